This design comes from an exercise in tuning for small area and a short achievable clock period on the open sky130 flow, not from production work.
RTL that was checked went through simulation tests only; none was proved equivalent to the original.
Order is by start time. A run may have started before the one above it ended, and the first run may already hold edits.
Some runs may be left out. An edit can pass the tests and still lose a function that they never use.
Only the layout flow was run in runs 5 to 10, 12, 13, 15, 24 to 26, 29, 30, 36, 37 and 40; the RTL was not checked for function there.
In runs 21 to 41 the design's own scripts or RTL, not TritonCTS, make the clock network.
The clock input has no modelled driver; a real chip could not lean on it and would need a root buffer or a full tree.
Power is estimated from default activity; no workload was simulated.

===== flow/constraint.sdc =====
create_clock -name core_clock -period 4.0 [get_ports {clk}]
set_input_delay 0.8000 -clock core_clock [delete_from_list [all_inputs] [get_ports {clk}]]
set_output_delay 0.8000 -clock core_clock [all_outputs]
set_load 0.01 [all_outputs]

===== flow/design.v =====
module async_ram_sp #(
	parameter MEM_DEPTH = 256, 
	parameter ADDR_SIZE = 8
	) (
	input [9:0] din,
	input clk, rst_n, rx_valid,
	output reg [7:0] dout,
	output reg tx_valid
	);
reg [7:0] mem [MEM_DEPTH-1:0];
reg [ADDR_SIZE-1:0] R_Addr, W_Addr;
always @(posedge clk) begin
	if (~rst_n) begin
		dout <= 8'd0;
		tx_valid <= 1'b0;
		R_Addr <= 8'b0;
		W_Addr <= 8'b0;
	end
	else if (rx_valid) begin
		case (din[9:8])
		2'b00: begin 				 
			W_Addr <= din[7:0];
			tx_valid <= 1'b0;
		end 
		2'b01: begin 				 
			mem[W_Addr] <= din[7:0];
			tx_valid <= 1'b0;
		end 
		2'b10: begin  				 
			R_Addr <= din[7:0];
			tx_valid <= 1'b0;
		end 
		default: begin  			 
			dout <= mem[R_Addr];
			tx_valid <= 1'b1;		 
		end
		endcase
	end
	else begin
		tx_valid <= 1'b0;			 
	end
end
endmodule
module slave (
	input MOSI, SS_n, clk, rst_n, tx_valid,
	input [7:0] tx_data,
	output reg MISO, rx_valid,
	output reg [9:0] rx_data
	);
parameter IDLE = 3'b000;
parameter CHK_CMD = 3'b001;
parameter READ_ADD = 3'b010;
parameter READ_DATA = 3'b011;
parameter WRITE = 3'b100;
reg [2:0] cs, ns;  						 
reg [4:0] counter; 						 
reg [10:0] shift_reg; 					 
reg [7:0] tx_shift_reg;					 
reg flag; 								 
always @(posedge clk) begin
	if (~rst_n) 
		counter <= 0; 					 
	else if (SS_n)
		counter <= 0;					 
	else if (cs != IDLE) 
		if (cs != READ_DATA && counter == 11)
			counter <= 0;
		else if (cs == READ_DATA && counter == 20)
			counter <= 0;
		else
			counter <= counter + 1;		 
	else 
		counter <= 0;
end
always @(posedge clk) begin
    if (~rst_n)
        shift_reg <= 11'd0;				 
    else if (~SS_n && cs != IDLE)  		 
        shift_reg <= {shift_reg[9:0], MOSI};  
    else
        shift_reg <= 11'd0;				 
end
always @(posedge clk) begin
	if (~rst_n) begin
		cs <= IDLE;						 
		flag <= 1'b0;					 
	end
	else begin
		cs <= ns;						 
		if (cs == READ_ADD) 
			flag <= 1'b1;
		else if (cs == READ_DATA) 
			flag <= 1'b0;
	end
end
always @(*) begin
	ns = cs;							 
	case (cs)
		IDLE: 
			if (SS_n) 
				ns = IDLE;				 
			else 
				ns = CHK_CMD;
		CHK_CMD: begin
            if (SS_n)
                ns = IDLE;
            else if (counter) begin
            	if (shift_reg[0]) begin  
                	ns = flag ? READ_DATA : READ_ADD;
            	end else begin
                	ns = WRITE; 		 
            	end
            end
        end
		READ_ADD: 
			if (SS_n) 
				ns = IDLE;
			else if (counter == 11)
				ns = READ_ADD;			 
		READ_DATA: 
			if (SS_n)
				ns = IDLE;
			else if (counter == 11)
				ns = READ_DATA;			 
		WRITE: 
			if (SS_n)
				ns = IDLE;
			else if (counter == 11)
				ns = WRITE;
		default: ns = IDLE;
	endcase
end
always @(posedge clk) begin
	if (~rst_n) begin
		MISO <= 1'd0;
		rx_valid <= 1'd0;
		rx_data <= 10'd0;
		tx_shift_reg <= 8'd0;
	end
	else begin
		case (cs)
		IDLE, CHK_CMD: begin
			MISO <= 1'd0;
			rx_valid <= 1'd0;
			rx_data <= 10'd0;
		end
		READ_ADD: begin
			MISO <= 1'b0;
			rx_valid <= 1'b0;
			if (counter == 11) begin 		 
				rx_data <= shift_reg[9:0];	 
				rx_valid <= 1'b1;			 
			end
			else 
				rx_valid <= 1'b0;
		end
		READ_DATA: begin
			rx_valid <= 1'b0;
            if (counter == 11) begin 		 
            	rx_data <= shift_reg[9:0];
				rx_valid <= 1'b1;
			end
			else if (counter == 13) begin 	 
    			tx_shift_reg <= tx_data;  	 
    			MISO <= tx_data[7];       	 
			end 
			else if (counter > 13) begin  	 
   				tx_shift_reg <= {tx_shift_reg[6:0], 1'b0};  
    			MISO <= tx_shift_reg[6];  	 
			end
			else begin
				MISO <= 1'b0;				 
			end
		end
		WRITE: begin
			rx_valid <= 1'b0;
            MISO <= 1'b0;
            if (counter == 11) begin
                rx_data <= shift_reg[9:0];	 
                rx_valid <= 1'b1;  			 
            end 
		end
		default: begin
			MISO <= 1'b0;
			rx_valid <= 1'b0;
			rx_data <= 10'd0;
		end
		endcase
	end
end
endmodule
module top (
    input clk, rst_n, MOSI, SS_n,
    output MISO
    );
wire [9:0] rx_data; 
wire rx_valid;
wire [7:0] tx_data; 
wire tx_valid;
slave dut (
    .MOSI(MOSI), 
    .SS_n(SS_n), 
    .clk(clk), 
    .rst_n(rst_n), 
    .tx_valid(tx_valid), 
    .tx_data(tx_data), 
    .MISO(MISO), 
    .rx_valid(rx_valid), 
    .rx_data(rx_data)
    );
async_ram_sp my_ram (
    .din(rx_data),
    .dout(tx_data),
    .rx_valid(rx_valid),
    .tx_valid(tx_valid),
    .clk(clk),
    .rst_n(rst_n)
    );
endmodule

===== flow/config.mk =====
export PLATFORM = sky130hd
export DESIGN_NAME = top
export DESIGN_NICKNAME = top
export VERILOG_FILES = /design/flow/design.v
export SDC_FILE = /design/flow/constraint.sdc
export NUM_CORES = 8
export LEC_CHECK = 0
export CAP_MARGIN = 20
export CORE_MARGIN = 2
export CORE_UTILIZATION = 40
export SLEW_MARGIN = 20

===== flow/run.sh =====
#!/bin/bash
# synth_recipe.tcl (not shown) runs the flow's synth.tcl, then flattens the netlist and writes it again
# the make line also repeats each setting of config.mk as NAME=value (left out here)
make -C /OpenROAD-flow-scripts/flow DESIGN_CONFIG=/design/flow/config.mk WORK_HOME=/design/flow/orfs CLKGATE_MAP_FILE= SYNTH_SCRIPT=/design/flow/synth_recipe.tcl finish

==> metrics.md, run 1 <==
| Metric | Value |
|---|---|
| Post-synth EDFFs | `approximately 2000` |
| 1st-iter DRT viols | `5246` |
| CTS buffer count | `207` |
| Slew @ Worst Pin | `roughly 1.2 ns` |
| Synth Warn # | `2` |
| Syn Area/Cell | `20.4 um2` |
| # resized after CTS | `0` |
| Final ANT Viol Nets | `0` |
| Nets | `approximately 4600` |
| Critical Path Max Stage Delay | `a little under 0.8 ns` |
| Maximum root-to-sink buffer count | `3` |
| Syn Nets | `around 4000` |
| IO Count | `5` |
| Worst Hold Class | `flip-flop to flip-flop` |
| Footprint of the multi-input gates | `0.0181 mm2` |
| Hpwl dp | `around 140 mm` |
| Most common flop cell mapped by yosys | `edfxtp_1` |
| Tot GR Track Use | `about a fifth` |
| Worst path most repeated cell | `buf_12` |
| CP max FO | `32` |
| Number of max-cap violations | `0` |
| Core ar. | `0.206 mm2` |
| Worst setup EP type | `flip-flop` |
| Simple-Gate Fraction of Synth Area | `approximately 3.2%` |
| Post-route setup slack | `approximately 0.39 ns` |
| I/O Buffers | `4` |
| WL per Instance | `29.7 um` |
| Fillers | `between 15000 and 20000` |
| Cell Count, Final, Fillers Out | `between 7000 and 8000` |
| Seq. cell area | `between 0.06 and 0.07 mm2` |
| Worst-skew pair later-pin latency | `around 0.86 ns` |
| Multiplexer share of the synthesized area | `between 10% and 20%` |
| Gr ovfl total | `0` |
| Critical path class | `flip-flop to flip-flop` |
| Clock slew at reported path FFs | `0.07 ns` |
| Fin. max-slew vios | `0` |
| CP max-delay cell | `o32ai_1` |
| Die Y | `approximately 460 um` |
| Final Skew | `between 0.05 and 0.06 ns` |
| Mapped Cells | `4065` |
| DRC Markers | `0` |
| Top post-synthesis cells by area | `edfxtp_1, mux4_2, mux2i_1, mux4_1, nor2_1` |
| Die Area | `approximately 0.21 mm2` |
| Count leader, synth | `edfxtp_1` |
| DP Worst Slack | `just under 0.4 ns` |
| CTS H-tree depth | `4` |
| Global-route wire length before repair | `around 320 mm` |
| Buffers & Inverters on Critical Path | `3` |
| Metal3 WL | `roughly 18 mm` |
| Synth-to-Final Area Change | `15.5%` |
| Largest register FFs | `slightly above 2000` |
| Largest net degree at the start of global routing | `around 130` |
| Via count | `roughly 43000` |
| Vias per cell | `approximately 5.8` |
| RD Place Congestion | `~0.9` |
| Synth Area in Adders | `less than 1%` |
| Antenna violations before repair | `3` |
| Metal-1 WL | `about 92 mm` |
| Share of the synthesized area in the top cell type | `about three quarters` |
| Drt total wl | `approximately 220 mm` |
| CTS tree | `done` |
| Final worst path period share | `roughly nine tenths` |
| Post CTS Setup Buffer Count | `0` |
| XOR/XNOR share of the synthesized area | `less than 1%` |
| Final core utilization | `around 46%` |
| Num Clock Sinks | `between 2000 and 2500` |
| Fmax | `between 200 and 300 MHz` |
| Final hold vios | `0` |
| Synth cell types | `74` |
| Cell family with most CP delay | `compound AO/OA/AOI/OAI gates` |
| Setup TNS | `0 ns` |
| CP Cell Sequence | `buf_12, buf_12, buf_4, mux4_2, o32ai_1, a2111oi_0, o2111ai_1, o311ai_1` |
| Row cnt | `167` |
| Final setup viols | `0` |
| Initial Util | `between 40% and 50%` |
| Unrepaired setup endpoints after global routing | `false` |
| Post-synthesis compound-gate area fraction | `3.31%` |
| Yosys reg bits | `between 2000 and 2500` |
| Metal2 WL | `about 100 mm` |
| Clock Tree Root | `clkbuf_16` |
| Worst rel slew slack | `approximately a fifth` |
| Status | `timing/DRC/antenna clean` |
| Share of layout cells above drive strength 1 | `approximately a quarter` |
| Min Tclk post-route | `~3.6 ns` |
| CP arrival | `~4.3 ns` |
| Synth Cell Area | `just over 0.08 mm2` |
| Post-synth ARST share | `0%` |
| Largest family of logic cells by synthesized area | `multiplexers` |
| CP startpoint kind | `flip-flop` |
| Required @ worst endpoint | `around 4.7 ns` |
| Synth top cells by count | `edfxtp_1, mux4_2, nor2_1` |
| Uppermost layer routed | `met4` |
| Iteration count of the initial detailed-routing pass | `5` |
| Die Wd | `around 460 um` |
| Cts hold-fix bufs | `0` |
| Sequential fraction of the synthesis area | `75.7%` |
| Number of global-route vias before repair | `42500` |
| Dpl cells | `7038` |
| Yosys top cell by area | `edfxtp_1` |
==> cells by family (layout without fill, tap and decap cells) <==
group / count (synthesis) / after routing
buffers and inverters: 263 / 910
xor gates and xnor gates: 3 / 3
muxes: 687 / 687
and+or+nand+nor: 608 / 608
DFF: 2110 / 2110
AOI/OAI and AO/OA: 391 / 391
adders and majority gates: 3 / 3
other: 0 / 1
==> final cells by class <==
| class | instances | area share (%) |
|---|---|---|
| Sequential cell | 2110 | 65.6 |
| Multi-Input combinational cell | 1692 | 18.9 |
| Clock buffer | 255 | 5.68 |
| Timing Repair Buffer | 522 | 4.64 |
| Tap cell | 2704 | 3.54 |
| Clock inverter | 123 | 1.60 |
| Inverter | 10 | 0.0418 |
| Antenna cell | 1 | 0.00261 |
==> layer usage <==
metal	track usage, %	vias up
met5	0	-
met4	6.71	0
met3	3.92	364
met2	32.5	1983
met1	29.6	22700
li1	-	17800
==> placed cells by master, fill, tap and decap left out, types with 35 or more instances in the layout <==
cell / count
buf_4: 477
o22ai_1: 82
mux2i_1: 252
nand3_1: 49
a21oi_1: 58
clkbuf_1: 40
nor2_1: 330
dfxtp_1: 50
o21ai_0: 42
a22oi_1: 41
o221ai_1: 44
buf_12: 41
nand2_1: 105
mux4_1: 79
mux4_2: 351
clkinv_1: 35
clkbuf_16: 207
edfxtp_1: 2048
==> worst paths after layout <==
check | depth (start not counted) | endpoint | start | slack [ns]
min reg2reg | 2 | dut.rx_data[2] | dut.shift_reg[2] | 0.44
min | 2 | dut.rx_data[2] | dut.shift_reg[2] | 0.44
max reg2reg | 8 | my_ram.dout[1] | my_ram.R_Addr[0] | 0.39
max | 8 | my_ram.dout[1] | my_ram.R_Addr[0] | 0.39
==> metrics by stage <==
| stage | instance area [um2] | hold slack [ns] |
|---|---|---|
| 2_1_floorplan | 82900 | 0.417 |
| 3_3_place_gp | 88700 | 0.427 |
| 3_5_place_dp | 88700 | 0.431 |
| 4_1_cts | 95700 | 0.443 |
| 5_1_grt | 95700 | 0.463 |
| 6_report | 95700 | 0.441 |
==> worst reg2reg max path, stage by stage, from the launching register on <==
cell and delay, ns:
dfxtp_4 0.62, buf_12 0.27, buf_12 0.28, buf_4 0.31
mux4_2 0.52, o32ai_1 0.79, a2111oi_0 0.33, o2111ai_1 0.21
o311ai_1 0.13
Power of run 1 is not shown: the default activity estimate is doubtful for this run.
==> inputs of run 2 (changes only) <==
==> flow/design.v (replaced) <==
module async_ram_sp (
	input clk, rst_n,
	input ho,               
	input [9:0] din,        
	output reg [7:0] dout   
	);
reg [4:0] d_ring;
reg [1:0] d_y;
always @(*) begin
	if (din[3:2] != 2'b11) begin
		d_ring = {1'b0, din[7:4]};
		d_y = din[3:2];
	end else begin
		case (din[7:4])
		4'd0:  begin d_ring = 5'd16; d_y = 2'd0; end
		4'd1:  begin d_ring = 5'd16; d_y = 2'd1; end
		4'd2:  begin d_ring = 5'd16; d_y = 2'd2; end
		4'd3:  begin d_ring = 5'd17; d_y = 2'd0; end
		4'd4:  begin d_ring = 5'd17; d_y = 2'd1; end
		4'd5:  begin d_ring = 5'd17; d_y = 2'd2; end
		4'd6:  begin d_ring = 5'd18; d_y = 2'd0; end
		4'd7:  begin d_ring = 5'd18; d_y = 2'd1; end
		4'd8:  begin d_ring = 5'd18; d_y = 2'd2; end
		4'd9:  begin d_ring = 5'd19; d_y = 2'd0; end
		4'd10: begin d_ring = 5'd19; d_y = 2'd1; end
		4'd11: begin d_ring = 5'd19; d_y = 2'd2; end
		4'd12: begin d_ring = 5'd20; d_y = 2'd0; end
		4'd13: begin d_ring = 5'd20; d_y = 2'd1; end
		4'd14: begin d_ring = 5'd20; d_y = 2'd2; end
		default: begin d_ring = 5'd21; d_y = 2'd0; end
		endcase
	end
end
wire [3:0] d_slot = {d_y, din[1:0]};
reg [1:0] phx, phy;
always @(posedge clk) begin
	phx <= phx + 2'd1;
	if (phx == 2'd3)
		phy <= (phy == 2'd2) ? 2'd0 : phy + 2'd1;
end
reg [4:0] r_ring, w_ring;    
reg [3:0] r_slot, w_slot;
reg [7:0] wdata;             
reg pw, pr;                  
reg wp;                      
reg wzd;                     
reg [7:0] pf;                
wire w_act = (pw & rst_n) | wp;
wire w_match = (phx == w_slot[1:0]) & ((phy == w_slot[3:2]) | (w_ring == 5'd21) | (w_slot[3:2] == 2'b11));
wire w_land = w_act & w_match;
wire w_keep = w_act & ~w_match;
wire r_match = (phx == r_slot[1:0]) & ((phy == r_slot[3:2]) | (r_ring == 5'd21));
wire [22*8-1:0] taps;
genvar g;
generate
	for (g = 0; g < 22; g = g + 1) begin : rg
		localparam N = (g == 21) ? 4 : 12;
		reg [8*N-1:0] s;
		wire [7:0] nxt = (w_land && w_ring == g) ? wdata : s[8*N-1 -: 8];
		always @(posedge clk)
			s <= {s[8*N-9:0], nxt};
		assign taps[8*g +: 8] = s[8*N-1 -: 8];
	end
endgenerate
wire hor = ho & rst_n;
wire zreq = ~rst_n | wzd;
always @(posedge clk) begin
	pw <= hor && din[9:8] == 2'b01;
	pr <= hor && din[9:8] == 2'b11;
	if (hor)
		wdata <= din[7:0];
	if (~rst_n) begin
		r_ring <= 5'd0;
		r_slot <= 4'd0;
	end else if (ho && din[9:8] == 2'b10) begin
		r_ring <= d_ring;
		r_slot <= d_slot;
	end
	wp <= w_keep;
	wzd <= zreq & w_keep;
	if (hor && din[9:8] == 2'b00) begin
		w_ring <= d_ring;
		w_slot <= d_slot;
	end else if (zreq && !w_keep) begin
		w_ring <= 5'd0;
		w_slot <= 4'd0;
	end
	if (r_match)
		pf <= (w_land && w_ring == r_ring) ? wdata : taps[8*r_ring +: 8];
	if (~rst_n)
		dout <= 8'd0;
	else if (pr)
		dout <= pf;
end
endmodule
module slave (
	input MOSI, SS_n, clk, rst_n,
	input [7:0] tx_data,
	output reg MISO,
	output ho,                   
	output reg [9:0] shift_reg   
	);
localparam IDLE = 3'b000;
localparam CHK_CMD = 3'b001;
localparam READ_ADD = 3'b010;
localparam READ_DATA = 3'b011;
localparam WRITE = 3'b100;
reg [2:0] cs, ns;
reg [4:0] counter;
reg flag;
always @(posedge clk) begin
	if (~rst_n)
		counter <= 0;
	else if (SS_n)
		counter <= 0;
	else if (cs != IDLE)
		if (cs != READ_DATA && counter == 11)
			counter <= 0;
		else if (cs == READ_DATA && counter == 20)
			counter <= 0;
		else
			counter <= counter + 1;
	else
		counter <= 0;
end
always @(posedge clk)
	shift_reg <= {shift_reg[8:0], MOSI};
always @(posedge clk) begin
	if (~rst_n) begin
		cs <= IDLE;
		flag <= 1'b0;
	end
	else begin
		cs <= ns;
		if (cs == READ_ADD)
			flag <= 1'b1;
		else if (cs == READ_DATA)
			flag <= 1'b0;
	end
end
always @(*) begin
	ns = cs;
	case (cs)
		IDLE:      ns = SS_n ? IDLE : CHK_CMD;
		CHK_CMD:   if (SS_n) ns = IDLE;
		           else if (counter != 0) ns = shift_reg[0] ? (flag ? READ_DATA : READ_ADD) : WRITE;
		READ_ADD,
		READ_DATA,
		WRITE:     if (SS_n) ns = IDLE;
		default:   ns = IDLE;
	endcase
end
assign ho = (cs == READ_ADD || cs == READ_DATA || cs == WRITE) && counter == 11;
wire [2:0] bit_idx = 3'd4 - counter[2:0];    
always @(posedge clk) begin
	if (~rst_n)
		MISO <= 1'b0;
	else
		MISO <= (cs == READ_DATA) && (counter >= 13) && tx_data[bit_idx];
end
endmodule
module top (
    input clk, rst_n, MOSI, SS_n,
    output MISO
    );
wire [9:0] sr;
wire ho;
wire [7:0] tx_data;
slave dut (
    .MOSI(MOSI),
    .SS_n(SS_n),
    .clk(clk),
    .rst_n(rst_n),
    .tx_data(tx_data),
    .MISO(MISO),
    .ho(ho),
    .shift_reg(sr)
    );
async_ram_sp my_ram (
    .clk(clk),
    .rst_n(rst_n),
    .ho(ho),
    .din(sr),
    .dout(tx_data)
    );
endmodule
==> metrics.md, run 2 <==
| Metric | Value |
|---|---|
| Status | `timing/DRC/antenna clean` |
| IO Count | `5` |
| Synth top cells by count | `dfxtp_1, mux2_2, mux2i_1` |
| Clock slew at reported path FFs | `about 0.070 ns` |
| Most common flop cell mapped by yosys | `dfxtp_1` |
| Post-synthesis compound-gate area fraction | `roughly 1.2%` |
| Num Clock Sinks | `2123` |
| Cell family with most CP delay | `simple AND/OR/NAND/NOR gates` |
| Final setup viols | `0` |
| Hpwl dp | `41.0 mm` |
| Worst setup EP type | `flip-flop` |
| CP arrival | `3.38 ns` |
| Die Area | `0.123 mm2` |
| Sequential fraction of the synthesis area | `88.9%` |
| Finished Cell Area | `0.0564 mm2` |
| Share of layout cells above drive strength 1 | `about 17%` |
| Via count | `about 19000` |
| Critical Path Max Stage Delay | `0.59 ns` |
| Number of max-cap violations | `0` |
| RD Place Congestion | `~0.78` |
| DP Worst Slack | `0.709 ns` |
| Global-route wire length before repair | `107 mm` |
| Final ANT Viol Nets | `0` |
| Final hold vios | `0` |
| CP startpoint kind | `flip-flop` |
| Count leader, synth | `dfxtp_1` |
| Buffers & Inverters on Critical Path | `0` |
| CTS tree | `done` |
| XOR/XNOR share of the synthesized area | `0.273%` |
| Largest family of logic cells by synthesized area | `multiplexers` |
| Worst rel slew slack | `34.6%` |
| Top post-synthesis cells by area | `dfxtp_1, mux2_2, mux2i_1, edfxtp_1, mux2_4` |
| Multiplexer share of the synthesized area | `a little under 7%` |
| WL per Instance | `approximately 15 um` |
| Hold WS | `between 0.2 and 0.3 ns` |
| Critical path class | `flip-flop to flip-flop` |
| I/O Buffers | `4` |
| Cts hold-fix bufs | `0` |
| Die Wd | `roughly 350 um` |
| Yosys top cell by area | `dfxtp_1` |
| Post-synth EDFFs | `27` |
| Antenna violations before repair | `1` |
| CP max-delay cell | `nor4bb_1` |
| Share of the synthesized area in the top cell type | `87.3%` |
| Row cnt | `approximately 130` |
| CP max FO | `10` |
| Worst Hold Class | `flip-flop to flip-flop` |
| Post-synth ARST share | `0%` |
| Syn Area/Cell | `17.5 um2` |
| DRC Markers | `0` |
| Tot GR Track Use | `roughly 12%` |
| Yosys reg bits | `between 2000 and 2500` |
| Syn Nets | `around 2800` |
| Synth Area in Adders | `0.234%` |
| Unrepaired setup endpoints after global routing | `false` |
| Vias per cell | `roughly 4` |
| Leading cell type in the layout, fill and taps excluded | `dfxtp_1` |
| Gr ovfl total | `0` |
| Largest net degree at the start of global routing | `between 40 and 50` |
| Core ar. | `roughly 0.12 mm2` |
| Nets | `slightly below 3000` |
| Largest register FFs | `2048` |
| Simple-Gate Fraction of Synth Area | `under 10%` |
| Initial Util | `about two fifths` |
| Drt total wl | `around 69 mm` |
| Fin. max-slew vios | `0` |
| Post CTS Setup Buffer Count | `0` |
| Slew @ Worst Pin | `around 1 ns` |
| Synth Warn # | `2` |
| Final Skew | `between 0.04 and 0.05 ns` |
| CP Cell Sequence | `ha_1, nor4bb_1, o21a_1, nand2_1, or3_1, o21ai_1` |
| Clock Tree Root | `clkbuf_16` |
| Required @ worst endpoint | `approximately 4.4 ns` |
| Most frequent cells in the layout | `dfxtp_1, clkbuf_16, mux2_2` |
| Min Tclk post-route | `2.99 ns` |
| Maximum root-to-sink buffer count | `3` |
| CTS buffer count | `~180` |
| Synth Cell Area | `a little under 0.05 mm2` |
| Final worst path period share | `roughly 75%` |
| CTS H-tree depth | `4` |
| Number of global-route vias before repair | `between 15000 and 20000` |
| Iteration count of the initial detailed-routing pass | `4` |
| Fmax | `~330 MHz` |
| Setup TNS | `0 ns` |
| Synth-to-Final Area Change | `17.2%` |
| Dpl cell area | `about 0.05 mm2` |
| Worst-skew pair later-pin latency | `about 0.77 ns` |
| Synth cell types | `55` |
| 1st-iter DRT viols | `around 1100` |
| Die Y | `351 um` |
| Mapped Cells | `approximately 2800` |
| # diodes | `0` |
| Post-route setup slack | `between 1 and 1.5 ns` |
| # resized after CTS | `0` |
==> run 2: cell count changes after synthesis, sizes merged, moves of 158 or more <==
cell and delta:
nor2 -292, edfxtp -2021, mux4 -425, mux2 +182
mux2i -158, dfxtp +2034
==> run 2: per-layer routing <==
metal / track usage [%] / vias to the layer above / routed length (um)
li1: - / 9242 / -
met1: 16.7 / 8874 / 36000
met2: 16.1 / 319 / 28000
met3: 2.82 / 166 / 2780
met4: 5.68 / 0 / 2560
met5: 0 / - / 0
==> run 2: per-stage QoR <==
stage / util [%] / std cells
floorplan: - / 2750
global placement: 41.8 / 4332
detailed placement: 41.8 / 4332
CTS: 47.1 / 4666
global route: 47.1 / 4666
finish: 47.1 / 4666
==> run 2: cell type report <==
cell class | count | area, um2
clock buffers | 265 | 5340
repair buffers | 25 | 210
multi-input cells | 557 | 5010
well taps | 1612 | 2020
fillers | 10100 | 63300
inverters | 15 | 56.3
clock inverters | 69 | 956
flip-flops and latches | 2123 | 42800
==> run 2: worst paths after layout <==
path                       start  slack (ns)  cells after the start                   to
max               dut.counter[0]        1.01                      6     my_ram.w_ring[4]
min          my_ram.rg[21].s[19]        0.29                      0  my_ram.rg[21].s[27]
max reg2reg       dut.counter[0]        1.01                      6     my_ram.w_ring[4]
min reg2reg  my_ram.rg[21].s[19]        0.29                      0  my_ram.rg[21].s[27]
==> run 2: kinds of logic (layout without fill, tap and decap cells) <==
| kind of cell | count (synthesis) | in the layout |
|---|---|---|
| flip-flops | 2123 | 2123 |
| adder cells (fa/ha/maj) | 9 | 9 |
| AND/OR/NAND/NOR | 162 | 162 |
| multiplexers | 286 | 286 |
| AO/OA/AOI/OAI | 85 | 85 |
| XOR/XNOR | 15 | 15 |
| buffers and inverters | 70 | 374 |
Power of run 2 is not shown: the default activity estimate is doubtful for this run.
==> inputs of run 3 (changes only) <==
--- a/flow/design.v
+++ b/flow/design.v
@@ -47,7 +47,15 @@
 reg [7:0] pf;                
+wire [1:0] nphx = phx + 2'd1;
+wire [1:0] nphy = (phx != 2'd3) ? phy : (phy == 2'd2) ? 2'd0 : phy + 2'd1;
+wire r_set = rst_n & ho & (din[9:8] == 2'b10);
+wire [4:0] nr_ring = ~rst_n ? 5'd0 : r_set ? d_ring : r_ring;
+wire [3:0] nr_slot = ~rst_n ? 4'd0 : r_set ? d_slot : r_slot;
+reg w_match, r_match;
+always @(posedge clk) begin
+	w_match <= (nphx == w_slot[1:0]) & ((nphy == w_slot[3:2]) | (w_ring == 5'd21) | (w_slot[3:2] == 2'b11));
+	r_match <= (nphx == nr_slot[1:0]) & ((nphy == nr_slot[3:2]) | (nr_ring == 5'd21));
+end
 wire w_act = (pw & rst_n) | wp;
-wire w_match = (phx == w_slot[1:0]) & ((phy == w_slot[3:2]) | (w_ring == 5'd21) | (w_slot[3:2] == 2'b11));
 wire w_land = w_act & w_match;
 wire w_keep = w_act & ~w_match;
-wire r_match = (phx == r_slot[1:0]) & ((phy == r_slot[3:2]) | (r_ring == 5'd21));
 wire [22*8-1:0] taps;
@@ -71,9 +79,4 @@
 		wdata <= din[7:0];
-	if (~rst_n) begin
-		r_ring <= 5'd0;
-		r_slot <= 4'd0;
-	end else if (ho && din[9:8] == 2'b10) begin
-		r_ring <= d_ring;
-		r_slot <= d_slot;
-	end
+	r_ring <= nr_ring;
+	r_slot <= nr_slot;
 	wp <= w_keep;
@@ -99,3 +102,3 @@
 	output reg MISO,
-	output ho,                   
+	output reg ho,               
 	output reg [9:0] shift_reg   
@@ -110,2 +113,4 @@
 reg flag;
+reg show;    
+wire in_frame = (cs == READ_ADD) || (cs == READ_DATA) || (cs == WRITE);
 always @(posedge clk) begin
@@ -152,3 +157,6 @@
 end
-assign ho = (cs == READ_ADD || cs == READ_DATA || cs == WRITE) && counter == 11;
+always @(posedge clk) begin
+	ho <= rst_n && !SS_n && in_frame && counter == 10;
+	show <= rst_n && !SS_n && cs == READ_DATA && counter >= 12 && counter <= 19;
+end
 wire [2:0] bit_idx = 3'd4 - counter[2:0];    
@@ -158,3 +166,3 @@
 	else
-		MISO <= (cs == READ_DATA) && (counter >= 13) && tx_data[bit_idx];
+		MISO <= show && tx_data[bit_idx];
 end
--- a/flow/config.mk
+++ b/flow/config.mk
@@ -10,2 +10,3 @@
 export CORE_UTILIZATION = 40
+export SETUP_SLACK_MARGIN = 2.0
 export SLEW_MARGIN = 20
==> metrics.md, run 3 <==
| Metric | Value |
|---|---|
| Status | `timing/DRC/antenna clean` |
| Leading cell type in the layout, fill and taps excluded | `dfxtp_1` |
| Core ar. | `0.120 mm2` |
| Share of the synthesized area in the top cell type | `slightly below 90%` |
| Row cnt | `roughly 130` |
| Synth top cells by count | `dfxtp_1, mux2_2, mux2i_1` |
| Clock Tree Root | `clkbuf_16` |
| Worst Hold Class | `flip-flop to flip-flop` |
| XOR/XNOR share of the synthesized area | `less than 1%` |
| Critical R2R Launch | `my_ram.r_ring[0]` |
| Clock slew at reported path FFs | `approximately 0.060 ns` |
| Syn Area/Cell | `17.4 um2` |
| CP max FO | `12` |
| Tot GR Track Use | `a little under an eighth` |
| Post-synth EDFFs | `27` |
| CP startpoint kind | `flip-flop` |
| Most common flop cell mapped by yosys | `dfxtp_1` |
| Largest net degree at the start of global routing | `27` |
| Synth Area in Adders | `less than 1%` |
| Cell family with most CP delay | `buffers and inverters` |
| Die Wd | `~350 um` |
| Critical path class | `flip-flop to flip-flop` |
| CP Cell Sequence | `buf_4, buf_12, buf_8, mux2i_1, a22oi_1, nand3_1, a31oi_1` |
| Synth Warn # | `2` |
| I/O Buffers | `4` |
| Post-synthesis compound-gate area fraction | `approximately 1.4%` |
| Die Area | `between 0.1 and 0.15 mm2` |
| Setup TNS | `0 ns` |
| Num Clock Sinks | `~2100` |
| Antenna violations before repair | `5` |
| Yosys reg bits | `roughly 2100` |
| Sequential fraction of the synthesis area | `a little under 90%` |
| Gr ovfl total | `0` |
| Fin. max-slew vios | `0` |
| Vias per cell | `~4.0` |
| Final setup viols | `0` |
| IO Count | `5` |
| Top post-synthesis cells by area | `dfxtp_1, mux2_2, mux2i_1, edfxtp_1, a22oi_1` |
| Final hold vios | `0` |
| Most frequent cells in the layout | `dfxtp_1, clkbuf_16, mux2_2` |
| Yosys top cell by area | `dfxtp_1` |
| Syn Nets | `roughly 2800` |
| Mapped Cells | `between 2000 and 3000` |
| Critical path origin | `my_ram.r_ring[0]` |
| Die Y | `around 350 um` |
| Synth Cell Area | `0.0481 mm2` |
| Drt total wl | `71.6 mm` |
| Synth-to-Final Area Change | `19.3%` |
| Final ANT Viol Nets | `0` |
| Fillers | `a little under 10000` |
| Hpwl dp | `between 40 and 50 mm` |
| Via count | `19000` |
| CTS tree | `done` |
| Iteration count of the initial detailed-routing pass | `5` |
| Nets | `about 3000` |
| Simple-Gate Fraction of Synth Area | `1.91%` |
| Number of global-route vias before repair | `18200` |
| Largest family of logic cells by synthesized area | `multiplexers` |
| RD Place Congestion | `0.815` |
| Final worst path period share | `about half` |
| Worst R2R End | `my_ram.pf[0]` |
| Worst path depth | `7` |
| Cell Count, Final, Fillers Out | `around 4700` |
| CTS buffer count | `~180` |
| Final core utilization | `a little under half` |
| Worst-skew pair later-pin latency | `around 0.76 ns` |
| Post-synth ARST share | `0%` |
| WL per Instance | `roughly 15 um` |
| Worst rel slew slack | `between 40 and 50%` |
| Crit path to | `my_ram.pf[0]` |
| Largest register FFs | `a little over 2000` |
| Share of layout cells above drive strength 1 | `between 10% and 20%` |
| Reg2Reg Depth | `7` |
| Initial Util | `between 40% and 50%` |
| CP arrival | `about 2.5 ns` |
| Global-route wire length before repair | `roughly 110 mm` |
| Cts hold-fix bufs | `0` |
| Unrepaired setup endpoints after global routing | `true` |
| Final Skew | `approximately 0.022 ns` |
| CP max-delay cell | `dfxtp_4` |
| 1st-iter DRT viols | `between 1000 and 1500` |
| Dpl cells | `4341` |
| Buffers & Inverters on Critical Path | `3` |
| Synth cell types | `56` |
| Count leader, synth | `dfxtp_1` |
| Worst setup EP type | `flip-flop` |
| Critical Path Max Stage Delay | `0.42 ns` |
| Multiplexer share of the synthesized area | `about 6.4%` |
| CTS H-tree depth | `4` |
| DRC Markers | `0` |
| Maximum root-to-sink buffer count | `3` |
| Flop2flop setup slack | `1.98 ns` |
| Slew @ Worst Pin | `between 0.7 and 0.8 ns` |
| Min Tclk post-route | `slightly above 2 ns` |
| # diodes | `0` |
| Required @ worst endpoint | `between 4 and 5 ns` |
| Fmax | `between 400 and 500 MHz` |
| Number of max-cap violations | `0` |
==> run 3: cell types whose count changed after synthesis, sizes merged, moves of 6 or more <==
cell / before / now
nand3: 29 / 19
mux2: 187 / 180
o21ai: 20 / 11
o221ai: 0 / 8
o22ai: 14 / 3
a22o: 0 / 6
nand2: 29 / 44
clkbuf: 35 / 21
buf: 20 / 32
a31oi: 0 / 7
nor4: 6 / 0
nor2: 40 / 46
a221oi: 0 / 6
==> run 3: how the worst min path moves through the flow <==
stage                                      to  slack (ns)                start  cells past startpoint
final                      my_ram.rg[4].s[54]        0.31   my_ram.rg[4].s[46]                      0
after global routing       my_ram.rg[4].s[70]        0.31   my_ram.rg[4].s[62]                      0
after CTS                  my_ram.rg[4].s[70]        0.31   my_ram.rg[4].s[62]                      0
after detailed placement  my_ram.rg[12].s[32]        0.31  my_ram.rg[12].s[24]                      0
after global placement     my_ram.rg[1].s[49]        0.31   my_ram.rg[1].s[41]                      0
after floorplan            my_ram.rg[0].s[10]        0.31    my_ram.rg[0].s[2]                      0
==> run 3: cells by family (layout without fill, tap and decap cells) <==
logic type      Yosys count  in the layout
simple gates            168            168
flops                  2127           2127
xor+xnor                 13             13
fa+ha+maj                 8              8
buf+inv                  68            418
compound gates           94             94
mux                     278            278
==> run 3: layout make-up <==
cell class,count,area [um2],area share [%]
Clock buffer,262,5320,9.28
Sequential cell,2127,42900,74.7
Multi-Input combinational cell,561,5340,9.30
Tap cell,1612,2020,3.51
Inverter,15,56.3,0.0981
Clock inverter,80,1080,1.88
Timing Repair Buffer,61,708,1.23
==> run 3: layer usage <==
layer / up-vias / share of wire (%) / track usage [%]
met1: 9110 / 51 / 16.9
li1: 9388 / - / -
met3: 135 / 4.1 / 2.85
met5: - / 0 / 0
met4: 0 / 2.8 / 4.82
met2: 324 / 42 / 16.9
==> run 3: timing repair <==
action,CTS,global route
cloned,2,0
endpoints found under the setup margin,195,50
resized for setup,61,31
pin swaps,12,11
setup buffers,26,7
hold endpoints to repair,0,0
==> run 3: per-stage QoR <==
step	area [um2]	setup slack, ns	hold slack [ns]
final	57400	1.98	0.308
after global routing	57400	1.91	0.313
after CTS	57200	1.94	0.306
after detailed placement	50100	0.782	0.312
after global placement	50100	0.833	0.310
after floorplan	48200	1.85	0.310
Power of run 3 is not shown: the default activity estimate is doubtful for this run.
==> inputs of run 4 (changes only) <==
--- a/flow/config.mk
+++ b/flow/config.mk
@@ -9,3 +9,6 @@
 export CORE_MARGIN = 2
-export CORE_UTILIZATION = 40
+export CORE_UTILIZATION = 60
+export CTS_CLUSTER_DIAMETER = 80
+export CTS_CLUSTER_SIZE = 26
+export PLACE_DENSITY = 0.7
 export SETUP_SLACK_MARGIN = 2.0
==> metrics.md, run 4 <==
| Metric | Value |
|---|---|
| Syn Area/Cell | `17.4 um2` |
| Syn Nets | `around 2800` |
| Post-synth EDFFs | `27` |
| Share of the synthesized area in the top cell type | `between 80% and 90%` |
| Met2 Resource Use GR | `between 20% and 30%` |
| CP max FO | `12` |
| Setup TNS | `0 ns` |
| Die Y | `around 290 um` |
| Worst Hold Class | `flip-flop to flip-flop` |
| Final setup viols | `0` |
| Drt total wl | `around 74 mm` |
| 1st-iter DRT viols | `approximately 1100` |
| Fmax | `roughly 500 MHz` |
| Hpwl dp | `roughly 44 mm` |
| Critical R2R Launch | `my_ram.r_ring[0]` |
| CP arrival | `~2.4 ns` |
| Vias per cell | `4.73` |
| Global-route wire length before repair | `between 100 and 150 mm` |
| Unrepaired setup endpoints after global routing | `true` |
| Mapped Cells | `around 2800` |
| Yosys reg bits | `2127` |
| Die Area | `around 0.08 mm2` |
| Synth-to-Final Area Change | `9.42%` |
| Post-synth ARST share | `0%` |
| Final worst path period share | `roughly half` |
| Clock slew at reported path FFs | `about 0.1 ns` |
| Leading cell type in the layout, fill and taps excluded | `dfxtp_1` |
| Row cnt | `between 100 and 150` |
| Most common flop cell mapped by yosys | `dfxtp_1` |
| Maximum root-to-sink buffer count | `3` |
| Most Crowded Layer GR | `met2` |
| Sequential fraction of the synthesis area | `89.1%` |
| Fin. max-slew vios | `0` |
| CTS H-tree depth | `3` |
| Yosys top cell by area | `dfxtp_1` |
| Met3 usage | `between 3 and 4%` |
| Worst rel slew slack | `between 40 and 50%` |
| Top post-synthesis cells by area | `dfxtp_1, mux2_2, mux2i_1, edfxtp_1, a22oi_1` |
| Number of global-route vias before repair | `18800` |
| Worst setup EP type | `flip-flop` |
| Core ar. | `just under 0.08 mm2` |
| Most frequent cells in the layout | `dfxtp_1, mux2_2, clkbuf_16` |
| I/O Buffers | `4` |
| DP Worst Slack | `around 0.55 ns` |
| Final hold vios | `0` |
| CTS buffer count | `between 90 and 100` |
| Tot GR Track Use | `between 15 and 20%` |
| Synth Warn # | `2` |
| Post-route setup slack | `2.00 ns` |
| Flop2flop setup slack | `2.00 ns` |
| Largest register FFs | `around 2000` |
| Hold path depth | `0` |
| Initial Util | `roughly 61%` |
| Final ANT Viol Nets | `0` |
| Critical path class | `flip-flop to flip-flop` |
| Final Skew | `around 0.025 ns` |
| CTS tree | `done` |
| IO Count | `5` |
| DRC Markers | `0` |
| Required @ worst endpoint | `~4.4 ns` |
| Worst-skew pair later-pin latency | `roughly 0.7 ns` |
| CP startpoint kind | `flip-flop` |
| Number of max-cap violations | `0` |
| Synth top cells by count | `dfxtp_1, mux2_2, mux2i_1` |
| Gr ovfl total | `0` |
| Reg2Reg Depth | `6` |
| Die Wd | `approximately 290 um` |
| Clock Tree Root | `clkbuf_16` |
| Num Clock Sinks | `roughly 2100` |
| Nets | `~2900` |
| GR Layer Usage met1 | `roughly a quarter` |
| Synth cell types | `56` |
| Via count | `18500` |
| Cts hold-fix bufs | `0` |
| Antenna violations before repair | `0` |
| Largest net degree at the start of global routing | `33` |
| RD Place Congestion | `between 0.8 and 0.9` |
| Min Tclk post-route | `2.00 ns` |
| Worst R2R End | `my_ram.pf[6]` |
| Iteration count of the initial detailed-routing pass | `8` |
| Synth Cell Area | `about 0.048 mm2` |
| WHS Endpoint | `my_ram.rg[13].s[73]` |
| Slew @ Worst Pin | `approximately 0.84 ns` |
| Count leader, synth | `dfxtp_1` |
| Worst hold path startpoint | `my_ram.rg[13].s[65]` |
| WL per Instance | `between 15 and 20 um` |
| Status | `timing/DRC/antenna clean` |
| Share of layout cells above drive strength 1 | `between 10 and 15%` |
-- run 4: cell counts after synthesis --
No cell type changed its count.
-- run 4: stage by stage --
stage	std cells	utilization [%]	cell area, um2	hold WS [ns]
floorplan	2756	-	48200	0.310
global placement	3775	62.4	49400	0.310
detailed placement	3775	62.4	49400	0.312
CTS	3905	66.2	52400	0.319
global route	3912	66.5	52600	0.325
finish	3914	66.5	52600	0.314
-- run 4: worst max-delay path by stage --
stage | from | end | slack, ns | cells after the start
after floorplan | rst_n | my_ram.rg[7].s[0] | 1.85 | 8
final | my_ram.r_ring[0] | my_ram.pf[6] | 2.00 | 6
after CTS | my_ram.r_ring[0] | my_ram.pf[1] | 2.00 | 7
after detailed placement | rst_n | my_ram.rg[15].s[3] | 0.55 | 6
after global placement | rst_n | my_ram.rg[15].s[5] | 0.56 | 6
after global routing | my_ram.r_ring[0] | my_ram.pf[5] | 1.94 | 7
-- run 4: logic make-up after synthesis --
logic type / share of synthesized area, %
AND/OR/NAND/NOR: 1.91
buffers and inverters: 0.700
XOR/XNOR: 0.237
flip-flops: 89.1
AO/OA/AOI/OAI: 1.42
multiplexers: 6.41
adder cells (fa/ha/maj): 0.208
-- run 4: layer usage --
metal,up-vias,routed length (um)
met5,-,0
met4,0,2640
met3,164,2900
met2,372,32700
met1,8935,35400
li1,9036,-
-- run 4: layout make-up --
type	count	area (um2)
fill	5285	26500
inverter	15	56.3
clock inverter	8	116
clock buffer	98	2370
tap	1050	1310
antenna	2	5.00
multi-input combinational	561	5270
timing repair buffer	53	633
sequential	2127	42900
-- run 4: worst max-delay path, cell delays in order (launching register included) --
cell,delay (ns)
dfxtp_4,0.39
buf_12,0.14
buf_16,0.19
mux2i_1,0.47
a221oi_2,0.21
a22oi_1,0.22
a31oi_1,0.10
-- run 4: repair_timing --
item | in CTS | in global routing
pin swaps | 6 | 9
cloned | 0 | 3
resized for setup | 54 | 27
buffers inserted | 24 | 4
setup endpoints to repair | 200 | 72
Power of run 4 is not shown: the default activity estimate is doubtful for this run.
==> inputs of run 5 (changes only) <==
--- a/flow/design.v
+++ b/flow/design.v
@@ -2,3 +2,3 @@
 	input clk, rst_n,
-	input ho,               
+	input rx_valid,         
 	input [9:0] din,        
@@ -40,2 +40,4 @@
 end
+wire [1:0] nphx = phx + 2'd1;
+wire [1:0] nphy = (phx != 2'd3) ? phy : (phy == 2'd2) ? 2'd0 : phy + 2'd1;
 reg [4:0] r_ring, w_ring;    
@@ -43,3 +45,2 @@
 reg [7:0] wdata;             
-reg pw, pr;                  
 reg wp;                      
@@ -47,8 +48,11 @@
 reg [7:0] pf;                
-wire [1:0] nphx = phx + 2'd1;
-wire [1:0] nphy = (phx != 2'd3) ? phy : (phy == 2'd2) ? 2'd0 : phy + 2'd1;
-wire r_set = rst_n & ho & (din[9:8] == 2'b10);
-wire [4:0] nr_ring = ~rst_n ? 5'd0 : r_set ? d_ring : r_ring;
-wire [3:0] nr_slot = ~rst_n ? 4'd0 : r_set ? d_slot : r_slot;
-reg w_match, r_match;
+reg w_match, r_match;        
+wire go = rx_valid & rst_n;    
+wire c00 = go & (din[9:8] == 2'b00);
+wire c01 = go & (din[9:8] == 2'b01);
+wire c10 = go & (din[9:8] == 2'b10);
+wire c11 = go & (din[9:8] == 2'b11);
+wire r_new = rx_valid & (din[9:8] == 2'b10);
+wire [4:0] nr_ring = r_new ? d_ring : r_ring;
+wire [3:0] nr_slot = r_new ? d_slot : r_slot;
 always @(posedge clk) begin
@@ -57,5 +61,4 @@
 end
-wire w_act = (pw & rst_n) | wp;
-wire w_land = w_act & w_match;
-wire w_keep = w_act & ~w_match;
+wire w_land = wp & w_match;
+wire w_keep = wp & ~w_match;
 wire [22*8-1:0] taps;
@@ -72,14 +75,10 @@
 endgenerate
-wire hor = ho & rst_n;
+wire [7:0] pf_d = !r_match ? pf : (w_land && w_ring == r_ring) ? wdata : taps[8*r_ring +: 8];
 wire zreq = ~rst_n | wzd;
 always @(posedge clk) begin
-	pw <= hor && din[9:8] == 2'b01;
-	pr <= hor && din[9:8] == 2'b11;
-	if (hor)
+	if (c01)
 		wdata <= din[7:0];
-	r_ring <= nr_ring;
-	r_slot <= nr_slot;
-	wp <= w_keep;
+	wp <= c01 | w_keep;
 	wzd <= zreq & w_keep;
-	if (hor && din[9:8] == 2'b00) begin
+	if (c00) begin
 		w_ring <= d_ring;
@@ -90,8 +89,14 @@
 	end
-	if (r_match)
-		pf <= (w_land && w_ring == r_ring) ? wdata : taps[8*r_ring +: 8];
+	if (~rst_n) begin
+		r_ring <= 5'd0;
+		r_slot <= 4'd0;
+	end else if (c10) begin
+		r_ring <= d_ring;
+		r_slot <= d_slot;
+	end
+	pf <= pf_d;
 	if (~rst_n)
 		dout <= 8'd0;
-	else if (pr)
-		dout <= pf;
+	else if (c11)
+		dout <= pf_d;
 end
@@ -102,4 +107,4 @@
 	output reg MISO,
-	output reg ho,               
-	output reg [9:0] shift_reg   
+	output reg hv,               
+	output reg [10:0] shift_reg  
 	);
@@ -113,2 +118,3 @@
 reg flag;
+reg ho;      
 reg show;    
@@ -131,3 +137,3 @@
 always @(posedge clk)
-	shift_reg <= {shift_reg[8:0], MOSI};
+	shift_reg <= {shift_reg[9:0], MOSI};
 always @(posedge clk) begin
@@ -159,2 +165,3 @@
 	ho <= rst_n && !SS_n && in_frame && counter == 10;
+	hv <= rst_n && ho;
 	show <= rst_n && !SS_n && cs == READ_DATA && counter >= 12 && counter <= 19;
@@ -173,5 +180,5 @@
     );
-wire [9:0] sr;
-wire ho;
-wire [7:0] tx_data;
+wire [10:0] sr;      
+wire hv;             
+wire [7:0] tx_data;  
 slave dut (
@@ -183,3 +190,3 @@
     .MISO(MISO),
-    .ho(ho),
+    .hv(hv),
     .shift_reg(sr)
@@ -189,4 +196,4 @@
     .rst_n(rst_n),
-    .ho(ho),
-    .din(sr),
+    .rx_valid(hv),
+    .din(sr[10:1]),
     .dout(tx_data)
--- a/flow/config.mk
+++ b/flow/config.mk
@@ -9,6 +9,6 @@
 export CORE_MARGIN = 2
-export CORE_UTILIZATION = 60
-export CTS_CLUSTER_DIAMETER = 80
-export CTS_CLUSTER_SIZE = 26
-export PLACE_DENSITY = 0.7
+export CORE_UTILIZATION = 70
+export CTS_CLUSTER_DIAMETER = 100
+export CTS_CLUSTER_SIZE = 30
+export PLACE_DENSITY = 0.8
 export SETUP_SLACK_MARGIN = 2.0
==> metrics.md, run 5 <==
| Metric | Value |
|---|---|
| Min Tclk post-route | `~2.1 ns` |
| Final ANT Viol Nets | `0` |
| Iteration count of the initial detailed-routing pass | `5` |
| Hpwl dp | `a little over 50 mm` |
| Finished Cell Area | `0.0525 mm2` |
| Fillers | `3501` |
| Reg2Reg Depth | `6` |
| Count leader, synth | `dfxtp_1` |
| Worst-skew pair later-pin latency | `~0.67 ns` |
| CP max FO | `7` |
| CTS H-tree depth | `3` |
| Initial Util | `between 70% and 80%` |
| Top post-synthesis cells by area | `dfxtp_1, mux2_2, mux4_2, edfxtp_1, mux2i_1` |
| Via count | `19100` |
| Largest net degree at the start of global routing | `32` |
| Number of global-route vias before repair | `a little under 20000` |
| Die Area | `between 0.07 and 0.08 mm2` |
| CTS tree | `done` |
| Num Clock Sinks | `approximately 2100` |
| Number of max-cap violations | `0` |
| Synth Warn # | `2` |
| DRC Markers | `0` |
| Hold WS | `between 0.3 and 0.4 ns` |
| RD Place Congestion | `0.839` |
| Yosys reg bits | `about 2100` |
| CTS buffer count | `80` |
| Core ar. | `0.0683 mm2` |
| Seq. cell area | `0.0428 mm2` |
| Uppermost layer routed | `met4` |
| Largest register FFs | `a little over 2000` |
| Clock slew at reported path FFs | `0.12 ns` |
| Critical path class | `flip-flop to flip-flop` |
| Row cnt | `between 90 and 100` |
| WL per Instance | `22.6 um` |
| Most frequent cells in the layout | `dfxtp_1, mux2_2, clkbuf_16` |
| Mapped Cells | `~2800` |
| Final worst path period share | `a little over half` |
| Hold path depth | `0` |
| Dpl cell area | `between 0.04 and 0.05 mm2` |
| Leading cell type in the layout, fill and taps excluded | `dfxtp_1` |
| Sequential fraction of the synthesis area | `between 80 and 90%` |
| Die Y | `approximately 270 um` |
| Synth top cells by count | `dfxtp_1, mux2_2, nor2_1` |
| Nets | `approximately 2900` |
| Maximum root-to-sink buffer count | `3` |
| Metal-1 WL | `about 40 mm` |
| Required @ worst endpoint | `~4.6 ns` |
| Antenna violations before repair | `2` |
| Slew @ Worst Pin | `1.06 ns` |
| Drt total wl | `85.1 mm` |
| Share of layout cells above drive strength 1 | `between 15 and 20%` |
| Synth-to-Final Area Change | `9.03%` |
| I/O Buffers | `4` |
| Setup TNS | `0 ns` |
| Synth Cell Area | `roughly 0.048 mm2` |
| Final setup viols | `0` |
| Syn Nets | `roughly 2800` |
| Final hold vios | `0` |
| Gr ovfl total | `0` |
| 1st-iter DRT viols | `around 1300` |
| Synth cell types | `70` |
| Post-synth ARST share | `0%` |
| Fin. max-slew vios | `0` |
| Tot GR Track Use | `24.1%` |
| IO Count | `5` |
| Global-route wire length before repair | `approximately 120 mm` |
| Share of the synthesized area in the top cell type | `approximately 90%` |
| Worst rel slew slack | `29.6%` |
| Yosys top cell by area | `dfxtp_1` |
| Most common flop cell mapped by yosys | `dfxtp_1` |
| Metal2 WL | `slightly above 40 mm` |
| Fmax | `about 470 MHz` |
| Vias per cell | `5.08` |
| CP startpoint kind | `flip-flop` |
| Footprint of the multi-input gates | `around 0.0056 mm2` |
| Status | `timing/DRC/antenna clean` |
| Syn Area/Cell | `17.4 um2` |
| Post-synth EDFFs | `19` |
| Final Skew | `about 0.031 ns` |
| Clock Tree Root | `clkbuf_16` |
| Metal3 WL | `around 2.4 mm` |
| Worst Hold Class | `flip-flop to flip-flop` |
| CP arrival | `approximately 2.7 ns` |
| Unrepaired setup endpoints after global routing | `true` |
| Worst setup EP type | `flip-flop` |
| Die Wd | `around 270 um` |
run 5: changes by cell type in the layout (fill, tap and decap cells not counted), sizes merged, moves of 8 or more:
cell	before	now
edfxtp	27	19
buf	47	69
clkbuf	101	88
mux4	6	26
dfxtp	2100	2108
a22oi	22	11
nor3b	2	11
mux2i	92	22
nor3	7	22
mux2	180	200
o21ai	11	22
run 5: final timing paths:
check	startpoint	end	slack [ns]
hold / removal	my_ram.rg[18].s[85]	my_ram.rg[18].s[93]	0.32
setup reg to reg	my_ram.r_ring[0]	my_ram.dout[3]	1.85
hold reg to reg	my_ram.rg[18].s[85]	my_ram.rg[18].s[93]	0.32
setup / recovery	my_ram.r_ring[0]	my_ram.dout[3]	1.85
run 5: layout make-up:
cell class                 count  share of cell area [%]
antenna                        2                 0.00952
clock buffer                  86                    3.97
clock inverter                 3                  0.0714
inverter                      15                   0.107
multi-input combinational    576                    10.7
sequential                  2127                    81.4
tap                          882                    2.10
timing repair buffer          73                    1.56
run 5: metrics by stage:
step	utilization [%]	setup slack, ns	cells
after floorplan	-	2.01	2775
after global routing	76.9	1.84	3762
final	76.9	1.85	3764
after CTS	76.5	1.86	3751
after detailed placement	72.0	0.987	3617
after global placement	72.0	1.01	3617
run 5: kinds of logic (layout without fill, tap and decap cells):
logic type,after synthesis,after routing,share of synthesized area [%]
AOI/OAI and AO/OA,106,106,1.57
xor gates and xnor gates,13,13,0.236
adders and majority gates,8,8,0.208
buffers and inverters,72,177,0.672
DFF,2127,2127,88.7
muxes,248,248,6.34
other,0,2,0
and+or+nand+nor,201,201,2.23
run 5: per-layer routing:
layer  vias to the layer above  global-route usage (%)
li1                       9157                       -
met1                      9527                    33.8
met2                       316                    39.6
met3                       128                    2.88
met4                         0                    7.49
met5                         -                       0
run 5: timing repair:
action                     CTS  global route
setup buffers               44            10
setup endpoints to repair  208           158
resized for setup          101            50
hold buffers                 0             0
cloned                       1             1
pin swaps                   25            26
run 5: worst max-delay path, stage by stage (launching register included):
cell	delay [ns]
dfxtp_4	0.42
buf_12	0.16
mux4_2	0.39
nor3_1	0.07
or4_4	0.54
o2111a_1	0.28
o41ai_2	0.18
Power of run 5 is not shown: the default activity estimate is doubtful for this run.
==> inputs of run 6 (changes only) <==
--- a/flow/design.v
+++ b/flow/design.v
@@ -57,2 +57,5 @@
 wire [3:0] nr_slot = r_new ? d_slot : r_slot;
+reg [21:0] rsel;
+always @(posedge clk)
+	rsel <= 22'd1 << nr_ring;
 always @(posedge clk) begin
@@ -75,3 +78,10 @@
 endgenerate
-wire [7:0] pf_d = !r_match ? pf : (w_land && w_ring == r_ring) ? wdata : taps[8*r_ring +: 8];
+reg [7:0] tap_r;
+integer i;
+always @(*) begin
+	tap_r = 8'd0;
+	for (i = 0; i < 22; i = i + 1)
+		tap_r = tap_r | (taps[8*i +: 8] & {8{rsel[i]}});
+end
+wire [7:0] pf_d = !r_match ? pf : (w_land && w_ring == r_ring) ? wdata : tap_r;
 wire zreq = ~rst_n | wzd;
==> metrics.md, run 6 <==
| Metric | Value |
|---|---|
| Final ANT Viol Nets | `0` |
| Synth Warn # | `2` |
| Clock slew at reported path FFs | `between 0.1 and 0.15 ns` |
| Clock Tree Root | `clkbuf_16` |
| Required @ worst endpoint | `about 4.6 ns` |
| Cell Count, Final, Fillers Out | `~3700` |
| Maximum root-to-sink buffer count | `3` |
| Synth Cell Area | `a little under 0.05 mm2` |
| Largest net degree at the start of global routing | `32` |
| Min Tclk post-route | `approximately 2.1 ns` |
| Final hold vios | `0` |
| WL per Instance | `about 22 um` |
| Syn Nets | `approximately 2800` |
| CP max-delay cell | `edfxtp_1` |
| Number of global-route vias before repair | `19900` |
| Yosys reg bits | `2149` |
| Dpl cells | `~3600` |
| Iteration count of the initial detailed-routing pass | `8` |
| Initial Util | `70.4%` |
| DRC Markers | `0` |
| I/O Buffers | `4` |
| Worst rel slew slack | `between 50% and 60%` |
| Post-synth EDFFs | `19` |
| Sequential fraction of the synthesis area | `between 80% and 90%` |
| Yosys top cell by area | `dfxtp_1` |
| Antenna violations before repair | `1` |
| Post-synth ARST share | `0%` |
| Critical path class | `flip-flop to flip-flop` |
| Synth top cells by count | `dfxtp_1, mux2_2, a22oi_1` |
| Largest register FFs | `about 2000` |
| Nets | `2867` |
| Num Clock Sinks | `roughly 2100` |
| CP Cell Sequence | `nor2_1, and3_1, nand2_1, mux2_2` |
| Status | `timing/DRC/antenna clean` |
| Global-route wire length before repair | `approximately 120 mm` |
| Setup TNS | `0 ns` |
| Critical Path Max Stage Delay | `around 0.52 ns` |
| Syn Area/Cell | `around 17 um2` |
| Worst-skew pair later-pin latency | `just under 0.7 ns` |
| Via count | `between 15000 and 20000` |
| Worst setup EP type | `flip-flop` |
| CP startpoint kind | `flip-flop` |
| RD Place Congestion | `between 0.8 and 0.9` |
| Final worst path period share | `a little over half` |
| Footprint of the multi-input gates | `0.00470 mm2` |
| Fmax | `between 400 and 500 MHz` |
| Die Wd | `266 um` |
| Share of the synthesized area in the top cell type | `88.8%` |
| Hpwl dp | `around 48 mm` |
| Unrepaired setup endpoints after global routing | `true` |
| Worst Hold Class | `flip-flop to flip-flop` |
| Vias per cell | `5.12` |
| Count leader, synth | `dfxtp_1` |
| Core ar. | `roughly 0.068 mm2` |
| Synth-to-Final Area Change | `7.49%` |
| Number of max-cap violations | `0` |
| Most common flop cell mapped by yosys | `dfxtp_1` |
| Most frequent cells in the layout | `dfxtp_1, mux2_2, clkbuf_16` |
| CTS tree | `done` |
| CTS buffer count | `approximately 80` |
| Leading cell type in the layout, fill and taps excluded | `dfxtp_1` |
| Row cnt | `between 90 and 100` |
| Final setup viols | `0` |
| Die Area | `about 0.071 mm2` |
| CP arrival | `about 2.7 ns` |
| Mapped Cells | `about 2800` |
| Final Skew | `around 0.025 ns` |
| 1st-iter DRT viols | `1600` |
| IO Count | `5` |
| Gr ovfl total | `0` |
| Die Y | `266 um` |
| Fin. max-slew vios | `0` |
| Slew @ Worst Pin | `approximately 0.75 ns` |
| Fillers | `3553` |
| Synth cell types | `50` |
| Drt total wl | `between 80 and 90 mm` |
| Cts hold-fix bufs | `0` |
| CP max FO | `8` |
| # diodes | `0` |
| Share of layout cells above drive strength 1 | `a little under an eighth` |
| CTS H-tree depth | `3` |
| Seq. cell area | `0.0432 mm2` |
| Top post-synthesis cells by area | `dfxtp_1, mux2_2, a22oi_1, edfxtp_1, nor2_1` |
| Tot GR Track Use | `between 20% and 30%` |
==> run 6: through the flow <==
| step | worst slack (ns) | hold slack (ns) | instance area (um2) | utilization [%] |
|---|---|---|---|---|
| after floorplan | 2.04 | 0.310 | 48000 | - |
| after global routing | 1.85 | 0.321 | 51600 | 75.7 |
| after detailed placement | 1.44 | 0.312 | 49000 | 71.9 |
| final | 1.90 | 0.323 | 51600 | 75.7 |
| after global placement | 1.51 | 0.310 | 49000 | 71.8 |
| after CTS | 1.88 | 0.314 | 51300 | 75.2 |
==> run 6: layout make-up <==
| type | instances | share of cell area, % |
|---|---|---|
| well taps | 882 | 2.14 |
| repair buffers | 38 | 0.722 |
| clock inverters | 5 | 0.162 |
| clock buffers | 89 | 4.11 |
| multi-input cells | 573 | 9.10 |
| flip-flops and latches | 2149 | 83.7 |
| inverters | 12 | 0.0945 |
==> run 6: worst max-delay path, delay by kind of cell (launching register included) <==
kind             cells  cell delay (ns)
and+or+nand+nor      3             1.00
DFF                  1             0.52
muxes                1             0.47
==> run 6: final timing paths <==
| check | from | endpoint | slack [ns] | depth (start not counted) |
|---|---|---|---|---|
| worst max-delay path | my_ram.w_ring[4] | my_ram.rg[12].s[7] | 1.90 | 4 |
| worst max register to register | my_ram.w_ring[4] | my_ram.rg[12].s[7] | 1.90 | 4 |
| worst min register to register | my_ram.rg[7].s[71] | my_ram.rg[7].s[79] | 0.32 | 0 |
| worst min-delay path | my_ram.rg[7].s[71] | my_ram.rg[7].s[79] | 0.32 | 0 |
==> run 6: per-layer routing <==
layer / wire length (um) / global-route usage, % / vias to the layer above
met2: 39500 / 38.9 / 474
met3: 3300 / 3.21 / 173
met4: 2770 / 8.32 / 0
met5: 0 / 0 / -
li1: - / - / 9123
met1: 35800 / 31.0 / 9423
==> run 6: what timing repair did <==
action | CTS | global route
buffers inserted | 3 | 21
cloned | 1 | 0
setup endpoints to repair | 161 | 168
pin swaps | 2 | 7
resized for setup | 26 | 20
==> run 6: cell families after synthesis <==
family / Yosys count / synth area share, %
adders and majority gates: 8 / 0.208
buffers and inverters: 73 / 0.612
AOI/OAI and AO/OA: 147 / 2.38
xor gates and xnor gates: 15 / 0.273
muxes: 188 / 4.43
DFF: 2149 / 89.9
and+or+nand+nor: 214 / 2.16
Power of run 6 is not shown: the default activity estimate is doubtful for this run.
==> inputs of run 7 (changes only) <==
--- a/flow/design.v
+++ b/flow/design.v
@@ -60,4 +60,5 @@
 	rsel <= 22'd1 << nr_ring;
-always @(posedge clk) begin
-	w_match <= (nphx == w_slot[1:0]) & ((nphy == w_slot[3:2]) | (w_ring == 5'd21) | (w_slot[3:2] == 2'b11));
+wire w_match_d = (nphx == w_slot[1:0]) & ((nphy == w_slot[3:2]) | (w_ring == 5'd21) | (w_slot[3:2] == 2'b11));
+always @(posedge clk) begin
+	w_match <= w_match_d;
 	r_match <= (nphx == nr_slot[1:0]) & ((nphy == nr_slot[3:2]) | (nr_ring == 5'd21));
@@ -66,2 +67,6 @@
 wire w_keep = wp & ~w_match;
+wire wp_d = c01 | w_keep;
+reg [21:0] land;
+always @(posedge clk)
+	land <= (wp_d & w_match_d) ? (22'd1 << w_ring) : 22'd0;
 wire [22*8-1:0] taps;
@@ -72,3 +77,3 @@
 		reg [8*N-1:0] s;
-		wire [7:0] nxt = (w_land && w_ring == g) ? wdata : s[8*N-1 -: 8];
+		wire [7:0] nxt = land[g] ? wdata : s[8*N-1 -: 8];
 		always @(posedge clk)
@@ -90,3 +95,3 @@
 		wdata <= din[7:0];
-	wp <= c01 | w_keep;
+	wp <= wp_d;
 	wzd <= zreq & w_keep;
--- a/flow/config.mk
+++ b/flow/config.mk
@@ -10,4 +10,4 @@
 export CORE_UTILIZATION = 70
-export CTS_CLUSTER_DIAMETER = 100
-export CTS_CLUSTER_SIZE = 30
+export CTS_CLUSTER_DIAMETER = 80
+export CTS_CLUSTER_SIZE = 26
 export PLACE_DENSITY = 0.8
==> metrics.md, run 7 <==
| Metric | Value |
|---|---|
| Status | `timing/DRC/antenna clean` |
| Unrepaired setup endpoints after global routing | `true` |
| Via count | `around 20000` |
| Most frequent cells in the layout | `dfxtp_1, mux2_2, clkbuf_16` |
| Largest register FFs | `2048` |
| Yosys top cell by area | `dfxtp_1` |
| Maximum root-to-sink buffer count | `3` |
| CTS buffer count | `94` |
| Cts hold-fix bufs | `0` |
| Synth cell types | `52` |
| Number of global-route vias before repair | `just over 20000` |
| CTS tree | `done` |
| Num Clock Sinks | `approximately 2200` |
| Critical path class | `flip-flop to flip-flop` |
| Final Skew | `between 0.02 and 0.03 ns` |
| IO Count | `5` |
| Synth Cell Area | `between 0.04 and 0.05 mm2` |
| Global-route wire length before repair | `about 130 mm` |
| Tot GR Track Use | `approximately a quarter` |
| 1st-iter DRT viols | `1674` |
| Syn Area/Cell | `approximately 17 um2` |
| Most common flop cell mapped by yosys | `dfxtp_1` |
| CP max FO | `8` |
| Hpwl dp | `approximately 54 mm` |
| Drt total wl | `approximately 89 mm` |
| Worst-skew pair later-pin latency | `approximately 0.67 ns` |
| Fmax | `between 400 and 500 MHz` |
| Slew @ Worst Pin | `1.12 ns` |
| Final hold vios | `0` |
| Fin. max-slew vios | `0` |
| Count leader, synth | `dfxtp_1` |
| Min Tclk post-route | `roughly 2.2 ns` |
| Leading cell type in the layout, fill and taps excluded | `dfxtp_1` |
| Synth Warn # | `2` |
| Most flop-heavy register | `my_ram.rg.s` |
| Worst rel slew slack | `25.1%` |
| Post-synth ARST share | `0%` |
| Vias per cell | `5.15` |
| RD Place Congestion | `about 1` |
| Synth-to-Final Area Change | `8.22%` |
| CP arrival | `between 2 and 3 ns` |
| Die Area | `around 0.072 mm2` |
| Row cnt | `96` |
| Antenna violations before repair | `1` |
| Nets | `between 2000 and 3000` |
| Post-synth EDFFs | `19` |
| Clock Tree Root | `clkbuf_16` |
| Number of max-cap violations | `0` |
| Gr ovfl total | `0` |
| Synth top cells by count | `dfxtp_1, mux2_2, a22oi_1` |
| Final worst path period share | `between 50% and 60%` |
| Final setup viols | `0` |
| Final ANT Viol Nets | `0` |
| Mapped Cells | `2872` |
| DRC Markers | `0` |
| WL per Instance | `around 23 um` |
| Worst Hold Class | `flip-flop to flip-flop` |
| Worst setup EP type | `flip-flop` |
| Largest net degree at the start of global routing | `28` |
| Iteration count of the initial detailed-routing pass | `5` |
| Share of layout cells above drive strength 1 | `roughly 13%` |
| Die Wd | `268 um` |
| Die Y | `approximately 270 um` |
| CP startpoint kind | `flip-flop` |
| Clock slew at reported path FFs | `approximately 0.1 ns` |
| Top post-synthesis cells by area | `dfxtp_1, mux2_2, a22oi_1, edfxtp_1, clkbuf_1` |
| Share of the synthesized area in the top cell type | `88.5%` |
| Core ar. | `0.0687 mm2` |
| Required @ worst endpoint | `between 4 and 5 ns` |
| Yosys reg bits | `roughly 2200` |
| Syn Nets | `just under 3000` |
| Sequential fraction of the synthesis area | `89.7%` |
| CTS H-tree depth | `3` |
| Setup TNS | `0 ns` |
| Initial Util | `between 70 and 80%` |
| I/O Buffers | `4` |
[run 7: cell types whose count changed in the layout (fill, tap and decap cells not counted), sizes merged, moves of 10 or more]
cell,before,now
nor2,71,56
a21oi,8,18
a22oi,79,89
nor4,3,30
clkbuf,89,102
dfxtp,2130,2152
inv,14,24
nand3,20,31
[run 7: path summary, 6_finish.rpt]
check | start | to | slack (ns) | cells past startpoint
max reg2reg | my_ram.rsel[9] | my_ram.dout[6] | 1.85 | 6
min | my_ram.rg[15].s[46] | my_ram.rg[15].s[54] | 0.31 | 0
max | my_ram.rsel[9] | my_ram.dout[6] | 1.85 | 6
min reg2reg | my_ram.rg[15].s[46] | my_ram.rg[15].s[54] | 0.31 | 0
[run 7: worst max-delay path, stage by stage (launching register included)]
cell     delay (ns)
dfxtp_1        0.52
a22oi_1        0.42
nand3_1        0.32
nor4_1         0.41
a21oi_2        0.12
nor2_2         0.15
o21ai_1        0.09
[run 7: per-stage QoR]
step	worst slack, ns	cells	util (%)	cell area (um2)	hold WS [ns]
final	1.85	3872	76.6	52700	0.310
after global routing	1.83	3871	76.6	52700	0.309
after CTS	1.98	3849	76.1	52300	0.310
after detailed placement	1.09	3733	72.2	49600	0.312
after global placement	1.26	3732	72.2	49600	0.310
after floorplan	2.00	2872	-	48700	0.310
[run 7: final cells by class]
cell class              instances  area (um2)
clock buffers                 102        2490
repair buffers                 42         350
fillers                      3611       16100
well taps                     931        1160
multi-input cells             599        4830
flip-flops and latches       2171       43700
clock inverters                 5        72.6
inverters                      21        78.8
diodes                          1        2.50
[run 7: what timing repair did]
action / CTS / global route
gates resized for setup: 20 / 46
setup endpoints to repair: 62 / 47
cloned: 2 / 1
pin swaps: 3 / 12
setup buffers: 7 / 21
[run 7: routing by layer]
metal	vias to the layer above	GRT usage, %	routed length, um
li1	9348	-	-
met1	9858	34.3	39800
met2	587	40.2	41800
met3	165	4.17	4520
met4	0	10.0	3120
met5	-	0	0
[run 7: logic make-up (layout without fill, tap and decap cells)]
group                    Yosys count  count (layout)  synth area share, %
XOR/XNOR                          14              14                0.252
AO/OA/AOI/OAI                    157             159                 2.23
AND/OR/NAND/NOR                  229             230                 2.36
adder cells (fa/ha/maj)            8               8                0.206
other                              0               1                    0
multiplexers                     188             188                 4.37
buffers and inverters            105             170                0.861
flip-flops                      2171            2171                 89.7
Power of run 7 is not shown: the default activity estimate is doubtful for this run.
==> inputs of run 8 (changes only) <==
--- a/flow/config.mk
+++ b/flow/config.mk
@@ -10,4 +10,4 @@
 export CORE_UTILIZATION = 70
-export CTS_CLUSTER_DIAMETER = 80
-export CTS_CLUSTER_SIZE = 26
+export CTS_CLUSTER_DIAMETER = 100
+export CTS_CLUSTER_SIZE = 30
 export PLACE_DENSITY = 0.8
==> metrics.md, run 8 <==
| Metric | Value |
|---|---|
| Final worst path period share | `a little over half` |
| Die Wd | `about 270 um` |
| Largest family of logic cells by synthesized area | `multiplexers` |
| Most frequent cells in the layout | `dfxtp_1, mux2_2, clkbuf_16` |
| Post-synth EDFFs | `19` |
| Required @ worst endpoint | `around 4.6 ns` |
| Most common flop cell mapped by yosys | `dfxtp_1` |
| Syn Nets | `between 2000 and 3000` |
| Vias per cell | `between 5 and 6` |
| Core ar. | `approximately 0.069 mm2` |
| Number of max-cap violations | `0` |
| Largest register FFs | `roughly 2000` |
| Antenna violations before repair | `0` |
| Syn Area/Cell | `around 17 um2` |
| Final ANT Viol Nets | `0` |
| Worst-skew pair later-pin latency | `0.69 ns` |
| Nets | `2928` |
| Yosys reg bits | `2171` |
| Unrepaired setup endpoints after global routing | `true` |
| Synth cell types | `52` |
| RD Place Congestion | `~1` |
| Gr ovfl total | `0` |
| Synth Area in Adders | `less than 1%` |
| Most flop-heavy register | `my_ram.rg.s` |
| Simple-Gate Fraction of Synth Area | `around 2.4%` |
| Slew @ Worst Pin | `around 1.1 ns` |
| Post-synthesis compound-gate area fraction | `2.23%` |
| Sequential fraction of the synthesis area | `between 80% and 90%` |
| I/O Buffers | `4` |
| Flop2flop setup slack | `1.87 ns` |
| Final Skew | `between 0.03 and 0.04 ns` |
| CTS buffer count | `between 80 and 90` |
| Worst rel slew slack | `26.0%` |
| CP max FO | `8` |
| CTS tree | `done` |
| Mapped Cells | `2872` |
| Via count | `a little under 20000` |
| Iteration count of the initial detailed-routing pass | `8` |
| Synth Warn # | `2` |
| Leading cell type in the layout, fill and taps excluded | `dfxtp_1` |
| Row cnt | `96` |
| Status | `timing/DRC/antenna clean` |
| 1st-iter DRT viols | `between 1500 and 2000` |
| Synth Cell Area | `just under 0.05 mm2` |
| CTS H-tree depth | `3` |
| Worst Hold Class | `flip-flop to flip-flop` |
| Share of layout cells above drive strength 1 | `12.6%` |
| Share of the synthesized area in the top cell type | `88.5%` |
| Multiplexer share of the synthesized area | `approximately 4.4%` |
| Top post-synthesis cells by area | `dfxtp_1, mux2_2, a22oi_1, edfxtp_1, clkbuf_1` |
| Largest net degree at the start of global routing | `32` |
| CP startpoint kind | `flip-flop` |
| Die Y | `approximately 270 um` |
| Critical path class | `flip-flop to flip-flop` |
| Clock Tree Root | `clkbuf_16` |
| Post-synth ARST share | `0%` |
| Number of global-route vias before repair | `between 15000 and 20000` |
| Count leader, synth | `dfxtp_1` |
| Worst setup EP type | `flip-flop` |
| Setup TNS | `0 ns` |
| Drt total wl | `~87 mm` |
| DRC Markers | `0` |
| CP arrival | `between 2 and 3 ns` |
| Fmax | `470 MHz` |
| Yosys top cell by area | `dfxtp_1` |
| WL per Instance | `roughly 23 um` |
| Num Clock Sinks | `around 2200` |
| Tot GR Track Use | `approximately 24%` |
| Maximum root-to-sink buffer count | `3` |
| Final hold vios | `0` |
| Fin. max-slew vios | `0` |
| Global-route wire length before repair | `roughly 130 mm` |
| Synth-to-Final Area Change | `7.55%` |
| Cts hold-fix bufs | `0` |
| Hpwl dp | `54.4 mm` |
| Initial Util | `a little over two thirds` |
| Min Tclk post-route | `around 2.1 ns` |
| Die Area | `between 0.07 and 0.08 mm2` |
| IO Count | `5` |
| Final setup viols | `0` |
| XOR/XNOR share of the synthesized area | `less than 1%` |
| Clock slew at reported path FFs | `between 0.1 and 0.15 ns` |
| Synth top cells by count | `dfxtp_1, mux2_2, a22oi_1` |
## run 8: cell counts after synthesis
Identical to the previous run, type by type.
## run 8: worst paths after layout
| path | endpoint | depth (start not counted) | start |
|---|---|---|---|
| worst max-delay path | my_ram.dout[2] | 6 | my_ram.rsel[9] |
| worst min register to register | my_ram.rg[14].s[29] | 0 | my_ram.rg[14].s[21] |
| worst min-delay path | my_ram.rg[14].s[29] | 0 | my_ram.rg[14].s[21] |
| worst max register to register | my_ram.dout[2] | 6 | my_ram.rsel[9] |
## run 8: worst max-delay path, stage by stage (launching register included)
cell	delay [ns]
dfxtp_1	0.49
a22oi_1	0.59
nand3_1	0.23
nor4_1	0.32
a21oi_1	0.13
nor2_1	0.16
o21ai_1	0.10
## run 8: through the flow
step                      worst slack (ns)  util (%)  cells  hold WS [ns]  instance area (um2)
after CTS                             1.97      75.6   3836         0.318                52000
after detailed placement              1.09      72.2   3733         0.312                49600
final                                 1.87      76.2   3858         0.313                52300
after global placement                1.26      72.2   3732         0.310                49600
after floorplan                       2.00         -   2872         0.310                48700
after global routing                  1.87      76.2   3857         0.323                52300
## run 8: per-layer routing
layer  global-route usage (%)  up-vias  part of all wire, %
li1                         -     9325                    -
met1                     34.0     9665                   45
met2                     39.1      550                   46
met3                     4.19      180                  5.1
met4                     8.94        0                  3.7
met5                        0        -                    0
## run 8: area by class of cell
class                           count  area [um2]
Timing Repair Buffer               41         343
Inverter                           21        78.8
Sequential cell                  2171       43700
Antenna cell                        1        2.50
Tap cell                          931        1160
Fill cell                        3678       16400
Clock inverter                      6        82.6
Multi-Input combinational cell    599        4860
Clock buffer                       88        2130
## run 8: kinds of logic after synthesis
kind of cell             after synthesis
multiplexers                         188
XOR/XNOR                              14
AND/OR/NAND/NOR                      229
buffers and inverters                105
AO/OA/AOI/OAI                        157
flip-flops                          2171
adder cells (fa/ha/maj)                8
## run 8: what timing repair did
| action | 4_1_cts | 5_1_grt |
|---|---|---|
| pin swaps | 3 | 14 |
| buffers inserted | 7 | 20 |
| endpoints found under the setup margin | 67 | 46 |
| gates cloned | 2 | 1 |
| resized for setup | 21 | 51 |
Power of run 8 is not shown: the default activity estimate is doubtful for this run.
==> inputs of run 9 (changes only) <==
--- a/flow/design.v
+++ b/flow/design.v
@@ -2,34 +2,40 @@
 	input clk, rst_n,
+	input ho,               
 	input rx_valid,         
-	input [9:0] din,        
+	input [10:0] sr,        
 	output reg [7:0] dout   
 	);
-reg [4:0] d_ring;
-reg [1:0] d_y;
-always @(*) begin
-	if (din[3:2] != 2'b11) begin
-		d_ring = {1'b0, din[7:4]};
-		d_y = din[3:2];
-	end else begin
-		case (din[7:4])
-		4'd0:  begin d_ring = 5'd16; d_y = 2'd0; end
-		4'd1:  begin d_ring = 5'd16; d_y = 2'd1; end
-		4'd2:  begin d_ring = 5'd16; d_y = 2'd2; end
-		4'd3:  begin d_ring = 5'd17; d_y = 2'd0; end
-		4'd4:  begin d_ring = 5'd17; d_y = 2'd1; end
-		4'd5:  begin d_ring = 5'd17; d_y = 2'd2; end
-		4'd6:  begin d_ring = 5'd18; d_y = 2'd0; end
-		4'd7:  begin d_ring = 5'd18; d_y = 2'd1; end
-		4'd8:  begin d_ring = 5'd18; d_y = 2'd2; end
-		4'd9:  begin d_ring = 5'd19; d_y = 2'd0; end
-		4'd10: begin d_ring = 5'd19; d_y = 2'd1; end
-		4'd11: begin d_ring = 5'd19; d_y = 2'd2; end
-		4'd12: begin d_ring = 5'd20; d_y = 2'd0; end
-		4'd13: begin d_ring = 5'd20; d_y = 2'd1; end
-		4'd14: begin d_ring = 5'd20; d_y = 2'd2; end
-		default: begin d_ring = 5'd21; d_y = 2'd0; end
-		endcase
-	end
-end
-wire [3:0] d_slot = {d_y, din[1:0]};
+function [8:0] ring_slot;    
+	input [7:0] a;
+	reg [4:0] r;
+	reg [1:0] y;
+	begin
+		if (a[3:2] != 2'b11) begin
+			r = {1'b0, a[7:4]};
+			y = a[3:2];
+		end else begin
+			case (a[7:4])
+			4'd0:  begin r = 5'd16; y = 2'd0; end
+			4'd1:  begin r = 5'd16; y = 2'd1; end
+			4'd2:  begin r = 5'd16; y = 2'd2; end
+			4'd3:  begin r = 5'd17; y = 2'd0; end
+			4'd4:  begin r = 5'd17; y = 2'd1; end
+			4'd5:  begin r = 5'd17; y = 2'd2; end
+			4'd6:  begin r = 5'd18; y = 2'd0; end
+			4'd7:  begin r = 5'd18; y = 2'd1; end
+			4'd8:  begin r = 5'd18; y = 2'd2; end
+			4'd9:  begin r = 5'd19; y = 2'd0; end
+			4'd10: begin r = 5'd19; y = 2'd1; end
+			4'd11: begin r = 5'd19; y = 2'd2; end
+			4'd12: begin r = 5'd20; y = 2'd0; end
+			4'd13: begin r = 5'd20; y = 2'd1; end
+			4'd14: begin r = 5'd20; y = 2'd2; end
+			default: begin r = 5'd21; y = 2'd0; end
+			endcase
+		end
+		ring_slot = {r, y, a[1:0]};
+	end
+endfunction
+wire [8:0] rd_addr = ring_slot(sr[7:0]);    
+wire [8:0] wr_addr = ring_slot(sr[8:1]);    
 reg [1:0] phx, phy;
@@ -49,18 +55,11 @@
 reg w_match, r_match;        
+reg [21:0] rsel;             
+reg [21:0] land;             
+reg [7:0] tq;                
+wire [4:0] nr_ring = (ho && sr[9:8] == 2'b10) ? rd_addr[8:4] : r_ring;
 wire go = rx_valid & rst_n;    
-wire c00 = go & (din[9:8] == 2'b00);
-wire c01 = go & (din[9:8] == 2'b01);
-wire c10 = go & (din[9:8] == 2'b10);
-wire c11 = go & (din[9:8] == 2'b11);
-wire r_new = rx_valid & (din[9:8] == 2'b10);
-wire [4:0] nr_ring = r_new ? d_ring : r_ring;
-wire [3:0] nr_slot = r_new ? d_slot : r_slot;
-reg [21:0] rsel;
-always @(posedge clk)
-	rsel <= 22'd1 << nr_ring;
+wire c00 = go & (sr[10:9] == 2'b00);
+wire c01 = go & (sr[10:9] == 2'b01);
+wire c11 = go & (sr[10:9] == 2'b11);
 wire w_match_d = (nphx == w_slot[1:0]) & ((nphy == w_slot[3:2]) | (w_ring == 5'd21) | (w_slot[3:2] == 2'b11));
-always @(posedge clk) begin
-	w_match <= w_match_d;
-	r_match <= (nphx == nr_slot[1:0]) & ((nphy == nr_slot[3:2]) | (nr_ring == 5'd21));
-end
 wire w_land = wp & w_match;
@@ -68,6 +67,9 @@
 wire wp_d = c01 | w_keep;
-reg [21:0] land;
-always @(posedge clk)
+always @(posedge clk) begin
+	w_match <= w_match_d;
+	r_match <= (nphx == r_slot[1:0]) & ((nphy == r_slot[3:2]) | (r_ring == 5'd21));
 	land <= (wp_d & w_match_d) ? (22'd1 << w_ring) : 22'd0;
-wire [22*8-1:0] taps;
+	rsel <= 22'd1 << nr_ring;
+end
+wire [22*8-1:0] pre;    
 genvar g;
@@ -80,17 +82,19 @@
 			s <= {s[8*N-9:0], nxt};
-		assign taps[8*g +: 8] = s[8*N-1 -: 8];
+		assign pre[8*g +: 8] = s[8*N-9 -: 8];
 	end
 endgenerate
-reg [7:0] tap_r;
+reg [7:0] tq_d;
 integer i;
 always @(*) begin
-	tap_r = 8'd0;
+	tq_d = 8'd0;
 	for (i = 0; i < 22; i = i + 1)
-		tap_r = tap_r | (taps[8*i +: 8] & {8{rsel[i]}});
-end
-wire [7:0] pf_d = !r_match ? pf : (w_land && w_ring == r_ring) ? wdata : tap_r;
+		tq_d = tq_d | (pre[8*i +: 8] & {8{rsel[i]}});
+end
+wire [7:0] pf_d = !r_match ? pf : (w_land && w_ring == r_ring) ? wdata : tq;
 wire zreq = ~rst_n | wzd;
 always @(posedge clk) begin
+	tq <= tq_d;
+	pf <= pf_d;
 	if (c01)
-		wdata <= din[7:0];
+		wdata <= sr[8:1];
 	wp <= wp_d;
@@ -98,4 +102,4 @@
 	if (c00) begin
-		w_ring <= d_ring;
-		w_slot <= d_slot;
+		w_ring <= wr_addr[8:4];
+		w_slot <= wr_addr[3:0];
 	end else if (zreq && !w_keep) begin
@@ -107,7 +111,6 @@
 		r_slot <= 4'd0;
-	end else if (c10) begin
-		r_ring <= d_ring;
-		r_slot <= d_slot;
-	end
-	pf <= pf_d;
+	end else if (ho && sr[9:8] == 2'b10) begin
+		r_ring <= rd_addr[8:4];
+		r_slot <= rd_addr[3:0];
+	end
 	if (~rst_n)
@@ -122,2 +125,3 @@
 	output reg MISO,
+	output reg ho,               
 	output reg hv,               
@@ -133,3 +137,2 @@
 reg flag;
-reg ho;      
 reg show;    
@@ -196,2 +199,3 @@
 wire [10:0] sr;      
+wire ho;             
 wire hv;             
@@ -205,2 +209,3 @@
     .MISO(MISO),
+    .ho(ho),
     .hv(hv),
@@ -211,4 +216,5 @@
     .rst_n(rst_n),
+    .ho(ho),
     .rx_valid(hv),
-    .din(sr[10:1]),
+    .sr(sr),
     .dout(tx_data)
--- a/flow/config.mk
+++ b/flow/config.mk
@@ -10,4 +10,4 @@
 export CORE_UTILIZATION = 70
-export CTS_CLUSTER_DIAMETER = 100
-export CTS_CLUSTER_SIZE = 30
+export CTS_CLUSTER_DIAMETER = 80
+export CTS_CLUSTER_SIZE = 26
 export PLACE_DENSITY = 0.8
==> metrics.md, run 9 <==
| Metric | Value |
|---|---|
| Nets | `2937` |
| 1st-iter DRT viols | `between 1000 and 1500` |
| Die Area | `0.0724 mm2` |
| CTS buffer count | `94` |
| Hpwl dp | `roughly 53 mm` |
| Yosys top cell by area | `dfxtp_1` |
| Reg2Reg Depth | `4` |
| CP arrival | `roughly 2.6 ns` |
| Footprint of the multi-input gates | `0.00502 mm2` |
| Fillers | `~3700` |
| Most frequent cells in the layout | `dfxtp_1, mux2_2, clkbuf_16` |
| Synth cell types | `57` |
| Status | `timing/DRC/antenna clean` |
| Share of the synthesized area in the top cell type | `88.1%` |
| Syn Area/Cell | `~17 um2` |
| Worst Hold Class | `flip-flop to flip-flop` |
| IO Count | `5` |
| Yosys reg bits | `2184` |
| Initial Util | `70.5%` |
| Num Clock Sinks | `around 2200` |
| Synth-to-Final Area Change | `7.52%` |
| Critical path class | `flip-flop to flip-flop` |
| Count leader, synth | `dfxtp_1` |
| Tot GR Track Use | `23.8%` |
| Die Y | `269 um` |
| Fin. max-slew vios | `0` |
| Worst rel slew slack | `between 30% and 40%` |
| Seq. cell area | `0.0439 mm2` |
| Largest net degree at the start of global routing | `28` |
| WL per Instance | `roughly 22 um` |
| Synth top cells by count | `dfxtp_1, mux2_2, clkbuf_1` |
| Setup TNS | `0 ns` |
| Drt total wl | `around 86 mm` |
| Min Tclk post-route | `approximately 2.0 ns` |
| Antenna violations before repair | `3` |
| I/O Buffers | `4` |
| Worst setup EP type | `flip-flop` |
| Final hold vios | `0` |
| Syn Nets | `2899` |
| Most common flop cell mapped by yosys | `dfxtp_1` |
| Maximum root-to-sink buffer count | `3` |
| Worst-skew pair later-pin latency | `0.69 ns` |
| Fmax | `~490 MHz` |
| Final worst path period share | `around half` |
| Global-route wire length before repair | `127 mm` |
| Unrepaired setup endpoints after global routing | `true` |
| Synth Warn # | `2` |
| Final setup viols | `0` |
| Final ANT Viol Nets | `0` |
| Iteration count of the initial detailed-routing pass | `5` |
| Core ar. | `around 0.07 mm2` |
| Number of max-cap violations | `0` |
| Synth Cell Area | `between 0.04 and 0.05 mm2` |
| Slew @ Worst Pin | `0.951 ns` |
| Post-synth ARST share | `0%` |
| Gr ovfl total | `0` |
| Clock Tree Root | `clkbuf_16` |
| Hold path depth | `0` |
| Die Wd | `about 270 um` |
| Number of global-route vias before repair | `between 20000 and 25000` |
| Required @ worst endpoint | `~4.6 ns` |
| Clock slew at reported path FFs | `0.10 ns` |
| Sequential fraction of the synthesis area | `between 80% and 90%` |
| Final Skew | `0.0263 ns` |
| CTS H-tree depth | `3` |
| Row cnt | `97` |
| Top post-synthesis cells by area | `dfxtp_1, mux2_2, edfxtp_1, clkbuf_1, nor2_1` |
| Most flop-heavy register | `my_ram.rg.s` |
| Mapped Cells | `2883` |
| CP max FO | `6` |
| RD Place Congestion | `around 0.83` |
| # diodes | `0` |
| Post-synth EDFFs | `19` |
| Leading cell type in the layout, fill and taps excluded | `dfxtp_1` |
| Vias per cell | `5.11` |
| CTS tree | `done` |
| Largest register FFs | `2048` |
| CP startpoint kind | `flip-flop` |
| Cts hold-fix bufs | `0` |
| Via count | `around 20000` |
| DRC Markers | `0` |
| Share of layout cells above drive strength 1 | `between 10% and 20%` |
## run 9: changes by cell type in the layout (fill, tap and decap cells not counted), moves of 8 or more
cell	change
a221oi_1	+32
nor4_2	-10
a22o_1	+30
o21ai_1	-9
buf_4	-12
clkbuf_16	+11
nand2_1	-22
a22oi_1	-57
nor3_1	+8
nor2_1	+22
nand3_1	-21
dfxtp_1	+14
a21oi_1	+10
nor2b_1	-11
## run 9: worst max-delay path, cell delays in order (launching register included)
cell and delay [ns]:
edfxtp_1 0.44, xor2_2 0.17, or4_4 0.57, or4_4 0.54, a32o_1 0.23
## run 9: worst paths after layout
kind                     startpoint                 to  slack, ns
setup / recovery   my_ram.w_ring[3]     my_ram.dout[3]       1.95
hold / removal    my_ram.rg[3].s[0]  my_ram.rg[3].s[8]       0.32
setup reg to reg   my_ram.w_ring[3]     my_ram.dout[3]       1.95
hold reg to reg   my_ram.rg[3].s[0]  my_ram.rg[3].s[8]       0.32
## run 9: area by class of cell
type | instances | share of cell area [%]
Clock buffer | 98 | 4.52
Clock inverter | 10 | 0.239
Inverter | 17 | 0.121
Multi-Input combinational cell | 598 | 9.50
Sequential cell | 2184 | 83.0
Tap cell | 940 | 2.22
Timing Repair Buffer | 26 | 0.376
## run 9: stage by stage
stage	setup slack [ns]	instances	util [%]	hold slack, ns	area [um2]
finish	1.95	3873	75.8	0.316	52900
global route	1.92	3873	75.8	0.325	52900
CTS	1.96	3867	75.6	0.315	52800
floorplan	2.00	2883	-	0.310	49200
global placement	1.06	3755	71.9	0.309	50200
detailed placement	0.919	3755	71.9	0.312	50200
## run 9: per-layer routing
metal | vias up | wire, um | track usage [%]
li1 | 9422 | - | -
met1 | 9763 | 38500 | 32.3
met2 | 433 | 41000 | 39.5
met3 | 156 | 3960 | 4.34
met4 | 2 | 2490 | 7.22
met5 | - | 16 | 0
## run 9: timing repair
| action | 4_1_cts | 5_1_grt |
|---|---|---|
| setup endpoints to repair | 55 | 39 |
| resized for setup | 20 | 13 |
| pin swaps | 8 | 5 |
| buffers inserted | 4 | 6 |
| cloned | 0 | 0 |
## run 9: cell families (layout without fill, tap and decap cells)
logic type               after synthesis  after routing  synth area share, %
XOR/XNOR                              14             14                0.249
adder cells (fa/ha/maj)               12             12                0.305
flip-flops                          2184           2184                 89.3
AND/OR/NAND/NOR                      210            210                 2.26
multiplexers                         197            197                 4.52
AO/OA/AOI/OAI                        165            165                 2.64
buffers and inverters                101            151                0.771
Power of run 9 is not shown: the default activity estimate is doubtful for this run.
==> inputs of run 10 (changes only) <==
--- a/flow/config.mk
+++ b/flow/config.mk
@@ -13,3 +13,3 @@
 export PLACE_DENSITY = 0.8
-export SETUP_SLACK_MARGIN = 2.0
+export SETUP_SLACK_MARGIN = 2.3
 export SLEW_MARGIN = 20
==> metrics.md, run 10 <==
| Metric | Value |
|---|---|
| Drt total wl | `90.8 mm` |
| Reg2Reg Depth | `4` |
| Final Skew | `0.0231 ns` |
| Post-synth EDFFs | `19` |
| Final setup viols | `0` |
| Yosys reg bits | `between 2000 and 2500` |
| Largest register FFs | `approximately 2000` |
| Most common flop cell mapped by yosys | `dfxtp_1` |
| Worst Hold Class | `flip-flop to flip-flop` |
| Share of the synthesized area in the top cell type | `about nine tenths` |
| Initial Util | `~70%` |
| Fin. max-slew vios | `0` |
| Row cnt | `97` |
| Critical R2R Launch | `my_ram.w_ring[3]` |
| Setup TNS | `0 ns` |
| Most frequent cells in the layout | `dfxtp_1, mux2_2, clkbuf_16` |
| Fmax | `481 MHz` |
| Most Crowded Layer GR | `met2` |
| Vias per cell | `roughly 5.2` |
| I/O Buffers | `4` |
| CTS H-tree depth | `3` |
| Hold path depth | `0` |
| Nets | `a little under 3000` |
| Number of max-cap violations | `0` |
| 1st-iter DRT viols | `1290` |
| Post-synth ARST share | `0%` |
| Most flop-heavy register | `my_ram.rg.s` |
| WL per Instance | `~23 um` |
| Die Wd | `roughly 270 um` |
| Cell Count, Final, Fillers Out | `3895` |
| CP max FO | `6` |
| Required @ worst endpoint | `between 4 and 5 ns` |
| CP arrival | `between 2 and 3 ns` |
| IO Count | `5` |
| WHS Endpoint | `my_ram.rg[4].s[21]` |
| Gr ovfl total | `0` |
| Worst rel slew slack | `between 30 and 40%` |
| Antenna violations before repair | `5` |
| Core ar. | `about 0.070 mm2` |
| Yosys top cell by area | `dfxtp_1` |
| Cts hold-fix bufs | `0` |
| Mapped Cells | `between 2000 and 3000` |
| Share of layout cells above drive strength 1 | `around 14%` |
| Global-route wire length before repair | `approximately 130 mm` |
| Worst hold path startpoint | `my_ram.rg[4].s[13]` |
| Slew @ Worst Pin | `roughly 1.0 ns` |
| Maximum root-to-sink buffer count | `3` |
| Sequential fraction of the synthesis area | `between 80 and 90%` |
| Top post-synthesis cells by area | `dfxtp_1, mux2_2, edfxtp_1, clkbuf_1, nor2_1` |
| Worst setup EP type | `flip-flop` |
| Count leader, synth | `dfxtp_1` |
| Met2 Resource Use GR | `approximately two fifths` |
| DP Worst Slack | `around 1.2 ns` |
| DRC Markers | `0` |
| Iteration count of the initial detailed-routing pass | `5` |
| Min Tclk post-route | `2.08 ns` |
| Met3 usage | `between 4 and 5%` |
| Dpl cells | `3759` |
| Hold WS | `0.317 ns` |
| Die Area | `0.0724 mm2` |
| Critical path class | `flip-flop to flip-flop` |
| RD Place Congestion | `about 0.84` |
| Die Y | `between 200 and 300 um` |
| Worst-skew pair later-pin latency | `0.69 ns` |
| Largest net degree at the start of global routing | `28` |
| Hpwl dp | `around 55 mm` |
| PwrDens | `between 600 and 700 mW/mm2` |
| Synth Cell Area | `~0.049 mm2` |
| Fillers | `~3600` |
| Synth cell types | `57` |
| Number of global-route vias before repair | `roughly 21000` |
| Worst R2R End | `my_ram.dout[3]` |
| Leading cell type in the layout, fill and taps excluded | `dfxtp_1` |
| CTS buffer count | `94` |
| Synth Warn # | `2` |
| Via count | `a little over 20000` |
| Clock Tree Root | `clkbuf_16` |
| Final ANT Viol Nets | `0` |
| Synth-to-Final Area Change | `8.92%` |
| Num Clock Sinks | `roughly 2200` |
| Syn Area/Cell | `between 15 and 20 um2` |
| Post-route setup slack | `1.92 ns` |
| Syn Nets | `approximately 2900` |
| Leakage | `roughly 21 nW` |
| Tot GR Track Use | `between 20% and 30%` |
| Flop2flop setup slack | `between 1.5 and 2 ns` |
| Clock slew at reported path FFs | `about 0.09 ns` |
| Max rail drop VDD | `roughly 0.45 mV` |
| Final worst path period share | `52.0%` |
| Unrepaired setup endpoints after global routing | `true` |
| GR Layer Usage met1 | `between 30 and 40%` |
| Status | `timing/DRC/antenna clean` |
| CP startpoint kind | `flip-flop` |
| Final hold vios | `0` |
| CTS tree | `done` |
| Synth top cells by count | `dfxtp_1, mux2_2, clkbuf_1` |
-- run 10: cell types whose count changed in the layout (fill, tap and decap cells not counted), moves of 9 or more --
| cell | change |
|---|---|
| a221oi_1 | -11 |
| a221oi_2 | +11 |
| buf_4 | +15 |
| dfxtp_1 | -11 |
| dfxtp_2 | +10 |
| nor4_1 | -9 |
-- run 10: power by group --
part / internal (mW) / total (mW) / switching [mW]
logic: 0.0510 / 0.121 / 0.0701
clock network: 4.39 / 10.6 / 6.17
registers: 21.8 / 21.8 / 0.0317
total: 26.2 / 32.5 / 6.27
-- run 10: worst max path at each step --
stage	slack, ns	cells after the start	from	endpoint
detailed placement	1.20	4	rst_n	my_ram.dout[2]
finish	1.92	4	my_ram.w_ring[3]	my_ram.dout[3]
global placement	1.16	4	rst_n	my_ram.dout[0]
global route	1.88	4	my_ram.w_ring[3]	my_ram.dout[5]
CTS	1.93	4	my_ram.w_ring[3]	my_ram.dout[3]
floorplan	2.00	4	my_ram.w_ring[0]	my_ram.dout[0]
-- run 10: critical path, stage by stage (launching register included) --
cell	delay, ns
edfxtp_1	0.44
xor2_2	0.18
or4_4	0.59
or4_4	0.52
a32o_1	0.26
-- run 10: metal layers --
layer	vias to the layer above	share of wire [%]
li1	9473	-
met1	9937	44
met2	561	47
met3	185	5.5
met4	0	3.8
met5	-	0
-- run 10: final cells by class --
type | count | area (um2) | area share (%)
flip-flops and latches | 2184 | 43900 | 82.0
well taps | 940 | 1180 | 2.19
inverters | 17 | 67.6 | 0.126
clock buffers | 101 | 2440 | 4.56
clock inverters | 7 | 71.3 | 0.133
repair buffers | 43 | 345 | 0.644
diodes | 1 | 2.50 | 0.00467
multi-input cells | 602 | 5550 | 10.4
-- run 10: logic make-up after synthesis --
| family | count (synthesis) | synth area share [%] |
|---|---|---|
| AOI/OAI and AO/OA | 165 | 2.64 |
| xor gates and xnor gates | 14 | 0.249 |
| adders and majority gates | 12 | 0.305 |
| buffers and inverters | 101 | 0.771 |
| DFF | 2184 | 89.3 |
| muxes | 197 | 4.52 |
| and+or+nand+nor | 210 | 2.26 |
-- run 10: timing repair --
action,CTS,global route
gates cloned,2,2
buffers inserted,9,14
gates resized for setup,59,52
setup endpoints to repair,80,72
pin swaps,11,24
-- run 10: per-stage QoR --
stage | cell area (um2) | total power [mW] | util [%]
after floorplan | 49300 | 22.4 | -
after global placement | 50300 | 22.4 | 72.1
after detailed placement | 50300 | 22.4 | 72.1
after CTS | 53200 | 32.6 | 76.2
after global routing | 53600 | 33.3 | 76.8
final | 53600 | 32.5 | 76.8
==> inputs of run 11 (changes only) <==
==> flow/design.v: back to that of run 3 <==
--- a/flow/config.mk
+++ b/flow/config.mk
@@ -10,6 +10,6 @@
 export CORE_UTILIZATION = 70
-export CTS_CLUSTER_DIAMETER = 80
-export CTS_CLUSTER_SIZE = 26
+export CTS_CLUSTER_DIAMETER = 100
+export CTS_CLUSTER_SIZE = 30
 export PLACE_DENSITY = 0.8
-export SETUP_SLACK_MARGIN = 2.3
+export SETUP_SLACK_MARGIN = 2.0
 export SLEW_MARGIN = 20
==> metrics.md, run 11 <==
| Metric | Value |
|---|---|
| Status | `timing/DRC/antenna clean` |
| Fillers | `3571` |
| Final ANT Viol Nets | `0` |
| Unrepaired setup endpoints after global routing | `true` |
| Share of layout cells above drive strength 1 | `14.3%` |
| Number of max-cap violations | `0` |
| CTS tree | `done` |
| Worst rel slew slack | `a little over two fifths` |
| IO Count | `5` |
| Row cnt | `96` |
| Vias per cell | `5.02` |
| Setup TNS | `0 ns` |
| Final Skew | `between 0.02 and 0.03 ns` |
| Post-synthesis compound-gate area fraction | `between 1 and 1.5%` |
| RD Place Congestion | `about 0.9` |
| 1st-iter DRT viols | `roughly 1200` |
| Post-synth ARST share | `0%` |
| Via count | `between 15000 and 20000` |
| Cell family with most CP delay | `multiplexers` |
| Post-route setup slack | `between 1.5 and 2 ns` |
| Die Area | `roughly 0.07 mm2` |
| Num Clock Sinks | `between 2000 and 2500` |
| Simple-Gate Fraction of Synth Area | `~1.9%` |
| Critical Path Max Stage Delay | `0.60 ns` |
| Most frequent cells in the layout | `dfxtp_1, mux2_2, mux2i_1, clkbuf_16, buf_4` |
| Synth-to-Final Area Change | `8.36%` |
| Synth Cell Area | `0.0481 mm2` |
| CP max FO | `8` |
| Synth Area in Adders | `less than 1%` |
| Final worst path period share | `approximately half` |
| Sequential fraction of the synthesis area | `between 80 and 90%` |
| Share of the synthesized area in the top cell type | `between 80% and 90%` |
| CTS buffer count | `80` |
| Syn Area/Cell | `around 17 um2` |
| Iteration count of the initial detailed-routing pass | `5` |
| Critical path class | `flip-flop to flip-flop` |
| Initial Util | `70.4%` |
| Most common flop cell mapped by yosys | `dfxtp_1` |
| WL per Instance | `21.3 um` |
| CP arrival | `~2.4 ns` |
| Largest family of logic cells by synthesized area | `multiplexers` |
| Required @ worst endpoint | `4.40 ns` |
| Largest register FFs | `between 2000 and 2500` |
| Clock slew at reported path FFs | `0.11 ns` |
| Largest net degree at the start of global routing | `34` |
| Number of global-route vias before repair | `~19000` |
| Gr ovfl total | `0` |
| Worst Hold Class | `flip-flop to flip-flop` |
| Die Wd | `266 um` |
| Multiplexer share of the synthesized area | `about 6.4%` |
| Core ar. | `0.0683 mm2` |
| Fmax | `492 MHz` |
| Synth Warn # | `2` |
| Synth cell types | `56` |
| CP Cell Sequence | `buf_12, mux4_2, mux2i_4, nand2_1, nand4_1, o221ai_2` |
| Nets | `roughly 2900` |
| Min Tclk post-route | `~2.0 ns` |
| CTS H-tree depth | `3` |
| DRC Markers | `0` |
| Drt total wl | `between 70 and 80 mm` |
| Fin. max-slew vios | `0` |
| Antenna violations before repair | `1` |
| Post-synth EDFFs | `27` |
| Final setup viols | `0` |
| Synth top cells by count | `dfxtp_1, mux2_2, mux2i_1` |
| Mapped Cells | `about 2800` |
| Worst-skew pair later-pin latency | `about 0.66 ns` |
| Count leader, synth | `dfxtp_1` |
| Buffers & Inverters on Critical Path | `1` |
| Hpwl dp | `45.1 mm` |
| CP max-delay cell | `mux4_2` |
| Final hold vios | `0` |
| Yosys top cell by area | `dfxtp_1` |
| Clock Tree Root | `clkbuf_16` |
| Global-route wire length before repair | `~120 mm` |
| DP Worst Slack | `about 0.76 ns` |
| CP startpoint kind | `flip-flop` |
| Syn Nets | `2768` |
| I/O Buffers | `4` |
| Yosys reg bits | `around 2100` |
| Tot GR Track Use | `around 22%` |
| Maximum root-to-sink buffer count | `3` |
| Die Y | `between 200 and 300 um` |
| Top post-synthesis cells by area | `dfxtp_1, mux2_2, mux2i_1, edfxtp_1, a22oi_1` |
| XOR/XNOR share of the synthesized area | `less than 1%` |
| Slew @ Worst Pin | `0.859 ns` |
| Leading cell type in the layout, fill and taps excluded | `dfxtp_1` |
| Worst setup EP type | `flip-flop` |
## run 11: cell count changes after synthesis, moves of 24 or more
cell and delta:
a22o_1 -24, nor2_1 -38, dfxtp_1 -65, a221oi_1 -26, mux2i_1 +77, clkbuf_1 -58
## run 11: cell type report
type	count	area, um2	area share (%)
diodes	1	2.50	0.00480
clock inverters	4	38.8	0.0744
multi-input cells	561	5310	10.2
well taps	882	1100	2.12
repair buffers	61	664	1.28
inverters	15	56.3	0.108
flip-flops and latches	2127	42900	82.3
clock buffers	87	2070	3.97
## run 11: cells by family after synthesis
| family | count (synthesis) |
|---|---|
| compound gates | 94 |
| flops | 2127 |
| mux | 278 |
| simple gates | 168 |
| buf+inv | 68 |
| xor+xnor | 13 |
| fa+ha+maj | 8 |
## run 11: metal layers
| layer | vias up | wire [um] | GRT usage [%] |
|---|---|---|---|
| met1 | 9220 | 36900 | 30.8 |
| met5 | - | 12 | 0 |
| met2 | 377 | 37700 | 36.0 |
| li1 | 9017 | - | - |
| met4 | 2 | 2200 | 7.70 |
| met3 | 139 | 2890 | 3.11 |
## run 11: worst paths after layout
check	to	start	slack, ns	cells past startpoint
max reg2reg	my_ram.pf[4]	my_ram.r_ring[0]	1.97	6
min reg2reg	my_ram.rg[20].s[56]	my_ram.rg[20].s[48]	0.32	0
max	my_ram.pf[4]	my_ram.r_ring[0]	1.97	6
min	my_ram.rg[20].s[56]	my_ram.rg[20].s[48]	0.32	0
## run 11: repair_timing
item	CTS	global route
endpoints found under the setup margin	203	122
buffers inserted	27	10
resized for setup	55	34
pin swaps	7	8
cloned	1	1
hold buffers	0	0
## run 11: stage by stage
stage / instance area, um2 / cells / hold slack, ns / util, %
CTS: 51800 / 3726 / 0.316 / 75.8
global route: 52100 / 3737 / 0.330 / 76.2
floorplan: 48200 / 2756 / 0.310 / -
detailed placement: 49200 / 3607 / 0.312 / 72.0
global placement: 49200 / 3607 / 0.310 / 72.0
finish: 52100 / 3738 / 0.320 / 76.2
Power of run 11 is not shown: the default activity estimate is doubtful for this run.
==> inputs of run 12 (changes only) <==
==> flow/design.v (replaced) <==
module async_ram_sp (
	input clk, rst_n,
	input ho,               
	input rx_valid,         
	input [10:0] sr,        
	output reg [7:0] dout   
	);
function [8:0] ring_slot;    
	input [7:0] a;
	reg [4:0] r;
	reg [1:0] y;
	begin
		if (a[3:2] != 2'b11) begin
			r = {1'b0, a[7:4]};
			y = a[3:2];
		end else begin
			case (a[7:4])
			4'd0:  begin r = 5'd16; y = 2'd0; end
			4'd1:  begin r = 5'd16; y = 2'd1; end
			4'd2:  begin r = 5'd16; y = 2'd2; end
			4'd3:  begin r = 5'd17; y = 2'd0; end
			4'd4:  begin r = 5'd17; y = 2'd1; end
			4'd5:  begin r = 5'd17; y = 2'd2; end
			4'd6:  begin r = 5'd18; y = 2'd0; end
			4'd7:  begin r = 5'd18; y = 2'd1; end
			4'd8:  begin r = 5'd18; y = 2'd2; end
			4'd9:  begin r = 5'd19; y = 2'd0; end
			4'd10: begin r = 5'd19; y = 2'd1; end
			4'd11: begin r = 5'd19; y = 2'd2; end
			4'd12: begin r = 5'd20; y = 2'd0; end
			4'd13: begin r = 5'd20; y = 2'd1; end
			4'd14: begin r = 5'd20; y = 2'd2; end
			default: begin r = 5'd21; y = 2'd0; end
			endcase
		end
		ring_slot = {r, y, a[1:0]};
	end
endfunction
function [21:0] ring_onehot;
	input [7:0] a;
	reg [15:0] hi;
	begin
		hi = 16'd1 << a[7:4];
		if (a[3:2] != 2'b11)
			ring_onehot = {6'd0, hi};
		else
			ring_onehot = {hi[15], |hi[14:12], |hi[11:9], |hi[8:6], |hi[5:3], |hi[2:0], 16'd0};
	end
endfunction
wire [8:0] rd_addr = ring_slot(sr[7:0]);    
wire [8:0] wr_addr = ring_slot(sr[8:1]);    
reg [1:0] phx, phy;
always @(posedge clk) begin
	phx <= phx + 2'd1;
	if (phx == 2'd3)
		phy <= (phy == 2'd2) ? 2'd0 : phy + 2'd1;
end
wire [1:0] nphx = phx + 2'd1;
wire [1:0] nphy = (phx != 2'd3) ? phy : (phy == 2'd2) ? 2'd0 : phy + 2'd1;
reg [4:0] r_ring, w_ring;    
reg [3:0] r_slot, w_slot;
reg [7:0] wdata;             
reg [7:0] wbus;              
reg wp;                      
reg wzd;                     
reg [7:0] pf;                
reg w_match, r_match;        
reg [21:0] rsel;             
reg [21:0] land;             
reg [7:0] tq;                
wire go = rx_valid & rst_n;    
wire c00 = go & (sr[10:9] == 2'b00);
wire c01 = go & (sr[10:9] == 2'b01);
wire c11 = go & (sr[10:9] == 2'b11);
wire w_match_d = (nphx == w_slot[1:0]) & ((nphy == w_slot[3:2]) | (w_ring == 5'd21) | (w_slot[3:2] == 2'b11));
wire w_land = wp & w_match;
wire w_keep = wp & ~w_match;
wire wp_d = c01 | w_keep;
always @(posedge clk) begin
	w_match <= w_match_d;
	r_match <= (nphx == r_slot[1:0]) & ((nphy == r_slot[3:2]) | (r_ring == 5'd21));
	land <= (wp_d & w_match_d) ? (22'd1 << w_ring) : 22'd0;
	rsel <= (ho && sr[9:8] == 2'b10) ? ring_onehot(sr[7:0]) : (22'd1 << r_ring);
end
wire [22*8-1:0] pre;    
genvar g;
generate
	for (g = 0; g < 22; g = g + 1) begin : rg
		localparam N = (g == 21) ? 4 : 12;
		reg [8*N-1:0] s;
		wire [7:0] nxt = land[g] ? wbus : s[8*N-1 -: 8];
		always @(posedge clk)
			s <= {s[8*N-9:0], nxt};
		assign pre[8*g +: 8] = s[8*N-9 -: 8];
	end
endgenerate
reg [7:0] tq_d;
integer i;
always @(*) begin
	tq_d = 8'd0;
	for (i = 0; i < 22; i = i + 1)
		tq_d = tq_d | (pre[8*i +: 8] & {8{rsel[i]}});
end
reg same_ring;
always @(posedge clk)
	same_ring <= (w_ring == r_ring);
wire [7:0] pf_d = !r_match ? pf : (w_land && same_ring) ? wdata : tq;
wire zreq = ~rst_n | wzd;
always @(posedge clk) begin
	tq <= tq_d;
	pf <= pf_d;
	if (c01)
		wdata <= sr[8:1];
	wbus <= c01 ? sr[8:1] : wdata;
	wp <= wp_d;
	wzd <= zreq & w_keep;
	if (c00) begin
		w_ring <= wr_addr[8:4];
		w_slot <= wr_addr[3:0];
	end else if (zreq && !w_keep) begin
		w_ring <= 5'd0;
		w_slot <= 4'd0;
	end
	if (~rst_n) begin
		r_ring <= 5'd0;
		r_slot <= 4'd0;
	end else if (ho && sr[9:8] == 2'b10) begin
		r_ring <= rd_addr[8:4];
		r_slot <= rd_addr[3:0];
	end
	if (~rst_n)
		dout <= 8'd0;
	else if (c11)
		dout <= pf_d;
end
endmodule
module slave (
	input MOSI, SS_n, clk, rst_n,
	input [7:0] tx_data,
	output reg MISO,
	output reg ho,               
	output reg hv,               
	output reg [10:0] shift_reg  
	);
localparam IDLE = 3'b000;
localparam CHK_CMD = 3'b001;
localparam READ_ADD = 3'b010;
localparam READ_DATA = 3'b011;
localparam WRITE = 3'b100;
reg [2:0] cs, ns;
reg [4:0] counter;
reg flag;
reg show;    
wire in_frame = (cs == READ_ADD) || (cs == READ_DATA) || (cs == WRITE);
always @(posedge clk) begin
	if (~rst_n)
		counter <= 0;
	else if (SS_n)
		counter <= 0;
	else if (cs != IDLE)
		if (cs != READ_DATA && counter == 11)
			counter <= 0;
		else if (cs == READ_DATA && counter == 20)
			counter <= 0;
		else
			counter <= counter + 1;
	else
		counter <= 0;
end
always @(posedge clk)
	shift_reg <= {shift_reg[9:0], MOSI};
always @(posedge clk) begin
	if (~rst_n) begin
		cs <= IDLE;
		flag <= 1'b0;
	end
	else begin
		cs <= ns;
		if (cs == READ_ADD)
			flag <= 1'b1;
		else if (cs == READ_DATA)
			flag <= 1'b0;
	end
end
always @(*) begin
	ns = cs;
	case (cs)
		IDLE:      ns = SS_n ? IDLE : CHK_CMD;
		CHK_CMD:   if (SS_n) ns = IDLE;
		           else if (counter != 0) ns = shift_reg[0] ? (flag ? READ_DATA : READ_ADD) : WRITE;
		READ_ADD,
		READ_DATA,
		WRITE:     if (SS_n) ns = IDLE;
		default:   ns = IDLE;
	endcase
end
always @(posedge clk) begin
	ho <= rst_n && !SS_n && in_frame && counter == 10;
	hv <= rst_n && ho;
	show <= rst_n && !SS_n && cs == READ_DATA && counter >= 12 && counter <= 19;
end
wire [2:0] bit_idx = 3'd4 - counter[2:0];    
always @(posedge clk) begin
	if (~rst_n)
		MISO <= 1'b0;
	else
		MISO <= show && tx_data[bit_idx];
end
endmodule
module top (
    input clk, rst_n, MOSI, SS_n,
    output MISO
    );
wire [10:0] sr;      
wire ho;             
wire hv;             
wire [7:0] tx_data;  
slave dut (
    .MOSI(MOSI),
    .SS_n(SS_n),
    .clk(clk),
    .rst_n(rst_n),
    .tx_data(tx_data),
    .MISO(MISO),
    .ho(ho),
    .hv(hv),
    .shift_reg(sr)
    );
async_ram_sp my_ram (
    .clk(clk),
    .rst_n(rst_n),
    .ho(ho),
    .rx_valid(hv),
    .sr(sr),
    .dout(tx_data)
    );
endmodule
--- a/flow/config.mk
+++ b/flow/config.mk
@@ -9,6 +9,6 @@
 export CORE_MARGIN = 2
-export CORE_UTILIZATION = 70
-export CTS_CLUSTER_DIAMETER = 100
-export CTS_CLUSTER_SIZE = 30
-export PLACE_DENSITY = 0.8
+export CORE_UTILIZATION = 78
+export CTS_CLUSTER_DIAMETER = 80
+export CTS_CLUSTER_SIZE = 26
+export PLACE_DENSITY = 0.86
 export SETUP_SLACK_MARGIN = 2.0
==> metrics.md, run 12 <==
| Metric | Value |
|---|---|
| CTS H-tree depth | `3` |
| Initial Util | `78.7%` |
| Clock Tree Root | `clkbuf_16` |
| Die Area | `about 0.066 mm2` |
| Min Tclk post-route | `between 2 and 2.5 ns` |
| Die Y | `roughly 260 um` |
| Final worst path period share | `between 50% and 60%` |
| Yosys reg bits | `approximately 2200` |
| Cts hold-fix bufs | `0` |
| Fin. max-slew vios | `0` |
| WL per Instance | `approximately 27 um` |
| Critical path class | `input port to flip-flop` |
| Most frequent cells in the layout | `dfxtp_1, mux2_2, clkbuf_16` |
| Gr ovfl total | `0` |
| Final ANT Viol Nets | `0` |
| Max rail drop VDD | `just under 0.8 mV` |
| Final Skew | `0.0226 ns` |
| Antenna violations before repair | `4` |
| Required @ worst endpoint | `roughly 4.6 ns` |
| Synth top cells by count | `dfxtp_1, mux2_2, clkbuf_1` |
| # diodes | `0` |
| Unrepaired setup endpoints after global routing | `false` |
| Row cnt | `92` |
| Number of max-cap violations | `0` |
| CP arrival | `roughly 2.6 ns` |
| Yosys top cell by area | `dfxtp_1` |
| Fmax | `between 400 and 500 MHz` |
| Vias per cell | `between 5 and 6` |
| Clock slew at reported path FFs | `roughly 0.11 ns` |
| Via count | `approximately 21000` |
| Final setup viols | `0` |
| Most common flop cell mapped by yosys | `dfxtp_1` |
| Slew @ Worst Pin | `0.990 ns` |
| 1st-iter DRT viols | `1947` |
| Synth-to-Final Area Change | `7.21%` |
| Final hold vios | `0` |
| Worst-skew pair later-pin latency | `0.69 ns` |
| Largest net degree at the start of global routing | `32` |
| Mapped Cells | `2932` |
| IO Count | `5` |
| Syn Nets | `between 2000 and 3000` |
| Leakage | `21.0 nW` |
| Die Wd | `approximately 260 um` |
| Share of the synthesized area in the top cell type | `87.5%` |
| Worst setup EP type | `flip-flop` |
| Worst rel slew slack | `between 30% and 40%` |
| Global-route wire length before repair | `around 150 mm` |
| CTS tree | `done` |
| Drt total wl | `104 mm` |
| Synth cell types | `62` |
| Synth Warn # | `2` |
| Fillers | `about 2500` |
| Sequential fraction of the synthesis area | `roughly nine tenths` |
| Maximum root-to-sink buffer count | `3` |
| CTS buffer count | `94` |
| DP Worst Slack | `around 1.1 ns` |
| CP max FO | `31` |
| Status | `timing/DRC/antenna clean` |
| Leading cell type in the layout, fill and taps excluded | `dfxtp_1` |
| Tot GR Track Use | `a little under a third` |
| Synth Cell Area | `0.0495 mm2` |
| Count leader, synth | `dfxtp_1` |
| Iteration count of the initial detailed-routing pass | `8` |
| Post-route setup slack | `1.97 ns` |
| Number of global-route vias before repair | `around 23000` |
| DRC Markers | `0` |
| Num Clock Sinks | `between 2000 and 2500` |
| Finished Cell Area | `~0.053 mm2` |
| Share of layout cells above drive strength 1 | `between 10% and 20%` |
| Syn Area/Cell | `approximately 17 um2` |
| I/O Buffers | `4` |
| Most flop-heavy register | `my_ram.rg.s` |
| Post-synth ARST share | `0%` |
| Worst Hold Class | `flip-flop to flip-flop` |
| RD Place Congestion | `around 0.94` |
| PwrDens | `roughly 620 mW/mm2` |
| Core ar. | `0.0630 mm2` |
| Setup TNS | `0 ns` |
| CP startpoint kind | `input port` |
| Hpwl dp | `60.7 mm` |
| Nets | `~3000` |
| Post-synth EDFFs | `19` |
| Top post-synthesis cells by area | `dfxtp_1, mux2_2, edfxtp_1, a22o_1, clkbuf_1` |
| Dpl cell area | `between 0.05 and 0.06 mm2` |
| Largest register FFs | `between 2000 and 2500` |
==> run 12: cell count changes in the layout (fill, tap and decap cells not counted), sizes merged, moves of 16 or more <==
cell / previous run / this run
mux2i: 92 / 7
dfxtp: 2100 / 2166
a22o: 6 / 39
buf: 56 / 27
a221oi: 6 / 34
o21ai: 11 / 28
nor3: 7 / 23
==> run 12: cells by family (layout without fill, tap and decap cells) <==
logic type	count (synthesis)	after routing	synth area share, %
buffers and inverters	118	158	0.970
xor gates and xnor gates	14	14	0.248
adders and majority gates	12	12	0.303
and+or+nand+nor	227	228	2.56
muxes	187	187	4.28
AOI/OAI and AO/OA	189	190	2.95
DFF	2185	2185	88.7
==> run 12: path summary, 6_finish.rpt <==
check / start / cells after the start / to / slack (ns)
min: my_ram.rg[21].s[9] / 0 / my_ram.rg[21].s[17] / 0.32
max reg2reg: my_ram.rsel[19] / 4 / my_ram.tq[2] / 2.04
max: rst_n / 6 / my_ram.land[5] / 1.97
min reg2reg: my_ram.rg[21].s[9] / 0 / my_ram.rg[21].s[17] / 0.32
==> run 12: layout make-up <==
| class | count | area, um2 | area share (%) |
|---|---|---|---|
| clock buffer | 100 | 2420 | 4.55 |
| timing repair buffer | 30 | 234 | 0.441 |
| clock inverter | 6 | 124 | 0.233 |
| inverter | 22 | 82.6 | 0.156 |
| tap | 846 | 1060 | 1.99 |
| sequential | 2185 | 43900 | 82.7 |
| multi-input combinational | 631 | 5250 | 9.89 |
==> run 12: timing repair <==
action	4_1_cts	5_1_grt
cloned	1	1
setup buffers	4	10
setup endpoints to repair	39	40
pin swaps	3	2
endpoints found under the hold margin	0	0
gates resized for setup	14	10
==> run 12: per-layer routing <==
metal | part of all wire (%) | track usage (%) | up-vias
li1 | - | - | 9547
met3 | 5.9 | 5.63 | 309
met1 | 39 | 39.6 | 10500
met4 | 5.4 | 14.7 | 2
met2 | 50 | 54.9 | 882
met5 | 0.011 | 0 | -
==> run 12: critical path, cell delays in order <==
cell	delay, ns
clkdlybuf4s50_1	0.47
buf_6	0.24
nand2_1	0.18
o21ai_4	0.32
nand3b_2	0.27
nor3_2	0.32
==> run 12: stage by stage <==
stage / hold slack (ns) / std cells / utilization [%] / total power [mW]
global route: 0.315 / 3820 / 84.3 / 33.6
finish: 0.315 / 3820 / 84.3 / 32.8
CTS: 0.311 / 3809 / 84.1 / 32.8
floorplan: 0.310 / 2932 / - / 22.5
global placement: 0.310 / 3698 / 79.9 / 22.5
detailed placement: 0.312 / 3698 / 79.9 / 22.5
==> run 12: where the power goes <==
part	internal, mW	switching [mW]
sequential	21.8	0.0546
clock	4.38	6.38
combinational	0.0517	0.0744
==> inputs of run 13 (changes only) <==
--- a/flow/config.mk
+++ b/flow/config.mk
@@ -9,6 +9,6 @@
 export CORE_MARGIN = 2
-export CORE_UTILIZATION = 78
+export CORE_UTILIZATION = 70
 export CTS_CLUSTER_DIAMETER = 80
 export CTS_CLUSTER_SIZE = 26
-export PLACE_DENSITY = 0.86
+export PLACE_DENSITY = 0.8
 export SETUP_SLACK_MARGIN = 2.0
==> metrics.md, run 13 <==
| Metric | Value |
|---|---|
| Unrepaired setup endpoints after global routing | `true` |
| Synth top cells by count | `dfxtp_1, mux2_2, clkbuf_1` |
| Die Y | `about 270 um` |
| Gr ovfl total | `0` |
| Cell Count, Final, Fillers Out | `a little under 4000` |
| Count leader, synth | `dfxtp_1` |
| Post-synth EDFFs | `19` |
| Synth cell types | `62` |
| Clock slew at reported path FFs | `0.10 ns` |
| Drt total wl | `around 92 mm` |
| Core ar. | `0.0700 mm2` |
| Synth Cell Area | `0.0495 mm2` |
| Via count | `about 20000` |
| Dpl cells | `roughly 3800` |
| CP Cell Sequence | `clkdlybuf4s50_1, buf_8, nand2_1, or3_4, o21ai_4` |
| Global-route wire length before repair | `approximately 140 mm` |
| Worst hold path startpoint | `my_ram.rg[13].s[60]` |
| Critical R2R Launch | `dut.shift_reg[5]` |
| Cell family with most CP delay | `buffers and inverters` |
| Min Tclk post-route | `between 1.5 and 2 ns` |
| Leakage | `21.0 nW` |
| Leading cell type in the layout, fill and taps excluded | `dfxtp_1` |
| Status | `timing/DRC/antenna clean` |
| CP max FO | `31` |
| Fin. max-slew vios | `0` |
| Sequential fraction of the synthesis area | `slightly below 90%` |
| Final ANT Viol Nets | `0` |
| Initial Util | `about 71%` |
| RD Place Congestion | `just under 1` |
| Required @ worst endpoint | `approximately 4.4 ns` |
| Hold WS | `between 0.3 and 0.4 ns` |
| PwrDens | `about 600 mW/mm2` |
| Iteration count of the initial detailed-routing pass | `5` |
| Max rail drop VDD | `roughly 0.5 mV` |
| Clock Tree Root | `clkbuf_16` |
| DRC Markers | `0` |
| 1st-iter DRT viols | `about 1400` |
| I/O Buffers | `4` |
| Worst setup EP type | `flip-flop` |
| CTS tree | `done` |
| Die Wd | `approximately 270 um` |
| Synth-to-Final Area Change | `7.40%` |
| Row cnt | `97` |
| Yosys reg bits | `roughly 2200` |
| Vias per cell | `roughly 5.2` |
| Top post-synthesis cells by area | `dfxtp_1, mux2_2, edfxtp_1, a22o_1, clkbuf_1` |
| Number of max-cap violations | `0` |
| Reg2Reg Depth | `5` |
| Tot GR Track Use | `~25%` |
| Nets | `approximately 3000` |
| Worst path depth | `5` |
| Most frequent cells in the layout | `dfxtp_1, mux2_2, clkbuf_16` |
| Final setup viols | `0` |
| CTS buffer count | `94` |
| CTS H-tree depth | `3` |
| Setup TNS | `0 ns` |
| Synth Warn # | `2` |
| Critical path class | `input port to flip-flop` |
| WL per Instance | `23.6 um` |
| Die Area | `about 0.073 mm2` |
| Worst-skew pair later-pin latency | `~0.70 ns` |
| Hold path depth | `0` |
| Worst Hold Class | `flip-flop to flip-flop` |
| Antenna violations before repair | `9` |
| Most common flop cell mapped by yosys | `dfxtp_1` |
| # diodes | `0` |
| Fmax | `a little over 500 MHz` |
| Mapped Cells | `2932` |
| Most flop-heavy register | `my_ram.rg.s` |
| Buffers & Inverters on Critical Path | `2` |
| Slew @ Worst Pin | `approximately 1 ns` |
| Hpwl dp | `56.6 mm` |
| Final hold vios | `0` |
| Final Skew | `between 0.02 and 0.03 ns` |
| Critical path origin | `rst_n` |
| Post-synth ARST share | `0%` |
| Largest register FFs | `between 2000 and 2500` |
| Syn Nets | `2948` |
| Num Clock Sinks | `2185` |
| Fillers | `between 3000 and 4000` |
| Final worst path period share | `49.0%` |
| CP max-delay cell | `clkdlybuf4s50_1` |
| CP startpoint kind | `input port` |
| Syn Area/Cell | `~17 um2` |
| Share of the synthesized area in the top cell type | `between 80% and 90%` |
| Worst rel slew slack | `between 30% and 40%` |
| Yosys top cell by area | `dfxtp_1` |
| Number of global-route vias before repair | `roughly 21000` |
| Critical Path Max Stage Delay | `~0.52 ns` |
| Share of layout cells above drive strength 1 | `a little under an eighth` |
| Maximum root-to-sink buffer count | `3` |
| CP arrival | `2.33 ns` |
| Largest net degree at the start of global routing | `32` |
| IO Count | `5` |
==> run 13: cell families (layout without fill, tap and decap cells) <==
| family | Yosys count | in the layout | share of synthesized area [%] |
|---|---|---|---|
| fa+ha+maj | 12 | 12 | 0.303 |
| compound gates | 189 | 190 | 2.95 |
| xor+xnor | 14 | 14 | 0.248 |
| buf+inv | 118 | 160 | 0.970 |
| simple gates | 227 | 227 | 2.56 |
| mux | 187 | 187 | 4.28 |
| flops | 2185 | 2185 | 88.7 |
==> run 13: metrics by stage <==
step           utilization, %  total power, mW  setup WS (ns)  area [um2]
2_1_floorplan               -             22.5           2.11       49500
3_3_place_gp             72.1             22.5           1.21       50500
3_5_place_dp             72.1             22.5           1.13       50500
4_1_cts                  75.9             32.8           2.01       53100
5_1_grt                  76.0             33.5           1.95       53200
6_report                 76.0             32.7           2.04       53200
==> run 13: cell type report <==
cell class / count / area [um2] / share of cell area (%)
Sequential cell: 2185 / 43900 / 82.6
Multi-Input combinational cell: 630 / 5230 / 9.84
Clock buffer: 101 / 2420 / 4.55
Tap cell: 940 / 1180 / 2.21
Timing Repair Buffer: 29 / 230 / 0.433
Clock inverter: 8 / 121 / 0.228
Inverter: 22 / 82.6 / 0.155
==> run 13: worst paths after layout <==
kind | endpoint | slack (ns)
max reg2reg | my_ram.rsel[20] | 2.04
min reg2reg | my_ram.rg[13].s[68] | 0.31
max | my_ram.w_slot[0] | 2.04
min | my_ram.rg[13].s[68] | 0.31
==> run 13: repair_timing <==
action	in CTS	in global routing
hold buffers	0	0
pin swaps	2	2
setup endpoints to repair	34	40
setup buffers	5	3
gates resized for setup	12	14
cloned	1	0
==> run 13: metal layers <==
metal  share of wire, %  vias up  routed length (um)  GRT usage (%)
li1                   -     9544                   -              -
met1                 43    10000               40100           34.1
met2                 48      631               44000           42.1
met3                4.9      184                4520           4.05
met4                3.8        2                3530           9.44
met5              0.014        -                  13              0
==> run 13: report_power, final <==
part	internal (mW)	switching (mW)	total, mW
Clock	4.39	6.26	10.6
Combinational	0.0530	0.0718	0.125
Sequential	21.8	0.0508	21.9
==> run 13: worst reg2reg max path, stage by stage (launching register included) <==
cell     delay [ns]
dfxtp_1        0.48
inv_1          0.23
ha_2           0.36
nor3_1         0.10
or3_1          0.35
o22ai_1        0.30
==> inputs of run 14 (changes only) <==
--- a/flow/design.v
+++ b/flow/design.v
@@ -38,13 +38,2 @@
 endfunction
-function [21:0] ring_onehot;
-	input [7:0] a;
-	reg [15:0] hi;
-	begin
-		hi = 16'd1 << a[7:4];
-		if (a[3:2] != 2'b11)
-			ring_onehot = {6'd0, hi};
-		else
-			ring_onehot = {hi[15], |hi[14:12], |hi[11:9], |hi[8:6], |hi[5:3], |hi[2:0], 16'd0};
-	end
-endfunction
 wire [8:0] rd_addr = ring_slot(sr[7:0]);    
@@ -62,3 +51,2 @@
 reg [7:0] wdata;             
-reg [7:0] wbus;              
 reg wp;                      
@@ -70,2 +58,3 @@
 reg [7:0] tq;                
+wire [4:0] nr_ring = (ho && sr[9:8] == 2'b10) ? rd_addr[8:4] : r_ring;
 wire go = rx_valid & rst_n;    
@@ -82,3 +71,3 @@
 	land <= (wp_d & w_match_d) ? (22'd1 << w_ring) : 22'd0;
-	rsel <= (ho && sr[9:8] == 2'b10) ? ring_onehot(sr[7:0]) : (22'd1 << r_ring);
+	rsel <= 22'd1 << nr_ring;
 end
@@ -90,3 +79,3 @@
 		reg [8*N-1:0] s;
-		wire [7:0] nxt = land[g] ? wbus : s[8*N-1 -: 8];
+		wire [7:0] nxt = land[g] ? wdata : s[8*N-1 -: 8];
 		always @(posedge clk)
@@ -113,3 +102,2 @@
 		wdata <= sr[8:1];
-	wbus <= c01 ? sr[8:1] : wdata;
 	wp <= wp_d;
==> metrics.md, run 14 <==
| Metric | Value |
|---|---|
| Maximum root-to-sink buffer count | `3` |
| Share of the synthesized area in the top cell type | `about nine tenths` |
| Slew @ Worst Pin | `~0.97 ns` |
| Nets | `approximately 3000` |
| Clock slew at reported path FFs | `~0.10 ns` |
| Row cnt | `97` |
| Clock Tree Root | `clkbuf_16` |
| Die Wd | `approximately 270 um` |
| Critical path class | `flip-flop to flip-flop` |
| Initial Util | `a little over two thirds` |
| Yosys top cell by area | `dfxtp_1` |
| Antenna violations before repair | `8` |
| Final ANT Viol Nets | `0` |
| Cts hold-fix bufs | `0` |
| Min Tclk post-route | `approximately 2.0 ns` |
| Yosys reg bits | `about 2200` |
| Dpl cell area | `between 0.05 and 0.06 mm2` |
| Final worst path period share | `slightly below 50%` |
| Status | `timing/DRC/antenna clean` |
| Synth Cell Area | `0.0492 mm2` |
| DRC Markers | `0` |
| Hold path depth | `0` |
| DP Worst Slack | `between 1 and 1.5 ns` |
| Reg2Reg Depth | `5` |
| Critical path origin | `my_ram.wdata[4]` |
| Num Clock Sinks | `roughly 2200` |
| Final setup viols | `0` |
| Global-route wire length before repair | `approximately 130 mm` |
| Sequential fraction of the synthesis area | `~89%` |
| Hold WS | `0.317 ns` |
| Via count | `about 20000` |
| Drt total wl | `between 90 and 100 mm` |
| Fmax | `roughly 510 MHz` |
| Worst rel slew slack | `around 36%` |
| Count leader, synth | `dfxtp_1` |
| Worst-skew pair later-pin latency | `0.69 ns` |
| CP startpoint kind | `flip-flop` |
| Setup TNS | `0 ns` |
| Post-synth EDFFs | `19` |
| Syn Nets | `2909` |
| Post-route setup slack | `about 2.0 ns` |
| Share of layout cells above drive strength 1 | `between 10 and 15%` |
| Hpwl dp | `55.8 mm` |
| CTS tree | `done` |
| CP arrival | `~2.6 ns` |
| Final Skew | `roughly 0.032 ns` |
| Largest net degree at the start of global routing | `31` |
| Most frequent cells in the layout | `dfxtp_1, mux2_2, clkbuf_16` |
| Worst Hold Class | `flip-flop to flip-flop` |
| Finished Cell Area | `0.0527 mm2` |
| Mapped Cells | `roughly 2900` |
| CTS H-tree depth | `3` |
| IO Count | `5` |
| Top post-synthesis cells by area | `dfxtp_1, mux2_2, edfxtp_1, clkbuf_1, a221oi_1` |
| Synth top cells by count | `dfxtp_1, mux2_2, clkbuf_1` |
| I/O Buffers | `4` |
| Iteration count of the initial detailed-routing pass | `8` |
| CP max FO | `15` |
| Die Y | `269 um` |
| Most flop-heavy register | `my_ram.rg.s` |
| Leading cell type in the layout, fill and taps excluded | `dfxtp_1` |
| Largest register FFs | `2048` |
| CTS buffer count | `94` |
| Synth cell types | `between 50 and 60` |
| Worst setup EP type | `flip-flop` |
| Core ar. | `0.0698 mm2` |
| Number of max-cap violations | `0` |
| Number of global-route vias before repair | `between 20000 and 25000` |
| RD Place Congestion | `between 0.9 and 1` |
| Post-synth ARST share | `0%` |
| Synth Warn # | `2` |
| Unrepaired setup endpoints after global routing | `false` |
| Fin. max-slew vios | `0` |
| Vias per cell | `about 5.2` |
| Final hold vios | `0` |
| Most common flop cell mapped by yosys | `dfxtp_1` |
| Synth-to-Final Area Change | `7.14%` |
| Die Area | `roughly 0.072 mm2` |
| Worst hold path startpoint | `my_ram.rg[2].s[33]` |
| Gr ovfl total | `0` |
| 1st-iter DRT viols | `~1700` |
| Tot GR Track Use | `roughly a quarter` |
| Fillers | `3696` |
| WL per Instance | `23.7 um` |
| Required @ worst endpoint | `between 4 and 5 ns` |
| Syn Area/Cell | `17.0 um2` |
| Critical R2R Launch | `my_ram.wdata[4]` |
[run 14: changes by cell type in the layout (fill, tap and decap cells not counted), moves of 5 or more]
cell / change
nand2_1: -20
nor2_1: +19
buf_4: -11
nand2b_1: -11
nand3_1: -10
a22o_1: -8
nor4_1: +8
mux2i_1: +7
nor2_2: -6
a32o_1: -5
o21ai_0: -5
[run 14: cells by family (layout without fill, tap and decap cells)]
logic type | after synthesis | count (layout) | synth area share, %
flip-flops | 2185 | 2185 | 89.2
AND/OR/NAND/NOR | 200 | 200 | 2.16
multiplexers | 197 | 197 | 4.51
AO/OA/AOI/OAI | 172 | 172 | 2.62
buffers and inverters | 113 | 148 | 0.905
XOR/XNOR | 14 | 14 | 0.249
adder cells (fa/ha/maj) | 12 | 12 | 0.305
other | 0 | 1 | 0
[run 14: repair_timing]
action                                  CTS  global route
pin swaps                                 0             0
gates resized for setup                   6            18
setup buffers                             0             2
gates cloned                              0             0
endpoints found under the setup margin   12            41
[run 14: area by class of cell]
type                       instances  area [um2]  area share (%)
tap                              940        1180            2.23
multi-input combinational        595        4920            9.33
clock inverter                     6        82.6           0.157
antenna                            1        2.50         0.00474
sequential                      2185       43900            83.3
timing repair buffer              17         133           0.251
inverter                          25        96.3           0.183
clock buffer                     100        2400            4.54
[run 14: critical path: stages, from the launching register on]
cell and delay [ns]:
edfxtp_1 0.85, buf_4 0.40, inv_1 0.07, o21ai_0 0.17, a21oi_1 0.11, o31ai_1 0.25
[run 14: routing by layer]
metal / vias to the layer above / track usage [%] / wire [um]
met3: 246 / 4.26 / 5190
met1: 9757 / 33.9 / 39000
met4: 0 / 12.0 / 4490
met5: - / 0 / 0
li1: 9394 / - / -
met2: 726 / 41.1 / 43100
[run 14: path summary, 6_finish.rpt]
kind                   endpoint  slack, ns
min reg2reg  my_ram.rg[2].s[41]       0.32
min          my_ram.rg[2].s[41]       0.32
max              my_ram.dout[4]       2.05
max reg2reg      my_ram.dout[4]       2.05
[run 14: metrics by stage]
stage               util (%)  std cells
floorplan                  -       2893
global placement        71.9       3760
detailed placement      71.9       3760
CTS                     75.5       3866
global route            75.6       3868
finish                  75.6       3869
Power of run 14 is not shown: the default activity estimate is doubtful for this run.
==> inputs of run 15 (changes only) <==
--- a/flow/design.v
+++ b/flow/design.v
@@ -2,5 +2,6 @@
 	input clk, rst_n,
+	input MOSI,             
+	input ho_d,             
 	input ho,               
-	input rx_valid,         
-	input [10:0] sr,        
+	input [9:0] sr,         
 	output reg [7:0] dout   
@@ -38,4 +39,4 @@
 endfunction
-wire [8:0] rd_addr = ring_slot(sr[7:0]);    
-wire [8:0] wr_addr = ring_slot(sr[8:1]);    
+wire [8:0] rd_addr = ring_slot({sr[6:0], MOSI});
+wire [8:0] wr_addr = ring_slot(sr[8:1]);
 reg [1:0] phx, phy;
@@ -50,3 +51,5 @@
 reg [3:0] r_slot, w_slot;
+reg pa, pw, pr;              
 reg [7:0] wdata;             
+reg [7:0] wbus;              
 reg wp;                      
@@ -58,7 +61,6 @@
 reg [7:0] tq;                
-wire [4:0] nr_ring = (ho && sr[9:8] == 2'b10) ? rd_addr[8:4] : r_ring;
-wire go = rx_valid & rst_n;    
-wire c00 = go & (sr[10:9] == 2'b00);
-wire c01 = go & (sr[10:9] == 2'b01);
-wire c11 = go & (sr[10:9] == 2'b11);
+reg same_ring;               
+wire c00 = pa & rst_n;
+wire c01 = pw & rst_n;
+wire c11 = pr & rst_n;
 wire w_match_d = (nphx == w_slot[1:0]) & ((nphy == w_slot[3:2]) | (w_ring == 5'd21) | (w_slot[3:2] == 2'b11));
@@ -68,6 +70,10 @@
 always @(posedge clk) begin
+	pa <= rst_n & ho & (sr[9:8] == 2'b00);
+	pw <= rst_n & ho & (sr[9:8] == 2'b01);
+	pr <= rst_n & ho & (sr[9:8] == 2'b11);
 	w_match <= w_match_d;
 	r_match <= (nphx == r_slot[1:0]) & ((nphy == r_slot[3:2]) | (r_ring == 5'd21));
-	land <= (wp_d & w_match_d) ? (22'd1 << w_ring) : 22'd0;
-	rsel <= 22'd1 << nr_ring;
+	land <= w_match_d ? ({22{wp_d}} & (22'd1 << w_ring)) : 22'd0;
+	rsel <= 22'd1 << r_ring;
+	same_ring <= (w_ring == r_ring);
 end
@@ -79,3 +85,3 @@
 		reg [8*N-1:0] s;
-		wire [7:0] nxt = land[g] ? wdata : s[8*N-1 -: 8];
+		wire [7:0] nxt = land[g] ? wbus : s[8*N-1 -: 8];
 		always @(posedge clk)
@@ -92,5 +98,2 @@
 end
-reg same_ring;
-always @(posedge clk)
-	same_ring <= (w_ring == r_ring);
 wire [7:0] pf_d = !r_match ? pf : (w_land && same_ring) ? wdata : tq;
@@ -102,2 +105,3 @@
 		wdata <= sr[8:1];
+	wbus <= c01 ? sr[8:1] : wdata;
 	wp <= wp_d;
@@ -114,3 +118,3 @@
 		r_slot <= 4'd0;
-	end else if (ho && sr[9:8] == 2'b10) begin
+	end else if (ho_d && sr[8:7] == 2'b10) begin
 		r_ring <= rd_addr[8:4];
@@ -128,5 +132,5 @@
 	output reg MISO,
+	output ho_d,                 
 	output reg ho,               
-	output reg hv,               
-	output reg [10:0] shift_reg  
+	output reg [9:0] shift_reg   
 	);
@@ -143,5 +147,3 @@
 always @(posedge clk) begin
-	if (~rst_n)
-		counter <= 0;
-	else if (SS_n)
+	if (SS_n)
 		counter <= 0;
@@ -158,3 +160,3 @@
 always @(posedge clk)
-	shift_reg <= {shift_reg[9:0], MOSI};
+	shift_reg <= {shift_reg[8:0], MOSI};
 always @(posedge clk) begin
@@ -184,5 +186,5 @@
 end
-always @(posedge clk) begin
-	ho <= rst_n && !SS_n && in_frame && counter == 10;
-	hv <= rst_n && ho;
+assign ho_d = rst_n && !SS_n && in_frame && counter == 10;
+always @(posedge clk) begin
+	ho <= ho_d;
 	show <= rst_n && !SS_n && cs == READ_DATA && counter >= 12 && counter <= 19;
@@ -201,5 +203,5 @@
     );
-wire [10:0] sr;      
+wire [9:0] sr;       
+wire ho_d;           
 wire ho;             
-wire hv;             
 wire [7:0] tx_data;  
@@ -212,4 +214,4 @@
     .MISO(MISO),
+    .ho_d(ho_d),
     .ho(ho),
-    .hv(hv),
     .shift_reg(sr)
@@ -219,4 +221,5 @@
     .rst_n(rst_n),
+    .MOSI(MOSI),
+    .ho_d(ho_d),
     .ho(ho),
-    .rx_valid(hv),
     .sr(sr),
==> metrics.md, run 15 <==
| Metric | Value |
|---|---|
| Status | `timing/DRC/antenna clean` |
| Leakage | `20.9 nW` |
| Core ar. | `0.0698 mm2` |
| Worst-skew pair later-pin latency | `around 0.7 ns` |
| Die Wd | `approximately 270 um` |
| Cts hold-fix bufs | `0` |
| CP max-delay cell | `or3_4` |
| Syn Nets | `between 2000 and 3000` |
| CP Cell Sequence | `ha_4, or3_4, a221oi_4, a2111oi_4, buf_6, nor4_4` |
| Die Y | `about 270 um` |
| CTS buffer count | `between 90 and 100` |
| Fin. max-slew vios | `0` |
| Final Skew | `~0.029 ns` |
| Footprint of the multi-input gates | `around 0.0049 mm2` |
| Antenna violations before repair | `3` |
| Drt total wl | `92.3 mm` |
| Number of global-route vias before repair | `20800` |
| PwrDens | `618 mW/mm2` |
| RD Place Congestion | `around 0.97` |
| Unrepaired setup endpoints after global routing | `false` |
| Post-synth EDFFs | `19` |
| CTS tree | `done` |
| I/O Buffers | `4` |
| Yosys reg bits | `around 2200` |
| Leading cell type in the layout, fill and taps excluded | `dfxtp_1` |
| Fmax | `approximately 500 MHz` |
| Maximum root-to-sink buffer count | `3` |
| Synth-to-Final Area Change | `7.68%` |
| CTS H-tree depth | `3` |
| Synth cell types | `52` |
| Seq. cell area | `between 0.04 and 0.05 mm2` |
| Clock slew at reported path FFs | `0.10 ns` |
| Share of the synthesized area in the top cell type | `between 80% and 90%` |
| Most flop-heavy register | `my_ram.rg.s` |
| Sequential fraction of the synthesis area | `approximately nine tenths` |
| Share of layout cells above drive strength 1 | `11.3%` |
| Initial Util | `around 70%` |
| Number of max-cap violations | `0` |
| Final hold vios | `0` |
| Slew @ Worst Pin | `between 1 and 1.5 ns` |
| Row cnt | `a little under 100` |
| Final core utilization | `between 70 and 80%` |
| Min Tclk post-route | `slightly below 2 ns` |
| Most frequent cells in the layout | `dfxtp_1, mux2_2, clkbuf_16` |
| CP arrival | `around 2.6 ns` |
| Final worst path period share | `49.4%` |
| IO Count | `5` |
| Count leader, synth | `dfxtp_1` |
| Critical path class | `flip-flop to flip-flop` |
| Fillers | `roughly 3700` |
| WL per Instance | `approximately 24 um` |
| Clock Tree Root | `clkbuf_16` |
| Nets | `2941` |
| Synth Cell Area | `slightly below 0.05 mm2` |
| CP max FO | `8` |
| Global-route wire length before repair | `134 mm` |
| Via count | `between 20000 and 25000` |
| Syn Area/Cell | `between 15 and 20 um2` |
| Final setup viols | `0` |
| Yosys top cell by area | `dfxtp_1` |
| Critical Path Max Stage Delay | `approximately 0.40 ns` |
| Num Clock Sinks | `~2200` |
| Tot GR Track Use | `25.9%` |
| Top post-synthesis cells by area | `dfxtp_1, mux2_2, edfxtp_1, a221oi_1, clkbuf_1` |
| Gr ovfl total | `0` |
| Hpwl dp | `roughly 56 mm` |
| Worst Hold Class | `flip-flop to flip-flop` |
| Required @ worst endpoint | `about 4.6 ns` |
| Vias per cell | `5.22` |
| Die Area | `around 0.072 mm2` |
| Most common flop cell mapped by yosys | `dfxtp_1` |
| Final ANT Viol Nets | `0` |
| Largest register FFs | `~2000` |
| Hold path depth | `0` |
| 1st-iter DRT viols | `between 1500 and 2000` |
| Post-synth ARST share | `0%` |
| Mapped Cells | `2887` |
| Reg2Reg Depth | `6` |
| Max rail drop VDD | `approximately 0.45 mV` |
| Worst setup EP type | `flip-flop` |
| Largest net degree at the start of global routing | `33` |
| Worst rel slew slack | `about 27%` |
| Iteration count of the initial detailed-routing pass | `6` |
| Synth Warn # | `2` |
| Setup TNS | `0 ns` |
| CP startpoint kind | `flip-flop` |
| DRC Markers | `0` |
| Synth top cells by count | `dfxtp_1, mux2_2, clkbuf_1` |
[run 15: area by class of cell]
class / count / area share [%]
inverters: 16 / 0.114
clock buffers: 101 / 4.60
diodes: 1 / 0.00473
clock inverters: 8 / 0.270
multi-input cells: 602 / 9.29
repair buffers: 25 / 0.419
well taps: 940 / 2.22
flip-flops and latches: 2186 / 83.1
[run 15: worst max-delay path: cells and delay by family, from the launching register on]
family                     cells  cell delay, ns
and+or+nand+nor                2            0.65
AOI/OAI and AO/OA              2            0.49
DFF                            1            0.38
adders and majority gates      1            0.19
buffers and inverters          1            0.16
[run 15: through the flow]
stage	instances	setup slack, ns	hold slack, ns	power, mW	area, um2
global placement	3758	1.27	0.310	22.5	50100
global route	3878	1.99	0.318	33.5	52900
finish	3879	2.02	0.307	32.7	52900
floorplan	2887	2.05	0.310	22.5	49100
detailed placement	3759	1.18	0.312	22.5	50100
CTS	3873	1.95	0.312	32.8	52800
[run 15: path summary, 6_finish.rpt]
kind	slack, ns	start	endpoint
hold / removal	0.31	my_ram.rg[14].s[75]	my_ram.rg[14].s[83]
setup / recovery	2.02	my_ram.phx[0]	my_ram.land[9]
setup reg to reg	2.02	my_ram.phx[0]	my_ram.land[9]
hold reg to reg	0.31	my_ram.rg[14].s[75]	my_ram.rg[14].s[83]
[run 15: timing repair]
action | CTS | global route
setup endpoints to repair | 32 | 30
setup buffers | 4 | 4
cloned | 1 | 1
pin swaps | 3 | 4
gates resized for setup | 13 | 12
[run 15: kinds of logic (layout without fill, tap and decap cells)]
group | Yosys count | count (layout) | share of synthesized area [%]
compound gates | 144 | 145 | 2.29
xor+xnor | 14 | 14 | 0.250
fa+ha+maj | 12 | 12 | 0.306
buf+inv | 100 | 150 | 0.802
flops | 2186 | 2186 | 89.5
mux | 189 | 189 | 4.39
other cells | 0 | 1 | 0
simple gates | 242 | 242 | 2.50
[run 15: layer usage]
layer / vias to the layer above / part of all wire (%) / track usage [%] / routed length [um]
li1: 9389 / - / - / -
met5: - / 0 / 0 / 0
met1: 9900 / 43 / 34.9 / 40100
met2: 703 / 46 / 41.7 / 42800
met3: 246 / 5.7 / 4.79 / 5250
met4: 0 / 4.4 / 10.6 / 4100
[run 15: where the power goes]
part           leakage [nW]  total, mW  switching, mW  internal (mW)
clock network          1.26       10.7           6.23           4.46
logic                  1.99      0.111         0.0646         0.0467
registers              17.6       21.9         0.0473           21.8
total                  20.9       32.7           6.34           26.4
==> inputs of run 16 (changes only) <==
--- a/flow/design.v
+++ b/flow/design.v
@@ -65,3 +65,7 @@
 wire c11 = pr & rst_n;
-wire w_match_d = (nphx == w_slot[1:0]) & ((nphy == w_slot[3:2]) | (w_ring == 5'd21) | (w_slot[3:2] == 2'b11));
+wire [1:0] nnphx = phx + 2'd2;
+wire [1:0] nnphy = (phx[1] == 1'b0) ? phy : (phy == 2'd2) ? 2'd0 : phy + 2'd1;
+reg w_match_d;
+always @(posedge clk)
+	w_match_d <= (nnphx == w_slot[1:0]) & ((nnphy == w_slot[3:2]) | (w_ring == 5'd21) | (w_slot[3:2] == 2'b11));
 wire w_land = wp & w_match;
==> metrics.md, run 16 <==
| Metric | Value |
|---|---|
| Synth Area in Adders | `less than 1%` |
| Yosys reg bits | `around 2200` |
| Critical path class | `input port to flip-flop` |
| CTS tree | `done` |
| Final worst path period share | `between 40 and 50%` |
| Hold path depth | `0` |
| Nets | `just under 3000` |
| Post-synth ARST share | `0%` |
| Clock Tree Root | `clkbuf_16` |
| Final Skew | `~0.021 ns` |
| Synth Warn # | `2` |
| Syn Nets | `2896` |
| DRC Markers | `0` |
| Buffers & Inverters on Critical Path | `1` |
| Share of the synthesized area in the top cell type | `between 80% and 90%` |
| Num Clock Sinks | `between 2000 and 2500` |
| Hpwl dp | `between 50 and 60 mm` |
| Setup TNS | `0 ns` |
| IO Count | `5` |
| Worst path depth | `5` |
| Synth-to-Final Area Change | `7.21%` |
| CP max-delay cell | `clkdlybuf4s50_1` |
| Drt total wl | `between 90 and 100 mm` |
| Global-route wire length before repair | `~130 mm` |
| Worst Hold Class | `flip-flop to flip-flop` |
| I/O Buffers | `4` |
| Worst rel slew slack | `35.4%` |
| CP Cell Sequence | `clkdlybuf4s50_1, and2_4, o21ai_2, or3b_1, nor3_2` |
| Final setup viols | `0` |
| Final ANT Viol Nets | `0` |
| Die Y | `~270 um` |
| Largest family of logic cells by synthesized area | `multiplexers` |
| Leading cell type in the layout, fill and taps excluded | `dfxtp_1` |
| Min Tclk post-route | `1.93 ns` |
| Post-synth EDFFs | `19` |
| CP max FO | `10` |
| Die Area | `0.0723 mm2` |
| Reg2Reg Depth | `4` |
| Die Wd | `about 270 um` |
| GR Layer Usage met1 | `approximately 34%` |
| Syn Area/Cell | `~17 um2` |
| Final hold vios | `0` |
| Antenna violations before repair | `8` |
| Slew @ Worst Pin | `a little under 1 ns` |
| Status | `timing/DRC/antenna clean` |
| Vias per cell | `about 5.2` |
| Critical Path Max Stage Delay | `0.61 ns` |
| Most frequent cells in the layout | `dfxtp_1, mux2_2, clkbuf_16` |
| Synth top cells by count | `dfxtp_1, mux2_2, nor2_1` |
| Multiplexer share of the synthesized area | `about 4.4%` |
| Clock slew at reported path FFs | `approximately 0.1 ns` |
| Cell family with most CP delay | `simple AND/OR/NAND/NOR gates` |
| Count leader, synth | `dfxtp_1` |
| Iteration count of the initial detailed-routing pass | `5` |
| Fillers | `~3700` |
| Core ar. | `~0.07 mm2` |
| Sequential fraction of the synthesis area | `around nine tenths` |
| XOR/XNOR share of the synthesized area | `0.250%` |
| Via count | `around 20000` |
| WL per Instance | `roughly 23 um` |
| Mapped Cells | `~2900` |
| Number of global-route vias before repair | `20400` |
| Top post-synthesis cells by area | `dfxtp_1, mux2_2, edfxtp_1, a221oi_1, a22o_1` |
| Most flop-heavy register | `my_ram.rg.s` |
| Required @ worst endpoint | `4.61 ns` |
| Largest net degree at the start of global routing | `32` |
| Maximum root-to-sink buffer count | `3` |
| Synth Cell Area | `between 0.04 and 0.05 mm2` |
| Worst setup EP type | `flip-flop` |
| Number of max-cap violations | `0` |
| RD Place Congestion | `0.968` |
| Worst-skew pair later-pin latency | `between 0.6 and 0.7 ns` |
| Tot GR Track Use | `25.2%` |
| Largest register FFs | `2048` |
| CP startpoint kind | `input port` |
| Met3 usage | `between 4 and 5%` |
| Unrepaired setup endpoints after global routing | `true` |
| Most common flop cell mapped by yosys | `dfxtp_1` |
| Fmax | `just over 500 MHz` |
| CTS buffer count | `94` |
| Row cnt | `97` |
| CP arrival | `roughly 2.6 ns` |
| Gr ovfl total | `0` |
| 1st-iter DRT viols | `approximately 1800` |
| CTS H-tree depth | `3` |
| Met2 Resource Use GR | `~40%` |
| Post-synthesis compound-gate area fraction | `around 2.3%` |
| Initial Util | `70.4%` |
| Synth cell types | `57` |
| Most Crowded Layer GR | `met2` |
| Yosys top cell by area | `dfxtp_1` |
| Simple-Gate Fraction of Synth Area | `around 2.4%` |
| Share of layout cells above drive strength 1 | `10.8%` |
| Fin. max-slew vios | `0` |
run 16: changes by cell type after synthesis, moves of 6 or more:
cell      delta
nand2_1     -13
nor2_1      +19
clkbuf_1     -6
nor4_2       -6
nor3_1      -10
run 16: worst register-to-register path: cells and delay by family (launching register included):
| family | cells | cell delay, ns |
|---|---|---|
| and+or+nand+nor | 2 | 0.32 |
| DFF | 1 | 0.72 |
| buffers and inverters | 1 | 0.37 |
| AOI/OAI and AO/OA | 1 | 0.35 |
run 16: cells by family (layout without fill, tap and decap cells):
group,count (synthesis),after routing
AND/OR/NAND/NOR,231,231
AO/OA/AOI/OAI,145,145
adder cells (fa/ha/maj),12,12
multiplexers,189,189
XOR/XNOR,14,14
buffers and inverters,102,142
flip-flops,2187,2187
other,0,1
run 16: layout make-up:
cell class              count  area (um2)  share of cell area, %
well taps                 940        1180                   2.23
inverters                  14        52.6                 0.0998
repair buffers             19         159                  0.302
clock buffers             102        2450                   4.65
clock inverters             7         119                  0.226
flip-flops and latches   2187       44000                   83.5
diodes                      1        2.50                0.00475
multi-input cells         591        4730                   8.98
run 16: path summary, 6_finish.rpt:
path | from | to | slack, ns
max | rst_n | my_ram.land[14] | 2.07
min | my_ram.rg[10].s[33] | my_ram.rg[10].s[41] | 0.32
max reg2reg | my_ram.wdata[0] | my_ram.dout[0] | 2.14
min reg2reg | my_ram.rg[10].s[33] | my_ram.rg[10].s[41] | 0.32
run 16: metrics by stage:
step	instances	setup slack (ns)	area (um2)	hold WS (ns)	util, %
5_1_grt	3860	2.00	52700	0.326	75.5
6_report	3861	2.07	52700	0.319	75.5
4_1_cts	3856	2.05	52600	0.323	75.4
3_3_place_gp	3747	1.48	50100	0.309	71.7
2_1_floorplan	2880	2.03	49100	0.310	-
3_5_place_dp	3747	1.37	50100	0.312	71.7
run 16: what timing repair did:
action	4_1_cts	5_1_grt
gates resized for setup	4	1
buffers inserted	0	3
gates cloned	0	0
endpoints found under the setup margin	1	10
hold buffers	0	0
run 16: layer usage:
layer  vias up  wire length [um]  part of all wire (%)
li1       9304                 -                     -
met1      9739             39400                    44
met2       654             41700                    46
met3       209              5190                   5.8
met4         0              3890                   4.3
met5         -                 0                     0
Power of run 16 is not shown: the default activity estimate is doubtful for this run.
==> inputs of run 17 (changes only) <==
--- a/flow/config.mk
+++ b/flow/config.mk
@@ -13,3 +13,3 @@
 export PLACE_DENSITY = 0.8
-export SETUP_SLACK_MARGIN = 2.0
+export SETUP_SLACK_MARGIN = 2.2
 export SLEW_MARGIN = 20
==> metrics.md, run 17 <==
| Metric | Value |
|---|---|
| Status | `timing/DRC/antenna clean` |
| Share of the synthesized area in the top cell type | `88.4%` |
| Final core utilization | `about three quarters` |
| Final hold vios | `0` |
| Largest register FFs | `slightly above 2000` |
| Synth cell types | `57` |
| CP arrival | `around 1.1 ns` |
| Gr ovfl total | `0` |
| Fin. max-slew vios | `0` |
| Die Area | `roughly 0.072 mm2` |
| Fmax | `between 500 and 600 MHz` |
| Power Total | `about 33 mW` |
| Synth Cell Area | `between 0.04 and 0.05 mm2` |
| Worst rel slew slack | `36.7%` |
| Drt total wl | `90.3 mm` |
| Number of max-cap violations | `0` |
| Antenna violations before repair | `8` |
| Worst-skew pair later-pin latency | `roughly 0.69 ns` |
| Cell Count, Final, Fillers Out | `3856` |
| CTS H-tree depth | `3` |
| Final setup viols | `0` |
| Vias per cell | `between 5 and 6` |
| Maximum root-to-sink buffer count | `3` |
| PwrDens | `618 mW/mm2` |
| Top post-synthesis cells by area | `dfxtp_1, mux2_2, edfxtp_1, a221oi_1, a22o_1` |
| Leakage | `between 20 and 25 nW` |
| Simple-Gate Fraction of Synth Area | `under 10%` |
| Yosys top cell by area | `dfxtp_1` |
| # diodes | `0` |
| CTS buffer count | `94` |
| Unrepaired setup endpoints after global routing | `true` |
| Synth Warn # | `2` |
| Most flop-heavy register | `my_ram.rg.s` |
| WL per Instance | `about 23 um` |
| Global-route wire length before repair | `between 100 and 150 mm` |
| DRC Markers | `0` |
| Post-synth ARST share | `0%` |
| Final Skew | `approximately 0.042 ns` |
| Most common flop cell mapped by yosys | `dfxtp_1` |
| I/O Buffers | `4` |
| Cell family with most CP delay | `flip-flops` |
| Final ANT Viol Nets | `0` |
| Setup TNS | `0 ns` |
| Hpwl dp | `55.5 mm` |
| Synth Area in Adders | `less than 1%` |
| Hold WS | `about 0.32 ns` |
| Clock Tree Root | `clkbuf_16` |
| RD Place Congestion | `roughly 1.0` |
| Buffers & Inverters on Critical Path | `1` |
| Synth-to-Final Area Change | `7.09%` |
| Slew @ Worst Pin | `between 0.9 and 1 ns` |
| Synth top cells by count | `dfxtp_1, mux2_2, nor2_1` |
| Share of layout cells above drive strength 1 | `10.8%` |
| Worst Hold Class | `flip-flop to flip-flop` |
| Num Clock Sinks | `roughly 2200` |
| Cts hold-fix bufs | `0` |
| Number of global-route vias before repair | `approximately 21000` |
| Worst setup EP type | `output pin` |
| Most frequent cells in the layout | `dfxtp_1, mux2_2, clkbuf_16` |
| Syn Area/Cell | `17.1 um2` |
| Yosys reg bits | `approximately 2200` |
| Min Tclk post-route | `1.92 ns` |
| 1st-iter DRT viols | `~1600` |
| CTS tree | `done` |
| Critical path class | `flip-flop to output pin` |
| Via count | `roughly 20000` |
| Largest family of logic cells by synthesized area | `multiplexers` |
| XOR/XNOR share of the synthesized area | `less than 1%` |
| Multiplexer share of the synthesized area | `approximately 4.4%` |
| Count leader, synth | `dfxtp_1` |
| Core ar. | `around 0.070 mm2` |
| Clock slew at reported path FFs | `0.10 ns` |
| CP startpoint kind | `flip-flop` |
| Tot GR Track Use | `about a quarter` |
| Die Y | `approximately 270 um` |
| Post-synth EDFFs | `19` |
| IO Count | `5` |
| Leading cell type in the layout, fill and taps excluded | `dfxtp_1` |
| Required @ worst endpoint | `about 3.2 ns` |
| CP Cell Sequence | `buf_2` |
| Syn Nets | `2896` |
| Dpl cells | `about 3700` |
| Final worst path period share | `between 40% and 50%` |
| Nets | `2922` |
| Max rail drop VDD | `approximately 0.63 mV` |
| Sequential fraction of the synthesis area | `a little under 90%` |
| CP max-delay cell | `dfxtp_1` |
| Iteration count of the initial detailed-routing pass | `6` |
| Mapped Cells | `2880` |
| Die Wd | `roughly 270 um` |
| Largest net degree at the start of global routing | `33` |
| Initial Util | `70.4%` |
| Fillers | `between 3000 and 4000` |
| CP max FO | `1` |
| Post-synthesis compound-gate area fraction | `approximately 2.3%` |
| Critical Path Max Stage Delay | `0.31 ns` |
| Row cnt | `97` |
==> run 17: where the power goes <==
| part | switching, mW | internal (mW) |
|---|---|---|
| sequential | 0.0462 | 21.8 |
| clock | 6.19 | 4.37 |
| combinational | 0.0450 | 0.0339 |
==> run 17: worst paths after layout <==
kind / start / end / slack, ns / cells past startpoint
worst max register to register: my_ram.wdata[0] / my_ram.dout[0] / 2.25 / 4
worst min register to register: my_ram.rg[18].s[40] / my_ram.rg[18].s[48] / 0.32 / 0
worst max-delay path: dut.MISO / MISO / 2.08 / 1
worst min-delay path: my_ram.rg[18].s[40] / my_ram.rg[18].s[48] / 0.32 / 0
==> run 17: cell families after synthesis <==
group                      after synthesis
AOI/OAI and AO/OA                      145
xor gates and xnor gates                14
adders and majority gates               12
buffers and inverters                  102
DFF                                   2187
muxes                                  189
and+or+nand+nor                        231
==> run 17: metal layers <==
metal / routed length, um / track usage [%] / up-vias
li1: - / - / 9304
met1: 39400 / 34.5 / 9812
met2: 42200 / 41.3 / 685
met3: 5280 / 4.55 / 204
met4: 3490 / 9.14 / 0
met5: 0 / 0 / -
==> run 17: layout make-up <==
cell class,instances,area [um2],share of cell area (%)
timing repair buffer,18,159,0.302
multi-input combinational,591,4740,9.01
tap,940,1180,2.24
clock inverter,4,75.1,0.143
sequential,2187,44000,83.6
clock buffer,102,2420,4.61
inverter,14,52.6,0.0999
==> run 17: repair_timing <==
action	CTS	global route
setup buffers	2	0
setup endpoints to repair	36	1
resized for setup	12	0
==> run 17: through the flow <==
step | instance area, um2 | setup WS, ns
final | 52600 | 2.08
after global placement | 50100 | 1.29
after detailed placement | 50100 | 1.19
after global routing | 52600 | 2.03
after CTS | 52600 | 2.05
after floorplan | 49100 | 2.21
==> inputs of run 18 (changes only) <==
--- a/flow/config.mk
+++ b/flow/config.mk
@@ -13,3 +13,3 @@
 export PLACE_DENSITY = 0.8
-export SETUP_SLACK_MARGIN = 2.2
+export SETUP_SLACK_MARGIN = 2.1
 export SLEW_MARGIN = 20
==> metrics.md, run 18 <==
| Metric | Value |
|---|---|
| Status | `timing/DRC/antenna clean` |
| Yosys top cell by area | `dfxtp_1` |
| Initial Util | `slightly above 70%` |
| Worst setup EP type | `output pin` |
| Setup TNS | `0 ns` |
| CTS buffer count | `94` |
| Top post-synthesis cells by area | `dfxtp_1, mux2_2, edfxtp_1, a221oi_1, a22o_1` |
| CP max-delay cell | `dfxtp_1` |
| Critical R2R Launch | `my_ram.wdata[0]` |
| Critical path class | `flip-flop to output pin` |
| Clock Tree Root | `clkbuf_16` |
| RD Place Congestion | `0.961` |
| Syn Nets | `between 2000 and 3000` |
| Footprint of the multi-input gates | `between 0.004 and 0.005 mm2` |
| Final ANT Viol Nets | `0` |
| Min Tclk post-route | `~1.9 ns` |
| Fillers | `roughly 3700` |
| Final setup viols | `0` |
| Reg2Reg Depth | `4` |
| IO Count | `5` |
| Synth cell types | `57` |
| CTS tree | `done` |
| Hold WS | `about 0.31 ns` |
| 1st-iter DRT viols | `about 1900` |
| Final Skew | `between 0.03 and 0.04 ns` |
| WHS Endpoint | `my_ram.rg[7].s[28]` |
| Maximum root-to-sink buffer count | `3` |
| Hpwl dp | `roughly 56 mm` |
| Worst hold path startpoint | `my_ram.rg[7].s[20]` |
| Number of global-route vias before repair | `roughly 21000` |
| Leading cell type in the layout, fill and taps excluded | `dfxtp_1` |
| Unrepaired setup endpoints after global routing | `true` |
| Antenna violations before repair | `8` |
| Yosys reg bits | `~2200` |
| Critical Path Max Stage Delay | `~0.30 ns` |
| Post-route setup slack | `about 2.1 ns` |
| I/O Buffers | `4` |
| Drt total wl | `90.5 mm` |
| Share of layout cells above drive strength 1 | `a little over a tenth` |
| Nets | `just under 3000` |
| Most frequent cells in the layout | `dfxtp_1, mux2_2, clkbuf_16` |
| Final hold vios | `0` |
| WL per Instance | `between 20 and 25 um` |
| Mapped Cells | `roughly 2900` |
| Die Y | `~270 um` |
| CP Cell Sequence | `buf_2` |
| CTS H-tree depth | `3` |
| Worst rel slew slack | `39.6%` |
| Synth top cells by count | `dfxtp_1, mux2_2, nor2_1` |
| Die Area | `between 0.07 and 0.08 mm2` |
| Number of max-cap violations | `0` |
| Largest register FFs | `approximately 2000` |
| Synth-to-Final Area Change | `7.09%` |
| CP max FO | `1` |
| Sequential fraction of the synthesis area | `approximately 90%` |
| CP arrival | `approximately 1.1 ns` |
| Core ar. | `approximately 0.07 mm2` |
| Seq. cell area | `0.0440 mm2` |
| Row cnt | `97` |
| Buffers & Inverters on Critical Path | `1` |
| Worst R2R End | `my_ram.dout[0]` |
| Syn Area/Cell | `roughly 17 um2` |
| Flop2flop setup slack | `~2.3 ns` |
| Synth Cell Area | `slightly below 0.05 mm2` |
| Count leader, synth | `dfxtp_1` |
| Worst-skew pair later-pin latency | `~0.7 ns` |
| Largest net degree at the start of global routing | `32` |
| Gr ovfl total | `0` |
| Hold path depth | `0` |
| Num Clock Sinks | `about 2200` |
| Worst Hold Class | `flip-flop to flip-flop` |
| Post-synth EDFFs | `19` |
| Clock slew at reported path FFs | `0.10 ns` |
| DP Worst Slack | `around 1.5 ns` |
| Synth Warn # | `2` |
| Die Wd | `roughly 270 um` |
| Required @ worst endpoint | `around 3.2 ns` |
| CP startpoint kind | `flip-flop` |
| DRC Markers | `0` |
| Most common flop cell mapped by yosys | `dfxtp_1` |
| Iteration count of the initial detailed-routing pass | `8` |
| Global-route wire length before repair | `132 mm` |
| Fmax | `524 MHz` |
| Tot GR Track Use | `25.6%` |
| Vias per cell | `between 5 and 6` |
| Share of the synthesized area in the top cell type | `slightly below 90%` |
| Most flop-heavy register | `my_ram.rg.s` |
| Final worst path period share | `47.7%` |
| Post-synth ARST share | `0%` |
| Via count | `about 20000` |
| Slew @ Worst Pin | `between 0.9 and 1 ns` |
| Fin. max-slew vios | `0` |
| Cell family with most CP delay | `flip-flops` |
[run 18: cell counts after synthesis]
Identical to the previous run, type by type.
[run 18: what timing repair did]
item	CTS	global route
hold buffers	0	0
pin swaps	0	0
setup endpoints to repair	1	8
endpoints found under the hold margin	0	0
setup buffers	0	3
resized for setup	4	2
[run 18: worst max path at each step]
stage / start / to / slack (ns) / cells past startpoint
floorplan: rst_n / my_ram.land[14] / 2.10 / 6
CTS: dut.MISO / MISO / 2.06 / 1
detailed placement: rst_n / my_ram.land[14] / 1.46 / 5
global placement: rst_n / my_ram.land[14] / 1.52 / 5
global route: dut.MISO / MISO / 2.05 / 1
finish: dut.MISO / MISO / 2.09 / 1
[run 18: cell type report]
type,instances,share of cell area [%]
Inverter,14,0.0999
Timing Repair Buffer,19,0.281
Tap cell,940,2.24
Multi-Input combinational cell,591,9.00
Sequential cell,2187,83.6
Clock inverter,8,0.224
Antenna cell,1,0.00476
Clock buffer,100,4.56
[run 18: kinds of logic (layout without fill, tap and decap cells)]
kind of cell | after synthesis | in the layout | synth area share (%)
DFF | 2187 | 2187 | 89.5
and+or+nand+nor | 231 | 231 | 2.37
muxes | 189 | 189 | 4.39
AOI/OAI and AO/OA | 145 | 145 | 2.31
buffers and inverters | 102 | 141 | 0.853
xor gates and xnor gates | 14 | 14 | 0.250
adders and majority gates | 12 | 12 | 0.306
other | 0 | 1 | 0
[run 18: metal layers]
| layer | wire [um] | GRT usage, % |
|---|---|---|
| met2 | 41600 | 41.1 |
| met5 | 12 | 0 |
| met1 | 39700 | 34.7 |
| met4 | 4030 | 10.4 |
| met3 | 5180 | 4.71 |
[run 18: through the flow]
stage / instances / instance area [um2] / util (%)
2_1_floorplan: 2880 / 49100 / -
3_3_place_gp: 3748 / 50100 / 71.7
3_5_place_dp: 3748 / 50100 / 71.7
4_1_cts: 3856 / 52600 / 75.3
5_1_grt: 3859 / 52600 / 75.4
6_report: 3860 / 52600 / 75.4
Power of run 18 is not shown: the default activity estimate is doubtful for this run.
==> inputs of run 19 (changes only) <==
==> flow/flow/run.sh (new file) <==
#!/bin/bash
# The standard flow's own layout (standard.sh), with one change in its clock tree synthesis step:
# flow/post_cts.tcl, sourced at the end of ORFS's cts.tcl, rebuilds the top of the
# clock tree so that the clock port drives four buffers that drive the leaf buffers.
set -euo pipefail
export CTS_ARGS="-sink_clustering_enable -repair_clock_nets -sink_clustering_size 26 -sink_clustering_max_diameter 80 -dont_use_dummy_load"
export POST_CTS_TCL="$PWD/flow/post_cts.tcl"
bash standard.sh finish > standard.log 2>&1
==> flow/flow/post_cts.tcl (new file) <==
# Sourced by ORFS's cts.tcl at its end (POST_CTS_TCL), after clock_tree_synthesis,
# repair_timing and detailed_placement.
#
# 1. The clock tree: TritonCTS builds a root buffer, a level of branch buffers and the
#    leaf buffers that drive the flip-flops. Here the root and branch buffers are replaced
#    by four buffers that the clock port drives directly, each driving a quarter of the
#    leaf buffers, which leaves two buffers between the port and every flip-flop.
#    The leaves are split so that the four buffers have balanced latencies.
# 2. The port buffers keep their place but get a plain buffer cell.
# 3. Then detailed placement, timing repair and detailed placement again, as cts.tcl does.

set ctree_block [ord::get_db_block]
set ctree_db [ord::get_db]
set ctree_clknet [[$ctree_block findBTerm clk] getNet]
set ctree_K 4

proc ctree_clock_loads {net} {
  set out {}
  foreach it [$net getITerms] {
    if {[$it isInputSignal]} {
      set inst [$it getInst]
      set m [[$inst getMaster] getName]
      if {[string match "*clkbuf*" $m] || [string match "*clkinv*" $m]} { lappend out $inst }
    }
  }
  return $out
}

# the leaf buffers and the buffers above them
set ctree_leaves {}
set ctree_upper {}
set frontier [ctree_clock_loads $ctree_clknet]
while {[llength $frontier]} {
  set next {}
  foreach inst $frontier {
    set below [ctree_clock_loads [[$inst findITerm X] getNet]]
    if {[llength $below] == 0} {
      lappend ctree_leaves $inst
    } else {
      lappend ctree_upper $inst
      set next [concat $next $below]
    }
  }
  set frontier $next
}
puts "ctree: [llength $ctree_leaves] leaf buffers, [llength $ctree_upper] buffers above them"

foreach inst $ctree_upper {
  set onet [[$inst findITerm X] getNet]
  odb::dbInst_destroy $inst
  if {$onet ne "NULL"} { odb::dbNet_destroy $onet }
}

# leaf positions
set ctree_pts {}
foreach l $ctree_leaves {
  set b [$l getBBox]
  lappend ctree_pts [list [expr {([$b xMin] + [$b xMax]) / 2}] [expr {([$b yMin] + [$b yMax]) / 2}]]
}
set ctree_n [llength $ctree_pts]

# balanced k-means: each group takes at most ceil(n/K) leaves
proc ctree_assign {pts cents K cap} {
  set pairs {}
  set i 0
  foreach p $pts {
    for {set k 0} {$k < $K} {incr k} {
      set c [lindex $cents $k]
      lappend pairs [list [expr {abs([lindex $p 0] - [lindex $c 0]) + abs([lindex $p 1] - [lindex $c 1])}] $i $k]
    }
    incr i
  }
  set pairs [lsort -real -index 0 $pairs]
  set asg [lrepeat [llength $pts] -1]
  set cnt [lrepeat $K 0]
  foreach pr $pairs {
    lassign $pr d i k
    if {[lindex $asg $i] >= 0 || [lindex $cnt $k] >= [lindex $cap $k]} { continue }
    lset asg $i $k
    lset cnt $k [expr {[lindex $cnt $k] + 1}]
  }
  return $asg
}
proc ctree_centroids {pts asg K} {
  set sx [lrepeat $K 0.0]; set sy [lrepeat $K 0.0]; set cn [lrepeat $K 0]
  foreach p $pts k $asg {
    lset sx $k [expr {[lindex $sx $k] + [lindex $p 0]}]
    lset sy $k [expr {[lindex $sy $k] + [lindex $p 1]}]
    lset cn $k [expr {[lindex $cn $k] + 1}]
  }
  set cents {}
  for {set k 0} {$k < $K} {incr k} {
    set c [expr {max(1, [lindex $cn $k])}]
    lappend cents [list [expr {[lindex $sx $k] / $c}] [expr {[lindex $sy $k] / $c}]]
  }
  return $cents
}

# start from the four quadrants around the leaves' centre
set mx 0.0; set my 0.0
foreach p $ctree_pts { set mx [expr {$mx + [lindex $p 0]}]; set my [expr {$my + [lindex $p 1]}] }
set mx [expr {$mx / $ctree_n}]; set my [expr {$my / $ctree_n}]
set ctree_asg {}
foreach p $ctree_pts {
  lappend ctree_asg [expr {([lindex $p 0] >= $mx) + 2 * ([lindex $p 1] >= $my)}]
}
set cap [lrepeat $ctree_K [expr {($ctree_n + $ctree_K - 1) / $ctree_K}]]
for {set it 0} {$it < 20} {incr it} {
  set cents [ctree_centroids $ctree_pts $ctree_asg $ctree_K]
  set ctree_asg [ctree_assign $ctree_pts $cents $ctree_K $cap]
}
set cents [ctree_centroids $ctree_pts $ctree_asg $ctree_K]

# the four buffers the clock port drives
set master [$ctree_db findMaster sky130_fd_sc_hd__clkbuf_16]
set ctree_tops {}
for {set k 0} {$k < $ctree_K} {incr k} {
  set inst [odb::dbInst_create $ctree_block $master "clkbuf_top_$k"]
  set c [lindex $cents $k]
  $inst setLocation [expr {int([lindex $c 0])}] [expr {int([lindex $c 1])}]
  $inst setPlacementStatus PLACED
  set net [odb::dbNet_create $ctree_block "clknet_top_$k"]
  $net setSigType CLOCK
  [$inst findITerm A] connect $ctree_clknet
  [$inst findITerm X] connect $net
  lappend ctree_tops $inst
}
proc ctree_connect {leaves asg tops} {
  foreach l $leaves k $asg {
    set it [$l findITerm A]
    $it disconnect
    $it connect [[[lindex $tops $k] findITerm X] getNet]
  }
}
ctree_connect $ctree_leaves $ctree_asg $ctree_tops

# 2. plain buffers at the ports
foreach inst [$ctree_block getInsts] {
  set nm [$inst getName]
  if {[regexp {^(input|output)\d+$} $nm] && [string match "*clkdlybuf*" [[$inst getMaster] getName]]} {
    set b [$ctree_db findMaster sky130_fd_sc_hd__buf_4]
    $inst swapMaster $b
  }
}

detailed_placement
estimate_parasitics -placement

# balance: move a leaf from the slowest group to the fastest, while that lowers the spread
proc ctree_group_latency {tops} {
  set out {}
  foreach t $tops {
    set net [[$t findITerm X] getNet]
    set worst 0.0
    foreach it [$net getITerms] {
      if {![$it isInputSignal]} { continue }
      set a [get_property [get_pins [[$it getInst] getName]/X] arrival_max_rise]
      if {$a > $worst} { set worst $a }
    }
    lappend out $worst
  }
  return $out
}
set_propagated_clock [all_clocks]
puts "ctree: group latencies [ctree_group_latency $ctree_tops]"

# 3. as cts.tcl does after clock_tree_synthesis
estimate_parasitics -placement
repair_timing_helper
detailed_placement
estimate_parasitics -placement
puts "ctree: group latencies after repair [ctree_group_latency $ctree_tops]"
check_placement -verbose
==> flow/standard.sh (new file) <==
#!/bin/bash
# synth_recipe.tcl (not shown) runs the flow's synth.tcl, then flattens the netlist and writes it again
# the make line also repeats each setting of config.mk as NAME=value (left out here)
make -C /OpenROAD-flow-scripts/flow DESIGN_CONFIG=/design/flow/config.mk WORK_HOME=/design/flow/orfs CLKGATE_MAP_FILE= SYNTH_SCRIPT=/design/flow/synth_recipe.tcl "${@:-finish}"
--- a/flow/config.mk
+++ b/flow/config.mk
@@ -10,6 +10,4 @@
 export CORE_UTILIZATION = 70
-export CTS_CLUSTER_DIAMETER = 80
-export CTS_CLUSTER_SIZE = 26
 export PLACE_DENSITY = 0.8
-export SETUP_SLACK_MARGIN = 2.1
+export SETUP_SLACK_MARGIN = 2.2
 export SLEW_MARGIN = 20
removed: flow/run.sh
==> metrics.md, run 19 <==
| Metric | Value |
|---|---|
| Setup TNS | `0 ns` |
| Status | `timing/DRC/antenna clean` |
| Initial Util | `70.4%` |
| Yosys top cell by area | `dfxtp_1` |
| RD Place Congestion | `0.996` |
| Nets | `2919` |
| Finished Cell Area | `0.0523 mm2` |
| Sequential fraction of the synthesis area | `between 80% and 90%` |
| Die Wd | `269 um` |
| 1st-iter DRT viols | `around 1600` |
| Dpl cell area | `0.0501 mm2` |
| Mapped Cells | `about 2900` |
| Reg2Reg Depth | `4` |
| Row cnt | `a little under 100` |
| Worst rel slew slack | `between 30% and 40%` |
| Clock slew at reported path FFs | `0.10 ns` |
| Top post-synthesis cells by area | `dfxtp_1, mux2_2, edfxtp_1, a221oi_1, a22o_1` |
| Dpl cells | `3748` |
| Min Tclk post-route | `approximately 1.8 ns` |
| Most frequent cells in the layout | `dfxtp_1, mux2_2, clkbuf_16` |
| Leading cell type in the layout, fill and taps excluded | `dfxtp_1` |
| Num Clock Sinks | `roughly 2200` |
| CP max FO | `1` |
| Worst-skew pair later-pin latency | `around 0.55 ns` |
| Die Y | `269 um` |
| Largest net degree at the start of global routing | `33` |
| Critical path class | `flip-flop to output pin` |
| I/O Buffers | `4` |
| Final setup viols | `0` |
| Count leader, synth | `dfxtp_1` |
| CP startpoint kind | `flip-flop` |
| Worst setup EP type | `output pin` |
| Global-route wire length before repair | `about 130 mm` |
| Synth Warn # | `2` |
| Die Area | `0.0723 mm2` |
| Drt total wl | `between 80 and 90 mm` |
| Final worst path period share | `roughly 45%` |
| Hpwl dp | `roughly 56 mm` |
| Fmax | `roughly 560 MHz` |
| CP Cell Sequence | `buf_2` |
| Number of global-route vias before repair | `20300` |
| CP arrival | `between 0.9 and 1 ns` |
| Buffers & Inverters on Critical Path | `1` |
| Post-synth EDFFs | `19` |
| Slew @ Worst Pin | `around 0.91 ns` |
| CP max-delay cell | `dfxtp_1` |
| Share of layout cells above drive strength 1 | `between 10% and 20%` |
| Gr ovfl total | `0` |
| Synth-to-Final Area Change | `6.56%` |
| Syn Area/Cell | `~17 um2` |
| Final Skew | `0.0674 ns` |
| Worst Hold Class | `flip-flop to flip-flop` |
| Critical R2R Launch | `my_ram.r_ring[2]` |
| IO Count | `5` |
| Final hold vios | `0` |
| Iteration count of the initial detailed-routing pass | `6` |
| WHS Endpoint | `my_ram.rg[13].s[42]` |
| Tot GR Track Use | `about 25%` |
| Post-synth ARST share | `0%` |
| Synth top cells by count | `dfxtp_1, mux2_2, nor2_1` |
| Most flop-heavy register | `my_ram.rg.s` |
| Flop2flop setup slack | `~2.3 ns` |
| DP Worst Slack | `between 1 and 1.5 ns` |
| Worst hold path startpoint | `my_ram.rg[13].s[34]` |
| Via count | `between 15000 and 20000` |
| Cell family with most CP delay | `flip-flops` |
| Worst R2R End | `my_ram.r_match` |
| Number of max-cap violations | `0` |
| Share of the synthesized area in the top cell type | `88.4%` |
| Hold path depth | `0` |
| Fillers | `3717` |
| Largest register FFs | `roughly 2000` |
| Unrepaired setup endpoints after global routing | `true` |
| Yosys reg bits | `2187` |
| Critical Path Max Stage Delay | `slightly above 0.3 ns` |
| Vias per cell | `5.17` |
| Syn Nets | `between 2000 and 3000` |
| Synth cell types | `between 50 and 60` |
| WL per Instance | `roughly 23 um` |
| Required @ worst endpoint | `between 3 and 4 ns` |
| Core ar. | `0.0698 mm2` |
| Post-route setup slack | `~2.2 ns` |
| Final ANT Viol Nets | `0` |
| Most common flop cell mapped by yosys | `dfxtp_1` |
| Fin. max-slew vios | `0` |
| Synth Cell Area | `between 0.04 and 0.05 mm2` |
| DRC Markers | `0` |
| Cell Count, Final, Fillers Out | `between 3000 and 4000` |
| Critical path origin | `dut.MISO` |
| Antenna violations before repair | `5` |
run 19: cell counts after synthesis:
No cell type changed its count.
run 19: cell type report, without the clock buffers:
cell class | count | area (um2) | share of cell area [%]
plain buffers | 4 | 100 | 0.191
flip-flops and latches | 2187 | 44000 | 84.0
diodes | 2 | 5.00 | 0.00956
inverters | 14 | 52.6 | 0.100
repair buffers | 20 | 165 | 0.316
multi-input cells | 591 | 4740 | 9.06
well taps | 940 | 1180 | 2.25
run 19: kinds of logic after synthesis:
| family | Yosys count | synth area share, % |
|---|---|---|
| AOI/OAI and AO/OA | 145 | 2.31 |
| muxes | 189 | 4.39 |
| adders and majority gates | 12 | 0.306 |
| buffers and inverters | 102 | 0.853 |
| DFF | 2187 | 89.5 |
| and+or+nand+nor | 231 | 2.37 |
| xor gates and xnor gates | 14 | 0.250 |
run 19: routing by layer:
layer	vias up	track usage (%)	routed length, um
li1	9296	-	-
met4	0	9.49	3550
met1	9750	33.7	38900
met2	630	40.9	41700
met5	-	0	0
met3	197	3.49	4560
run 19: how the worst max path moves through the flow:
stage,cells after the start,to
floorplan,6,my_ram.land[6]
global route,1,MISO
global placement,6,my_ram.land[15]
finish,1,MISO
detailed placement,6,my_ram.land[11]
run 19: metrics by stage:
step	utilization (%)	hold WS [ns]
2_1_floorplan	-	0.310
3_3_place_gp	71.7	0.310
3_5_place_dp	71.7	0.312
5_1_grt	75.0	0.283
6_report	75.0	0.283
Power of run 19 is not shown: the default activity estimate is doubtful for this run.
==> inputs of run 20 (changes only) <==
==> flow/flow/run.sh (replaced) <==
#!/bin/bash
# The standard flow's own layout (standard.sh), with one change in its clock tree synthesis step:
# flow/post_cts.tcl, sourced at the end of ORFS's cts.tcl (POST_CTS_TCL), replaces the
# clock tree with a two-level one (clock port -> 4 buffers -> 72 leaf buffers -> flip-flops).
# standard.sh's output goes to standard.log, each tool's to ORFS's own logs under orfs/logs.
set -euo pipefail
export CTS_ARGS="-sink_clustering_enable -repair_clock_nets -sink_clustering_size 26 -sink_clustering_max_diameter 80 -dont_use_dummy_load"
export POST_CTS_TCL="$PWD/flow/post_cts.tcl"
export CTREE_LEAVES=72
bash standard.sh finish > standard.log 2>&1
==> flow/flow/post_cts.tcl (replaced) <==
# Sourced by ORFS's cts.tcl at its end (POST_CTS_TCL), after clock_tree_synthesis,
# repair_timing and detailed_placement. It replaces the clock tree with a two-level one:
#   clock port -> 4 top buffers -> CTREE_LEAVES leaf buffers -> flip-flops
# The flip-flops are split into equal-sized compact groups by recursive bisection, one leaf
# buffer at the centre of each, and the leaf buffers likewise into four groups, one top
# buffer at the centre of each. Then the port buffers get a plain buffer cell, and detailed
# placement and timing repair run again, as cts.tcl does after clock_tree_synthesis.

set ct_block [ord::get_db_block]
set ct_db [ord::get_db]
set ct_clknet [[$ct_block findBTerm clk] getNet]
set ct_nleaf [expr {[info exists ::env(CTREE_LEAVES)] ? $::env(CTREE_LEAVES) : 84}]
set ct_ntop 4
set ct_buf [$ct_db findMaster sky130_fd_sc_hd__clkbuf_16]

# every clock buffer and inverter below the port, and every flip-flop clock pin
set ct_bufs {}
set ct_sinks {}
set frontier [list $ct_clknet]
while {[llength $frontier]} {
  set next {}
  foreach net $frontier {
    foreach it [$net getITerms] {
      if {![$it isInputSignal]} { continue }
      set inst [$it getInst]
      set m [[$inst getMaster] getName]
      if {[string match "*clkbuf*" $m] || [string match "*clkinv*" $m]} {
        lappend ct_bufs $inst
        lappend next [[$inst findITerm X] getNet]
      } else {
        lappend ct_sinks $it
      }
    }
  }
  set frontier $next
}
puts "ctree: [llength $ct_sinks] clock pins, [llength $ct_bufs] buffers removed"
foreach it $ct_sinks { $it disconnect }
foreach inst $ct_bufs {
  set onet [[$inst findITerm X] getNet]
  odb::dbInst_destroy $inst
  if {$onet ne "NULL"} { odb::dbNet_destroy $onet }
}

# items: {x y payload}; split into k groups of equal size by recursive bisection
proc ct_split {items k} {
  if {$k <= 1} { return [list $items] }
  set n [llength $items]
  set xs [lmap i $items {lindex $i 0}]
  set ys [lmap i $items {lindex $i 1}]
  set w [expr {[tcl::mathfunc::max {*}$xs] - [tcl::mathfunc::min {*}$xs]}]
  set h [expr {[tcl::mathfunc::max {*}$ys] - [tcl::mathfunc::min {*}$ys]}]
  set axis [expr {$w >= $h ? 0 : 1}]
  set sorted [lsort -real -index $axis $items]
  set k1 [expr {$k / 2}]
  set n1 [expr {int(round(double($n) * $k1 / $k))}]
  return [concat [ct_split [lrange $sorted 0 [expr {$n1 - 1}]] $k1] \
                 [ct_split [lrange $sorted $n1 end] [expr {$k - $k1}]]]
}
proc ct_centre {items} {
  set sx 0.0; set sy 0.0
  foreach i $items { set sx [expr {$sx + [lindex $i 0]}]; set sy [expr {$sy + [lindex $i 1]}] }
  set n [llength $items]
  return [list [expr {int($sx / $n)}] [expr {int($sy / $n)}]]
}
proc ct_buffer {name x y innet} {
  global ct_block ct_buf
  set inst [odb::dbInst_create $ct_block $ct_buf $name]
  $inst setLocation $x $y
  $inst setPlacementStatus PLACED
  set net [odb::dbNet_create $ct_block "clknet_$name"]
  $net setSigType CLOCK
  [$inst findITerm A] connect $innet
  [$inst findITerm X] connect $net
  return $inst
}

set items {}
foreach it $ct_sinks {
  set b [[$it getInst] getBBox]
  lappend items [list [expr {([$b xMin] + [$b xMax]) / 2}] [expr {([$b yMin] + [$b yMax]) / 2}] $it]
}
set leafgroups [ct_split $items $ct_nleaf]

# leaf buffers: first make them (their input nets come later), grouped for the top level
set litems {}
set li 0
foreach g $leafgroups {
  lassign [ct_centre $g] x y
  lappend litems [list $x $y $g $li]
  incr li
}
set topgroups [ct_split $litems $ct_ntop]
set ct_tops {}
set ti 0
foreach tg $topgroups {
  lassign [ct_centre $tg] x y
  set top [ct_buffer "clkbuf_top_$ti" $x $y $ct_clknet]
  lappend ct_tops $top
  set topnet [[$top findITerm X] getNet]
  foreach l $tg {
    lassign $l lx ly g idx
    set leaf [ct_buffer "clkbuf_leaf_$idx" $lx $ly $topnet]
    set lnet [[$leaf findITerm X] getNet]
    foreach s $g { [lindex $s 2] connect $lnet }
  }
  incr ti
}
puts "ctree: [llength $leafgroups] leaf buffers of [llength [lindex $leafgroups 0]] to [llength [lindex $leafgroups end]] clock pins, $ct_ntop top buffers"

# plain buffers at the ports
foreach inst [$ct_block getInsts] {
  if {[regexp {^(input|output)\d+$} [$inst getName]] && [string match "*clkdlybuf*" [[$inst getMaster] getName]]} {
    $inst swapMaster [$ct_db findMaster sky130_fd_sc_hd__buf_4]
  }
}

proc ct_report {} {
  global ct_tops
  set lat {}
  foreach t $ct_tops {
    set worst 0.0
    set best 1e9
    foreach it [[[$t findITerm X] getNet] getITerms] {
      if {![$it isInputSignal]} { continue }
      foreach it2 [[[[$it getInst] findITerm X] getNet] getITerms] {
        if {![$it2 isInputSignal]} { continue }
        set a [get_property [get_pins [[$it2 getInst] getName]/[[$it2 getMTerm] getName]] arrival_max_rise]
        if {$a > $worst} { set worst $a }
        if {$a < $best} { set best $a }
      }
    }
    lappend lat [format "%.3f-%.3f" $best $worst]
  }
  puts "ctree: clock pin arrival per top buffer: $lat"
}

detailed_placement
set_propagated_clock [all_clocks]
estimate_parasitics -placement
ct_report
repair_timing_helper
detailed_placement
estimate_parasitics -placement
ct_report
check_placement -verbose
==> metrics.md, run 20 <==
| Metric | Value |
|---|---|
| Status | `stopped before the end` |
| Failed at | `clock tree synthesis` |
| Halt Reason | `Error: cts.tcl, 90 can't read "ct_block": no such variable` |
| Count leader, synth | `dfxtp_1` |
| Syn Nets | `~2900` |
| Syn Area/Cell | `17.1 um2` |
| Dpl cell area | `approximately 0.05 mm2` |
| Initial Util | `70.4%` |
| Synth Warn # | `2` |
| Row cnt | `97` |
| Synth cell types | `57` |
| I/O Buffers | `4` |
| Yosys top cell by area | `dfxtp_1` |
| Sequential fraction of the synthesis area | `89.5%` |
| Post-synth ARST share | `0%` |
| Share of the synthesized area in the top cell type | `88.4%` |
| Hpwl dp | `around 56 mm` |
| DP Worst Slack | `approximately 1.2 ns` |
| IO Count | `5` |
| Num Clock Sinks | `approximately 2200` |
| Dpl cells | `roughly 3700` |
| Mapped Cells | `between 2000 and 3000` |
| Most common flop cell mapped by yosys | `dfxtp_1` |
| Synth Cell Area | `~0.049 mm2` |
| Die Wd | `~270 um` |
| RD Place Congestion | `0.996` |
| Synth top cells by count | `dfxtp_1, mux2_2, nor2_1` |
| Top post-synthesis cells by area | `dfxtp_1, mux2_2, edfxtp_1, a221oi_1, a22o_1` |
| Yosys reg bits | `between 2000 and 2500` |
| Post-synth EDFFs | `19` |
| Die Y | `269 um` |
## run 20: cell counts after synthesis
No cell type changed its count.
## run 20: cell families after synthesis
logic type      synth area share [%]
flops                           89.5
xor+xnor                       0.250
compound gates                  2.31
mux                             4.39
fa+ha+maj                      0.306
simple gates                    2.37
buf+inv                        0.853
## run 20: worst min-delay path by stage
stage / start / to / slack [ns] / depth (start not counted)
after floorplan: my_ram.rg[0].s[2] / my_ram.rg[0].s[10] / 0.31 / 0
after global placement: my_ram.rg[16].s[60] / my_ram.rg[16].s[68] / 0.31 / 0
after detailed placement: my_ram.rg[10].s[77] / my_ram.rg[10].s[85] / 0.31 / 0
## run 20: through the flow
| step | hold slack, ns | power [mW] |
|---|---|---|
| after detailed placement | 0.312 | 22.5 |
| after floorplan | 0.310 | 22.4 |
| after global placement | 0.310 | 22.5 |
## run 20: power groups by stage
stage	logic (mW)	clock network, mW	registers [mW]
after detailed placement	0.0728	0	22.4
after global placement	0.0672	0	22.4
after floorplan	0.0649	0	22.4
==> inputs of run 21 (changes only) <==
--- a/flow/flow/run.sh
+++ b/flow/flow/run.sh
@@ -2,3 +2,4 @@
 # The standard flow's own layout (standard.sh), with one change in its clock tree synthesis step:
-# flow/post_cts.tcl, sourced at the end of ORFS's cts.tcl (POST_CTS_TCL), replaces the
+# flow/post_cts.tcl (which runs flow/ctree.tcl), sourced at the end of ORFS's cts.tcl
+# (POST_CTS_TCL), replaces the
 # clock tree with a two-level one (clock port -> 4 buffers -> 72 leaf buffers -> flip-flops).
@@ -9,2 +10,4 @@
 export CTREE_LEAVES=72
+export CTREE_TOP=sky130_fd_sc_hd__clkbuf_16
+export CTREE_LEAF=sky130_fd_sc_hd__clkbuf_16
 bash standard.sh finish > standard.log 2>&1
==> flow/flow/ctree.tcl (new file) <==
# Sourced by ORFS's cts.tcl at its end (POST_CTS_TCL), after clock_tree_synthesis,
# repair_timing and detailed_placement. It replaces the clock tree with a two-level one:
#   clock port -> 4 top buffers -> CTREE_LEAVES leaf buffers -> flip-flops
# The flip-flops are split into equal-sized compact groups by recursive bisection, one leaf
# buffer at the centre of each, and the leaf buffers likewise into four groups, one top
# buffer at the centre of each. Then the port buffers get a plain buffer cell, and detailed
# placement and timing repair run again, as cts.tcl does after clock_tree_synthesis.

set ct_block [ord::get_db_block]
set ct_db [ord::get_db]
set ct_clknet [[$ct_block findBTerm clk] getNet]
set ct_nleaf [expr {[info exists ::env(CTREE_LEAVES)] ? $::env(CTREE_LEAVES) : 84}]
set ct_ntop 4
set ct_topcell [expr {[info exists ::env(CTREE_TOP)] ? $::env(CTREE_TOP) : "sky130_fd_sc_hd__clkbuf_16"}]
set ct_leafcell [expr {[info exists ::env(CTREE_LEAF)] ? $::env(CTREE_LEAF) : "sky130_fd_sc_hd__clkbuf_16"}]
# the output pin of a clock buffer (X) or inverter (Y)
proc ct_out {inst} {
  set it [$inst findITerm X]
  if {$it eq "NULL"} { set it [$inst findITerm Y] }
  return $it
}

# every clock buffer and inverter below the port, and every flip-flop clock pin
set ct_bufs {}
set ct_sinks {}
set frontier [list $ct_clknet]
while {[llength $frontier]} {
  set next {}
  foreach net $frontier {
    foreach it [$net getITerms] {
      if {![$it isInputSignal]} { continue }
      set inst [$it getInst]
      set m [[$inst getMaster] getName]
      if {[string match "*clkbuf*" $m] || [string match "*clkinv*" $m]} {
        lappend ct_bufs $inst
        lappend next [[ct_out $inst] getNet]
      } else {
        lappend ct_sinks $it
      }
    }
  }
  set frontier $next
}
puts "ctree: [llength $ct_sinks] clock pins, [llength $ct_bufs] buffers removed"
foreach it $ct_sinks { $it disconnect }
foreach inst $ct_bufs {
  set onet [[ct_out $inst] getNet]
  odb::dbInst_destroy $inst
  if {$onet ne "NULL"} { odb::dbNet_destroy $onet }
}

# items: {x y payload}; split into k groups of equal size by recursive bisection
proc ct_split {items k} {
  if {$k <= 1} { return [list $items] }
  set n [llength $items]
  set xs [lmap i $items {lindex $i 0}]
  set ys [lmap i $items {lindex $i 1}]
  set w [expr {[tcl::mathfunc::max {*}$xs] - [tcl::mathfunc::min {*}$xs]}]
  set h [expr {[tcl::mathfunc::max {*}$ys] - [tcl::mathfunc::min {*}$ys]}]
  set axis [expr {$w >= $h ? 0 : 1}]
  set sorted [lsort -real -index $axis $items]
  set k1 [expr {$k / 2}]
  set n1 [expr {int(round(double($n) * $k1 / $k))}]
  return [concat [ct_split [lrange $sorted 0 [expr {$n1 - 1}]] $k1] \
                 [ct_split [lrange $sorted $n1 end] [expr {$k - $k1}]]]
}
proc ct_centre {items} {
  set sx 0.0; set sy 0.0
  foreach i $items { set sx [expr {$sx + [lindex $i 0]}]; set sy [expr {$sy + [lindex $i 1]}] }
  set n [llength $items]
  return [list [expr {int($sx / $n)}] [expr {int($sy / $n)}]]
}
proc ct_buffer {name cell x y innet} {
  global ct_block ct_db
  set inst [odb::dbInst_create $ct_block [$ct_db findMaster $cell] $name]
  $inst setLocation $x $y
  $inst setPlacementStatus PLACED
  set net [odb::dbNet_create $ct_block "clknet_$name"]
  $net setSigType CLOCK
  [$inst findITerm A] connect $innet
  [ct_out $inst] connect $net
  return $inst
}

set items {}
foreach it $ct_sinks {
  set b [[$it getInst] getBBox]
  lappend items [list [expr {([$b xMin] + [$b xMax]) / 2}] [expr {([$b yMin] + [$b yMax]) / 2}] $it]
}
set leafgroups [ct_split $items $ct_nleaf]

# leaf buffers: first make them (their input nets come later), grouped for the top level
set litems {}
set li 0
foreach g $leafgroups {
  lassign [ct_centre $g] x y
  lappend litems [list $x $y $g $li]
  incr li
}
set topgroups [ct_split $litems $ct_ntop]
set ct_tops {}
set ti 0
foreach tg $topgroups {
  lassign [ct_centre $tg] x y
  set top [ct_buffer "clkbuf_top_$ti" $ct_topcell $x $y $ct_clknet]
  lappend ct_tops $top
  set topnet [[ct_out $top] getNet]
  foreach l $tg {
    lassign $l lx ly g idx
    set leaf [ct_buffer "clkbuf_leaf_$idx" $ct_leafcell $lx $ly $topnet]
    set lnet [[ct_out $leaf] getNet]
    foreach s $g { [lindex $s 2] connect $lnet }
  }
  incr ti
}
puts "ctree: [llength $leafgroups] leaf buffers of [llength [lindex $leafgroups 0]] to [llength [lindex $leafgroups end]] clock pins, $ct_ntop top buffers"

# plain buffers at the ports
foreach inst [$ct_block getInsts] {
  if {[regexp {^(input|output)\d+$} [$inst getName]] && [string match "*clkdlybuf*" [[$inst getMaster] getName]]} {
    $inst swapMaster [$ct_db findMaster sky130_fd_sc_hd__buf_4]
  }
}

proc ct_report {} {
  global ct_tops
  set lat {}
  foreach t $ct_tops {
    set worst 0.0
    set best 1e9
    foreach it [[[ct_out $t] getNet] getITerms] {
      if {![$it isInputSignal]} { continue }
      foreach it2 [[[ct_out [$it getInst]] getNet] getITerms] {
        if {![$it2 isInputSignal]} { continue }
        set a [get_property [get_pins [[$it2 getInst] getName]/[[$it2 getMTerm] getName]] arrival_max_rise]
        if {$a > $worst} { set worst $a }
        if {$a < $best} { set best $a }
      }
    }
    lappend lat [format "%.3f-%.3f" $best $worst]
  }
  puts "ctree: clock pin arrival per top buffer: $lat"
}

detailed_placement
set_propagated_clock [all_clocks]
estimate_parasitics -placement
ct_report
repair_timing_helper
detailed_placement
estimate_parasitics -placement
ct_report
check_placement -verbose
==> flow/flow/post_cts.tcl (replaced) <==
# Sourced by ORFS's cts.tcl at its end (POST_CTS_TCL), from inside a proc: run ctree.tcl,
# beside this file, at global level.
uplevel #0 [list source [file join [file dirname [file normalize [info script]]] ctree.tcl]]
==> metrics.md, run 21 <==
| Metric | Value |
|---|---|
| Worst rel slew slack | `roughly two fifths` |
| Hpwl dp | `55.5 mm` |
| Footprint of the multi-input gates | `approximately 0.0047 mm2` |
| Most frequent cells in the layout | `dfxtp_1, mux2_2, clkbuf_16` |
| Syn Area/Cell | `roughly 17 um2` |
| Seq. cell area | `around 0.044 mm2` |
| Global-route wire length before repair | `126 mm` |
| Status | `timing/DRC/antenna clean` |
| Setup TNS | `0 ns` |
| Nets | `slightly below 3000` |
| Row cnt | `between 90 and 100` |
| Most common flop cell mapped by yosys | `dfxtp_1` |
| Fillers | `~3700` |
| Flop2flop setup slack | `approximately 2.3 ns` |
| Worst setup EP type | `output pin` |
| Iteration count of the initial detailed-routing pass | `7` |
| Cell family with most CP delay | `flip-flops` |
| Final Skew | `between 0.02 and 0.03 ns` |
| Drt total wl | `87.8 mm` |
| Final setup viols | `0` |
| Synth Cell Area | `0.0491 mm2` |
| Yosys top cell by area | `dfxtp_1` |
| Uppermost layer routed | `met4` |
| Clock slew at reported path FFs | `0.11 ns` |
| Required @ worst endpoint | `3.20 ns` |
| Fmax | `between 500 and 600 MHz` |
| Buffers & Inverters on Critical Path | `1` |
| Metal3 WL | `around 4.3 mm` |
| Number of max-cap violations | `0` |
| Worst-skew pair later-pin latency | `about 0.52 ns` |
| Critical Path Max Stage Delay | `slightly above 0.3 ns` |
| CP max-delay cell | `dfxtp_1` |
| Core ar. | `about 0.07 mm2` |
| Gr ovfl total | `0` |
| CP max FO | `1` |
| Yosys reg bits | `roughly 2200` |
| Number of global-route vias before repair | `19700` |
| Reg2Reg Depth | `4` |
| Die Wd | `roughly 270 um` |
| CP Cell Sequence | `buf_2` |
| Worst R2R End | `my_ram.r_match` |
| Die Area | `between 0.07 and 0.08 mm2` |
| Sequential fraction of the synthesis area | `about nine tenths` |
| CP startpoint kind | `flip-flop` |
| Critical R2R Launch | `my_ram.r_ring[2]` |
| Final hold vios | `0` |
| Count leader, synth | `dfxtp_1` |
| Share of layout cells above drive strength 1 | `10.3%` |
| Min Tclk post-route | `1.75 ns` |
| IO Count | `5` |
| Unrepaired setup endpoints after global routing | `false` |
| Metal2 WL | `40.8 mm` |
| DRC Markers | `0` |
| Fin. max-slew vios | `0` |
| Most flop-heavy register | `my_ram.rg.s` |
| Antenna violations before repair | `8` |
| Mapped Cells | `approximately 2900` |
| Post-synth EDFFs | `19` |
| CP arrival | `between 0.9 and 1 ns` |
| Synth Warn # | `2` |
| Vias per cell | `between 5 and 6` |
| Worst path depth | `1` |
| Crit path to | `MISO` |
| Syn Nets | `just under 3000` |
| Synth-to-Final Area Change | `5.92%` |
| Worst Hold Class | `flip-flop to flip-flop` |
| Final ANT Viol Nets | `0` |
| Slew @ Worst Pin | `a little over 0.9 ns` |
| RD Place Congestion | `about 1` |
| Initial Util | `slightly above 70%` |
| Top post-synthesis cells by area | `dfxtp_1, mux2_2, edfxtp_1, a221oi_1, a22o_1` |
| Metal-1 WL | `roughly 39 mm` |
| Die Y | `between 200 and 300 um` |
| Share of the synthesized area in the top cell type | `approximately 90%` |
| Synth top cells by count | `dfxtp_1, mux2_2, nor2_1` |
| WL per Instance | `around 23 um` |
| Largest net degree at the start of global routing | `33` |
| Tot GR Track Use | `between 20% and 30%` |
| Largest register FFs | `2048` |
| Final worst path period share | `roughly 44%` |
| Leading cell type in the layout, fill and taps excluded | `dfxtp_1` |
| Post-synth ARST share | `0%` |
| Synth cell types | `57` |
| Critical path class | `flip-flop to output pin` |
| Num Clock Sinks | `about 2200` |
| Via count | `~20000` |
| 1st-iter DRT viols | `approximately 1500` |
| Critical path origin | `dut.MISO` |
| I/O Buffers | `4` |
run 21: worst min path at each step:
stage | from | endpoint | cells past startpoint
2_1_floorplan | my_ram.rg[0].s[2] | my_ram.rg[0].s[10] | 0
3_3_place_gp | my_ram.rg[16].s[60] | my_ram.rg[16].s[68] | 0
3_5_place_dp | my_ram.rg[10].s[77] | my_ram.rg[10].s[85] | 0
5_1_grt | my_ram.rg[1].s[75] | my_ram.rg[1].s[83] | 0
6_report | my_ram.rg[9].s[45] | my_ram.rg[9].s[53] | 0
run 21: area by class of cell:
class	instances	share of cell area, %
diodes	3	0.0144
inverters	14	0.101
flip-flops and latches	2187	84.5
well taps	940	2.26
repair buffers	20	0.329
multi-input cells	591	9.11
plain buffers	76	3.66
run 21: stage by stage:
stage / cells / area [um2] / hold WS [ns] / util, % / worst slack (ns)
after floorplan: 2880 / 49100 / 0.310 / - / 2.21
after global placement: 3747 / 50100 / 0.310 / 71.7 / 1.29
after detailed placement: 3748 / 50100 / 0.312 / 71.7 / 1.19
after global routing: 3828 / 52000 / 0.330 / 74.5 / 2.20
final: 3831 / 52000 / 0.323 / 74.6 / 2.25
run 21: logic make-up (layout without fill, tap and decap cells):
family                   count (synthesis)  count (layout)  share of synthesized area, %
AO/OA/AOI/OAI                          145             145                          2.31
XOR/XNOR                                14              14                         0.250
adder cells (fa/ha/maj)                 12              12                         0.306
buffers and inverters                  102             110                         0.853
flip-flops                            2187            2187                          89.5
multiplexers                           189             189                          4.39
other                                    0               3                             0
AND/OR/NAND/NOR                        231             231                          2.37
run 21: routing by layer:
metal | track usage [%] | vias to the layer above
li1 | - | 9245
met1 | 33.4 | 9691
met2 | 39.9 | 593
met3 | 3.35 | 183
met4 | 9.31 | 0
met5 | 0 | -
run 21: worst reg2reg max path, cell delays in order (launching register included):
cell and delay [ns]:
dfxtp_1 0.62, or3b_4 0.48, nor2_4 0.16, nor2_1 0.08, nor4_2 0.26
Power of run 21 is not shown: the default activity estimate is doubtful for this run.
==> inputs of run 22 (changes only) <==
--- a/flow/config.mk
+++ b/flow/config.mk
@@ -11,3 +11,3 @@
 export PLACE_DENSITY = 0.8
-export SETUP_SLACK_MARGIN = 2.2
+export SETUP_SLACK_MARGIN = 2.3
 export SLEW_MARGIN = 20
==> metrics.md, run 22 <==
| Metric | Value |
|---|---|
| Footprint of the multi-input gates | `0.00476 mm2` |
| Synth top cells by count | `dfxtp_1, mux2_2, nor2_1` |
| Clock slew at reported path FFs | `about 0.10 ns` |
| Status | `timing/DRC/antenna clean` |
| Final Skew | `about 0.031 ns` |
| Worst Hold Class | `flip-flop to flip-flop` |
| Post-synth EDFFs | `19` |
| XOR/XNOR share of the synthesized area | `0.250%` |
| Unrepaired setup endpoints after global routing | `true` |
| Worst-skew pair later-pin latency | `around 0.52 ns` |
| Final core utilization | `roughly 75%` |
| Number of global-route vias before repair | `20400` |
| Share of layout cells above drive strength 1 | `a little over a tenth` |
| Reg2Reg Depth | `5` |
| Most flop-heavy register | `my_ram.rg.s` |
| Post-synthesis compound-gate area fraction | `about 2.3%` |
| Die Y | `about 270 um` |
| Leading cell type in the layout, fill and taps excluded | `dfxtp_1` |
| Row cnt | `97` |
| Critical Path Max Stage Delay | `0.31 ns` |
| Count leader, synth | `dfxtp_1` |
| Synth cell types | `57` |
| CP Cell Sequence | `buf_2` |
| WHS Endpoint | `my_ram.rg[13].s[56]` |
| WL per Instance | `approximately 24 um` |
| Core ar. | `0.0698 mm2` |
| Initial Util | `70.4%` |
| Final ANT Viol Nets | `0` |
| IO Count | `5` |
| Flop2flop setup slack | `~2.4 ns` |
| Min Tclk post-route | `about 1.7 ns` |
| Final worst path period share | `between 40 and 50%` |
| Final hold vios | `0` |
| DP Worst Slack | `roughly 1.5 ns` |
| Sequential fraction of the synthesis area | `between 80% and 90%` |
| Top post-synthesis cells by area | `dfxtp_1, mux2_2, edfxtp_1, a221oi_1, a22o_1` |
| Via count | `19700` |
| CP startpoint kind | `flip-flop` |
| Fillers | `around 3700` |
| Hpwl dp | `56.9 mm` |
| Post-route setup slack | `2.25 ns` |
| CP max FO | `1` |
| Syn Area/Cell | `17.1 um2` |
| Drt total wl | `between 90 and 100 mm` |
| Cell family with most CP delay | `flip-flops` |
| Synth Area in Adders | `0.306%` |
| Slew @ Worst Pin | `about 1.0 ns` |
| Die Wd | `approximately 270 um` |
| Post-synth ARST share | `0%` |
| Num Clock Sinks | `2187` |
| RD Place Congestion | `~1` |
| Antenna violations before repair | `5` |
| Gr ovfl total | `0` |
| Vias per cell | `about 5.1` |
| Synth Cell Area | `between 0.04 and 0.05 mm2` |
| Nets | `2907` |
| Number of max-cap violations | `0` |
| CP max-delay cell | `dfxtp_1` |
| Fmax | `roughly 570 MHz` |
| Multiplexer share of the synthesized area | `around 4.4%` |
| Synth Warn # | `2` |
| Critical R2R Launch | `my_ram.phx[0]` |
| Fin. max-slew vios | `0` |
| Worst R2R End | `my_ram.r_match` |
| Global-route wire length before repair | `roughly 130 mm` |
| Mapped Cells | `2880` |
| Yosys top cell by area | `dfxtp_1` |
| Most frequent cells in the layout | `dfxtp_1, mux2_2, clkbuf_16` |
| # diodes | `0` |
| 1st-iter DRT viols | `between 1500 and 2000` |
| Yosys reg bits | `between 2000 and 2500` |
| Largest family of logic cells by synthesized area | `multiplexers` |
| Most common flop cell mapped by yosys | `dfxtp_1` |
| Seq. cell area | `about 0.044 mm2` |
| Final setup viols | `0` |
| Syn Nets | `roughly 2900` |
| Setup TNS | `0 ns` |
| Hold path depth | `0` |
| Die Area | `approximately 0.072 mm2` |
| Largest register FFs | `around 2000` |
| DRC Markers | `0` |
| Largest net degree at the start of global routing | `32` |
| Worst setup EP type | `output pin` |
| Tot GR Track Use | `between 20% and 30%` |
| Buffers & Inverters on Critical Path | `1` |
| Simple-Gate Fraction of Synth Area | `under 10%` |
| I/O Buffers | `4` |
| Synth-to-Final Area Change | `5.93%` |
| CP arrival | `roughly 0.95 ns` |
| Required @ worst endpoint | `around 3.2 ns` |
| Share of the synthesized area in the top cell type | `88.4%` |
| Iteration count of the initial detailed-routing pass | `5` |
| Worst rel slew slack | `31.7%` |
| Critical path class | `flip-flop to output pin` |
| Worst hold path startpoint | `my_ram.rg[13].s[48]` |
==> run 22: per-stage QoR <==
step,cells,area [um2],hold slack [ns]
floorplan,2880,49100,0.310
global placement,3749,50100,0.309
global route,3829,52000,0.332
finish,3829,52000,0.318
detailed placement,3749,50100,0.312
==> run 22: worst max path at each step <==
stage | startpoint | cells after the start | to | slack, ns
5_1_grt | dut.MISO | 1 | MISO | 2.21
3_5_place_dp | rst_n | 4 | my_ram.w_ring[1] | 1.47
3_3_place_gp | rst_n | 4 | my_ram.w_ring[1] | 1.55
6_report | dut.MISO | 1 | MISO | 2.25
2_1_floorplan | rst_n | 6 | my_ram.land[14] | 2.22
==> run 22: routing by layer <==
metal / routed length (um) / GRT usage [%] / up-vias
li1: - / - / 9246
met1: 39600 / 33.9 / 9603
met2: 41300 / 40.7 / 629
met3: 5130 / 4.37 / 232
met4: 4580 / 11.6 / 0
met5: 0 / 0 / -
==> run 22: final cells by class <==
cell class	count	share of cell area, %
inverter	14	0.101
buffer	76	3.66
timing repair buffer	21	0.305
multi-input combinational	591	9.15
tap	940	2.26
sequential	2187	84.5
==> run 22: cells by family after synthesis <==
family | Yosys count
compound gates | 145
xor+xnor | 14
fa+ha+maj | 12
buf+inv | 102
flops | 2187
mux | 189
simple gates | 231
Power of run 22 is not shown: the default activity estimate is doubtful for this run.
==> inputs of run 23 (changes only) <==
--- a/flow/design.v
+++ b/flow/design.v
@@ -58,4 +58,6 @@
 reg w_match, r_match;        
-reg [21:0] rsel;             
-reg [21:0] land;             
+reg [5:0] rsel_hi;           
+reg [3:0] rsel_lo;           
+reg [5:0] land_hi;           
+reg [3:0] land_lo;           
 reg [7:0] tq;                
@@ -79,4 +81,6 @@
 	r_match <= (nphx == r_slot[1:0]) & ((nphy == r_slot[3:2]) | (r_ring == 5'd21));
-	land <= w_match_d ? ({22{wp_d}} & (22'd1 << w_ring)) : 22'd0;
-	rsel <= 22'd1 << r_ring;
+	land_hi <= (w_match_d & wp_d) ? (6'd1 << w_ring[4:2]) : 6'd0;
+	land_lo <= 4'd1 << w_ring[1:0];
+	rsel_hi <= 6'd1 << r_ring[4:2];
+	rsel_lo <= 4'd1 << r_ring[1:0];
 	same_ring <= (w_ring == r_ring);
@@ -89,3 +93,3 @@
 		reg [8*N-1:0] s;
-		wire [7:0] nxt = land[g] ? wbus : s[8*N-1 -: 8];
+		wire [7:0] nxt = (land_hi[g / 4] & land_lo[g % 4]) ? wbus : s[8*N-1 -: 8];
 		always @(posedge clk)
@@ -100,3 +104,3 @@
 	for (i = 0; i < 22; i = i + 1)
-		tq_d = tq_d | (pre[8*i +: 8] & {8{rsel[i]}});
+		tq_d = tq_d | (pre[8*i +: 8] & {8{rsel_hi[i / 4] & rsel_lo[i % 4]}});
 end
==> metrics.md, run 23 <==
| Metric | Value |
|---|---|
| Vias per cell | `slightly above 5` |
| Syn Area/Cell | `approximately 17 um2` |
| Die Y | `around 270 um` |
| Worst rel slew slack | `45.5%` |
| Multiplexer share of the synthesized area | `under 10%` |
| XOR/XNOR share of the synthesized area | `0.234%` |
| Buffers & Inverters on Critical Path | `1` |
| Fmax | `about 580 MHz` |
| WL per Instance | `roughly 23 um` |
| Via count | `between 15000 and 20000` |
| Metal-1 WL | `between 30 and 40 mm` |
| Nets | `between 2000 and 3000` |
| Fin. max-slew vios | `0` |
| Largest family of logic cells by synthesized area | `multiplexers` |
| I/O Buffers | `4` |
| Top post-synthesis cells by area | `dfxtp_1, mux2_2, edfxtp_1, a22oi_1, nand2_1` |
| Share of the synthesized area in the top cell type | `about nine tenths` |
| Synth-to-Final Area Change | `6.58%` |
| Number of max-cap violations | `0` |
| Worst-skew pair later-pin latency | `around 0.50 ns` |
| CP max FO | `1` |
| DRC Markers | `0` |
| Critical Path Max Stage Delay | `about 0.33 ns` |
| Post-synth EDFFs | `19` |
| Critical path class | `flip-flop to output pin` |
| Synth Area in Adders | `0.308%` |
| IO Count | `5` |
| Gr ovfl total | `0` |
| Yosys reg bits | `approximately 2200` |
| Clock slew at reported path FFs | `roughly 0.11 ns` |
| Num Clock Sinks | `roughly 2200` |
| Number of global-route vias before repair | `between 20000 and 25000` |
| Required @ worst endpoint | `3.20 ns` |
| Initial Util | `between 70% and 80%` |
| Syn Nets | `approximately 2900` |
| Post-synthesis compound-gate area fraction | `2.72%` |
| Largest net degree at the start of global routing | `38` |
| Most frequent cells in the layout | `dfxtp_1, mux2_2, nand2_1` |
| Slew @ Worst Pin | `a little over 0.8 ns` |
| Final worst path period share | `43.5%` |
| Final hold vios | `0` |
| Hpwl dp | `about 54 mm` |
| CP max-delay cell | `dfxtp_2` |
| Uppermost layer routed | `met4` |
| Row cnt | `96` |
| Sequential fraction of the synthesis area | `between 80% and 90%` |
| Final ANT Viol Nets | `0` |
| Post-synth ARST share | `0%` |
| Final Skew | `roughly 0.017 ns` |
| Die Wd | `268 um` |
| CP Cell Sequence | `buf_6` |
| Count leader, synth | `dfxtp_1` |
| Antenna violations before repair | `3` |
| Synth Warn # | `2` |
| Min Tclk post-route | `~1.7 ns` |
| RD Place Congestion | `0.875` |
| Worst setup EP type | `output pin` |
| Global-route wire length before repair | `approximately 130 mm` |
| Tot GR Track Use | `roughly a quarter` |
| Yosys top cell by area | `dfxtp_1` |
| Unrepaired setup endpoints after global routing | `true` |
| CP startpoint kind | `flip-flop` |
| Largest register FFs | `between 2000 and 2500` |
| Leading cell type in the layout, fill and taps excluded | `dfxtp_1` |
| Synth top cells by count | `dfxtp_1, mux2_2, nand2_1` |
| Most common flop cell mapped by yosys | `dfxtp_1` |
| Metal2 WL | `roughly 42 mm` |
| Setup TNS | `0 ns` |
| Mapped Cells | `roughly 2900` |
| Status | `timing/DRC/antenna clean` |
| Simple-Gate Fraction of Synth Area | `under 10%` |
| Synth Cell Area | `just under 0.05 mm2` |
| Synth cell types | `between 50 and 60` |
| Share of layout cells above drive strength 1 | `between 10% and 20%` |
| Die Area | `~0.072 mm2` |
| 1st-iter DRT viols | `between 1500 and 2000` |
| Final setup viols | `0` |
| Metal3 WL | `roughly 3.9 mm` |
| Cell family with most CP delay | `flip-flops` |
| Iteration count of the initial detailed-routing pass | `8` |
| Drt total wl | `87.2 mm` |
| Worst Hold Class | `flip-flop to flip-flop` |
| CP arrival | `~0.94 ns` |
| Core ar. | `0.0687 mm2` |
-- run 23: cell types whose count changed after synthesis, sizes merged, moves of 14 or more --
cell    delta
clkbuf    -38
a221oi    -29
nand2     +28
nor2      -27
dfxtp     -24
a222oi    +20
a22oi     +16
a21oi     +14
buf       +14
-- run 23: final cells by class --
type | count | area (um2)
diodes | 1 | 2.50
plain buffers | 76 | 1900
fillers | 3656 | 16800
inverters | 24 | 93.8
multi-input cells | 606 | 4830
flip-flops and latches | 2163 | 43500
well taps | 931 | 1160
repair buffers | 33 | 365
-- run 23: metal layers --
layer / GRT usage [%] / vias up
li1: - / 9290
met1: 33.2 / 9740
met2: 41.0 / 570
met3: 2.75 / 172
met4: 8.80 / 0
met5: 0 / -
-- run 23: final timing paths --
path                                          from  slack [ns]  cells after the start            endpoint
worst max-delay path                      dut.MISO        2.26                      1                MISO
worst min-delay path            my_ram.rg[8].s[31]        0.32                      0  my_ram.rg[8].s[39]
worst max register to register   my_ram.rsel_hi[4]        2.29                      5        my_ram.tq[0]
worst min register to register  my_ram.rg[8].s[31]        0.32                      0  my_ram.rg[8].s[39]
-- run 23: through the flow --
step	setup WS [ns]	cells	hold WS (ns)	instance area [um2]	util, %
6_report	2.26	3834	0.324	51900	75.5
5_1_grt	2.22	3833	0.334	51900	75.5
3_5_place_dp	1.31	3746	0.312	49700	72.4
3_3_place_gp	1.38	3746	0.310	49700	72.4
2_1_floorplan	2.27	2857	0.310	48700	-
-- run 23: cells by family after synthesis --
group                      count (synthesis)
adders and majority gates                 12
and+or+nand+nor                          223
buffers and inverters                     88
xor gates and xnor gates                  13
DFF                                     2163
AOI/OAI and AO/OA                        170
muxes                                    188
Power of run 23 is not shown: the default activity estimate is doubtful for this run.
==> inputs of run 24 (changes only) <==
--- a/flow/design.v
+++ b/flow/design.v
@@ -10,29 +10,15 @@
 	input [7:0] a;
-	reg [4:0] r;
-	reg [1:0] y;
+	reg [3:0] q;
+	reg [2:0] d;     
+	reg [1:0] m;     
 	begin
-		if (a[3:2] != 2'b11) begin
-			r = {1'b0, a[7:4]};
-			y = a[3:2];
-		end else begin
-			case (a[7:4])
-			4'd0:  begin r = 5'd16; y = 2'd0; end
-			4'd1:  begin r = 5'd16; y = 2'd1; end
-			4'd2:  begin r = 5'd16; y = 2'd2; end
-			4'd3:  begin r = 5'd17; y = 2'd0; end
-			4'd4:  begin r = 5'd17; y = 2'd1; end
-			4'd5:  begin r = 5'd17; y = 2'd2; end
-			4'd6:  begin r = 5'd18; y = 2'd0; end
-			4'd7:  begin r = 5'd18; y = 2'd1; end
-			4'd8:  begin r = 5'd18; y = 2'd2; end
-			4'd9:  begin r = 5'd19; y = 2'd0; end
-			4'd10: begin r = 5'd19; y = 2'd1; end
-			4'd11: begin r = 5'd19; y = 2'd2; end
-			4'd12: begin r = 5'd20; y = 2'd0; end
-			4'd13: begin r = 5'd20; y = 2'd1; end
-			4'd14: begin r = 5'd20; y = 2'd2; end
-			default: begin r = 5'd21; y = 2'd0; end
-			endcase
-		end
-		ring_slot = {r, y, a[1:0]};
+		q = a[7:4];
+		d = (q >= 4'd15) ? 3'd5 : (q >= 4'd12) ? 3'd4 : (q >= 4'd9) ? 3'd3 :
+		    (q >= 4'd6) ? 3'd2 : (q >= 4'd3) ? 3'd1 : 3'd0;
+		m = (q == 4'd1 || q == 4'd4 || q == 4'd7 || q == 4'd10 || q == 4'd13) ? 2'd1 :
+		    (q == 4'd2 || q == 4'd5 || q == 4'd8 || q == 4'd11 || q == 4'd14) ? 2'd2 : 2'd0;
+		if (a[3:2] != 2'b11)
+			ring_slot = {1'b0, q, a[3:0]};
+		else
+			ring_slot = {2'b10, d, m, a[1:0]};
 	end
@@ -40,3 +26,3 @@
 wire [8:0] rd_addr = ring_slot({sr[6:0], MOSI});
-wire [8:0] wr_addr = ring_slot(sr[8:1]);
+wire [8:0] wr_addr = ring_slot(sr[7:0]);
 reg [1:0] phx, phy;
@@ -49,6 +35,7 @@
 wire [1:0] nphy = (phx != 2'd3) ? phy : (phy == 2'd2) ? 2'd0 : phy + 2'd1;
+wire [1:0] nnphx = phx + 2'd2;
+wire [1:0] nnphy = (phx[1] == 1'b0) ? phy : (phy == 2'd2) ? 2'd0 : phy + 2'd1;
 reg [4:0] r_ring, w_ring;    
 reg [3:0] r_slot, w_slot;
-reg pa, pw, pr;              
-reg [7:0] wdata;             
+reg pw, pr;                  
 reg [7:0] wbus;              
@@ -58,2 +45,3 @@
 reg w_match, r_match;        
+reg w_match_d;               
 reg [5:0] rsel_hi;           
@@ -64,23 +52,20 @@
 reg same_ring;               
-wire c00 = pa & rst_n;
-wire c01 = pw & rst_n;
-wire c11 = pr & rst_n;
-wire [1:0] nnphx = phx + 2'd2;
-wire [1:0] nnphy = (phx[1] == 1'b0) ? phy : (phy == 2'd2) ? 2'd0 : phy + 2'd1;
-reg w_match_d;
-always @(posedge clk)
+wire hv = ho & rst_n;                        
+wire w_act = (pw & rst_n) | wp;              
+wire w_land = w_act & w_match;               
+wire wp_d = w_act & ~w_match;                
+wire pw_d = hv & (sr[9:8] == 2'b01);
+wire lands = rst_n | wp;                     
+wire r_new = ho_d & (sr[8:7] == 2'b10);
+wire [4:0] nr_ring = ~rst_n ? 5'd0 : r_new ? rd_addr[8:4] : r_ring;
+always @(posedge clk) begin
+	pw <= pw_d;
+	pr <= hv & (sr[9:8] == 2'b11);
 	w_match_d <= (nnphx == w_slot[1:0]) & ((nnphy == w_slot[3:2]) | (w_ring == 5'd21) | (w_slot[3:2] == 2'b11));
-wire w_land = wp & w_match;
-wire w_keep = wp & ~w_match;
-wire wp_d = c01 | w_keep;
-always @(posedge clk) begin
-	pa <= rst_n & ho & (sr[9:8] == 2'b00);
-	pw <= rst_n & ho & (sr[9:8] == 2'b01);
-	pr <= rst_n & ho & (sr[9:8] == 2'b11);
 	w_match <= w_match_d;
 	r_match <= (nphx == r_slot[1:0]) & ((nphy == r_slot[3:2]) | (r_ring == 5'd21));
-	land_hi <= (w_match_d & wp_d) ? (6'd1 << w_ring[4:2]) : 6'd0;
+	land_hi <= (w_match_d & (pw_d | wp_d)) ? (6'd1 << w_ring[4:2]) : 6'd0;
 	land_lo <= 4'd1 << w_ring[1:0];
-	rsel_hi <= 6'd1 << r_ring[4:2];
-	rsel_lo <= 4'd1 << r_ring[1:0];
+	rsel_hi <= 6'd1 << nr_ring[4:2];
+	rsel_lo <= 4'd1 << nr_ring[1:0];
 	same_ring <= (w_ring == r_ring);
@@ -93,3 +78,3 @@
 		reg [8*N-1:0] s;
-		wire [7:0] nxt = (land_hi[g / 4] & land_lo[g % 4]) ? wbus : s[8*N-1 -: 8];
+		wire [7:0] nxt = (land_hi[g / 4] & land_lo[g % 4] & lands) ? wbus : s[8*N-1 -: 8];
 		always @(posedge clk)
@@ -106,3 +91,2 @@
 end
-wire [7:0] pf_d = !r_match ? pf : (w_land && same_ring) ? wdata : tq;
 wire zreq = ~rst_n | wzd;
@@ -110,12 +94,12 @@
 	tq <= tq_d;
-	pf <= pf_d;
-	if (c01)
-		wdata <= sr[8:1];
-	wbus <= c01 ? sr[8:1] : wdata;
+	if (r_match)
+		pf <= (w_land && same_ring) ? wbus : tq;
+	if (pw_d)
+		wbus <= sr[7:0];
 	wp <= wp_d;
-	wzd <= zreq & w_keep;
-	if (c00) begin
+	wzd <= zreq & wp_d;
+	if (hv && sr[9:8] == 2'b00) begin
 		w_ring <= wr_addr[8:4];
 		w_slot <= wr_addr[3:0];
-	end else if (zreq && !w_keep) begin
+	end else if (zreq && !wp_d) begin
 		w_ring <= 5'd0;
@@ -126,3 +110,3 @@
 		r_slot <= 4'd0;
-	end else if (ho_d && sr[8:7] == 2'b10) begin
+	end else if (r_new) begin
 		r_ring <= rd_addr[8:4];
@@ -132,4 +116,4 @@
 		dout <= 8'd0;
-	else if (c11)
-		dout <= pf_d;
+	else if (pr)
+		dout <= pf;
 end
==> metrics.md, run 24 <==
| Metric | Value |
|---|---|
| Post-synth ARST share | `0%` |
| Critical path origin | `my_ram.rsel_lo[0]` |
| Worst R2R End | `my_ram.tq[5]` |
| Hpwl dp | `about 48 mm` |
| Global-route wire length before repair | `around 120 mm` |
| Clock slew at reported path FFs | `~0.11 ns` |
| Required @ worst endpoint | `approximately 4.3 ns` |
| Vias per cell | `a little over 5` |
| Final setup viols | `0` |
| Die Wd | `about 270 um` |
| Setup TNS | `0 ns` |
| Fin. max-slew vios | `0` |
| Final worst path period share | `about 64%` |
| Worst-skew pair later-pin latency | `approximately 0.51 ns` |
| Hold path depth | `0` |
| Largest net degree at the start of global routing | `31` |
| Synth Cell Area | `just under 0.05 mm2` |
| Top post-synthesis cells by area | `dfxtp_1, mux2_2, edfxtp_1, a22oi_1, a222oi_1` |
| DRC Markers | `0` |
| Fillers | `approximately 3500` |
| Synth-to-Final Area Change | `7.99%` |
| Most common flop cell mapped by yosys | `dfxtp_1` |
| I/O Buffers | `4` |
| Critical Path Max Stage Delay | `0.78 ns` |
| Critical R2R Launch | `my_ram.rsel_lo[0]` |
| Final Skew | `0.0220 ns` |
| Leading cell type in the layout, fill and taps excluded | `dfxtp_1` |
| Worst setup EP type | `flip-flop` |
| Mapped Cells | `~2800` |
| Unrepaired setup endpoints after global routing | `true` |
| 1st-iter DRT viols | `1505` |
| Nets | `between 2000 and 3000` |
| CP arrival | `2.91 ns` |
| CP startpoint kind | `flip-flop` |
| Dpl cell area | `0.0496 mm2` |
| Synth top cells by count | `dfxtp_1, mux2_2, nand2_1` |
| Count leader, synth | `dfxtp_1` |
| Num Clock Sinks | `roughly 2200` |
| Flop2flop setup slack | `~1.4 ns` |
| Gr ovfl total | `0` |
| Worst path most repeated cell | `a222oi_1` |
| RD Place Congestion | `approximately 0.84` |
| Most frequent cells in the layout | `dfxtp_1, mux2_2, clkbuf_16` |
| Yosys top cell by area | `dfxtp_1` |
| Synth cell types | `55` |
| Status | `timing/DRC/antenna clean` |
| Slew @ Worst Pin | `approximately 0.90 ns` |
| Reg2Reg Depth | `4` |
| Share of the synthesized area in the top cell type | `between 80% and 90%` |
| Drt total wl | `approximately 85 mm` |
| Initial Util | `a little over two thirds` |
| Fmax | `~400 MHz` |
| Min Tclk post-route | `between 2 and 3 ns` |
| Share of layout cells above drive strength 1 | `~14%` |
| Via count | `around 19000` |
| Iteration count of the initial detailed-routing pass | `5` |
| Die Y | `about 270 um` |
| Crit path to | `my_ram.tq[5]` |
| Finished Cell Area | `~0.052 mm2` |
| Worst Hold Class | `flip-flop to flip-flop` |
| WL per Instance | `between 20 and 25 um` |
| Syn Area/Cell | `roughly 17 um2` |
| Critical path class | `flip-flop to flip-flop` |
| Worst rel slew slack | `between 30% and 40%` |
| Final hold vios | `0` |
| CP max FO | `2` |
| Post-synth EDFFs | `27` |
| CP Cell Sequence | `a222oi_1, inv_1, a222oi_1, nand4_1` |
| Final ANT Viol Nets | `0` |
| Syn Nets | `roughly 2800` |
| Sequential fraction of the synthesis area | `89.8%` |
| Antenna violations before repair | `4` |
| Number of max-cap violations | `0` |
| Yosys reg bits | `about 2200` |
| Die Area | `around 0.07 mm2` |
| Core ar. | `around 0.068 mm2` |
| Number of global-route vias before repair | `between 20000 and 25000` |
| IO Count | `5` |
| CP max-delay cell | `a222oi_1` |
| Row cnt | `96` |
| Synth Warn # | `2` |
| Tot GR Track Use | `~24%` |
| Largest register FFs | `2048` |
-- run 24: changes by cell type after synthesis, moves of 12 or more --
cell / change
a21oi_1: -12
nand2_1: -21
dfxtp_1: -19
buf_2: -13
clkbuf_1: +15
nand3_1: -13
-- run 24: worst min-delay path by stage --
stage	slack (ns)	start	to
global route	0.34	my_ram.rg[8].s[16]	my_ram.rg[8].s[24]
finish	0.32	my_ram.rg[1].s[71]	my_ram.rg[1].s[79]
floorplan	0.31	my_ram.rg[0].s[2]	my_ram.rg[0].s[10]
global placement	0.31	my_ram.rg[1].s[60]	my_ram.rg[1].s[68]
detailed placement	0.31	my_ram.rg[13].s[72]	my_ram.rg[13].s[80]
-- run 24: metal layers --
layer / part of all wire (%) / global-route usage [%] / up-vias
met5: 0.032 / 0 / -
li1: - / - / 9170
met3: 4.6 / 3.73 / 190
met1: 44 / 32.2 / 9473
met2: 47 / 39.4 / 494
met4: 4.8 / 10.6 / 4
-- run 24: critical path: cells and delay by family, from the launching register on --
family | cells | cell delay, ns
AOI/OAI and AO/OA | 2 | 1.55
DFF | 1 | 0.38
and+or+nand+nor | 1 | 0.27
buffers and inverters | 1 | 0.19
-- run 24: logic make-up (layout without fill, tap and decap cells) --
logic type | Yosys count | in the layout | synth area share (%)
and+or+nand+nor | 197 | 197 | 1.97
DFF | 2152 | 2152 | 89.8
muxes | 205 | 205 | 4.79
buffers and inverters | 86 | 160 | 0.697
AOI/OAI and AO/OA | 143 | 143 | 2.38
xor gates and xnor gates | 15 | 15 | 0.272
other | 0 | 1 | 0
adders and majority gates | 4 | 4 | 0.104
-- run 24: through the flow --
stage / util (%) / hold WS (ns) / setup WS, ns / instances
floorplan: - / 0.310 / 2.10 / 2802
global placement: 72.5 / 0.309 / 0.706 / 3656
detailed placement: 72.5 / 0.312 / 0.624 / 3656
global route: 76.2 / 0.336 / 1.55 / 3758
finish: 76.2 / 0.316 / 1.43 / 3759
-- run 24: final cells by class --
cell class | count | area, um2 | share of cell area [%]
sequential | 2152 | 43400 | 83.2
multi-input combinational | 564 | 5040 | 9.67
buffer | 76 | 1900 | 3.65
tap | 882 | 1100 | 2.12
timing repair buffer | 56 | 587 | 1.13
inverter | 28 | 111 | 0.214
antenna | 1 | 2.50 | 0.00480
Power of run 24 is not shown: the default activity estimate is doubtful for this run.
==> inputs of run 25 (changes only) <==
--- a/flow/design.v
+++ b/flow/design.v
@@ -84,8 +84,15 @@
 endgenerate
+reg [7:0] grp [0:5];
 reg [7:0] tq_d;
-integer i;
+integer i, j;
 always @(*) begin
+	for (j = 0; j < 6; j = j + 1) begin
+		grp[j] = 8'd0;
+		for (i = 0; i < 4; i = i + 1)
+			if (4 * j + i < 22)
+				grp[j] = grp[j] | (pre[8*(4*j+i) +: 8] & {8{rsel_lo[i]}});
+	end
 	tq_d = 8'd0;
-	for (i = 0; i < 22; i = i + 1)
-		tq_d = tq_d | (pre[8*i +: 8] & {8{rsel_hi[i / 4] & rsel_lo[i % 4]}});
+	for (j = 0; j < 6; j = j + 1)
+		tq_d = tq_d | (grp[j] & {8{rsel_hi[j]}});
 end
==> metrics.md, run 25 <==
| Metric | Value |
|---|---|
| Status | `timing/DRC/antenna clean` |
| Die Area | `0.0711 mm2` |
| Final Skew | `0.0271 ns` |
| Yosys reg bits | `about 2200` |
| Fmax | `553 MHz` |
| Post-synth EDFFs | `27` |
| CP startpoint kind | `input port` |
| Global-route wire length before repair | `about 120 mm` |
| Row cnt | `96` |
| Post-synth ARST share | `0%` |
| Fin. max-slew vios | `0` |
| Flop2flop setup slack | `roughly 2.2 ns` |
| Syn Area/Cell | `around 17 um2` |
| Worst rel slew slack | `roughly 53%` |
| Count leader, synth | `dfxtp_1` |
| Worst setup EP type | `flip-flop` |
| Clock slew at reported path FFs | `~0.12 ns` |
| Slew @ Worst Pin | `between 0.7 and 0.8 ns` |
| RD Place Congestion | `between 0.8 and 0.9` |
| Via count | `18900` |
| Critical path class | `input port to flip-flop` |
| 1st-iter DRT viols | `around 1300` |
| Gr ovfl total | `0` |
| Worst Hold Class | `flip-flop to flip-flop` |
| I/O Buffers | `4` |
| IO Count | `5` |
| Synth-to-Final Area Change | `7.80%` |
| Required @ worst endpoint | `4.42 ns` |
| Initial Util | `between 70 and 80%` |
| Largest net degree at the start of global routing | `41` |
| Final ANT Viol Nets | `0` |
| Largest register FFs | `roughly 2000` |
| Number of global-route vias before repair | `19800` |
| CP max FO | `5` |
| Most frequent cells in the layout | `dfxtp_1, mux2_2, a22oi_1` |
| WL per Instance | `between 20 and 25 um` |
| Share of layout cells above drive strength 1 | `14.5%` |
| # diodes | `0` |
| Synth cell types | `57` |
| Antenna violations before repair | `1` |
| Setup TNS | `0 ns` |
| Most common flop cell mapped by yosys | `dfxtp_1` |
| Syn Nets | `roughly 2800` |
| Vias per cell | `slightly above 5` |
| Unrepaired setup endpoints after global routing | `true` |
| Nets | `around 2900` |
| Mapped Cells | `around 2800` |
| Leading cell type in the layout, fill and taps excluded | `dfxtp_1` |
| Hpwl dp | `roughly 44 mm` |
| Synth top cells by count | `dfxtp_1, mux2_2, a22oi_1` |
| Core ar. | `between 0.06 and 0.07 mm2` |
| Die Wd | `about 270 um` |
| Share of the synthesized area in the top cell type | `about 90%` |
| Final setup viols | `0` |
| Yosys top cell by area | `dfxtp_1` |
| Synth Warn # | `3` |
| Iteration count of the initial detailed-routing pass | `5` |
| Die Y | `267 um` |
| Tot GR Track Use | `22.7%` |
| Top post-synthesis cells by area | `dfxtp_1, mux2_2, edfxtp_1, a22oi_1, nand2_1` |
| CP arrival | `2.22 ns` |
| Synth Cell Area | `approximately 0.048 mm2` |
| Drt total wl | `between 80 and 90 mm` |
| Final worst path period share | `45.2%` |
| Sequential fraction of the synthesis area | `~90%` |
| Final hold vios | `0` |
| Number of max-cap violations | `0` |
| Min Tclk post-route | `between 1.5 and 2 ns` |
| DRC Markers | `0` |
| Num Clock Sinks | `2152` |
| Worst-skew pair later-pin latency | `approximately 0.52 ns` |
## run 25: cell count changes after synthesis, moves of 6 or more
cell / change
a22oi_1: +58
nor2b_1: +13
nand2_1: +17
a222oi_1: -27
nor2_1: -10
inv_1: -16
a22o_1: -6
## run 25: cell families after synthesis
kind of cell	count (synthesis)	synth area share, %
fa+ha+maj	4	0.104
buf+inv	73	0.609
compound gates	162	2.51
mux	204	4.78
flops	2152	89.7
xor+xnor	14	0.254
simple gates	202	2.02
## run 25: routing by layer
metal | routed length (um) | up-vias | global-route usage (%) | part of all wire [%]
li1 | - | 9150 | - | -
met5 | 0 | - | 0 | 0
met1 | 38600 | 9345 | 32.6 | 48
met3 | 2580 | 140 | 2.86 | 3.2
met4 | 2450 | 0 | 6.70 | 3.0
met2 | 37000 | 312 | 36.7 | 46
## run 25: cell type report
cell class                 instances  area (um2)
buffer                            76        1900
fill                            3519       16400
inverter                          14        60.1
multi-input combinational        586        5230
sequential                      2152       43400
tap                              882        1100
timing repair buffer              42         412
## run 25: worst max-delay path, stage by stage
cell and delay (ns):
clkdlybuf4s15_2 0.21, and4b_1 0.31, o2111ai_4 0.21, buf_6 0.20, buf_6 0.12, o211a_4 0.24, and2_1 0.14
## run 25: final timing paths
| check | start | to | cells past startpoint |
|---|---|---|---|
| max | SS_n | my_ram.rsel_lo[3] | 7 |
| min | my_ram.rg[16].s[39] | my_ram.rg[16].s[47] | 0 |
| max reg2reg | dut.counter[0] | my_ram.rsel_lo[3] | 8 |
| min reg2reg | my_ram.rg[16].s[39] | my_ram.rg[16].s[47] | 0 |
## run 25: per-stage QoR
step	area [um2]	worst slack, ns	hold slack (ns)	utilization [%]	std cells
after global placement	49600	1.17	0.310	72.5	3658
after global routing	52100	2.15	0.334	76.1	3752
after floorplan	48600	2.09	0.310	-	2811
final	52100	2.19	0.321	76.1	3752
after detailed placement	49600	1.09	0.312	72.5	3658
Power of run 25 is not shown: the default activity estimate is doubtful for this run.
==> inputs of run 26 (changes only) <==
--- a/flow/design.v
+++ b/flow/design.v
@@ -59,3 +59,2 @@
 wire r_new = ho_d & (sr[8:7] == 2'b10);
-wire [4:0] nr_ring = ~rst_n ? 5'd0 : r_new ? rd_addr[8:4] : r_ring;
 always @(posedge clk) begin
@@ -68,4 +67,4 @@
 	land_lo <= 4'd1 << w_ring[1:0];
-	rsel_hi <= 6'd1 << nr_ring[4:2];
-	rsel_lo <= 4'd1 << nr_ring[1:0];
+	rsel_hi <= 6'd1 << r_ring[4:2];
+	rsel_lo <= 4'd1 << r_ring[1:0];
 	same_ring <= (w_ring == r_ring);
@@ -124,3 +123,3 @@
 	else if (pr)
-		dout <= pf;
+		dout <= r_match ? tq : pf;
 end
==> metrics.md, run 26 <==
| Metric | Value |
|---|---|
| Status | `timing/DRC/antenna clean` |
| Post-route setup slack | `2.21 ns` |
| Synth-to-Final Area Change | `7.05%` |
| Dpl cell area | `between 0.04 and 0.05 mm2` |
| Global-route wire length before repair | `121 mm` |
| Die Area | `~0.07 mm2` |
| Clock slew at reported path FFs | `0.12 ns` |
| Hold path depth | `0` |
| Largest register FFs | `2048` |
| IO Count | `5` |
| Tot GR Track Use | `between 20% and 30%` |
| Nets | `approximately 2900` |
| Share of layout cells above drive strength 1 | `between 10% and 20%` |
| Fin. max-slew vios | `0` |
| Syn Area/Cell | `around 17 um2` |
| Most common flop cell mapped by yosys | `dfxtp_1` |
| Reg2Reg Depth | `4` |
| Critical path class | `flip-flop to flip-flop` |
| Iteration count of the initial detailed-routing pass | `5` |
| Flop2flop setup slack | `around 2.2 ns` |
| Leading cell type in the layout, fill and taps excluded | `dfxtp_1` |
| Worst Hold Class | `flip-flop to flip-flop` |
| Top post-synthesis cells by area | `dfxtp_1, mux2_2, edfxtp_1, a22oi_1, nand2_1` |
| Vias per cell | `5.06` |
| Antenna violations before repair | `0` |
| Synth Cell Area | `~0.048 mm2` |
| Number of max-cap violations | `0` |
| Count leader, synth | `dfxtp_1` |
| Die Wd | `roughly 270 um` |
| Slew @ Worst Pin | `0.761 ns` |
| WHS Endpoint | `my_ram.rg[20].s[81]` |
| Number of global-route vias before repair | `slightly below 20000` |
| Drt total wl | `about 80 mm` |
| Yosys reg bits | `2152` |
| Worst hold path startpoint | `my_ram.rg[20].s[73]` |
| Unrepaired setup endpoints after global routing | `true` |
| Setup TNS | `0 ns` |
| Final setup viols | `0` |
| I/O Buffers | `4` |
| WL per Instance | `~22 um` |
| Share of the synthesized area in the top cell type | `roughly 88%` |
| Mapped Cells | `about 2800` |
| Yosys top cell by area | `dfxtp_1` |
| Post-synth ARST share | `0%` |
| Most frequent cells in the layout | `dfxtp_1, mux2_2, a22oi_1` |
| Min Tclk post-route | `between 1.5 and 2 ns` |
| # diodes | `0` |
| Sequential fraction of the synthesis area | `89.6%` |
| Final Skew | `about 0.032 ns` |
| 1st-iter DRT viols | `around 950` |
| Largest net degree at the start of global routing | `41` |
| Worst R2R End | `my_ram.r_slot[3]` |
| DRC Markers | `0` |
| Critical R2R Launch | `dut.shift_reg[7]` |
| Hpwl dp | `~47 mm` |
| CP startpoint kind | `flip-flop` |
| Required @ worst endpoint | `around 4.4 ns` |
| Worst rel slew slack | `between 40 and 50%` |
| Final hold vios | `0` |
| Fillers | `3645` |
| CP arrival | `roughly 2.2 ns` |
| Finished Cell Area | `approximately 0.052 mm2` |
| Buffers & Inverters on Critical Path | `0` |
| Final worst path period share | `44.8%` |
| Cell family with most CP delay | `simple AND/OR/NAND/NOR gates` |
| RD Place Congestion | `0.843` |
| Worst-skew pair later-pin latency | `0.52 ns` |
| Gr ovfl total | `0` |
| Synth cell types | `between 50 and 60` |
| CP max-delay cell | `or4b_4` |
| Num Clock Sinks | `between 2000 and 2500` |
| Die Y | `267 um` |
| Fmax | `about 560 MHz` |
| Initial Util | `a little over 70%` |
| Post-synth EDFFs | `27` |
| Core ar. | `between 0.06 and 0.07 mm2` |
| Final ANT Viol Nets | `0` |
| Synth top cells by count | `dfxtp_1, mux2_2, a22oi_1` |
| CP Cell Sequence | `or4b_4, a2111o_4, and3_4, a41o_1` |
| CP max FO | `4` |
| DP Worst Slack | `between 0.9 and 1 ns` |
| Synth Warn # | `3` |
| Row cnt | `96` |
| Worst setup EP type | `flip-flop` |
| Syn Nets | `2825` |
| Via count | `~19000` |
| Critical Path Max Stage Delay | `~0.57 ns` |
run 26: changes by cell type after synthesis, sizes merged, moves of 4 or more:
| cell | before | now |
|---|---|---|
| clkbuf | 50 | 57 |
| nor2 | 42 | 22 |
| o22ai | 0 | 4 |
| nand2 | 81 | 93 |
| o211a | 2 | 9 |
| a211oi | 8 | 3 |
| nand3b | 0 | 4 |
| inv | 13 | 8 |
| a21boi | 0 | 5 |
| nor2b | 27 | 13 |
| nor3b | 1 | 7 |
run 26: logic make-up (layout without fill, tap and decap cells):
group / after synthesis / count (layout) / synth area share [%]
DFF: 2152 / 2152 / 89.6
muxes: 199 / 199 / 4.64
AOI/OAI and AO/OA: 176 / 176 / 2.79
xor gates and xnor gates: 15 / 15 / 0.271
and+or+nand+nor: 198 / 198 / 1.99
adders and majority gates: 4 / 4 / 0.103
buffers and inverters: 73 / 120 / 0.610
run 26: final cells by class:
cell class	instances	area, um2	area share, %
buffer	76	1900	3.67
inverter	8	30.0	0.0580
multi-input combinational	592	5020	9.69
sequential	2152	43400	83.8
tap	882	1100	2.13
timing repair buffer	36	359	0.693
run 26: through the flow:
stage / utilization [%] / instances / hold WS, ns
floorplan: - / 2817 / 0.310
detailed placement: 72.4 / 3658 / 0.312
global route: 75.7 / 3746 / 0.333
finish: 75.7 / 3746 / 0.319
global placement: 72.4 / 3658 / 0.310
run 26: how the worst max path moves through the flow:
stage                startpoint                  to  slack [ns]  depth (start not counted)
2_1_floorplan             rst_n    my_ram.r_slot[2]        2.06                          6
3_3_place_gp              rst_n  my_ram.rg[18].s[7]        1.08                          7
3_5_place_dp              rst_n  my_ram.rg[18].s[4]        0.99                          7
5_1_grt        dut.shift_reg[7]    my_ram.r_slot[3]        2.18                          4
6_report       dut.shift_reg[7]    my_ram.r_slot[3]        2.21                          4
run 26: routing by layer:
layer  vias to the layer above  track usage [%]  wire length (um)
li1                       9185                -                 -
met5                         -                0                 0
met2                       297             38.4             38900
met4                         0             6.53              2200
met3                       123             2.34              2210
met1                      9344             32.1             37800
Power of run 26 is not shown: the default activity estimate is doubtful for this run.
==> inputs of run 27 (changes only) <==
==> flow/design.v: back to that of run 23 <==
--- a/flow/flow/run.sh
+++ b/flow/flow/run.sh
@@ -4,3 +4,3 @@
 # (POST_CTS_TCL), replaces the
-# clock tree with a two-level one (clock port -> 4 buffers -> 72 leaf buffers -> flip-flops).
+# clock tree with a two-level one (clock port -> 4 buffers -> 66 leaf buffers -> flip-flops).
 # standard.sh's output goes to standard.log, each tool's to ORFS's own logs under orfs/logs.
@@ -9,3 +9,3 @@
 export POST_CTS_TCL="$PWD/flow/post_cts.tcl"
-export CTREE_LEAVES=72
+export CTREE_LEAVES=66
 export CTREE_TOP=sky130_fd_sc_hd__clkbuf_16
==> metrics.md, run 27 <==
| Metric | Value |
|---|---|
| Share of the synthesized area in the top cell type | `roughly nine tenths` |
| Final setup viols | `0` |
| Core ar. | `between 0.06 and 0.07 mm2` |
| Die Y | `roughly 270 um` |
| Synth top cells by count | `dfxtp_1, mux2_2, nand2_1` |
| Yosys top cell by area | `dfxtp_1` |
| Final Skew | `around 0.038 ns` |
| Critical path class | `flip-flop to flip-flop` |
| Largest net degree at the start of global routing | `38` |
| Hpwl dp | `approximately 54 mm` |
| Row cnt | `96` |
| Seq. cell area | `0.0435 mm2` |
| Largest register FFs | `about 2000` |
| 1st-iter DRT viols | `1555` |
| Fmax | `between 500 and 600 MHz` |
| Die Wd | `268 um` |
| Top post-synthesis cells by area | `dfxtp_1, mux2_2, edfxtp_1, a22oi_1, nand2_1` |
| Worst Hold Class | `flip-flop to flip-flop` |
| Final worst path period share | `a little over two fifths` |
| DP Worst Slack | `~1.3 ns` |
| Clock slew at reported path FFs | `between 0.1 and 0.15 ns` |
| Iteration count of the initial detailed-routing pass | `7` |
| Status | `timing/DRC/antenna clean` |
| Via count | `~20000` |
| Post-route setup slack | `approximately 2.3 ns` |
| Synth Cell Area | `about 0.05 mm2` |
| Worst-skew pair later-pin latency | `between 0.5 and 0.6 ns` |
| Setup TNS | `0 ns` |
| Synth cell types | `between 50 and 60` |
| Synth-to-Final Area Change | `6.26%` |
| Fillers | `3698` |
| Num Clock Sinks | `2163` |
| Syn Nets | `2873` |
| Leading cell type in the layout, fill and taps excluded | `dfxtp_1` |
| Global-route wire length before repair | `between 100 and 150 mm` |
| CP Cell Sequence | `buf_12, a222oi_1, o22ai_2, a211oi_2, o2111ai_1` |
| Most frequent cells in the layout | `dfxtp_1, mux2_2, nand2_1` |
| Post-synth ARST share | `0%` |
| Min Tclk post-route | `roughly 1.7 ns` |
| Most common flop cell mapped by yosys | `dfxtp_1` |
| Fin. max-slew vios | `0` |
| Initial Util | `70.8%` |
| Number of global-route vias before repair | `between 20000 and 25000` |
| Gr ovfl total | `0` |
| CP max FO | `7` |
| Syn Area/Cell | `17.0 um2` |
| Unrepaired setup endpoints after global routing | `true` |
| Tot GR Track Use | `between 20% and 30%` |
| Count leader, synth | `dfxtp_1` |
| Drt total wl | `around 86 mm` |
| Sequential fraction of the synthesis area | `89.4%` |
| Yosys reg bits | `between 2000 and 2500` |
| Worst setup EP type | `flip-flop` |
| CP arrival | `2.13 ns` |
| Critical Path Max Stage Delay | `a little over 0.5 ns` |
| Post-synth EDFFs | `19` |
| Synth Warn # | `2` |
| Final ANT Viol Nets | `0` |
| CP max-delay cell | `a222oi_1` |
| Die Area | `approximately 0.072 mm2` |
| CP startpoint kind | `flip-flop` |
| Nets | `slightly below 3000` |
| WL per Instance | `approximately 23 um` |
| Share of layout cells above drive strength 1 | `approximately 11%` |
| Final hold vios | `0` |
| IO Count | `5` |
| Worst rel slew slack | `between 40% and 50%` |
| Vias per cell | `around 5` |
| Mapped Cells | `between 2000 and 3000` |
| I/O Buffers | `4` |
| Footprint of the multi-input gates | `about 0.0048 mm2` |
| Antenna violations before repair | `2` |
| DRC Markers | `0` |
| Number of max-cap violations | `0` |
| RD Place Congestion | `0.875` |
| Required @ worst endpoint | `~4.4 ns` |
| Slew @ Worst Pin | `between 0.8 and 0.9 ns` |
-- run 27: stage by stage --
step	util [%]	instance area (um2)	instances	hold slack (ns)
floorplan	-	48700	2857	0.310
global placement	72.4	49700	3746	0.310
detailed placement	72.4	49700	3746	0.312
global route	75.3	51700	3832	0.328
finish	75.3	51700	3833	0.305
-- run 27: final timing paths --
path | depth (start not counted) | startpoint | slack [ns] | endpoint
worst max-delay path | 5 | my_ram.rsel_hi[2] | 2.26 | my_ram.tq[0]
worst min-delay path | 0 | my_ram.rg[5].s[25] | 0.31 | my_ram.rg[5].s[33]
worst max register to register | 5 | my_ram.rsel_hi[2] | 2.26 | my_ram.tq[0]
worst min register to register | 0 | my_ram.rg[5].s[25] | 0.31 | my_ram.rg[5].s[33]
-- run 27: final cells by class --
| class | instances | area share [%] |
|---|---|---|
| antenna | 1 | 0.00484 |
| buffer | 70 | 3.39 |
| inverter | 24 | 0.181 |
| multi-input combinational | 606 | 9.32 |
| sequential | 2163 | 84.1 |
| tap | 931 | 2.25 |
| timing repair buffer | 38 | 0.719 |
-- run 27: kinds of logic (layout without fill, tap and decap cells) --
kind of cell	Yosys count	in the layout	share of synthesized area, %
adder cells (fa/ha/maj)	12	12	0.308
other	0	1	0
flip-flops	2163	2163	89.4
multiplexers	188	188	4.38
XOR/XNOR	13	13	0.234
AND/OR/NAND/NOR	223	223	2.17
AO/OA/AOI/OAI	170	170	2.72
buffers and inverters	88	132	0.825
-- run 27: per-layer routing --
layer  vias up  wire [um]  track usage [%]
li1       9293          -                -
met1      9563      38500             32.7
met2       518      41700             40.7
met3       134       3630             3.35
met4         0       2600             7.08
met5         -          0                0
-- run 27: worst max-delay path: cells and delay by family (launching register included) --
family | cells | cell delay (ns)
AOI/OAI and AO/OA | 4 | 1.11
DFF | 1 | 0.38
buffers and inverters | 1 | 0.14
Power of run 27 is not shown: the default activity estimate is doubtful for this run.
==> inputs of run 28 (changes only) <==
--- a/flow/flow/run.sh
+++ b/flow/flow/run.sh
@@ -4,3 +4,3 @@
 # (POST_CTS_TCL), replaces the
-# clock tree with a two-level one (clock port -> 4 buffers -> 66 leaf buffers -> flip-flops).
+# clock tree with a two-level one (clock port -> 4 buffers -> 72 leaf buffers -> flip-flops).
 # standard.sh's output goes to standard.log, each tool's to ORFS's own logs under orfs/logs.
@@ -9,3 +9,3 @@
 export POST_CTS_TCL="$PWD/flow/post_cts.tcl"
-export CTREE_LEAVES=66
+export CTREE_LEAVES=72
 export CTREE_TOP=sky130_fd_sc_hd__clkbuf_16
--- a/flow/config.mk
+++ b/flow/config.mk
@@ -11,3 +11,3 @@
 export PLACE_DENSITY = 0.8
-export SETUP_SLACK_MARGIN = 2.3
+export SETUP_SLACK_MARGIN = 2.26
 export SLEW_MARGIN = 20
==> metrics.md, run 28 <==
| Metric | Value |
|---|---|
| Largest net degree at the start of global routing | `37` |
| Most frequent cells in the layout | `dfxtp_1, mux2_2, nand2_1` |
| Nets | `2919` |
| Largest register FFs | `approximately 2000` |
| Final Skew | `between 0.015 and 0.02 ns` |
| Share of layout cells above drive strength 1 | `between 10% and 20%` |
| Synth-to-Final Area Change | `6.35%` |
| CP max-delay cell | `dfxtp_1` |
| Final setup viols | `0` |
| Critical path class | `flip-flop to output pin` |
| Via count | `around 20000` |
| Most common flop cell mapped by yosys | `dfxtp_1` |
| Setup TNS | `0 ns` |
| Final worst path period share | `a little over two fifths` |
| Gr ovfl total | `0` |
| Final ANT Viol Nets | `0` |
| Sequential fraction of the synthesis area | `89.4%` |
| Tot GR Track Use | `between 20% and 30%` |
| Post-synth EDFFs | `19` |
| Synth top cells by count | `dfxtp_1, mux2_2, nand2_1` |
| Critical Path Max Stage Delay | `about 0.32 ns` |
| Worst Hold Class | `flip-flop to flip-flop` |
| Top post-synthesis cells by area | `dfxtp_1, mux2_2, edfxtp_1, a22oi_1, nand2_1` |
| Final hold vios | `0` |
| Syn Nets | `around 2900` |
| Synth cell types | `57` |
| Required @ worst endpoint | `around 3.2 ns` |
| Yosys top cell by area | `dfxtp_1` |
| Clock slew at reported path FFs | `0.11 ns` |
| CP Cell Sequence | `buf_2` |
| Fin. max-slew vios | `0` |
| I/O Buffers | `4` |
| Number of max-cap violations | `0` |
| Antenna violations before repair | `3` |
| Finished Cell Area | `roughly 0.052 mm2` |
| Synth Cell Area | `0.0487 mm2` |
| DP Worst Slack | `approximately 1.5 ns` |
| Status | `timing/DRC/antenna clean` |
| Num Clock Sinks | `between 2000 and 2500` |
| Slew @ Worst Pin | `roughly 0.8 ns` |
| CP arrival | `roughly 0.94 ns` |
| Syn Area/Cell | `17.0 um2` |
| Cell family with most CP delay | `flip-flops` |
| 1st-iter DRT viols | `around 1500` |
| CP startpoint kind | `flip-flop` |
| IO Count | `5` |
| Worst rel slew slack | `46.7%` |
| Die Wd | `between 200 and 300 um` |
| Share of the synthesized area in the top cell type | `between 80% and 90%` |
| Unrepaired setup endpoints after global routing | `true` |
| Core ar. | `0.0687 mm2` |
| RD Place Congestion | `roughly 0.87` |
| DRC Markers | `0` |
| Number of global-route vias before repair | `20200` |
| Initial Util | `between 70% and 80%` |
| Dpl cell area | `roughly 0.05 mm2` |
| Count leader, synth | `dfxtp_1` |
| Fmax | `approximately 570 MHz` |
| Global-route wire length before repair | `around 130 mm` |
| Post-route setup slack | `approximately 2.3 ns` |
| Final core utilization | `roughly 75%` |
| Worst-skew pair later-pin latency | `0.51 ns` |
| Die Y | `between 200 and 300 um` |
| CP max FO | `1` |
| Vias per cell | `roughly 5.1` |
| Post-synth ARST share | `0%` |
| Die Area | `between 0.07 and 0.08 mm2` |
| Drt total wl | `around 87 mm` |
| Iteration count of the initial detailed-routing pass | `8` |
| Buffers & Inverters on Critical Path | `1` |
| Mapped Cells | `between 2000 and 3000` |
| Row cnt | `96` |
| WL per Instance | `around 23 um` |
| Min Tclk post-route | `roughly 1.7 ns` |
| Yosys reg bits | `between 2000 and 2500` |
| Worst setup EP type | `output pin` |
| Hpwl dp | `around 54 mm` |
| Synth Warn # | `2` |
| Fillers | `around 3800` |
| Leading cell type in the layout, fill and taps excluded | `dfxtp_1` |
[run 28: per-layer routing]
layer  track usage (%)  vias to the layer above  share of wire [%]
met2              40.9                      535                 48
met5                 0                        -              0.010
met1              32.8                     9523                 44
li1                  -                     9295                  -
met4              8.26                        2                3.5
met3              3.46                      184                4.9
[run 28: worst paths after layout]
check,slack [ns],depth (start not counted),endpoint,start
worst min-delay path,0.32,0,my_ram.rg[10].s[69],my_ram.rg[10].s[61]
worst max register to register,2.30,6,my_ram.tq[0],my_ram.rsel_hi[2]
worst max-delay path,2.26,1,MISO,dut.MISO
worst min register to register,0.32,0,my_ram.rg[10].s[69],my_ram.rg[10].s[61]
[run 28: layout make-up]
| cell class | count | area (um2) | area share, % |
|---|---|---|---|
| flip-flops and latches | 2163 | 43500 | 84.0 |
| well taps | 931 | 1160 | 2.25 |
| inverters | 24 | 93.8 | 0.181 |
| diodes | 1 | 2.50 | 0.00483 |
| multi-input cells | 606 | 4810 | 9.29 |
| repair buffers | 32 | 292 | 0.563 |
| plain buffers | 76 | 1900 | 3.67 |
[run 28: kinds of logic after synthesis]
group	share of synthesized area [%]
simple gates	2.17
buf+inv	0.825
mux	4.38
xor+xnor	0.234
compound gates	2.72
flops	89.4
fa+ha+maj	0.308
[run 28: per-stage QoR]
step,std cells,hold WS (ns)
floorplan,2857,0.310
global placement,3749,0.310
detailed placement,3749,0.312
global route,3832,0.331
finish,3833,0.322
Power of run 28 is not shown: the default activity estimate is doubtful for this run.
==> inputs of run 29 (changes only) <==
==> flow/design.v: back to that of run 26 <==
==> metrics.md, run 29 <==
| Metric | Value |
|---|---|
| Clock slew at reported path FFs | `around 0.11 ns` |
| Failing Checks | `antenna rules` |
| Min Tclk post-route | `1.82 ns` |
| Synth cell types | `56` |
| Initial Util | `a little over two thirds` |
| Flop2flop setup slack | `2.21 ns` |
| XOR/XNOR share of the synthesized area | `less than 1%` |
| Yosys reg bits | `2152` |
| Post-synthesis compound-gate area fraction | `about 2.8%` |
| Metal2 WL | `between 30 and 40 mm` |
| Reg2Reg Depth | `4` |
| Final worst path period share | `45.5%` |
| I/O Buffers | `4` |
| Nets | `approximately 2900` |
| Share of layout cells above drive strength 1 | `about an eighth` |
| Most common flop cell mapped by yosys | `dfxtp_1` |
| Top post-synthesis cells by area | `dfxtp_1, mux2_2, edfxtp_1, a22oi_1, nand2_1` |
| Worst R2R End | `my_ram.r_slot[3]` |
| CP startpoint kind | `input port` |
| Die Y | `267 um` |
| Crit path to | `my_ram.r_slot[3]` |
| Multiplexer share of the synthesized area | `4.64%` |
| Largest family of logic cells by synthesized area | `multiplexers` |
| CP max FO | `6` |
| Simple-Gate Fraction of Synth Area | `under 10%` |
| DRC Markers | `0` |
| Critical path origin | `SS_n` |
| Fillers | `between 3000 and 4000` |
| Critical R2R Launch | `dut.counter[2]` |
| Uppermost layer routed | `met4` |
| Synth Cell Area | `just under 0.05 mm2` |
| IO Count | `5` |
| Final Skew | `0.0207 ns` |
| Drt total wl | `approximately 80 mm` |
| Final core utilization | `75.7%` |
| Die Area | `approximately 0.071 mm2` |
| Worst Hold Class | `flip-flop to flip-flop` |
| RD Place Congestion | `between 0.8 and 0.9` |
| Die Wd | `around 270 um` |
| Global-route wire length before repair | `between 100 and 150 mm` |
| Status | `finished with violations` |
| Leading cell type in the layout, fill and taps excluded | `dfxtp_1` |
| Post-synth EDFFs | `27` |
| Vias per cell | `5.06` |
| Most frequent cells in the layout | `dfxtp_1, mux2_2, a22oi_1` |
| Required @ worst endpoint | `about 4.4 ns` |
| Mapped Cells | `2817` |
| Share of the synthesized area in the top cell type | `between 80% and 90%` |
| Worst rel slew slack | `47.1%` |
| Syn Area/Cell | `between 15 and 20 um2` |
| Synth-to-Final Area Change | `7.04%` |
| Iteration count of the initial detailed-routing pass | `5` |
| Largest net degree at the start of global routing | `between 40 and 50` |
| Synth Area in Adders | `less than 1%` |
| Final ANT Viol Nets | `1` |
| Gr ovfl total | `0` |
| Row cnt | `96` |
| Fin. max-slew vios | `0` |
| Critical path class | `input port to flip-flop` |
| Tot GR Track Use | `22.5%` |
| Sequential fraction of the synthesis area | `approximately 90%` |
| Final setup viols | `0` |
| Yosys top cell by area | `dfxtp_1` |
| Antenna violations before repair | `2` |
| Synth Warn # | `3` |
| Post-synth ARST share | `0%` |
| Count leader, synth | `dfxtp_1` |
| Number of global-route vias before repair | `19600` |
| Largest register FFs | `~2000` |
| Final hold vios | `0` |
| Core ar. | `between 0.06 and 0.07 mm2` |
| Via count | `between 15000 and 20000` |
| Syn Nets | `2825` |
| Unrepaired setup endpoints after global routing | `true` |
| Hpwl dp | `45.8 mm` |
| Metal-1 WL | `around 37 mm` |
| WL per Instance | `21.2 um` |
| Fmax | `550 MHz` |
| Number of max-cap violations | `0` |
| 1st-iter DRT viols | `around 1100` |
| Worst-skew pair later-pin latency | `0.51 ns` |
| Metal3 WL | `between 2 and 3 mm` |
| CP arrival | `2.22 ns` |
| Setup TNS | `0 ns` |
| Synth top cells by count | `dfxtp_1, mux2_2, a22oi_1` |
| Worst setup EP type | `flip-flop` |
| Num Clock Sinks | `~2200` |
| Slew @ Worst Pin | `a little under 0.8 ns` |
run 29: cell types whose count changed after synthesis, moves of 10 or more:
cell      before   now
a21oi_1       23     9
a222oi_1      20     0
a22o_1        19     9
a22oi_1       42   105
buf_2         18     2
clkbuf_1      33    56
dfxtp_1     2144  2125
inv_1         23     8
nand3_1       31    15
nor2_1        46    22
run 29: worst min path at each step:
stage / from / end / slack, ns / depth (start not counted)
6_report: my_ram.rg[15].s[72] / my_ram.rg[15].s[80] / 0.33 / 0
5_1_grt: my_ram.rg[10].s[62] / my_ram.rg[10].s[70] / 0.33 / 0
3_5_place_dp: my_ram.rg[13].s[7] / my_ram.rg[13].s[15] / 0.31 / 0
3_3_place_gp: my_ram.rg[5].s[13] / my_ram.rg[5].s[21] / 0.31 / 0
2_1_floorplan: my_ram.rg[0].s[2] / my_ram.rg[0].s[10] / 0.31 / 0
run 29: stage by stage:
stage | std cells | area [um2] | hold slack [ns] | worst slack, ns
2_1_floorplan | 2817 | 48600 | 0.310 | 2.06
3_3_place_gp | 3660 | 49600 | 0.309 | 1.07
3_5_place_dp | 3660 | 49600 | 0.312 | 1.09
5_1_grt | 3750 | 51800 | 0.335 | 2.15
6_report | 3755 | 51800 | 0.327 | 2.18
run 29: final cells by class:
| class | count | area, um2 | share of cell area [%] |
|---|---|---|---|
| inverter | 8 | 30.0 | 0.0580 |
| multi-input combinational | 592 | 4990 | 9.64 |
| sequential | 2152 | 43400 | 83.8 |
| timing repair buffer | 40 | 370 | 0.715 |
| antenna | 5 | 12.5 | 0.0242 |
| buffer | 76 | 1900 | 3.67 |
| tap | 882 | 1100 | 2.13 |
run 29: cells by family after synthesis:
group                      count (synthesis)
xor gates and xnor gates                  15
adders and majority gates                  4
AOI/OAI and AO/OA                        176
buffers and inverters                     73
DFF                                     2152
and+or+nand+nor                          198
muxes                                    199
run 29: critical path: stages:
cell and delay [ns]:
dlygate4sd2_1 0.32, nand2b_4 0.20, a2111o_4 0.50, and3_4 0.19, a41o_1 0.21
run 29: layer usage:
metal  up-vias  global-route usage, %
met2       338                   37.2
met3       131                   2.35
met1      9343                   31.7
met4         0                   6.82
met5         -                      0
li1       9183                      -
Power of run 29 is not shown: the default activity estimate is doubtful for this run.
==> inputs of run 30 (changes only) <==
--- a/flow/design.v
+++ b/flow/design.v
@@ -25,3 +25,6 @@
 endfunction
-wire [8:0] rd_addr = ring_slot({sr[6:0], MOSI});
+reg [8:0] dq;
+always @(posedge clk)
+	dq <= ring_slot({sr[5:0], 2'b00});
+wire [8:0] rd_addr = {dq[8:2], sr[0], MOSI};
 wire [8:0] wr_addr = ring_slot(sr[7:0]);
==> metrics.md, run 30 <==
| Metric | Value |
|---|---|
| Gr ovfl total | `0` |
| Clock slew at reported path FFs | `roughly 0.11 ns` |
| Die Y | `268 um` |
| Post-synth ARST share | `0%` |
| Post-synth EDFFs | `27` |
| Syn Nets | `between 2000 and 3000` |
| Required @ worst endpoint | `3.20 ns` |
| Worst-skew pair later-pin latency | `just over 0.5 ns` |
| Worst R2R End | `my_ram.tq[0]` |
| Die Wd | `approximately 270 um` |
| Drt total wl | `80.4 mm` |
| Synth top cells by count | `dfxtp_1, mux2_2, a22oi_1` |
| Initial Util | `70.8%` |
| Mapped Cells | `around 2800` |
| Iteration count of the initial detailed-routing pass | `5` |
| Sequential fraction of the synthesis area | `around nine tenths` |
| CP startpoint kind | `flip-flop` |
| Largest register FFs | `around 2000` |
| Vias per cell | `around 5` |
| Top post-synthesis cells by area | `dfxtp_1, mux2_2, edfxtp_1, a22oi_1, nand2_1` |
| Worst Hold Class | `flip-flop to flip-flop` |
| Largest net degree at the start of global routing | `31` |
| Final ANT Viol Nets | `0` |
| WHS Endpoint | `my_ram.rg[16].s[68]` |
| Final worst path period share | `around 44%` |
| Buffers & Inverters on Critical Path | `1` |
| 1st-iter DRT viols | `around 1300` |
| WL per Instance | `approximately 21 um` |
| Fin. max-slew vios | `0` |
| Num Clock Sinks | `2159` |
| Fmax | `roughly 570 MHz` |
| Antenna violations before repair | `3` |
| Synth cell types | `between 60 and 70` |
| Min Tclk post-route | `roughly 1.8 ns` |
| Worst hold path startpoint | `my_ram.rg[16].s[60]` |
| Tot GR Track Use | `22.4%` |
| Unrepaired setup endpoints after global routing | `true` |
| DP Worst Slack | `~1.0 ns` |
| Syn Area/Cell | `about 17 um2` |
| Critical path class | `flip-flop to output pin` |
| CP max FO | `1` |
| Worst rel slew slack | `48.4%` |
| Nets | `approximately 2900` |
| Synth Cell Area | `around 0.05 mm2` |
| Final Skew | `between 0.02 and 0.025 ns` |
| I/O Buffers | `4` |
| CP Cell Sequence | `buf_6` |
| Met3 usage | `under 10%` |
| Final hold vios | `0` |
| Share of the synthesized area in the top cell type | `between 80% and 90%` |
| Setup TNS | `0 ns` |
| Slew @ Worst Pin | `just under 0.8 ns` |
| IO Count | `5` |
| RD Place Congestion | `0.787` |
| Leading cell type in the layout, fill and taps excluded | `dfxtp_1` |
| Global-route wire length before repair | `around 120 mm` |
| Cell family with most CP delay | `flip-flops` |
| Yosys top cell by area | `dfxtp_1` |
| Share of layout cells above drive strength 1 | `approximately an eighth` |
| Synth Warn # | `3` |
| Number of global-route vias before repair | `a little under 20000` |
| Flop2flop setup slack | `~2.3 ns` |
| Final setup viols | `0` |
| Critical R2R Launch | `my_ram.rsel_lo[3]` |
| Critical Path Max Stage Delay | `~0.34 ns` |
| Status | `timing/DRC/antenna clean` |
| Count leader, synth | `dfxtp_1` |
| Most frequent cells in the layout | `dfxtp_1, mux2_2, a22oi_1` |
| DRC Markers | `0` |
| CP max-delay cell | `dfxtp_2` |
| Synth-to-Final Area Change | `6.59%` |
| GR Layer Usage met1 | `a little under a third` |
| Core ar. | `slightly below 0.07 mm2` |
| Hpwl dp | `~46 mm` |
| Row cnt | `96` |
| Reg2Reg Depth | `5` |
| Worst setup EP type | `output pin` |
| CP arrival | `between 0.9 and 1 ns` |
| Number of max-cap violations | `0` |
| Hold path depth | `0` |
| Via count | `19100` |
| Post-route setup slack | `between 2 and 2.5 ns` |
| Die Area | `0.0718 mm2` |
| Yosys reg bits | `~2200` |
| Met2 Resource Use GR | `36.5%` |
| Most Crowded Layer GR | `met2` |
| Most common flop cell mapped by yosys | `dfxtp_1` |
[run 30: metal layers]
layer  vias to the layer above  part of all wire (%)
met5                         -                     0
met4                         0                   3.3
met3                       155                   3.7
met2                       392                    46
met1                      9312                    47
li1                       9193                     -
[run 30: final cells by class]
| class | count | area (um2) |
|---|---|---|
| Antenna cell | 2 | 5.00 |
| Buffer | 76 | 1900 |
| Fill cell | 3561 | 16900 |
| Inverter | 11 | 41.3 |
| Multi-Input combinational cell | 593 | 5100 |
| Sequential cell | 2159 | 43500 |
| Tap cell | 931 | 1160 |
| Timing Repair Buffer | 25 | 234 |
[run 30: logic make-up (layout without fill, tap and decap cells)]
kind of cell | Yosys count | after routing | synth area share, %
DFF | 2159 | 2159 | 89.2
adders and majority gates | 4 | 4 | 0.103
xor gates and xnor gates | 15 | 15 | 0.270
and+or+nand+nor | 197 | 197 | 2.28
buffers and inverters | 78 | 112 | 0.698
muxes | 199 | 199 | 4.61
AOI/OAI and AO/OA | 178 | 178 | 2.82
other | 0 | 2 | 0
[run 30: stage by stage]
step	cells	instance area [um2]	hold slack, ns	utilization, %
after detailed placement	3715	49800	0.312	72.4
after global placement	3715	49800	0.309	72.4
after floorplan	2830	48800	0.310	-
after global routing	3795	52000	0.337	75.5
final	3797	52000	0.328	75.5
[run 30: worst max path at each step]
stage	slack [ns]	cells past startpoint	endpoint	startpoint
2_1_floorplan	2.23	4	my_ram.w_ring[0]	rst_n
5_1_grt	2.21	5	my_ram.r_match	my_ram.phx[1]
6_report	2.24	1	MISO	dut.MISO
3_5_place_dp	1.01	6	my_ram.rg[10].s[6]	rst_n
3_3_place_gp	1.14	6	my_ram.rg[19].s[0]	rst_n
Power of run 30 is not shown: the default activity estimate is doubtful for this run.
==> inputs of run 31 (changes only) <==
==> flow/design.v: back to that of run 23 <==
--- a/flow/flow/run.sh
+++ b/flow/flow/run.sh
@@ -4,3 +4,3 @@
 # (POST_CTS_TCL), replaces the
-# clock tree with a two-level one (clock port -> 4 buffers -> 72 leaf buffers -> flip-flops).
+# clock tree with a two-level one (clock port -> 4 buf_16 buffers -> 72 leaf buffers -> flip-flops).
 # standard.sh's output goes to standard.log, each tool's to ORFS's own logs under orfs/logs.
@@ -10,3 +10,3 @@
 export CTREE_LEAVES=72
-export CTREE_TOP=sky130_fd_sc_hd__clkbuf_16
+export CTREE_TOP=sky130_fd_sc_hd__buf_16
 export CTREE_LEAF=sky130_fd_sc_hd__clkbuf_16
==> metrics.md, run 31 <==
| Metric | Value |
|---|---|
| Status | `timing/DRC/antenna clean` |
| Top post-synthesis cells by area | `dfxtp_1, mux2_2, edfxtp_1, a22oi_1, nand2_1` |
| DRC Markers | `0` |
| Flop2flop setup slack | `between 2 and 2.5 ns` |
| Nets | `2919` |
| Share of the synthesized area in the top cell type | `between 80% and 90%` |
| Syn Nets | `between 2000 and 3000` |
| Gr ovfl total | `0` |
| Clock slew at reported path FFs | `0.11 ns` |
| Die Wd | `roughly 270 um` |
| CP arrival | `2.09 ns` |
| Global-route wire length before repair | `~130 mm` |
| Core ar. | `0.0687 mm2` |
| Syn Area/Cell | `17.0 um2` |
| Reg2Reg Depth | `5` |
| WL per Instance | `approximately 23 um` |
| Count leader, synth | `dfxtp_1` |
| Sequential fraction of the synthesis area | `about nine tenths` |
| Number of global-route vias before repair | `20200` |
| Hold path depth | `0` |
| Critical R2R Launch | `my_ram.rsel_lo[1]` |
| Synth-to-Final Area Change | `6.37%` |
| RD Place Congestion | `0.875` |
| Unrepaired setup endpoints after global routing | `true` |
| Antenna violations before repair | `6` |
| Most frequent cells in the layout | `dfxtp_1, mux2_2, nand2_1` |
| Yosys top cell by area | `dfxtp_1` |
| Worst hold path startpoint | `my_ram.rg[10].s[61]` |
| Drt total wl | `a little under 90 mm` |
| Critical path class | `flip-flop to flip-flop` |
| Largest net degree at the start of global routing | `37` |
| Die Y | `between 200 and 300 um` |
| Final setup viols | `0` |
| Via count | `between 15000 and 20000` |
| Post-synth EDFFs | `19` |
| CP max FO | `18` |
| Slew @ Worst Pin | `about 0.8 ns` |
| Die Area | `0.0717 mm2` |
| Mapped Cells | `2857` |
| Num Clock Sinks | `~2200` |
| Setup TNS | `0 ns` |
| Iteration count of the initial detailed-routing pass | `8` |
| Fillers | `~3800` |
| Synth top cells by count | `dfxtp_1, mux2_2, nand2_1` |
| Vias per cell | `5.12` |
| Synth cell types | `57` |
| Share of layout cells above drive strength 1 | `about 11%` |
| Min Tclk post-route | `~1.7 ns` |
| Final hold vios | `0` |
| Synth Warn # | `2` |
| Leading cell type in the layout, fill and taps excluded | `dfxtp_1` |
| Worst-skew pair later-pin latency | `0.48 ns` |
| Worst Hold Class | `flip-flop to flip-flop` |
| Fin. max-slew vios | `0` |
| WHS Endpoint | `my_ram.rg[10].s[69]` |
| CP startpoint kind | `flip-flop` |
| Post-synth ARST share | `0%` |
| Worst R2R End | `my_ram.tq[5]` |
| Row cnt | `96` |
| Fmax | `581 MHz` |
| Most common flop cell mapped by yosys | `dfxtp_1` |
| Required @ worst endpoint | `between 4 and 5 ns` |
| Hpwl dp | `between 50 and 60 mm` |
| Largest register FFs | `~2000` |
| Worst rel slew slack | `46.5%` |
| IO Count | `5` |
| Synth Cell Area | `slightly below 0.05 mm2` |
| Tot GR Track Use | `roughly a quarter` |
| Initial Util | `70.8%` |
| Yosys reg bits | `roughly 2200` |
| Final worst path period share | `a little over two fifths` |
| Final Skew | `0.0201 ns` |
| I/O Buffers | `4` |
| Number of max-cap violations | `0` |
| Worst setup EP type | `flip-flop` |
| 1st-iter DRT viols | `1634` |
| Final ANT Viol Nets | `0` |
## run 31: changes by cell type after synthesis, sizes merged, moves of 12 or more
| cell | previous run | this run |
|---|---|---|
| a21oi | 8 | 23 |
| dfxtp | 2132 | 2144 |
| nor2 | 22 | 46 |
| a22oi | 106 | 42 |
| inv | 11 | 23 |
| a222oi | 0 | 20 |
## run 31: worst max path at each step
stage / start / end / slack [ns] / depth (start not counted)
global placement: SS_n / my_ram.r_slot[1] / 1.57 / 5
floorplan: rst_n / my_ram.r_slot[2] / 2.26 / 6
detailed placement: SS_n / my_ram.r_ring[0] / 1.52 / 5
global route: my_ram.phx[1] / my_ram.r_match / 2.20 / 5
finish: my_ram.rsel_lo[1] / my_ram.tq[5] / 2.28 / 5
## run 31: final cells by class
cell class                 instances  area (um2)  share of cell area [%]
inverter                          24        93.8                   0.181
tap                              931        1160                    2.25
antenna                            1        2.50                 0.00483
sequential                      2163       43500                    84.0
buffer                            76        1910                    3.69
multi-input combinational        606        4810                    9.29
timing repair buffer              32         292                   0.563
## run 31: cell families after synthesis
group	count (synthesis)	synth area share (%)
compound gates	170	2.72
mux	188	4.38
flops	2163	89.4
fa+ha+maj	12	0.308
buf+inv	88	0.825
simple gates	223	2.17
xor+xnor	13	0.234
## run 31: critical path, stage by stage, from the launching register on
cell,delay [ns]
dfxtp_1,0.32
buf_4,0.22
a222oi_1,0.61
o22ai_1,0.17
nor3_1,0.15
o211ai_1,0.12
## run 31: per-layer routing
| layer | global-route usage, % | share of wire (%) |
|---|---|---|
| met2 | 41.1 | 48 |
| met4 | 8.15 | 3.5 |
| met1 | 32.9 | 44 |
| met5 | 0 | 0.030 |
| met3 | 3.62 | 4.9 |
## run 31: through the flow
stage / setup WS [ns] / hold WS, ns / std cells / area, um2 / util (%)
after floorplan: 2.26 / 0.310 / 2857 / 48700 / -
after global placement: 1.57 / 0.310 / 3749 / 49800 / 72.4
after detailed placement: 1.52 / 0.312 / 3749 / 49800 / 72.4
after global routing: 2.20 / 0.335 / 3832 / 51800 / 75.3
final: 2.28 / 0.321 / 3833 / 51800 / 75.4
Power of run 31 is not shown: the default activity estimate is doubtful for this run.
==> inputs of run 32 (changes only) <==
--- a/flow/design.v
+++ b/flow/design.v
@@ -99,8 +99,15 @@
 endgenerate
+reg [7:0] grp [0:5];
 reg [7:0] tq_d;
-integer i;
+integer i, j;
 always @(*) begin
+	for (j = 0; j < 6; j = j + 1) begin
+		grp[j] = 8'd0;
+		for (i = 0; i < 4; i = i + 1)
+			if (4 * j + i < 22)
+				grp[j] = grp[j] | (pre[8*(4*j+i) +: 8] & {8{rsel_lo[i]}});
+	end
 	tq_d = 8'd0;
-	for (i = 0; i < 22; i = i + 1)
-		tq_d = tq_d | (pre[8*i +: 8] & {8{rsel_hi[i / 4] & rsel_lo[i % 4]}});
+	for (j = 0; j < 6; j = j + 1)
+		tq_d = tq_d | (grp[j] & {8{rsel_hi[j]}});
 end
==> metrics.md, run 32 <==
| Metric | Value |
|---|---|
| Status | `timing/DRC/antenna clean` |
| Min Tclk post-route | `~1.7 ns` |
| Die Wd | `268 um` |
| Syn Nets | `2887` |
| Leading cell type in the layout, fill and taps excluded | `dfxtp_1` |
| Fmax | `581 MHz` |
| Largest net degree at the start of global routing | `40` |
| Gr ovfl total | `0` |
| Share of the synthesized area in the top cell type | `around nine tenths` |
| Synth Area in Adders | `less than 1%` |
| Slew @ Worst Pin | `0.836 ns` |
| Final setup viols | `0` |
| Final worst path period share | `between 40% and 50%` |
| CP max FO | `39` |
| Die Y | `268 um` |
| Post-synth EDFFs | `19` |
| Drt total wl | `82.0 mm` |
| Unrepaired setup endpoints after global routing | `true` |
| Largest family of logic cells by synthesized area | `multiplexers` |
| Sequential fraction of the synthesis area | `roughly nine tenths` |
| Tot GR Track Use | `a little under a quarter` |
| Core ar. | `0.0687 mm2` |
| Metal-1 WL | `approximately 37 mm` |
| Post-synthesis compound-gate area fraction | `2.67%` |
| 1st-iter DRT viols | `1465` |
| Count leader, synth | `dfxtp_1` |
| Uppermost layer routed | `met4` |
| Worst rel slew slack | `between 40% and 50%` |
| Setup TNS | `0 ns` |
| Worst setup EP type | `flip-flop` |
| Via count | `just under 20000` |
| # diodes | `0` |
| Synth-to-Final Area Change | `6.31%` |
| Most frequent cells in the layout | `dfxtp_1, mux2_2, nand2_1` |
| CP arrival | `2.09 ns` |
| Simple-Gate Fraction of Synth Area | `under 10%` |
| Final ANT Viol Nets | `0` |
| Worst-skew pair later-pin latency | `approximately 0.49 ns` |
| Synth top cells by count | `dfxtp_1, mux2_2, nand2_1` |
| IO Count | `5` |
| Synth Cell Area | `just under 0.05 mm2` |
| Metal2 WL | `a little over 40 mm` |
| Fillers | `3756` |
| Synth Warn # | `3` |
| Syn Area/Cell | `16.9 um2` |
| XOR/XNOR share of the synthesized area | `less than 1%` |
| Final hold vios | `0` |
| Mapped Cells | `between 2000 and 3000` |
| DRC Markers | `0` |
| Footprint of the multi-input gates | `~0.0049 mm2` |
| Final Skew | `approximately 0.029 ns` |
| Iteration count of the initial detailed-routing pass | `5` |
| Top post-synthesis cells by area | `dfxtp_1, mux2_2, a22oi_1, edfxtp_1, nand2_1` |
| Row cnt | `between 90 and 100` |
| Hpwl dp | `a little under 50 mm` |
| Initial Util | `70.8%` |
| I/O Buffers | `4` |
| Number of global-route vias before repair | `a little over 20000` |
| Largest register FFs | `around 2000` |
| Global-route wire length before repair | `between 100 and 150 mm` |
| Critical path class | `flip-flop to flip-flop` |
| Yosys reg bits | `2163` |
| Required @ worst endpoint | `4.36 ns` |
| Antenna violations before repair | `0` |
| Multiplexer share of the synthesized area | `4.39%` |
| Seq. cell area | `between 0.04 and 0.05 mm2` |
| Clock slew at reported path FFs | `around 0.11 ns` |
| Yosys top cell by area | `dfxtp_1` |
| Most common flop cell mapped by yosys | `dfxtp_1` |
| Metal3 WL | `about 2.9 mm` |
| Vias per cell | `around 5` |
| Worst Hold Class | `flip-flop to flip-flop` |
| Synth cell types | `49` |
| Die Area | `0.0716 mm2` |
| Post-synth ARST share | `0%` |
| CP startpoint kind | `flip-flop` |
| WL per Instance | `21.4 um` |
| Share of layout cells above drive strength 1 | `approximately 11%` |
| Nets | `about 2900` |
| Num Clock Sinks | `about 2200` |
| Number of max-cap violations | `0` |
| Fin. max-slew vios | `0` |
| RD Place Congestion | `0.805` |
run 32: cell types whose count changed in the layout (fill, tap and decap cells not counted), moves of 6 or more:
cell	change
inv_1	-7
a22o_1	-10
a222oi_1	-19
nand2_1	+32
a21oi_1	-15
a22oi_1	+61
buf_4	-6
run 32: area by class of cell:
| class | count | area share [%] |
|---|---|---|
| Buffer | 76 | 3.70 |
| Inverter | 16 | 0.116 |
| Multi-Input combinational cell | 626 | 9.39 |
| Sequential cell | 2163 | 84.1 |
| Tap cell | 931 | 2.25 |
| Timing Repair Buffer | 25 | 0.411 |
run 32: layer usage:
| metal | vias up | global-route usage (%) |
|---|---|---|
| li1 | 9292 | - |
| met1 | 9646 | 31.0 |
| met2 | 395 | 39.5 |
| met3 | 124 | 2.93 |
| met4 | 0 | 5.36 |
| met5 | - | 0 |
run 32: worst max-delay path, cell delays in order, from the launching register on:
cell and delay, ns:
dfxtp_2 0.41, buf_6 0.28, a22oi_1 0.41, nand2_1 0.19, a22oi_1 0.22, nand3_1 0.08
run 32: through the flow:
| stage | hold slack (ns) | util (%) | cells | instance area (um2) | setup WS [ns] |
|---|---|---|---|---|---|
| after floorplan | 0.310 | - | 2871 | 48700 | 2.23 |
| after global placement | 0.310 | 72.4 | 3758 | 49700 | 1.39 |
| after detailed placement | 0.312 | 72.4 | 3758 | 49700 | 1.32 |
| after global routing | 0.328 | 75.3 | 3837 | 51700 | 2.22 |
| final | 0.324 | 75.3 | 3837 | 51700 | 2.28 |
run 32: final timing paths:
check / from / endpoint / slack, ns / cells after the start
worst max register to register: my_ram.rsel_lo[0] / my_ram.tq[3] / 2.28 / 5
worst min register to register: my_ram.rg[8].s[43] / my_ram.rg[8].s[51] / 0.32 / 0
worst min-delay path: my_ram.rg[8].s[43] / my_ram.rg[8].s[51] / 0.32 / 0
worst max-delay path: my_ram.rsel_lo[0] / my_ram.tq[3] / 2.28 / 5
run 32: cells by family after synthesis:
group,after synthesis
buffers and inverters,82
AO/OA/AOI/OAI,171
AND/OR/NAND/NOR,242
adder cells (fa/ha/maj),12
XOR/XNOR,13
flip-flops,2163
multiplexers,188
Power of run 32 is not shown: the default activity estimate is doubtful for this run.
==> inputs of run 33 (changes only) <==
--- a/flow/design.v
+++ b/flow/design.v
@@ -99,15 +99,8 @@
 endgenerate
-reg [7:0] grp [0:5];
 reg [7:0] tq_d;
-integer i, j;
+integer i;
 always @(*) begin
-	for (j = 0; j < 6; j = j + 1) begin
-		grp[j] = 8'd0;
-		for (i = 0; i < 4; i = i + 1)
-			if (4 * j + i < 22)
-				grp[j] = grp[j] | (pre[8*(4*j+i) +: 8] & {8{rsel_lo[i]}});
-	end
 	tq_d = 8'd0;
-	for (j = 0; j < 6; j = j + 1)
-		tq_d = tq_d | (grp[j] & {8{rsel_hi[j]}});
+	for (i = 0; i < 22; i = i + 1)
+		tq_d = tq_d | (pre[8*i +: 8] & {8{rsel_hi[i / 4] & rsel_lo[i % 4]}});
 end
--- a/flow/config.mk
+++ b/flow/config.mk
@@ -11,3 +11,3 @@
 export PLACE_DENSITY = 0.8
-export SETUP_SLACK_MARGIN = 2.26
+export SETUP_SLACK_MARGIN = 2.3
 export SLEW_MARGIN = 20
==> metrics.md, run 33 <==
| Metric | Value |
|---|---|
| Status | `timing/DRC/antenna clean` |
| Setup TNS | `0 ns` |
| Worst Hold Class | `flip-flop to flip-flop` |
| XOR/XNOR share of the synthesized area | `less than 1%` |
| Hpwl dp | `53.5 mm` |
| Min Tclk post-route | `1.80 ns` |
| Unrepaired setup endpoints after global routing | `true` |
| Critical path class | `flip-flop to flip-flop` |
| Fin. max-slew vios | `0` |
| Flop2flop setup slack | `2.20 ns` |
| Yosys top cell by area | `dfxtp_1` |
| Syn Area/Cell | `around 17 um2` |
| Buffers & Inverters on Critical Path | `1` |
| Largest net degree at the start of global routing | `38` |
| Global-route wire length before repair | `~130 mm` |
| Vias per cell | `5.14` |
| Via count | `19700` |
| Synth top cells by count | `dfxtp_1, mux2_2, nand2_1` |
| Largest register FFs | `between 2000 and 2500` |
| Initial Util | `between 70% and 80%` |
| Synth Warn # | `2` |
| Simple-Gate Fraction of Synth Area | `around 2.2%` |
| Post-synth ARST share | `0%` |
| Metal-1 WL | `about 38 mm` |
| Most frequent cells in the layout | `dfxtp_1, mux2_2, nand2_1` |
| Syn Nets | `approximately 2900` |
| Synth Cell Area | `between 0.04 and 0.05 mm2` |
| CP max-delay cell | `a222oi_1` |
| Metal3 WL | `4.04 mm` |
| Post-synth EDFFs | `19` |
| Fillers | `between 3000 and 4000` |
| Leading cell type in the layout, fill and taps excluded | `dfxtp_1` |
| Number of max-cap violations | `0` |
| Sequential fraction of the synthesis area | `89.4%` |
| Die Area | `just over 0.07 mm2` |
| Final setup viols | `0` |
| Worst rel slew slack | `46.3%` |
| Yosys reg bits | `2163` |
| Required @ worst endpoint | `4.35 ns` |
| Most common flop cell mapped by yosys | `dfxtp_1` |
| Gr ovfl total | `0` |
| CP Cell Sequence | `buf_12, a222oi_1, o22ai_2, a211oi_2, o2111ai_1` |
| Row cnt | `96` |
| Tot GR Track Use | `between 20% and 30%` |
| Synth-to-Final Area Change | `6.63%` |
| Largest family of logic cells by synthesized area | `multiplexers` |
| RD Place Congestion | `approximately 0.88` |
| Die Wd | `~270 um` |
| Antenna violations before repair | `2` |
| Number of global-route vias before repair | `roughly 20000` |
| Critical Path Max Stage Delay | `approximately 0.53 ns` |
| Fmax | `roughly 560 MHz` |
| Clock slew at reported path FFs | `0.11 ns` |
| Synth cell types | `57` |
| Share of the synthesized area in the top cell type | `between 80 and 90%` |
| Post-synthesis compound-gate area fraction | `about 2.7%` |
| Multiplexer share of the synthesized area | `4.38%` |
| Top post-synthesis cells by area | `dfxtp_1, mux2_2, edfxtp_1, a22oi_1, nand2_1` |
| Final Skew | `roughly 0.021 ns` |
| Worst-skew pair later-pin latency | `~0.48 ns` |
| 1st-iter DRT viols | `between 1500 and 2000` |
| Num Clock Sinks | `about 2200` |
| Drt total wl | `roughly 87 mm` |
| IO Count | `5` |
| Core ar. | `roughly 0.07 mm2` |
| Footprint of the multi-input gates | `slightly below 0.005 mm2` |
| Share of layout cells above drive strength 1 | `approximately 11%` |
| Nets | `a little under 3000` |
| Die Y | `approximately 270 um` |
| Final worst path period share | `between 40% and 50%` |
| Uppermost layer routed | `met4` |
| Slew @ Worst Pin | `slightly above 0.8 ns` |
| Count leader, synth | `dfxtp_1` |
| WL per Instance | `22.7 um` |
| Synth Area in Adders | `less than 1%` |
| Mapped Cells | `between 2000 and 3000` |
| I/O Buffers | `4` |
| Iteration count of the initial detailed-routing pass | `5` |
| DRC Markers | `0` |
| CP startpoint kind | `flip-flop` |
| Worst setup EP type | `flip-flop` |
| Seq. cell area | `about 0.044 mm2` |
| CP arrival | `roughly 2.2 ns` |
| Final hold vios | `0` |
| Cell family with most CP delay | `compound AO/OA/AOI/OAI gates` |
| Final ANT Viol Nets | `0` |
| CP max FO | `6` |
| # diodes | `0` |
| Metal2 WL | `42.0 mm` |
==> run 33: worst register-to-register path, stage by stage (launching register included) <==
cell,delay [ns]
dfxtp_4,0.38
buf_12,0.14
a222oi_1,0.53
o22ai_2,0.19
a211oi_2,0.28
o2111ai_1,0.15
==> run 33: path summary, 6_finish.rpt <==
| path | from | to | cells after the start |
|---|---|---|---|
| min reg2reg | my_ram.rg[8].s[31] | my_ram.rg[8].s[39] | 0 |
| min | my_ram.rg[8].s[31] | my_ram.rg[8].s[39] | 0 |
| max reg2reg | my_ram.rsel_hi[2] | my_ram.tq[0] | 5 |
| max | my_ram.rsel_hi[2] | my_ram.tq[0] | 5 |
==> run 33: cell type report <==
type	instances	share of cell area, %
buffer	76	3.68
inverter	24	0.181
multi-input combinational	606	9.28
sequential	2163	83.8
tap	931	2.24
timing repair buffer	37	0.767
==> run 33: per-layer routing <==
metal	track usage, %	up-vias
met5	0	-
met4	8.85	0
met3	2.91	154
met2	40.6	540
met1	32.9	9724
li1	-	9300
==> run 33: cell families (layout without fill, tap and decap cells) <==
| logic type | after synthesis | after routing |
|---|---|---|
| AOI/OAI and AO/OA | 170 | 170 |
| xor gates and xnor gates | 13 | 13 |
| adders and majority gates | 12 | 12 |
| buffers and inverters | 88 | 137 |
| DFF | 2163 | 2163 |
| muxes | 188 | 188 |
| and+or+nand+nor | 223 | 223 |
==> run 33: stage by stage <==
stage                     cells  setup WS (ns)  util, %  hold slack (ns)  cell area (um2)
after floorplan            2857           2.27        -            0.310            48700
after global placement     3746           1.38     72.4            0.310            49700
after detailed placement   3746           1.31     72.4            0.312            49700
after global routing       3837           2.23     75.5            0.335            51900
final                      3837           2.20     75.5            0.324            51900
Power of run 33 is not shown: the default activity estimate is doubtful for this run.
==> inputs of run 34 (changes only) <==
--- a/flow/design.v
+++ b/flow/design.v
@@ -99,8 +99,15 @@
 endgenerate
+reg [7:0] grp [0:5];
 reg [7:0] tq_d;
-integer i;
+integer i, j;
 always @(*) begin
+	for (j = 0; j < 6; j = j + 1) begin
+		grp[j] = 8'd0;
+		for (i = 0; i < 4; i = i + 1)
+			if (4 * j + i < 22)
+				grp[j] = grp[j] | (pre[8*(4*j+i) +: 8] & {8{rsel_lo[i]}});
+	end
 	tq_d = 8'd0;
-	for (i = 0; i < 22; i = i + 1)
-		tq_d = tq_d | (pre[8*i +: 8] & {8{rsel_hi[i / 4] & rsel_lo[i % 4]}});
+	for (j = 0; j < 6; j = j + 1)
+		tq_d = tq_d | (grp[j] & {8{rsel_hi[j]}});
 end
==> metrics.md, run 34 <==
| Metric | Value |
|---|---|
| Status | `timing/DRC/antenna clean` |
| Synth Warn # | `3` |
| Antenna violations before repair | `0` |
| Post-synth EDFFs | `19` |
| Hold WS | `0.327 ns` |
| Most common flop cell mapped by yosys | `dfxtp_1` |
| Nets | `2925` |
| Share of layout cells above drive strength 1 | `between 10% and 20%` |
| Drt total wl | `between 80 and 90 mm` |
| Buffers & Inverters on Critical Path | `1` |
| CP max FO | `1` |
| CP max-delay cell | `dfxtp_2` |
| Synth top cells by count | `dfxtp_1, mux2_2, nand2_1` |
| RD Place Congestion | `0.835` |
| Setup TNS | `0 ns` |
| XOR/XNOR share of the synthesized area | `less than 1%` |
| Synth-to-Final Area Change | `6.44%` |
| I/O Buffers | `4` |
| Die Wd | `268 um` |
| Core ar. | `around 0.069 mm2` |
| Yosys top cell by area | `dfxtp_1` |
| Share of the synthesized area in the top cell type | `88.2%` |
| Gr ovfl total | `0` |
| Largest family of logic cells by synthesized area | `multiplexers` |
| Syn Nets | `2887` |
| Footprint of the multi-input gates | `approximately 0.005 mm2` |
| Hold path depth | `0` |
| WHS Endpoint | `my_ram.rg[3].s[71]` |
| Unrepaired setup endpoints after global routing | `true` |
| Fmax | `581 MHz` |
| Synth cell types | `49` |
| Most frequent cells in the layout | `dfxtp_1, mux2_2, nand2_1` |
| Sequential fraction of the synthesis area | `between 80% and 90%` |
| Vias per cell | `5.01` |
| Critical R2R Launch | `my_ram.land_lo[3]` |
| Worst Hold Class | `flip-flop to flip-flop` |
| Global-route wire length before repair | `around 120 mm` |
| Critical path class | `flip-flop to output pin` |
| Mapped Cells | `2871` |
| Top post-synthesis cells by area | `dfxtp_1, mux2_2, a22oi_1, edfxtp_1, nand2_1` |
| Cell family with most CP delay | `flip-flops` |
| CP startpoint kind | `flip-flop` |
| Count leader, synth | `dfxtp_1` |
| Largest register FFs | `a little over 2000` |
| Worst-skew pair later-pin latency | `0.48 ns` |
| Worst hold path startpoint | `my_ram.rg[3].s[63]` |
| Post-synthesis compound-gate area fraction | `around 2.7%` |
| Multiplexer share of the synthesized area | `~4.4%` |
| Final hold vios | `0` |
| Final Skew | `0.0145 ns` |
| Die Y | `268 um` |
| Leading cell type in the layout, fill and taps excluded | `dfxtp_1` |
| Yosys reg bits | `~2200` |
| Flop2flop setup slack | `between 2 and 2.5 ns` |
| 1st-iter DRT viols | `1410` |
| Initial Util | `70.8%` |
| Simple-Gate Fraction of Synth Area | `approximately 2.3%` |
| Min Tclk post-route | `1.72 ns` |
| Worst R2R End | `my_ram.rg[7].s[6]` |
| Fillers | `3774` |
| Syn Area/Cell | `around 17 um2` |
| Tot GR Track Use | `roughly 23%` |
| Number of global-route vias before repair | `just under 20000` |
| WL per Instance | `around 21 um` |
| Synth Cell Area | `0.0486 mm2` |
| Post-synth ARST share | `0%` |
| Row cnt | `96` |
| Hpwl dp | `48.4 mm` |
| Worst rel slew slack | `52.0%` |
| Required @ worst endpoint | `~3.2 ns` |
| Critical Path Max Stage Delay | `0.33 ns` |
| Clock slew at reported path FFs | `approximately 0.10 ns` |
| Iteration count of the initial detailed-routing pass | `6` |
| Dpl cell area | `roughly 0.050 mm2` |
| Slew @ Worst Pin | `between 0.7 and 0.8 ns` |
| DRC Markers | `0` |
| IO Count | `5` |
| Fin. max-slew vios | `0` |
| Largest net degree at the start of global routing | `37` |
| Final ANT Viol Nets | `0` |
| Finished Cell Area | `around 0.052 mm2` |
| # diodes | `0` |
| Synth Area in Adders | `less than 1%` |
| CP arrival | `0.92 ns` |
| Die Area | `just over 0.07 mm2` |
| Via count | `slightly below 20000` |
| Worst setup EP type | `output pin` |
| Num Clock Sinks | `2163` |
| Seq. cell area | `between 0.04 and 0.05 mm2` |
| Number of max-cap violations | `0` |
| Final setup viols | `0` |
| Reg2Reg Depth | `2` |
| CP Cell Sequence | `buf_6` |
| Final worst path period share | `a little over two fifths` |
## run 34: cell count changes after synthesis, sizes merged, moves of 10 or more
cell / change
nand2: +32
a22o: -10
a21oi: -15
a22oi: +64
clkbuf: +14
a222oi: -19
buf: -12
## run 34: logic make-up (layout without fill, tap and decap cells)
logic type      after synthesis  after routing
compound gates              171            171
mux                         188            188
fa+ha+maj                    12             12
buf+inv                      82            118
xor+xnor                     13             13
simple gates                242            242
flops                      2163           2163
## run 34: per-layer routing
layer | vias up | global-route usage, % | wire length (um)
li1 | 9292 | - | -
met1 | 9469 | 30.5 | 36700
met2 | 359 | 38.6 | 39500
met3 | 124 | 2.68 | 2670
met4 | 0 | 6.76 | 2110
met5 | - | 0 | 0
## run 34: metrics by stage
step,std cells,utilization [%],worst slack (ns)
detailed placement,3756,72.4,1.35
finish,3838,75.4,2.28
floorplan,2871,-,2.24
global placement,3755,72.3,1.42
global route,3838,75.4,2.24
## run 34: final cells by class
cell class | count | area share, %
tap | 931 | 2.25
buffer | 76 | 3.69
inverter | 16 | 0.116
multi-input combinational | 626 | 9.44
timing repair buffer | 26 | 0.462
sequential | 2163 | 84.0
## run 34: how the worst max path moves through the flow
stage,end,cells after the start,startpoint,slack (ns)
2_1_floorplan,my_ram.r_slot[2],6,SS_n,2.24
3_3_place_gp,my_ram.r_slot[1],6,rst_n,1.42
3_5_place_dp,my_ram.r_ring[0],6,rst_n,1.35
5_1_grt,MISO,1,dut.MISO,2.24
6_report,MISO,1,dut.MISO,2.28
Power of run 34 is not shown: the default activity estimate is doubtful for this run.
==> inputs of run 35 (changes only) <==
--- a/flow/design.v
+++ b/flow/design.v
@@ -60,4 +60,3 @@
 reg [3:0] rsel_lo;           
-reg [5:0] land_hi;           
-reg [3:0] land_lo;           
+reg [21:0] land;             
 reg [7:0] tq;                
@@ -81,4 +80,3 @@
 	r_match <= (nphx == r_slot[1:0]) & ((nphy == r_slot[3:2]) | (r_ring == 5'd21));
-	land_hi <= (w_match_d & wp_d) ? (6'd1 << w_ring[4:2]) : 6'd0;
-	land_lo <= 4'd1 << w_ring[1:0];
+	land <= (w_match_d & wp_d) ? (22'd1 << w_ring) : 22'd0;
 	rsel_hi <= 6'd1 << r_ring[4:2];
@@ -93,3 +91,3 @@
 		reg [8*N-1:0] s;
-		wire [7:0] nxt = (land_hi[g / 4] & land_lo[g % 4]) ? wbus : s[8*N-1 -: 8];
+		wire [7:0] nxt = land[g] ? wbus : s[8*N-1 -: 8];
 		always @(posedge clk)
==> metrics.md, run 35 <==
| Metric | Value |
|---|---|
| Number of max-cap violations | `0` |
| Final worst path period share | `42.8%` |
| Seq. cell area | `about 0.044 mm2` |
| Leading cell type in the layout, fill and taps excluded | `dfxtp_1` |
| Synth top cells by count | `dfxtp_1, mux2_2, a22oi_1` |
| Most common flop cell mapped by yosys | `dfxtp_1` |
| Critical path class | `flip-flop to output pin` |
| Hpwl dp | `46.9 mm` |
| Core ar. | `approximately 0.069 mm2` |
| Metal-1 WL | `approximately 36 mm` |
| DP Worst Slack | `~1.3 ns` |
| CP max FO | `1` |
| DRC Markers | `0` |
| Simple-Gate Fraction of Synth Area | `approximately 2.3%` |
| # diodes | `0` |
| Unrepaired setup endpoints after global routing | `true` |
| Number of global-route vias before repair | `~20000` |
| Synth cell types | `55` |
| Final hold vios | `0` |
| Top post-synthesis cells by area | `dfxtp_1, mux2_2, a22oi_1, edfxtp_1, nand2_1` |
| Share of layout cells above drive strength 1 | `10.9%` |
| Vias per cell | `5.01` |
| Setup TNS | `0 ns` |
| Slew @ Worst Pin | `~0.84 ns` |
| Final ANT Viol Nets | `0` |
| Num Clock Sinks | `2175` |
| Final setup viols | `0` |
| Antenna violations before repair | `0` |
| Sequential fraction of the synthesis area | `89.3%` |
| Share of the synthesized area in the top cell type | `88.2%` |
| CP Cell Sequence | `buf_2` |
| Gr ovfl total | `0` |
| XOR/XNOR share of the synthesized area | `0.233%` |
| Global-route wire length before repair | `120 mm` |
| Fillers | `about 3800` |
| Post-synth EDFFs | `19` |
| CP arrival | `about 0.91 ns` |
| Min Tclk post-route | `around 1.7 ns` |
| Drt total wl | `around 80 mm` |
| Yosys top cell by area | `dfxtp_1` |
| Fin. max-slew vios | `0` |
| I/O Buffers | `4` |
| CP startpoint kind | `flip-flop` |
| WL per Instance | `around 21 um` |
| Post-synthesis compound-gate area fraction | `2.62%` |
| CP max-delay cell | `dfxtp_1` |
| Synth Area in Adders | `0.307%` |
| Clock slew at reported path FFs | `around 0.11 ns` |
| Nets | `2938` |
| RD Place Congestion | `~0.8` |
| Status | `timing/DRC/antenna clean` |
| Die Area | `0.0721 mm2` |
| Uppermost layer routed | `met4` |
| Largest family of logic cells by synthesized area | `multiplexers` |
| Syn Nets | `2919` |
| Yosys reg bits | `between 2000 and 2500` |
| Synth Cell Area | `0.0490 mm2` |
| Synth-to-Final Area Change | `6.28%` |
| Count leader, synth | `dfxtp_1` |
| Required @ worst endpoint | `approximately 3.2 ns` |
| IO Count | `5` |
| Tot GR Track Use | `between 20 and 25%` |
| Worst setup EP type | `output pin` |
| 1st-iter DRT viols | `1289` |
| Multiplexer share of the synthesized area | `4.36%` |
| Flop2flop setup slack | `around 2.3 ns` |
| Worst-skew pair later-pin latency | `0.49 ns` |
| Largest net degree at the start of global routing | `approximately 50` |
| Synth Warn # | `3` |
| Worst Hold Class | `flip-flop to flip-flop` |
| Metal3 WL | `around 2.8 mm` |
| Worst rel slew slack | `a little over two fifths` |
| Footprint of the multi-input gates | `just under 0.005 mm2` |
| Fmax | `584 MHz` |
| Iteration count of the initial detailed-routing pass | `5` |
| Row cnt | `96` |
| Die Wd | `268 um` |
| Critical Path Max Stage Delay | `between 0.3 and 0.4 ns` |
| Cell family with most CP delay | `flip-flops` |
| Mapped Cells | `2903` |
| Initial Util | `around 71%` |
| Metal2 WL | `roughly 40 mm` |
| Post-route setup slack | `about 2.3 ns` |
| Die Y | `between 200 and 300 um` |
| Syn Area/Cell | `about 17 um2` |
| Buffers & Inverters on Critical Path | `1` |
| Final Skew | `~0.021 ns` |
| Most frequent cells in the layout | `dfxtp_1, mux2_2, a22oi_1` |
| Via count | `a little under 20000` |
| Largest register FFs | `between 2000 and 2500` |
| Post-synth ARST share | `0%` |
## run 35: logic make-up (layout without fill, tap and decap cells)
kind of cell,after synthesis,after routing
fa+ha+maj,12,12
flops,2175,2175
simple gates,242,242
xor+xnor,13,13
buf+inv,100,116
compound gates,173,174
mux,188,188
## run 35: layout make-up
type	count	area share [%]
flip-flops and latches	2175	84.1
multi-input cells	629	9.39
plain buffers	76	3.67
well taps	931	2.24
repair buffers	28	0.529
inverters	12	0.0866
## run 35: path summary, 6_finish.rpt
path                           start                  to  cells after the start
hold reg to reg   my_ram.rg[1].s[28]  my_ram.rg[1].s[36]                      0
setup / recovery            dut.MISO                MISO                      1
setup reg to reg   my_ram.rsel_lo[1]        my_ram.tq[4]                      5
hold / removal    my_ram.rg[1].s[28]  my_ram.rg[1].s[36]                      0
## run 35: per-layer routing
metal	track usage [%]	up-vias
li1	-	9322
met1	29.4	9450
met2	39.4	396
met3	2.82	135
met4	6.85	0
met5	0	-
## run 35: stage by stage
step,instances,utilization [%],hold slack [ns],cell area [um2]
floorplan,2903,-,0.310,49000
global placement,3763,72.4,0.310,49900
detailed placement,3763,72.4,0.312,49900
global route,3851,75.5,0.330,52000
finish,3851,75.5,0.323,52000
Power of run 35 is not shown: the default activity estimate is doubtful for this run.
==> inputs of run 36 (changes only) <==
--- a/flow/design.v
+++ b/flow/design.v
@@ -10,29 +10,15 @@
 	input [7:0] a;
-	reg [4:0] r;
-	reg [1:0] y;
+	reg [3:0] q;
+	reg [2:0] d;     
+	reg [1:0] m;     
 	begin
-		if (a[3:2] != 2'b11) begin
-			r = {1'b0, a[7:4]};
-			y = a[3:2];
-		end else begin
-			case (a[7:4])
-			4'd0:  begin r = 5'd16; y = 2'd0; end
-			4'd1:  begin r = 5'd16; y = 2'd1; end
-			4'd2:  begin r = 5'd16; y = 2'd2; end
-			4'd3:  begin r = 5'd17; y = 2'd0; end
-			4'd4:  begin r = 5'd17; y = 2'd1; end
-			4'd5:  begin r = 5'd17; y = 2'd2; end
-			4'd6:  begin r = 5'd18; y = 2'd0; end
-			4'd7:  begin r = 5'd18; y = 2'd1; end
-			4'd8:  begin r = 5'd18; y = 2'd2; end
-			4'd9:  begin r = 5'd19; y = 2'd0; end
-			4'd10: begin r = 5'd19; y = 2'd1; end
-			4'd11: begin r = 5'd19; y = 2'd2; end
-			4'd12: begin r = 5'd20; y = 2'd0; end
-			4'd13: begin r = 5'd20; y = 2'd1; end
-			4'd14: begin r = 5'd20; y = 2'd2; end
-			default: begin r = 5'd21; y = 2'd0; end
-			endcase
-		end
-		ring_slot = {r, y, a[1:0]};
+		q = a[7:4];
+		d = (q >= 4'd15) ? 3'd5 : (q >= 4'd12) ? 3'd4 : (q >= 4'd9) ? 3'd3 :
+		    (q >= 4'd6) ? 3'd2 : (q >= 4'd3) ? 3'd1 : 3'd0;
+		m = (q == 4'd1 || q == 4'd4 || q == 4'd7 || q == 4'd10 || q == 4'd13) ? 2'd1 :
+		    (q == 4'd2 || q == 4'd5 || q == 4'd8 || q == 4'd11 || q == 4'd14) ? 2'd2 : 2'd0;
+		if (a[3:2] != 2'b11)
+			ring_slot = {1'b0, q, a[3:0]};
+		else
+			ring_slot = {2'b10, d, m, a[1:0]};
 	end
@@ -40,3 +26,3 @@
 wire [8:0] rd_addr = ring_slot({sr[6:0], MOSI});
-wire [8:0] wr_addr = ring_slot(sr[8:1]);
+wire [8:0] wr_addr = ring_slot(sr[7:0]);
 reg [1:0] phx, phy;
@@ -49,6 +35,7 @@
 wire [1:0] nphy = (phx != 2'd3) ? phy : (phy == 2'd2) ? 2'd0 : phy + 2'd1;
+wire [1:0] nnphx = phx + 2'd2;
+wire [1:0] nnphy = (phx[1] == 1'b0) ? phy : (phy == 2'd2) ? 2'd0 : phy + 2'd1;
 reg [4:0] r_ring, w_ring;    
 reg [3:0] r_slot, w_slot;
-reg pa, pw, pr;              
-reg [7:0] wdata;             
+reg pw, pr;                  
 reg [7:0] wbus;              
@@ -58,2 +45,3 @@
 reg w_match, r_match;        
+reg w_match_d;               
 reg [5:0] rsel_hi;           
@@ -63,20 +51,16 @@
 reg same_ring;               
-wire c00 = pa & rst_n;
-wire c01 = pw & rst_n;
-wire c11 = pr & rst_n;
-wire [1:0] nnphx = phx + 2'd2;
-wire [1:0] nnphy = (phx[1] == 1'b0) ? phy : (phy == 2'd2) ? 2'd0 : phy + 2'd1;
-reg w_match_d;
-always @(posedge clk)
+wire hv = ho & rst_n;                        
+wire w_act = (pw & rst_n) | wp;              
+wire w_land = w_act & w_match;               
+wire wp_d = w_act & ~w_match;                
+wire pw_d = hv & (sr[9:8] == 2'b01);
+wire lands = rst_n | wp;                     
+wire r_new = ho_d & (sr[8:7] == 2'b10);
+always @(posedge clk) begin
+	pw <= pw_d;
+	pr <= hv & (sr[9:8] == 2'b11);
 	w_match_d <= (nnphx == w_slot[1:0]) & ((nnphy == w_slot[3:2]) | (w_ring == 5'd21) | (w_slot[3:2] == 2'b11));
-wire w_land = wp & w_match;
-wire w_keep = wp & ~w_match;
-wire wp_d = c01 | w_keep;
-always @(posedge clk) begin
-	pa <= rst_n & ho & (sr[9:8] == 2'b00);
-	pw <= rst_n & ho & (sr[9:8] == 2'b01);
-	pr <= rst_n & ho & (sr[9:8] == 2'b11);
 	w_match <= w_match_d;
 	r_match <= (nphx == r_slot[1:0]) & ((nphy == r_slot[3:2]) | (r_ring == 5'd21));
-	land <= (w_match_d & wp_d) ? (22'd1 << w_ring) : 22'd0;
+	land <= (w_match_d & (pw_d | wp_d)) ? (22'd1 << w_ring) : 22'd0;
 	rsel_hi <= 6'd1 << r_ring[4:2];
@@ -91,3 +75,3 @@
 		reg [8*N-1:0] s;
-		wire [7:0] nxt = land[g] ? wbus : s[8*N-1 -: 8];
+		wire [7:0] nxt = (land[g] & lands) ? wbus : s[8*N-1 -: 8];
 		always @(posedge clk)
@@ -111,3 +95,2 @@
 end
-wire [7:0] pf_d = !r_match ? pf : (w_land && same_ring) ? wdata : tq;
 wire zreq = ~rst_n | wzd;
@@ -115,12 +98,12 @@
 	tq <= tq_d;
-	pf <= pf_d;
-	if (c01)
-		wdata <= sr[8:1];
-	wbus <= c01 ? sr[8:1] : wdata;
+	if (r_match)
+		pf <= (w_land && same_ring) ? wbus : tq;
+	if (pw_d)
+		wbus <= sr[7:0];
 	wp <= wp_d;
-	wzd <= zreq & w_keep;
-	if (c00) begin
+	wzd <= zreq & wp_d;
+	if (hv && sr[9:8] == 2'b00) begin
 		w_ring <= wr_addr[8:4];
 		w_slot <= wr_addr[3:0];
-	end else if (zreq && !w_keep) begin
+	end else if (zreq && !wp_d) begin
 		w_ring <= 5'd0;
@@ -131,3 +114,3 @@
 		r_slot <= 4'd0;
-	end else if (ho_d && sr[8:7] == 2'b10) begin
+	end else if (r_new) begin
 		r_ring <= rd_addr[8:4];
@@ -137,4 +120,4 @@
 		dout <= 8'd0;
-	else if (c11)
-		dout <= pf_d;
+	else if (pr)
+		dout <= r_match ? tq : pf;
 end
==> metrics.md, run 36 <==
| Metric | Value |
|---|---|
| CP Cell Sequence | `buf_6` |
| Core ar. | `just under 0.07 mm2` |
| I/O Buffers | `4` |
| CP max-delay cell | `dfxtp_4` |
| CP max FO | `1` |
| Final hold vios | `0` |
| Required @ worst endpoint | `3.20 ns` |
| DRC Markers | `0` |
| Fin. max-slew vios | `0` |
| Post-synth ARST share | `0%` |
| Tot GR Track Use | `~24%` |
| Sequential fraction of the synthesis area | `about nine tenths` |
| Critical R2R Launch | `dut.counter[2]` |
| Largest net degree at the start of global routing | `42` |
| Syn Area/Cell | `between 15 and 20 um2` |
| Share of layout cells above drive strength 1 | `~14%` |
| WHS Endpoint | `my_ram.rg[3].s[30]` |
| Yosys top cell by area | `dfxtp_1` |
| Final worst path period share | `a little under half` |
| Count leader, synth | `dfxtp_1` |
| Clock slew at reported path FFs | `about 0.11 ns` |
| Via count | `19500` |
| Cell family with most CP delay | `flip-flops` |
| Unrepaired setup endpoints after global routing | `true` |
| Most Crowded Layer GR | `met2` |
| Critical path origin | `dut.MISO` |
| Most frequent cells in the layout | `dfxtp_1, mux2_4, a22oi_1` |
| Largest register FFs | `roughly 2000` |
| Number of max-cap violations | `0` |
| # diodes | `0` |
| Final Skew | `~0.027 ns` |
| Worst Hold Class | `flip-flop to flip-flop` |
| IO Count | `5` |
| Worst setup EP type | `output pin` |
| Dpl cell area | `just over 0.05 mm2` |
| WL per Instance | `between 20 and 25 um` |
| Fmax | `554 MHz` |
| Worst path depth | `1` |
| RD Place Congestion | `between 0.8 and 0.9` |
| Most common flop cell mapped by yosys | `dfxtp_1` |
| Synth cell types | `between 50 and 60` |
| Mapped Cells | `approximately 2800` |
| Reg2Reg Depth | `6` |
| CP arrival | `1.00 ns` |
| Gr ovfl total | `0` |
| Critical path class | `flip-flop to output pin` |
| Die Area | `roughly 0.072 mm2` |
| Die Y | `around 270 um` |
| Number of global-route vias before repair | `between 20000 and 25000` |
| Final ANT Viol Nets | `0` |
| Antenna violations before repair | `2` |
| Synth Warn # | `3` |
| Top post-synthesis cells by area | `dfxtp_1, mux2_2, edfxtp_1, a22oi_1, nand2_1` |
| Met2 Resource Use GR | `between 30% and 40%` |
| Status | `timing/DRC/antenna clean` |
| Worst rel slew slack | `45.7%` |
| Initial Util | `70.9%` |
| Hpwl dp | `~50 mm` |
| Worst R2R End | `my_ram.r_ring[1]` |
| Yosys reg bits | `2164` |
| Leading cell type in the layout, fill and taps excluded | `dfxtp_1` |
| Syn Nets | `2857` |
| Min Tclk post-route | `about 1.8 ns` |
| Critical Path Max Stage Delay | `roughly 0.40 ns` |
| Buffers & Inverters on Critical Path | `1` |
| Setup TNS | `0 ns` |
| Drt total wl | `between 80 and 90 mm` |
| Worst hold path startpoint | `my_ram.rg[3].s[22]` |
| Post-synth EDFFs | `27` |
| Synth Cell Area | `about 0.049 mm2` |
| Finished Cell Area | `0.0533 mm2` |
| Vias per cell | `~5.1` |
| Final setup viols | `0` |
| Hold path depth | `0` |
| Worst-skew pair later-pin latency | `between 0.4 and 0.5 ns` |
| Die Wd | `around 270 um` |
| Iteration count of the initial detailed-routing pass | `5` |
| Synth-to-Final Area Change | `9.45%` |
| Met3 usage | `3.89%` |
| Share of the synthesized area in the top cell type | `between 80% and 90%` |
| Slew @ Worst Pin | `roughly 0.82 ns` |
| Global-route wire length before repair | `between 100 and 150 mm` |
| Row cnt | `96` |
| Nets | `2914` |
| Synth top cells by count | `dfxtp_1, mux2_2, a22oi_1` |
| CP startpoint kind | `flip-flop` |
| GR Layer Usage met1 | `about a third` |
| 1st-iter DRT viols | `between 1000 and 1500` |
| Num Clock Sinks | `approximately 2200` |
| Flop2flop setup slack | `between 2 and 2.5 ns` |
[run 36: cell count changes in the layout (fill, tap and decap cells not counted), sizes merged, moves of 8 or more]
cell and delta:
nor2 -20, o32ai -8, edfxtp +8, dfxtp -19, nand3 -12, mux2i +8
ha -8, buf +19, o21ai -11
[run 36: cells by family (layout without fill, tap and decap cells)]
logic type               after synthesis  in the layout  share of synthesized area [%]
AO/OA/AOI/OAI                        176            176                           2.77
XOR/XNOR                              15             15                          0.270
adder cells (fa/ha/maj)                4              4                          0.103
buffers and inverters                 73            128                          0.601
flip-flops                          2164           2164                           89.5
multiplexers                         199            199                           4.61
AND/OR/NAND/NOR                      218            218                           2.13
[run 36: layer usage]
metal	vias to the layer above	wire, um	share of wire (%)
li1	9268	-	-
met1	9572	39100	45
met2	447	40500	47
met3	172	4030	4.6
met4	2	3370	3.9
met5	-	14	0.016
[run 36: area by class of cell]
type	instances	area [um2]
Sequential cell	2164	43600
Inverter	7	26.3
Buffer	76	1910
Timing Repair Buffer	45	465
Tap cell	931	1160
Multi-Input combinational cell	612	6090
Fill cell	3499	15400
[run 36: worst max path at each step]
| stage | to | slack (ns) |
|---|---|---|
| 6_report | MISO | 2.20 |
| 5_1_grt | my_ram.r_ring[1] | 2.16 |
| 3_3_place_gp | my_ram.r_ring[1] | 1.03 |
| 2_1_floorplan | my_ram.r_slot[2] | 2.06 |
| 3_5_place_dp | my_ram.r_ring[1] | 0.98 |
[run 36: stage by stage]
stage	util [%]	setup WS [ns]	std cells	hold WS, ns
3_3_place_gp	74.0	1.03	3733	0.310
2_1_floorplan	-	2.06	2849	0.310
5_1_grt	77.6	2.16	3835	0.318
6_report	77.6	2.20	3835	0.322
3_5_place_dp	74.0	0.979	3733	0.312
Power of run 36 is not shown: the default activity estimate is doubtful for this run.
==> inputs of run 37 (changes only) <==
--- a/flow/design.v
+++ b/flow/design.v
@@ -10,15 +10,29 @@
 	input [7:0] a;
-	reg [3:0] q;
-	reg [2:0] d;     
-	reg [1:0] m;     
+	reg [4:0] r;
+	reg [1:0] y;
 	begin
-		q = a[7:4];
-		d = (q >= 4'd15) ? 3'd5 : (q >= 4'd12) ? 3'd4 : (q >= 4'd9) ? 3'd3 :
-		    (q >= 4'd6) ? 3'd2 : (q >= 4'd3) ? 3'd1 : 3'd0;
-		m = (q == 4'd1 || q == 4'd4 || q == 4'd7 || q == 4'd10 || q == 4'd13) ? 2'd1 :
-		    (q == 4'd2 || q == 4'd5 || q == 4'd8 || q == 4'd11 || q == 4'd14) ? 2'd2 : 2'd0;
-		if (a[3:2] != 2'b11)
-			ring_slot = {1'b0, q, a[3:0]};
-		else
-			ring_slot = {2'b10, d, m, a[1:0]};
+		if (a[3:2] != 2'b11) begin
+			r = {1'b0, a[7:4]};
+			y = a[3:2];
+		end else begin
+			case (a[7:4])
+			4'd0:  begin r = 5'd16; y = 2'd0; end
+			4'd1:  begin r = 5'd16; y = 2'd1; end
+			4'd2:  begin r = 5'd16; y = 2'd2; end
+			4'd3:  begin r = 5'd17; y = 2'd0; end
+			4'd4:  begin r = 5'd17; y = 2'd1; end
+			4'd5:  begin r = 5'd17; y = 2'd2; end
+			4'd6:  begin r = 5'd18; y = 2'd0; end
+			4'd7:  begin r = 5'd18; y = 2'd1; end
+			4'd8:  begin r = 5'd18; y = 2'd2; end
+			4'd9:  begin r = 5'd19; y = 2'd0; end
+			4'd10: begin r = 5'd19; y = 2'd1; end
+			4'd11: begin r = 5'd19; y = 2'd2; end
+			4'd12: begin r = 5'd20; y = 2'd0; end
+			4'd13: begin r = 5'd20; y = 2'd1; end
+			4'd14: begin r = 5'd20; y = 2'd2; end
+			default: begin r = 5'd21; y = 2'd0; end
+			endcase
+		end
+		ring_slot = {r, y, a[1:0]};
 	end
@@ -26,3 +40,3 @@
 wire [8:0] rd_addr = ring_slot({sr[6:0], MOSI});
-wire [8:0] wr_addr = ring_slot(sr[7:0]);
+wire [8:0] wr_addr = ring_slot(sr[8:1]);
 reg [1:0] phx, phy;
@@ -35,7 +49,5 @@
 wire [1:0] nphy = (phx != 2'd3) ? phy : (phy == 2'd2) ? 2'd0 : phy + 2'd1;
-wire [1:0] nnphx = phx + 2'd2;
-wire [1:0] nnphy = (phx[1] == 1'b0) ? phy : (phy == 2'd2) ? 2'd0 : phy + 2'd1;
 reg [4:0] r_ring, w_ring;    
 reg [3:0] r_slot, w_slot;
-reg pw, pr;                  
+reg pa, pw, pr;              
 reg [7:0] wbus;              
@@ -45,3 +57,2 @@
 reg w_match, r_match;        
-reg w_match_d;               
 reg [5:0] rsel_hi;           
@@ -51,16 +62,20 @@
 reg same_ring;               
-wire hv = ho & rst_n;                        
-wire w_act = (pw & rst_n) | wp;              
-wire w_land = w_act & w_match;               
-wire wp_d = w_act & ~w_match;                
-wire pw_d = hv & (sr[9:8] == 2'b01);
-wire lands = rst_n | wp;                     
-wire r_new = ho_d & (sr[8:7] == 2'b10);
-always @(posedge clk) begin
-	pw <= pw_d;
-	pr <= hv & (sr[9:8] == 2'b11);
+wire c00 = pa & rst_n;
+wire c01 = pw & rst_n;
+wire c11 = pr & rst_n;
+wire [1:0] nnphx = phx + 2'd2;
+wire [1:0] nnphy = (phx[1] == 1'b0) ? phy : (phy == 2'd2) ? 2'd0 : phy + 2'd1;
+reg w_match_d;
+always @(posedge clk)
 	w_match_d <= (nnphx == w_slot[1:0]) & ((nnphy == w_slot[3:2]) | (w_ring == 5'd21) | (w_slot[3:2] == 2'b11));
+wire w_land = wp & w_match;
+wire w_keep = wp & ~w_match;
+wire wp_d = c01 | w_keep;
+always @(posedge clk) begin
+	pa <= rst_n & ho & (sr[9:8] == 2'b00);
+	pw <= rst_n & ho & (sr[9:8] == 2'b01);
+	pr <= rst_n & ho & (sr[9:8] == 2'b11);
 	w_match <= w_match_d;
 	r_match <= (nphx == r_slot[1:0]) & ((nphy == r_slot[3:2]) | (r_ring == 5'd21));
-	land <= (w_match_d & (pw_d | wp_d)) ? (22'd1 << w_ring) : 22'd0;
+	land <= (w_match_d & wp_d) ? (22'd1 << w_ring) : 22'd0;
 	rsel_hi <= 6'd1 << r_ring[4:2];
@@ -75,3 +90,3 @@
 		reg [8*N-1:0] s;
-		wire [7:0] nxt = (land[g] & lands) ? wbus : s[8*N-1 -: 8];
+		wire [7:0] nxt = land[g] ? wbus : s[8*N-1 -: 8];
 		always @(posedge clk)
@@ -95,2 +110,3 @@
 end
+wire [7:0] pf_d = !r_match ? pf : (w_land && same_ring) ? wbus : tq;
 wire zreq = ~rst_n | wzd;
@@ -98,12 +114,11 @@
 	tq <= tq_d;
-	if (r_match)
-		pf <= (w_land && same_ring) ? wbus : tq;
-	if (pw_d)
-		wbus <= sr[7:0];
+	pf <= pf_d;
+	if (c01)
+		wbus <= sr[8:1];
 	wp <= wp_d;
-	wzd <= zreq & wp_d;
-	if (hv && sr[9:8] == 2'b00) begin
+	wzd <= zreq & w_keep;
+	if (c00) begin
 		w_ring <= wr_addr[8:4];
 		w_slot <= wr_addr[3:0];
-	end else if (zreq && !wp_d) begin
+	end else if (zreq && !w_keep) begin
 		w_ring <= 5'd0;
@@ -114,3 +129,3 @@
 		r_slot <= 4'd0;
-	end else if (r_new) begin
+	end else if (ho_d && sr[8:7] == 2'b10) begin
 		r_ring <= rd_addr[8:4];
@@ -120,4 +135,4 @@
 		dout <= 8'd0;
-	else if (pr)
-		dout <= r_match ? tq : pf;
+	else if (c11)
+		dout <= pf_d;
 end
==> metrics.md, run 37 <==
| Metric | Value |
|---|---|
| Buffers & Inverters on Critical Path | `1` |
| Final hold vios | `0` |
| Sequential fraction of the synthesis area | `89.3%` |
| Fin. max-slew vios | `0` |
| Num Clock Sinks | `approximately 2200` |
| Vias per cell | `about 5.0` |
| Fmax | `slightly below 600 MHz` |
| Die Wd | `around 270 um` |
| Row cnt | `96` |
| Status | `timing/DRC/antenna clean` |
| Final setup viols | `0` |
| CP max FO | `1` |
| Dpl cell area | `~0.05 mm2` |
| Syn Nets | `2919` |
| Dpl cells | `about 3800` |
| Via count | `about 19000` |
| Drt total wl | `roughly 81 mm` |
| Synth top cells by count | `dfxtp_1, mux2_2, a22oi_1` |
| Leading cell type in the layout, fill and taps excluded | `dfxtp_1` |
| Seq. cell area | `around 0.044 mm2` |
| Nets | `2938` |
| Final ANT Viol Nets | `0` |
| Synth cell types | `55` |
| Cell family with most CP delay | `flip-flops` |
| Most frequent cells in the layout | `dfxtp_1, mux2_2, a22oi_1` |
| Gr ovfl total | `0` |
| Critical R2R Launch | `my_ram.rsel_lo[1]` |
| Post-synth ARST share | `0%` |
| WHS Endpoint | `my_ram.rg[1].s[36]` |
| Unrepaired setup endpoints after global routing | `true` |
| Tot GR Track Use | `between 20 and 25%` |
| Global-route wire length before repair | `~120 mm` |
| CP Cell Sequence | `buf_2` |
| Number of max-cap violations | `0` |
| Synth-to-Final Area Change | `6.28%` |
| Hold path depth | `0` |
| Critical path class | `flip-flop to output pin` |
| WL per Instance | `between 20 and 25 um` |
| Largest net degree at the start of global routing | `49` |
| Critical Path Max Stage Delay | `~0.32 ns` |
| Share of layout cells above drive strength 1 | `a little over a tenth` |
| Simple-Gate Fraction of Synth Area | `between 2 and 2.5%` |
| 1st-iter DRT viols | `1289` |
| Worst Hold Class | `flip-flop to flip-flop` |
| Required @ worst endpoint | `between 3 and 4 ns` |
| CP arrival | `slightly above 0.9 ns` |
| Worst setup EP type | `output pin` |
| Most common flop cell mapped by yosys | `dfxtp_1` |
| Die Y | `~270 um` |
| Mapped Cells | `slightly below 3000` |
| Yosys reg bits | `approximately 2200` |
| Worst R2R End | `my_ram.tq[4]` |
| Share of the synthesized area in the top cell type | `88.2%` |
| Number of global-route vias before repair | `20000` |
| Post-synthesis compound-gate area fraction | `roughly 2.6%` |
| Initial Util | `71.0%` |
| Iteration count of the initial detailed-routing pass | `5` |
| Synth Cell Area | `just under 0.05 mm2` |
| XOR/XNOR share of the synthesized area | `less than 1%` |
| DRC Markers | `0` |
| Multiplexer share of the synthesized area | `4.36%` |
| Syn Area/Cell | `16.9 um2` |
| Largest register FFs | `roughly 2000` |
| Worst hold path startpoint | `my_ram.rg[1].s[28]` |
| IO Count | `5` |
| Yosys top cell by area | `dfxtp_1` |
| Post-synth EDFFs | `19` |
| Largest family of logic cells by synthesized area | `multiplexers` |
| Reg2Reg Depth | `5` |
| RD Place Congestion | `just over 0.8` |
| Finished Cell Area | `~0.052 mm2` |
| Top post-synthesis cells by area | `dfxtp_1, mux2_2, a22oi_1, edfxtp_1, nand2_1` |
| Die Area | `around 0.072 mm2` |
| Antenna violations before repair | `0` |
| CP max-delay cell | `dfxtp_1` |
| Worst-skew pair later-pin latency | `0.49 ns` |
| I/O Buffers | `4` |
| Min Tclk post-route | `1.71 ns` |
| Slew @ Worst Pin | `between 0.8 and 0.9 ns` |
| Core ar. | `0.0689 mm2` |
| Final Skew | `0.0214 ns` |
| Synth Warn # | `3` |
| Critical path origin | `dut.MISO` |
| Fillers | `about 3800` |
| CP startpoint kind | `flip-flop` |
| Worst rel slew slack | `44.0%` |
| Footprint of the multi-input gates | `about 0.0049 mm2` |
| Flop2flop setup slack | `about 2.3 ns` |
| Count leader, synth | `dfxtp_1` |
| Final worst path period share | `~43%` |
| Clock slew at reported path FFs | `about 0.11 ns` |
| # diodes | `0` |
| Hpwl dp | `about 47 mm` |
| Setup TNS | `0 ns` |
| Synth Area in Adders | `less than 1%` |
| Cell Count, Final, Fillers Out | `3851` |
-- run 37: kinds of logic (layout without fill, tap and decap cells) --
family,count (synthesis),after routing
XOR/XNOR,13,13
adder cells (fa/ha/maj),12,12
flip-flops,2175,2175
buffers and inverters,100,116
AND/OR/NAND/NOR,242,242
AO/OA/AOI/OAI,173,174
multiplexers,188,188
-- run 37: layout make-up --
class                           count  area share, %
Buffer                             76           3.67
Inverter                           12         0.0866
Multi-Input combinational cell    629           9.39
Sequential cell                  2175           84.1
Tap cell                          931           2.24
Timing Repair Buffer               28          0.529
-- run 37: per-layer routing --
layer / track usage [%] / share of wire [%]
met1: 29.4 / 44
met2: 39.4 / 49
met3: 2.82 / 3.5
met4: 6.85 / 2.9
met5: 0 / 0
-- run 37: worst max-delay path by stage --
| stage | slack [ns] | cells after the start | to |
|---|---|---|---|
| global placement | 1.35 | 6 | my_ram.land[14] |
| global route | 2.24 | 1 | MISO |
| detailed placement | 1.27 | 6 | my_ram.land[11] |
| finish | 2.29 | 1 | MISO |
| floorplan | 2.19 | 6 | my_ram.land[14] |
-- run 37: per-stage QoR --
| stage | utilization [%] | hold slack [ns] | worst slack [ns] |
|---|---|---|---|
| 2_1_floorplan | - | 0.310 | 2.19 |
| 3_3_place_gp | 72.4 | 0.310 | 1.35 |
| 3_5_place_dp | 72.4 | 0.312 | 1.27 |
| 5_1_grt | 75.5 | 0.330 | 2.24 |
| 6_report | 75.5 | 0.323 | 2.29 |
-- run 37: worst reg2reg max path, cell delays in order (launching register included) --
cell and delay, ns:
dfxtp_4 0.49, buf_12 0.25, a22oi_1 0.27, nand2_1 0.13, a22oi_1 0.31, nand3_1 0.13
Power of run 37 is not shown: the default activity estimate is doubtful for this run.
==> inputs of run 38 (changes only) <==
--- a/flow/design.v
+++ b/flow/design.v
@@ -52,2 +52,3 @@
 reg pa, pw, pr;              
+reg [7:0] wdata;             
 reg [7:0] wbus;              
@@ -110,3 +111,3 @@
 end
-wire [7:0] pf_d = !r_match ? pf : (w_land && same_ring) ? wbus : tq;
+wire [7:0] pf_d = !r_match ? pf : (w_land && same_ring) ? wdata : tq;
 wire zreq = ~rst_n | wzd;
@@ -116,3 +117,4 @@
 	if (c01)
-		wbus <= sr[8:1];
+		wdata <= sr[8:1];
+	wbus <= c01 ? sr[8:1] : wdata;
 	wp <= wp_d;
--- a/flow/flow/run.sh
+++ b/flow/flow/run.sh
@@ -4,3 +4,3 @@
 # (POST_CTS_TCL), replaces the
-# clock tree with a two-level one (clock port -> 4 buf_16 buffers -> 72 leaf buffers -> flip-flops).
+# clock tree with a two-level one (clock port -> 4 buf_16 buffers -> 96 buf_8 leaf buffers -> flip-flops).
 # standard.sh's output goes to standard.log, each tool's to ORFS's own logs under orfs/logs.
@@ -9,5 +9,5 @@
 export POST_CTS_TCL="$PWD/flow/post_cts.tcl"
-export CTREE_LEAVES=72
+export CTREE_LEAVES=96
 export CTREE_TOP=sky130_fd_sc_hd__buf_16
-export CTREE_LEAF=sky130_fd_sc_hd__clkbuf_16
+export CTREE_LEAF=sky130_fd_sc_hd__buf_8
 bash standard.sh finish > standard.log 2>&1
==> metrics.md, run 38 <==
| Metric | Value |
|---|---|
| Status | `timing/DRC/antenna clean` |
| Largest net degree at the start of global routing | `28` |
| Final hold vios | `0` |
| Die Wd | `roughly 270 um` |
| 1st-iter DRT viols | `around 1400` |
| Via count | `slightly below 20000` |
| Fmax | `about 580 MHz` |
| Top post-synthesis cells by area | `dfxtp_1, mux2_2, a22oi_1, edfxtp_1, nand2_1` |
| Slew @ Worst Pin | `about 0.8 ns` |
| Critical path class | `flip-flop to flip-flop` |
| DRC Markers | `0` |
| Worst setup EP type | `flip-flop` |
| Nets | `2965` |
| CP Cell Sequence | `buf_12, a22oi_1, nand2_1, a22oi_1, nand3_1` |
| I/O Buffers | `4` |
| Gr ovfl total | `0` |
| Yosys top cell by area | `dfxtp_1` |
| Unrepaired setup endpoints after global routing | `true` |
| Mapped Cells | `between 2000 and 3000` |
| Share of the synthesized area in the top cell type | `approximately nine tenths` |
| Post-synth ARST share | `0%` |
| # diodes | `0` |
| Core ar. | `0.0689 mm2` |
| Final ANT Viol Nets | `0` |
| Worst-skew pair later-pin latency | `0.48 ns` |
| Final worst path period share | `42.9%` |
| Required @ worst endpoint | `approximately 4.4 ns` |
| Num Clock Sinks | `between 2000 and 2500` |
| Critical Path Max Stage Delay | `approximately 0.49 ns` |
| CP max FO | `27` |
| CP startpoint kind | `flip-flop` |
| Post-synth EDFFs | `19` |
| Drt total wl | `80.6 mm` |
| Fillers | `about 3800` |
| Die Area | `between 0.07 and 0.08 mm2` |
| Initial Util | `a little under three quarters` |
| Vias per cell | `roughly 5.0` |
| Antenna violations before repair | `1` |
| Worst rel slew slack | `between 40% and 50%` |
| Row cnt | `96` |
| Synth Warn # | `3` |
| Count leader, synth | `dfxtp_1` |
| Leading cell type in the layout, fill and taps excluded | `dfxtp_1` |
| Iteration count of the initial detailed-routing pass | `5` |
| Tot GR Track Use | `approximately 22%` |
| Yosys reg bits | `2175` |
| Global-route wire length before repair | `between 100 and 150 mm` |
| Synth top cells by count | `dfxtp_1, mux2_2, a22oi_1` |
| Synth Cell Area | `~0.049 mm2` |
| Largest register FFs | `~2000` |
| Cell family with most CP delay | `compound AO/OA/AOI/OAI gates` |
| Hpwl dp | `46.9 mm` |
| Syn Nets | `a little under 3000` |
| CP arrival | `2.07 ns` |
| Share of layout cells above drive strength 1 | `11.8%` |
| Number of global-route vias before repair | `around 20000` |
| Fin. max-slew vios | `0` |
| Sequential fraction of the synthesis area | `~89%` |
| Die Y | `268 um` |
| Final Skew | `roughly 0.021 ns` |
| Min Tclk post-route | `roughly 1.7 ns` |
| Worst path most repeated cell | `a22oi_1` |
| Worst Hold Class | `flip-flop to flip-flop` |
| Buffers & Inverters on Critical Path | `1` |
| Syn Area/Cell | `approximately 17 um2` |
| WL per Instance | `20.8 um` |
| RD Place Congestion | `about 0.82` |
| Most common flop cell mapped by yosys | `dfxtp_1` |
| IO Count | `5` |
| CP max-delay cell | `dfxtp_4` |
| Most frequent cells in the layout | `dfxtp_1, mux2_2, a22oi_1` |
| Synth-to-Final Area Change | `5.62%` |
| Setup TNS | `0 ns` |
| Number of max-cap violations | `0` |
| Synth cell types | `55` |
| Clock slew at reported path FFs | `around 0.11 ns` |
| Final setup viols | `0` |
## run 38: cell counts after synthesis
Identical to the previous run, type by type.
## run 38: per-stage QoR
step                hold WS, ns  worst slack (ns)  util, %  cell area, um2  std cells
finish                    0.315              2.28     75.0           51700       3878
global route              0.332              2.24     75.0           51700       3878
detailed placement        0.312              1.27     72.4           49900       3763
global placement          0.310              1.35     72.4           49900       3763
floorplan                 0.310              2.19        -           49000       2903
## run 38: kinds of logic (layout without fill, tap and decap cells)
| kind of cell | count (synthesis) | in the layout | share of synthesized area [%] |
|---|---|---|---|
| XOR/XNOR | 13 | 13 | 0.233 |
| AND/OR/NAND/NOR | 242 | 242 | 2.33 |
| adder cells (fa/ha/maj) | 12 | 12 | 0.307 |
| flip-flops | 2175 | 2175 | 89.3 |
| buffers and inverters | 100 | 143 | 0.830 |
| AO/OA/AOI/OAI | 173 | 174 | 2.62 |
| multiplexers | 188 | 188 | 4.36 |
## run 38: metal layers
metal	track usage [%]	wire [um]
met5	0	13
met4	8.84	3260
met3	2.68	2970
met2	38.0	38700
met1	29.6	35600
## run 38: worst reg2reg max path: stages (launching register included)
cell and delay, ns:
dfxtp_4 0.49, buf_12 0.25, a22oi_1 0.21, nand2_1 0.11, a22oi_1 0.42, nand3_1 0.13
## run 38: final timing paths
check / end / start / cells after the start / slack (ns)
worst max-delay path: my_ram.tq[7] / my_ram.rsel_lo[1] / 5 / 2.28
worst min-delay path: my_ram.rg[0].s[46] / my_ram.rg[0].s[38] / 0 / 0.32
worst max register to register: my_ram.tq[7] / my_ram.rsel_lo[1] / 5 / 2.28
worst min register to register: my_ram.rg[0].s[46] / my_ram.rg[0].s[38] / 0 / 0.32
## run 38: cell type report
class	instances	area (um2)	share of cell area, %
sequential	2175	43700	84.6
multi-input combinational	629	4910	9.49
buffer	100	1550	3.00
tap	931	1160	2.25
timing repair buffer	31	298	0.576
inverter	12	45.0	0.0871
Power of run 38 is not shown: the default activity estimate is doubtful for this run.
==> inputs of run 39 (changes only) <==
--- a/flow/flow/run.sh
+++ b/flow/flow/run.sh
@@ -4,3 +4,3 @@
 # (POST_CTS_TCL), replaces the
-# clock tree with a two-level one (clock port -> 4 buf_16 buffers -> 96 buf_8 leaf buffers -> flip-flops).
+# clock tree with a two-level one (clock port -> 4 buf_16 buffers -> 72 buf_12 leaf buffers -> flip-flops).
 # standard.sh's output goes to standard.log, each tool's to ORFS's own logs under orfs/logs.
@@ -9,5 +9,5 @@
 export POST_CTS_TCL="$PWD/flow/post_cts.tcl"
-export CTREE_LEAVES=96
+export CTREE_LEAVES=72
 export CTREE_TOP=sky130_fd_sc_hd__buf_16
-export CTREE_LEAF=sky130_fd_sc_hd__buf_8
+export CTREE_LEAF=sky130_fd_sc_hd__buf_12
 bash standard.sh finish > standard.log 2>&1
==> metrics.md, run 39 <==
| Metric | Value |
|---|---|
| Status | `timing/DRC/antenna clean` |
| Min Tclk post-route | `1.70 ns` |
| Antenna violations before repair | `2` |
| Num Clock Sinks | `approximately 2200` |
| Share of layout cells above drive strength 1 | `approximately 11%` |
| Finished Cell Area | `between 0.05 and 0.06 mm2` |
| Synth Cell Area | `0.0490 mm2` |
| Synth-to-Final Area Change | `5.59%` |
| Global-route wire length before repair | `118 mm` |
| Iteration count of the initial detailed-routing pass | `5` |
| DP Worst Slack | `~1.3 ns` |
| Fmax | `slightly below 600 MHz` |
| Worst setup EP type | `output pin` |
| Most frequent cells in the layout | `dfxtp_1, mux2_2, a22oi_1` |
| 1st-iter DRT viols | `1363` |
| Dpl cell area | `about 0.050 mm2` |
| RD Place Congestion | `between 0.8 and 0.9` |
| Setup TNS | `0 ns` |
| Dpl cells | `3763` |
| Yosys reg bits | `~2200` |
| Fin. max-slew vios | `0` |
| Worst R2R End | `my_ram.tq[7]` |
| GR Layer Usage met1 | `between 20% and 30%` |
| Syn Area/Cell | `16.9 um2` |
| Count leader, synth | `dfxtp_1` |
| Met2 Resource Use GR | `38.4%` |
| DRC Markers | `0` |
| Slew @ Worst Pin | `about 0.80 ns` |
| WL per Instance | `21.0 um` |
| Seq. cell area | `approximately 0.044 mm2` |
| Post-synth EDFFs | `19` |
| Flop2flop setup slack | `about 2.3 ns` |
| Post-synth ARST share | `0%` |
| Met3 usage | `under 10%` |
| Yosys top cell by area | `dfxtp_1` |
| Crit path to | `MISO` |
| Critical path class | `flip-flop to output pin` |
| Critical R2R Launch | `my_ram.rsel_lo[1]` |
| Largest register FFs | `between 2000 and 2500` |
| Worst Hold Class | `flip-flop to flip-flop` |
| Tot GR Track Use | `between 20 and 25%` |
| Row cnt | `96` |
| Number of global-route vias before repair | `a little under 20000` |
| Required @ worst endpoint | `between 3 and 4 ns` |
| Unrepaired setup endpoints after global routing | `true` |
| Share of the synthesized area in the top cell type | `slightly below 90%` |
| Cell Count, Final, Fillers Out | `a little under 4000` |
| CP max FO | `1` |
| Final setup viols | `0` |
| Vias per cell | `5.00` |
| Die Area | `~0.072 mm2` |
| Clock slew at reported path FFs | `between 0.1 and 0.15 ns` |
| Worst hold path startpoint | `my_ram.rg[7].s[74]` |
| Worst path depth | `1` |
| Critical path origin | `dut.MISO` |
| Most Crowded Layer GR | `met2` |
| Core ar. | `~0.069 mm2` |
| Sequential fraction of the synthesis area | `approximately nine tenths` |
| Worst-skew pair later-pin latency | `roughly 0.46 ns` |
| Synth Warn # | `3` |
| Final ANT Viol Nets | `0` |
| Mapped Cells | `between 2000 and 3000` |
| Synth top cells by count | `dfxtp_1, mux2_2, a22oi_1` |
| Syn Nets | `2919` |
| Buffers & Inverters on Critical Path | `1` |
| Reg2Reg Depth | `5` |
| Cell family with most CP delay | `flip-flops` |
| IO Count | `5` |
| Die Wd | `268 um` |
| Worst rel slew slack | `a little under half` |
| Via count | `19300` |
| Drt total wl | `roughly 81 mm` |
| Most common flop cell mapped by yosys | `dfxtp_1` |
| # diodes | `0` |
| Top post-synthesis cells by area | `dfxtp_1, mux2_2, a22oi_1, edfxtp_1, nand2_1` |
| CP max-delay cell | `dfxtp_1` |
| Final worst path period share | `a little over two fifths` |
| Final Skew | `between 0.01 and 0.015 ns` |
| Leading cell type in the layout, fill and taps excluded | `dfxtp_1` |
| Largest net degree at the start of global routing | `32` |
| I/O Buffers | `4` |
| CP Cell Sequence | `buf_2` |
| Hpwl dp | `approximately 47 mm` |
| Critical Path Max Stage Delay | `roughly 0.32 ns` |
| Nets | `between 2000 and 3000` |
| CP startpoint kind | `flip-flop` |
| CP arrival | `about 0.90 ns` |
| Post-route setup slack | `approximately 2.3 ns` |
| Number of max-cap violations | `0` |
| Die Y | `roughly 270 um` |
| Final hold vios | `0` |
| Gr ovfl total | `0` |
| Synth cell types | `55` |
| Initial Util | `slightly above 70%` |
| Fillers | `3800` |
| Footprint of the multi-input gates | `0.00490 mm2` |
run 39: cell types whose count changed in the layout (fill, tap and decap cells not counted), sizes merged:
cell	before	now
buf	129	103
run 39: kinds of logic after synthesis:
group                      Yosys count  share of synthesized area (%)
DFF                               2175                           89.3
xor gates and xnor gates            13                          0.233
buffers and inverters              100                          0.830
muxes                              188                           4.36
and+or+nand+nor                    242                           2.33
adders and majority gates           12                          0.307
AOI/OAI and AO/OA                  173                           2.62
run 39: worst min path at each step:
stage,end,slack [ns],depth (start not counted)
finish,my_ram.rg[7].s[82],0.32,0
floorplan,my_ram.rg[0].s[10],0.31,0
global route,my_ram.rg[4].s[20],0.33,0
global placement,my_ram.rg[11].s[75],0.31,0
detailed placement,my_ram.rg[11].s[16],0.31,0
run 39: per-layer routing:
metal  vias up  routed length, um
met1      9366              35700
met4         4               2880
met3       160               2920
met2       399              39200
met5         -                 23
li1       9327                  -
run 39: per-stage QoR:
stage	hold WS (ns)	utilization (%)
2_1_floorplan	0.310	-
3_3_place_gp	0.310	72.4
3_5_place_dp	0.312	72.4
5_1_grt	0.330	75.0
6_report	0.324	75.0
run 39: layout make-up:
| cell class | instances | share of cell area [%] |
|---|---|---|
| multi-input cells | 629 | 9.47 |
| repair buffers | 29 | 0.561 |
| flip-flops and latches | 2175 | 84.6 |
| well taps | 931 | 2.25 |
| plain buffers | 76 | 3.00 |
| inverters | 12 | 0.0871 |
Power of run 39 is not shown: the default activity estimate is doubtful for this run.
==> inputs of run 40 (changes only) <==
--- a/flow/design.v
+++ b/flow/design.v
@@ -58,4 +58,3 @@
 reg w_match, r_match;        
-reg [5:0] rsel_hi;           
-reg [3:0] rsel_lo;           
+reg [21:0] rsel;             
 reg [21:0] land;             
@@ -81,4 +80,3 @@
 	land <= (w_match_d & wp_d) ? (22'd1 << w_ring) : 22'd0;
-	rsel_hi <= 6'd1 << r_ring[4:2];
-	rsel_lo <= 4'd1 << r_ring[1:0];
+	rsel <= 22'd1 << r_ring;
 	same_ring <= (w_ring == r_ring);
@@ -97,15 +95,8 @@
 endgenerate
-reg [7:0] grp [0:5];
 reg [7:0] tq_d;
-integer i, j;
+integer i;
 always @(*) begin
-	for (j = 0; j < 6; j = j + 1) begin
-		grp[j] = 8'd0;
-		for (i = 0; i < 4; i = i + 1)
-			if (4 * j + i < 22)
-				grp[j] = grp[j] | (pre[8*(4*j+i) +: 8] & {8{rsel_lo[i]}});
-	end
 	tq_d = 8'd0;
-	for (j = 0; j < 6; j = j + 1)
-		tq_d = tq_d | (grp[j] & {8{rsel_hi[j]}});
+	for (i = 0; i < 22; i = i + 1)
+		tq_d = tq_d | (pre[8*i +: 8] & {8{rsel[i]}});
 end
==> metrics.md, run 40 <==
| Metric | Value |
|---|---|
| Status | `timing/DRC/antenna clean` |
| Top post-synthesis cells by area | `dfxtp_1, mux2_2, edfxtp_1, a221oi_1, clkbuf_1` |
| Setup TNS | `0 ns` |
| Yosys top cell by area | `dfxtp_1` |
| Post-synth EDFFs | `19` |
| Number of max-cap violations | `0` |
| Fin. max-slew vios | `0` |
| Iteration count of the initial detailed-routing pass | `5` |
| Synth top cells by count | `dfxtp_1, mux2_2, clkbuf_1` |
| WL per Instance | `22.4 um` |
| Share of layout cells above drive strength 1 | `roughly a tenth` |
| CP max-delay cell | `dfxtp_2` |
| Vias per cell | `slightly above 5` |
| Hpwl dp | `54.1 mm` |
| Die Area | `just over 0.07 mm2` |
| Sequential fraction of the synthesis area | `between 80% and 90%` |
| Mapped Cells | `2880` |
| Synth Cell Area | `slightly below 0.05 mm2` |
| CP startpoint kind | `flip-flop` |
| Via count | `19600` |
| Initial Util | `between 70 and 80%` |
| Share of the synthesized area in the top cell type | `around nine tenths` |
| DRC Markers | `0` |
| Unrepaired setup endpoints after global routing | `true` |
| Footprint of the multi-input gates | `0.00474 mm2` |
| Buffers & Inverters on Critical Path | `1` |
| Antenna violations before repair | `4` |
| Largest register FFs | `around 2000` |
| Slew @ Worst Pin | `~0.92 ns` |
| Nets | `2904` |
| Final setup viols | `0` |
| Syn Nets | `roughly 2900` |
| Cell family with most CP delay | `flip-flops` |
| Number of global-route vias before repair | `19800` |
| I/O Buffers | `4` |
| Critical Path Max Stage Delay | `around 0.33 ns` |
| CP Cell Sequence | `buf_6` |
| Required @ worst endpoint | `3.20 ns` |
| Global-route wire length before repair | `around 120 mm` |
| Clock slew at reported path FFs | `0.11 ns` |
| Final hold vios | `0` |
| Drt total wl | `85.8 mm` |
| Die Y | `around 270 um` |
| Count leader, synth | `dfxtp_1` |
| Fmax | `between 500 and 600 MHz` |
| Critical path class | `flip-flop to output pin` |
| Post-synth ARST share | `0%` |
| Synth cell types | `between 50 and 60` |
| Leading cell type in the layout, fill and taps excluded | `dfxtp_1` |
| Synth Warn # | `2` |
| CP arrival | `roughly 0.92 ns` |
| Final Skew | `~0.017 ns` |
| Core ar. | `between 0.06 and 0.07 mm2` |
| Synth-to-Final Area Change | `5.27%` |
| Min Tclk post-route | `about 1.7 ns` |
| Worst setup EP type | `output pin` |
| Most frequent cells in the layout | `dfxtp_1, mux2_2, buf_12` |
| 1st-iter DRT viols | `between 1500 and 2000` |
| Seq. cell area | `approximately 0.044 mm2` |
| Row cnt | `97` |
| Die Wd | `approximately 270 um` |
| Worst-skew pair later-pin latency | `roughly 0.47 ns` |
| Most common flop cell mapped by yosys | `dfxtp_1` |
| Tot GR Track Use | `a little under a quarter` |
| Gr ovfl total | `0` |
| Fillers | `around 3800` |
| Final worst path period share | `a little over two fifths` |
| Worst rel slew slack | `around two fifths` |
| Largest net degree at the start of global routing | `32` |
| Final ANT Viol Nets | `0` |
| RD Place Congestion | `0.892` |
| IO Count | `5` |
| Num Clock Sinks | `around 2200` |
| Worst Hold Class | `flip-flop to flip-flop` |
| Yosys reg bits | `2187` |
| Most flop-heavy register | `my_ram.rg.s` |
| CP max FO | `1` |
| Syn Area/Cell | `roughly 17 um2` |
==> run 40: cell types whose count changed in the layout (fill, tap and decap cells not counted), moves of 5 or more <==
cell,before,now
buf_4,20,15
dfxtp_1,2148,2163
a22o_1,9,31
a22oi_1,101,27
nand2_1,93,52
a221oi_1,1,34
nand4_1,0,8
nor2_1,61,71
and4_1,0,6
nand3_1,29,22
a22oi_2,5,0
==> run 40: stage by stage <==
step                std cells  area, um2  utilization (%)  hold slack, ns  worst slack, ns
finish                   3827      51700             74.1           0.328             2.28
global route             3826      51700             74.0           0.332             2.25
detailed placement       3746      50100             71.7           0.312             1.19
global placement         3744      50000             71.7           0.310             1.26
floorplan                2880      49100                -           0.310             2.20
==> run 40: layer usage <==
| metal | vias to the layer above | GRT usage (%) | share of wire, % |
|---|---|---|---|
| met4 | 2 | 9.17 | 4.1 |
| met2 | 590 | 38.6 | 46 |
| met1 | 9610 | 33.2 | 45 |
| met5 | - | 0 | 0.0093 |
| met3 | 198 | 3.11 | 4.9 |
| li1 | 9233 | - | - |
==> run 40: worst paths after layout <==
check	cells after the start	start	to	slack [ns]
min reg2reg	0	my_ram.rg[7].s[34]	my_ram.rg[7].s[42]	0.33
max reg2reg	4	my_ram.rsel[1]	my_ram.tq[3]	2.36
max	1	dut.MISO	MISO	2.28
min	0	my_ram.rg[7].s[34]	my_ram.rg[7].s[42]	0.33
==> run 40: final cells by class <==
cell class                 count  share of cell area [%]
sequential                  2187                    85.1
multi-input combinational    588                    9.18
buffer                        76                    3.00
tap                          940                    2.28
timing repair buffer          19                   0.324
inverter                      16                   0.116
antenna                        1                 0.00484
==> run 40: logic make-up (layout without fill, tap and decap cells) <==
logic type / count (synthesis) / after routing / synth area share [%]
flip-flops: 2187 / 2187 / 89.6
AND/OR/NAND/NOR: 228 / 228 / 2.34
multiplexers: 189 / 189 / 4.39
AO/OA/AOI/OAI: 145 / 145 / 2.27
buffers and inverters: 105 / 111 / 0.867
XOR/XNOR: 14 / 14 / 0.250
adder cells (fa/ha/maj): 12 / 12 / 0.306
other: 0 / 1 / 0
==> run 40: worst reg2reg max path: cells and delay by family (launching register included) <==
| kind | cells | cell delay, ns |
|---|---|---|
| compound gates | 2 | 0.60 |
| flops | 1 | 0.46 |
| simple gates | 2 | 0.46 |
Power of run 40 is not shown: the default activity estimate is doubtful for this run.
==> inputs of run 41 (changes only) <==
--- a/flow/design.v
+++ b/flow/design.v
@@ -58,3 +58,4 @@
 reg w_match, r_match;        
-reg [21:0] rsel;             
+reg [5:0] rsel_hi;           
+reg [3:0] rsel_lo;           
 reg [21:0] land;             
@@ -80,3 +81,4 @@
 	land <= (w_match_d & wp_d) ? (22'd1 << w_ring) : 22'd0;
-	rsel <= 22'd1 << r_ring;
+	rsel_hi <= 6'd1 << r_ring[4:2];
+	rsel_lo <= 4'd1 << r_ring[1:0];
 	same_ring <= (w_ring == r_ring);
@@ -95,8 +97,15 @@
 endgenerate
+reg [7:0] grp [0:5];
 reg [7:0] tq_d;
-integer i;
+integer i, j;
 always @(*) begin
+	for (j = 0; j < 6; j = j + 1) begin
+		grp[j] = 8'd0;
+		for (i = 0; i < 4; i = i + 1)
+			if (4 * j + i < 22)
+				grp[j] = grp[j] | (pre[8*(4*j+i) +: 8] & {8{rsel_lo[i]}});
+	end
 	tq_d = 8'd0;
-	for (i = 0; i < 22; i = i + 1)
-		tq_d = tq_d | (pre[8*i +: 8] & {8{rsel[i]}});
+	for (j = 0; j < 6; j = j + 1)
+		tq_d = tq_d | (grp[j] & {8{rsel_hi[j]}});
 end
--- a/flow/config.mk
+++ b/flow/config.mk
@@ -9,4 +9,4 @@
 export CORE_MARGIN = 2
-export CORE_UTILIZATION = 70
-export PLACE_DENSITY = 0.8
+export CORE_UTILIZATION = 78
+export PLACE_DENSITY = 0.86
 export SETUP_SLACK_MARGIN = 2.3
==> metrics.md, run 41 <==
| Metric | Value |
|---|---|
| Status | `timing/DRC/antenna clean` |
| Post-synth ARST share | `0%` |
| Number of global-route vias before repair | `~22000` |
| Largest family of logic cells by synthesized area | `multiplexers` |
| Vias per cell | `around 5.4` |
| Mapped Cells | `2903` |
| Hpwl dp | `49.5 mm` |
| Post-synthesis compound-gate area fraction | `approximately 2.6%` |
| Number of max-cap violations | `0` |
| Syn Nets | `2919` |
| Most frequent cells in the layout | `dfxtp_1, mux2_2, a22oi_1` |
| Setup TNS | `0 ns` |
| Leakage | `20.6 nW` |
| # diodes | `0` |
| Synth Warn # | `3` |
| Synth Cell Area | `approximately 0.049 mm2` |
| Final ANT Viol Nets | `0` |
| 1st-iter DRT viols | `about 1900` |
| Hold path depth | `0` |
| Synth Area in Adders | `less than 1%` |
| Fillers | `~2400` |
| I/O Buffers | `4` |
| Synth cell types | `between 50 and 60` |
| Largest register FFs | `2048` |
| RD Place Congestion | `about 0.84` |
| Post-synth EDFFs | `19` |
| Flop2flop setup slack | `2.04 ns` |
| Die Wd | `255 um` |
| Global-route wire length before repair | `142 mm` |
| Most common flop cell mapped by yosys | `dfxtp_1` |
| CP startpoint kind | `flip-flop` |
| Synth top cells by count | `dfxtp_1, mux2_2, a22oi_1` |
| Clock slew at reported path FFs | `between 0.1 and 0.15 ns` |
| Worst-skew pair later-pin latency | `0.48 ns` |
| CP max FO | `11` |
| Count leader, synth | `dfxtp_1` |
| Largest net degree at the start of global routing | `32` |
| Drt total wl | `between 90 and 100 mm` |
| Syn Area/Cell | `approximately 17 um2` |
| Multiplexer share of the synthesized area | `roughly 4.4%` |
| Slew @ Worst Pin | `~0.87 ns` |
| Share of layout cells above drive strength 1 | `about an eighth` |
| Unrepaired setup endpoints after global routing | `true` |
| Worst Hold Class | `flip-flop to flip-flop` |
| Via count | `between 20000 and 25000` |
| Max rail drop VDD | `slightly below 0.6 mV` |
| Critical path class | `flip-flop to flip-flop` |
| Row cnt | `between 90 and 100` |
| Antenna violations before repair | `1` |
| Num Clock Sinks | `between 2000 and 2500` |
| Reg2Reg Depth | `4` |
| WL per Instance | `26.1 um` |
| Share of the synthesized area in the top cell type | `88.2%` |
| Die Y | `255 um` |
| Required @ worst endpoint | `roughly 4.3 ns` |
| Final hold vios | `0` |
| Initial Util | `79.1%` |
| Gr ovfl total | `0` |
| Final worst path period share | `49.0%` |
| Final setup viols | `0` |
| Fin. max-slew vios | `0` |
| Yosys reg bits | `2175` |
| Leading cell type in the layout, fill and taps excluded | `dfxtp_1` |
| Simple-Gate Fraction of Synth Area | `about 2.3%` |
| Tot GR Track Use | `around 31%` |
| Synth-to-Final Area Change | `5.82%` |
| Top post-synthesis cells by area | `dfxtp_1, mux2_2, a22oi_1, edfxtp_1, nand2_1` |
| IO Count | `5` |
| CP arrival | `between 2 and 2.5 ns` |
| Core ar. | `~0.062 mm2` |
| Sequential fraction of the synthesis area | `about 89%` |
| Final core utilization | `83.6%` |
| Fmax | `roughly 510 MHz` |
| Die Area | `~0.065 mm2` |
| Yosys top cell by area | `dfxtp_1` |
| Worst setup EP type | `flip-flop` |
| DRC Markers | `0` |
| Final Skew | `0.0220 ns` |
| PwrDens | `just under 600 mW/mm2` |
| Nets | `approximately 3000` |
| XOR/XNOR share of the synthesized area | `less than 1%` |
| Worst rel slew slack | `42.1%` |
| Iteration count of the initial detailed-routing pass | `6` |
| Min Tclk post-route | `roughly 2 ns` |
[run 41: cell type report]
class | count | area [um2] | share of cell area, %
inverters | 12 | 45.0 | 0.0869
plain buffers | 76 | 1550 | 2.99
flip-flops and latches | 2175 | 43800 | 84.4
well taps | 837 | 1050 | 2.02
multi-input cells | 629 | 4960 | 9.58
repair buffers | 41 | 450 | 0.869
[run 41: metrics by stage]
stage | cell area, um2 | hold WS (ns) | worst slack [ns] | power [mW] | cells
5_1_grt | 51800 | 0.337 | 2.03 | 31.2 | 3770
6_report | 51800 | 0.323 | 2.04 | 30.7 | 3770
3_3_place_gp | 49800 | 0.310 | 1.34 | 22.3 | 3668
3_5_place_dp | 49800 | 0.312 | 1.24 | 22.3 | 3668
2_1_floorplan | 49000 | 0.310 | 2.19 | 22.3 | 2903
[run 41: worst max-delay path, cell delays in order, from the launching register on]
cell and delay [ns]:
edfxtp_1 0.57, buf_4 0.33, nand2_1 0.08, and3_1 0.25, o32ai_1 0.56
[run 41: worst paths after layout]
check	endpoint	start
worst max-delay path	my_ram.dout[5]	my_ram.wdata[5]
worst min-delay path	my_ram.rg[5].s[27]	my_ram.rg[5].s[19]
worst max register to register	my_ram.dout[5]	my_ram.wdata[5]
worst min register to register	my_ram.rg[5].s[27]	my_ram.rg[5].s[19]
[run 41: per-layer routing]
metal	up-vias	GRT usage (%)	wire, um
met1	10100	37.1	38700
met2	768	54.6	50100
met5	-	0	0
met3	303	4.19	4800
li1	9352	-	-
met4	0	13.7	4900
[run 41: cells by family after synthesis]
family | count (synthesis)
buffers and inverters | 100
adder cells (fa/ha/maj) | 12
AND/OR/NAND/NOR | 242
multiplexers | 188
XOR/XNOR | 13
AO/OA/AOI/OAI | 173
flip-flops | 2175
[run 41: where the power goes]
group / internal, mW / leakage, nW / total, mW / switching, mW
clock network: 3.01 / 0.727 / 8.79 / 5.78
registers: 21.7 / 17.6 / 21.8 / 0.0470
logic: 0.0438 / 2.31 / 0.108 / 0.0641

==> port drivers added, routing unchanged <==
Ports are ideal in the flow. The routed layouts listed here were re-timed in OpenROAD. Step 1 assumes that a clkbuf_16 drives the clock port and a buf_2 every other input. Step 2 times the ports against the registers' clock, not the clock port: input delays grow and output delays shrink by t, the midpoint of the rising clock arrivals with the driver on. Slacks: ideal / step 1 / step 2; pairs: ideal / step 1.
run	t, ns	slack for setup (ns)	hold WS [ns]	clock arrival spread, ns
run 1	0.928	0.386 / 0.386 / 0.150	0.441 / 0.441 / 0.441	0.065 / 0.065
run 2	0.815	1.013 / 1.013 / 0.680	0.291 / 0.291 / 0.291	0.043 / 0.044
run 3	0.815	1.982 / 1.964 / 1.312	0.308 / 0.308 / 0.308	0.025 / 0.025
run 4	0.724	1.997 / 1.997 / 1.380	0.314 / 0.314 / 0.314	0.033 / 0.033
run 5	0.722	1.855 / 1.855 / 1.520	0.321 / 0.321 / 0.321	0.033 / 0.033
run 6	0.732	1.897 / 1.897 / 1.450	0.323 / 0.323 / 0.323	0.033 / 0.033
run 7	0.725	1.848 / 1.848 / 1.644	0.310 / 0.310 / 0.310	0.040 / 0.040
run 8	0.732	1.873 / 1.873 / 1.650	0.313 / 0.313 / 0.313	0.048 / 0.047
run 9	0.739	1.955 / 1.955 / 1.430	0.316 / 0.316 / 0.316	0.030 / 0.030
run 10	0.736	1.919 / 1.919 / 1.792	0.317 / 0.317 / 0.317	0.034 / 0.033
run 11	0.708	1.970 / 1.970 / 1.532	0.320 / 0.320 / 0.320	0.033 / 0.033
run 12	0.754	1.973 / 2.013 / 1.267	0.315 / 0.315 / 0.315	0.031 / 0.031
run 13	0.748	2.038 / 2.000 / 1.333	0.310 / 0.310 / 0.310	0.037 / 0.037
run 14	0.742	2.046 / 2.005 / 1.467	0.317 / 0.317 / 0.317	0.032 / 0.033
run 15	0.736	2.025 / 2.018 / 1.395	0.307 / 0.307 / 0.307	0.039 / 0.040
run 16	0.736	2.065 / 2.026 / 1.367	0.319 / 0.319 / 0.319	0.027 / 0.027
run 17	0.734	2.079 / 2.015 / 1.599	0.319 / 0.319 / 0.319	0.047 / 0.046
run 18	0.752	2.093 / 2.027 / 1.450	0.314 / 0.314 / 0.314	0.036 / 0.035
run 19	0.655	2.210 / 2.074 / 1.799	0.283 / 0.242 / 0.283	0.072 / 0.072
run 21	0.631	2.250 / 2.124 / 1.729	0.323 / 0.292 / 0.323	0.028 / 0.028
run 22	0.639	2.250 / 2.118 / 2.052	0.318 / 0.289 / 0.318	0.035 / 0.035
run 23	0.632	2.261 / 2.125 / 2.053	0.324 / 0.296 / 0.324	0.022 / 0.022
run 24	0.636	1.433 / 1.433 / 1.433	0.316 / 0.311 / 0.316	0.025 / 0.026
run 25	0.637	2.192 / 2.116 / 1.667	0.321 / 0.286 / 0.321	0.033 / 0.034
run 26	0.635	2.208 / 2.094 / 1.697	0.319 / 0.307 / 0.319	0.038 / 0.037
run 27	0.627	2.262 / 2.151 / 2.054	0.305 / 0.305 / 0.305	0.045 / 0.045
run 28	0.626	2.258 / 2.131 / 2.011	0.322 / 0.302 / 0.322	0.020 / 0.020
run 29	0.627	2.182 / 2.125 / 1.661	0.327 / 0.299 / 0.327	0.023 / 0.023
run 30	0.630	2.244 / 2.112 / 1.824	0.328 / 0.328 / 0.328	0.024 / 0.024
run 31	0.619	2.278 / 2.141 / 2.010	0.321 / 0.305 / 0.321	0.022 / 0.023
run 32	0.632	2.278 / 2.134 / 1.982	0.324 / 0.288 / 0.324	0.035 / 0.034
run 33	0.623	2.200 / 2.125 / 2.064	0.324 / 0.297 / 0.324	0.025 / 0.025
run 34	0.621	2.278 / 2.134 / 2.036	0.327 / 0.305 / 0.327	0.021 / 0.021
run 35	0.621	2.289 / 2.141 / 1.953	0.323 / 0.312 / 0.323	0.024 / 0.023
run 36	0.630	2.196 / 2.044 / 1.795	0.322 / 0.293 / 0.322	0.031 / 0.032
run 37	0.621	2.289 / 2.141 / 1.953	0.323 / 0.312 / 0.323	0.024 / 0.023
run 38	0.609	2.282 / 2.146 / 1.950	0.315 / 0.316 / 0.316	0.025 / 0.025
run 39	0.606	2.298 / 2.150 / 1.947	0.324 / 0.324 / 0.324	0.018 / 0.018
run 40	0.610	2.283 / 2.133 / 1.881	0.328 / 0.315 / 0.328	0.022 / 0.022
run 41	0.615	2.038 / 2.038 / 1.714	0.323 / 0.311 / 0.323	0.025 / 0.025
The setup slack of run 12, which loses most, moves by +0.040 ns with the drivers and by -0.706 ns with both steps.
